Background: an optimization exercise with open tools, aiming at small area, a short achievable clock period and few clock cycles. Do not read the settings as production practice. At most, simulation tests tie the RTL to the original design; equivalence was not proved. Runs are listed by start time; runs that overlapped did not see each other's results, and the first one shown may already differ from the original design. Not every run is shown, and edits may drop behaviour that the tests do not exercise. Function not checked in runs 2 to 8, 12, 20, 21, 24, 28, 35, 36 and 38: the RTL went through the layout flow alone. Power is estimated from default activity; no workload was simulated.

--- flow/design.v ---
`timescale 1ns/1ps
module ALU (
    input  [7:0] A,
    input  [7:0] B,
    input  [3:0] instruction,
    output reg [7:0] F
);
    always @(*) begin
        case (instruction)
            4'b0000: F = A + B;                                    
            4'b0001: F = A - B;                                    
            4'b0010: F = A >> B;                                   
            4'b0011: F = A << B;                                   
            4'b0100: F = (A >> B) | (A << (8 - B));               
            4'b0101: F = (A << B) | (A >> (8 - B));               
            4'b0110: F = A & B;                                    
            4'b0111: F = A | B;                                    
            4'b1000: F = ~A;                                       
            4'b1001: F = A ^ B;                                    
            default: F = 8'h00;                                    
        endcase
    end
endmodule
`timescale 1ns/1ps
module top (
    input clk,
    input rst_n,
    input start,
    input valid,
    input [7:0] data_A,
    input [7:0] data_B,
    input [3:0] instruction,
    input [7:0] count,
    output reg [7:0] third_largest,
    output reg finish
);
    wire rst = ~rst_n;  
    wire [7:0] alu_result;
    ALU alu_inst (
        .A(data_A),
        .B(data_B),
        .instruction(instruction),
        .F(alu_result)
    );
    localparam IDLE = 2'b00;
    localparam COLLECT = 2'b01;
    localparam PROCESS = 2'b10;
    localparam DONE = 2'b11;
    reg [1:0] state, next_state;
    reg [7:0] largest, second_largest, third_largest_reg;
    reg [7:0] data_counter;
    reg [7:0] total_count;
    always @(posedge clk or posedge rst) begin
        if (rst)
            state <= IDLE;
        else
            state <= next_state;
    end
    always @(*) begin
        case (state)
            IDLE: begin
                if (start)
                    next_state = COLLECT;
                else
                    next_state = IDLE;
            end
            COLLECT: begin
                if (data_counter >= total_count)
                    next_state = PROCESS;
                else
                    next_state = COLLECT;
            end
            PROCESS: begin
                next_state = DONE;
            end
            DONE: begin
                if (!start)
                    next_state = IDLE;
                else
                    next_state = DONE;
            end
            default: next_state = IDLE;
        endcase
    end
    always @(posedge clk or posedge rst) begin
        if (rst) begin
            largest <= 0;
            second_largest <= 0;
            third_largest_reg <= 0;
            data_counter <= 0;
            total_count <= 0;
            finish <= 0;
            third_largest <= 0;
        end
        else begin
            case (state)
                IDLE: begin
                    finish <= 0;
                    if (start) begin
                        largest <= 0;
                        second_largest <= 0;
                        third_largest_reg <= 0;
                        data_counter <= 0;
                        total_count <= count;
                    end
                end
                COLLECT: begin
                    if (valid && data_counter < total_count) begin
                        data_counter <= data_counter + 1;
                        if (alu_result > largest) begin
                            third_largest_reg <= second_largest;
                            second_largest <= largest;
                            largest <= alu_result;
                        end
                        else if (alu_result > second_largest && alu_result != largest) begin
                            third_largest_reg <= second_largest;
                            second_largest <= alu_result;
                        end
                        else if (alu_result > third_largest_reg && 
                                alu_result != largest && 
                                alu_result != second_largest) begin
                            third_largest_reg <= alu_result;
                        end
                    end
                end
                PROCESS: begin
                    third_largest <= third_largest_reg;
                end
                DONE: begin
                    finish <= 1;
                end
            endcase
        end
    end
endmodule
--- flow/run.sh ---
#!/bin/bash
# synth_recipe.tcl (not shown) runs the flow's synth.tcl, then flattens the netlist and writes it again
# the make line also repeats each setting of config.mk as NAME=value (left out here)
make -C /OpenROAD-flow-scripts/flow DESIGN_CONFIG=/design/flow/config.mk WORK_HOME=/design/flow/orfs CLKGATE_MAP_FILE= SYNTH_SCRIPT=/design/flow/synth_recipe.tcl finish
--- flow/config.mk ---
export PLATFORM = sky130hd
export DESIGN_NAME = top
export DESIGN_NICKNAME = top
export VERILOG_FILES = /design/flow/design.v
export SDC_FILE = /design/flow/constraint.sdc
export NUM_CORES = 4
export LEC_CHECK = 0
export CAP_MARGIN = 20
export CORE_MARGIN = 2
export CORE_UTILIZATION = 40
export SLEW_MARGIN = 20
--- flow/constraint.sdc ---
create_clock -name core_clock -period 6.0 [get_ports {clk}]
set_input_delay 1.2000 -clock core_clock [delete_from_list [all_inputs] [get_ports {clk}]]
set_output_delay 1.2000 -clock core_clock [all_outputs]
set_load 0.01 [all_outputs]
==> metrics.md, run 1 <==
| Metric | Value |
|---|---|
| Post-Syn Area | `5400 um2` |
| YS warnings | `2` |
| Largest net degree at the start of global routing | `31` |
| # clock sinks | `51` |
| Worst-Skew Late Latency | `0.30 ns` |
| Area leader, netlist | `dfrtp_1` |
| Required @ worst endpoint | `6.17 ns` |
| DR pass1 iterations | `5` |
| Routed WL | `16600 um` |
| Instance area at placement | `6540 um2` |
| Hold-fix buffers, CTS | `0` |
| Vias in the first global route | `5350` |
| Starting Density | `0.409` |
| Pwr dens | `306 nW/um2` |
| Register area | `1280 um2` |
| Fin. Hold Viols | `0` |
| Port Buffers | `40` |
| Hold/Removal Path Class | `flop to flop` |
| EDFF count, synth | `0` |
| Status | `finished clean` |
| Startpoint types | `primary input` |
| Die area | `14400 um2` |
| Gpl congestion | `0.930` |
| Yosys reg bits | `51` |
| TritonCTS clock tree | `done` |
| Layout overhead on the synthesized area | `27.9%` |
| Residual DRC count | `0` |
| Htree depth | `2` |
| Layout cell share with drive strength beyond 1 | `0.226` |
| Total core area | `13200 um2` |
| Final worst path period need | `5.72 ns` |
| TritonCTS buffer count | `5` |
| VDD IR max | `0.000121 V` |
| Root Driver | `clkbuf_16` |
| Worst-path fanout max | `8` |
| Slew headroom | `0.495` |
| Pleak | `3.15 nW` |
| Final period util | `0.953` |
| Initial DRC Count | `448` |
| Post-DP HPWL | `13200 um` |
| Slew Viols, Final | `0` |
| DR vias | `5375` |
| Post-route cell area | `6900 um2` |
| Initial antenna violation count | `0` |
| Reg clk slew, reported paths | `0.06 ns` |
| Fillers | `1239` |
| Die Ht | `120 um` |
| Post-Syn Nets | `749` |
| Die width | `120 um` |
| Synth cell types | `75` |
| Area of the multi-input gates | `3900 um2` |
| Max-Cap Viols | `0` |
| Hold WS | `0.504 ns` |
| Seq/Total Area, Yosys | `0.237` |
| Syn Inst Count | `657` |
| Reg2reg path depth | `9` |
| Synth area leaders | `dfrtp_1 24%, ha_1 14%, nand2_1 5.0%` |
| Worst Hold Path Cells | `1` |
| Final setup vio count | `0` |
| WL per Instance | `17.6 um` |
| Commonest non-fill, non-tap cell in the layout | `buf_4` |
| Antenna-violating nets left | `0` |
| Global-route wire length before repair | `26800 um` |
| Clk_skew | `0.00563 ns` |
| Clock Path Buffers | `2` |
| Worst Tran Pin Value | `0.755 ns` |
| Layout net count | `855` |
| FMAX | `175 MHz` |
| Share of flip-flops with an asynchronous set or reset | `1.00` |
| Yosys top cell area share | `0.237` |
| Overall Global Routing Usage | `0.233` |
| WS Path Type | `primary input to flop` |
| Critical path endpoint category | `flop` |
| Most frequent cells in the layout | `94 x buf_4, 72 x nand2_1, 57 x ha_1, 54 x inv_1, 51 x dfrtp_1` |
| Ys flop type | `dfrtp_1` |
| Place WS | `-0.404 ns` |
| Post-Syn Area per Cell | `8.21 um2` |
| Antenna cells | `0` |
| Setup slack after layout | `0.281 ns` |
| WP data arrival | `5.89 ns` |
| FP Rows | `42` |
| Max FFs per register | `16` |
| GR Overflow Total | `0` |
| Boundary Pins | `41` |
| Vias/cell | `5.72` |
layout make-up:
type	instances	area share
Sequential cell	51	0.185
Clock inverter	2	0.00508
Clock buffer	6	0.0201
Timing Repair Buffer	134	0.161
Tap cell	176	0.0319
Multi-Input combinational cell	513	0.565
Inverter	58	0.0316
path summary, 6_finish.rpt:
kind                                   from                    to  slack [ns]
hold / removal             third_largest[6]      third_largest[6]        0.50
setup / recovery             instruction[0]  third_largest_reg[3]        0.28
setup reg to reg                   state[1]  third_largest_reg[2]        2.51
hold reg to reg            third_largest[6]      third_largest[6]        0.50
min in group asynchronous             rst_n     second_largest[4]        0.86
max in group asynchronous             rst_n        total_count[6]        4.38
logic make-up after synthesis:
| logic type | count (synthesis) | share of synthesized area |
|---|---|---|
| compound gates | 177 | 0.234 |
| xor+xnor | 18 | 0.0306 |
| fa+ha+maj | 60 | 0.141 |
| buf+inv | 93 | 0.0712 |
| flops | 51 | 0.237 |
| mux | 39 | 0.0904 |
| simple gates | 219 | 0.197 |
per-stage QoR:
stage / setup TNS [ns] / utilization / cells / total power, mW
2_1_floorplan: 0 / - / 657 / 1.28
3_3_place_gp: -3.92 / 0.496 / 929 / 1.66
3_5_place_dp: -7.39 / 0.496 / 929 / 1.71
4_1_cts: 0 / 0.512 / 937 / 2.07
5_1_grt: -0.00727 / 0.523 / 940 / 2.28
6_report: 0 / 0.523 / 940 / 2.11
routing by layer:
layer / track usage / part of all wire / up-vias
met2: 0.417 / 0.50 / 189
met4: 0.103 / 0.041 / 0
met1: 0.284 / 0.41 / 2537
met3: 0.0185 / 0.045 / 49
met5: 0 / 0 / -
li1: - / - / 2600
cell usage after synthesis (7+ instances only):
library cell,number
a21oi_1,40
dfrtp_1,51
o31ai_1,8
nand2_1,72
nor2b_1,7
o221ai_1,9
ha_1,59
nor2_1,51
a21o_1,10
xnor2_1,14
a211oi_1,10
buf_2,10
clkbuf_1,20
nor3_1,21
o21ai_0,32
mux2i_1,9
inv_1,58
nand3_1,18
mux2_2,24
nand4_1,8
a31oi_1,7
critical path: stages:
cell and delay, ns:
clkdlybuf4s50_1 0.48, and2_4 0.16, nor2_1 0.05, a21o_1 0.17
buf_4 0.13, buf_4 0.12, fa_1 0.42, xnor2_1 0.14
nand2_1 0.08, a21oi_1 0.06, or4_1 0.51, a21oi_2 0.18
inv_1 0.08, buf_4 0.15, ha_1 0.27, nand2_1 0.06
nor2_2 0.14, a221o_1 0.18, a21oi_1 0.04, or2_2 0.30
mux2_4 0.32, a41oi_4 0.30, nor2_1 0.09, a311o_1 0.28
where the power goes:
group	switching (mW)	internal, mW
combinational	0.667	0.573
clock	0.126	0.207
sequential	0.0879	0.453
what timing repair did:
action / 4_1_cts / 5_1_grt
resized for setup: 8 / 33
pin swaps: 9 / 20
endpoints found under the hold margin: 0 / 0
buffers inserted: 0 / 3
endpoints found under the setup margin: 17 / 24
Testbench counts, summed over its fixed seeds: cycles 3,813.
==> run 2, diff against run 1 <==
==> flow/design.v (replaced) <==
`timescale 1ns/1ps
module ALU (
    input  [7:0] A,
    input  [7:0] B,
    input  [3:0] instruction,
    output [7:0] F
);
    wire [2:0] k    = B[2:0];
    wire       left = instruction[0];           
    wire       rot  = instruction[2];           
    wire [2:0] kn  = 3'd0 - k;
    wire [2:0] amt = left ? kn : k;
    wire [7:0] s1  = amt[0] ? {A[0],    A[7:1]}  : A;
    wire [7:0] s2  = amt[1] ? {s1[1:0], s1[7:2]} : s1;
    wire [7:0] s4  = amt[2] ? {s2[3:0], s2[7:4]} : s2;
    wire [7:0] mr = 8'hff >> k;                 
    wire [7:0] ml = 8'hff << k;                 
    wire [7:0] mask = rot ? 8'hff : (left ? ml : mr);
    wire big  = |B[7:3];
    wire zero = rot ? (|B[7:4] | (B[3] & |k)) : big;
    wire [7:0] sh = (s4 & mask) & {8{~zero}};
    wire       sub = instruction[0];
    wire [7:0] sum = A + (B ^ {8{sub}}) + {7'd0, sub};
    reg [7:0] f;
    always @(*) begin
        case (instruction)
            4'b0000, 4'b0001:                   f = sum;
            4'b0010, 4'b0011, 4'b0100, 4'b0101: f = sh;
            4'b0110:                            f = A & B;
            4'b0111:                            f = A | B;
            4'b1000:                            f = ~A;
            4'b1001:                            f = A ^ B;
            default:                            f = 8'h00;
        endcase
    end
    assign F = f;
endmodule
`timescale 1ns/1ps
module top (
    input clk,
    input rst_n,
    input start,
    input valid,
    input [7:0] data_A,
    input [7:0] data_B,
    input [3:0] instruction,
    input [7:0] count,
    output reg [7:0] third_largest,
    output reg finish
);
    reg [7:0] a_q, b_q;
    reg [3:0] op_q;
    reg [7:0] r;           
    reg [7:0] remaining;   
    reg [7:0] largest, second_largest;
    reg       last1, last2;
    wire [7:0] alu_result;
    ALU alu_inst (
        .A(a_q),
        .B(b_q),
        .instruction(op_q),
        .F(alu_result)
    );
    always @(posedge clk) begin
        a_q  <= data_A;
        b_q  <= data_B;
        op_q <= valid ? instruction : 4'b1111;
        r    <= alu_result;
        if (start)
            remaining <= count;
        else if (valid)
            remaining <= remaining - 8'd1;
    end
    always @(posedge clk or negedge rst_n) begin
        if (!rst_n) begin
            last1  <= 1'b0;
            last2  <= 1'b0;
            finish <= 1'b0;
        end else begin
            last1  <= (valid && remaining == 8'd1) || (start && count == 8'd0);
            last2  <= last1;
            finish <= last2;
        end
    end
    wire gt1 = r > largest;
    wire lt1 = r < largest;
    wire gt2 = r > second_largest;
    wire lt2 = r < second_largest;
    wire gt3 = r > third_largest;
    always @(posedge clk) begin
        if (start) begin
            largest        <= 8'd0;
            second_largest <= 8'd0;
            third_largest  <= 8'd0;
        end else begin
            if (gt1)
                largest <= r;
            if (gt1)
                second_largest <= largest;
            else if (gt2 && lt1)
                second_largest <= r;
            if (gt1 || (gt2 && lt1))
                third_largest <= second_largest;
            else if (gt3 && lt2)
                third_largest <= r;
        end
    end
endmodule
==> run 2 against run 1 <==
First-iteration DRC count shrank 69%. Utilization down 4.8 points. Wire length is 44% lower. Sequential share of layout area up 9.4 points. Final cell count fell by 33%. Combinational power is 47% lower. Critical path type is now flop to flop. Global-route usage decreased by 5.8 points. Largest power group unchanged. Via count down 38%. Sequential cell count grew 12. Setup slack improved by 2.6 ns.
==> metrics.md, run 2 <==
| Metric | Value |
|---|---|
| Largest net degree at the start of global routing | `41 (+32%)` |
| Initial antenna violation count | `0 (unchanged)` |
| Hold/Removal Path Class | `flop to flop` |
| Yosys top cell area share | `0.248 (+0.0118)` |
| Worst R2R Setup Slack | `2.90 ns (+0.39 ns)` |
| Seq/Total Area, Yosys | `0.324 (+0.0870)` |
| Total core area | `10200 um2 (-22%)` |
| Total Power | `1.59 mW (-25%)` |
| Critical path endpoint category | `flop` |
| Reg2reg path depth | `7 (-2)` |
| Routed WL | `9270 um (-44%)` |
| Final setup vio count | `0 (unchanged)` |
| Commonest cells post-synth | `52 x dfxtp_1, 52 x ha_1, 45 x inv_1` |
| Syn Inst Count | `451 (-31%)` |
| Max-Cap Viols | `0 (unchanged)` |
| Vias in the first global route | `3320 (-38%)` |
| Antenna cells | `0 (unchanged)` |
| YS warnings | `2 (unchanged)` |
| GR Overflow Total | `0 (unchanged)` |
| Layout net count | `571 (-33%)` |
| Die width | `106 um (-11%)` |
| Reg clk slew, reported paths | `0.08 ns (+0.02 ns)` |
| Final worst path period need | `3.10 ns (-2.62 ns)` |
| DR vias | `3359 (-38%)` |
| FP Rows | `37 (-12%)` |
| Synth area leaders | `dfxtp_1 25%, ha_1 16%, mux2i_1 9.3%` |
| Post-Syn Nets | `536 (-28%)` |
| Yosys reg bits | `63 (+24%)` |
| Pwr dens | `327 nW/um2 (+6.8%)` |
| EDFF count, synth | `8 (+8)` |
| Die area | `11300 um2 (-22%)` |
| Gpl congestion | `0.886 (-4.7%)` |
| Antenna-violating nets left | `0 (unchanged)` |
| Post-Syn Area | `4190 um2 (-22%)` |
| Most frequent cells in the layout | `52 x ha_1, 52 x dfxtp_1, 45 x inv_1, 40 x clkdlybuf4s50_1, 39 x mux2i_1` |
| Worst-Skew Late Latency | `0.35 ns (+0.05 ns)` |
| Htree depth | `3 (+1)` |
| Layout overhead on the synthesized area | `15.9%` |
| Boundary Pins | `41 (unchanged)` |
| # clock sinks | `63 (+24%)` |
| Area leader, netlist | `dfxtp_1` |
| WS Path Type | `flop to flop` |
| WP data arrival | `3.32 ns (-2.57 ns)` |
| Fillers | `964 (-22%)` |
| Slew headroom | `0.292 (-0.203)` |
| TritonCTS buffer count | `9 (+4)` |
| Status | `finished clean` |
| Post-CTS Setup Inserts | `0 (unchanged)` |
| WL per Instance | `14.8 um (-16%)` |
| Clock Path Buffers | `2 (unchanged)` |
| RSZ-0062 raised after global routing | `no` |
| Worst Tran Pin Value | `1.06 ns (+0.304 ns)` |
| Root Driver | `clkbuf_8` |
| Worst-path fanout max | `8 (unchanged)` |
| Ys flop type | `dfxtp_1` |
| Share of flip-flops with an asynchronous set or reset | `0.0476 (-0.952)` |
| Worst Hold Launch | `last1` |
| Slew Viols, Final | `0 (unchanged)` |
| Vias/cell | `5.36 (-6.3%)` |
| Port Buffers | `40 (unchanged)` |
| TritonCTS clock tree | `done` |
| Required @ worst endpoint | `6.23 ns (+0.06 ns)` |
| Pleak | `2.15 nW (-32%)` |
| Post-DP HPWL | `7000 um (-47%)` |
| CP endpoint | `r[7]` |
| Startpoint types | `flop` |
| DR pass1 iterations | `5 (unchanged)` |
| Instance area at placement | `4670 um2 (-29%)` |
| Initial DRC Count | `138 (-69%)` |
| Die Ht | `106 um (-11%)` |
| Post-route cell area | `4860 um2 (-30%)` |
| Global-route wire length before repair | `15900 um (-41%)` |
| Residual DRC count | `0 (unchanged)` |
| Origin of the worst setup path | `b_q[0]` |
| Clk_skew | `0.0139 ns (+0.00831 ns)` |
| Reg-to-reg endpoint | `r[7]` |
| Core Util, Final | `0.475 (-0.0482)` |
| Hold-fix buffers, CTS | `0 (unchanged)` |
| Starting Density | `0.410 (+0.000655)` |
| Synth cell types | `57 (-24%)` |
| Final period util | `0.516 (-0.437)` |
| FMAX | `323 MHz (+85%)` |
| Crit Reg-Reg Startpoint | `b_q[0]` |
| Post-Syn Area per Cell | `9.29 um2 (+13%)` |
| Fin. Hold Viols | `0 (unchanged)` |
| VDD IR max | `0.000147 V (+21%)` |
| Overall Global Routing Usage | `0.175 (-0.0576)` |
| Cts repair resizes | `0 (-8)` |
| Layout cell share with drive strength beyond 1 | `0.0509 (-0.176)` |
| Setup TNS | `0 ns (unchanged)` |
==> run 2: changes by cell type after synthesis, sizes merged, moves of 15 or more <==
cell / previous run / this run
nand2: 73 / 21
mux2i: 9 / 40
dfxtp: 0 / 52
mux2: 25 / 1
nor3: 21 / 6
dfrtp: 51 / 3
nor2: 52 / 29
==> run 2: cell families (layout without fill, tap and decap cells) <==
group | Yosys count | in the layout | synth area share
compound gates | 114 | 114 | 0.188
xor+xnor | 17 | 17 | 0.0355
fa+ha+maj | 53 | 53 | 0.160
buf+inv | 64 | 104 | 0.0687
flops | 63 | 63 | 0.324
mux | 41 | 41 | 0.101
simple gates | 99 | 99 | 0.123
==> run 2: worst max-delay path: stages (launching register included) <==
cell and delay, ns:
dfxtp_1 0.55, clkinv_1 0.33, ha_1 0.31, ha_1 0.28, mux2i_1 0.77, mux2i_1 0.28, nor3_1 0.07, or3_1 0.38
==> run 2: final cells by class <==
| type | instances | area, um2 | share of cell area |
|---|---|---|---|
| Sequential cell | 63 | 1360 | 0.279 |
| Timing Repair Buffer | 42 | 415 | 0.0855 |
| Clock inverter | 5 | 58.8 | 0.0121 |
| Inverter | 46 | 173 | 0.0355 |
| Clock buffer | 11 | 131 | 0.0270 |
| Multi-Input combinational cell | 324 | 2550 | 0.526 |
| Tap cell | 136 | 170 | 0.0350 |
==> run 2: worst min path at each step <==
stage               endpoint  slack [ns]  depth (start not counted)
finish                 last2        0.35                          0
global route          finish        0.37                          0
CTS                    last2        0.36                          0
detailed placement     last2        0.34                          0
global placement      finish        0.34                          0
floorplan             finish        0.33                          0
==> run 2: per-stage QoR <==
stage | hold WS, ns | std cells | setup WS, ns
5_1_grt | 0.367 | 627 | 2.78
3_3_place_gp | 0.337 | 611 | 3.05
6_report | 0.354 | 627 | 2.90
4_1_cts | 0.361 | 627 | 2.93
3_5_place_dp | 0.344 | 611 | 2.97
2_1_floorplan | 0.331 | 451 | 3.14
==> run 2: power by group <==
part	total (mW)	internal (mW)	switching, mW
registers	0.567	0.500	0.0670
logic	0.653	0.299	0.353
clock network	0.372	0.192	0.179
total	1.59	0.991	0.600
==> run 2: layer usage <==
layer,routed length (um),global-route usage,part of all wire,vias to the layer above
met2,4380,0.293,0.47,81
met5,0,0,0,-
met3,349,0.0294,0.038,20
met4,191,0.0686,0.021,0
met1,4350,0.225,0.47,1560
li1,-,-,-,1698
==> run 3, diff against run 2 <==
--- a/flow/design.v
+++ b/flow/design.v
@@ -49,4 +49,24 @@
     output reg finish
 );
+    function [1:0] cmp8;
+        input [7:0] a, b;
+        reg [7:0] g, l;
+        reg [3:0] g1, l1;
+        reg [1:0] g2, l2;
+        integer i;
+        begin
+            g = a & ~b;
+            l = ~a & b;
+            for (i = 0; i < 4; i = i + 1) begin
+                g1[i] = g[2*i+1] | (~l[2*i+1] & g[2*i]);
+                l1[i] = l[2*i+1] | (~g[2*i+1] & l[2*i]);
+            end
+            for (i = 0; i < 2; i = i + 1) begin
+                g2[i] = g1[2*i+1] | (~l1[2*i+1] & g1[2*i]);
+                l2[i] = l1[2*i+1] | (~g1[2*i+1] & l1[2*i]);
+            end
+            cmp8 = {g2[1] | (~l2[1] & g2[0]), l2[1] | (~g2[1] & l2[0])};
+        end
+    endfunction
     reg [7:0] a_q, b_q;
     reg [3:0] op_q;
@@ -62,4 +82,9 @@
         .F(alu_result)
     );
+    wire [7:0] low_zero = {~|remaining[6:0], ~|remaining[5:0], ~|remaining[4:0],
+                           ~|remaining[3:0], ~|remaining[2:0], ~|remaining[1:0],
+                           ~remaining[0], 1'b1};
+    wire [7:0] remaining_dec = remaining ^ low_zero;
+    wire       remaining_one = remaining == 8'd1;
     always @(posedge clk) begin
         a_q  <= data_A;
@@ -70,5 +95,5 @@
             remaining <= count;
         else if (valid)
-            remaining <= remaining - 8'd1;
+            remaining <= remaining_dec;
     end
     always @(posedge clk or negedge rst_n) begin
@@ -78,14 +103,15 @@
             finish <= 1'b0;
         end else begin
-            last1  <= (valid && remaining == 8'd1) || (start && count == 8'd0);
+            last1  <= (valid && remaining_one) || (start && count == 8'd0);
             last2  <= last1;
             finish <= last2;
         end
     end
-    wire gt1 = r > largest;
-    wire lt1 = r < largest;
-    wire gt2 = r > second_largest;
-    wire lt2 = r < second_largest;
-    wire gt3 = r > third_largest;
+    wire gt1, lt1, gt2, lt2, gt3, lt3;
+    assign {gt1, lt1} = cmp8(r, largest);
+    assign {gt2, lt2} = cmp8(r, second_largest);
+    assign {gt3, lt3} = cmp8(r, third_largest);
+    wire in2 = gt2 && lt1;     
+    wire in3 = gt3 && lt2;     
     always @(posedge clk) begin
         if (start) begin
@@ -98,9 +124,9 @@
             if (gt1)
                 second_largest <= largest;
-            else if (gt2 && lt1)
+            else if (in2)
                 second_largest <= r;
-            if (gt1 || (gt2 && lt1))
+            if (gt1 || in2)
                 third_largest <= second_largest;
-            else if (gt3 && lt2)
+            else if (in3)
                 third_largest <= r;
         end
==> run 3 against run 2 <==
Still clean on timing, DRC and antenna. First-iteration DRC count increased by 25%. Global-route usage increased by 0.81 points. Critical path depth unchanged. Largest cell class unchanged.
==> metrics.md, run 3 <==
| Metric | Value |
|---|---|
| Layout overhead on the synthesized area | `16.3%` |
| Hold WS | `0.355 ns (+0.000740 ns)` |
| Area of the multi-input gates | `2530 um2 (-0.88%)` |
| Required @ worst endpoint | `6.24 ns (about the same)` |
| Sw Ratio | `0.363 (-0.0140)` |
| Sequential Power Share | `0.410 (+0.054)` |
| GR Overflow Total | `0 (unchanged)` |
| TritonCTS clock tree | `done` |
| Most frequent cells in the layout | `52 x dfxtp_1, 43 x nand2_1, 41 x inv_1, 40 x clkdlybuf4s50_1, 39 x nor2_1` |
| Routed WL | `9770 um (+5.4%)` |
| Post-Syn Area per Cell | `8.77 um2 (-5.6%)` |
| Max-Cap Viols | `0 (unchanged)` |
| Combinational share of power | `0.335 (-0.075)` |
| Antenna-violating nets left | `0 (unchanged)` |
| Final period util | `0.535 (+0.0191)` |
| Overall Global Routing Usage | `0.183 (+0.00813)` |
| Port Buffers | `40 (unchanged)` |
| DR pass1 iterations | `5 (unchanged)` |
| Pwr dens | `272 nW/um2 (-17%)` |
| Die width | `106 um (-0.69%)` |
| DR vias | `3460 (+3.0%)` |
| YS warnings | `2 (unchanged)` |
| Residual DRC count | `0 (unchanged)` |
| Yosys reg bits | `63 (unchanged)` |
| Final setup vio count | `0 (unchanged)` |
| Fin. Hold Viols | `0 (unchanged)` |
| Fillers | `1009 (+4.7%)` |
| Clock Path Buffers | `2 (unchanged)` |
| Register area | `1360 um2 (unchanged)` |
| Worst Tran Pin Value | `1.02 ns (-0.0383 ns)` |
| Hold/Removal Path Class | `flop to flop` |
| Worst-Skew Late Latency | `0.35 ns (about the same)` |
| WP data arrival | `3.45 ns (+0.13 ns)` |
| Vias/cell | `5.36 (+0.13%)` |
| Clk_skew | `0.00962 ns (-0.00432 ns)` |
| Setup TNS | `0 ns (unchanged)` |
| Die Ht | `106 um (-0.69%)` |
| Root Driver | `clkbuf_8` |
| Setup slack after layout | `2.79 ns (-0.114 ns)` |
| Status | `finished clean` |
| Largest net degree at the start of global routing | `43 (+4.9%)` |
| FMAX | `311 MHz (-3.6%)` |
| Antenna cells | `0 (unchanged)` |
| Startpoint types | `flop` |
| EDFF count, synth | `8 (unchanged)` |
| Share of flip-flops with an asynchronous set or reset | `0.0476 (unchanged)` |
| Seq/Total Area, Yosys | `0.328 (+0.00470)` |
| Clock share of power | `0.256 (+0.022)` |
| Commonest cells post-synth | `52 x dfxtp_1, 43 x nand2_1, 41 x inv_1` |
| Synth area leaders | `dfxtp_1 25%, ha_1 9.4%, mux2i_1 7.5%` |
| Place WS | `2.69 ns (-0.276 ns)` |
| Boundary Pins | `41 (unchanged)` |
| TritonCTS buffer count | `9 (unchanged)` |
| Sw Pwr | `0.474 mW (-21%)` |
| Post-DP HPWL | `7210 um (+3.0%)` |
| Starting Density | `0.406 (-0.00403)` |
| Post-Syn Area | `4130 um2 (-1.4%)` |
| Cts repair resizes | `0 (unchanged)` |
| VDD IR max | `0.000127 V (-13%)` |
| Post-Syn Nets | `535 (-0.19%)` |
| Syn Inst Count | `471 (+4.4%)` |
| Global-route wire length before repair | `16400 um (+3.0%)` |
| Hold-fix buffers, CTS | `0 (unchanged)` |
| FP Rows | `37 (unchanged)` |
| Die area | `11200 um2 (-1.4%)` |
| # clock sinks | `63 (unchanged)` |
| WS Path Type | `flop to flop` |
| Critical path endpoint category | `flop` |
| Vias in the first global route | `3366 (+1.4%)` |
| Initial DRC Count | `172 (+25%)` |
| Slew Viols, Final | `0 (unchanged)` |
| Ys flop type | `dfxtp_1` |
| Pleak | `1.93 nW (-10%)` |
| Post-CTS Setup Inserts | `0 (unchanged)` |
| Htree depth | `3 (unchanged)` |
| Commonest non-fill, non-tap cell in the layout | `dfxtp_1` |
| WL per Instance | `15.2 um (+2.5%)` |
| Layout cell share with drive strength beyond 1 | `0.0747 (+0.0237)` |
| RSZ-0062 raised after global routing | `no` |
| Final worst path period need | `3.21 ns (+0.114 ns)` |
| Worst-path fanout max | `9 (+1)` |
| Yosys top cell area share | `0.252 (+0.00361)` |
| Most frequent cell after synthesis | `dfxtp_1` |
| Initial antenna violation count | `0 (unchanged)` |
| Slew headroom | `0.300 (+0.00758)` |
| Gpl congestion | `0.861 (-2.9%)` |
| Reg clk slew, reported paths | `0.08 ns (about the same)` |
| Layout net count | `568 (-0.53%)` |
| Area leader, netlist | `dfxtp_1` |
| Internal cell power | `0.832 mW (-16%)` |
| Total core area | `10200 um2 (-0.45%)` |
| Synth cell types | `68 (+19%)` |
[run 3: cell type report]
class / count / share of cell area
Sequential cell: 63 / 0.282
Clock buffer: 9 / 0.0258
Multi-Input combinational cell: 346 / 0.527
Clock inverter: 7 / 0.0102
Timing Repair Buffer: 42 / 0.0865
Inverter: 42 / 0.0328
Tap cell: 136 / 0.0354
[run 3: critical path, cell delays in order, from the launching register on]
cell      delay (ns)
dfxtp_1         0.60
clkinv_1        0.38
ha_1            0.33
inv_1           0.06
ha_1            0.22
mux2i_1         0.80
mux2_2          0.42
a221o_1         0.30
[run 3: cells by family after synthesis]
logic type                 count (synthesis)  share of synthesized area
xor gates and xnor gates                  17                     0.0360
AOI/OAI and AO/OA                        119                      0.211
buffers and inverters                     62                     0.0612
muxes                                     32                     0.0778
adders and majority gates                 41                      0.122
DFF                                       63                      0.328
and+or+nand+nor                          137                      0.164
[run 3: through the flow]
stage               cells   util  total power, mW  cell area, um2
floorplan             471      -            0.863            4130
global placement      629  0.454            0.970            4620
detailed placement    629  0.454            0.980            4620
CTS                   645  0.471             1.32            4790
global route          645  0.472             1.39            4800
finish                645  0.472             1.31            4800
[run 3: power by group through the flow]
stage	Sequential (mW)	Combinational [mW]	Clock, mW
2_1_floorplan	0.528	0.335	0
3_3_place_gp	0.542	0.429	0
3_5_place_dp	0.544	0.436	0
4_1_cts	0.534	0.438	0.346
5_1_grt	0.544	0.485	0.365
6_report	0.535	0.437	0.334
[run 3: worst paths after layout]
path                               end  depth (start not counted)   start  slack (ns)
worst max register to register    r[0]                          7  b_q[0]        2.79
max in group asynchronous       finish                          1   rst_n        4.84
worst max-delay path              r[0]                          7  b_q[0]        2.79
min in group asynchronous        last1                          1   rst_n        1.02
worst min register to register   last2                          0   last1        0.36
worst min-delay path             last2                          0   last1        0.36
[run 3: routing by layer]
metal	wire length, um	vias to the layer above	global-route usage
met1	4470	1636	0.225
li1	-	1751	-
met2	4710	61	0.316
met3	413	12	0.0495
met4	174	0	0.0498
met5	0	-	0
==> run 4, diff against run 3 <==
--- a/flow/config.mk
+++ b/flow/config.mk
@@ -6,6 +6,8 @@
 export NUM_CORES = 4
 export LEC_CHECK = 0
+export ABC_CLOCK_PERIOD_IN_PS = 2200
 export CAP_MARGIN = 20
 export CORE_MARGIN = 2
 export CORE_UTILIZATION = 40
+export SETUP_SLACK_MARGIN = 3.8
 export SLEW_MARGIN = 20
==> run 4 against run 3 <==
Clock skew shrank 0.0036 ns. Setup slack gained 0.94 ns. Wire length grew 16%. Sequential share of layout area shrank 3.1 points. Sequential power grew 1%. Non-clock buffer count grew 42. Largest power group is now combinational logic. Largest cell class unchanged. Power grew 18%. Fmax grew 41%.
==> metrics.md, run 4 <==
| Metric | Value |
|---|---|
| Required @ worst endpoint | `6.24 ns (about the same)` |
| Critical path endpoint category | `flop` |
| Ys flop type | `dfxtp_1` |
| Die Ht | `106 um (unchanged)` |
| Largest net degree at the start of global routing | `22 (-49%)` |
| Max-Cap Viols | `0 (unchanged)` |
| Startpoint types | `flop` |
| Die area | `11200 um2 (unchanged)` |
| Layout cell share with drive strength beyond 1 | `0.252 (+0.178)` |
| Root Driver | `clkbuf_8` |
| Worst-path cell chain | `or2b_1 > o2111ai_1 > and4_4 > a2111o_1 > o2bb2ai_4 > and4b_4 > a221o_1` |
| Hold Path Sink | `last2` |
| RSZ-0062 raised after global routing | `yes` |
| Boundary Pins | `41 (unchanged)` |
| Worst-path fanout max | `6 (-3)` |
| Worst-Skew Late Latency | `0.35 ns (about the same)` |
| DR vias | `3793 (+9.6%)` |
| Clock share of power | `0.255 (about the same)` |
| Final setup vio count | `0 (unchanged)` |
| Synth area leaders | `dfxtp_1 25%, ha_1 9.4%, mux2i_1 7.5%` |
| Layout overhead on the synthesized area | `34.4%` |
| Setup slack after layout | `3.72 ns (+0.936 ns)` |
| Core Util, Final | `0.545 (+0.0736)` |
| Slew Viols, Final | `0 (unchanged)` |
| Routed WL | `11300 um (+16%)` |
| Final period util | `0.380 (-0.156)` |
| Vias in the first global route | `3801 (+13%)` |
| TritonCTS clock tree | `done` |
| Htree depth | `3 (unchanged)` |
| Synth cell types | `68 (unchanged)` |
| Post-Syn Nets | `535 (unchanged)` |
| Commonest non-fill, non-tap cell in the layout | `nand2_1` |
| WS Path Type | `flop to flop` |
| Post-Syn Area per Cell | `8.77 um2 (unchanged)` |
| Crit Reg-Reg Startpoint | `r[4]` |
| Reg2reg path depth | `7 (unchanged)` |
| Layout net count | `614 (+8.1%)` |
| Yosys reg bits | `63 (unchanged)` |
| WP data arrival | `2.51 ns (-0.94 ns)` |
| Seq/Total Area, Yosys | `0.328 (unchanged)` |
| Overall Global Routing Usage | `0.208 (+0.0245)` |
| FP Rows | `37 (unchanged)` |
| Fin. Hold Viols | `0 (unchanged)` |
| Max incr delay on CP | `0.51 ns (-0.29 ns)` |
| Worst Hold Path Cells | `0 (unchanged)` |
| Crit-path slowest cell | `a2111o_1` |
| Clock Path Buffers | `2 (unchanged)` |
| Worst R2R Setup Slack | `3.72 ns (+0.94 ns)` |
| FMAX | `439 MHz (+41%)` |
| Status | `finished clean` |
| Syn Inst Count | `471 (unchanged)` |
| Instance area at placement | `4680 um2 (+1.2%)` |
| Yosys top cell area share | `0.252 (unchanged)` |
| Reg clk slew, reported paths | `0.08 ns (about the same)` |
| Residual DRC count | `0 (unchanged)` |
| Post-DP HPWL | `7200 um (-0.13%)` |
| Vias/cell | `5.49 (+2.3%)` |
| Antenna-violating nets left | `0 (unchanged)` |
| Commonest cells post-synth | `52 x dfxtp_1, 43 x nand2_1, 41 x inv_1` |
| WL per Instance | `16.4 um (+8.4%)` |
| Most frequent cells in the layout | `43 x nand2_1, 39 x inv_1, 39 x nor2_1, 33 x dfxtp_1, 32 x buf_4` |
| GR Overflow Total | `0 (unchanged)` |
| Global-route wire length before repair | `18400 um (+12%)` |
| Die width | `106 um (unchanged)` |
| Sequential Power Share | `0.353 (-0.057)` |
| Pwr dens | `277 nW/um2 (+1.8%)` |
| DR pass1 iterations | `4 (-1)` |
| Initial DRC Count | `241 (+40%)` |
| Total Power | `1.54 mW (+18%)` |
| # clock sinks | `63 (unchanged)` |
| TritonCTS buffer count | `9 (unchanged)` |
| Setup TNS | `0 ns (unchanged)` |
| Final worst path period need | `2.28 ns (-0.936 ns)` |
| Share of flip-flops with an asynchronous set or reset | `0.0476 (unchanged)` |
| Total core area | `10200 um2 (unchanged)` |
| Hold-fix buffers, CTS | `0 (unchanged)` |
| Pleak | `2.24 nW (+16%)` |
| Most frequent cell after synthesis | `dfxtp_1` |
| Starting Density | `0.406 (unchanged)` |
| Sw Pwr | `0.558 mW (+18%)` |
| Place WS | `3.14 ns (+0.442 ns)` |
| Combinational share of power | `0.392 (+0.057)` |
| Gpl congestion | `0.858 (-0.34%)` |
| Area leader, netlist | `dfxtp_1` |
| Internal cell power | `0.979 mW (+18%)` |
| Worst Tran Pin Value | `0.922 ns (-0.0999 ns)` |
| Slew headroom | `0.381 (+0.0813)` |
| Reg-to-reg endpoint | `third_largest[3]` |
| Post-route cell area | `5550 um2 (+16%)` |
| Port Buffers | `40 (unchanged)` |
| Initial antenna violation count | `0 (unchanged)` |
| Worst Hold Launch | `last1` |
| Antenna cells | `0 (unchanged)` |
| EDFF count, synth | `8 (unchanged)` |
| YS warnings | `2 (unchanged)` |
| Sw Ratio | `0.363 (about the same)` |
| Post-Syn Area | `4130 um2 (unchanged)` |
| VDD IR max | `0.000119 V (-6.6%)` |
| Clk_skew | `0.00599 ns (-0.00362 ns)` |
| Hold/Removal Path Class | `flop to flop` |
==> run 4: cell count changes in the layout (fill, tap and decap cells not counted), moves of 4 or more <==
cell and change:
a21oi_1 -7, dfxtp_4 +7, mux2i_1 -4, dfxtp_2 +12, clkdlybuf4s15_1 +6, buf_4 +30, buf_6 +8, dfxtp_1 -19
clkdlybuf4s50_1 -10, mux2i_4 +4, a21oi_2 +7
==> run 4: final cells by class <==
| cell class | instances | area, um2 |
|---|---|---|
| Tap cell | 136 | 170 |
| Timing Repair Buffer | 84 | 797 |
| Multi-Input combinational cell | 350 | 2820 |
| Clock buffer | 9 | 124 |
| Inverter | 42 | 168 |
| Fill cell | 916 | 4630 |
| Sequential cell | 63 | 1400 |
| Clock inverter | 7 | 81.3 |
==> run 4: timing repair <==
action / 4_1_cts / 5_1_grt
cloned: 5 / 0
resized for setup: 59 / 45
endpoints found under the setup margin: 51 / 31
pin swaps: 19 / 11
hold endpoints to repair: 0 / 0
setup buffers: 28 / 13
==> run 4: routing by layer <==
metal	vias up	GRT usage	wire length (um)
met3	26	0.0501	671
li1	1854	-	-
met4	0	0.0902	380
met2	139	0.354	5410
met5	-	0	0
met1	1774	0.248	4880
==> run 4: worst max-delay path by stage <==
stage	start	endpoint	slack, ns
CTS	r[5]	third_largest[3]	3.72
global placement	r[5]	third_largest[6]	3.20
global route	r[4]	second_largest[3]	3.65
detailed placement	r[5]	third_largest[3]	3.14
finish	r[4]	third_largest[3]	3.72
floorplan	op_q[0]	r[7]	3.71
==> run 4: logic make-up after synthesis <==
| logic type | share of synthesized area |
|---|---|
| fa+ha+maj | 0.122 |
| mux | 0.0778 |
| compound gates | 0.211 |
| flops | 0.328 |
| buf+inv | 0.0612 |
| xor+xnor | 0.0360 |
| simple gates | 0.164 |
==> run 4: stage by stage <==
step	cells	hold WS (ns)
floorplan	471	0.331
global placement	629	0.334
detailed placement	629	0.340
CTS	678	0.361
global route	691	0.378
finish	691	0.356
==> run 4: power groups by stage <==
stage / clock network, mW / logic (mW) / registers [mW]
global placement: 0 / 0.431 / 0.547
finish: 0.391 / 0.602 / 0.543
CTS: 0.403 / 0.545 / 0.539
global route: 0.426 / 0.648 / 0.551
floorplan: 0 / 0.346 / 0.529
detailed placement: 0 / 0.436 / 0.549
==> run 4: worst max-delay path, delay by kind of cell, from the launching register on <==
family,cells,cell delay (ns)
flops,1,0.38
compound gates,4,1.15
simple gates,3,0.64
==> run 5, diff against run 4 <==
==> flow/design.v (replaced) <==
module ALU (input [7:0] A, input [7:0] B, input [3:0] instruction, output [7:0] F);
    wire [3:0] op = instruction;
    wire [2:0] k  = B[2:0];
    wire is_as  = ~op[3] & ~op[2] & ~op[1];           
    wire sub    = ~op[3] & ~op[2] & ~op[1] & op[0];   
    wire is_shf = ~op[3] & ~op[2] & op[1];            
    wire is_rot = ~op[3] & op[2] & ~op[1];            
    wire left   = op[0];
    wire is_and = ~op[3] & op[2] & op[1] & ~op[0];
    wire is_or  = ~op[3] & op[2] & op[1] & op[0];
    wire is_not = op[3] & ~op[2] & ~op[1] & ~op[0];
    wire is_xor = op[3] & ~op[2] & ~op[1] & op[0];
    wire [7:0] bx = B ^ {8{sub}};
    wire [7:0] p  = A ^ bx;
    wire [7:0] g  = A & bx;
    genvar i;
    wire [7:0] G0 = {g[7:1], g[0] | (p[0] & sub)};
    wire [7:0] P0 = p;
    wire [7:0] G1 = G0 | (P0 & {G0[6:0], 1'b0});
    wire [7:0] P1 = P0 & {P0[6:0], 1'b1};
    wire [7:0] G2 = G1 | (P1 & {G1[5:0], 2'b0});
    wire [7:0] P2 = P1 & {P1[5:0], 2'b11};
    wire [7:0] G3 = G2 | (P2 & {G2[3:0], 4'b0});
    wire [8:0] c = {G3, sub};
    wire [7:0] sum = p ^ c[7:0];
    wire a0 = k[0];
    wire a1 = k[1] ^ (left & k[0]);
    wire a2 = k[2] ^ (left & (k[1] | k[0]));
    wire [7:0] s1 = a0 ? {A[0],    A[7:1]}  : A;
    wire [7:0] s2 = a1 ? {s1[1:0], s1[7:2]} : s1;
    wire [7:0] s4 = a2 ? {s2[3:0], s2[7:4]} : s2;
    wire shf_ok = is_shf & ~|B[7:3];
    wire rot_ok = is_rot & ~|B[7:4] & ~(B[3] & |k);
    wire [7:0] keep;
    generate for (i = 0; i < 8; i = i + 1) begin : kp
        assign keep[i] = rot_ok | (shf_ok & (left ? (k <= i) : (k <= 7 - i)));
    end endgenerate
    assign F = ({8{is_as}} & sum) | (keep & s4) |
               ({8{is_xor | is_or}} & p) | ({8{is_and | is_or}} & g) | ({8{is_not}} & ~A);
endmodule
`timescale 1ns/1ps
module top (
    input clk,
    input rst_n,
    input start,
    input valid,
    input [7:0] data_A,
    input [7:0] data_B,
    input [3:0] instruction,
    input [7:0] count,
    output reg [7:0] third_largest,
    output reg finish
);
    reg [7:0] a_q, b_q;
    reg [3:0] op_q;
    reg [7:0] r;           
    reg [7:0] remaining;   
    reg [7:0] largest, second_largest;
    reg       start_q;
    reg       last1, last2;
    wire [7:0] alu_result;
    ALU alu_inst (
        .A(a_q),
        .B(b_q),
        .instruction(op_q),
        .F(alu_result)
    );
    wire [7:0] low_zero = {~|remaining[6:0], ~|remaining[5:0], ~|remaining[4:0],
                           ~|remaining[3:0], ~|remaining[2:0], ~|remaining[1:0],
                           ~remaining[0], 1'b1};
    always @(posedge clk) begin
        a_q     <= data_A;
        b_q     <= data_B;
        r       <= alu_result;
        start_q <= start;
        if (start)
            remaining <= count;
        else if (valid)
            remaining <= remaining ^ low_zero;
    end
    always @(posedge clk or negedge rst_n) begin
        if (!rst_n)
            op_q <= 4'b1111;
        else
            op_q <= valid ? instruction : 4'b1111;
    end
    always @(posedge clk or negedge rst_n) begin
        if (!rst_n) begin
            last1  <= 1'b0;
            last2  <= 1'b0;
            finish <= 1'b0;
        end else begin
            last1  <= (valid && remaining == 8'd1) || (start && count == 8'd0);
            last2  <= last1;
            finish <= last2;
        end
    end
    function [1:0] cmp8;
        input [7:0] a, b;
        reg [7:0] g, l;
        reg [3:0] g1, l1;
        reg [1:0] g2, l2;
        integer i;
        begin
            g = a & ~b;
            l = ~a & b;
            for (i = 0; i < 4; i = i + 1) begin
                g1[i] = g[2*i+1] | (~l[2*i+1] & g[2*i]);
                l1[i] = l[2*i+1] | (~g[2*i+1] & l[2*i]);
            end
            for (i = 0; i < 2; i = i + 1) begin
                g2[i] = g1[2*i+1] | (~l1[2*i+1] & g1[2*i]);
                l2[i] = l1[2*i+1] | (~g1[2*i+1] & l1[2*i]);
            end
            cmp8 = {g2[1] | (~l2[1] & g2[0]), l2[1] | (~g2[1] & l2[0])};
        end
    endfunction
    wire gt1, lt1, gt2, lt2, gt3, lt3;
    assign {gt1, lt1} = cmp8(r, largest);
    assign {gt2, lt2} = cmp8(r, second_largest);
    assign {gt3, lt3} = cmp8(r, third_largest);
    wire eq1 = ~gt1 & ~lt1;
    wire eq2 = ~gt2 & ~lt2;
    wire upd1 = gt1;
    wire upd2 = gt2 & ~eq1;
    wire upd3 = gt3 & ~eq2 & ~eq1;
    wire [7:0] new2 = gt1 ? largest : r;
    wire [7:0] new3 = gt2 ? second_largest : r;
    always @(posedge clk) begin
        largest        <= ({8{upd1}} & r)    | ({8{~upd1}} & largest        & {8{~start_q}});
        second_largest <= ({8{upd2}} & new2) | ({8{~upd2}} & second_largest & {8{~start_q}});
        third_largest  <= ({8{upd3}} & new3) | ({8{~upd3}} & third_largest  & {8{~start_q}});
    end
endmodule
==> run 5 against run 4 <==
Still clean on timing, DRC and antenna. Power fell by 6.3%. Sequential power up 2%. Fmax is 12% lower. Clock power fell by 1%.
==> metrics.md, run 5 <==
| Metric | Value |
|---|---|
| Status | `finished clean` |
| Commonest non-fill, non-tap cell in the layout | `mux2i_1` |
| Pwr dens | `291 nW/um2 (+5.1%)` |
| Global-route wire length before repair | `15700 um (-15%)` |
| Post-Syn Nets | `480 (-10%)` |
| Critical path endpoint category | `flop` |
| Setup TNS | `0 ns (unchanged)` |
| Initial DRC Count | `137 (-43%)` |
| Slew Viols, Final | `0 (unchanged)` |
| Share of flip-flops with an asynchronous set or reset | `0.109 (+0.0618)` |
| Startpoint types | `flop` |
| # clock sinks | `64 (+1.6%)` |
| FMAX | `386 MHz (-12%)` |
| RSZ-0062 raised after global routing | `yes` |
| Hold/Removal Path Class | `flop to flop` |
| Crit Reg-Reg Startpoint | `op_q[0]` |
| Layout cell share with drive strength beyond 1 | `0.175 (-0.0771)` |
| Overall Global Routing Usage | `0.193 (-0.0151)` |
| Max-Cap Viols | `0 (unchanged)` |
| Fin. Hold Viols | `0 (unchanged)` |
| Hold Path Sink | `finish` |
| Reg-to-reg endpoint | `r[7]` |
| Initial antenna violation count | `0 (unchanged)` |
| Most frequent cells in the layout | `51 x mux2i_1, 37 x dfxtp_1, 30 x nand2b_1, 30 x clkdlybuf4s50_1, 29 x nand2_1` |
| Worst-path fanout max | `2 (-4)` |
| Reg clk slew, reported paths | `0.08 ns (about the same)` |
| YS warnings | `1 (-1)` |
| Root Driver | `clkbuf_8` |
| Worst R2R Setup Slack | `3.41 ns (-0.31 ns)` |
| WP data arrival | `2.82 ns (+0.31 ns)` |
| Largest net degree at the start of global routing | `25 (+14%)` |
| WL per Instance | `15.7 um (-4.3%)` |
| Residual DRC count | `0 (unchanged)` |
| Required @ worst endpoint | `6.23 ns (about the same)` |
| Worst Tran Pin Value | `0.885 ns (-0.0368 ns)` |
| Syn Inst Count | `435 (-7.6%)` |
| Gpl congestion | `0.885 (+3.1%)` |
| Post-Syn Area per Cell | `9.07 um2 (+3.4%)` |
| FP Rows | `36 (-2.7%)` |
| Routed WL | `9810 um (-14%)` |
| Synth area leaders | `dfxtp_1 25%, mux2i_1 13%, edfxtp_1 6.1%` |
| Ys flop type | `dfxtp_1` |
| Synth Area in Adders | `0.0695 (-0.0523)` |
| Pleak | `1.99 nW (-11%)` |
| WS Path Type | `flop to flop` |
| Most frequent cell after synthesis | `mux2i_1` |
| Clock Path Buffers | `2 (unchanged)` |
| TritonCTS buffer count | `9 (unchanged)` |
| GR Overflow Total | `0 (unchanged)` |
| Die area | `10700 um2 (-4.3%)` |
| Final worst path period need | `2.59 ns (+0.311 ns)` |
| Area leader, netlist | `dfxtp_1` |
| VDD IR max | `0.000136 V (+14%)` |
| Starting Density | `0.407 (+0.00171)` |
| Worst Hold Launch | `last2` |
| Reg2reg path depth | `9 (+2)` |
| Fillers | `900 (-1.7%)` |
| Multiplexer share of the synthesized area | `0.132 (+0.0544)` |
| Layout overhead on the synthesized area | `25.5%` |
| Worst-Skew Late Latency | `0.36 ns (about the same)` |
| Xor-xnor portion of the synthesized cell area | `0.0488 (+0.0128)` |
| Slew headroom | `0.406 (+0.0247)` |
| Boundary Pins | `41 (unchanged)` |
| Final period util | `0.431 (+0.0519)` |
| Seq/Total Area, Yosys | `0.355 (+0.0269)` |
| Vias/cell | `5.40 (-1.6%)` |
| EDFF count, synth | `8 (unchanged)` |
| Post-Syn Area | `3950 um2 (-4.5%)` |
| Vias in the first global route | `3279 (-14%)` |
| TritonCTS clock tree | `done` |
| Post-route cell area | `4950 um2 (-11%)` |
| Post-synthesis simple-gate area fraction | `0.182 (+0.0185)` |
| Yosys top cell area share | `0.249 (-0.00332)` |
| Layout net count | `532 (-13%)` |
| Clk_skew | `0.0122 ns (+0.00622 ns)` |
| Total core area | `9680 um2 (-4.9%)` |
| Worst Hold Path Cells | `0 (unchanged)` |
| Instance area at placement | `4440 um2 (-5.1%)` |
| Synth cell types | `61 (-10%)` |
| Hold WS | `0.352 ns (-0.00316 ns)` |
| Main combinational cell family by area after synthesis | `simple AND/OR/NAND/NOR gates` |
| Final setup vio count | `0 (unchanged)` |
| Post-DP HPWL | `6760 um (-6.0%)` |
| Yosys reg bits | `64 (+1.6%)` |
| DR pass1 iterations | `5 (+1)` |
| Die Ht | `103 um (-2.2%)` |
| DR vias | `3371 (-11%)` |
| Htree depth | `3 (unchanged)` |
| Antenna-violating nets left | `0 (unchanged)` |
| Antenna cells | `0 (unchanged)` |
| Synth Area in Compound Gates | `0.164 (-0.0471)` |
| Die width | `103 um (-2.2%)` |
| Port Buffers | `40 (unchanged)` |
| Commonest cells post-synth | `51 x mux2i_1, 49 x dfxtp_1, 30 x nand2_1, 30 x nand2b_1, 27 x o21ai_0` |
run 5: power breakdown:
group / switching [mW] / leakage [nW] / total [mW] / internal, mW
Clock: 0.174 / 0.103 / 0.386 / 0.212
Sequential: 0.0634 / 0.576 / 0.553 / 0.489
Combinational: 0.248 / 1.31 / 0.501 / 0.253
Total: 0.486 / 1.99 / 1.44 / 0.955
run 5: what timing repair did:
| item | in CTS | in global routing |
|---|---|---|
| gates cloned | 1 | 0 |
| hold buffers | 0 | 0 |
| pin swaps | 14 | 10 |
| setup endpoints to repair | 49 | 32 |
| resized for setup | 41 | 28 |
| setup buffers | 17 | 4 |
run 5: metal layers:
layer,global-route usage,wire length (um)
met1,0.226,4230
met2,0.330,4780
met3,0.0397,426
met4,0.104,369
met5,0,0
run 5: how the worst max path moves through the flow:
stage             from   end  slack [ns]
2_1_floorplan  op_q[0]  r[7]        3.42
3_3_place_gp    b_q[0]  r[7]        3.05
3_5_place_dp    b_q[0]  r[7]        2.88
4_1_cts        op_q[2]  r[6]        3.44
5_1_grt        op_q[2]  r[6]        3.32
6_report       op_q[0]  r[7]        3.41
run 5: through the flow:
stage,worst slack [ns],utilization,cells,total power [mW]
5_1_grt,3.32,0.511,624,1.52
2_1_floorplan,3.42,-,435,0.874
3_3_place_gp,3.05,0.458,587,0.987
4_1_cts,3.44,0.500,620,1.41
6_report,3.41,0.511,624,1.44
3_5_place_dp,2.88,0.458,587,0.991
run 5: worst max-delay path: stages (launching register included):
cell      delay, ns
dfstp_2        0.54
nor4b_4        0.23
buf_4          0.20
xor2_4         0.20
ha_4           0.23
a21o_1         0.20
a21oi_4        0.14
a21oi_2        0.08
o2111a_1       0.25
or4_1          0.40
run 5: logic make-up after synthesis:
family          after synthesis
buf+inv                      47
simple gates                128
fa+ha+maj                    23
compound gates               99
xor+xnor                     22
flops                        64
mux                          52
run 5: area by class of cell:
cell class,count,area [um2],share of cell area
repair buffers,61,576,0.116
flip-flops and latches,64,1420,0.287
inverters,26,97.6,0.0197
multi-input cells,325,2490,0.504
clock buffers,12,155,0.0313
well taps,133,166,0.0336
clock inverters,3,41.3,0.00834
==> run 6, diff against run 5 <==
--- a/flow/design.v
+++ b/flow/design.v
@@ -1,41 +1,36 @@
-module ALU (input [7:0] A, input [7:0] B, input [3:0] instruction, output [7:0] F);
+`timescale 1ns/1ps
+module ALU (
+    input  [7:0] A,
+    input  [7:0] B,
+    input  [3:0] instruction,
+    output [7:0] F
+);
     wire [3:0] op = instruction;
-    wire [2:0] k  = B[2:0];
-    wire is_as  = ~op[3] & ~op[2] & ~op[1];           
-    wire sub    = ~op[3] & ~op[2] & ~op[1] & op[0];   
-    wire is_shf = ~op[3] & ~op[2] & op[1];            
-    wire is_rot = ~op[3] & op[2] & ~op[1];            
-    wire left   = op[0];
-    wire is_and = ~op[3] & op[2] & op[1] & ~op[0];
-    wire is_or  = ~op[3] & op[2] & op[1] & op[0];
-    wire is_not = op[3] & ~op[2] & ~op[1] & ~op[0];
-    wire is_xor = op[3] & ~op[2] & ~op[1] & op[0];
-    wire [7:0] bx = B ^ {8{sub}};
-    wire [7:0] p  = A ^ bx;
-    wire [7:0] g  = A & bx;
-    genvar i;
-    wire [7:0] G0 = {g[7:1], g[0] | (p[0] & sub)};
-    wire [7:0] P0 = p;
-    wire [7:0] G1 = G0 | (P0 & {G0[6:0], 1'b0});
-    wire [7:0] P1 = P0 & {P0[6:0], 1'b1};
-    wire [7:0] G2 = G1 | (P1 & {G1[5:0], 2'b0});
-    wire [7:0] P2 = P1 & {P1[5:0], 2'b11};
-    wire [7:0] G3 = G2 | (P2 & {G2[3:0], 4'b0});
-    wire [8:0] c = {G3, sub};
-    wire [7:0] sum = p ^ c[7:0];
-    wire a0 = k[0];
-    wire a1 = k[1] ^ (left & k[0]);
-    wire a2 = k[2] ^ (left & (k[1] | k[0]));
-    wire [7:0] s1 = a0 ? {A[0],    A[7:1]}  : A;
-    wire [7:0] s2 = a1 ? {s1[1:0], s1[7:2]} : s1;
-    wire [7:0] s4 = a2 ? {s2[3:0], s2[7:4]} : s2;
-    wire shf_ok = is_shf & ~|B[7:3];
-    wire rot_ok = is_rot & ~|B[7:4] & ~(B[3] & |k);
-    wire [7:0] keep;
-    generate for (i = 0; i < 8; i = i + 1) begin : kp
-        assign keep[i] = rot_ok | (shf_ok & (left ? (k <= i) : (k <= 7 - i)));
-    end endgenerate
-    assign F = ({8{is_as}} & sum) | (keep & s4) |
-               ({8{is_xor | is_or}} & p) | ({8{is_and | is_or}} & g) | ({8{is_not}} & ~A);
+    wire [2:0] k    = B[2:0];
+    wire       left = op[0];                    
+    wire       rot  = op[2];                    
+    wire [2:0] amt = k ^ {3{left}};
+    wire [7:0] s0  = left   ? {A[0],    A[7:1]}  : A;
+    wire [7:0] s1  = amt[0] ? {s0[0],   s0[7:1]} : s0;
+    wire [7:0] s2  = amt[1] ? {s1[1:0], s1[7:2]} : s1;
+    wire [7:0] s4  = amt[2] ? {s2[3:0], s2[7:4]} : s2;
+    wire [7:0] mr = 8'hff >> k;                 
+    wire [7:0] ml = 8'hff << k;                 
+    wire [7:0] mask = rot ? 8'hff : (left ? ml : mr);
+    wire zero = rot ? (|B[7:4] | (B[3] & |k)) : |B[7:3];
+    wire sub = op == 4'b0001;
+    wire [7:0] sum = A + (B ^ {8{sub}}) + {7'd0, sub};
+    wire is_add = op[3:1] == 3'b000;
+    wire is_sh  = (op[3:2] == 2'b00 && op[1]) || op[3:1] == 3'b010;
+    wire is_and = op == 4'b0110;
+    wire is_or  = op == 4'b0111;
+    wire is_not = op == 4'b1000;
+    wire is_xor = op == 4'b1001;
+    assign F = ({8{is_add}} & sum) |
+               ({8{is_sh & ~zero}} & s4 & mask) |
+               ({8{is_and}} & (A & B)) |
+               ({8{is_or}}  & (A | B)) |
+               ({8{is_not}} & ~A) |
+               ({8{is_xor}} & (A ^ B));
 endmodule
 `timescale 1ns/1ps
==> run 6 against run 5 <==
Largest power group is now combinational logic. Die area grew 11%. Sequential power grew 6.5%. Final cell count grew 11%. Still clean. Sequential share of layout area shrank 2.6 points. Critical path type unchanged. Cell area grew 10%. Sequential cell count is the same.
==> metrics.md, run 6 <==
| Metric | Value |
|---|---|
| Antenna-violating nets left | `0 (unchanged)` |
| Total core area | `10800 um2 (+11%)` |
| Commonest non-fill, non-tap cell in the layout | `mux2i_1` |
| Routed WL | `10900 um (+11%)` |
| Post-Syn Area | `4420 um2 (+12%)` |
| Max incr delay on CP | `0.62 ns (+0.08 ns)` |
| Fillers | `995 (+11%)` |
| Seq/Total Area, Yosys | `0.317 (-0.0379)` |
| Post-Syn Nets | `561 (+17%)` |
| VDD IR max | `0.000163 V (+20%)` |
| Vias in the first global route | `3604 (+9.9%)` |
| Synth area leaders | `dfxtp_1 22%, mux2i_1 10%, ha_1 7.4%` |
| Required @ worst endpoint | `6.22 ns (about the same)` |
| Die width | `109 um (+5.6%)` |
| YS warnings | `1 (unchanged)` |
| # clock sinks | `64 (unchanged)` |
| Post-route cell area | `5450 um2 (+10%)` |
| Layout cell share with drive strength beyond 1 | `0.190 (+0.0151)` |
| Port Buffers | `40 (unchanged)` |
| Setup TNS | `0 ns (unchanged)` |
| Worst-path cell chain | `or4b_4 > xnor2_4 > fa_2 > a21o_1 > a21o_1 > xor2_1 > a221oi_2 > o31ai_1` |
| FMAX | `364 MHz (-5.8%)` |
| Residual DRC count | `0 (unchanged)` |
| Slew headroom | `0.418 (+0.0127)` |
| Synth cell types | `61 (unchanged)` |
| Critical path endpoint category | `flop` |
| Most frequent cells in the layout | `43 x mux2i_1, 38 x dfxtp_1, 36 x inv_1, 31 x nor2_1, 30 x clkdlybuf4s50_1` |
| Reg clk slew, reported paths | `0.08 ns (about the same)` |
| Yosys top cell area share | `0.222 (-0.0266)` |
| Layout net count | `606 (+14%)` |
| Die Ht | `109 um (+5.6%)` |
| Boundary Pins | `41 (unchanged)` |
| Area of the multi-input gates | `2900 um2 (+16%)` |
| Instance area at placement | `4920 um2 (+11%)` |
| GR Overflow Total | `0 (unchanged)` |
| Max-Cap Viols | `0 (unchanged)` |
| DR vias | `3758 (+11%)` |
| Fin. Hold Viols | `0 (unchanged)` |
| EDFF count, synth | `8 (unchanged)` |
| TritonCTS buffer count | `9 (unchanged)` |
| Initial antenna violation count | `0 (unchanged)` |
| WL per Instance | `15.8 um (+0.31%)` |
| Gpl congestion | `0.873 (-1.4%)` |
| Layout overhead on the synthesized area | `23.4%` |
| Crit-path slowest cell | `dfstp_4` |
| Largest net degree at the start of global routing | `25 (unchanged)` |
| Post-Syn Area per Cell | `8.80 um2 (-3.0%)` |
| Commonest cells post-synth | `49 x dfxtp_1, 44 x mux2i_1, 36 x inv_1` |
| Vias/cell | `5.43 (+0.53%)` |
| Bufs and invs on worst path | `0 (-1)` |
| Starting Density | `0.409 (+0.00186)` |
| TritonCTS clock tree | `done` |
| Final period util | `0.458 (+0.0266)` |
| Clock Path Buffers | `2 (unchanged)` |
| Most frequent cell after synthesis | `dfxtp_1` |
| Overall Global Routing Usage | `0.189 (-0.00375)` |
| Share of flip-flops with an asynchronous set or reset | `0.109 (unchanged)` |
| Htree depth | `3 (unchanged)` |
| Syn Inst Count | `502 (+15%)` |
| Family with the most delay on the worst path | `compound AO/OA/AOI/OAI gates` |
| DR pass1 iterations | `4 (-1)` |
| Startpoint types | `flop` |
| Area leader, netlist | `dfxtp_1` |
| FP Rows | `38 (+5.6%)` |
| Worst-path fanout max | `4 (+2)` |
| Final setup vio count | `0 (unchanged)` |
| Final worst path period need | `2.75 ns (+0.160 ns)` |
| Clk_skew | `0.0100 ns (-0.00219 ns)` |
| Hold/Removal Path Class | `flop to flop` |
| Initial DRC Count | `152 (+11%)` |
| Yosys reg bits | `64 (unchanged)` |
| Antenna cells | `0 (unchanged)` |
| Register area | `1420 um2 (+0.18%)` |
| Worst Tran Pin Value | `0.866 ns (-0.0190 ns)` |
| Post-DP HPWL | `7510 um (+11%)` |
| Worst-Skew Late Latency | `0.35 ns (about the same)` |
| Pleak | `2.30 nW (+16%)` |
| Die area | `11900 um2 (+11%)` |
| WS Path Type | `flop to flop` |
| Root Driver | `clkbuf_8` |
| Global-route wire length before repair | `17500 um (+11%)` |
| RSZ-0062 raised after global routing | `yes` |
| Pwr dens | `307 nW/um2 (+5.5%)` |
| Ys flop type | `dfxtp_1` |
| WP data arrival | `2.97 ns (+0.15 ns)` |
| Slew Viols, Final | `0 (unchanged)` |
| CP most frequent cell | `a21o_1` |
| Status | `finished clean` |
run 6: cell count changes after synthesis, sizes merged, moves of 5 or more:
cell / previous run / this run
ha: 12 / 26
o221ai: 6 / 0
nor2: 15 / 31
buf: 6 / 11
o22ai: 3 / 8
nor2b: 10 / 17
mux2i: 51 / 44
xnor2: 4 / 16
nand2b: 30 / 24
xor2: 18 / 10
mux2: 1 / 10
nand3: 6 / 15
inv: 26 / 36
run 6: final cells by class:
class | instances | share of cell area
clock inverter | 7 | 0.0216
timing repair buffer | 64 | 0.105
inverter | 37 | 0.0255
clock buffer | 9 | 0.0227
sequential | 64 | 0.261
multi-input combinational | 371 | 0.532
tap | 140 | 0.0321
run 6: cell families after synthesis:
family	share of synthesized area
and+or+nand+nor	0.159
AOI/OAI and AO/OA	0.169
buffers and inverters	0.0652
DFF	0.317
muxes	0.126
adders and majority gates	0.112
xor gates and xnor gates	0.0516
run 6: what timing repair did:
item	4_1_cts	5_1_grt
gates resized for setup	42	27
pin swaps	10	6
hold buffers	0	0
buffers inserted	15	7
endpoints found under the setup margin	49	37
run 6: final timing paths:
kind,to,depth (start not counted),slack (ns),startpoint
hold reg to reg,last2,0,0.36,last1
max in group asynchronous,op_q[3],1,4.62,rst_n
setup reg to reg,r[4],8,3.25,op_q[0]
min in group asynchronous,last1,1,1.09,rst_n
setup / recovery,r[4],8,3.25,op_q[0]
hold / removal,last2,0,0.36,last1
run 6: metrics by stage:
stage	instances	setup WS (ns)	utilization	hold slack, ns	total power [mW]
finish	692	3.25	0.505	0.361	1.67
global route	692	3.19	0.505	0.377	1.77
CTS	685	3.30	0.497	0.363	1.64
detailed placement	654	2.75	0.456	0.342	1.14
global placement	654	2.81	0.456	0.341	1.14
floorplan	502	3.28	-	0.331	1.01
run 6: report_power, final:
part | leakage [nW] | internal [mW] | total, mW | switching, mW
registers | 0.578 | 0.509 | 0.589 | 0.0805
logic | 1.61 | 0.320 | 0.622 | 0.302
clock network | 0.114 | 0.276 | 0.460 | 0.184
total | 2.30 | 1.10 | 1.67 | 0.566
run 6: per-layer routing:
layer  global-route usage  share of wire  vias up
li1                     -              -     1851
met1                0.232           0.45     1801
met2                0.322           0.48       85
met3               0.0400          0.040       21
met4               0.0733          0.025        0
met5                    0              0        -
run 6: worst register-to-register path, cell delays in order (launching register included):
cell	delay, ns
dfstp_4	0.62
or4b_4	0.53
xnor2_4	0.18
fa_2	0.39
a21o_1	0.18
a21o_1	0.17
xor2_1	0.16
a221oi_2	0.27
o31ai_1	0.12
==> run 7, diff against run 6 <==
--- a/flow/design.v
+++ b/flow/design.v
@@ -2,35 +2,45 @@
 module ALU (
     input  [7:0] A,
-    input  [7:0] B,
+    input  [7:0] Bx,
     input  [3:0] instruction,
+    input        item,
     output [7:0] F
 );
     wire [3:0] op = instruction;
-    wire [2:0] k    = B[2:0];
-    wire       left = op[0];                    
-    wire       rot  = op[2];                    
-    wire [2:0] amt = k ^ {3{left}};
-    wire [7:0] s0  = left   ? {A[0],    A[7:1]}  : A;
-    wire [7:0] s1  = amt[0] ? {s0[0],   s0[7:1]} : s0;
-    wire [7:0] s2  = amt[1] ? {s1[1:0], s1[7:2]} : s1;
-    wire [7:0] s4  = amt[2] ? {s2[3:0], s2[7:4]} : s2;
-    wire [7:0] mr = 8'hff >> k;                 
-    wire [7:0] ml = 8'hff << k;                 
-    wire [7:0] mask = rot ? 8'hff : (left ? ml : mr);
-    wire zero = rot ? (|B[7:4] | (B[3] & |k)) : |B[7:3];
-    wire sub = op == 4'b0001;
-    wire [7:0] sum = A + (B ^ {8{sub}}) + {7'd0, sub};
-    wire is_add = op[3:1] == 3'b000;
-    wire is_sh  = (op[3:2] == 2'b00 && op[1]) || op[3:1] == 3'b010;
-    wire is_and = op == 4'b0110;
-    wire is_or  = op == 4'b0111;
-    wire is_not = op == 4'b1000;
-    wire is_xor = op == 4'b1001;
-    assign F = ({8{is_add}} & sum) |
-               ({8{is_sh & ~zero}} & s4 & mask) |
-               ({8{is_and}} & (A & B)) |
-               ({8{is_or}}  & (A | B)) |
-               ({8{is_not}} & ~A) |
-               ({8{is_xor}} & (A ^ B));
+    wire [2:0] k  = Bx[2:0];                    
+    wire sub    = ~op[3] & ~op[2] & ~op[1] & op[0];           
+    wire is_as  = item & ~op[3] & ~op[2] & ~op[1];            
+    wire is_shf = item & ~op[3] & ~op[2] & op[1];             
+    wire is_rot = item & ~op[3] & op[2] & ~op[1];             
+    wire left   = op[0];
+    wire is_and = item & ~op[3] & op[2] & op[1] & ~op[0];    
+    wire is_or  = item & ~op[3] & op[2] & op[1] & op[0];     
+    wire is_not = item & op[3] & ~op[2] & ~op[1] & ~op[0];   
+    wire is_xor = item & op[3] & ~op[2] & ~op[1] & op[0];    
+    wire [7:0] p  = A ^ Bx;
+    wire [7:0] g  = A & Bx;
+    wire [7:0] G0 = {g[7:1], g[0] | (p[0] & sub)};
+    wire [7:0] P0 = p;
+    wire [7:0] G1 = G0 | (P0 & {G0[6:0], 1'b0});
+    wire [7:0] P1 = P0 & {P0[6:0], 1'b1};
+    wire [7:0] G2 = G1 | (P1 & {G1[5:0], 2'b0});
+    wire [7:0] P2 = P1 & {P1[5:0], 2'b11};
+    wire [7:0] G3 = G2 | (P2 & {G2[3:0], 4'b0});
+    wire [7:0] sum = p ^ {G3[6:0], sub};
+    wire a0 = k[0];
+    wire a1 = k[1] ^ (left & k[0]);
+    wire a2 = k[2] ^ (left & (k[1] | k[0]));
+    wire [7:0] s1 = a0 ? {A[0],    A[7:1]}  : A;
+    wire [7:0] s2 = a1 ? {s1[1:0], s1[7:2]} : s1;
+    wire [7:0] s4 = a2 ? {s2[3:0], s2[7:4]} : s2;
+    wire shf_ok = is_shf & ~|Bx[7:3];
+    wire rot_ok = is_rot & ~|Bx[7:4] & ~(Bx[3] & |k);
+    wire [7:0] keep;
+    genvar i;
+    generate for (i = 0; i < 8; i = i + 1) begin : kp
+        assign keep[i] = rot_ok | (shf_ok & (left ? (k <= i) : (k <= 7 - i)));
+    end endgenerate
+    assign F = ({8{is_as}} & sum) | (keep & s4) |
+               ({8{is_xor | is_or}} & p) | ({8{is_and | is_or}} & g) | ({8{is_not}} & ~A);
 endmodule
 `timescale 1ns/1ps
@@ -49,4 +59,5 @@
     reg [7:0] a_q, b_q;
     reg [3:0] op_q;
+    reg       item_q;      
     reg [7:0] r;           
     reg [7:0] remaining;   
@@ -57,6 +68,7 @@
     ALU alu_inst (
         .A(a_q),
-        .B(b_q),
+        .Bx(b_q),
         .instruction(op_q),
+        .item(item_q),
         .F(alu_result)
     );
@@ -66,5 +78,6 @@
     always @(posedge clk) begin
         a_q     <= data_A;
-        b_q     <= data_B;
+        b_q     <= data_B ^ {8{instruction == 4'b0001}};    
+        op_q    <= instruction;
         r       <= alu_result;
         start_q <= start;
@@ -76,7 +89,7 @@
     always @(posedge clk or negedge rst_n) begin
         if (!rst_n)
-            op_q <= 4'b1111;
+            item_q <= 1'b0;
         else
-            op_q <= valid ? instruction : 4'b1111;
+            item_q <= valid;
     end
     always @(posedge clk or negedge rst_n) begin
==> run 7 against run 6 <==
Still clean. Setup slack improved by 0.48 ns. Clock power decreased by 23%. Sequential share of layout area increased by 3.3 points. Power decreased by 13%. Sequential power decreased by 3%. Die area decreased by 12%. Critical path type unchanged. Critical endpoint is now r[6].
==> metrics.md, run 7 <==
| Metric | Value |
|---|---|
| Status | `finished clean` |
| # clock sinks | `65 (+1.6%)` |
| FMAX | `440 MHz (+21%)` |
| Required @ worst endpoint | `6.28 ns (+0.06 ns)` |
| Total Power | `1.46 mW (-13%)` |
| Commonest non-fill, non-tap cell in the layout | `nand2_1` |
| Crit Reg-Reg Startpoint | `op_q[1]` |
| Slew headroom | `0.524 (+0.105)` |
| Synth area leaders | `dfxtp_1 27%, mux2i_1 9.8%, edfxtp_1 6.2%` |
| RSZ-0062 raised after global routing | `yes` |
| Internal cell power | `0.959 mW (-13%)` |
| WP data arrival | `2.55 ns (-0.42 ns)` |
| Clk_skew | `0.00362 ns (-0.00640 ns)` |
| Area of the multi-input gates | `2450 um2 (-15%)` |
| Fin. Hold Viols | `0 (unchanged)` |
| Residual DRC count | `0 (unchanged)` |
| TritonCTS clock tree | `done` |
| VDD IR max | `0.000114 V (-30%)` |
| Sw Ratio | `0.342 (+0.00296)` |
| Die area | `10500 um2 (-12%)` |
| Hold-fix buffers, CTS | `0 (unchanged)` |
| Worst Hold Path Cells | `0 (unchanged)` |
| Clock share of power | `0.242 (-0.033)` |
| Die width | `103 um (-6.0%)` |
| WS Path Type | `flop to flop` |
| Vias/cell | `5.29 (-2.6%)` |
| Final period util | `0.378 (-0.0796)` |
| Syn Inst Count | `439 (-13%)` |
| Combinational share of power | `0.365 (-0.007)` |
| Setup TNS | `0 ns (unchanged)` |
| EDFF count, synth | `8 (unchanged)` |
| Hold Path Sink | `finish` |
| Fillers | `884 (-11%)` |
| Worst Hold Launch | `last2` |
| Yosys top cell area share | `0.273 (+0.0513)` |
| Layout cell share with drive strength beyond 1 | `0.176 (-0.0141)` |
| Startpoint types | `flop` |
| Port Buffers | `40 (unchanged)` |
| Initial DRC Count | `88 (-42%)` |
| Layout overhead on the synthesized area | `25.3%` |
| Reg2reg path depth | `11 (+3)` |
| Worst-Skew Late Latency | `0.34 ns (about the same)` |
| Antenna-violating nets left | `0 (unchanged)` |
| Starting Density | `0.416 (+0.00687)` |
| Register area | `1430 um2 (+0.61%)` |
| Origin of the worst setup path | `op_q[1]` |
| Vias in the first global route | `3114 (-14%)` |
| Routed WL | `9530 um (-13%)` |
| DR pass1 iterations | `4 (unchanged)` |
| Final setup vio count | `0 (unchanged)` |
| Core Util, Final | `0.522 (+0.0167)` |
| TritonCTS buffer count | `9 (unchanged)` |
| Overall Global Routing Usage | `0.190 (+0.000668)` |
| FP Rows | `35 (-7.9%)` |
| Boundary Pins | `41 (unchanged)` |
| Post-Syn Area | `3880 um2 (-12%)` |
| Layout net count | `535 (-12%)` |
| Sw Pwr | `0.498 mW (-12%)` |
| Post-route cell area | `4860 um2 (-11%)` |
| Global-route wire length before repair | `15400 um (-12%)` |
| Die Ht | `103 um (-6.0%)` |
| Synth cell types | `62 (+1.6%)` |
| DR vias | `3295 (-12%)` |
| Reg-to-reg endpoint | `r[6]` |
| Hold/Removal Path Class | `flop to flop` |
| Max-Cap Viols | `0 (unchanged)` |
| Pleak | `1.98 nW (-14%)` |
| Most frequent cell after synthesis | `nand2_1` |
| Antenna cells | `0 (unchanged)` |
| Reg clk slew, reported paths | `0.07 ns (about the same)` |
| Share of flip-flops with an asynchronous set or reset | `0.0615 (-0.0478)` |
| # placed instances | `588 (-10%)` |
| Worst Tran Pin Value | `0.714 ns (-0.152 ns)` |
| Most frequent cells in the layout | `54 x nand2_1, 38 x mux2i_1, 38 x dfxtp_1, 30 x clkdlybuf4s50_1` |
| Total core area | `9330 um2 (-14%)` |
| Sequential Power Share | `0.394 (+0.041)` |
| Post-Syn Nets | `485 (-14%)` |
| Final worst path period need | `2.27 ns (-0.478 ns)` |
| Finished Layout Cells | `623 (-10%)` |
| Slew Viols, Final | `0 (unchanged)` |
| Gpl congestion | `0.858 (-1.6%)` |
| Pwr dens | `299 nW/um2 (-2.4%)` |
| Clock Path Buffers | `2 (unchanged)` |
| WL per Instance | `15.3 um (-2.9%)` |
| Yosys reg bits | `65 (+1.6%)` |
| Critical path endpoint category | `flop` |
| Worst R2R Setup Slack | `3.73 ns (+0.48 ns)` |
| Ys flop type | `dfxtp_1` |
| YS warnings | `1 (unchanged)` |
| Seq/Total Area, Yosys | `0.361 (+0.0438)` |
| Post-DP HPWL | `6860 um (-8.7%)` |
| Htree depth | `3 (unchanged)` |
| Instance area at placement | `4380 um2 (-11%)` |
| Initial antenna violation count | `0 (unchanged)` |
| Commonest cells post-synth | `54 x nand2_1, 53 x dfxtp_1, 38 x mux2i_1` |
| Post-Syn Area per Cell | `8.84 um2 (+0.49%)` |
| GR Overflow Total | `0 (unchanged)` |
| Largest net degree at the start of global routing | `23 (-8.0%)` |
| Root Driver | `clkbuf_8` |
| Worst-path fanout max | `6 (+2)` |
| Area leader, netlist | `dfxtp_1` |
[run 7: metrics by stage]
| stage | hold WS (ns) | worst slack [ns] |
|---|---|---|
| finish | 0.359 | 3.73 |
| global route | 0.362 | 3.63 |
| CTS | 0.359 | 3.56 |
| detailed placement | 0.337 | 3.06 |
| global placement | 0.345 | 3.18 |
| floorplan | 0.331 | 3.73 |
[run 7: final cells by class]
cell class,count,share of cell area
tap,129,0.0332
multi-input combinational,331,0.504
inverter,22,0.0175
clock buffer,14,0.0358
timing repair buffer,60,0.113
clock inverter,2,0.00206
sequential,65,0.294
[run 7: cells by family (layout without fill, tap and decap cells)]
logic type	after synthesis	count (layout)	share of synthesized area
and+or+nand+nor	137	137	0.174
AOI/OAI and AO/OA	107	107	0.176
DFF	65	65	0.361
buffers and inverters	43	98	0.0448
muxes	42	42	0.118
adders and majority gates	25	25	0.0783
xor gates and xnor gates	20	20	0.0471
[run 7: worst max-delay path by stage]
| stage | end |
|---|---|
| CTS | r[7] |
| global placement | b_q[2] |
| detailed placement | b_q[3] |
| global route | r[6] |
| floorplan | r[6] |
| finish | r[6] |
[run 7: timing repair]
| item | CTS | global route |
|---|---|---|
| resized for setup | 44 | 28 |
| pin swaps | 11 | 16 |
| setup endpoints to repair | 57 | 34 |
| buffers inserted | 7 | 12 |
[run 7: power by group through the flow]
stage	logic, mW	registers [mW]	clock network (mW)
floorplan	0.341	0.557	0
finish	0.531	0.574	0.352
detailed placement	0.447	0.580	0
global placement	0.438	0.577	0
global route	0.579	0.582	0.390
CTS	0.484	0.571	0.364
[run 7: routing by layer]
metal | routed length [um] | up-vias | share of wire | global-route usage
met5 | 0 | - | 0 | 0
met4 | 226 | 0 | 0.024 | 0.0738
met3 | 304 | 20 | 0.032 | 0.0475
met2 | 4680 | 64 | 0.49 | 0.311
met1 | 4320 | 1539 | 0.45 | 0.241
li1 | - | 1672 | - | -
[run 7: worst max-delay path, cell delays in order (launching register included)]
cell and delay, ns:
dfxtp_2 0.36, nor2_4 0.09, nand3b_1 0.10, fa_2 0.38, fa_2 0.35, nor2b_1 0.13, o21ai_1 0.07, nand2b_1 0.11
a21o_1 0.14, a21oi_1 0.06, or3_1 0.34, nand4_1 0.08
==> run 8, diff against run 7 <==
==> flow/flow/run.sh (new file) <==
#!/bin/bash
# Standard layout, with plain buffers (buf_2) on the ports instead of the
# delay buffers buffer_ports picks by default.
set -o pipefail
ls -la > ls.log 2>&1
cat standard.sh > standard_copy.log
export BUFFER_PORTS_ARGS="-buffer_cell sky130_fd_sc_hd__buf_2"
bash standard.sh > standard.log 2>&1
==> flow/standard.sh (new file) <==
#!/bin/bash
# synth_recipe.tcl (not shown) runs the flow's synth.tcl, then flattens the netlist and writes it again
# the make line also repeats each setting of config.mk as NAME=value (left out here)
make -C /OpenROAD-flow-scripts/flow DESIGN_CONFIG=/design/flow/config.mk WORK_HOME=/design/flow/orfs CLKGATE_MAP_FILE= SYNTH_SCRIPT=/design/flow/synth_recipe.tcl "${@:-finish}"
removed: flow/run.sh
==> run 8 against run 7 <==
Still clean on timing, DRC and antenna. Setup slack got worse by 0.036 ns. Utilization shrank 1.7 points. Area after synthesis unchanged. Non-clock buffer count fell by 1. Clock skew increased by 0.0085 ns. Critical path depth unchanged. Wire length about the same. Critical path type unchanged. Largest power group unchanged.
==> metrics.md, run 8 <==
| Metric | Value |
|---|---|
| Worst-path fanout max | `2 (-4)` |
| Global-route wire length before repair | `15900 um (+3.5%)` |
| Die width | `103 um (unchanged)` |
| Synth cell types | `62 (unchanged)` |
| Hold-fix buffers, CTS | `0 (unchanged)` |
| Initial antenna violation count | `0 (unchanged)` |
| Residual DRC count | `0 (unchanged)` |
| Antenna cells | `0 (unchanged)` |
| Post-Syn Nets | `485 (unchanged)` |
| Clock Path Buffers | `2 (unchanged)` |
| Post-Syn Area | `3880 um2 (unchanged)` |
| Final period util | `0.384 (+0.00592)` |
| Layout net count | `534 (-0.19%)` |
| VDD IR max | `0.000113 V (-0.52%)` |
| Clock share of power | `0.277 (+0.035)` |
| Post-DP HPWL | `6840 um (-0.21%)` |
| Gpl congestion | `0.880 (+2.5%)` |
| Htree depth | `3 (unchanged)` |
| FP Rows | `35 (unchanged)` |
| Slew Viols, Final | `0 (unchanged)` |
| Worst-path cell chain | `nor2_4 > nand3b_1 > fa_2 > fa_2 > nor2b_2 > o21ai_1 > nand2b_1 > a21o_1 > a21oi_1 > or3_1 > nand4_1` |
| Bufs and invs on worst path | `0 (unchanged)` |
| Post-route cell area | `4700 um2 (-3.3%)` |
| Most frequent cell after synthesis | `nand2_1` |
| Reg clk slew, reported paths | `0.07 ns (about the same)` |
| # clock sinks | `65 (unchanged)` |
| Setup TNS | `0 ns (unchanged)` |
| Hold/Removal Path Class | `flop to flop` |
| Largest net degree at the start of global routing | `23 (unchanged)` |
| YS warnings | `1 (unchanged)` |
| Vias in the first global route | `3323 (+6.7%)` |
| Yosys top cell area share | `0.273 (unchanged)` |
| Pleak | `1.99 nW (+0.86%)` |
| Area leader, netlist | `dfxtp_1` |
| Overall Global Routing Usage | `0.193 (+0.00332)` |
| Port Buffers | `40 (unchanged)` |
| Max-Cap Viols | `0 (unchanged)` |
| Antenna-violating nets left | `0 (unchanged)` |
| Share of flip-flops with an asynchronous set or reset | `0.0615 (unchanged)` |
| Crit-path slowest cell | `fa_2` |
| Worst Tran Pin Value | `0.731 ns (+0.0174 ns)` |
| Required @ worst endpoint | `6.28 ns (about the same)` |
| GR Overflow Total | `0 (unchanged)` |
| TritonCTS clock tree | `done` |
| # placed instances | `588 (unchanged)` |
| Crit Reg-Reg Startpoint | `op_q[1]` |
| EDFF count, synth | `8 (unchanged)` |
| Sequential Power Share | `0.379 (-0.015)` |
| Origin of the worst setup path | `op_q[1]` |
| Layout overhead on the synthesized area | `21.2%` |
| Syn Inst Count | `439 (unchanged)` |
| Sw Pwr | `0.503 mW (+0.90%)` |
| CP endpoint | `r[6]` |
| Max incr delay on CP | `0.38 ns (about the same)` |
| Routed WL | `9540 um (about the same)` |
| WP data arrival | `2.59 ns (+0.04 ns)` |
| Pwr dens | `321 nW/um2 (+7.2%)` |
| RSZ-0062 raised after global routing | `yes` |
| FMAX | `434 MHz (-1.5%)` |
| Commonest cells post-synth | `54 x nand2_1, 53 x dfxtp_1, 38 x mux2i_1` |
| Finished Layout Cells | `621 (-0.32%)` |
| Root Driver | `clkbuf_8` |
| Post-Syn Area per Cell | `8.84 um2 (unchanged)` |
| Vias/cell | `5.44 (+2.9%)` |
| Die area | `10500 um2 (unchanged)` |
| Total core area | `9330 um2 (unchanged)` |
| Clk_skew | `0.0121 ns (+0.00846 ns)` |
| Worst R2R Setup Slack | `3.69 ns (-0.04 ns)` |
| Initial DRC Count | `115 (+31%)` |
| DR vias | `3379 (+2.5%)` |
| DR pass1 iterations | `4 (unchanged)` |
| Instance area at placement | `4180 um2 (-4.6%)` |
| Die Ht | `103 um (unchanged)` |
| Most frequent cells in the layout | `54 x nand2_1, 40 x buf_2, 39 x dfxtp_1, 38 x mux2i_1, 31 x a21oi_1` |
| Ys flop type | `dfxtp_1` |
| Boundary Pins | `41 (unchanged)` |
| Fin. Hold Viols | `0 (unchanged)` |
| Seq/Total Area, Yosys | `0.361 (unchanged)` |
| TritonCTS buffer count | `9 (unchanged)` |
| Fillers | `888 (+0.45%)` |
| Total Power | `1.51 mW (+3.7%)` |
| Starting Density | `0.416 (unchanged)` |
| Family with the most delay on the worst path | `simple AND/OR/NAND/NOR gates` |
| Critical path endpoint category | `flop` |
| Sw Ratio | `0.333 (-0.00914)` |
| Layout cell share with drive strength beyond 1 | `0.238 (+0.0617)` |
| WL per Instance | `15.4 um (+0.40%)` |
| Startpoint types | `flop` |
| Internal cell power | `1.01 mW (+5.1%)` |
| Status | `finished clean` |
| Commonest non-fill, non-tap cell in the layout | `nand2_1` |
| Synth area leaders | `dfxtp_1 27%, mux2i_1 9.8%, edfxtp_1 6.2%` |
| Yosys reg bits | `65 (unchanged)` |
| CP most frequent cell | `fa_2` |
| CP Depth | `11 (unchanged)` |
| Worst-Skew Late Latency | `0.34 ns (about the same)` |
| Reg2reg path depth | `11 (unchanged)` |
| WS Path Type | `flop to flop` |
| Final setup vio count | `0 (unchanged)` |
| Combinational share of power | `0.344 (-0.021)` |
| Slew headroom | `0.512 (-0.0116)` |
| Final worst path period need | `2.31 ns (+0.0355 ns)` |
| Reg-to-reg endpoint | `r[6]` |
==> run 8: cell counts after synthesis <==
Identical to the previous run, type by type.
==> run 8: area by class of cell <==
cell class | instances | area [um2] | share of cell area
clock buffer | 14 | 194 | 0.0412
clock inverter | 1 | 30.0 | 0.00638
inverter | 22 | 85.1 | 0.0181
multi-input combinational | 331 | 2440 | 0.518
sequential | 65 | 1430 | 0.305
tap | 129 | 161 | 0.0343
timing repair buffer | 59 | 363 | 0.0771
==> run 8: how the worst min path moves through the flow <==
| stage | from | end | cells after the start |
|---|---|---|---|
| 6_report | last2 | finish | 0 |
| 5_1_grt | last1 | last2 | 0 |
| 4_1_cts | last2 | finish | 0 |
| 3_5_place_dp | last1 | last2 | 0 |
| 3_3_place_gp | last2 | finish | 0 |
| 2_1_floorplan | last2 | finish | 0 |
==> run 8: cell families (layout without fill, tap and decap cells) <==
logic type,count (synthesis),in the layout,synth area share
AOI/OAI and AO/OA,107,107,0.176
and+or+nand+nor,137,137,0.174
xor gates and xnor gates,20,20,0.0471
DFF,65,65,0.361
adders and majority gates,25,25,0.0783
buffers and inverters,43,96,0.0448
muxes,42,42,0.118
==> run 8: power groups by stage <==
stage | sequential [mW] | clock (mW) | combinational [mW]
finish | 0.572 | 0.419 | 0.520
detailed placement | 0.580 | 0 | 0.421
global placement | 0.577 | 0 | 0.419
global route | 0.583 | 0.449 | 0.572
CTS | 0.570 | 0.427 | 0.458
floorplan | 0.557 | 0 | 0.341
==> run 8: per-stage QoR <==
step	worst slack (ns)	utilization	hold WS (ns)
global placement	3.27	0.449	0.336
global route	3.61	0.504	0.371
detailed placement	3.22	0.449	0.336
floorplan	3.73	-	0.331
finish	3.69	0.504	0.353
CTS	3.65	0.487	0.360
==> run 8: timing repair <==
| action | 4_1_cts | 5_1_grt |
|---|---|---|
| setup buffers | 10 | 8 |
| cloned | 0 | 0 |
| setup endpoints to repair | 30 | 25 |
| gates resized for setup | 17 | 29 |
| pin swaps | 4 | 15 |
==> run 8: metal layers <==
metal  track usage  up-vias  wire length (um)
met3        0.0319       17               405
met1         0.245     1605              4390
met2         0.325       81              4560
met4        0.0800        0               175
met5             0        -                 0
li1              -     1676                 -
==> run 9, diff against run 8 <==
--- a/flow/design.v
+++ b/flow/design.v
@@ -9,5 +9,4 @@
     wire [3:0] op = instruction;
     wire [2:0] k  = Bx[2:0];                    
-    wire sub    = ~op[3] & ~op[2] & ~op[1] & op[0];           
     wire is_as  = item & ~op[3] & ~op[2] & ~op[1];            
     wire is_shf = item & ~op[3] & ~op[2] & op[1];             
@@ -18,14 +17,7 @@
     wire is_not = item & op[3] & ~op[2] & ~op[1] & ~op[0];   
     wire is_xor = item & op[3] & ~op[2] & ~op[1] & op[0];    
-    wire [7:0] p  = A ^ Bx;
-    wire [7:0] g  = A & Bx;
-    wire [7:0] G0 = {g[7:1], g[0] | (p[0] & sub)};
-    wire [7:0] P0 = p;
-    wire [7:0] G1 = G0 | (P0 & {G0[6:0], 1'b0});
-    wire [7:0] P1 = P0 & {P0[6:0], 1'b1};
-    wire [7:0] G2 = G1 | (P1 & {G1[5:0], 2'b0});
-    wire [7:0] P2 = P1 & {P1[5:0], 2'b11};
-    wire [7:0] G3 = G2 | (P2 & {G2[3:0], 4'b0});
-    wire [7:0] sum = p ^ {G3[6:0], sub};
+    wire [7:0] sum = A + Bx;
+    wire [7:0] p   = A ^ Bx;
+    wire [7:0] g   = A & Bx;
     wire a0 = k[0];
     wire a1 = k[1] ^ (left & k[0]);
@@ -73,4 +65,6 @@
         .F(alu_result)
     );
+    wire [7:0] b_neg = {|data_B[6:0], |data_B[5:0], |data_B[4:0], |data_B[3:0],
+                        |data_B[2:0], |data_B[1:0], data_B[0], 1'b0};
     wire [7:0] low_zero = {~|remaining[6:0], ~|remaining[5:0], ~|remaining[4:0],
                            ~|remaining[3:0], ~|remaining[2:0], ~|remaining[1:0],
@@ -78,5 +72,5 @@
     always @(posedge clk) begin
         a_q     <= data_A;
-        b_q     <= data_B ^ {8{instruction == 4'b0001}};    
+        b_q     <= data_B ^ ({8{instruction == 4'b0001}} & b_neg);    
         op_q    <= instruction;
         r       <= alu_result;
==> flow/run.sh (new file) <==
#!/bin/bash
# synth_recipe.tcl (not shown) runs the flow's synth.tcl, then flattens the netlist and writes it again
# the make line also repeats each setting of config.mk as NAME=value (left out here)
make -C /OpenROAD-flow-scripts/flow DESIGN_CONFIG=/design/flow/config.mk WORK_HOME=/design/flow/orfs CLKGATE_MAP_FILE= SYNTH_SCRIPT=/design/flow/synth_recipe.tcl finish
removed: flow/flow/run.sh
removed: flow/standard.sh
==> run 9 against run 8 <==
Cell area rose by 5.5%. Critical endpoint is now second_largest[3]. Global-route usage fell by 1.2 points. First-iteration DRC count increased by 7.0%. Critical path depth down 3. Power down 5.0%. Combinational power fell by 6.2%. Largest power group unchanged. Clock skew decreased by 0.0048 ns. Still clean. Hold slack better by 0.0054 ns. Wire length is 3.6% lower.
==> metrics.md, run 9 <==
| Metric | Value |
|---|---|
| Commonest non-fill, non-tap cell in the layout | `mux2i_1` |
| Pwr dens | `289 nW/um2 (-9.9%)` |
| FP Rows | `36 (+2.9%)` |
| Commonest cells post-synth | `53 x dfxtp_1, 47 x mux2i_1, 44 x o21ai_0` |
| Worst-path fanout max | `8 (+6)` |
| DR pass1 iterations | `4 (unchanged)` |
| Residual DRC count | `0 (unchanged)` |
| Overall Global Routing Usage | `0.181 (-0.0123)` |
| VDD IR max | `0.000140 V (+24%)` |
| Origin of the worst setup path | `second_largest[4]` |
| Required @ worst endpoint | `6.22 ns (-0.06 ns)` |
| WS Path Type | `flop to flop` |
| Fillers | `940 (+5.9%)` |
| Port Buffers | `40 (unchanged)` |
| Worst Hold Launch | `last1` |
| WL per Instance | `14.9 um (-3.3%)` |
| Gpl congestion | `0.913 (+3.8%)` |
| Reg clk slew, reported paths | `0.07 ns (about the same)` |
| Setup TNS | `0 ns (unchanged)` |
| Final worst path period need | `2.27 ns (-0.0366 ns)` |
| DR vias | `3313 (-2.0%)` |
| Worst Hold Path Cells | `0 (unchanged)` |
| Synth area leaders | `dfxtp_1 27%, mux2i_1 12%, edfxtp_1 6.1%` |
| Post-Syn Area | `3940 um2 (+1.4%)` |
| Initial DRC Count | `123 (+7.0%)` |
| Most frequent cell after synthesis | `dfxtp_1` |
| Critical path endpoint category | `flop` |
| Hold/Removal Path Class | `flop to flop` |
| Clock Path Buffers | `2 (unchanged)` |
| Layout cell share with drive strength beyond 1 | `0.183 (-0.0547)` |
| # placed instances | `587 (-0.17%)` |
| Htree depth | `3 (unchanged)` |
| Crit Reg-Reg Startpoint | `second_largest[4]` |
| Area leader, netlist | `dfxtp_1` |
| Ys flop type | `dfxtp_1` |
| Final period util | `0.378 (-0.00611)` |
| Worst-Skew Late Latency | `0.34 ns (about the same)` |
| Worst R2R Setup Slack | `3.73 ns (+0.04 ns)` |
| Vias/cell | `5.35 (-1.6%)` |
| Routed WL | `9190 um (-3.6%)` |
| TritonCTS clock tree | `done` |
| Layout net count | `526 (-1.5%)` |
| GR Overflow Total | `0 (unchanged)` |
| Die width | `103 um (+0.66%)` |
| Max-Cap Viols | `0 (unchanged)` |
| RSZ-0062 raised after global routing | `yes` |
| Most frequent cells in the layout | `46 x mux2i_1, 41 x o21ai_0, 39 x dfxtp_1, 31 x nand2_1, 29 x nand2b_1` |
| Startpoint types | `flop` |
| Post-DP HPWL | `6690 um (-2.2%)` |
| Die Ht | `103 um (+0.66%)` |
| Initial antenna violation count | `0 (unchanged)` |
| Share of flip-flops with an asynchronous set or reset | `0.0615 (unchanged)` |
| Fin. Hold Viols | `0 (unchanged)` |
| Worst Tran Pin Value | `0.981 ns (+0.250 ns)` |
| Die area | `10600 um2 (+1.3%)` |
| Antenna cells | `0 (unchanged)` |
| Vias in the first global route | `3077 (-7.4%)` |
| Post-Syn Nets | `478 (-1.4%)` |
| Seq/Total Area, Yosys | `0.356 (-0.00494)` |
| Reg2reg path depth | `8 (-3)` |
| Starting Density | `0.408 (-0.00787)` |
| Hold-fix buffers, CTS | `0 (unchanged)` |
| Finished Layout Cells | `619 (-0.32%)` |
| Root Driver | `clkbuf_8` |
| Hold Path Sink | `last2` |
| Syn Inst Count | `433 (-1.4%)` |
| WP data arrival | `2.49 ns (-0.10 ns)` |
| Antenna-violating nets left | `0 (unchanged)` |
| Slew headroom | `0.341 (-0.171)` |
| Total Power | `1.44 mW (-5.0%)` |
| Largest net degree at the start of global routing | `25 (+8.7%)` |
| Global-route wire length before repair | `14700 um (-7.5%)` |
| YS warnings | `1 (unchanged)` |
| Pleak | `1.91 nW (-4.2%)` |
| Final setup vio count | `0 (unchanged)` |
| # clock sinks | `65 (unchanged)` |
| Slew Viols, Final | `0 (unchanged)` |
| Yosys reg bits | `65 (unchanged)` |
| Synth cell types | `54 (-13%)` |
| Post-Syn Area per Cell | `9.09 um2 (+2.8%)` |
| Status | `finished clean` |
| FMAX | `441 MHz (+1.6%)` |
| Layout overhead on the synthesized area | `26.2%` |
| Clk_skew | `0.00729 ns (-0.00478 ns)` |
| Yosys top cell area share | `0.270 (-0.00374)` |
| EDFF count, synth | `8 (unchanged)` |
| Boundary Pins | `41 (unchanged)` |
| TritonCTS buffer count | `9 (unchanged)` |
| Reg-to-reg endpoint | `second_largest[3]` |
| Total core area | `9640 um2 (+3.3%)` |
[run 9: cell types whose count changed in the layout (fill, tap and decap cells not counted), sizes merged, moves of 6 or more]
| cell | previous run | this run |
|---|---|---|
| buf | 59 | 17 |
| o21ai | 34 | 44 |
| mux2i | 38 | 47 |
| xor2 | 14 | 4 |
| clkdlybuf4s50 | 0 | 26 |
| nand2 | 54 | 31 |
| nand3b | 1 | 9 |
| nand2b | 17 | 30 |
| xnor2 | 6 | 18 |
| a21oi | 31 | 14 |
| maj3 | 11 | 18 |
| clkdlybuf4s15 | 0 | 6 |
[run 9: how the worst max path moves through the flow]
stage | end | slack, ns | cells after the start
floorplan | second_largest[4] | 3.81 | 8
global placement | b_q[5] | 3.24 | 4
detailed placement | b_q[2] | 3.16 | 4
CTS | r[7] | 3.58 | 5
global route | third_largest[4] | 3.66 | 8
finish | second_largest[3] | 3.73 | 8
[run 9: cell type report]
cell class | instances | area [um2] | area share
multi-input combinational | 327 | 2520 | 0.508
sequential | 65 | 1430 | 0.288
timing repair buffer | 57 | 549 | 0.111
tap | 133 | 166 | 0.0335
clock buffer | 10 | 138 | 0.0277
clock inverter | 6 | 81.3 | 0.0164
inverter | 21 | 78.8 | 0.0159
[run 9: critical path, cell delays in order, from the launching register on]
cell and delay [ns]:
dfxtp_4 0.38, and2b_1 0.18, maj3_2 0.29, maj3_2 0.31, maj3_2 0.35, a31o_4 0.25
nor2b_4 0.14, buf_12 0.15, mux2i_1 0.11
[run 9: per-stage QoR]
stage                     area [um2]  setup slack (ns)  hold WS (ns)  utilization
after global routing            4960              3.66         0.367        0.515
after floorplan                 3960              3.81         0.331            -
after detailed placement        4440              3.16         0.337        0.461
after global placement          4440              3.24         0.335        0.461
final                           4960              3.73         0.358        0.515
after CTS                       4850              3.58         0.359        0.503
[run 9: kinds of logic after synthesis]
family          count (synthesis)  synth area share
flops                          65             0.356
mux                            48             0.122
xor+xnor                       22            0.0490
simple gates                  125             0.177
fa+ha+maj                      31            0.0916
buf+inv                        41            0.0432
compound gates                101             0.161
[run 9: per-layer routing]
layer,GRT usage,share of wire,wire [um]
met1,0.222,0.44,4070
met2,0.298,0.50,4600
met3,0.0430,0.037,338
met4,0.0870,0.020,180
met5,0,0,0
[run 9: power breakdown]
group | total (mW) | switching, mW | internal [mW]
Combinational | 0.488 | 0.233 | 0.255
Sequential | 0.533 | 0.0500 | 0.483
Clock | 0.415 | 0.172 | 0.242
Total | 1.44 | 0.455 | 0.980
[run 9: what timing repair did]
item / in CTS / in global routing
cloned: 0 / 0
setup endpoints to repair: 53 / 37
gates resized for setup: 51 / 28
pin swaps: 11 / 8
setup buffers: 9 / 7
Testbench counts for the RTL of run 9, summed over its fixed seeds: cycles 3,621.
==> run 10, diff against run 9 <==
==> flow/flow/run.sh (new file) <==
#!/bin/bash
# Standard layout, with plain buffers (buf_2) on the ports instead of the
# delay buffers buffer_ports picks by default.
set -o pipefail
export BUFFER_PORTS_ARGS="-buffer_cell sky130_fd_sc_hd__buf_2"
bash standard.sh > standard.log 2>&1
==> flow/standard.sh (new file) <==
#!/bin/bash
# synth_recipe.tcl (not shown) runs the flow's synth.tcl, then flattens the netlist and writes it again
# the make line also repeats each setting of config.mk as NAME=value (left out here)
make -C /OpenROAD-flow-scripts/flow DESIGN_CONFIG=/design/flow/config.mk WORK_HOME=/design/flow/orfs CLKGATE_MAP_FILE= SYNTH_SCRIPT=/design/flow/synth_recipe.tcl "${@:-finish}"
--- a/flow/config.mk
+++ b/flow/config.mk
@@ -6,8 +6,8 @@
 export NUM_CORES = 4
 export LEC_CHECK = 0
-export ABC_CLOCK_PERIOD_IN_PS = 2200
+export ABC_CLOCK_PERIOD_IN_PS = 2000
 export CAP_MARGIN = 20
 export CORE_MARGIN = 2
 export CORE_UTILIZATION = 40
-export SETUP_SLACK_MARGIN = 3.8
+export SETUP_SLACK_MARGIN = 4.1
 export SLEW_MARGIN = 20
removed: flow/run.sh
==> run 10 against run 9 <==
Power down 0.47%. Fmax up 2.2%. Via count up 1.7%. Non-clock buffer count up 14. Clock skew up 0.00065 ns. Clock-buffer cell count up 2. Clock power down 5.3%. Die area unchanged. Largest cell class unchanged. Area after synthesis unchanged. Hold slack better by 0.021 ns. Setup slack better by 0.049 ns. Critical endpoint is now second_largest[6].
==> metrics.md, run 10 <==
| Metric | Value |
|---|---|
| Final period util | `0.370 (-0.00811)` |
| Worst-Skew Late Latency | `0.35 ns (about the same)` |
| # placed instances | `587 (unchanged)` |
| Worst R2R Setup Slack | `3.78 ns (+0.05 ns)` |
| M1 wire length | `4220 um (+3.5%)` |
| Startpoint types | `flop` |
| Status | `finished clean` |
| Family with the most delay on the worst path | `adder cells` |
| Die width | `103 um (unchanged)` |
| Metal2 WL | `4970 um (+8.0%)` |
| FP Rows | `36 (unchanged)` |
| Fin. Hold Viols | `0 (unchanged)` |
| Vias in the first global route | `3319 (+7.9%)` |
| Overall Global Routing Usage | `0.189 (+0.00895)` |
| Max-Cap Viols | `0 (unchanged)` |
| Layout cell share with drive strength beyond 1 | `0.316 (+0.133)` |
| Commonest non-fill, non-tap cell in the layout | `mux2i_1` |
| Largest net degree at the start of global routing | `25 (unchanged)` |
| Worst-path fanout max | `8 (unchanged)` |
| Port Buffers | `40 (unchanged)` |
| Worst Tran Pin Value | `0.638 ns (-0.343 ns)` |
| Commonest cells post-synth | `53 x dfxtp_1, 47 x mux2i_1, 44 x o21ai_0` |
| Crit Reg-Reg Startpoint | `second_largest[4]` |
| Layout net count | `540 (+2.7%)` |
| Hold Path Sink | `finish` |
| VDD IR max | `0.000110 V (-21%)` |
| Antenna cells | `0 (unchanged)` |
| Post-Syn Area | `3940 um2 (unchanged)` |
| Die Ht | `103 um (unchanged)` |
| WS Path Type | `flop to flop` |
| EDFF count, synth | `8 (unchanged)` |
| Met3 routed WL | `342 um (+1.2%)` |
| Post-DP HPWL | `6890 um (+2.9%)` |
| Post-Syn Nets | `478 (unchanged)` |
| Reg clk slew, reported paths | `0.08 ns (about the same)` |
| Syn Inst Count | `433 (unchanged)` |
| Seq/Total Area, Yosys | `0.356 (unchanged)` |
| Yosys top cell area share | `0.270 (unchanged)` |
| Synth area leaders | `dfxtp_1 27%, mux2i_1 12%, edfxtp_1 6.1%` |
| Final setup vio count | `0 (unchanged)` |
| Initial DRC Count | `93 (-24%)` |
| Gpl congestion | `0.872 (-4.5%)` |
| Yosys reg bits | `65 (unchanged)` |
| Routed WL | `9730 um (+5.8%)` |
| Pleak | `2.00 nW (+4.7%)` |
| Final worst path period need | `2.22 ns (-0.0487 ns)` |
| Clk_skew | `0.00795 ns (+0.000653 ns)` |
| Reg-to-reg endpoint | `second_largest[6]` |
| DR pass1 iterations | `4 (unchanged)` |
| Area leader, netlist | `dfxtp_1` |
| CP most frequent cell | `maj3_2` |
| GR Overflow Total | `0 (unchanged)` |
| Clock Path Buffers | `2 (unchanged)` |
| Most frequent cell after synthesis | `dfxtp_1` |
| Starting Density | `0.408 (unchanged)` |
| Critical path endpoint category | `flop` |
| Post-Syn Area per Cell | `9.09 um2 (unchanged)` |
| Worst Hold Path Cells | `0 (unchanged)` |
| DR vias | `3369 (+1.7%)` |
| Hold/Removal Path Class | `flop to flop` |
| Htree depth | `3 (unchanged)` |
| Slew headroom | `0.574 (+0.233)` |
| Fillers | `920 (-2.1%)` |
| Antenna-violating nets left | `0 (unchanged)` |
| Finished Layout Cells | `633 (+2.3%)` |
| Root Driver | `clkbuf_8` |
| Layout overhead on the synthesized area | `28.8%` |
| Max incr delay on CP | `0.35 ns (-0.03 ns)` |
| Setup TNS | `0 ns (unchanged)` |
| Slew Viols, Final | `0 (unchanged)` |
| Vias/cell | `5.32 (-0.56%)` |
| Global-route wire length before repair | `15500 um (+5.4%)` |
| TritonCTS clock tree | `done` |
| Residual DRC count | `0 (unchanged)` |
| Required @ worst endpoint | `6.24 ns (+0.02 ns)` |
| Worst Hold Launch | `last2` |
| Die area | `10600 um2 (unchanged)` |
| Ys flop type | `dfxtp_1` |
| WL per Instance | `15.4 um (+3.5%)` |
| Boundary Pins | `41 (unchanged)` |
| Total core area | `9640 um2 (unchanged)` |
| FMAX | `450 MHz (+2.2%)` |
| YS warnings | `1 (unchanged)` |
| # clock sinks | `65 (unchanged)` |
| Crit-path slowest cell | `dfxtp_2` |
| RSZ-0062 raised after global routing | `yes` |
| Max layer used | `met4` |
| WP data arrival | `2.46 ns (-0.03 ns)` |
| TritonCTS buffer count | `9 (unchanged)` |
| Share of flip-flops with an asynchronous set or reset | `0.0615 (unchanged)` |
| Synth cell types | `54 (unchanged)` |
| Bufs and invs on worst path | `1 (unchanged)` |
| Reg2reg path depth | `8 (unchanged)` |
| Worst-path cell chain | `and2b_1 > maj3_2 > maj3_2 > maj3_2 > a31o_4 > nor2b_4 > buf_12 > mux2i_1` |
| Initial antenna violation count | `0 (unchanged)` |
| Pwr dens | `282 nW/um2 (-2.5%)` |
| Most frequent cells in the layout | `44 x mux2i_1, 36 x o21ai_0, 32 x buf_2, 30 x nand2_1, 30 x dfxtp_1` |
[run 10: per-stage QoR]
step           hold WS [ns]  setup WS (ns)   util  total power, mW  cell area (um2)
2_1_floorplan         0.331           3.82      -            0.841             4010
3_3_place_gp          0.335           3.45  0.444            0.908             4280
3_5_place_dp          0.368           3.43  0.444            0.916             4280
4_1_cts               0.382           3.74  0.508             1.41             4900
5_1_grt               0.383           3.72  0.526             1.51             5070
6_report              0.379           3.78  0.526             1.43             5070
[run 10: logic make-up (layout without fill, tap and decap cells)]
family | count (synthesis) | count (layout) | share of synthesized area
buffers and inverters | 41 | 108 | 0.0432
AO/OA/AOI/OAI | 101 | 101 | 0.161
AND/OR/NAND/NOR | 125 | 125 | 0.177
adder cells (fa/ha/maj) | 31 | 31 | 0.0916
flip-flops | 65 | 65 | 0.356
XOR/XNOR | 22 | 22 | 0.0490
multiplexers | 48 | 48 | 0.122
[run 10: worst max-delay path by stage]
stage / cells after the start / endpoint / startpoint
floorplan: 3 / b_q[7] / data_B[1]
global placement: 5 / r[7] / b_q[0]
detailed placement: 7 / second_largest[6] / r[0]
CTS: 7 / second_largest[4] / largest[0]
global route: 8 / second_largest[4] / second_largest[4]
finish: 8 / second_largest[6] / second_largest[4]
[run 10: repair_timing]
action | 4_1_cts | 5_1_grt
cloned | 1 | 0
hold buffers | 0 | 0
setup endpoints to repair | 44 | 44
gates resized for setup | 56 | 30
buffers inserted | 24 | 5
pin swaps | 22 | 15
[run 10: per-layer routing]
metal | vias to the layer above | global-route usage
met4 | 0 | 0.0921
met3 | 16 | 0.0309
li1 | 1685 | -
met5 | - | 0
met2 | 71 | 0.330
met1 | 1597 | 0.227
[run 10: layout make-up]
type / count / area, um2 / area share
Multi-Input combinational cell: 327 / 2620 / 0.518
Tap cell: 133 / 166 / 0.0328
Timing Repair Buffer: 71 / 546 / 0.108
Clock inverter: 4 / 51.3 / 0.0101
Clock buffer: 12 / 155 / 0.0306
Sequential cell: 65 / 1450 / 0.286
Inverter: 21 / 78.8 / 0.0156
[run 10: power by group]
| group | total, mW | internal [mW] | switching, mW |
|---|---|---|---|
| logic | 0.502 | 0.270 | 0.232 |
| registers | 0.534 | 0.483 | 0.0511 |
| clock network | 0.393 | 0.215 | 0.178 |
==> run 11, diff against run 10 <==
--- a/flow/config.mk
+++ b/flow/config.mk
@@ -10,4 +10,4 @@
 export CORE_MARGIN = 2
 export CORE_UTILIZATION = 40
-export SETUP_SLACK_MARGIN = 4.1
+export SETUP_SLACK_MARGIN = 4.4
 export SLEW_MARGIN = 20
==> run 11 against run 10 <==
Utilization up 5.2 points. Critical path depth unchanged. Final cell count up 2.8%. Combinational power up 21%. Clock skew up 0.0032 ns. Via count up 3.8%. Fmax down 1.5%. Synthesized cell count unchanged. Wire length up 9.2%. Clock power down 16%.
==> metrics.md, run 11 <==
| Metric | Value |
|---|---|
| Status | `finished clean` |
| Commonest cells post-synth | `53 x dfxtp_1, 47 x mux2i_1, 44 x o21ai_0` |
| Pwr dens | `264 nW/um2 (-6.2%)` |
| Slew Viols, Final | `0 (unchanged)` |
| Hold/Removal Path Class | `flop to flop` |
| Htree depth | `3 (unchanged)` |
| Antenna cells | `0 (unchanged)` |
| Antenna-violating nets left | `0 (unchanged)` |
| Initial antenna violation count | `0 (unchanged)` |
| Most frequent cell after synthesis | `dfxtp_1` |
| Worst Tran Pin Value | `0.731 ns (+0.0931 ns)` |
| Initial DRC Count | `113 (+22%)` |
| DR pass1 iterations | `4 (unchanged)` |
| Share of flip-flops with an asynchronous set or reset | `0.0615 (unchanged)` |
| Post-DP HPWL | `6710 um (-2.6%)` |
| Syn Inst Count | `433 (unchanged)` |
| Hold WS | `0.351 ns (-0.0284 ns)` |
| Layout net count | `558 (+3.3%)` |
| Final period util | `0.376 (+0.00560)` |
| Final worst path period need | `2.25 ns (+0.0336 ns)` |
| Die area | `10600 um2 (unchanged)` |
| Global-route wire length before repair | `16200 um (+4.7%)` |
| TritonCTS buffer count | `9 (unchanged)` |
| Port Buffers | `40 (unchanged)` |
| Startpoint types | `flop` |
| TritonCTS clock tree | `done` |
| Synth area leaders | `dfxtp_1 27%, mux2i_1 12%, edfxtp_1 6.1%` |
| Max-Cap Viols | `0 (unchanged)` |
| Largest net degree at the start of global routing | `25 (unchanged)` |
| Total core area | `9640 um2 (unchanged)` |
| GR Overflow Total | `0 (unchanged)` |
| DR vias | `3497 (+3.8%)` |
| Synth Area in Adders | `0.0916 (unchanged)` |
| WS Path Type | `flop to flop` |
| Multiplexer share of the synthesized area | `0.122 (unchanged)` |
| Fillers | `829 (-9.9%)` |
| Synth Area in Compound Gates | `0.161 (unchanged)` |
| Commonest non-fill, non-tap cell in the layout | `mux2i_1` |
| Hold-fix buffers, CTS | `0 (unchanged)` |
| Routed WL | `10600 um (+9.2%)` |
| Main combinational cell family by area after synthesis | `simple AND/OR/NAND/NOR gates` |
| Layout overhead on the synthesized area | `41.7%` |
| Vias in the first global route | `3367 (+1.4%)` |
| Yosys top cell area share | `0.270 (unchanged)` |
| Post-Syn Area | `3940 um2 (unchanged)` |
| Clk_skew | `0.0112 ns (+0.00322 ns)` |
| WL per Instance | `16.3 um (+6.1%)` |
| Boundary Pins | `41 (unchanged)` |
| # clock sinks | `65 (unchanged)` |
| Setup TNS | `0 ns (unchanged)` |
| EDFF count, synth | `8 (unchanged)` |
| Required @ worst endpoint | `6.22 ns (-0.02 ns)` |
| Gpl congestion | `0.995 (+14%)` |
| RSZ-0062 raised after global routing | `yes` |
| VDD IR max | `0.000129 V (+17%)` |
| Ys flop type | `dfxtp_1` |
| FMAX | `444 MHz (-1.5%)` |
| Yosys reg bits | `65 (unchanged)` |
| Reg clk slew, reported paths | `0.07 ns (about the same)` |
| Vias/cell | `5.37 (+0.93%)` |
| Most frequent cells in the layout | `35 x mux2i_1, 32 x dfxtp_1, 29 x buf_4, 28 x buf_6` |
| Synth cell types | `54 (unchanged)` |
| Final setup vio count | `0 (unchanged)` |
| Seq/Total Area, Yosys | `0.356 (unchanged)` |
| Root Driver | `clkbuf_8` |
| Post-synthesis simple-gate area fraction | `0.177 (unchanged)` |
| Finished Layout Cells | `651 (+2.8%)` |
| Residual DRC count | `0 (unchanged)` |
| WP data arrival | `2.48 ns (+0.02 ns)` |
| Die width | `103 um (unchanged)` |
| FP Rows | `36 (unchanged)` |
| Fin. Hold Viols | `0 (unchanged)` |
| Clock Path Buffers | `2 (unchanged)` |
| Pleak | `2.17 nW (+8.6%)` |
| Area leader, netlist | `dfxtp_1` |
| # placed instances | `587 (unchanged)` |
| Die Ht | `103 um (unchanged)` |
| Starting Density | `0.408 (unchanged)` |
| YS warnings | `1 (unchanged)` |
| Critical path endpoint category | `flop` |
| Post-Syn Area per Cell | `9.09 um2 (unchanged)` |
| Layout cell share with drive strength beyond 1 | `0.419 (+0.103)` |
| Xor-xnor portion of the synthesized cell area | `0.0490 (unchanged)` |
| Slew headroom | `0.512 (-0.0622)` |
| Overall Global Routing Usage | `0.199 (+0.00951)` |
| Post-Syn Nets | `478 (unchanged)` |
| Total Power | `1.47 mW (+3.1%)` |
| Worst-Skew Late Latency | `0.35 ns (about the same)` |
| Worst-path fanout max | `7 (-1)` |
-- run 11: per-layer routing --
| layer | wire length, um | global-route usage | vias up | share of wire |
|---|---|---|---|---|
| li1 | - | - | 1722 | - |
| met2 | 5420 | 0.340 | 79 | 0.51 |
| met4 | 322 | 0.0951 | 0 | 0.030 |
| met3 | 321 | 0.0397 | 23 | 0.030 |
| met5 | 0 | 0 | - | 0 |
| met1 | 4560 | 0.241 | 1673 | 0.43 |
-- run 11: final cells by class --
type	count	area [um2]	area share
Clock inverter	4	20.0	0.00359
Inverter	21	78.8	0.0141
Timing Repair Buffer	89	783	0.141
Sequential cell	65	1450	0.260
Tap cell	133	166	0.0299
Multi-Input combinational cell	327	2930	0.526
Clock buffer	12	145	0.0260
-- run 11: worst max-delay path, stage by stage (launching register included) --
cell and delay (ns):
dfxtp_4 0.35, nand2b_1 0.14, maj3_2 0.30, maj3_2 0.31, maj3_2 0.31, a31o_4 0.30
nor2b_4 0.15, buf_12 0.15, mux2i_2 0.14
-- run 11: cells by family after synthesis --
kind of cell | count (synthesis)
flip-flops | 65
XOR/XNOR | 22
buffers and inverters | 41
AND/OR/NAND/NOR | 125
multiplexers | 48
AO/OA/AOI/OAI | 101
adder cells (fa/ha/maj) | 31
-- run 11: timing repair --
item / 4_1_cts / 5_1_grt
pin swaps: 31 / 25
gates resized for setup: 90 / 58
endpoints found under the setup margin: 58 / 50
cloned: 1 / 1
buffers inserted: 34 / 12
-- run 11: report_power, final --
part / internal (mW) / total (mW) / switching (mW) / leakage (nW)
sequential: 0.482 / 0.535 / 0.0525 / 0.582
combinational: 0.325 / 0.607 / 0.282 / 1.51
clock: 0.158 / 0.332 / 0.173 / 0.0815
-- run 11: worst paths after layout --
kind / from / endpoint / slack [ns] / depth (start not counted)
min in group asynchronous: rst_n / last1 / 0.64 / 1
min: last2 / finish / 0.35 / 0
min reg2reg: last2 / finish / 0.35 / 0
max reg2reg: r[4] / second_largest[6] / 3.75 / 8
max: r[4] / second_largest[6] / 3.75 / 8
max in group asynchronous: rst_n / item_q / 5.22 / 1
-- run 11: through the flow --
stage,worst slack (ns),instance area (um2),util
2_1_floorplan,3.82,4110,-
3_3_place_gp,3.62,4350,0.451
3_5_place_dp,3.53,4350,0.451
4_1_cts,3.75,5150,0.535
5_1_grt,3.68,5570,0.578
6_report,3.75,5570,0.578
==> run 12, diff against run 11 <==
--- a/flow/design.v
+++ b/flow/design.v
@@ -2,5 +2,5 @@
 module ALU (
     input  [7:0] A,
-    input  [7:0] Bx,
+    input  [7:0] B,
     input  [3:0] instruction,
     input        item,
@@ -8,5 +8,6 @@
 );
     wire [3:0] op = instruction;
-    wire [2:0] k  = Bx[2:0];                    
+    wire [2:0] k  = B[2:0];
+    wire sub    = ~op[3] & ~op[2] & ~op[1] & op[0];           
     wire is_as  = item & ~op[3] & ~op[2] & ~op[1];            
     wire is_shf = item & ~op[3] & ~op[2] & op[1];             
@@ -17,7 +18,5 @@
     wire is_not = item & op[3] & ~op[2] & ~op[1] & ~op[0];   
     wire is_xor = item & op[3] & ~op[2] & ~op[1] & op[0];    
-    wire [7:0] sum = A + Bx;
-    wire [7:0] p   = A ^ Bx;
-    wire [7:0] g   = A & Bx;
+    wire [7:0] sum = A + (B ^ {8{sub}}) + {7'd0, sub};
     wire a0 = k[0];
     wire a1 = k[1] ^ (left & k[0]);
@@ -26,6 +25,6 @@
     wire [7:0] s2 = a1 ? {s1[1:0], s1[7:2]} : s1;
     wire [7:0] s4 = a2 ? {s2[3:0], s2[7:4]} : s2;
-    wire shf_ok = is_shf & ~|Bx[7:3];
-    wire rot_ok = is_rot & ~|Bx[7:4] & ~(Bx[3] & |k);
+    wire shf_ok = is_shf & ~|B[7:3];
+    wire rot_ok = is_rot & ~|B[7:4] & ~(B[3] & |k);
     wire [7:0] keep;
     genvar i;
@@ -34,5 +33,6 @@
     end endgenerate
     assign F = ({8{is_as}} & sum) | (keep & s4) |
-               ({8{is_xor | is_or}} & p) | ({8{is_and | is_or}} & g) | ({8{is_not}} & ~A);
+               ({8{is_and}} & (A & B)) | ({8{is_or}} & (A | B)) |
+               ({8{is_not}} & ~A) | ({8{is_xor}} & (A ^ B));
 endmodule
 `timescale 1ns/1ps
@@ -49,29 +49,21 @@
     output reg finish
 );
-    reg [7:0] a_q, b_q;
-    reg [3:0] op_q;
-    reg       item_q;      
     reg [7:0] r;           
     reg [7:0] remaining;   
     reg [7:0] largest, second_largest;
-    reg       start_q;
-    reg       last1, last2;
+    reg       start_q;     
+    reg       last;        
     wire [7:0] alu_result;
     ALU alu_inst (
-        .A(a_q),
-        .Bx(b_q),
-        .instruction(op_q),
-        .item(item_q),
+        .A(data_A),
+        .B(data_B),
+        .instruction(instruction),
+        .item(valid),
         .F(alu_result)
     );
-    wire [7:0] b_neg = {|data_B[6:0], |data_B[5:0], |data_B[4:0], |data_B[3:0],
-                        |data_B[2:0], |data_B[1:0], data_B[0], 1'b0};
     wire [7:0] low_zero = {~|remaining[6:0], ~|remaining[5:0], ~|remaining[4:0],
                            ~|remaining[3:0], ~|remaining[2:0], ~|remaining[1:0],
                            ~remaining[0], 1'b1};
     always @(posedge clk) begin
-        a_q     <= data_A;
-        b_q     <= data_B ^ ({8{instruction == 4'b0001}} & b_neg);    
-        op_q    <= instruction;
         r       <= alu_result;
         start_q <= start;
@@ -82,18 +74,10 @@
     end
     always @(posedge clk or negedge rst_n) begin
-        if (!rst_n)
-            item_q <= 1'b0;
-        else
-            item_q <= valid;
-    end
-    always @(posedge clk or negedge rst_n) begin
         if (!rst_n) begin
-            last1  <= 1'b0;
-            last2  <= 1'b0;
+            last   <= 1'b0;
             finish <= 1'b0;
         end else begin
-            last1  <= (valid && remaining == 8'd1) || (start && count == 8'd0);
-            last2  <= last1;
-            finish <= last2;
+            last   <= (valid && remaining == 8'd1) || (start && count == 8'd0);
+            finish <= last;
         end
     end
--- a/flow/config.mk
+++ b/flow/config.mk
@@ -6,8 +6,8 @@
 export NUM_CORES = 4
 export LEC_CHECK = 0
-export ABC_CLOCK_PERIOD_IN_PS = 2000
+export ABC_CLOCK_PERIOD_IN_PS = 2200
 export CAP_MARGIN = 20
 export CORE_MARGIN = 2
 export CORE_UTILIZATION = 40
-export SETUP_SLACK_MARGIN = 4.4
+export SETUP_SLACK_MARGIN = 3.8
 export SLEW_MARGIN = 20
==> run 12 against run 11 <==
Still clean on timing, DRC and antenna. Clock power fell by 25%. Register-to-register slack improved by 0.05 ns. Final cell count is 6.3% lower. Wire length decreased by 11%. Global-route usage shrank 1.6 points. Sequential share of layout area shrank 5.4 points. Sequential cell count is 22 lower. Critical path depth rose by 4. Critical path type is now primary input to flop. Critical endpoint is now r[6]. Largest power group unchanged.
==> metrics.md, run 12 <==
| Metric | Value |
|---|---|
| Instance area at placement | `4170 um2 (-4.2%)` |
| Most frequent cell after synthesis | `mux2i_1` |
| Slew headroom | `0.388 (-0.124)` |
| # placed instances | `588 (+0.17%)` |
| WL per Instance | `15.4 um (-5.4%)` |
| Most frequent cells in the layout | `48 x mux2i_1, 38 x nand2_1, 34 x buf_2, 32 x dfxtp_1, 30 x inv_1` |
| Global-route wire length before repair | `15200 um (-6.4%)` |
| Initial antenna violation count | `0 (unchanged)` |
| FMAX | `345 MHz (-22%)` |
| Final period util | `0.484 (+0.108)` |
| Port Buffers | `40 (unchanged)` |
| Post-Syn Area | `3810 um2 (-3.1%)` |
| Required @ worst endpoint | `6.16 ns (-0.06 ns)` |
| Post-Syn Area per Cell | `8.75 um2 (-3.7%)` |
| Share of flip-flops with an asynchronous set or reset | `0.0465 (-0.0150)` |
| Starting Density | `0.413 (+0.00463)` |
| Clock Path Buffers | `2 (unchanged)` |
| Startpoint types | `primary input` |
| # clock sinks | `43 (-34%)` |
| Vias in the first global route | `3159 (-6.2%)` |
| Setup TNS | `0 ns (unchanged)` |
| EDFF count, synth | `8 (unchanged)` |
| Critical path endpoint category | `flop` |
| Reg clk slew, reported paths | `0.08 ns (about the same)` |
| Worst-path cell chain | `buf_8 > nor4b_4 > buf_6 > xnor2_4 > fa_2 > a21oi_2 > nor2_1 > nor2_2 > o21bai_1 > a21oi_1 > xor2_1 > o221ai_1` |
| Commonest cells post-synth | `50 x mux2i_1, 39 x nand2_1, 33 x dfxtp_1` |
| Fin. Hold Viols | `0 (unchanged)` |
| Setup slack after layout | `3.10 ns (-0.648 ns)` |
| Final worst path period need | `2.90 ns (+0.648 ns)` |
| Initial DRC Count | `95 (-16%)` |
| Area leader, netlist | `dfxtp_1` |
| Commonest non-fill, non-tap cell in the layout | `mux2i_1` |
| GR Overflow Total | `0 (unchanged)` |
| Place WS | `2.23 ns (-1.30 ns)` |
| Hold/Removal Path Class | `flop to flop` |
| Synth area leaders | `dfxtp_1 17%, mux2i_1 13%, ha_1 8.5%` |
| Worst-Skew Late Latency | `0.29 ns (-0.06 ns)` |
| Die width | `102 um (-1.5%)` |
| TritonCTS buffer count | `5 (-4)` |
| Fillers | `848 (+2.3%)` |
| Clk_skew | `0.00670 ns (-0.00446 ns)` |
| RSZ-0062 raised after global routing | `yes` |
| Slew Viols, Final | `0 (unchanged)` |
| Yosys reg bits | `43 (-34%)` |
| Worst Tran Pin Value | `0.911 ns (+0.180 ns)` |
| Finished Layout Cells | `610 (-6.3%)` |
| TritonCTS clock tree | `done` |
| Status | `finished clean` |
| Pwr dens | `238 nW/um2 (-9.8%)` |
| WS Path Type | `primary input to flop` |
| Htree depth | `2 (-1)` |
| Worst-path fanout max | `8 (+1)` |
| Ys flop type | `dfxtp_1` |
| Total core area | `9240 um2 (-4.1%)` |
| Worst Hold Launch | `last` |
| YS warnings | `1 (unchanged)` |
| Max-Cap Viols | `0 (unchanged)` |
| Layout cell share with drive strength beyond 1 | `0.235 (-0.184)` |
| Gpl congestion | `0.876 (-12%)` |
| Seq/Total Area, Yosys | `0.249 (-0.107)` |
| Antenna-violating nets left | `0 (unchanged)` |
| Origin of the worst setup path | `instruction[3]` |
| Residual DRC count | `0 (unchanged)` |
| Die Ht | `102 um (-1.5%)` |
| DR pass1 iterations | `4 (unchanged)` |
| Syn Inst Count | `436 (+0.69%)` |
| Crit Reg-Reg Startpoint | `r[5]` |
| Post-Syn Nets | `495 (+3.6%)` |
| Root Driver | `clkbuf_8` |
| FP Rows | `35 (-2.8%)` |
| Hold-fix buffers, CTS | `0 (unchanged)` |
| Overall Global Routing Usage | `0.183 (-0.0158)` |
| VDD IR max | `0.000140 V (+8.2%)` |
| WP data arrival | `3.06 ns (+0.58 ns)` |
| Boundary Pins | `41 (unchanged)` |
| Post-route cell area | `4630 um2 (-17%)` |
| DR vias | `3347 (-4.3%)` |
| Vias/cell | `5.49 (+2.1%)` |
| Synth cell types | `66 (+22%)` |
| Largest net degree at the start of global routing | `25 (unchanged)` |
| Final setup vio count | `0 (unchanged)` |
| Die area | `10300 um2 (-2.9%)` |
| Layout overhead on the synthesized area | `21.3%` |
| Antenna cells | `0 (unchanged)` |
| Pleak | `1.92 nW (-12%)` |
| Max incr delay on CP | `0.38 ns (+0.03 ns)` |
| Yosys top cell area share | `0.173 (-0.0965)` |
| Routed WL | `9410 um (-11%)` |
| Crit-path slowest cell | `fa_2` |
| Post-DP HPWL | `6880 um (+2.5%)` |
| Layout net count | `539 (-3.4%)` |
[run 12: worst max-delay path, delay by kind of cell]
family	cells	cell delay (ns)
AOI/OAI and AO/OA	4	0.49
and+or+nand+nor	3	0.43
adders and majority gates	1	0.38
buffers and inverters	2	0.29
xor gates and xnor gates	2	0.24
[run 12: area by class of cell]
type                            instances  area, um2  area share
Clock buffer                            7       97.6      0.0211
Clock inverter                          1       30.0     0.00649
Inverter                               35        140      0.0303
Multi-Input combinational cell        341       2850       0.615
Sequential cell                        43        952       0.206
Tap cell                              129        161      0.0349
Timing Repair Buffer                   54        400      0.0865
[run 12: timing repair]
action | in CTS | in global routing
resized for setup | 28 | 14
pin swaps | 23 | 16
gates cloned | 0 | 1
buffers inserted | 10 | 3
endpoints found under the setup margin | 20 | 27
[run 12: power by group]
part	total (mW)	internal, mW	switching (mW)
combinational	0.488	0.231	0.257
sequential	0.367	0.327	0.0398
clock	0.248	0.150	0.0988
total	1.10	0.708	0.396
[run 12: kinds of logic (layout without fill, tap and decap cells)]
| group | after synthesis | after routing | synth area share |
|---|---|---|---|
| XOR/XNOR | 28 | 28 | 0.0692 |
| flip-flops | 43 | 43 | 0.249 |
| AO/OA/AOI/OAI | 99 | 100 | 0.193 |
| buffers and inverters | 53 | 97 | 0.0603 |
| adder cells (fa/ha/maj) | 34 | 34 | 0.110 |
| AND/OR/NAND/NOR | 128 | 128 | 0.183 |
| multiplexers | 51 | 51 | 0.135 |
[run 12: per-layer routing]
metal	GRT usage	routed length, um	up-vias
li1	-	-	1646
met1	0.232	4300	1625
met2	0.319	4560	59
met3	0.0228	297	17
met4	0.0644	249	0
met5	0	0	-
[run 12: through the flow]
step           utilization  power [mW]  hold WS [ns]
6_report             0.501        1.10         0.354
5_1_grt              0.501        1.16         0.361
4_1_cts              0.488        1.06         0.357
2_1_floorplan            -       0.704         0.331
3_5_place_dp         0.451       0.790         0.337
3_3_place_gp         0.451       0.785         0.335
[run 12: final timing paths]
path,end,slack [ns],depth (start not counted)
setup / recovery,r[6],3.10,12
hold / removal,finish,0.35,0
min in group asynchronous,finish,0.67,1
setup reg to reg,second_largest[4],3.80,8
max in group asynchronous,last,5.23,1
hold reg to reg,finish,0.35,0
==> run 13, diff against run 12 <==
==> flow/design.v: back to that of run 9 <==
--- a/flow/config.mk
+++ b/flow/config.mk
@@ -6,8 +6,8 @@
 export NUM_CORES = 4
 export LEC_CHECK = 0
-export ABC_CLOCK_PERIOD_IN_PS = 2200
+export ABC_CLOCK_PERIOD_IN_PS = 1400
 export CAP_MARGIN = 20
 export CORE_MARGIN = 2
 export CORE_UTILIZATION = 40
-export SETUP_SLACK_MARGIN = 3.8
+export SETUP_SLACK_MARGIN = 4.0
 export SLEW_MARGIN = 20
==> run 13 against run 12 <==
Clock power increased by 67%. Sequential power up 44%. Utilization is 0.74 points higher. Largest power group is now sequential cells.
==> metrics.md, run 13 <==
| Metric | Value |
|---|---|
| Initial antenna violation count | `0 (unchanged)` |
| Commonest non-fill, non-tap cell in the layout | `mux2i_1` |
| Critical path endpoint category | `flop` |
| Layout overhead on the synthesized area | `24.5%` |
| Slew headroom | `0.560 (+0.172)` |
| Largest net degree at the start of global routing | `25 (unchanged)` |
| Ys flop type | `dfxtp_1` |
| Htree depth | `3 (+1)` |
| Root Driver | `clkbuf_8` |
| RSZ-0062 raised after global routing | `yes` |
| Required @ worst endpoint | `6.24 ns (+0.08 ns)` |
| DR vias | `3290 (-1.7%)` |
| Global-route wire length before repair | `15100 um (-0.68%)` |
| Syn Inst Count | `433 (-0.69%)` |
| FP Rows | `36 (+2.9%)` |
| Reg-to-reg endpoint | `second_largest[0]` |
| Post-route cell area | `4900 um2 (+5.9%)` |
| Met1 Usage GRT | `0.238 (+0.00626)` |
| Post-DP HPWL | `6680 um (-2.8%)` |
| Synth cell types | `54 (-18%)` |
| Vias/cell | `5.24 (-4.5%)` |
| Worst-Skew Late Latency | `0.35 ns (+0.06 ns)` |
| Worst-path fanout max | `8 (unchanged)` |
| Crit Reg-Reg Startpoint | `second_largest[4]` |
| Vias in the first global route | `3123 (-1.1%)` |
| Area leader, netlist | `dfxtp_1` |
| Place WS | `3.36 ns (+1.14 ns)` |
| Clk_skew | `0.00993 ns (+0.00323 ns)` |
| WP data arrival | `2.48 ns (-0.58 ns)` |
| FMAX | `446 MHz (+30%)` |
| GR Overflow Total | `0 (unchanged)` |
| Fin. Hold Viols | `0 (unchanged)` |
| Yosys reg bits | `65 (+51%)` |
| Synth area leaders | `dfxtp_1 27%, mux2i_1 12%, edfxtp_1 6.1%` |
| Layout cell share with drive strength beyond 1 | `0.265 (+0.0297)` |
| Initial DRC Count | `109 (+15%)` |
| WL per Instance | `14.7 um (-5.0%)` |
| Die area | `10600 um2 (+3.0%)` |
| Finished Layout Cells | `628 (+3.0%)` |
| Antenna-violating nets left | `0 (unchanged)` |
| WS Path Type | `flop to flop` |
| Die width | `103 um (+1.5%)` |
| Status | `finished clean` |
| Reg2reg path depth | `8 (unchanged)` |
| Commonest cells post-synth | `53 x dfxtp_1, 47 x mux2i_1, 44 x o21ai_0` |
| Final setup vio count | `0 (unchanged)` |
| # placed instances | `587 (-0.17%)` |
| TritonCTS clock tree | `done` |
| Yosys top cell area share | `0.270 (+0.0965)` |
| CP endpoint | `second_largest[0]` |
| Met3 global-route usage | `0.0309 (+0.00814)` |
| Seq/Total Area, Yosys | `0.356 (+0.107)` |
| Gpl congestion | `0.849 (-3.0%)` |
| Clock Path Buffers | `2 (unchanged)` |
| Max-Cap Viols | `0 (unchanged)` |
| Port Buffers | `40 (unchanged)` |
| Slew Viols, Final | `0 (unchanged)` |
| Reg clk slew, reported paths | `0.08 ns (about the same)` |
| Setup TNS | `0 ns (unchanged)` |
| # clock sinks | `65 (+51%)` |
| VDD IR max | `0.000123 V (-12%)` |
| Hold/Removal Path Class | `flop to flop` |
| TritonCTS buffer count | `9 (+4)` |
| Die Ht | `103 um (+1.5%)` |
| Layout net count | `535 (-0.74%)` |
| Most frequent cells in the layout | `47 x mux2i_1, 38 x o21ai_0, 34 x dfxtp_1, 32 x buf_2, 31 x nand2_1` |
| Setup slack after layout | `3.76 ns (+0.663 ns)` |
| Final period util | `0.373 (-0.110)` |
| Overall Global Routing Usage | `0.181 (-0.00232)` |
| YS warnings | `1 (unchanged)` |
| Pwr dens | `289 nW/um2 (+21%)` |
| Origin of the worst setup path | `second_largest[4]` |
| Instance area at placement | `4260 um2 (+2.4%)` |
| Worst Hold Launch | `last1` |
| Pleak | `1.96 nW (+2.4%)` |
| Worst R2R Setup Slack | `3.76 ns (-0.04 ns)` |
| Boundary Pins | `41 (unchanged)` |
| Worst Tran Pin Value | `0.659 ns (-0.252 ns)` |
| Final worst path period need | `2.24 ns (-0.663 ns)` |
| Total core area | `9640 um2 (+4.3%)` |
| Post-Syn Area per Cell | `9.09 um2 (+3.9%)` |
| Most used routing layer | `met2` |
| Antenna cells | `0 (unchanged)` |
| Residual DRC count | `0 (unchanged)` |
| Post-Syn Nets | `478 (-3.4%)` |
| Share of flip-flops with an asynchronous set or reset | `0.0615 (+0.0150)` |
| EDFF count, synth | `8 (unchanged)` |
| Startpoint types | `flop` |
| Post-Syn Area | `3940 um2 (+3.1%)` |
| Hold-fix buffers, CTS | `0 (unchanged)` |
| Most frequent cell after synthesis | `dfxtp_1` |
| Starting Density | `0.408 (-0.00463)` |
| Routed WL | `9200 um (-2.2%)` |
| DR pass1 iterations | `4 (unchanged)` |
| Grt met2 use | `0.302 (-0.0171)` |
-- run 13: cell count changes in the layout (fill, tap and decap cells not counted), moves of 6 or more --
cell / previous run / this run
o21ai_0: 24 / 38
buf_6: 4 / 16
ha_1: 23 / 11
dfxtp_2: 1 / 11
inv_1: 30 / 20
dfxtp_4: 0 / 8
buf_4: 10 / 17
maj3_2: 2 / 9
nand2_1: 38 / 31
a21o_1: 2 / 8
a22oi_1: 0 / 6
o221ai_1: 9 / 3
o22ai_1: 7 / 1
-- run 13: worst min-delay path by stage --
stage / to / slack [ns] / cells past startpoint
after floorplan: finish / 0.33 / 0
after global placement: last2 / 0.33 / 0
after detailed placement: last2 / 0.34 / 0
after CTS: last2 / 0.36 / 0
after global routing: last2 / 0.36 / 0
final: last2 / 0.36 / 0
-- run 13: cell families (layout without fill, tap and decap cells) --
logic type,Yosys count,count (layout),synth area share
simple gates,125,125,0.177
buf+inv,41,103,0.0432
fa+ha+maj,31,31,0.0916
flops,65,65,0.356
xor+xnor,22,22,0.0490
compound gates,101,101,0.161
mux,48,48,0.122
-- run 13: layout make-up --
type / instances / area (um2)
well taps: 133 / 166
multi-input cells: 327 / 2500
inverters: 21 / 78.8
clock buffers: 9 / 124
fillers: 927 / 4740
clock inverters: 7 / 93.8
flip-flops and latches: 65 / 1450
repair buffers: 66 / 488
-- run 13: critical path, stage by stage, from the launching register on --
cell	delay (ns)
dfxtp_2	0.35
and2b_1	0.18
maj3_2	0.30
maj3_2	0.29
maj3_2	0.33
a31o_4	0.28
nor2b_4	0.15
buf_6	0.14
mux2i_1	0.11
-- run 13: metal layers --
layer  share of wire  vias to the layer above
met4           0.018                        0
met3           0.034                       13
met2            0.50                       72
li1                -                     1669
met5               0                        -
met1            0.45                     1536
-- run 13: timing repair --
item                                    in CTS  in global routing
pin swaps                                    9                 17
resized for setup                           43                 22
setup buffers                               16                  8
endpoints found under the setup margin      42                 43
gates cloned                                 0                  1
-- run 13: where the power goes --
group | internal (mW) | switching, mW
logic | 0.246 | 0.223
registers | 0.483 | 0.0476
clock network | 0.234 | 0.181
-- run 13: metrics by stage --
step | utilization | total power [mW] | hold WS [ns]
after global routing | 0.508 | 1.50 | 0.365
after CTS | 0.495 | 1.40 | 0.360
final | 0.508 | 1.42 | 0.358
after detailed placement | 0.442 | 0.912 | 0.342
after floorplan | - | 0.839 | 0.331
after global placement | 0.442 | 0.905 | 0.335
Testbench counts for the RTL of run 13, summed over its fixed seeds: cycles 3,621.
==> run 14, diff against run 13 <==
--- a/flow/config.mk
+++ b/flow/config.mk
@@ -6,8 +6,8 @@
 export NUM_CORES = 4
 export LEC_CHECK = 0
-export ABC_CLOCK_PERIOD_IN_PS = 1400
+export ABC_CLOCK_PERIOD_IN_PS = 1000
 export CAP_MARGIN = 20
 export CORE_MARGIN = 2
 export CORE_UTILIZATION = 40
-export SETUP_SLACK_MARGIN = 4.0
+export SETUP_SLACK_MARGIN = 3.8
 export SLEW_MARGIN = 20
==> run 14 against run 13 <==
Global-route usage increased by 0.57 points. First-iteration DRC count decreased by 22%. Sequential share of layout area increased by 0.59 points. Fmax increased by 0.31%. Via count increased by 3.0%. Cell area decreased by 3.2%. Clock skew decreased by 0.0032 ns. Final cell count decreased by 0.96%. Synthesized cell count unchanged. Sequential cell count unchanged. Critical path type unchanged. Hold slack got worse by 0.0041 ns.
==> metrics.md, run 14 <==
| Metric | Value |
|---|---|
| Post-Syn Nets | `478 (unchanged)` |
| Vias/cell | `5.45 (+4.0%)` |
| Post-route cell area | `4740 um2 (-3.2%)` |
| Critical path endpoint category | `flop` |
| Global-route wire length before repair | `15400 um (+2.0%)` |
| Instance area at placement | `4240 um2 (-0.50%)` |
| WL per Instance | `15.4 um (+5.0%)` |
| FP Rows | `36 (unchanged)` |
| Clk_skew | `0.00672 ns (-0.00321 ns)` |
| Area leader, netlist | `dfxtp_1` |
| DR vias | `3390 (+3.0%)` |
| Share of flip-flops with an asynchronous set or reset | `0.0615 (unchanged)` |
| Overall Global Routing Usage | `0.187 (+0.00571)` |
| Core Util, Final | `0.492 (-0.0164)` |
| Worst Hold Path Cells | `0 (unchanged)` |
| Startpoint types | `flop` |
| Max layer used | `met4` |
| Yosys reg bits | `65 (unchanged)` |
| Routed WL | `9570 um (+4.0%)` |
| Fin. Hold Viols | `0 (unchanged)` |
| Vias in the first global route | `3236 (+3.6%)` |
| Root Driver | `clkbuf_8` |
| Most frequent cell after synthesis | `dfxtp_1` |
| Multiplexer share of the synthesized area | `0.122 (unchanged)` |
| YS warnings | `1 (unchanged)` |
| Port Buffers | `40 (unchanged)` |
| WS Path Type | `flop to flop` |
| Initial DRC Count | `85 (-22%)` |
| Crit Reg-Reg Startpoint | `second_largest[4]` |
| Met3 routed WL | `401 um (+27%)` |
| Max-Cap Viols | `0 (unchanged)` |
| # clock sinks | `65 (unchanged)` |
| Reg2reg path depth | `9 (+1)` |
| Total core area | `9640 um2 (unchanged)` |
| Layout cell share with drive strength beyond 1 | `0.239 (-0.0254)` |
| Final worst path period need | `2.23 ns (-0.00687 ns)` |
| Reg-to-reg endpoint | `second_largest[4]` |
| Post-DP HPWL | `6820 um (+2.1%)` |
| DR pass1 iterations | `5 (+1)` |
| Ys flop type | `dfxtp_1` |
| Slew Viols, Final | `0 (unchanged)` |
| Largest net degree at the start of global routing | `25 (unchanged)` |
| Worst Hold Launch | `last1` |
| Layout net count | `529 (-1.1%)` |
| Post-synthesis simple-gate area fraction | `0.177 (unchanged)` |
| Syn Inst Count | `433 (unchanged)` |
| Synth area leaders | `dfxtp_1 27%, mux2i_1 12%, edfxtp_1 6.1%` |
| Starting Density | `0.408 (unchanged)` |
| Pwr dens | `296 nW/um2 (+2.5%)` |
| Setup TNS | `0 ns (unchanged)` |
| GR Overflow Total | `0 (unchanged)` |
| Boundary Pins | `41 (unchanged)` |
| Hold Path Sink | `last2` |
| Die Ht | `103 um (unchanged)` |
| RSZ-0062 raised after global routing | `yes` |
| Hold/Removal Path Class | `flop to flop` |
| Slew headroom | `0.329 (-0.232)` |
| Worst-path fanout max | `7 (-1)` |
| EDFF count, synth | `8 (unchanged)` |
| Reg clk slew, reported paths | `0.07 ns (about the same)` |
| Status | `finished clean` |
| Metal2 WL | `4920 um (+7.4%)` |
| Post-Syn Area per Cell | `9.09 um2 (unchanged)` |
| Gpl congestion | `0.899 (+5.9%)` |
| VDD IR max | `0.000158 V (+28%)` |
| Post-Syn Area | `3940 um2 (unchanged)` |
| Commonest cells post-synth | `53 x dfxtp_1, 47 x mux2i_1, 44 x o21ai_0` |
| M1 wire length | `4110 um (-0.87%)` |
| Xor-xnor portion of the synthesized cell area | `0.0490 (unchanged)` |
| Initial antenna violation count | `0 (unchanged)` |
| Seq/Total Area, Yosys | `0.356 (unchanged)` |
| Required @ worst endpoint | `6.22 ns (-0.02 ns)` |
| Hold-fix buffers, CTS | `0 (unchanged)` |
| FMAX | `448 MHz (+0.31%)` |
| Layout overhead on the synthesized area | `20.5%` |
| Most frequent cells in the layout | `47 x mux2i_1, 43 x dfxtp_1, 40 x o21ai_0, 40 x buf_2, 31 x nand2_1` |
| Synth Area in Adders | `0.0916 (unchanged)` |
| Die area | `10600 um2 (unchanged)` |
| Antenna cells | `0 (unchanged)` |
| Die width | `103 um (unchanged)` |
| Main combinational cell family by area after synthesis | `simple AND/OR/NAND/NOR gates` |
| Residual DRC count | `0 (unchanged)` |
| TritonCTS buffer count | `9 (unchanged)` |
| Htree depth | `3 (unchanged)` |
| Antenna-violating nets left | `0 (unchanged)` |
| Pleak | `1.91 nW (-2.3%)` |
| WP data arrival | `2.45 ns (-0.03 ns)` |
| Synth Area in Compound Gates | `0.161 (unchanged)` |
| TritonCTS clock tree | `done` |
| Hold WS | `0.354 ns (-0.00410 ns)` |
| Worst-Skew Late Latency | `0.34 ns (about the same)` |
| Worst Tran Pin Value | `1.00 ns (+0.341 ns)` |
| Yosys top cell area share | `0.270 (unchanged)` |
| Worst R2R Setup Slack | `3.77 ns (about the same)` |
| Commonest non-fill, non-tap cell in the layout | `mux2i_1` |
| Synth cell types | `54 (unchanged)` |
| Final period util | `0.372 (-0.00115)` |
| Clock Path Buffers | `2 (unchanged)` |
| Final setup vio count | `0 (unchanged)` |
-- run 14: final cells by class --
| type | count | area [um2] |
|---|---|---|
| clock buffers | 10 | 128 |
| clock inverters | 6 | 82.6 |
| fillers | 939 | 4900 |
| inverters | 21 | 78.8 |
| multi-input cells | 327 | 2480 |
| flip-flops and latches | 65 | 1430 |
| well taps | 133 | 166 |
| repair buffers | 60 | 374 |
-- run 14: power by group --
group	internal [mW]	switching (mW)	total (mW)
Combinational	0.240	0.227	0.468
Clock	0.232	0.173	0.405
Sequential	0.482	0.0491	0.531
Total	0.954	0.450	1.40
-- run 14: metal layers --
layer | vias to the layer above | track usage
met2 | 101 | 0.324
met3 | 13 | 0.0370
li1 | 1661 | -
met1 | 1615 | 0.229
met5 | - | 0
met4 | 0 | 0.0688
-- run 14: kinds of logic (layout without fill, tap and decap cells) --
| family | after synthesis | after routing |
|---|---|---|
| buffers and inverters | 41 | 97 |
| adder cells (fa/ha/maj) | 31 | 31 |
| AO/OA/AOI/OAI | 101 | 101 |
| flip-flops | 65 | 65 |
| AND/OR/NAND/NOR | 125 | 125 |
| XOR/XNOR | 22 | 22 |
| multiplexers | 48 | 48 |
-- run 14: worst max path at each step --
stage               slack, ns              start                end
floorplan                3.81               r[0]  second_largest[4]
CTS                      3.77               r[4]  second_largest[4]
global placement         3.30             b_q[0]               r[7]
detailed placement       3.18             b_q[0]               r[7]
finish                   3.77  second_largest[4]  second_largest[4]
global route             3.72               r[4]  second_largest[5]
-- run 14: critical path, cell delays in order (launching register included) --
cell and delay [ns]:
dfxtp_2 0.34, buf_4 0.11, nand2b_4 0.05, maj3_2 0.31
maj3_2 0.31, maj3_2 0.30, a31o_4 0.28, nor2b_4 0.15
buf_12 0.15, mux2i_1 0.11
-- run 14: timing repair --
item	in CTS	in global routing
buffers inserted	15	4
pin swaps	10	4
resized for setup	21	18
endpoints found under the setup margin	28	21
-- run 14: metrics by stage --
stage / instances / setup slack, ns / power, mW
after floorplan: 433 / 3.81 / 0.836
after global placement: 587 / 3.30 / 0.906
after detailed placement: 587 / 3.18 / 0.916
after CTS: 618 / 3.77 / 1.39
after global routing: 622 / 3.72 / 1.49
final: 622 / 3.77 / 1.40
==> run 15, diff against run 14 <==
--- a/flow/config.mk
+++ b/flow/config.mk
@@ -6,8 +6,8 @@
 export NUM_CORES = 4
 export LEC_CHECK = 0
-export ABC_CLOCK_PERIOD_IN_PS = 1000
+export ABC_CLOCK_PERIOD_IN_PS = 800
 export CAP_MARGIN = 20
 export CORE_MARGIN = 2
 export CORE_UTILIZATION = 40
-export SETUP_SLACK_MARGIN = 3.8
+export SETUP_SLACK_MARGIN = 4.0
 export SLEW_MARGIN = 20
==> run 15 against run 14 <==
Sequential cell count unchanged. Wire length decreased by 3.8%. Largest power group unchanged. Area after synthesis unchanged. Synthesized cell count unchanged. Via count decreased by 2.9%. Sequential share of layout area decreased by 0.59 points. Power increased by 0.78%. Combinational power about the same. Fmax decreased by 0.31%. Still clean on timing, DRC and antenna.
==> metrics.md, run 15 <==
| Metric | Value |
|---|---|
| Layout cell share with drive strength beyond 1 | `0.265 (+0.0254)` |
| Worst Hold Launch | `last1` |
| Sw Pwr | `0.452 mW (+0.62%)` |
| Starting Density | `0.408 (unchanged)` |
| Syn Inst Count | `433 (unchanged)` |
| Routed WL | `9200 um (-3.8%)` |
| Fin. Hold Viols | `0 (unchanged)` |
| Fillers | `927 (-1.3%)` |
| Global-route wire length before repair | `15100 um (-1.9%)` |
| Vias/cell | `5.24 (-3.9%)` |
| Hold/Removal Path Class | `flop to flop` |
| Slew headroom | `0.560 (+0.232)` |
| Layout net count | `535 (+1.1%)` |
| Yosys reg bits | `65 (unchanged)` |
| Sw Ratio | `0.320 (-0.000528)` |
| Layout overhead on the synthesized area | `24.5%` |
| Combinational share of power | `0.332 (about the same)` |
| Pleak | `1.96 nW (+2.4%)` |
| Synth cell types | `54 (unchanged)` |
| Antenna cells | `0 (unchanged)` |
| Area leader, netlist | `dfxtp_1` |
| Initial antenna violation count | `0 (unchanged)` |
| Overall Global Routing Usage | `0.181 (-0.00571)` |
| Clock Path Buffers | `2 (unchanged)` |
| Area of the multi-input gates | `2500 um2 (+0.71%)` |
| Hold-fix buffers, CTS | `0 (unchanged)` |
| CP Depth | `8 (-1)` |
| DR vias | `3290 (-2.9%)` |
| Reg2reg path depth | `8 (-1)` |
| WL per Instance | `14.7 um (-4.8%)` |
| Antenna-violating nets left | `0 (unchanged)` |
| Post-Syn Nets | `478 (unchanged)` |
| FMAX | `446 MHz (-0.31%)` |
| Core Util, Final | `0.508 (+0.0164)` |
| Yosys top cell area share | `0.270 (unchanged)` |
| Instance area at placement | `4260 um2 (+0.50%)` |
| DR pass1 iterations | `4 (-1)` |
| Worst-path fanout max | `8 (+1)` |
| Post-route cell area | `4900 um2 (+3.3%)` |
| Worst Hold Path Cells | `0 (unchanged)` |
| WS Path Type | `flop to flop` |
| Synth area leaders | `dfxtp_1 27%, mux2i_1 12%, edfxtp_1 6.1%` |
| Slew Viols, Final | `0 (unchanged)` |
| Register area | `1450 um2 (+1.3%)` |
| EDFF count, synth | `8 (unchanged)` |
| CP most frequent cell | `maj3_2` |
| Setup TNS | `0 ns (unchanged)` |
| Die Ht | `103 um (unchanged)` |
| Internal cell power | `0.963 mW (+0.86%)` |
| Most frequent cells in the layout | `47 x mux2i_1, 38 x o21ai_0, 34 x dfxtp_1, 32 x buf_2, 31 x nand2_1` |
| Post-Syn Area | `3940 um2 (unchanged)` |
| Required @ worst endpoint | `6.24 ns (+0.02 ns)` |
| Htree depth | `3 (unchanged)` |
| Clk_skew | `0.00993 ns (+0.00321 ns)` |
| Worst-Skew Late Latency | `0.35 ns (about the same)` |
| Max incr delay on CP | `0.35 ns (about the same)` |
| Share of flip-flops with an asynchronous set or reset | `0.0615 (unchanged)` |
| Origin of the worst setup path | `second_largest[4]` |
| YS warnings | `1 (unchanged)` |
| Boundary Pins | `41 (unchanged)` |
| Vias in the first global route | `3123 (-3.5%)` |
| Crit Reg-Reg Startpoint | `second_largest[4]` |
| Reg clk slew, reported paths | `0.08 ns (about the same)` |
| Die area | `10600 um2 (unchanged)` |
| FP Rows | `36 (unchanged)` |
| Worst-path cell chain | `and2b_1 > maj3_2 > maj3_2 > maj3_2 > a31o_4 > nor2b_4 > buf_6 > mux2i_1` |
| Crit-path slowest cell | `dfxtp_2` |
| Bufs and invs on worst path | `1 (-1)` |
| Post-DP HPWL | `6680 um (-2.1%)` |
| Total core area | `9640 um2 (unchanged)` |
| Reg-to-reg endpoint | `second_largest[0]` |
| Die width | `103 um (unchanged)` |
| TritonCTS clock tree | `done` |
| Max-Cap Viols | `0 (unchanged)` |
| RSZ-0062 raised after global routing | `yes` |
| Family with the most delay on the worst path | `adder cells` |
| VDD IR max | `0.000123 V (-22%)` |
| Ys flop type | `dfxtp_1` |
| Final worst path period need | `2.24 ns (+0.00687 ns)` |
| WP data arrival | `2.48 ns (+0.03 ns)` |
| Port Buffers | `40 (unchanged)` |
| Worst Tran Pin Value | `0.659 ns (-0.341 ns)` |
| Critical path endpoint category | `flop` |
| Hold Path Sink | `last2` |
| Most frequent cell after synthesis | `dfxtp_1` |
| Largest net degree at the start of global routing | `25 (unchanged)` |
| Status | `finished clean` |
| Worst R2R Setup Slack | `3.76 ns (about the same)` |
| Commonest non-fill, non-tap cell in the layout | `mux2i_1` |
| Post-Syn Area per Cell | `9.09 um2 (unchanged)` |
| Commonest cells post-synth | `53 x dfxtp_1, 47 x mux2i_1, 44 x o21ai_0` |
| GR Overflow Total | `0 (unchanged)` |
| Initial DRC Count | `109 (+28%)` |
| TritonCTS buffer count | `9 (unchanged)` |
| Final period util | `0.373 (+0.00115)` |
| # clock sinks | `65 (unchanged)` |
| Seq/Total Area, Yosys | `0.356 (unchanged)` |
| Gpl congestion | `0.849 (-5.6%)` |
| Final setup vio count | `0 (unchanged)` |
| Startpoint types | `flop` |
| Sequential Power Share | `0.375 (-0.003)` |
| Pwr dens | `289 nW/um2 (-2.5%)` |
| Clock share of power | `0.293 (+0.004)` |
| Residual DRC count | `0 (unchanged)` |
| Root Driver | `clkbuf_8` |
==> run 15: cell counts after synthesis <==
No cell type changed its count.
==> run 15: what timing repair did <==
item / in CTS / in global routing
setup buffers: 16 / 8
hold endpoints to repair: 0 / 0
pin swaps: 9 / 17
setup endpoints to repair: 42 / 43
gates resized for setup: 43 / 22
gates cloned: 0 / 1
==> run 15: kinds of logic after synthesis <==
group / after synthesis / share of synthesized area
adders and majority gates: 31 / 0.0916
buffers and inverters: 41 / 0.0432
and+or+nand+nor: 125 / 0.177
muxes: 48 / 0.122
xor gates and xnor gates: 22 / 0.0490
DFF: 65 / 0.356
AOI/OAI and AO/OA: 101 / 0.161
==> run 15: layer usage <==
layer	vias to the layer above	track usage	share of wire
met3	13	0.0309	0.034
li1	1669	-	-
met2	72	0.302	0.50
met1	1536	0.238	0.45
met5	-	0	0
met4	0	0.0597	0.018
==> run 15: final cells by class <==
type	instances	area share
Tap cell	133	0.0340
Clock buffer	9	0.0253
Inverter	21	0.0161
Clock inverter	7	0.0192
Sequential cell	65	0.295
Multi-Input combinational cell	327	0.511
Timing Repair Buffer	66	0.0996
==> run 15: power groups by stage <==
stage	Clock (mW)	Sequential [mW]	Combinational, mW
detailed placement	0	0.541	0.371
global placement	0	0.539	0.366
CTS	0.425	0.530	0.447
global route	0.444	0.538	0.514
floorplan	0	0.521	0.318
finish	0.415	0.530	0.470
==> run 15: stage by stage <==
step | setup slack, ns | hold WS (ns) | power, mW | cells
6_report | 3.76 | 0.358 | 1.42 | 628
2_1_floorplan | 3.82 | 0.331 | 0.839 | 433
3_5_place_dp | 3.36 | 0.342 | 0.912 | 587
5_1_grt | 3.70 | 0.365 | 1.50 | 628
4_1_cts | 3.75 | 0.360 | 1.40 | 619
3_3_place_gp | 3.50 | 0.335 | 0.905 | 587
==> run 15: worst max-delay path by stage <==
stage / to
3_3_place_gp: r[7]
5_1_grt: second_largest[0]
4_1_cts: second_largest[2]
3_5_place_dp: r[7]
2_1_floorplan: b_q[7]
6_report: second_largest[0]
==> run 16, diff against run 15 <==
--- a/flow/config.mk
+++ b/flow/config.mk
@@ -6,8 +6,8 @@
 export NUM_CORES = 4
 export LEC_CHECK = 0
-export ABC_CLOCK_PERIOD_IN_PS = 800
+export ABC_CLOCK_PERIOD_IN_PS = 2200
 export CAP_MARGIN = 20
 export CORE_MARGIN = 2
 export CORE_UTILIZATION = 40
-export SETUP_SLACK_MARGIN = 4.0
+export SETUP_SLACK_MARGIN = 3.8
 export SLEW_MARGIN = 20
==> run 16 against run 15 <==
Register-to-register slack hardly changed. Sequential cell count stayed put. Die area stayed put. Wire length is 4.0% higher. Largest power group unchanged. Cell area is 3.2% lower. Sequential power hardly changed. Synthesized cell count stayed put. Still clean. Clock skew is 0.0032 ns lower. Combinational power hardly changed. Global-route usage is 0.57 points higher. Fmax is 0.31% higher. Utilization is 1.6 points lower.
==> metrics.md, run 16 <==
| Metric | Value |
|---|---|
| Status | `finished clean` |
| Global-route wire length before repair | `15400 um (+2.0%)` |
| VDD IR max | `0.000158 V (+28%)` |
| YS warnings | `1 (unchanged)` |
| FMAX | `448 MHz (+0.31%)` |
| Clk_skew | `0.00672 ns (-0.00321 ns)` |
| Final worst path period need | `2.23 ns (-0.00687 ns)` |
| Antenna-violating nets left | `0 (unchanged)` |
| Most frequent cells in the layout | `47 x mux2i_1, 43 x dfxtp_1, 40 x o21ai_0, 40 x buf_2, 31 x nand2_1` |
| Layout cell share with drive strength beyond 1 | `0.239 (-0.0254)` |
| # clock sinks | `65 (unchanged)` |
| EDFF count, synth | `8 (unchanged)` |
| DR vias | `3390 (+3.0%)` |
| Worst-Skew Late Latency | `0.34 ns (about the same)` |
| Layout net count | `529 (-1.1%)` |
| RSZ-0062 raised after global routing | `yes` |
| Post-Syn Area per Cell | `9.09 um2 (unchanged)` |
| Worst-path fanout max | `7 (-1)` |
| Post-Syn Area | `3940 um2 (unchanged)` |
| WL per Instance | `15.4 um (+5.0%)` |
| Gpl congestion | `0.899 (+5.9%)` |
| Met1 Usage GRT | `0.229 (-0.00907)` |
| Startpoint types | `flop` |
| Port Buffers | `40 (unchanged)` |
| Post-DP HPWL | `6820 um (+2.1%)` |
| Initial DRC Count | `85 (-22%)` |
| Hold/Removal Path Class | `flop to flop` |
| Ys flop type | `dfxtp_1` |
| FP Rows | `36 (unchanged)` |
| Most frequent cell after synthesis | `dfxtp_1` |
| Die Ht | `103 um (unchanged)` |
| CP most frequent cell | `maj3_2` |
| Commonest cells post-synth | `53 x dfxtp_1, 47 x mux2i_1, 44 x o21ai_0` |
| Most used routing layer | `met2` |
| Required @ worst endpoint | `6.22 ns (-0.02 ns)` |
| Reg-to-reg endpoint | `second_largest[4]` |
| Hold Path Sink | `last2` |
| Vias in the first global route | `3236 (+3.6%)` |
| Antenna cells | `0 (unchanged)` |
| Overall Global Routing Usage | `0.187 (+0.00571)` |
| Final setup vio count | `0 (unchanged)` |
| Commonest non-fill, non-tap cell in the layout | `mux2i_1` |
| Initial antenna violation count | `0 (unchanged)` |
| GR Overflow Total | `0 (unchanged)` |
| Pwr dens | `296 nW/um2 (+2.5%)` |
| Htree depth | `3 (unchanged)` |
| Routed WL | `9570 um (+4.0%)` |
| Largest net degree at the start of global routing | `25 (unchanged)` |
| Grt met2 use | `0.324 (+0.0220)` |
| Clock Path Buffers | `2 (unchanged)` |
| Worst Hold Path Cells | `0 (unchanged)` |
| Place WS | `3.18 ns (-0.185 ns)` |
| Setup slack after layout | `3.77 ns (+0.00687 ns)` |
| Combinational share of power | `0.333 (about the same)` |
| Reg2reg path depth | `9 (+1)` |
| Fillers | `939 (+1.3%)` |
| Max incr delay on CP | `0.34 ns (about the same)` |
| Crit Reg-Reg Startpoint | `second_largest[4]` |
| Total Power | `1.40 mW (-0.78%)` |
| Setup TNS | `0 ns (unchanged)` |
| Sequential Power Share | `0.378 (+0.003)` |
| Worst Hold Launch | `last1` |
| Final period util | `0.372 (-0.00115)` |
| Synth cell types | `54 (unchanged)` |
| DR pass1 iterations | `5 (+1)` |
| Seq/Total Area, Yosys | `0.356 (unchanged)` |
| Pleak | `1.91 nW (-2.3%)` |
| Share of flip-flops with an asynchronous set or reset | `0.0615 (unchanged)` |
| Die width | `103 um (unchanged)` |
| Vias/cell | `5.45 (+4.0%)` |
| Root Driver | `clkbuf_8` |
| Yosys top cell area share | `0.270 (unchanged)` |
| Crit-path slowest cell | `dfxtp_2` |
| Hold WS | `0.354 ns (-0.00410 ns)` |
| Sw Pwr | `0.450 mW (-0.61%)` |
| Met3 global-route usage | `0.0370 (+0.00605)` |
| WS Path Type | `flop to flop` |
| Layout overhead on the synthesized area | `20.5%` |
| Starting Density | `0.408 (unchanged)` |
| Yosys reg bits | `65 (unchanged)` |
| Origin of the worst setup path | `second_largest[4]` |
| Reg clk slew, reported paths | `0.07 ns (about the same)` |
| Clock share of power | `0.289 (-0.004)` |
| Residual DRC count | `0 (unchanged)` |
| Worst Tran Pin Value | `1.00 ns (+0.341 ns)` |
| Syn Inst Count | `433 (unchanged)` |
| Total core area | `9640 um2 (unchanged)` |
| Worst R2R Setup Slack | `3.77 ns (about the same)` |
| TritonCTS buffer count | `9 (unchanged)` |
| Core Util, Final | `0.492 (-0.0164)` |
| Sw Ratio | `0.320 (+0.000528)` |
| Die area | `10600 um2 (unchanged)` |
| Synth area leaders | `dfxtp_1 27%, mux2i_1 12%, edfxtp_1 6.1%` |
| Slew Viols, Final | `0 (unchanged)` |
| Boundary Pins | `41 (unchanged)` |
| Slew headroom | `0.329 (-0.232)` |
| Critical path endpoint category | `flop` |
| TritonCTS clock tree | `done` |
| Internal cell power | `0.954 mW (-0.85%)` |
| Post-Syn Nets | `478 (unchanged)` |
| Max-Cap Viols | `0 (unchanged)` |
| Worst-path cell chain | `buf_4 > nand2b_4 > maj3_2 > maj3_2 > maj3_2 > a31o_4 > nor2b_4 > buf_12 > mux2i_1` |
| Area leader, netlist | `dfxtp_1` |
| WP data arrival | `2.45 ns (-0.03 ns)` |
| Fin. Hold Viols | `0 (unchanged)` |
-- run 16: area by class of cell --
cell class / count / area (um2) / area share
multi-input combinational: 327 / 2480 / 0.524
sequential: 65 / 1430 / 0.301
timing repair buffer: 60 / 374 / 0.0789
tap: 133 / 166 / 0.0351
clock buffer: 10 / 128 / 0.0269
clock inverter: 6 / 82.6 / 0.0174
inverter: 21 / 78.8 / 0.0166
-- run 16: worst max path at each step --
stage	to	cells after the start
after floorplan	second_largest[4]	8
after global placement	r[7]	7
after detailed placement	r[7]	7
after CTS	second_largest[4]	8
after global routing	second_largest[5]	8
final	second_largest[4]	9
-- run 16: metrics by stage --
stage	area (um2)	cells
5_1_grt	4740	622
3_5_place_dp	4240	587
4_1_cts	4650	618
2_1_floorplan	3960	433
3_3_place_gp	4240	587
6_report	4740	622
-- run 16: cells by family after synthesis --
family                   count (synthesis)  synth area share
XOR/XNOR                                22            0.0490
buffers and inverters                   41            0.0432
adder cells (fa/ha/maj)                 31            0.0916
multiplexers                            48             0.122
AO/OA/AOI/OAI                          101             0.161
flip-flops                              65             0.356
AND/OR/NAND/NOR                        125             0.177
-- run 16: critical path: cells and delay by family, from the launching register on --
| kind | cells | cell delay [ns] |
|---|---|---|
| AO/OA/AOI/OAI | 1 | 0.28 |
| multiplexers | 1 | 0.11 |
| buffers and inverters | 2 | 0.26 |
| flip-flops | 1 | 0.34 |
| adder cells (fa/ha/maj) | 3 | 0.92 |
| AND/OR/NAND/NOR | 2 | 0.20 |
-- run 16: what timing repair did --
action                     in CTS  in global routing
hold buffers                    0                  0
setup endpoints to repair      28                 21
pin swaps                      10                  4
gates resized for setup        21                 18
buffers inserted               15                  4
-- run 16: power groups by stage --
stage	clock network, mW	logic (mW)	registers (mW)
CTS	0.416	0.440	0.529
global placement	0	0.366	0.540
floorplan	0	0.315	0.521
detailed placement	0	0.374	0.542
global route	0.443	0.507	0.537
finish	0.405	0.468	0.531
-- run 16: metal layers --
| metal | part of all wire | wire (um) |
|---|---|---|
| met1 | 0.43 | 4110 |
| met2 | 0.51 | 4920 |
| met3 | 0.042 | 401 |
| met4 | 0.015 | 144 |
| met5 | 0 | 0 |
==> run 17, diff against run 16 <==
--- a/flow/design.v
+++ b/flow/design.v
@@ -55,5 +55,4 @@
     reg [7:0] remaining;   
     reg [7:0] largest, second_largest;
-    reg       start_q;
     reg       last1, last2;
     wire [7:0] alu_result;
@@ -75,5 +74,4 @@
         op_q    <= instruction;
         r       <= alu_result;
-        start_q <= start;
         if (start)
             remaining <= count;
@@ -124,13 +122,13 @@
     wire eq1 = ~gt1 & ~lt1;
     wire eq2 = ~gt2 & ~lt2;
-    wire upd1 = gt1;
-    wire upd2 = gt2 & ~eq1;
-    wire upd3 = gt3 & ~eq2 & ~eq1;
+    wire upd1 = gt1 | start;
+    wire upd2 = (gt2 & ~eq1) | start;
+    wire upd3 = (gt3 & ~eq2 & ~eq1) | start;
     wire [7:0] new2 = gt1 ? largest : r;
     wire [7:0] new3 = gt2 ? second_largest : r;
     always @(posedge clk) begin
-        largest        <= ({8{upd1}} & r)    | ({8{~upd1}} & largest        & {8{~start_q}});
-        second_largest <= ({8{upd2}} & new2) | ({8{~upd2}} & second_largest & {8{~start_q}});
-        third_largest  <= ({8{upd3}} & new3) | ({8{~upd3}} & third_largest  & {8{~start_q}});
+        if (upd1) largest        <= r;
+        if (upd2) second_largest <= new2;
+        if (upd3) third_largest  <= new3;
     end
 endmodule
==> run 17 against run 16 <==
Still clean on timing, DRC and antenna. Utilization down 0.99 points. Clock power down 23%. Register-to-register slack worse by 0.05 ns. Synthesized cell count down 12%. Largest cell class unchanged. Hold slack worse by 0.0038 ns. Critical endpoint is now third_largest[0]. Power down 17%.
==> metrics.md, run 17 <==
| Metric | Value |
|---|---|
| Status | `finished clean` |
| Worst-Skew Late Latency | `0.35 ns (about the same)` |
| Clk_skew | `0.0122 ns (+0.00546 ns)` |
| Starting Density | `0.410 (+0.00189)` |
| # clock sinks | `64 (-1.5%)` |
| Pleak | `1.75 nW (-8.3%)` |
| Htree depth | `3 (unchanged)` |
| Commonest non-fill, non-tap cell in the layout | `buf_2` |
| Final setup vio count | `0 (unchanged)` |
| Slew Viols, Final | `0 (unchanged)` |
| Antenna cells | `0 (unchanged)` |
| TritonCTS clock tree | `done` |
| Antenna-violating nets left | `0 (unchanged)` |
| Synth area leaders | `edfxtp_1 26%, dfxtp_1 15%, mux2i_1 5.9%` |
| Die width | `101 um (-2.2%)` |
| Hold/Removal Path Class | `flop to flop` |
| DR pass1 iterations | `4 (-1)` |
| Layout overhead on the synthesized area | `17.5%` |
| Area leader, netlist | `edfxtp_1` |
| Initial DRC Count | `131 (+54%)` |
| Yosys reg bits | `64 (-1.5%)` |
| Share of flip-flops with an asynchronous set or reset | `0.0625 (+0.000962)` |
| GR Overflow Total | `0 (unchanged)` |
| Overall Global Routing Usage | `0.173 (-0.0133)` |
| Post-Syn Area per Cell | `9.90 um2 (+9.0%)` |
| Routed WL | `8380 um (-12%)` |
| Reg clk slew, reported paths | `0.07 ns (about the same)` |
| TritonCTS buffer count | `9 (unchanged)` |
| Startpoint types | `flop` |
| Yosys top cell area share | `0.256 (-0.0136)` |
| Pwr dens | `263 nW/um2 (-11%)` |
| Root Driver | `clkbuf_8` |
| FP Rows | `35 (-2.8%)` |
| RSZ-0062 raised after global routing | `yes` |
| Vias in the first global route | `2910 (-10%)` |
| Worst Tran Pin Value | `0.676 ns (-0.324 ns)` |
| Commonest cells post-synth | `32 x edfxtp_1, 32 x o21ai_0, 28 x dfxtp_1` |
| Most frequent cells in the layout | `40 x buf_2, 32 x o21ai_0, 32 x edfxtp_1, 24 x inv_1, 24 x nand2_1` |
| Layout net count | `470 (-11%)` |
| Slew headroom | `0.545 (+0.217)` |
| EDFF count, synth | `32 (+24)` |
| Layout cell share with drive strength beyond 1 | `0.242 (+0.00260)` |
| FMAX | `438 MHz (-2.1%)` |
| WP data arrival | `2.38 ns (-0.07 ns)` |
| YS warnings | `1 (unchanged)` |
| Final worst path period need | `2.28 ns (+0.0478 ns)` |
| Critical path endpoint category | `flop` |
| Global-route wire length before repair | `13500 um (-12%)` |
| VDD IR max | `0.000111 V (-30%)` |
| Boundary Pins | `41 (unchanged)` |
| Fin. Hold Viols | `0 (unchanged)` |
| Gpl congestion | `0.864 (-3.9%)` |
| Total Power | `1.16 mW (-17%)` |
| Max-Cap Viols | `0 (unchanged)` |
| Die area | `10200 um2 (-4.4%)` |
| Ys flop type | `edfxtp_1` |
| Required @ worst endpoint | `6.10 ns (-0.12 ns)` |
| Largest net degree at the start of global routing | `20 (-20%)` |
| Synth cell types | `62 (+15%)` |
| WS Path Type | `flop to flop` |
| Seq/Total Area, Yosys | `0.432 (+0.0759)` |
| Vias/cell | `5.48 (+0.49%)` |
| Post-Syn Area | `3750 um2 (-4.6%)` |
| Setup TNS | `0 ns (unchanged)` |
| Final period util | `0.380 (+0.00797)` |
| Initial antenna violation count | `0 (unchanged)` |
| WL per Instance | `15.5 um (+0.63%)` |
| Post-Syn Nets | `424 (-11%)` |
| DR vias | `2963 (-13%)` |
| Clock Path Buffers | `2 (unchanged)` |
| Port Buffers | `40 (unchanged)` |
| Die Ht | `101 um (-2.2%)` |
| Worst-path fanout max | `5 (-2)` |
| Residual DRC count | `0 (unchanged)` |
| Syn Inst Count | `379 (-12%)` |
| Total core area | `9150 um2 (-5.0%)` |
| Post-DP HPWL | `6230 um (-8.7%)` |
-- run 17: cell count changes after synthesis, sizes merged, moves of 5 or more --
cell	before	now
nand3b	9	1
a21o	8	3
edfxtp	8	32
mux2	1	7
nand2	31	24
dfxtp	53	28
o21ai	44	34
and3	2	7
mux2i	47	22
nand2b	30	7
-- run 17: path summary, 6_finish.rpt --
kind	from	end	slack [ns]	cells past startpoint
max	second_largest[0]	third_largest[0]	3.72	6
min in group asynchronous	rst_n	last1	0.63	1
min reg2reg	last2	finish	0.35	0
max in group asynchronous	rst_n	item_q	5.24	1
max reg2reg	second_largest[0]	third_largest[0]	3.72	6
min	last2	finish	0.35	0
-- run 17: logic make-up after synthesis --
group / count (synthesis) / share of synthesized area
buf+inv: 39 / 0.0410
compound gates: 97 / 0.164
fa+ha+maj: 27 / 0.0837
flops: 64 / 0.432
xor+xnor: 22 / 0.0553
mux: 29 / 0.0817
simple gates: 101 / 0.142
-- run 17: layer usage --
layer,vias to the layer above,wire [um],global-route usage
li1,1484,-,-
met1,1383,3660,0.211
met2,80,4140,0.299
met3,16,416,0.0416
met4,0,168,0.0601
met5,-,0,0
-- run 17: timing repair --
item / in CTS / in global routing
pin swaps: 8 / 5
endpoints found under the setup margin: 37 / 45
endpoints found under the hold margin: 0 / 0
hold buffers: 0 / 0
gates resized for setup: 13 / 12
setup buffers: 6 / 2
-- run 17: area by class of cell --
| type | count | area, um2 |
|---|---|---|
| clock inverter | 2 | 10.0 |
| clock buffer | 14 | 143 |
| tap | 111 | 139 |
| sequential | 64 | 1640 |
| fill | 870 | 4740 |
| multi-input combinational | 276 | 2110 |
| timing repair buffer | 49 | 280 |
| inverter | 25 | 93.8 |
-- run 17: report_power, final --
group / switching, mW / total, mW / internal [mW]
Combinational: 0.144 / 0.284 / 0.140
Clock: 0.161 / 0.311 / 0.149
Sequential: 0.0453 / 0.565 / 0.519
-- run 17: worst max-delay path: stages (launching register included) --
cell      delay (ns)
edfxtp_1        0.35
and2b_1         0.20
maj3_2          0.31
maj3_2          0.31
maj3_2          0.32
a21o_4          0.24
mux2_4          0.29
-- run 17: metrics by stage --
stage	cell area [um2]	setup WS (ns)	util	std cells	hold slack (ns)
floorplan	3800	3.76	-	379	0.331
global placement	4090	3.57	0.446	517	0.337
detailed placement	4090	3.49	0.446	517	0.340
CTS	4340	3.72	0.474	539	0.355
global route	4410	3.67	0.482	541	0.368
finish	4410	3.72	0.482	541	0.350
Testbench counts for the RTL of run 17, summed over its fixed seeds: cycles 3,621.
==> run 18, diff against run 17 <==
==> flow/flow/run.sh (replaced) <==
#!/bin/bash
# Standard layout, with plain buffers (buf_2) on the ports instead of the
# delay buffers buffer_ports picks by default.
set -o pipefail
export BUFFER_PORTS_ARGS="-buffer_cell sky130_fd_sc_hd__buf_1"
bash standard.sh > standard.log 2>&1
==> run 18 against run 17 <==
Synthesized cell count unchanged. Hold slack better by 0.0091 ns. Cell area down 0.51%. Critical path type unchanged.
==> metrics.md, run 18 <==
| Metric | Value |
|---|---|
| DR vias | `2960 (-0.10%)` |
| Boundary Pins | `41 (unchanged)` |
| Seq/Total Area, Yosys | `0.432 (unchanged)` |
| Synth cell types | `62 (unchanged)` |
| Clock share of power | `0.285 (+0.017)` |
| Die area | `10200 um2 (unchanged)` |
| # clock sinks | `64 (unchanged)` |
| Port Buffers | `40 (unchanged)` |
| Antenna cells | `0 (unchanged)` |
| Post-DP HPWL | `6160 um (-1.2%)` |
| Commonest cells post-synth | `32 x edfxtp_1, 32 x o21ai_0, 28 x dfxtp_1` |
| Initial antenna violation count | `0 (unchanged)` |
| Root Driver | `clkbuf_8` |
| Commonest non-fill, non-tap cell in the layout | `buf_1` |
| Global-route wire length before repair | `13200 um (-2.6%)` |
| Vias/cell | `5.47 (-0.10%)` |
| Post-Syn Nets | `424 (unchanged)` |
| Layout cell share with drive strength beyond 1 | `0.153 (-0.0884)` |
| Reg2reg path depth | `6 (unchanged)` |
| WS Path Type | `flop to flop` |
| Yosys top cell area share | `0.256 (unchanged)` |
| Yosys reg bits | `64 (unchanged)` |
| TritonCTS clock tree | `done` |
| Clock Path Buffers | `2 (unchanged)` |
| Htree depth | `3 (unchanged)` |
| Die Ht | `101 um (unchanged)` |
| Most frequent cells in the layout | `40 x buf_1, 32 x o21ai_0, 32 x edfxtp_1, 24 x inv_1, 24 x nand2_1` |
| RSZ-0062 raised after global routing | `yes` |
| Place WS | `3.55 ns (+0.0618 ns)` |
| Sequential Power Share | `0.481 (-0.006)` |
| Pleak | `1.65 nW (-6.2%)` |
| Slew headroom | `0.486 (-0.0593)` |
| Max layer used | `met4` |
| Hold-fix buffers, CTS | `0 (unchanged)` |
| Vias in the first global route | `2886 (-0.82%)` |
| Final setup vio count | `0 (unchanged)` |
| Instance area at placement | `4030 um2 (-1.4%)` |
| Clk_skew | `0.0108 ns (-0.00141 ns)` |
| Post-Syn Area per Cell | `9.90 um2 (unchanged)` |
| Routed WL | `8070 um (-3.7%)` |
| Post-Syn Area | `3750 um2 (unchanged)` |
| Max incr delay on CP | `0.38 ns (+0.03 ns)` |
| Worst Tran Pin Value | `0.771 ns (+0.0952 ns)` |
| Critical path endpoint category | `flop` |
| Combinational share of power | `0.234 (-0.011)` |
| Syn Inst Count | `379 (unchanged)` |
| Crit-path slowest cell | `dfxtp_4` |
| Final period util | `0.376 (-0.00376)` |
| Gpl congestion | `0.839 (-2.9%)` |
| Initial DRC Count | `137 (+4.6%)` |
| Synth area leaders | `edfxtp_1 26%, dfxtp_1 15%, mux2i_1 5.9%` |
| Finished Layout Cells | `541 (unchanged)` |
| Sw Ratio | `0.297 (-0.00573)` |
| Antenna-violating nets left | `0 (unchanged)` |
| FP Rows | `35 (unchanged)` |
| Layout net count | `470 (unchanged)` |
| Fillers | `873 (+0.34%)` |
| Met3 routed WL | `258 um (-38%)` |
| Internal cell power | `0.825 mW (+2.0%)` |
| Reg clk slew, reported paths | `0.07 ns (about the same)` |
| Fin. Hold Viols | `0 (unchanged)` |
| WP data arrival | `2.35 ns (-0.03 ns)` |
| Setup TNS | `0 ns (unchanged)` |
| Sw Pwr | `0.348 mW (-0.73%)` |
| Pwr dens | `267 nW/um2 (+1.7%)` |
| Die width | `101 um (unchanged)` |
| FMAX | `443 MHz (+1.0%)` |
| Layout overhead on the synthesized area | `16.9%` |
| Worst-Skew Late Latency | `0.34 ns (about the same)` |
| Largest net degree at the start of global routing | `20 (unchanged)` |
| Startpoint types | `flop` |
| Post-route cell area | `4390 um2 (-0.51%)` |
| Residual DRC count | `0 (unchanged)` |
| Final worst path period need | `2.26 ns (-0.0225 ns)` |
| Ys flop type | `edfxtp_1` |
| Area leader, netlist | `edfxtp_1` |
| Setup slack after layout | `3.74 ns (+0.0225 ns)` |
| M1 wire length | `3570 um (-2.3%)` |
| # placed instances | `516 (-0.19%)` |
| Total core area | `9150 um2 (unchanged)` |
| YS warnings | `1 (unchanged)` |
| CP most frequent cell | `maj3_2` |
| DR pass1 iterations | `4 (unchanged)` |
| EDFF count, synth | `32 (unchanged)` |
| Share of flip-flops with an asynchronous set or reset | `0.0625 (unchanged)` |
| Worst-path fanout max | `7 (+2)` |
| TritonCTS buffer count | `9 (unchanged)` |
| WL per Instance | `14.9 um (-3.7%)` |
| Metal2 WL | `4130 um (about the same)` |
| Worst Hold Path Cells | `0 (unchanged)` |
| GR Overflow Total | `0 (unchanged)` |
| Slew Viols, Final | `0 (unchanged)` |
| VDD IR max | `0.000137 V (+24%)` |
| Max-Cap Viols | `0 (unchanged)` |
| Hold/Removal Path Class | `flop to flop` |
| Overall Global Routing Usage | `0.166 (-0.00711)` |
| Required @ worst endpoint | `6.09 ns (about the same)` |
| Worst-path cell chain | `and2b_1 > maj3_2 > maj3_2 > maj3_2 > a21o_4 > mux2_4` |
| Starting Density | `0.410 (unchanged)` |
| Status | `finished clean` |
-- run 18: cell types whose count changed in the layout (fill, tap and decap cells not counted), moves of 2 or more --
| cell | previous run | this run |
|---|---|---|
| buf_6 | 0 | 2 |
| buf_2 | 40 | 0 |
| clkbuf_8 | 9 | 11 |
| clkbuf_1 | 5 | 2 |
| buf_4 | 8 | 6 |
| buf_1 | 0 | 40 |
-- run 18: power by group through the flow --
stage	Combinational (mW)	Clock (mW)	Sequential, mW
after CTS	0.268	0.342	0.564
after floorplan	0.194	0	0.562
after global placement	0.243	0	0.570
final	0.274	0.334	0.565
after global routing	0.305	0.360	0.572
after detailed placement	0.246	0	0.573
-- run 18: logic make-up (layout without fill, tap and decap cells) --
kind of cell | count (synthesis) | count (layout) | share of synthesized area
simple gates | 101 | 101 | 0.142
buf+inv | 39 | 90 | 0.0410
mux | 29 | 29 | 0.0817
xor+xnor | 22 | 22 | 0.0553
compound gates | 97 | 97 | 0.164
fa+ha+maj | 27 | 27 | 0.0837
flops | 64 | 64 | 0.432
-- run 18: repair_timing --
item | 4_1_cts | 5_1_grt
resized for setup | 19 | 7
pin swaps | 8 | 4
buffers inserted | 6 | 3
setup endpoints to repair | 38 | 40
-- run 18: worst paths after layout --
kind | startpoint | to | slack [ns]
max | r[0] | third_largest[0] | 3.74
min | last1 | last2 | 0.36
max reg2reg | r[0] | third_largest[0] | 3.74
min reg2reg | last1 | last2 | 0.36
max in group asynchronous | rst_n | item_q | 5.15
min in group asynchronous | rst_n | last2 | 0.67
-- run 18: critical path, delay by kind of cell (launching register included) --
family / cells / cell delay [ns]
fa+ha+maj: 3 / 0.92
compound gates: 1 / 0.24
flops: 1 / 0.38
simple gates: 1 / 0.18
mux: 1 / 0.29
-- run 18: cell type report --
cell class / count / area [um2] / share of cell area
clock buffer: 13 / 159 / 0.0362
clock inverter: 3 / 17.5 / 0.00399
inverter: 25 / 93.8 / 0.0214
multi-input combinational: 276 / 2100 / 0.480
sequential: 64 / 1640 / 0.373
tap: 111 / 139 / 0.0317
timing repair buffer: 49 / 238 / 0.0542
-- run 18: layer usage --
layer	vias to the layer above	track usage
met2	55	0.296
met3	9	0.0416
met4	0	0.0506
met5	-	0
met1	1411	0.196
li1	1485	-
-- run 18: metrics by stage --
step,util,total power [mW],hold WS [ns]
after floorplan,-,0.756,0.331
after global placement,0.440,0.814,0.339
after detailed placement,0.440,0.819,0.340
after CTS,0.473,1.17,0.362
after global routing,0.479,1.24,0.383
final,0.479,1.17,0.360
==> run 19, diff against run 18 <==
==> flow/flow/run.sh (replaced) <==
#!/bin/bash
# Standard layout, except:
#  - plain buffers (buf_1) on the ports instead of the delay buffers
#    buffer_ports picks by default;
#  - synthesis maps the logic with a delay-driven ABC script
#    (flow/abc_delay.script) instead of ORFS's abc_speed script. Everything
#    else in synthesis is the standard flow's own (flow/synth.tcl is synth_recipe.tcl with
#    an abc wrapper that swaps in the script), so the registers are the same.
set -o pipefail
FLOW_DIR=$(cd "$(dirname "$0")" && pwd)
export BUFFER_PORTS_ARGS="-buffer_cell sky130_fd_sc_hd__buf_1"
export MY_ABC_SCRIPT=$FLOW_DIR/abc_delay.script
bash standard.sh SYNTH_SCRIPT=$FLOW_DIR/synth.tcl finish > standard.log 2>&1
==> flow/flow/abc_delay.script (new file) <==
strash
dch
map -D 1000
buffer -p
upsize -D 1000
dnsize -D 1000
stime -p
==> flow/flow/synth.tcl (new file) <==
proc synth {args} { yosys synth -nofsm -noshare {*}$args }

proc abc {args} {
  set i [lsearch -exact $args -script]
  if {$i >= 0 && [info exists ::env(MY_ABC_SCRIPT)]} { lset args [expr {$i + 1}] $::env(MY_ABC_SCRIPT) }
  yosys abc {*}$args
}
source $::env(SCRIPTS_DIR)/synth.tcl
# left out here: clear keep_hierarchy, flatten, clean up, hide names made inside functions, write 1_2_yosys.v
--- a/flow/config.mk
+++ b/flow/config.mk
@@ -6,8 +6,7 @@
 export NUM_CORES = 4
 export LEC_CHECK = 0
-export ABC_CLOCK_PERIOD_IN_PS = 2200
 export CAP_MARGIN = 20
 export CORE_MARGIN = 2
 export CORE_UTILIZATION = 40
-export SETUP_SLACK_MARGIN = 3.8
+export SETUP_SLACK_MARGIN = 4.0
 export SLEW_MARGIN = 20
==> run 19 against run 18 <==
Still clean. Final cell count increased by 13%. Combinational power increased by 7%. Cell area decreased by 1.5%. Utilization increased by 1.6 points. Sequential cell count unchanged. Sequential share of layout area increased by 0.41 points. Clock power increased by 17%. Setup slack improved by 0.18 ns. Clock skew about the same. Highest routed layer unchanged.
==> metrics.md, run 19 <==
| Metric | Value |
|---|---|
| Pwr dens | `290 nW/um2 (+8.3%)` |
| Root Driver | `clkbuf_8` |
| YS warnings | `1 (unchanged)` |
| WS Path Type | `flop to output pin` |
| Initial antenna violation count | `0 (unchanged)` |
| TritonCTS clock tree | `done` |
| Reg-to-reg endpoint | `r[7]` |
| Crit-path slowest cell | `edfxtp_1` |
| Post-route cell area | `4320 um2 (-1.5%)` |
| Crit Reg-Reg Startpoint | `b_q[2]` |
| Slew Viols, Final | `0 (unchanged)` |
| Fillers | `845 (-3.2%)` |
| Share of flip-flops with an asynchronous set or reset | `0.0625 (unchanged)` |
| Yosys reg bits | `64 (unchanged)` |
| Die area | `9780 um2 (-3.8%)` |
| Worst-path cell chain | `clkbuf_2` |
| Initial DRC Count | `126 (-8.0%)` |
| Seq/Total Area, Yosys | `0.450 (+0.0180)` |
| Worst R2R Setup Slack | `3.99 ns (+0.25 ns)` |
| Starting Density | `0.413 (+0.00308)` |
| Antenna-violating nets left | `0 (unchanged)` |
| Status | `finished clean` |
| Worst-Skew Late Latency | `0.34 ns (about the same)` |
| Hold-fix buffers, CTS | `0 (unchanged)` |
| Layout net count | `543 (+16%)` |
| Total core area | `8720 um2 (-4.7%)` |
| Synth area leaders | `edfxtp_1 27%, dfxtp_1 16%, nand2_1 10%` |
| Vias/cell | `5.23 (-4.4%)` |
| Commonest non-fill, non-tap cell in the layout | `nand2_1` |
| Worst-path fanout max | `3 (-4)` |
| WL per Instance | `13.4 um (-10%)` |
| Reg clk slew, reported paths | `0.07 ns (about the same)` |
| # clock sinks | `64 (unchanged)` |
| Antenna cells | `0 (unchanged)` |
| Post-DP HPWL | `6260 um (+1.7%)` |
| Instance area at placement | `3870 um2 (-3.9%)` |
| Hold/Removal Path Class | `flop to flop` |
| Die width | `98.9 um (-1.9%)` |
| WP data arrival | `0.88 ns (-1.47 ns)` |
| Most frequent cell after synthesis | `nand2_1` |
| TritonCTS buffer count | `9 (unchanged)` |
| Final worst path period need | `2.08 ns (-0.179 ns)` |
| Clk_skew | `0.0107 ns (-0.000116 ns)` |
| Fin. Hold Viols | `0 (unchanged)` |
| Sequential Power Share | `0.454 (-0.027)` |
| GR Overflow Total | `0 (unchanged)` |
| Largest net degree at the start of global routing | `20 (unchanged)` |
| Combinational share of power | `0.233 (about the same)` |
| Clock share of power | `0.313 (+0.028)` |
| Most frequent cells in the layout | `98 x nand2_1, 40 x inv_1, 33 x o21ai_0, 32 x buf_1, 32 x edfxtp_1` |
| Post-Syn Nets | `481 (+13%)` |
| Family with the most delay on the worst path | `flip-flops` |
| EDFF count, synth | `32 (unchanged)` |
| Yosys top cell area share | `0.267 (+0.0107)` |
| RSZ-0062 raised after global routing | `yes` |
| Final setup vio count | `0 (unchanged)` |
| Htree depth | `3 (unchanged)` |
| Origin of the worst setup path | `third_largest[1]` |
| Bufs and invs on worst path | `1 (+1)` |
| Vias in the first global route | `3147 (+9.0%)` |
| Gpl congestion | `0.873 (+4.1%)` |
| Die Ht | `98.9 um (-1.9%)` |
| Clock Path Buffers | `2 (unchanged)` |
| Worst Tran Pin Value | `0.536 ns (-0.234 ns)` |
| Max incr delay on CP | `0.40 ns (+0.02 ns)` |
| Synth cell types | `47 (-24%)` |
| VDD IR max | `0.000126 V (-7.9%)` |
| Sw Pwr | `0.379 mW (+8.9%)` |
| Boundary Pins | `41 (unchanged)` |
| CP Depth | `1 (-5)` |
| Startpoint types | `flop` |
| DR pass1 iterations | `4 (unchanged)` |
| FMAX | `481 MHz (+8.6%)` |
| Setup TNS | `0 ns (unchanged)` |
| Area leader, netlist | `edfxtp_1` |
| Pleak | `1.81 nW (+9.8%)` |
| Required @ worst endpoint | `4.80 ns (-1.29 ns)` |
| Ys flop type | `edfxtp_1` |
| Slew headroom | `0.641 (+0.155)` |
| Reg2reg path depth | `9 (+3)` |
| Global-route wire length before repair | `13900 um (+5.2%)` |
| Final period util | `0.346 (-0.0299)` |
| Layout overhead on the synthesized area | `19.9%` |
| Post-Syn Area | `3600 um2 (-4.0%)` |
| Post-Syn Area per Cell | `8.26 um2 (-17%)` |
| Residual DRC count | `0 (unchanged)` |
| Sw Ratio | `0.303 (+0.00644)` |
| Critical path endpoint category | `output pin` |
| DR vias | `3195 (+7.9%)` |
| Syn Inst Count | `436 (+15%)` |
| CP endpoint | `third_largest[1]` |
| Port Buffers | `40 (unchanged)` |
| Layout cell share with drive strength beyond 1 | `0.157 (+0.00357)` |
| Overall Global Routing Usage | `0.175 (+0.00938)` |
| Routed WL | `8180 um (+1.4%)` |
| Max-Cap Viols | `0 (unchanged)` |
| Commonest cells post-synth | `100 x nand2_1, 42 x inv_1, 36 x o21ai_0` |
| Internal cell power | `0.872 mW (+5.6%)` |
| FP Rows | `34 (-2.9%)` |
[run 19: cell count changes after synthesis, moves of 7 or more]
cell	delta
nand2_1	+76
o21ai_1	+19
inv_1	+18
mux2i_1	-18
clkbuf_1	-11
maj3_1	-11
nand3_1	+11
nor2_1	+10
xnor2_1	-9
a21oi_1	+8
nor2b_1	-8
and3_1	-7
nand2b_1	-7
o31ai_1	-7
[run 19: layout make-up]
class | instances | area [um2] | area share
multi-input combinational | 318 | 1840 | 0.427
sequential | 64 | 1630 | 0.377
timing repair buffer | 57 | 315 | 0.0730
inverter | 48 | 183 | 0.0423
clock buffer | 11 | 163 | 0.0376
tap | 108 | 135 | 0.0313
clock inverter | 5 | 52.6 | 0.0122
[run 19: per-stage QoR]
stage | util | setup slack, ns | hold WS, ns | power (mW) | instances
floorplan | - | 3.96 | 0.331 | 0.760 | 436
global placement | 0.444 | 3.56 | 0.346 | 0.812 | 578
detailed placement | 0.444 | 3.47 | 0.345 | 0.825 | 578
CTS | 0.480 | 3.90 | 0.362 | 1.24 | 602
global route | 0.495 | 3.87 | 0.378 | 1.32 | 611
finish | 0.495 | 3.92 | 0.357 | 1.25 | 611
[run 19: power groups by stage]
stage | logic (mW) | clock network (mW) | registers [mW]
after detailed placement | 0.245 | 0 | 0.580
after global placement | 0.236 | 0 | 0.576
after global routing | 0.330 | 0.418 | 0.575
after floorplan | 0.187 | 0 | 0.573
after CTS | 0.274 | 0.399 | 0.567
final | 0.292 | 0.392 | 0.567
[run 19: cells by family (layout without fill, tap and decap cells)]
| group | after synthesis | after routing | synth area share |
|---|---|---|---|
| simple gates | 169 | 169 | 0.199 |
| compound gates | 121 | 121 | 0.201 |
| flops | 64 | 64 | 0.450 |
| buf+inv | 54 | 121 | 0.0635 |
| fa+ha+maj | 13 | 13 | 0.0472 |
| xor+xnor | 11 | 11 | 0.0288 |
| mux | 4 | 4 | 0.0111 |
[run 19: timing repair]
action	in CTS	in global routing
endpoints found under the setup margin	42	37
pin swaps	1	6
gates resized for setup	9	27
buffers inserted	8	9
[run 19: how the worst min path moves through the flow]
stage | from | end | slack, ns | cells past startpoint
after detailed placement | last1 | last2 | 0.35 | 0
after global placement | last2 | finish | 0.35 | 0
after CTS | last2 | finish | 0.36 | 0
final | last2 | finish | 0.36 | 0
after floorplan | last2 | finish | 0.33 | 0
after global routing | last2 | finish | 0.38 | 0
[run 19: routing by layer]
metal / wire length [um] / up-vias / part of all wire / GRT usage
li1: - / 1650 / - / -
met1: 3480 / 1478 / 0.43 / 0.202
met2: 4260 / 56 / 0.52 / 0.318
met3: 278 / 11 / 0.034 / 0.0369
met4: 157 / 0 / 0.019 / 0.0664
met5: 0 / - / 0 / 0
==> run 20, diff against run 19 <==
--- a/flow/design.v
+++ b/flow/design.v
@@ -122,13 +122,13 @@
     wire eq1 = ~gt1 & ~lt1;
     wire eq2 = ~gt2 & ~lt2;
-    wire upd1 = gt1 | start;
-    wire upd2 = (gt2 & ~eq1) | start;
-    wire upd3 = (gt3 & ~eq2 & ~eq1) | start;
+    wire upd1 = gt1;
+    wire upd2 = gt2 & ~eq1;
+    wire upd3 = gt3 & ~eq2 & ~eq1;
     wire [7:0] new2 = gt1 ? largest : r;
     wire [7:0] new3 = gt2 ? second_largest : r;
     always @(posedge clk) begin
-        if (upd1) largest        <= r;
-        if (upd2) second_largest <= new2;
-        if (upd3) third_largest  <= new3;
+        largest        <= upd1 ? r    : (largest        & {8{~start}});
+        second_largest <= upd2 ? new2 : (second_largest & {8{~start}});
+        third_largest  <= upd3 ? new3 : (third_largest  & {8{~start}});
     end
 endmodule
--- a/flow/config.mk
+++ b/flow/config.mk
@@ -9,4 +9,4 @@
 export CORE_MARGIN = 2
 export CORE_UTILIZATION = 40
-export SETUP_SLACK_MARGIN = 4.0
+export SETUP_SLACK_MARGIN = 3.8
 export SLEW_MARGIN = 20
==> run 20 against run 19 <==
Sequential cell count did not move. First-iteration DRC count rose by 79%. Global-route usage rose by 0.31 points. Utilization fell by 1.3 points. Via count rose by 8.8%. Non-clock buffer count fell by 10. Largest cell class unchanged. Largest power group unchanged.
==> metrics.md, run 20 <==
| Metric | Value |
|---|---|
| Status | `finished clean` |
| Area leader, netlist | `dfxtp_1` |
| Final worst path period need | `2.14 ns (+0.0562 ns)` |
| TritonCTS clock tree | `done` |
| Hold/Removal Path Class | `flop to flop` |
| Post-Syn Area | `3630 um2 (+0.66%)` |
| WP data arrival | `0.94 ns (+0.06 ns)` |
| Post-Syn Area per Cell | `7.31 um2 (-12%)` |
| Yosys reg bits | `64 (unchanged)` |
| Die Ht | `99.2 um (+0.31%)` |
| Seq/Total Area, Yosys | `0.381 (-0.0692)` |
| Pleak | `1.69 nW (-6.5%)` |
| # placed instances | `632 (+9.3%)` |
| Core Util, Final | `0.483 (-0.0127)` |
| Clock Path Buffers | `2 (unchanged)` |
| Reg-to-reg endpoint | `r[6]` |
| WS Path Type | `flop to output pin` |
| # clock sinks | `64 (unchanged)` |
| DR pass1 iterations | `4 (unchanged)` |
| Worst Tran Pin Value | `0.610 ns (+0.0738 ns)` |
| Overall Global Routing Usage | `0.179 (+0.00314)` |
| Commonest non-fill, non-tap cell in the layout | `nand2_1` |
| GR Overflow Total | `0 (unchanged)` |
| Most frequent cells in the layout | `102 x nand2_1, 66 x o21ai_0, 51 x dfxtp_1, 45 x inv_1, 39 x buf_1` |
| Htree depth | `3 (unchanged)` |
| TritonCTS buffer count | `9 (unchanged)` |
| Residual DRC count | `0 (unchanged)` |
| Boundary Pins | `41 (unchanged)` |
| VDD IR max | `0.000152 V (+20%)` |
| Global-route wire length before repair | `14200 um (+2.3%)` |
| Reg clk slew, reported paths | `0.07 ns (about the same)` |
| Routed WL | `8750 um (+7.0%)` |
| Fin. Hold Viols | `0 (unchanged)` |
| Post-DP HPWL | `6500 um (+3.8%)` |
| Commonest cells post-synth | `103 x nand2_1, 67 x o21ai_0, 52 x dfxtp_1` |
| Antenna cells | `0 (unchanged)` |
| Most frequent cell after synthesis | `nand2_1` |
| Largest net degree at the start of global routing | `25 (+25%)` |
| Worst-path cell chain | `buf_1` |
| YS warnings | `1 (unchanged)` |
| Layout overhead on the synthesized area | `16.6%` |
| Port Buffers | `40 (unchanged)` |
| FP Rows | `34 (unchanged)` |
| Hold-fix buffers, CTS | `0 (unchanged)` |
| Required @ worst endpoint | `4.80 ns (about the same)` |
| Synth cell types | `44 (-6.4%)` |
| Worst R2R Setup Slack | `3.94 ns (-0.05 ns)` |
| Layout cell share with drive strength beyond 1 | `0.0839 (-0.0731)` |
| Die width | `99.2 um (+0.31%)` |
| Worst-path fanout max | `4 (+1)` |
| Max-Cap Viols | `0 (unchanged)` |
| Gpl congestion | `0.873 (about the same)` |
| FMAX | `468 MHz (-2.6%)` |
| Sw Ratio | `0.366 (+0.0624)` |
| Pwr dens | `339 nW/um2 (+17%)` |
| Starting Density | `0.414 (+0.000707)` |
| Startpoint types | `flop` |
| Clk_skew | `0.00698 ns (-0.00367 ns)` |
| Syn Inst Count | `496 (+14%)` |
| Initial antenna violation count | `0 (unchanged)` |
| RSZ-0062 raised after global routing | `no` |
| CP Depth | `1 (unchanged)` |
| Sw Pwr | `0.524 mW (+38%)` |
| Ys flop type | `dfxtp_1` |
| Antenna-violating nets left | `0 (unchanged)` |
| Slew headroom | `0.590 (-0.0510)` |
| Internal cell power | `0.910 mW (+4.4%)` |
| Worst Hold Path Cells | `0 (unchanged)` |
| Total core area | `8760 um2 (+0.49%)` |
| Vias/cell | `5.30 (+1.3%)` |
| Share of flip-flops with an asynchronous set or reset | `0.0625 (unchanged)` |
| Finished Layout Cells | `656 (+7.4%)` |
| Bufs and invs on worst path | `1 (unchanged)` |
| Max incr delay on CP | `0.41 ns (about the same)` |
| Clock share of power | `0.267 (-0.046)` |
| Vias in the first global route | `3052 (-3.0%)` |
| Initial DRC Count | `226 (+79%)` |
| Sequential Power Share | `0.390 (-0.064)` |
| Critical path endpoint category | `output pin` |
| Synth area leaders | `dfxtp_1 29%, nand2_1 11%, o21ai_0 9.2%` |
| Die area | `9850 um2 (+0.63%)` |
| Final period util | `0.356 (+0.00936)` |
| Crit-path slowest cell | `dfxtp_1` |
| Combinational share of power | `0.343 (+0.110)` |
| Post-Syn Nets | `541 (+12%)` |
| Final setup vio count | `0 (unchanged)` |
| Root Driver | `clkbuf_8` |
| Crit Reg-Reg Startpoint | `a_q[0]` |
| Hold Path Sink | `finish` |
| WL per Instance | `13.3 um (-0.37%)` |
| Layout net count | `588 (+8.3%)` |
| Setup TNS | `0 ns (unchanged)` |
| Worst-Skew Late Latency | `0.34 ns (about the same)` |
| EDFF count, synth | `8 (-75%)` |
| DR vias | `3475 (+8.8%)` |
| Yosys top cell area share | `0.287 (+0.0203)` |
| Slew Viols, Final | `0 (unchanged)` |
| Reg2reg path depth | `11 (+2)` |
| Family with the most delay on the worst path | `flip-flops` |
| Worst Hold Launch | `last2` |
-- run 20: power by group through the flow --
| stage | Sequential (mW) | Combinational [mW] | Clock, mW |
|---|---|---|---|
| final | 0.559 | 0.493 | 0.383 |
| after global placement | 0.567 | 0.397 | 0 |
| after global routing | 0.569 | 0.551 | 0.409 |
| after floorplan | 0.563 | 0.318 | 0 |
| after CTS | 0.560 | 0.424 | 0.390 |
| after detailed placement | 0.569 | 0.400 | 0 |
-- run 20: timing repair --
| action | CTS | global route |
|---|---|---|
| cloned | 0 | 1 |
| pin swaps | 0 | 3 |
| setup buffers | 0 | 7 |
| endpoints found under the setup margin | 42 | 26 |
| gates resized for setup | 8 | 10 |
-- run 20: worst max path at each step --
stage	to	slack, ns	start
3_3_place_gp	remaining[6]	2.66	start
6_report	third_largest[3]	3.86	third_largest[3]
3_5_place_dp	remaining[6]	2.64	start
4_1_cts	r[0]	3.83	b_q[0]
5_1_grt	remaining[6]	3.81	start
2_1_floorplan	b_q[7]	3.83	data_B[1]
-- run 20: final cells by class --
type                       count  area, um2
clock inverter                 3       40.0
timing repair buffer          47        234
sequential                    64       1390
multi-input combinational    370       2080
inverter                      51        196
tap                          108        135
fill                         909       4530
clock buffer                  13        160
-- run 20: per-stage QoR --
stage / worst slack (ns) / hold WS, ns / cell area, um2 / power (mW)
after global routing: 3.81 / 0.377 / 4230 / 1.53
after detailed placement: 2.64 / 0.341 / 3850 / 0.969
final: 3.86 / 0.372 / 4230 / 1.43
after floorplan: 3.83 / 0.331 / 3630 / 0.881
after global placement: 2.66 / 0.344 / 3850 / 0.964
after CTS: 3.83 / 0.370 / 4100 / 1.37
-- run 20: per-layer routing --
metal / part of all wire / wire, um / track usage / vias to the layer above
li1: - / - / - / 1805
met1: 0.50 / 4330 / 0.247 / 1559
met2: 0.43 / 3760 / 0.282 / 100
met3: 0.061 / 534 / 0.0309 / 11
met4: 0.014 / 123 / 0.0632 / 0
met5: 0 / 0 / 0 / -
-- run 20: logic make-up after synthesis --
group | Yosys count | synth area share
flops | 64 | 0.381
buf+inv | 63 | 0.0704
mux | 4 | 0.0110
compound gates | 148 | 0.239
xor+xnor | 11 | 0.0266
simple gates | 193 | 0.225
fa+ha+maj | 13 | 0.0469
==> run 21, diff against run 20 <==
--- a/flow/design.v
+++ b/flow/design.v
@@ -122,13 +122,13 @@
     wire eq1 = ~gt1 & ~lt1;
     wire eq2 = ~gt2 & ~lt2;
-    wire upd1 = gt1;
-    wire upd2 = gt2 & ~eq1;
+    wire upd1 = gt1 | start;
+    wire upd2 = (gt2 & ~eq1) | start;
     wire upd3 = gt3 & ~eq2 & ~eq1;
     wire [7:0] new2 = gt1 ? largest : r;
     wire [7:0] new3 = gt2 ? second_largest : r;
     always @(posedge clk) begin
-        largest        <= upd1 ? r    : (largest        & {8{~start}});
-        second_largest <= upd2 ? new2 : (second_largest & {8{~start}});
-        third_largest  <= upd3 ? new3 : (third_largest  & {8{~start}});
+        if (upd1) largest <= r;
+        if (upd2) second_largest <= new2;
+        third_largest <= upd3 ? new3 : (third_largest & {8{~start}});
     end
 endmodule
==> run 21 against run 20 <==
Critical path type unchanged. Sequential share of layout area increased by 4.5 points. Global-route usage decreased by 1.0 points. Fmax increased by 2.3%. Clock-buffer cell count decreased by 2. Final cell count decreased by 6.3%. Area after synthesis decreased by 1.1%. Sequential power increased by 5.7%.
==> metrics.md, run 21 <==
| Metric | Value |
|---|---|
| Crit-path slowest cell | `dfxtp_1` |
| Worst-Skew Late Latency | `0.34 ns (about the same)` |
| Most frequent cells in the layout | `88 x nand2_1, 50 x o21ai_0, 43 x inv_1, 39 x buf_1, 35 x dfxtp_1` |
| Setup TNS | `0 ns (unchanged)` |
| Vias/cell | `5.22 (-1.5%)` |
| Synth area leaders | `dfxtp_1 20%, edfxtp_1 20%, nand2_1 9.3%` |
| Bufs and invs on worst path | `1 (unchanged)` |
| Fin. Hold Viols | `0 (unchanged)` |
| Routed WL | `7900 um (-9.7%)` |
| Yosys top cell area share | `0.201 (-0.0860)` |
| Synth cell types | `43 (-2.3%)` |
| FP Rows | `34 (unchanged)` |
| Core Util, Final | `0.476 (-0.00683)` |
| Layout net count | `547 (-7.0%)` |
| Finished Layout Cells | `615 (-6.3%)` |
| Vias in the first global route | `2982 (-2.3%)` |
| Final period util | `0.348 (-0.00798)` |
| Status | `finished clean` |
| Die Ht | `98.7 um (-0.55%)` |
| Initial DRC Count | `119 (-47%)` |
| Post-Syn Area per Cell | `7.95 um2 (+8.7%)` |
| Antenna cells | `0 (unchanged)` |
| Worst Hold Launch | `last1` |
| Residual DRC count | `0 (unchanged)` |
| RSZ-0062 raised after global routing | `no` |
| Worst Tran Pin Value | `0.763 ns (+0.153 ns)` |
| Family with the most delay on the worst path | `flip-flops` |
| Slew headroom | `0.492 (-0.0986)` |
| Max-Cap Viols | `0 (unchanged)` |
| Origin of the worst setup path | `third_largest[6]` |
| Overall Global Routing Usage | `0.168 (-0.0104)` |
| Fillers | `845 (-7.0%)` |
| Max incr delay on CP | `0.38 ns (-0.03 ns)` |
| Clk_skew | `0.00841 ns (+0.00143 ns)` |
| Commonest non-fill, non-tap cell in the layout | `nand2_1` |
| Critical path endpoint category | `output pin` |
| WL per Instance | `12.8 um (-3.6%)` |
| Ys flop type | `dfxtp_1` |
| DR pass1 iterations | `4 (unchanged)` |
| Required @ worst endpoint | `4.80 ns (about the same)` |
| Share of flip-flops with an asynchronous set or reset | `0.0625 (unchanged)` |
| Layout overhead on the synthesized area | `15.7%` |
| Setup slack after layout | `3.91 ns (+0.0479 ns)` |
| WS Path Type | `flop to output pin` |
| GR Overflow Total | `0 (unchanged)` |
| Slew Viols, Final | `0 (unchanged)` |
| Total core area | `8720 um2 (-0.49%)` |
| Largest net degree at the start of global routing | `20 (-20%)` |
| Htree depth | `3 (unchanged)` |
| Startpoint types | `flop` |
| Final setup vio count | `0 (unchanged)` |
| VDD IR max | `0.000131 V (-14%)` |
| Clock Path Buffers | `2 (unchanged)` |
| Root Driver | `clkbuf_8` |
| Place WS | `3.19 ns (+0.558 ns)` |
| YS warnings | `1 (unchanged)` |
| Gpl congestion | `0.904 (+3.7%)` |
| Area leader, netlist | `dfxtp_1` |
| Crit Reg-Reg Startpoint | `b_q[0]` |
| Post-DP HPWL | `6070 um (-6.6%)` |
| Pleak | `1.73 nW (+2.5%)` |
| Die area | `9740 um2 (-1.1%)` |
| Antenna-violating nets left | `0 (unchanged)` |
| TritonCTS buffer count | `9 (unchanged)` |
| # clock sinks | `64 (unchanged)` |
| Global-route wire length before repair | `13100 um (-7.5%)` |
| Layout cell share with drive strength beyond 1 | `0.103 (+0.0186)` |
| Die width | `98.7 um (-0.55%)` |
| Most frequent cell after synthesis | `nand2_1` |
| Worst-path cell chain | `buf_1` |
| # placed instances | `591 (-6.5%)` |
| Total Power | `1.34 mW (-6.5%)` |
| WP data arrival | `0.89 ns (-0.05 ns)` |
| Hold/Removal Path Class | `flop to flop` |
| Commonest cells post-synth | `89 x nand2_1, 52 x o21ai_0, 43 x inv_1` |
| Reg clk slew, reported paths | `0.07 ns (about the same)` |
| Post-Syn Nets | `496 (-8.3%)` |
| FMAX | `479 MHz (+2.3%)` |
| Seq/Total Area, Yosys | `0.430 (+0.0490)` |
| Yosys reg bits | `64 (unchanged)` |
| EDFF count, synth | `24 (+16)` |
| Boundary Pins | `41 (unchanged)` |
| Syn Inst Count | `451 (-9.1%)` |
| Port Buffers | `40 (unchanged)` |
| DR vias | `3209 (-7.7%)` |
| TritonCTS clock tree | `done` |
| Worst-path fanout max | `4 (unchanged)` |
| Final worst path period need | `2.09 ns (-0.0479 ns)` |
| Initial antenna violation count | `0 (unchanged)` |
| Pwr dens | `323 nW/um2 (-4.7%)` |
| Post-Syn Area | `3590 um2 (-1.1%)` |
| Starting Density | `0.411 (-0.00272)` |
[run 21: timing repair]
action	CTS	global route
setup buffers	0	8
endpoints found under the setup margin	24	25
pin swaps	0	2
resized for setup	5	6
hold buffers	0	0
[run 21: final timing paths]
path	to	depth (start not counted)	slack, ns
worst max-delay path	third_largest[6]	1	3.91
worst min-delay path	last2	0	0.37
worst max register to register	r[6]	11	3.94
worst min register to register	last2	0	0.37
max in group asynchronous	item_q	1	5.13
min in group asynchronous	finish	1	0.68
[run 21: cells by family (layout without fill, tap and decap cells)]
group                      count (synthesis)  in the layout  share of synthesized area
DFF                                       64             64                      0.430
xor gates and xnor gates                  11             11                     0.0269
buffers and inverters                     57            113                     0.0635
muxes                                      4              4                     0.0112
AOI/OAI and AO/OA                        130            130                      0.217
and+or+nand+nor                          172            172                      0.204
adders and majority gates                 13             13                     0.0475
[run 21: area by class of cell]
| cell class | instances | area [um2] | area share |
|---|---|---|---|
| Tap cell | 108 | 135 | 0.0326 |
| Multi-Input combinational cell | 330 | 1870 | 0.450 |
| Inverter | 49 | 184 | 0.0443 |
| Timing Repair Buffer | 48 | 211 | 0.0509 |
| Clock buffer | 11 | 153 | 0.0368 |
| Sequential cell | 64 | 1550 | 0.372 |
| Clock inverter | 5 | 52.6 | 0.0127 |
[run 21: worst reg2reg max path, cell delays in order (launching register included)]
cell	delay, ns
dfxtp_4	0.41
ha_1	0.24
fa_1	0.41
nand2_1	0.09
nand2_1	0.06
a21oi_1	0.17
or2_2	0.15
nand2_1	0.05
nand2_1	0.05
nand2_1	0.06
o21ai_0	0.14
o2111ai_1	0.11
[run 21: through the flow]
| step | hold slack [ns] | cell area (um2) |
|---|---|---|
| after CTS | 0.371 | 4050 |
| after floorplan | 0.331 | 3590 |
| final | 0.368 | 4150 |
| after global placement | 0.336 | 3830 |
| after global routing | 0.376 | 4150 |
| after detailed placement | 0.344 | 3830 |
[run 21: where the power goes]
group	internal (mW)	total [mW]	switching (mW)
Sequential	0.532	0.591	0.0593
Combinational	0.144	0.366	0.221
Clock	0.216	0.384	0.168
[run 21: routing by layer]
| layer | vias to the layer above | GRT usage | routed length [um] |
|---|---|---|---|
| met4 | 0 | 0.0959 | 213 |
| met1 | 1457 | 0.205 | 3610 |
| met3 | 16 | 0.0319 | 292 |
| met5 | - | 0 | 0 |
| met2 | 67 | 0.279 | 3790 |
| li1 | 1669 | - | - |
==> run 22, diff against run 21 <==
--- a/flow/design.v
+++ b/flow/design.v
@@ -124,11 +124,11 @@
     wire upd1 = gt1 | start;
     wire upd2 = (gt2 & ~eq1) | start;
-    wire upd3 = gt3 & ~eq2 & ~eq1;
+    wire upd3 = (gt3 & ~eq2 & ~eq1) | start;
     wire [7:0] new2 = gt1 ? largest : r;
     wire [7:0] new3 = gt2 ? second_largest : r;
     always @(posedge clk) begin
-        if (upd1) largest <= r;
+        if (upd1) largest        <= r;
         if (upd2) second_largest <= new2;
-        third_largest <= upd3 ? new3 : (third_largest & {8{~start}});
+        if (upd3) third_largest  <= new3;
     end
 endmodule
--- a/flow/config.mk
+++ b/flow/config.mk
@@ -9,4 +9,4 @@
 export CORE_MARGIN = 2
 export CORE_UTILIZATION = 40
-export SETUP_SLACK_MARGIN = 3.8
+export SETUP_SLACK_MARGIN = 3.6
 export SLEW_MARGIN = 20
==> run 22 against run 21 <==
Still clean on timing, DRC and antenna. Register-to-register slack got worse by 0.15 ns. Clock power is 9.9% lower. Clock skew rose by 0.0026 ns. Synthesized cell count decreased by 3.3%. Critical path type is now primary input to flop. Critical endpoint is now b_q[7].
==> metrics.md, run 22 <==
| Metric | Value |
|---|---|
| Ys flop type | `edfxtp_1` |
| Largest net degree at the start of global routing | `20 (unchanged)` |
| Post-synthesis simple-gate area fraction | `0.199 (-0.00551)` |
| Internal cell power | `0.803 mW (-9.9%)` |
| Core Util, Final | `0.464 (-0.0122)` |
| YS warnings | `1 (unchanged)` |
| Die Ht | `98.9 um (+0.24%)` |
| Multiplexer share of the synthesized area | `0.0111 (-0.0000543)` |
| Crit Reg-Reg Startpoint | `r[7]` |
| DR pass1 iterations | `4 (unchanged)` |
| Combinational share of power | `0.211 (-0.062)` |
| Clock share of power | `0.298 (+0.011)` |
| Pwr dens | `287 nW/um2 (-11%)` |
| Xor-xnor portion of the synthesized cell area | `0.0288 (+0.00195)` |
| Sequential Power Share | `0.491 (+0.050)` |
| WP data arrival | `2.49 ns (+1.60 ns)` |
| Starting Density | `0.413 (+0.00201)` |
| Routed WL | `7780 um (-1.5%)` |
| Clock Path Buffers | `2 (unchanged)` |
| Post-Syn Nets | `481 (-3.0%)` |
| Worst Hold Launch | `last2` |
| TritonCTS clock tree | `done` |
| Antenna-violating nets left | `0 (unchanged)` |
| GR Overflow Total | `0 (unchanged)` |
| Post-CTS Setup Inserts | `0 (unchanged)` |
| Final setup vio count | `0 (unchanged)` |
| Main combinational cell family by area after synthesis | `compound AO/OA/AOI/OAI gates` |
| Vias in the first global route | `2961 (-0.70%)` |
| Final worst path period need | `2.23 ns (+0.141 ns)` |
| Post-Syn Area per Cell | `8.26 um2 (+3.9%)` |
| WS Path Type | `primary input to flop` |
| # clock sinks | `64 (unchanged)` |
| Max-Cap Viols | `0 (unchanged)` |
| Setup TNS | `0 ns (unchanged)` |
| Worst-path fanout max | `5 (+1)` |
| Layout overhead on the synthesized area | `12.2%` |
| Critical path endpoint category | `flop` |
| Fillers | `875 (+3.6%)` |
| Most frequent cell after synthesis | `nand2_1` |
| Layout net count | `526 (-3.8%)` |
| Synth Area in Compound Gates | `0.201 (-0.0163)` |
| Worst Tran Pin Value | `0.693 ns (-0.0699 ns)` |
| Port Buffers | `40 (unchanged)` |
| Synth area leaders | `edfxtp_1 27%, dfxtp_1 16%, nand2_1 10%` |
| Sw Ratio | `0.309 (-0.0259)` |
| DR vias | `3117 (-2.9%)` |
| Synth Area in Adders | `0.0472 (-0.000231)` |
| FP Rows | `34 (unchanged)` |
| Antenna cells | `0 (unchanged)` |
| Syn Inst Count | `436 (-3.3%)` |
| Initial DRC Count | `124 (+4.2%)` |
| Origin of the worst setup path | `instruction[1]` |
| Yosys top cell area share | `0.267 (+0.0657)` |
| Clk_skew | `0.0111 ns (+0.00264 ns)` |
| Slew headroom | `0.534 (+0.0424)` |
| Pleak | `1.66 nW (-4.4%)` |
| Hold/Removal Path Class | `flop to flop` |
| EDFF count, synth | `32 (+33%)` |
| Post-DP HPWL | `6130 um (+1.0%)` |
| Worst R2R Setup Slack | `3.79 ns (-0.15 ns)` |
| Slew Viols, Final | `0 (unchanged)` |
| Gpl congestion | `0.893 (-1.2%)` |
| Die area | `9780 um2 (+0.48%)` |
| Htree depth | `3 (unchanged)` |
| Global-route wire length before repair | `13100 um (-0.21%)` |
| Area leader, netlist | `edfxtp_1` |
| WL per Instance | `13.1 um (+2.0%)` |
| Place WS | `3.41 ns (+0.215 ns)` |
| RSZ-0062 raised after global routing | `no` |
| Status | `finished clean` |
| FMAX | `449 MHz (-6.3%)` |
| Setup slack after layout | `3.77 ns (-0.141 ns)` |
| Sw Pwr | `0.359 mW (-20%)` |
| VDD IR max | `0.000238 V (+82%)` |
| Post-Syn Area | `3600 um2 (+0.49%)` |
| Required @ worst endpoint | `6.26 ns (+1.46 ns)` |
| Synth cell types | `47 (+9.3%)` |
| Commonest non-fill, non-tap cell in the layout | `nand2_1` |
| Reg clk slew, reported paths | `0.06 ns (about the same)` |
| Layout cell share with drive strength beyond 1 | `0.0761 (-0.0264)` |
| Yosys reg bits | `64 (unchanged)` |
| TritonCTS buffer count | `9 (unchanged)` |
| Root Driver | `clkbuf_8` |
| Commonest cells post-synth | `100 x nand2_1, 42 x inv_1, 36 x o21ai_0` |
| Worst-Skew Late Latency | `0.33 ns (about the same)` |
| Residual DRC count | `0 (unchanged)` |
| Boundary Pins | `41 (unchanged)` |
| Startpoint types | `primary input` |
| Fin. Hold Viols | `0 (unchanged)` |
| Share of flip-flops with an asynchronous set or reset | `0.0625 (unchanged)` |
| Initial antenna violation count | `0 (unchanged)` |
| Final period util | `0.371 (+0.0235)` |
| Die width | `98.9 um (+0.24%)` |
| Total core area | `8720 um2 (unchanged)` |
| Overall Global Routing Usage | `0.167 (-0.00119)` |
| Most frequent cells in the layout | `100 x nand2_1, 42 x inv_1, 39 x buf_1, 36 x o21ai_0, 32 x edfxtp_1` |
| Seq/Total Area, Yosys | `0.450 (+0.0201)` |
| Vias/cell | `5.25 (+0.57%)` |
==> run 22: changes by cell type in the layout (fill, tap and decap cells not counted), sizes merged, moves of 5 or more <==
cell	change
a21oi	-7
edfxtp	+8
nor3	-5
nand3	-7
o21ai	-6
buf	-9
dfxtp	-8
nand2	+11
nor2	-5
==> run 22: worst paths after layout <==
path                                         end  depth (start not counted)
worst min-delay path                      finish                          0
worst max register to register  third_largest[2]                         10
worst max-delay path                      b_q[7]                          5
min in group asynchronous                 item_q                          1
max in group asynchronous                  last2                          1
worst min register to register            finish                          0
==> run 22: per-layer routing <==
layer / GRT usage / routed length [um]
met1: 0.190 / 3280
met2: 0.292 / 3860
met5: 0 / 0
met3: 0.0461 / 384
met4: 0.0738 / 261
==> run 22: layout make-up <==
type,count,area (um2),share of cell area
Tap cell,108,135,0.0334
Inverter,48,180,0.0446
Multi-Input combinational cell,318,1770,0.437
Timing Repair Buffer,40,151,0.0374
Sequential cell,64,1620,0.401
Clock buffer,9,124,0.0306
Clock inverter,7,62.6,0.0155
==> run 22: worst max-delay path: stages <==
cell and delay [ns]:
buf_1 0.08, nor4_1 0.63, o21ai_0 0.27, o21ai_0 0.16, xor2_1 0.15
==> run 22: cells by family (layout without fill, tap and decap cells) <==
family	count (synthesis)	count (layout)
flops	64	64
simple gates	169	169
compound gates	121	121
mux	4	4
xor+xnor	11	11
fa+ha+maj	13	13
buf+inv	54	104
==> run 22: what timing repair did <==
action | in CTS | in global routing
endpoints found under the setup margin | 0 | 25
hold buffers | 0 | 0
gates resized for setup | 0 | 4
==> run 22: metrics by stage <==
| step | hold slack (ns) | instance area, um2 | power [mW] | std cells |
|---|---|---|---|---|
| 3_3_place_gp | 0.336 | 3840 | 0.811 | 578 |
| 3_5_place_dp | 0.336 | 3840 | 0.823 | 578 |
| 4_1_cts | 0.359 | 4030 | 1.17 | 594 |
| 2_1_floorplan | 0.331 | 3600 | 0.759 | 436 |
| 6_report | 0.356 | 4040 | 1.16 | 594 |
| 5_1_grt | 0.361 | 4040 | 1.24 | 594 |
==> run 22: power groups by stage <==
| stage | combinational (mW) | clock [mW] | sequential (mW) |
|---|---|---|---|
| after floorplan | 0.186 | 0 | 0.573 |
| after global placement | 0.233 | 0 | 0.578 |
| after detailed placement | 0.242 | 0 | 0.581 |
| after CTS | 0.243 | 0.358 | 0.571 |
| after global routing | 0.281 | 0.377 | 0.579 |
| final | 0.245 | 0.346 | 0.571 |
Testbench counts for the RTL of run 22, summed over its fixed seeds: cycles 3,621.
==> run 23, diff against run 22 <==
==> flow/flow/abc_delay.script (replaced) <==
strash
dch
map -D 800
buffer -p
upsize -D 800
dnsize -D 800
stime -p
--- a/flow/config.mk
+++ b/flow/config.mk
@@ -9,4 +9,4 @@
 export CORE_MARGIN = 2
 export CORE_UTILIZATION = 40
-export SETUP_SLACK_MARGIN = 3.6
+export SETUP_SLACK_MARGIN = 3.8
 export SLEW_MARGIN = 20
==> run 23 against run 22 <==
Non-clock buffer count grew 3. Still clean. Clock power up 4%. Setup slack improved by 0.11 ns. Combinational power is 6% higher. Power increased by 2.4%. Sequential power is essentially flat. Via count increased by 2.4%.
==> metrics.md, run 23 <==
| Metric | Value |
|---|---|
| Place WS | `3.45 ns (+0.0446 ns)` |
| Internal cell power | `0.816 mW (+1.6%)` |
| Reg-to-reg endpoint | `r[4]` |
| Overall Global Routing Usage | `0.166 (-0.00139)` |
| Hold Path Sink | `last2` |
| Max-Cap Viols | `0 (unchanged)` |
| Core Util, Final | `0.470 (+0.00603)` |
| Area of the multi-input gates | `1820 um2 (+3.2%)` |
| Global-route wire length before repair | `12900 um (-1.2%)` |
| Family with the most delay on the worst path | `flip-flops` |
| Hold WS | `0.353 ns (-0.00253 ns)` |
| Vias/cell | `5.27 (+0.38%)` |
| Htree depth | `3 (unchanged)` |
| Die width | `99.3 um (+0.38%)` |
| Worst-Skew Late Latency | `0.35 ns (+0.02 ns)` |
| Max incr delay on CP | `0.43 ns (-0.20 ns)` |
| Routed WL | `7760 um (-0.36%)` |
| Critical path endpoint category | `output pin` |
| Port Buffers | `40 (unchanged)` |
| Initial antenna violation count | `0 (unchanged)` |
| Hold-fix buffers, CTS | `0 (unchanged)` |
| Clock share of power | `0.301 (+0.003)` |
| Syn Inst Count | `445 (+2.1%)` |
| Total core area | `8760 um2 (+0.49%)` |
| Initial DRC Count | `99 (-20%)` |
| Reg2reg path depth | `7 (-3)` |
| Antenna-violating nets left | `0 (unchanged)` |
| Post-Syn Area per Cell | `8.16 um2 (-1.2%)` |
| Layout net count | `538 (+2.3%)` |
| Sw Ratio | `0.315 (+0.00575)` |
| Vias in the first global route | `2932 (-0.98%)` |
| Crit-path slowest cell | `edfxtp_1` |
| Post-Syn Area | `3630 um2 (+0.80%)` |
| EDFF count, synth | `32 (unchanged)` |
| Die area | `9860 um2 (+0.76%)` |
| Total Power | `1.19 mW (+2.4%)` |
| Commonest non-fill, non-tap cell in the layout | `nand2_1` |
| Worst R2R Setup Slack | `3.99 ns (+0.20 ns)` |
| Layout cell share with drive strength beyond 1 | `0.0823 (+0.00620)` |
| Worst-path fanout max | `4 (-1)` |
| Worst Tran Pin Value | `0.868 ns (+0.175 ns)` |
| DR pass1 iterations | `5 (+1)` |
| Boundary Pins | `41 (unchanged)` |
| Pwr dens | `289 nW/um2 (+0.61%)` |
| FP Rows | `34 (unchanged)` |
| GR Overflow Total | `0 (unchanged)` |
| FMAX | `471 MHz (+5.0%)` |
| # clock sinks | `64 (unchanged)` |
| Required @ worst endpoint | `4.80 ns (-1.46 ns)` |
| Setup slack after layout | `3.88 ns (+0.106 ns)` |
| Metal2 WL | `3900 um (+0.91%)` |
| Antenna cells | `0 (unchanged)` |
| DR vias | `3192 (+2.4%)` |
| Root Driver | `clkbuf_8` |
| Met3 routed WL | `296 um (-23%)` |
| Starting Density | `0.414 (+0.00128)` |
| Fillers | `880 (+0.57%)` |
| Pleak | `1.70 nW (+2.8%)` |
| WS Path Type | `flop to output pin` |
| Synth area leaders | `edfxtp_1 26%, dfxtp_1 15%, nand2_1 11%` |
| M1 wire length | `3410 um (+4.0%)` |
| Post-Syn Nets | `490 (+1.9%)` |
| Slew headroom | `0.416 (-0.118)` |
| YS warnings | `1 (unchanged)` |
| Commonest cells post-synth | `107 x nand2_1, 49 x o21ai_0, 41 x inv_1` |
| WL per Instance | `12.8 um (-2.3%)` |
| Share of flip-flops with an asynchronous set or reset | `0.0625 (unchanged)` |
| Worst-path cell chain | `buf_1` |
| Seq/Total Area, Yosys | `0.446 (-0.00357)` |
| Sw Pwr | `0.374 mW (+4.3%)` |
| Final setup vio count | `0 (unchanged)` |
| Worst Hold Path Cells | `0 (unchanged)` |
| Startpoint types | `flop` |
| Bufs and invs on worst path | `1 (unchanged)` |
| Final worst path period need | `2.12 ns (-0.106 ns)` |
| Most frequent cells in the layout | `106 x nand2_1, 48 x o21ai_0, 41 x inv_1, 39 x buf_1, 32 x edfxtp_1` |
| Area leader, netlist | `edfxtp_1` |
| Post-DP HPWL | `6150 um (+0.20%)` |
| Sequential Power Share | `0.480 (-0.011)` |
| RSZ-0062 raised after global routing | `no` |
| Clk_skew | `0.0100 ns (-0.00102 ns)` |
| Clock Path Buffers | `2 (unchanged)` |
| Max layer used | `met4` |
| Hold/Removal Path Class | `flop to flop` |
| Yosys reg bits | `64 (unchanged)` |
| Origin of the worst setup path | `third_largest[3]` |
| Most frequent cell after synthesis | `nand2_1` |
| TritonCTS buffer count | `9 (unchanged)` |
| Setup TNS | `0 ns (unchanged)` |
| Status | `finished clean` |
| Layout overhead on the synthesized area | `13.3%` |
| Crit Reg-Reg Startpoint | `b_q[0]` |
| Synth cell types | `47 (unchanged)` |
| TritonCTS clock tree | `done` |
| Die Ht | `99.3 um (+0.38%)` |
| Reg clk slew, reported paths | `0.07 ns (about the same)` |
| Residual DRC count | `0 (unchanged)` |
| Ys flop type | `edfxtp_1` |
| VDD IR max | `0.000114 V (-52%)` |
| Yosys top cell area share | `0.265 (-0.00211)` |
| Register area | `1620 um2 (unchanged)` |
| Gpl congestion | `0.822 (-8.0%)` |
| Largest net degree at the start of global routing | `20 (unchanged)` |
| Final period util | `0.354 (-0.0177)` |
| Fin. Hold Viols | `0 (unchanged)` |
| Slew Viols, Final | `0 (unchanged)` |
| WP data arrival | `0.92 ns (-1.57 ns)` |
| Combinational share of power | `0.219 (+0.008)` |
| Worst Hold Launch | `last1` |
[run 23: changes by cell type in the layout (fill, tap and decap cells not counted), sizes merged, moves of 2 or more]
cell,delta
o21ai,-3
o2111ai,-2
nand2,+7
a31oi,+2
buf,+3
o211ai,+2
nand4,+3
inv,-2
nand3,+5
nand3b,+2
a211oi,+2
a22oi,-5
a21oi,-5
a221oi,+2
[run 23: layout make-up]
| type | instances | area share |
|---|---|---|
| inverter | 46 | 0.0419 |
| sequential | 64 | 0.394 |
| multi-input combinational | 329 | 0.443 |
| clock inverter | 6 | 0.0146 |
| tap | 108 | 0.0328 |
| clock buffer | 10 | 0.0310 |
| timing repair buffer | 43 | 0.0422 |
[run 23: per-stage QoR]
step / std cells / instance area [um2]
4_1_cts: 603 / 4090
6_report: 606 / 4120
3_3_place_gp: 587 / 3890
3_5_place_dp: 587 / 3890
2_1_floorplan: 445 / 3640
5_1_grt: 606 / 4120
[run 23: worst max path at each step]
| stage | endpoint | cells past startpoint | slack, ns |
|---|---|---|---|
| global route | b_q[7] | 5 | 3.80 |
| detailed placement | largest[7] | 3 | 3.45 |
| CTS | largest[1] | 3 | 3.79 |
| finish | third_largest[3] | 1 | 3.88 |
| floorplan | b_q[7] | 5 | 3.83 |
| global placement | largest[6] | 3 | 3.49 |
[run 23: what timing repair did]
action	in CTS	in global routing
gates resized for setup	2	3
pin swaps	1	1
setup buffers	0	3
endpoints found under the setup margin	12	33
[run 23: cells by family after synthesis]
logic type	Yosys count	share of synthesized area
AOI/OAI and AO/OA	115	0.189
xor gates and xnor gates	13	0.0334
adders and majority gates	13	0.0468
buffers and inverters	52	0.0575
DFF	64	0.446
muxes	4	0.0110
and+or+nand+nor	184	0.215
[run 23: power by group through the flow]
stage / Sequential [mW] / Combinational (mW) / Clock (mW)
6_report: 0.571 / 0.260 / 0.359
5_1_grt: 0.578 / 0.297 / 0.391
4_1_cts: 0.571 / 0.254 / 0.369
3_5_place_dp: 0.580 / 0.252 / 0
3_3_place_gp: 0.578 / 0.245 / 0
2_1_floorplan: 0.576 / 0.192 / 0
[run 23: layer usage]
layer / up-vias / track usage
met4: 0 / 0.0632
li1: 1660 / -
met1: 1450 / 0.195
met2: 70 / 0.293
met3: 12 / 0.0379
met5: - / 0
==> run 24, diff against run 23 <==
--- a/flow/design.v
+++ b/flow/design.v
@@ -17,5 +17,7 @@
     wire is_not = item & op[3] & ~op[2] & ~op[1] & ~op[0];   
     wire is_xor = item & op[3] & ~op[2] & ~op[1] & op[0];    
-    wire [7:0] sum = A + Bx;
+    wire       sub = ~op[3] & ~op[2] & ~op[1] & op[0];    
+    wire [8:0] sum9 = {A, 1'b1} + {Bx, sub};      
+    wire [7:0] sum  = sum9[8:1];
     wire [7:0] p   = A ^ Bx;
     wire [7:0] g   = A & Bx;
@@ -64,6 +66,4 @@
         .F(alu_result)
     );
-    wire [7:0] b_neg = {|data_B[6:0], |data_B[5:0], |data_B[4:0], |data_B[3:0],
-                        |data_B[2:0], |data_B[1:0], data_B[0], 1'b0};
     wire [7:0] low_zero = {~|remaining[6:0], ~|remaining[5:0], ~|remaining[4:0],
                            ~|remaining[3:0], ~|remaining[2:0], ~|remaining[1:0],
@@ -71,5 +71,5 @@
     always @(posedge clk) begin
         a_q     <= data_A;
-        b_q     <= data_B ^ ({8{instruction == 4'b0001}} & b_neg);    
+        b_q     <= data_B ^ {8{instruction == 4'b0001}};    
         op_q    <= instruction;
         r       <= alu_result;
==> flow/flow/abc_delay.script (replaced) <==
strash
dch
map -D 1000
buffer -p
upsize -D 1000
dnsize -D 1000
stime -p
==> run 24 against run 23 <==
Critical path depth unchanged. Wire length up 7.4%. Final cell count down 0.17%. Largest cell class unchanged. Still clean on timing, DRC and antenna. Register-to-register slack worse by 0.05 ns. Hold slack better by 0.0081 ns.
==> metrics.md, run 24 <==
| Metric | Value |
|---|---|
| Xor-xnor portion of the synthesized cell area | `0.0311 (-0.00230)` |
| WS Path Type | `flop to output pin` |
| Pleak | `1.73 nW (+1.4%)` |
| Most frequent cell after synthesis | `nand2_1` |
| Antenna-violating nets left | `0 (unchanged)` |
| Status | `finished clean` |
| Synth Area in Compound Gates | `0.204 (+0.0143)` |
| Starting Density | `0.416 (+0.00112)` |
| FP Rows | `34 (unchanged)` |
| Commonest cells post-synth | `102 x nand2_1, 47 x o21ai_0, 42 x inv_1` |
| Gpl congestion | `0.949 (+15%)` |
| EDFF count, synth | `32 (unchanged)` |
| Layout net count | `537 (-0.19%)` |
| Global-route wire length before repair | `13700 um (+6.1%)` |
| DR vias | `3140 (-1.6%)` |
| Synth cell types | `53 (+13%)` |
| Hold/Removal Path Class | `flop to flop` |
| RSZ-0062 raised after global routing | `yes` |
| Reg clk slew, reported paths | `0.07 ns (about the same)` |
| Layout overhead on the synthesized area | `15.9%` |
| Final worst path period need | `2.11 ns (-0.0116 ns)` |
| Crit-path slowest cell | `edfxtp_1` |
| Slew Viols, Final | `0 (unchanged)` |
| Largest net degree at the start of global routing | `20 (unchanged)` |
| Post-Syn Area | `3660 um2 (+0.76%)` |
| Final setup vio count | `0 (unchanged)` |
| Commonest non-fill, non-tap cell in the layout | `nand2_1` |
| Family with the most delay on the worst path | `flip-flops` |
| Routed WL | `8330 um (+7.4%)` |
| Most frequent cells in the layout | `101 x nand2_1, 46 x o21ai_0, 39 x inv_1, 39 x buf_1, 32 x edfxtp_1` |
| Seq/Total Area, Yosys | `0.443 (-0.00336)` |
| Multiplexer share of the synthesized area | `0.00274 (-0.00829)` |
| WP data arrival | `0.91 ns (about the same)` |
| TritonCTS buffer count | `9 (unchanged)` |
| Boundary Pins | `41 (unchanged)` |
| Htree depth | `3 (unchanged)` |
| Slew headroom | `0.682 (+0.266)` |
| Worst Hold Launch | `last2` |
| Synth Area in Adders | `0.0465 (-0.000352)` |
| Critical path endpoint category | `output pin` |
| Share of flip-flops with an asynchronous set or reset | `0.0625 (unchanged)` |
| Initial DRC Count | `97 (-2.0%)` |
| Root Driver | `clkbuf_8` |
| TritonCTS clock tree | `done` |
| VDD IR max | `0.000125 V (+9.6%)` |
| Die width | `99.7 um (+0.36%)` |
| Pwr dens | `295 nW/um2 (+2.1%)` |
| Instance area at placement | `3900 um2 (+0.39%)` |
| Worst-path fanout max | `4 (unchanged)` |
| Fillers | `870 (-1.1%)` |
| Setup TNS | `0 ns (unchanged)` |
| Core Util, Final | `0.482 (+0.0119)` |
| Port Buffers | `40 (unchanged)` |
| Syn Inst Count | `442 (-0.67%)` |
| Layout cell share with drive strength beyond 1 | `0.123 (+0.0404)` |
| DR pass1 iterations | `4 (-1)` |
| Fin. Hold Viols | `0 (unchanged)` |
| YS warnings | `1 (unchanged)` |
| Worst-Skew Late Latency | `0.34 ns (about the same)` |
| Main combinational cell family by area after synthesis | `simple AND/OR/NAND/NOR gates` |
| Final period util | `0.352 (-0.00193)` |
| Bufs and invs on worst path | `1 (unchanged)` |
| # clock sinks | `64 (unchanged)` |
| Initial antenna violation count | `0 (unchanged)` |
| Crit Reg-Reg Startpoint | `op_q[2]` |
| GR Overflow Total | `0 (unchanged)` |
| Worst-path cell chain | `buf_1` |
| Hold-fix buffers, CTS | `0 (unchanged)` |
| Post-route cell area | `4240 um2 (+3.0%)` |
| Post-DP HPWL | `6460 um (+5.2%)` |
| Clock Path Buffers | `2 (unchanged)` |
| Vias in the first global route | `2972 (+1.4%)` |
| Required @ worst endpoint | `4.80 ns (about the same)` |
| Yosys top cell area share | `0.263 (-0.00199)` |
| Clk_skew | `0.00455 ns (-0.00550 ns)` |
| Area leader, netlist | `edfxtp_1` |
| Die area | `9930 um2 (+0.73%)` |
| Antenna cells | `0 (unchanged)` |
| Synth area leaders | `edfxtp_1 26%, dfxtp_1 15%, nand2_1 10%` |
| Overall Global Routing Usage | `0.176 (+0.0106)` |
| Residual DRC count | `0 (unchanged)` |
| Vias/cell | `5.19 (-1.5%)` |
| WL per Instance | `13.8 um (+7.6%)` |
| Post-Syn Area per Cell | `8.28 um2 (+1.4%)` |
| Max-Cap Viols | `0 (unchanged)` |
| Total core area | `8810 um2 (+0.49%)` |
| Yosys reg bits | `64 (unchanged)` |
| FMAX | `474 MHz (+0.55%)` |
| Startpoint types | `flop` |
| Post-Syn Nets | `487 (-0.61%)` |
| Ys flop type | `edfxtp_1` |
| Origin of the worst setup path | `third_largest[5]` |
| Post-synthesis simple-gate area fraction | `0.213 (-0.00230)` |
| Die Ht | `99.7 um (+0.36%)` |
| Worst Tran Pin Value | `0.475 ns (-0.392 ns)` |
| Max incr delay on CP | `0.42 ns (about the same)` |
## run 24: cell count changes after synthesis, moves of 3 or more
cell      before  now
nand2_1      107  102
nor4_1         6    1
xor2_1         6    2
and2_1         0    3
xnor2_1        6   11
a21oi_1       22   32
mux2i_1        4    1
o211ai_1       4    1
a221oi_1       5    2
a31oi_1        5    2
## run 24: final timing paths
path / depth (start not counted) / end / slack [ns]
worst max-delay path: 1 / third_largest[5] / 3.89
worst min-delay path: 0 / finish / 0.36
worst max register to register: 11 / r[7] / 3.94
worst min register to register: 0 / finish / 0.36
max in group asynchronous: 1 / last1 / 5.16
min in group asynchronous: 1 / item_q / 0.67
## run 24: kinds of logic after synthesis
family / after synthesis
AO/OA/AOI/OAI: 122
XOR/XNOR: 13
adder cells (fa/ha/maj): 13
buffers and inverters: 54
flip-flops: 64
multiplexers: 1
AND/OR/NAND/NOR: 175
## run 24: final cells by class
cell class	instances	area [um2]	share of cell area
timing repair buffer	46	196	0.0463
sequential	64	1630	0.384
inverter	47	181	0.0428
multi-input combinational	324	1880	0.443
tap	108	135	0.0319
clock inverter	7	96.3	0.0227
clock buffer	9	124	0.0292
## run 24: what timing repair did
action                                  in CTS  in global routing
buffers inserted                             1                  5
pin swaps                                    1                  9
endpoints found under the setup margin      13                 29
cloned                                       0                  0
resized for setup                            5                 20
## run 24: per-layer routing
| metal | up-vias | global-route usage | part of all wire |
|---|---|---|---|
| met5 | - | 0 | 0 |
| met4 | 0 | 0.0506 | 0.012 |
| met3 | 11 | 0.0422 | 0.035 |
| met2 | 65 | 0.319 | 0.52 |
| met1 | 1420 | 0.207 | 0.44 |
| li1 | 1644 | - | - |
## run 24: through the flow
| step | hold WS [ns] | power [mW] | worst slack (ns) | cells |
|---|---|---|---|---|
| 5_1_grt | 0.369 | 1.33 | 3.74 | 605 |
| 6_report | 0.361 | 1.25 | 3.89 | 605 |
| 4_1_cts | 0.364 | 1.24 | 3.82 | 600 |
| 2_1_floorplan | 0.331 | 0.763 | 3.76 | 442 |
| 3_5_place_dp | 0.337 | 0.830 | 3.44 | 583 |
| 3_3_place_gp | 0.350 | 0.823 | 3.47 | 583 |
## run 24: where the power goes
group | internal [mW] | switching (mW) | leakage, nW | total [mW]
Sequential | 0.526 | 0.0438 | 0.623 | 0.570
Combinational | 0.101 | 0.173 | 0.991 | 0.275
Clock | 0.234 | 0.172 | 0.113 | 0.407
Total | 0.862 | 0.390 | 1.73 | 1.25
==> run 25, diff against run 24 <==
--- a/flow/design.v
+++ b/flow/design.v
@@ -17,7 +17,5 @@
     wire is_not = item & op[3] & ~op[2] & ~op[1] & ~op[0];   
     wire is_xor = item & op[3] & ~op[2] & ~op[1] & op[0];    
-    wire       sub = ~op[3] & ~op[2] & ~op[1] & op[0];    
-    wire [8:0] sum9 = {A, 1'b1} + {Bx, sub};      
-    wire [7:0] sum  = sum9[8:1];
+    wire [7:0] sum = A + Bx;
     wire [7:0] p   = A ^ Bx;
     wire [7:0] g   = A & Bx;
@@ -66,4 +64,6 @@
         .F(alu_result)
     );
+    wire [7:0] b_neg = {|data_B[6:0], |data_B[5:0], |data_B[4:0], |data_B[3:0],
+                        |data_B[2:0], |data_B[1:0], data_B[0], 1'b0};
     wire [7:0] low_zero = {~|remaining[6:0], ~|remaining[5:0], ~|remaining[4:0],
                            ~|remaining[3:0], ~|remaining[2:0], ~|remaining[1:0],
@@ -71,5 +71,5 @@
     always @(posedge clk) begin
         a_q     <= data_A;
-        b_q     <= data_B ^ {8{instruction == 4'b0001}};    
+        b_q     <= data_B ^ ({8{instruction == 4'b0001}} & b_neg);    
         op_q    <= instruction;
         r       <= alu_result;
==> run 25 against run 24 <==
Power shrank 6.3%. Sequential power is essentially flat. Die area shrank 1.5%. Critical path depth is the same. Global-route usage shrank 0.13 points. Synthesized cell count shrank 1.4%. Combinational power shrank 7.3%. Clock skew grew 0.0057 ns. Non-clock buffer count shrank 2. Cell area shrank 3.3%. Critical endpoint unchanged. Highest routed layer unchanged.
==> metrics.md, run 25 <==
| Metric | Value |
|---|---|
| Crit Reg-Reg Startpoint | `r[7]` |
| WP data arrival | `0.91 ns (about the same)` |
| Syn Inst Count | `436 (-1.4%)` |
| Share of flip-flops with an asynchronous set or reset | `0.0625 (unchanged)` |
| Met1 Usage GRT | `0.210 (+0.00312)` |
| Starting Density | `0.413 (-0.00240)` |
| Routed WL | `7960 um (-4.5%)` |
| Worst-path cell chain | `buf_1` |
| WS Path Type | `flop to output pin` |
| Final period util | `0.352 (+0.000605)` |
| Hold/Removal Path Class | `flop to flop` |
| Worst Tran Pin Value | `0.558 ns (+0.0822 ns)` |
| VDD IR max | `0.000128 V (+2.3%)` |
| Area leader, netlist | `edfxtp_1` |
| Die Ht | `98.9 um (-0.74%)` |
| Post-DP HPWL | `6080 um (-5.9%)` |
| Slew Viols, Final | `0 (unchanged)` |
| Max-Cap Viols | `0 (unchanged)` |
| Hold-fix buffers, CTS | `0 (unchanged)` |
| Post-Syn Area | `3600 um2 (-1.5%)` |
| Fillers | `871 (+0.11%)` |
| Clock Path Buffers | `2 (unchanged)` |
| Antenna cells | `0 (unchanged)` |
| Crit-path slowest cell | `edfxtp_1` |
| Bufs and invs on worst path | `1 (unchanged)` |
| Htree depth | `3 (unchanged)` |
| Residual DRC count | `0 (unchanged)` |
| Root Driver | `clkbuf_8` |
| Core Util, Final | `0.470 (-0.0112)` |
| Boundary Pins | `41 (unchanged)` |
| Met3 global-route usage | `0.0383 (-0.00387)` |
| Critical path endpoint category | `output pin` |
| Port Buffers | `40 (unchanged)` |
| Worst Hold Launch | `last2` |
| Slew headroom | `0.627 (-0.0552)` |
| # clock sinks | `64 (unchanged)` |
| Worst-path fanout max | `4 (unchanged)` |
| GR Overflow Total | `0 (unchanged)` |
| Hold Path Sink | `finish` |
| Worst R2R Setup Slack | `4.03 ns (+0.09 ns)` |
| Pleak | `1.68 nW (-2.5%)` |
| Vias/cell | `5.29 (+1.9%)` |
| Layout overhead on the synthesized area | `13.9%` |
| FMAX | `473 MHz (-0.17%)` |
| Largest net degree at the start of global routing | `20 (unchanged)` |
| Startpoint types | `flop` |
| Synth area leaders | `edfxtp_1 27%, dfxtp_1 16%, nand2_1 10%` |
| TritonCTS buffer count | `9 (unchanged)` |
| Most used routing layer | `met2` |
| Synth cell types | `47 (-11%)` |
| Most frequent cell after synthesis | `nand2_1` |
| Clk_skew | `0.0103 ns (+0.00572 ns)` |
| Layout cell share with drive strength beyond 1 | `0.0939 (-0.0289)` |
| Family with the most delay on the worst path | `flip-flops` |
| DR pass1 iterations | `4 (unchanged)` |
| Fin. Hold Viols | `0 (unchanged)` |
| Reg-to-reg endpoint | `third_largest[0]` |
| Worst Hold Path Cells | `0 (unchanged)` |
| Layout net count | `530 (-1.3%)` |
| Vias in the first global route | `3110 (+4.6%)` |
| Initial antenna violation count | `0 (unchanged)` |
| Most frequent cells in the layout | `99 x nand2_1, 42 x inv_1, 39 x buf_1, 35 x o21ai_0, 32 x edfxtp_1` |
| Max incr delay on CP | `0.43 ns (about the same)` |
| Antenna-violating nets left | `0 (unchanged)` |
| Reg2reg path depth | `10 (-1)` |
| Overall Global Routing Usage | `0.175 (-0.00126)` |
| Yosys reg bits | `64 (unchanged)` |
| Commonest non-fill, non-tap cell in the layout | `nand2_1` |
| Seq/Total Area, Yosys | `0.450 (+0.00692)` |
| Reg clk slew, reported paths | `0.07 ns (about the same)` |
| Final worst path period need | `2.11 ns (+0.00363 ns)` |
| Commonest cells post-synth | `100 x nand2_1, 42 x inv_1, 36 x o21ai_0` |
| Required @ worst endpoint | `4.80 ns (about the same)` |
| FP Rows | `34 (unchanged)` |
| Final setup vio count | `0 (unchanged)` |
| Global-route wire length before repair | `13700 um (about the same)` |
| Total core area | `8720 um2 (-0.97%)` |
| Status | `finished clean` |
| WL per Instance | `13.3 um (-3.4%)` |
| TritonCTS clock tree | `done` |
| Post-Syn Area per Cell | `8.26 um2 (-0.18%)` |
| Gpl congestion | `0.904 (-4.8%)` |
| Post-Syn Nets | `481 (-1.2%)` |
| Die area | `9780 um2 (-1.5%)` |
| RSZ-0062 raised after global routing | `yes` |
| Ys flop type | `edfxtp_1` |
| Yosys top cell area share | `0.267 (+0.00410)` |
| EDFF count, synth | `32 (unchanged)` |
| Grt met2 use | `0.300 (-0.0187)` |
| Setup TNS | `0 ns (unchanged)` |
| Die width | `98.9 um (-0.74%)` |
| DR vias | `3162 (+0.70%)` |
| Initial DRC Count | `134 (+38%)` |
| Worst-Skew Late Latency | `0.34 ns (about the same)` |
| Pwr dens | `286 nW/um2 (-3.1%)` |
| YS warnings | `1 (unchanged)` |
-- run 25: how the worst max path moves through the flow --
stage | from | end | slack [ns] | depth (start not counted)
2_1_floorplan | data_B[1] | b_q[7] | 3.83 | 5
3_5_place_dp | data_B[1] | b_q[7] | 3.46 | 6
4_1_cts | data_B[1] | b_q[7] | 3.83 | 6
5_1_grt | b_q[2] | r[7] | 3.76 | 9
3_3_place_gp | data_B[1] | b_q[7] | 3.53 | 6
6_report | third_largest[5] | third_largest[5] | 3.89 | 1
-- run 25: layout make-up --
type | count | area, um2 | share of cell area
Clock buffer | 13 | 169 | 0.0412
Clock inverter | 3 | 16.3 | 0.00396
Inverter | 48 | 180 | 0.0439
Multi-Input combinational cell | 318 | 1800 | 0.438
Sequential cell | 64 | 1620 | 0.396
Tap cell | 108 | 135 | 0.0329
Timing Repair Buffer | 44 | 181 | 0.0442
-- run 25: logic make-up (layout without fill, tap and decap cells) --
logic type / count (synthesis) / count (layout) / synth area share
AOI/OAI and AO/OA: 121 / 121 / 0.201
buffers and inverters: 54 / 108 / 0.0635
DFF: 64 / 64 / 0.450
muxes: 4 / 4 / 0.0111
adders and majority gates: 13 / 13 / 0.0472
xor gates and xnor gates: 11 / 11 / 0.0288
and+or+nand+nor: 169 / 169 / 0.199
-- run 25: repair_timing --
item / CTS / global route
gates cloned: 0 / 0
pin swaps: 1 / 0
endpoints found under the setup margin: 24 / 28
resized for setup: 4 / 5
buffers inserted: 1 / 3
-- run 25: power by group --
part	internal [mW]	leakage [nW]	switching, mW
combinational	0.0954	0.968	0.160
sequential	0.527	0.622	0.0428
clock	0.182	0.0931	0.166
total	0.804	1.68	0.368
-- run 25: per-stage QoR --
stage	area [um2]	hold WS [ns]	power (mW)	std cells	setup slack (ns)
floorplan	3610	0.331	0.760	436	3.83
global placement	3850	0.349	0.811	578	3.53
detailed placement	3850	0.343	0.821	578	3.46
CTS	4060	0.358	1.18	595	3.83
global route	4100	0.362	1.25	598	3.76
finish	4100	0.356	1.17	598	3.89
-- run 25: routing by layer --
metal	routed length, um	vias to the layer above
met5	0	-
met4	211	0
met3	268	15
met2	3950	74
met1	3520	1453
li1	-	1620
Testbench counts for the RTL of run 25, summed over its fixed seeds: cycles 3,621.
==> run 26, diff against run 25 <==
--- a/flow/config.mk
+++ b/flow/config.mk
@@ -9,4 +9,6 @@
 export CORE_MARGIN = 2
 export CORE_UTILIZATION = 40
+export CTS_CLUSTER_DIAMETER = 100
+export CTS_CLUSTER_SIZE = 30
 export SETUP_SLACK_MARGIN = 3.8
 export SLEW_MARGIN = 20
==> run 26 against run 25 <==
Clock-buffer cell count did not move. Largest power group unchanged. Synthesized cell count did not move. Fmax did not move. Clock power barely moved. First-iteration DRC count did not move. Critical path type unchanged. Global-route usage did not move. Non-clock buffer count did not move. Register-to-register slack barely moved. Cell area did not move. Critical path depth did not move. Via count did not move.
==> metrics.md, run 26 <==
| Metric | Value |
|---|---|
| Status | `finished clean` |
| Total core area | `8720 um2 (unchanged)` |
| Initial DRC Count | `134 (unchanged)` |
| Pleak | `1.68 nW (unchanged)` |
| Layout cell share with drive strength beyond 1 | `0.0939 (unchanged)` |
| Grt met2 use | `0.300 (unchanged)` |
| Reg clk slew, reported paths | `0.07 ns (about the same)` |
| Bufs and invs on worst path | `1 (unchanged)` |
| Gpl congestion | `0.904 (unchanged)` |
| Port Buffers | `40 (unchanged)` |
| Vias in the first global route | `3110 (unchanged)` |
| Post-Syn Area | `3600 um2 (unchanged)` |
| Setup slack after layout | `3.89 ns (unchanged)` |
| Overall Global Routing Usage | `0.175 (unchanged)` |
| Residual DRC count | `0 (unchanged)` |
| FP Rows | `34 (unchanged)` |
| WP data arrival | `0.91 ns (about the same)` |
| TritonCTS clock tree | `done` |
| Initial antenna violation count | `0 (unchanged)` |
| Post-DP HPWL | `6080 um (unchanged)` |
| # clock sinks | `64 (unchanged)` |
| Sw Pwr | `0.368 mW (unchanged)` |
| Most frequent cells in the layout | `99 x nand2_1, 42 x inv_1, 39 x buf_1, 35 x o21ai_0, 32 x edfxtp_1` |
| Most frequent cell after synthesis | `nand2_1` |
| Place WS | `3.46 ns (unchanged)` |
| Finished Layout Cells | `598 (unchanged)` |
| Max incr delay on CP | `0.43 ns (about the same)` |
| Die area | `9780 um2 (unchanged)` |
| Routed WL | `7960 um (unchanged)` |
| TritonCTS buffer count | `9 (unchanged)` |
| Crit-path slowest cell | `edfxtp_1` |
| Most used routing layer | `met2` |
| Worst Tran Pin Value | `0.558 ns (unchanged)` |
| Slew Viols, Final | `0 (unchanged)` |
| RSZ-0062 raised after global routing | `yes` |
| GR Overflow Total | `0 (unchanged)` |
| Ys flop type | `edfxtp_1` |
| Core Util, Final | `0.470 (unchanged)` |
| Final period util | `0.352 (unchanged)` |
| Hold/Removal Path Class | `flop to flop` |
| WL per Instance | `13.3 um (unchanged)` |
| Sw Ratio | `0.314 (unchanged)` |
| Area of the multi-input gates | `1800 um2 (unchanged)` |
| Synth area leaders | `edfxtp_1 27%, dfxtp_1 16%, nand2_1 10%` |
| EDFF count, synth | `32 (unchanged)` |
| Final setup vio count | `0 (unchanged)` |
| Register area | `1620 um2 (unchanged)` |
| Root Driver | `clkbuf_8` |
| Starting Density | `0.413 (unchanged)` |
| Family with the most delay on the worst path | `flip-flops` |
| Fin. Hold Viols | `0 (unchanged)` |
| Setup TNS | `0 ns (unchanged)` |
| Crit Reg-Reg Startpoint | `r[7]` |
| Met3 global-route usage | `0.0383 (unchanged)` |
| Critical path endpoint category | `output pin` |
| Global-route wire length before repair | `13700 um (unchanged)` |
| Met1 Usage GRT | `0.210 (unchanged)` |
| Yosys reg bits | `64 (unchanged)` |
| Combinational share of power | `0.218 (about the same)` |
| YS warnings | `1 (unchanged)` |
| # placed instances | `578 (unchanged)` |
| Layout overhead on the synthesized area | `13.9% (unchanged)` |
| Slew headroom | `0.627 (unchanged)` |
| Yosys top cell area share | `0.267 (unchanged)` |
| Final worst path period need | `2.11 ns (unchanged)` |
| Post-Syn Nets | `481 (unchanged)` |
| Area leader, netlist | `edfxtp_1` |
| Max-Cap Viols | `0 (unchanged)` |
| Worst Hold Launch | `last2` |
| Largest net degree at the start of global routing | `20 (unchanged)` |
| FMAX | `473 MHz (unchanged)` |
| Clk_skew | `0.0103 ns (unchanged)` |
| Hold WS | `0.356 ns (unchanged)` |
| VDD IR max | `0.000128 V (unchanged)` |
| Die width | `98.9 um (unchanged)` |
| Boundary Pins | `41 (unchanged)` |
| WS Path Type | `flop to output pin` |
| Instance area at placement | `3850 um2 (unchanged)` |
| Worst-path fanout max | `4 (unchanged)` |
| Htree depth | `3 (unchanged)` |
| Antenna cells | `0 (unchanged)` |
| Post-Syn Area per Cell | `8.26 um2 (unchanged)` |
| Pwr dens | `286 nW/um2 (unchanged)` |
| Seq/Total Area, Yosys | `0.450 (unchanged)` |
| Die Ht | `98.9 um (unchanged)` |
| Origin of the worst setup path | `third_largest[5]` |
| Fillers | `871 (unchanged)` |
| Required @ worst endpoint | `4.80 ns (about the same)` |
| Total Power | `1.17 mW (unchanged)` |
| Hold-fix buffers, CTS | `0 (unchanged)` |
| Vias/cell | `5.29 (unchanged)` |
| Sequential Power Share | `0.486 (about the same)` |
| Clock Path Buffers | `2 (unchanged)` |
| Worst-path cell chain | `buf_1` |
| Commonest non-fill, non-tap cell in the layout | `nand2_1` |
| Syn Inst Count | `436 (unchanged)` |
| Post-route cell area | `4100 um2 (unchanged)` |
| Commonest cells post-synth | `100 x nand2_1, 42 x inv_1, 36 x o21ai_0` |
| DR vias | `3162 (unchanged)` |
| Synth cell types | `47 (unchanged)` |
| Internal cell power | `0.804 mW (unchanged)` |
| Share of flip-flops with an asynchronous set or reset | `0.0625 (unchanged)` |
| Worst-Skew Late Latency | `0.34 ns (about the same)` |
| Startpoint types | `flop` |
| Layout net count | `530 (unchanged)` |
| Clock share of power | `0.297 (about the same)` |
| DR pass1 iterations | `4 (unchanged)` |
| Antenna-violating nets left | `0 (unchanged)` |
==> run 26: cell counts in the layout (fill, tap and decap cells not counted) <==
Identical to the previous run, type by type.
==> run 26: timing repair <==
item / CTS / global route
endpoints found under the hold margin: 0 / 0
setup endpoints to repair: 24 / 28
setup buffers: 1 / 3
resized for setup: 4 / 5
pin swaps: 1 / 0
==> run 26: area by class of cell <==
cell class	count	area share
inverter	48	0.0439
sequential	64	0.396
multi-input combinational	318	0.438
clock inverter	3	0.00396
timing repair buffer	44	0.0442
tap	108	0.0329
clock buffer	13	0.0412
==> run 26: per-layer routing <==
metal,routed length [um],vias to the layer above,part of all wire
met3,268,15,0.034
met2,3950,74,0.50
li1,-,1620,-
met5,0,-,0
met4,211,0,0.027
met1,3520,1453,0.44
==> run 26: cells by family after synthesis <==
family                   count (synthesis)  share of synthesized area
flip-flops                              64                      0.450
AO/OA/AOI/OAI                          121                      0.201
XOR/XNOR                                11                     0.0288
adder cells (fa/ha/maj)                 13                     0.0472
multiplexers                             4                     0.0111
AND/OR/NAND/NOR                        169                      0.199
buffers and inverters                   54                     0.0635
==> run 26: path summary, 6_finish.rpt <==
path	end	slack [ns]	cells after the start
worst max-delay path	third_largest[5]	3.89	1
worst min-delay path	finish	0.36	0
worst max register to register	third_largest[0]	4.03	10
worst min register to register	finish	0.36	0
max in group asynchronous	last1	5.16	1
min in group asynchronous	finish	0.67	1
==> run 26: power by group through the flow <==
stage | registers, mW | clock network, mW | logic (mW)
2_1_floorplan | 0.573 | 0 | 0.187
3_3_place_gp | 0.577 | 0 | 0.235
3_5_place_dp | 0.579 | 0 | 0.242
4_1_cts | 0.570 | 0.358 | 0.249
5_1_grt | 0.579 | 0.375 | 0.294
6_report | 0.570 | 0.348 | 0.255
==> run 26: worst reg2reg max path, stage by stage (launching register included) <==
cell and delay [ns]:
dfxtp_1 0.43, inv_2 0.10, nor2_1 0.13, o21a_1 0.17, nand3_1 0.07, and2_1 0.16
o21ai_4 0.07, inv_2 0.05, nand4_1 0.09, nand3_1 0.08, nand2_1 0.28
==> run 27, diff against run 26 <==
--- a/flow/config.mk
+++ b/flow/config.mk
@@ -8,7 +8,5 @@
 export CAP_MARGIN = 20
 export CORE_MARGIN = 2
-export CORE_UTILIZATION = 40
-export CTS_CLUSTER_DIAMETER = 100
-export CTS_CLUSTER_SIZE = 30
+export CORE_UTILIZATION = 60
 export SETUP_SLACK_MARGIN = 3.8
 export SLEW_MARGIN = 20
==> run 27 against run 26 <==
Still clean on timing, DRC and antenna. Area after synthesis unchanged. Setup slack worse by 0.014 ns. Clock skew down 0.0012 ns. First-iteration DRC count up 100%. Die area down 32%. Utilization up 22 points. Hold slack better by 0.0033 ns. Sequential share of layout area up 0.53 points. Synthesized cell count unchanged. Critical path type unchanged.
==> metrics.md, run 27 <==
| Metric | Value |
|---|---|
| Status | `finished clean` |
| WS Path Type | `flop to output pin` |
| Seq/Total Area, Yosys | `0.450 (unchanged)` |
| Vias/cell | `5.70 (+7.8%)` |
| Final period util | `0.355 (+0.00229)` |
| Port Buffers | `40 (unchanged)` |
| Vias in the first global route | `2804 (-9.8%)` |
| Antenna cells | `0 (unchanged)` |
| Largest net degree at the start of global routing | `20 (unchanged)` |
| Syn Inst Count | `436 (unchanged)` |
| Most frequent cell after synthesis | `nand2_1` |
| Layout cell share with drive strength beyond 1 | `0.0903 (-0.00353)` |
| TritonCTS clock tree | `done` |
| GR Overflow Total | `0 (unchanged)` |
| Worst Tran Pin Value | `0.494 ns (-0.0632 ns)` |
| Boundary Pins | `41 (unchanged)` |
| Gpl congestion | `0.999 (+11%)` |
| Hold-fix buffers, CTS | `0 (unchanged)` |
| Post-Syn Area | `3600 um2 (unchanged)` |
| Total Power | `1.21 mW (+3.2%)` |
| Layout net count | `527 (-0.57%)` |
| Residual DRC count | `0 (unchanged)` |
| Overall Global Routing Usage | `0.254 (+0.0793)` |
| Yosys top cell area share | `0.267 (unchanged)` |
| Most frequent cells in the layout | `98 x nand2_1, 42 x inv_1, 39 x buf_1, 35 x o21ai_0, 32 x edfxtp_1` |
| Ys flop type | `edfxtp_1` |
| Commonest non-fill, non-tap cell in the layout | `nand2_1` |
| EDFF count, synth | `32 (unchanged)` |
| Register area | `1620 um2 (about the same)` |
| TritonCTS buffer count | `9 (unchanged)` |
| Total core area | `5850 um2 (-33%)` |
| Routed WL | `7890 um (-0.84%)` |
| Clk_skew | `0.00902 ns (-0.00125 ns)` |
| Die width | `81.5 um (-18%)` |
| YS warnings | `1 (unchanged)` |
| Family with the most delay on the worst path | `flip-flops` |
| Slew headroom | `0.669 (+0.0423)` |
| WP data arrival | `0.93 ns (+0.02 ns)` |
| Slew Viols, Final | `0 (unchanged)` |
| FMAX | `470 MHz (-0.65%)` |
| Setup TNS | `0 ns (unchanged)` |
| WL per Instance | `14.0 um (+5.5%)` |
| Startpoint types | `flop` |
| Critical path endpoint category | `output pin` |
| Worst-path cell chain | `buf_1` |
| FP Rows | `28 (-18%)` |
| Reg clk slew, reported paths | `0.07 ns (about the same)` |
| Global-route wire length before repair | `12800 um (-6.8%)` |
| Die area | `6640 um2 (-32%)` |
| Worst-path fanout max | `4 (unchanged)` |
| Fillers | `480 (-45%)` |
| Starting Density | `0.616 (+0.203)` |
| Max-Cap Viols | `0 (unchanged)` |
| Post-Syn Nets | `481 (unchanged)` |
| RSZ-0062 raised after global routing | `yes` |
| Post-DP HPWL | `5960 um (-2.0%)` |
| Initial antenna violation count | `0 (unchanged)` |
| Die Ht | `81.5 um (-18%)` |
| Antenna-violating nets left | `0 (unchanged)` |
| Final setup vio count | `0 (unchanged)` |
| Clock Path Buffers | `2 (unchanged)` |
| Required @ worst endpoint | `4.80 ns (about the same)` |
| Synth area leaders | `edfxtp_1 27%, dfxtp_1 16%, nand2_1 10%` |
| # clock sinks | `64 (unchanged)` |
| Yosys reg bits | `64 (unchanged)` |
| Share of flip-flops with an asynchronous set or reset | `0.0625 (unchanged)` |
| VDD IR max | `0.000200 V (+56%)` |
| Area leader, netlist | `edfxtp_1` |
| Initial DRC Count | `268 (+100%)` |
| Max incr delay on CP | `0.43 ns (about the same)` |
| Root Driver | `clkbuf_8` |
| Htree depth | `3 (unchanged)` |
| DR pass1 iterations | `5 (+1)` |
| Fin. Hold Viols | `0 (unchanged)` |
| Pleak | `1.68 nW (about the same)` |
| Final worst path period need | `2.13 ns (+0.0137 ns)` |
| Hold/Removal Path Class | `flop to flop` |
| Pwr dens | `299 nW/um2 (+4.5%)` |
| Synth cell types | `47 (unchanged)` |
| Post-Syn Area per Cell | `8.26 um2 (unchanged)` |
| Area of the multi-input gates | `1790 um2 (-0.70%)` |
| Commonest cells post-synth | `100 x nand2_1, 42 x inv_1, 36 x o21ai_0` |
| Crit-path slowest cell | `edfxtp_1` |
| DR vias | `3202 (+1.3%)` |
| Worst-Skew Late Latency | `0.34 ns (about the same)` |
| Layout overhead on the synthesized area | `12.4%` |
| Bufs and invs on worst path | `1 (unchanged)` |
## run 27: metal layers
metal / vias to the layer above / share of wire / track usage
met1: 1450 / 0.49 / 0.378
li1: 1622 / - / -
met2: 123 / 0.42 / 0.368
met3: 7 / 0.081 / 0.0670
met4: 0 / 0.010 / 0.0678
met5: - / 0 / 0
## run 27: cell type report
type / count / area share
clock buffers: 13 / 0.0417
flip-flops and latches: 64 / 0.401
well taps: 75 / 0.0232
inverters: 48 / 0.0445
clock inverters: 3 / 0.00988
repair buffers: 41 / 0.0392
multi-input cells: 318 / 0.441
## run 27: kinds of logic (layout without fill, tap and decap cells)
| group | Yosys count | after routing | share of synthesized area |
|---|---|---|---|
| and+or+nand+nor | 169 | 169 | 0.199 |
| AOI/OAI and AO/OA | 121 | 121 | 0.201 |
| DFF | 64 | 64 | 0.450 |
| buffers and inverters | 54 | 105 | 0.0635 |
| adders and majority gates | 13 | 13 | 0.0472 |
| xor gates and xnor gates | 11 | 11 | 0.0288 |
| muxes | 4 | 4 | 0.0111 |
## run 27: timing repair
item / in CTS / in global routing
pin swaps: 1 / 0
buffers inserted: 1 / 0
endpoints found under the setup margin: 24 / 34
gates resized for setup: 2 / 6
## run 27: worst paths after layout
kind / cells after the start / endpoint / from / slack [ns]
min in group asynchronous: 1 / last1 / rst_n / 0.68
hold reg to reg: 0 / finish / last2 / 0.36
max in group asynchronous: 1 / item_q / rst_n / 5.14
hold / removal: 0 / finish / last2 / 0.36
setup reg to reg: 9 / r[7] / a_q[2] / 3.92
setup / recovery: 1 / third_largest[5] / third_largest[5] / 3.87
## run 27: report_power, final
part / leakage [nW] / internal, mW / switching, mW
registers: 0.622 / 0.527 / 0.0455
clock network: 0.109 / 0.225 / 0.161
logic: 0.950 / 0.0918 / 0.161
total: 1.68 / 0.844 / 0.367
## run 27: through the flow
step | std cells | util | setup slack [ns] | hold WS (ns) | cell area, um2
after floorplan | 436 | - | 3.83 | 0.331 | 3610
after global placement | 545 | 0.650 | 3.56 | 0.345 | 3800
after detailed placement | 545 | 0.650 | 3.51 | 0.344 | 3800
after CTS | 562 | 0.689 | 3.86 | 0.360 | 4030
after global routing | 562 | 0.692 | 3.73 | 0.365 | 4050
final | 562 | 0.692 | 3.87 | 0.359 | 4050
==> run 28, diff against run 27 <==
--- a/flow/design.v
+++ b/flow/design.v
@@ -2,5 +2,5 @@
 module ALU (
     input  [7:0] A,
-    input  [7:0] Bx,
+    input  [7:0] B,
     input  [3:0] instruction,
     input        item,
@@ -8,5 +8,6 @@
 );
     wire [3:0] op = instruction;
-    wire [2:0] k  = Bx[2:0];                    
+    wire [2:0] k  = B[2:0];
+    wire sub    = ~op[3] & ~op[2] & ~op[1] & op[0];           
     wire is_as  = item & ~op[3] & ~op[2] & ~op[1];            
     wire is_shf = item & ~op[3] & ~op[2] & op[1];             
@@ -17,7 +18,6 @@
     wire is_not = item & op[3] & ~op[2] & ~op[1] & ~op[0];   
     wire is_xor = item & op[3] & ~op[2] & ~op[1] & op[0];    
-    wire [7:0] sum = A + Bx;
-    wire [7:0] p   = A ^ Bx;
-    wire [7:0] g   = A & Bx;
+    wire [8:0] sum9 = {A, 1'b1} + {B ^ {8{sub}}, sub};    
+    wire [7:0] sum  = sum9[8:1];
     wire a0 = k[0];
     wire a1 = k[1] ^ (left & k[0]);
@@ -26,6 +26,6 @@
     wire [7:0] s2 = a1 ? {s1[1:0], s1[7:2]} : s1;
     wire [7:0] s4 = a2 ? {s2[3:0], s2[7:4]} : s2;
-    wire shf_ok = is_shf & ~|Bx[7:3];
-    wire rot_ok = is_rot & ~|Bx[7:4] & ~(Bx[3] & |k);
+    wire shf_ok = is_shf & ~|B[7:3];
+    wire rot_ok = is_rot & ~|B[7:4] & ~(B[3] & |k);
     wire [7:0] keep;
     genvar i;
@@ -34,5 +34,6 @@
     end endgenerate
     assign F = ({8{is_as}} & sum) | (keep & s4) |
-               ({8{is_xor | is_or}} & p) | ({8{is_and | is_or}} & g) | ({8{is_not}} & ~A);
+               ({8{is_and}} & (A & B)) | ({8{is_or}} & (A | B)) |
+               ({8{is_not}} & ~A) | ({8{is_xor}} & (A ^ B));
 endmodule
 `timescale 1ns/1ps
@@ -49,29 +50,23 @@
     output reg finish
 );
-    reg [7:0] a_q, b_q;
-    reg [3:0] op_q;
-    reg       item_q;      
     reg [7:0] r;           
     reg [7:0] remaining;   
     reg [7:0] largest, second_largest;
-    reg       last1, last2;
+    reg       start_q;     
+    reg       last;        
     wire [7:0] alu_result;
     ALU alu_inst (
-        .A(a_q),
-        .Bx(b_q),
-        .instruction(op_q),
-        .item(item_q),
+        .A(data_A),
+        .B(data_B),
+        .instruction(instruction),
+        .item(valid),
         .F(alu_result)
     );
-    wire [7:0] b_neg = {|data_B[6:0], |data_B[5:0], |data_B[4:0], |data_B[3:0],
-                        |data_B[2:0], |data_B[1:0], data_B[0], 1'b0};
     wire [7:0] low_zero = {~|remaining[6:0], ~|remaining[5:0], ~|remaining[4:0],
                            ~|remaining[3:0], ~|remaining[2:0], ~|remaining[1:0],
                            ~remaining[0], 1'b1};
     always @(posedge clk) begin
-        a_q     <= data_A;
-        b_q     <= data_B ^ ({8{instruction == 4'b0001}} & b_neg);    
-        op_q    <= instruction;
         r       <= alu_result;
+        start_q <= start;
         if (start)
             remaining <= count;
@@ -80,18 +75,10 @@
     end
     always @(posedge clk or negedge rst_n) begin
-        if (!rst_n)
-            item_q <= 1'b0;
-        else
-            item_q <= valid;
-    end
-    always @(posedge clk or negedge rst_n) begin
         if (!rst_n) begin
-            last1  <= 1'b0;
-            last2  <= 1'b0;
+            last   <= 1'b0;
             finish <= 1'b0;
         end else begin
-            last1  <= (valid && remaining == 8'd1) || (start && count == 8'd0);
-            last2  <= last1;
-            finish <= last2;
+            last   <= (valid && remaining == 8'd1) || (start && count == 8'd0);
+            finish <= last;
         end
     end
@@ -122,7 +109,7 @@
     wire eq1 = ~gt1 & ~lt1;
     wire eq2 = ~gt2 & ~lt2;
-    wire upd1 = gt1 | start;
-    wire upd2 = (gt2 & ~eq1) | start;
-    wire upd3 = (gt3 & ~eq2 & ~eq1) | start;
+    wire upd1 = gt1 | start_q;
+    wire upd2 = (gt2 & ~eq1) | start_q;
+    wire upd3 = (gt3 & ~eq2 & ~eq1) | start_q;
     wire [7:0] new2 = gt1 ? largest : r;
     wire [7:0] new3 = gt2 ? second_largest : r;
--- a/flow/config.mk
+++ b/flow/config.mk
@@ -8,5 +8,5 @@
 export CAP_MARGIN = 20
 export CORE_MARGIN = 2
-export CORE_UTILIZATION = 60
+export CORE_UTILIZATION = 40
 export SETUP_SLACK_MARGIN = 3.8
 export SLEW_MARGIN = 20
==> run 28 against run 27 <==
Still clean. Critical path depth increased by 12. Setup slack got worse by 0.66 ns. Clock power is 44% lower. Sequential cell count decreased by 21. Sequential power down 29%. Final cell count grew 11%. Critical path type is now primary input to flop. Critical endpoint is now r[4]. Largest power group unchanged.
==> metrics.md, run 28 <==
| Metric | Value |
|---|---|
| Worst-path fanout max | `5 (+1)` |
| EDFF count, synth | `32 (unchanged)` |
| Grt met2 use | `0.331 (-0.0372)` |
| Fin. Hold Viols | `0 (unchanged)` |
| Slew Viols, Final | `0 (unchanged)` |
| Htree depth | `2 (-1)` |
| # clock sinks | `43 (-33%)` |
| Xor-xnor portion of the synthesized cell area | `0.0323 (+0.00348)` |
| Total core area | `8640 um2 (+48%)` |
| Ys flop type | `edfxtp_1` |
| Residual DRC count | `0 (unchanged)` |
| Antenna-violating nets left | `0 (unchanged)` |
| Most used routing layer | `met2` |
| CP most frequent cell | `nor2_1` |
| Slew headroom | `0.643 (-0.0258)` |
| Critical path endpoint category | `flop` |
| Post-Syn Nets | `506 (+5.2%)` |
| Global-route wire length before repair | `14400 um (+13%)` |
| Required @ worst endpoint | `6.23 ns (+1.43 ns)` |
| Vias in the first global route | `3111 (+11%)` |
| Synth Area in Adders | `0.0994 (+0.0522)` |
| Initial antenna violation count | `0 (unchanged)` |
| Yosys top cell area share | `0.273 (+0.00596)` |
| Synth area leaders | `edfxtp_1 27%, ha_1 9.9%, nand2_1 9.4%` |
| Clk_skew | `0.00734 ns (-0.00168 ns)` |
| Initial DRC Count | `143 (-47%)` |
| Layout net count | `577 (+9.5%)` |
| VDD IR max | `0.000110 V (-45%)` |
| TritonCTS clock tree | `done` |
| Vias/cell | `5.32 (-6.6%)` |
| Boundary Pins | `41 (unchanged)` |
| Hold-fix buffers, CTS | `0 (unchanged)` |
| Register area | `1190 um2 (-27%)` |
| Synth Area in Compound Gates | `0.206 (+0.00555)` |
| Setup TNS | `0 ns (unchanged)` |
| Die width | `97.9 um (+20%)` |
| Commonest cells post-synth | `88 x nand2_1, 46 x o21ai_0, 45 x inv_1` |
| FMAX | `359 MHz (-24%)` |
| # placed instances | `587 (+7.7%)` |
| Main combinational cell family by area after synthesis | `simple AND/OR/NAND/NOR gates` |
| Met1 Usage GRT | `0.224 (-0.153)` |
| Routed WL | `8800 um (+12%)` |
| Met3 global-route usage | `0.0215 (-0.0456)` |
| Final worst path period need | `2.78 ns (+0.656 ns)` |
| Final period util | `0.464 (+0.109)` |
| Reg clk slew, reported paths | `0.08 ns (about the same)` |
| DR vias | `3330 (+4.0%)` |
| Seq/Total Area, Yosys | `0.338 (-0.112)` |
| Max incr delay on CP | `0.31 ns (-0.12 ns)` |
| WL per Instance | `14.1 um (+0.15%)` |
| Most frequent cells in the layout | `80 x nand2_1, 43 x inv_1, 43 x o21ai_0, 38 x nor2_1, 33 x buf_1` |
| Share of flip-flops with an asynchronous set or reset | `0.0465 (-0.0160)` |
| Startpoint types | `primary input` |
| Gpl congestion | `0.935 (-6.4%)` |
| Commonest non-fill, non-tap cell in the layout | `nand2_1` |
| Port Buffers | `40 (unchanged)` |
| Clock Path Buffers | `2 (unchanged)` |
| Layout overhead on the synthesized area | `24.8%` |
| Post-synthesis simple-gate area fraction | `0.233 (+0.0339)` |
| Max-Cap Viols | `0 (unchanged)` |
| Status | `finished clean` |
| Syn Inst Count | `446 (+2.3%)` |
| Worst Tran Pin Value | `0.533 ns (+0.0386 ns)` |
| Yosys reg bits | `43 (-33%)` |
| Multiplexer share of the synthesized area | `0.0227 (+0.0116)` |
| Pwr dens | `215 nW/um2 (-28%)` |
| Synth cell types | `53 (+13%)` |
| Post-DP HPWL | `6690 um (+12%)` |
| Antenna cells | `0 (unchanged)` |
| Overall Global Routing Usage | `0.183 (-0.0716)` |
| Post-Syn Area per Cell | `7.90 um2 (-4.4%)` |
| Pleak | `1.83 nW (+9.0%)` |
| Total Power | `0.946 mW (-22%)` |
| YS warnings | `1 (unchanged)` |
| Crit-path slowest cell | `ha_1` |
| FP Rows | `34 (+21%)` |
| WS Path Type | `primary input to flop` |
| Post-Syn Area | `3520 um2 (-2.2%)` |
| Area of the multi-input gates | `2280 um2 (+28%)` |
| DR pass1 iterations | `4 (-1)` |
| Largest net degree at the start of global routing | `20 (unchanged)` |
| Hold/Removal Path Class | `flop to flop` |
| Finished Layout Cells | `626 (+11%)` |
| Root Driver | `clkbuf_8` |
| Final setup vio count | `0 (unchanged)` |
| RSZ-0062 raised after global routing | `yes` |
| Most frequent cell after synthesis | `nand2_1` |
| Fillers | `835 (+74%)` |
| Worst-Skew Late Latency | `0.29 ns (-0.05 ns)` |
| Area leader, netlist | `edfxtp_1` |
| Worst-path cell chain | `buf_1 > inv_2 > nand3_4 > xor2_2 > buf_4 > ha_1 > a211oi_2 > nor2_2 > a21oi_2 > nor2_1 > nor2_1 > nand2_1 > nand3_1` |
| Die Ht | `97.9 um (+20%)` |
| Starting Density | `0.408 (-0.208)` |
| TritonCTS buffer count | `5 (-4)` |
| GR Overflow Total | `0 (unchanged)` |
| WP data arrival | `3.01 ns (+2.08 ns)` |
| Layout cell share with drive strength beyond 1 | `0.208 (+0.118)` |
| Die area | `9580 um2 (+44%)` |
[run 28: changes by cell type after synthesis, moves of 4 or more]
| cell | previous run | this run |
|---|---|---|
| dfxtp_1 | 28 | 9 |
| o21ai_1 | 21 | 4 |
| ha_1 | 12 | 28 |
| nand2_1 | 100 | 88 |
| nor2_1 | 28 | 40 |
| o21ai_0 | 36 | 46 |
| a22oi_1 | 6 | 1 |
| o22ai_1 | 7 | 2 |
| mux2i_1 | 4 | 8 |
| o31ai_1 | 0 | 4 |
| xor2_1 | 5 | 9 |
[run 28: routing by layer]
metal / vias up / routed length (um)
met5: - / 0
met4: 0 / 202
met3: 14 / 390
met2: 87 / 4440
met1: 1531 / 3770
li1: 1698 / -
[run 28: worst paths after layout]
kind | startpoint | endpoint | slack [ns] | depth (start not counted)
setup / recovery | instruction[3] | r[4] | 3.22 | 13
hold / removal | last | finish | 0.35 | 0
min in group asynchronous | rst_n | finish | 0.68 | 1
max in group asynchronous | rst_n | last | 5.20 | 1
setup reg to reg | r[2] | largest[7] | 4.01 | 6
hold reg to reg | last | finish | 0.35 | 0
[run 28: where the power goes]
part	leakage [nW]	internal, mW	switching, mW
registers	0.436	0.380	0.0290
clock network	0.0556	0.122	0.0948
logic	1.34	0.132	0.187
[run 28: through the flow]
stage / setup slack [ns] / utilization / instance area, um2 / hold slack (ns)
3_3_place_gp: 2.63 / 0.441 / 3800 / 0.336
2_1_floorplan: 3.21 / - / 3590 / 0.331
3_5_place_dp: 2.58 / 0.441 / 3800 / 0.335
4_1_cts: 3.21 / 0.489 / 4220 / 0.353
5_1_grt: 3.10 / 0.509 / 4400 / 0.359
6_report: 3.22 / 0.509 / 4400 / 0.351
[run 28: worst max-delay path, delay by kind of cell]
family	cells	cell delay (ns)
AO/OA/AOI/OAI	2	0.44
XOR/XNOR	1	0.19
adder cells (fa/ha/maj)	1	0.31
AND/OR/NAND/NOR	6	0.49
buffers and inverters	3	0.39
[run 28: cell families after synthesis]
| logic type | Yosys count |
|---|---|
| AND/OR/NAND/NOR | 180 |
| multiplexers | 8 |
| flip-flops | 43 |
| adder cells (fa/ha/maj) | 28 |
| buffers and inverters | 57 |
| XOR/XNOR | 13 |
| AO/OA/AOI/OAI | 117 |
[run 28: repair_timing]
action | in CTS | in global routing
pin swaps | 24 | 21
gates cloned | 1 | 0
endpoints found under the setup margin | 32 | 32
gates resized for setup | 41 | 25
setup buffers | 20 | 10
[run 28: final cells by class]
class / instances / share of cell area
multi-input cells: 347 / 0.519
flip-flops and latches: 43 / 0.271
repair buffers: 70 / 0.106
inverters: 50 / 0.0484
well taps: 108 / 0.0307
clock buffers: 5 / 0.0156
clock inverters: 3 / 0.00882
==> run 29, diff against run 28 <==
==> flow/design.v: back to that of run 17 <==
--- a/flow/config.mk
+++ b/flow/config.mk
@@ -11,2 +11,3 @@
 export SETUP_SLACK_MARGIN = 3.8
 export SLEW_MARGIN = 20
+export TNS_END_PERCENT = 10
==> run 29 against run 28 <==
Clock skew increased by 0.0029 ns. Setup slack improved by 0.60 ns. Via count decreased by 4.6%. Sequential power increased by 39%. Area after synthesis increased by 2.2%. Critical path type unchanged. Synthesized cell count decreased by 2.2%. Global-route usage decreased by 0.78 points. Power increased by 24%. Largest cell class unchanged. Non-clock buffer count decreased by 28. Die area increased by 2.1%. Cell area decreased by 7.5%.
==> metrics.md, run 29 <==
| Metric | Value |
|---|---|
| Status | `finished clean` |
| Pleak | `1.67 nW (-8.8%)` |
| Initial DRC Count | `148 (+3.5%)` |
| Ys flop type | `edfxtp_1` |
| Port Buffers | `40 (unchanged)` |
| Yosys top cell area share | `0.267 (-0.00596)` |
| Initial antenna violation count | `0 (unchanged)` |
| Pwr dens | `287 nW/um2 (+34%)` |
| Share of flip-flops with an asynchronous set or reset | `0.0625 (+0.0160)` |
| Gpl congestion | `0.904 (-3.3%)` |
| Slew Viols, Final | `0 (unchanged)` |
| Multiplexer share of the synthesized area | `0.0111 (-0.0116)` |
| Reg clk slew, reported paths | `0.07 ns (about the same)` |
| Root Driver | `clkbuf_8` |
| VDD IR max | `0.000128 V (+16%)` |
| Most frequent cell after synthesis | `nand2_1` |
| Setup TNS | `0 ns (unchanged)` |
| Hold WS | `0.356 ns (+0.00480 ns)` |
| Antenna-violating nets left | `0 (unchanged)` |
| Global-route wire length before repair | `13700 um (-5.1%)` |
| Post-synthesis simple-gate area fraction | `0.199 (-0.0339)` |
| Area leader, netlist | `edfxtp_1` |
| Clk_skew | `0.0103 ns (+0.00295 ns)` |
| Sw Pwr | `0.367 mW (+18%)` |
| GR Overflow Total | `0 (unchanged)` |
| # clock sinks | `64 (+49%)` |
| Sw Ratio | `0.314 (-0.0149)` |
| Commonest cells post-synth | `100 x nand2_1, 42 x inv_1, 36 x o21ai_0` |
| Overall Global Routing Usage | `0.175 (-0.00785)` |
| Post-Syn Area per Cell | `8.26 um2 (+4.6%)` |
| TritonCTS clock tree | `done` |
| Most frequent cells in the layout | `100 x nand2_1, 42 x inv_1, 39 x buf_1, 35 x o21ai_0, 32 x edfxtp_1` |
| Starting Density | `0.413 (+0.00506)` |
| Place WS | `3.46 ns (+0.887 ns)` |
| WP data arrival | `2.41 ns (-0.60 ns)` |
| Synth area leaders | `edfxtp_1 27%, dfxtp_1 16%, nand2_1 10%` |
| Main combinational cell family by area after synthesis | `compound AO/OA/AOI/OAI gates` |
| Total core area | `8720 um2 (+0.99%)` |
| Die area | `9780 um2 (+2.1%)` |
| Xor-xnor portion of the synthesized cell area | `0.0288 (-0.00348)` |
| Synth Area in Compound Gates | `0.201 (-0.00555)` |
| Post-Syn Nets | `481 (-4.9%)` |
| Hold/Removal Path Class | `flop to flop` |
| Startpoint types | `primary input` |
| Post-DP HPWL | `6080 um (-9.1%)` |
| Largest net degree at the start of global routing | `20 (unchanged)` |
| Final period util | `0.364 (-0.0997)` |
| Layout cell share with drive strength beyond 1 | `0.0840 (-0.124)` |
| DR pass1 iterations | `5 (+1)` |
| Required @ worst endpoint | `6.23 ns (about the same)` |
| Final setup vio count | `0 (unchanged)` |
| Vias in the first global route | `3109 (-0.064%)` |
| Yosys reg bits | `64 (+49%)` |
| Antenna cells | `0 (unchanged)` |
| FP Rows | `34 (unchanged)` |
| Worst Hold Path Cells | `0 (unchanged)` |
| YS warnings | `1 (unchanged)` |
| TritonCTS buffer count | `9 (+4)` |
| Vias/cell | `5.33 (+0.21%)` |
| Die width | `98.9 um (+1.1%)` |
| Post-Syn Area | `3600 um2 (+2.2%)` |
| FMAX | `458 MHz (+27%)` |
| Hold-fix buffers, CTS | `0 (unchanged)` |
| Layout overhead on the synthesized area | `13.0%` |
| Routed WL | `7970 um (-9.5%)` |
| Fin. Hold Viols | `0 (unchanged)` |
| WL per Instance | `13.4 um (-4.9%)` |
| Residual DRC count | `0 (unchanged)` |
| Htree depth | `3 (+1)` |
| Worst Tran Pin Value | `0.563 ns (+0.0304 ns)` |
| Setup slack after layout | `3.81 ns (+0.598 ns)` |
| Synth cell types | `47 (-11%)` |
| Reg2reg path depth | `9 (+3)` |
| Syn Inst Count | `436 (-2.2%)` |
| Synth Area in Adders | `0.0472 (-0.0522)` |
| Clock Path Buffers | `2 (unchanged)` |
| WS Path Type | `primary input to flop` |
| Boundary Pins | `41 (unchanged)` |
| Internal cell power | `0.803 mW (+26%)` |
| Worst-path fanout max | `4 (-1)` |
| Slew headroom | `0.623 (-0.0204)` |
| Max-Cap Viols | `0 (unchanged)` |
| RSZ-0062 raised after global routing | `yes` |
| Seq/Total Area, Yosys | `0.450 (+0.112)` |
| Clock share of power | `0.298 (+0.069)` |
| Sequential Power Share | `0.487 (+0.054)` |
| Commonest non-fill, non-tap cell in the layout | `nand2_1` |
| Die Ht | `98.9 um (+1.1%)` |
| Total Power | `1.17 mW (+24%)` |
| Worst-Skew Late Latency | `0.34 ns (+0.05 ns)` |
| Final worst path period need | `2.19 ns (-0.598 ns)` |
| Critical path endpoint category | `flop` |
| Layout net count | `528 (-8.5%)` |
| EDFF count, synth | `32 (unchanged)` |
| Combinational share of power | `0.215 (-0.123)` |
| DR vias | `3177 (-4.6%)` |
==> run 29: kinds of logic after synthesis <==
| logic type | Yosys count |
|---|---|
| AND/OR/NAND/NOR | 169 |
| AO/OA/AOI/OAI | 121 |
| flip-flops | 64 |
| multiplexers | 4 |
| XOR/XNOR | 11 |
| adder cells (fa/ha/maj) | 13 |
| buffers and inverters | 54 |
==> run 29: through the flow <==
stage / area (um2) / util / std cells
3_3_place_gp: 3850 / 0.441 / 578
5_1_grt: 4070 / 0.467 / 596
2_1_floorplan: 3610 / - / 436
6_report: 4070 / 0.467 / 596
4_1_cts: 4050 / 0.464 / 594
3_5_place_dp: 3850 / 0.441 / 578
==> run 29: cell type report <==
type / instances / area (um2)
timing repair buffer: 42 / 166
fill: 872 / 4650
multi-input combinational: 318 / 1780
inverter: 48 / 180
clock inverter: 3 / 16.3
clock buffer: 13 / 169
sequential: 64 / 1620
tap: 108 / 135
==> run 29: per-layer routing <==
metal / GRT usage / wire length, um / up-vias
met5: 0 / 0 / -
met4: 0.0769 / 215 / 0
met3: 0.0383 / 326 / 17
met2: 0.299 / 3920 / 84
met1: 0.210 / 3510 / 1459
li1: - / - / 1617
==> run 29: repair_timing <==
action,in CTS,in global routing
hold endpoints to repair,0,0
pin swaps,0,1
buffers inserted,0,2
setup endpoints to repair,24,28
gates resized for setup,3,2
==> run 29: power by group through the flow <==
stage,clock network (mW),registers [mW],logic (mW)
2_1_floorplan,0,0.573,0.187
3_3_place_gp,0,0.577,0.235
3_5_place_dp,0,0.579,0.242
4_1_cts,0.358,0.570,0.246
5_1_grt,0.375,0.579,0.290
6_report,0.349,0.570,0.251
==> run 29: final timing paths <==
kind	slack [ns]	startpoint	end
max	3.81	data_B[1]	b_q[7]
min	0.36	last2	finish
max reg2reg	3.91	r[1]	second_largest[4]
min reg2reg	0.36	last2	finish
max in group asynchronous	5.15	rst_n	last1
min in group asynchronous	0.67	rst_n	finish
==> run 29: critical path, cell delays in order <==
cell	delay, ns
buf_1	0.11
nor4_1	0.47
nand2_1	0.15
o21ai_1	0.20
o21ai_0	0.13
xor2_1	0.15
Testbench counts for the RTL of run 29, summed over its fixed seeds: cycles 3,621.
==> run 30, diff against run 29 <==
==> flow/flow/abc_delay.script (replaced) <==
strash
dc2
dch
map -D 1200
buffer -p
upsize -D 1200
dnsize -D 1200
--- a/flow/config.mk
+++ b/flow/config.mk
@@ -11,3 +11,2 @@
 export SETUP_SLACK_MARGIN = 3.8
 export SLEW_MARGIN = 20
-export TNS_END_PERCENT = 10
==> run 30 against run 29 <==
Still clean. Wire length grew 1.7%. Global-route usage shrank 1.2 points. First-iteration DRC count shrank 20%. Setup slack gained 0.013 ns. Hold slack lost 0.0029 ns. Fmax grew 0.60%. Cell area grew 8.8%. Critical endpoint is now b_q[6]. Largest cell class unchanged.
==> metrics.md, run 30 <==
| Metric | Value |
|---|---|
| Status | `finished clean` |
| Slew headroom | `0.612 (-0.0113)` |
| Max incr delay on CP | `0.19 ns (-0.28 ns)` |
| Finished Layout Cells | `598 (+0.34%)` |
| Yosys top cell area share | `0.269 (+0.00234)` |
| Root Driver | `clkbuf_8` |
| YS warnings | `1 (unchanged)` |
| Clk_skew | `0.0148 ns (+0.00454 ns)` |
| Hold/Removal Path Class | `flop to flop` |
| VDD IR max | `0.000135 V (+5.3%)` |
| Internal cell power | `0.891 mW (+11%)` |
| Residual DRC count | `0 (unchanged)` |
| Most frequent cells in the layout | `81 x nand2_1, 51 x o21ai_0, 44 x inv_1, 37 x buf_1, 32 x edfxtp_1` |
| Layout overhead on the synthesized area | `23.9%` |
| Total core area | `8680 um2 (-0.49%)` |
| Vias/cell | `5.18 (-2.8%)` |
| Hold WS | `0.353 ns (-0.00289 ns)` |
| Final worst path period need | `2.17 ns (-0.0131 ns)` |
| Place WS | `3.35 ns (-0.118 ns)` |
| Required @ worst endpoint | `6.22 ns (about the same)` |
| Core Util, Final | `0.510 (+0.0434)` |
| TritonCTS buffer count | `9 (unchanged)` |
| Synth area leaders | `edfxtp_1 27%, dfxtp_1 16%, nand2_1 8.6%` |
| Fin. Hold Viols | `0 (unchanged)` |
| Initial DRC Count | `118 (-20%)` |
| WS Path Type | `primary input to flop` |
| # placed instances | `561 (-2.9%)` |
| Largest net degree at the start of global routing | `23 (+15%)` |
| Yosys reg bits | `64 (unchanged)` |
| Starting Density | `0.412 (-0.00158)` |
| # clock sinks | `64 (unchanged)` |
| Layout net count | `530 (+0.38%)` |
| Startpoint types | `primary input` |
| Post-Syn Nets | `463 (-3.7%)` |
| Critical path endpoint category | `flop` |
| Most frequent cell after synthesis | `nand2_1` |
| Initial antenna violation count | `0 (unchanged)` |
| Boundary Pins | `41 (unchanged)` |
| Layout cell share with drive strength beyond 1 | `0.169 (+0.0854)` |
| Syn Inst Count | `418 (-4.1%)` |
| Die area | `9700 um2 (-0.84%)` |
| Crit-path slowest cell | `a21oi_4` |
| Post-Syn Area per Cell | `8.55 um2 (+3.4%)` |
| WP data arrival | `2.40 ns (about the same)` |
| Worst-Skew Late Latency | `0.34 ns (about the same)` |
| Slew Viols, Final | `0 (unchanged)` |
| Post-Syn Area | `3570 um2 (-0.87%)` |
| Antenna cells | `0 (unchanged)` |
| Port Buffers | `40 (unchanged)` |
| Share of flip-flops with an asynchronous set or reset | `0.0625 (unchanged)` |
| DR vias | `3099 (-2.5%)` |
| Post-route cell area | `4430 um2 (+8.8%)` |
| Register area | `1640 um2 (+1.2%)` |
| Antenna-violating nets left | `0 (unchanged)` |
| Die Ht | `98.5 um (-0.42%)` |
| FMAX | `460 MHz (+0.60%)` |
| Htree depth | `3 (unchanged)` |
| Worst-path cell chain | `buf_1 > nor4_4 > buf_4 > buf_4 > buf_4 > a21oi_4 > o21ai_2 > buf_4 > xor2_1` |
| Die width | `98.5 um (-0.42%)` |
| Instance area at placement | `3830 um2 (-0.29%)` |
| WL per Instance | `13.6 um (+1.4%)` |
| TritonCTS clock tree | `done` |
| Area leader, netlist | `edfxtp_1` |
| Pleak | `1.77 nW (+5.9%)` |
| Sw Pwr | `0.401 mW (+9.2%)` |
| Max-Cap Viols | `0 (unchanged)` |
| Clock Path Buffers | `2 (unchanged)` |
| Vias in the first global route | `2818 (-9.4%)` |
| CP most frequent cell | `buf_4` |
| Pwr dens | `292 nW/um2 (+1.6%)` |
| Reg clk slew, reported paths | `0.08 ns (about the same)` |
| Routed WL | `8110 um (+1.7%)` |
| DR pass1 iterations | `4 (-1)` |
| Final setup vio count | `0 (unchanged)` |
| Combinational share of power | `0.236 (+0.021)` |
| Ys flop type | `edfxtp_1` |
| Sequential Power Share | `0.441 (-0.046)` |
| FP Rows | `34 (unchanged)` |
| Post-DP HPWL | `5980 um (-1.6%)` |
| EDFF count, synth | `32 (unchanged)` |
| Commonest cells post-synth | `82 x nand2_1, 56 x o21ai_0, 47 x inv_1` |
| Hold-fix buffers, CTS | `0 (unchanged)` |
| Global-route wire length before repair | `12700 um (-7.1%)` |
| Overall Global Routing Usage | `0.163 (-0.0115)` |
| RSZ-0062 raised after global routing | `no` |
| Setup slack after layout | `3.83 ns (+0.0131 ns)` |
| Sw Ratio | `0.310 (-0.00353)` |
| Final period util | `0.362 (-0.00218)` |
| Clock share of power | `0.323 (+0.025)` |
| Commonest non-fill, non-tap cell in the layout | `nand2_1` |
| Synth cell types | `46 (-2.1%)` |
| Area of the multi-input gates | `1890 um2 (+6.1%)` |
| Total Power | `1.29 mW (+10%)` |
| GR Overflow Total | `0 (unchanged)` |
| Worst-path fanout max | `4 (unchanged)` |
| Worst Tran Pin Value | `0.580 ns (+0.0171 ns)` |
| Seq/Total Area, Yosys | `0.454 (+0.00394)` |
| Setup TNS | `0 ns (unchanged)` |
| Fillers | `851 (-2.4%)` |
| Gpl congestion | `0.813 (-10%)` |
[run 30: changes by cell type after synthesis, sizes merged, moves of 3 or more]
| cell | previous run | this run |
|---|---|---|
| a221oi | 3 | 0 |
| mux2i | 4 | 8 |
| nand2 | 101 | 84 |
| nor2 | 29 | 22 |
| nor3 | 4 | 7 |
| o211ai | 2 | 5 |
| or2 | 6 | 1 |
[run 30: per-layer routing]
layer | global-route usage | routed length [um] | up-vias
li1 | - | - | 1597
met1 | 0.209 | 3620 | 1420
met2 | 0.275 | 4010 | 70
met3 | 0.0319 | 342 | 12
met4 | 0.0590 | 137 | 0
met5 | 0 | 0 | -
[run 30: path summary, 6_finish.rpt]
check                          startpoint                to  slack (ns)  cells past startpoint
setup reg to reg               largest[3]  third_largest[3]        3.91                     10
setup / recovery           instruction[3]            b_q[6]        3.83                      9
hold reg to reg                     last2            finish        0.35                      0
min in group asynchronous           rst_n            item_q        0.67                      1
hold / removal                      last2            finish        0.35                      0
max in group asynchronous           rst_n            finish        5.14                      1
[run 30: layout make-up]
cell class,instances,share of cell area
Clock buffer,9,0.0280
Clock inverter,7,0.0237
Inverter,49,0.0441
Multi-Input combinational cell,300,0.427
Sequential cell,64,0.371
Tap cell,108,0.0305
Timing Repair Buffer,61,0.0760
[run 30: cells by family after synthesis]
kind of cell               Yosys count  synth area share
muxes                                8            0.0224
and+or+nand+nor                    143             0.179
xor gates and xnor gates            11            0.0270
adders and majority gates           13            0.0476
AOI/OAI and AO/OA                  125             0.211
buffers and inverters               54            0.0588
DFF                                 64             0.454
[run 30: power groups by stage]
| stage | sequential, mW | clock, mW | combinational [mW] |
|---|---|---|---|
| final | 0.570 | 0.417 | 0.305 |
| after global routing | 0.578 | 0.446 | 0.341 |
| after CTS | 0.570 | 0.427 | 0.255 |
| after detailed placement | 0.580 | 0 | 0.239 |
| after global placement | 0.577 | 0 | 0.235 |
| after floorplan | 0.574 | 0 | 0.182 |
[run 30: worst max-delay path, delay by kind of cell]
family	cells	cell delay (ns)
buffers and inverters	5	0.71
xor gates and xnor gates	1	0.13
and+or+nand+nor	1	0.06
AOI/OAI and AO/OA	2	0.29
[run 30: timing repair]
action | 4_1_cts | 5_1_grt
endpoints found under the setup margin | 20 | 28
setup buffers | 8 | 13
cloned | 0 | 0
resized for setup | 11 | 38
pin swaps | 4 | 10
==> run 31, diff against run 30 <==
==> flow/flow/abc_delay.script (replaced) <==
strash
dch
map -D 1500
buffer -p
upsize -D 1500
dnsize -D 1500
==> run 31 against run 30 <==
Still clean on timing, DRC and antenna. Final cell count grew 2.2%. Clock skew shrank 0.0057 ns. Critical path depth shrank 8. Clock-buffer cell count is the same. Power shrank 11%. Sequential share of layout area grew 2.3 points. Fmax grew 2.8%.
==> metrics.md, run 31 <==
| Metric | Value |
|---|---|
| Fin. Hold Viols | `0 (unchanged)` |
| Slew headroom | `0.594 (-0.0180)` |
| Vias/cell | `5.19 (about the same)` |
| Reg clk slew, reported paths | `0.08 ns (about the same)` |
| TritonCTS clock tree | `done` |
| Starting Density | `0.412 (about the same)` |
| Post-DP HPWL | `6110 um (+2.2%)` |
| Most frequent cells in the layout | `84 x nand2_1, 62 x inv_1, 56 x o21ai_0, 44 x nor2_1, 39 x buf_1` |
| Layout cell share with drive strength beyond 1 | `0.0795 (-0.0899)` |
| TritonCTS buffer count | `9 (unchanged)` |
| Synth area leaders | `edfxtp_1 27%, dfxtp_1 16%, nand2_1 9.1%` |
| Worst R2R Setup Slack | `3.89 ns (-0.02 ns)` |
| Root Driver | `clkbuf_8` |
| Vias in the first global route | `2885 (+2.4%)` |
| RSZ-0062 raised after global routing | `yes` |
| Final setup vio count | `0 (unchanged)` |
| Setup TNS | `0 ns (unchanged)` |
| Boundary Pins | `41 (unchanged)` |
| Die area | `9750 um2 (+0.54%)` |
| Post-Syn Nets | `494 (+6.7%)` |
| EDFF count, synth | `32 (unchanged)` |
| Hold/Removal Path Class | `flop to flop` |
| Total Power | `1.15 mW (-11%)` |
| Worst Hold Launch | `last1` |
| Combinational share of power | `0.218 (-0.018)` |
| Yosys reg bits | `64 (unchanged)` |
| Worst-path cell chain | `buf_1` |
| Sw Pwr | `0.381 mW (-5.1%)` |
| Total core area | `8720 um2 (+0.49%)` |
| Crit-path slowest cell | `edfxtp_1` |
| Post-Syn Area per Cell | `8.00 um2 (-6.4%)` |
| GR Overflow Total | `0 (unchanged)` |
| Reg2reg path depth | `8 (-2)` |
| Syn Inst Count | `449 (+7.4%)` |
| Clock share of power | `0.285 (-0.038)` |
| Die Ht | `98.8 um (+0.27%)` |
| Pwr dens | `278 nW/um2 (-4.8%)` |
| Share of flip-flops with an asynchronous set or reset | `0.0625 (unchanged)` |
| Bufs and invs on worst path | `1 (-4)` |
| Worst Hold Path Cells | `0 (unchanged)` |
| Max layer used | `met4` |
| Antenna-violating nets left | `0 (unchanged)` |
| Layout overhead on the synthesized area | `14.9%` |
| Pleak | `1.70 nW (-3.9%)` |
| Seq/Total Area, Yosys | `0.451 (-0.00253)` |
| Gpl congestion | `0.901 (+11%)` |
| WL per Instance | `13.2 um (-2.8%)` |
| Global-route wire length before repair | `13100 um (+2.7%)` |
| Commonest cells post-synth | `87 x nand2_1, 62 x inv_1, 58 x o21ai_0` |
| Metal2 WL | `3910 um (-2.4%)` |
| Final worst path period need | `2.11 ns (-0.0596 ns)` |
| Critical path endpoint category | `output pin` |
| Antenna cells | `0 (unchanged)` |
| Initial antenna violation count | `0 (unchanged)` |
| WP data arrival | `0.91 ns (-1.49 ns)` |
| Clk_skew | `0.00913 ns (-0.00569 ns)` |
| Met3 routed WL | `375 um (+9.6%)` |
| # clock sinks | `64 (unchanged)` |
| Most frequent cell after synthesis | `nand2_1` |
| Routed WL | `8060 um (-0.64%)` |
| DR pass1 iterations | `4 (unchanged)` |
| Family with the most delay on the worst path | `flip-flops` |
| Max incr delay on CP | `0.42 ns (+0.23 ns)` |
| Commonest non-fill, non-tap cell in the layout | `nand2_1` |
| Worst Tran Pin Value | `0.607 ns (+0.0269 ns)` |
| FMAX | `473 MHz (+2.8%)` |
| Slew Viols, Final | `0 (unchanged)` |
| Sw Ratio | `0.332 (+0.0213)` |
| Ys flop type | `edfxtp_1` |
| WS Path Type | `flop to output pin` |
| M1 wire length | `3590 um (-0.91%)` |
| Area leader, netlist | `edfxtp_1` |
| Clock Path Buffers | `2 (unchanged)` |
| VDD IR max | `0.000118 V (-13%)` |
| Required @ worst endpoint | `4.80 ns (-1.42 ns)` |
| Sequential Power Share | `0.497 (+0.056)` |
| # placed instances | `591 (+5.3%)` |
| Crit Reg-Reg Startpoint | `b_q[0]` |
| Synth cell types | `37 (-20%)` |
| Largest net degree at the start of global routing | `20 (-13%)` |
| Die width | `98.8 um (+0.27%)` |
| Finished Layout Cells | `611 (+2.2%)` |
| Overall Global Routing Usage | `0.168 (+0.00464)` |
| Post-Syn Area | `3590 um2 (+0.56%)` |
| Hold Path Sink | `last2` |
| Internal cell power | `0.767 mW (-14%)` |
| Status | `finished clean` |
| Port Buffers | `40 (unchanged)` |
| Worst-path fanout max | `4 (unchanged)` |
| Final period util | `0.352 (-0.00993)` |
| DR vias | `3169 (+2.3%)` |
| YS warnings | `1 (unchanged)` |
| Initial DRC Count | `184 (+56%)` |
| Yosys top cell area share | `0.268 (-0.00150)` |
| Reg-to-reg endpoint | `r[3]` |
| Htree depth | `3 (unchanged)` |
| Startpoint types | `flop` |
| Residual DRC count | `0 (unchanged)` |
| Layout net count | `543 (+2.5%)` |
| Max-Cap Viols | `0 (unchanged)` |
| FP Rows | `34 (unchanged)` |
| Hold-fix buffers, CTS | `0 (unchanged)` |
| Worst-Skew Late Latency | `0.35 ns (about the same)` |
[run 31: how the worst max path moves through the flow]
stage	from	slack (ns)	cells past startpoint	end
2_1_floorplan	data_B[1]	3.83	5	b_q[7]
3_3_place_gp	r[7]	3.35	11	third_largest[7]
3_5_place_dp	r[7]	3.26	11	third_largest[7]
4_1_cts	op_q[3]	3.80	9	r[4]
5_1_grt	b_q[0]	3.73	11	r[4]
6_report	third_largest[5]	3.89	1	third_largest[5]
[run 31: metal layers]
metal,track usage,vias up
li1,-,1640
met1,0.210,1433
met2,0.281,78
met3,0.0404,18
met4,0.0632,0
met5,0,-
[run 31: what timing repair did]
item,4_1_cts,5_1_grt
cloned,0,1
setup endpoints to repair,35,25
gates resized for setup,8,12
pin swaps,1,0
buffers inserted,1,2
[run 31: cell families after synthesis]
kind of cell | after synthesis | share of synthesized area
mux | 4 | 0.0111
buf+inv | 68 | 0.0731
flops | 64 | 0.451
simple gates | 167 | 0.193
xor+xnor | 12 | 0.0293
compound gates | 121 | 0.195
fa+ha+maj | 13 | 0.0474
[run 31: area by class of cell]
type	instances	area, um2
Sequential cell	64	1630
Clock inverter	7	47.5
Timing Repair Buffer	43	174
Fill cell	863	4590
Tap cell	108	135
Clock buffer	9	124
Multi-Input combinational cell	318	1790
Inverter	62	233
[run 31: metrics by stage]
step                worst slack, ns  hold WS (ns)  area, um2  utilization
floorplan                      3.83         0.331       3600            -
global placement               3.35         0.334       3850        0.442
detailed placement             3.26         0.341       3850        0.442
CTS                            3.80         0.354       4060        0.466
global route                   3.73         0.358       4130        0.473
finish                         3.89         0.353       4130        0.473
[run 31: power groups by stage]
stage / clock [mW] / sequential (mW) / combinational, mW
6_report: 0.327 / 0.570 / 0.250
2_1_floorplan: 0 / 0.573 / 0.172
4_1_cts: 0.335 / 0.570 / 0.242
3_3_place_gp: 0 / 0.578 / 0.230
3_5_place_dp: 0 / 0.580 / 0.232
5_1_grt: 0.356 / 0.578 / 0.288
==> run 32, diff against run 31 <==
==> flow/flow/abc_delay.script (replaced) <==
strash
dch
map -D 1000
buffer -p
upsize -D 1000
dnsize -D 1000
stime -p
--- a/flow/config.mk
+++ b/flow/config.mk
@@ -9,4 +9,5 @@
 export CORE_MARGIN = 2
 export CORE_UTILIZATION = 40
+export PLACE_DENSITY = 0.8
 export SETUP_SLACK_MARGIN = 3.8
 export SLEW_MARGIN = 20
==> run 32 against run 31 <==
Clock skew up 0.0019 ns. Sequential share of layout area decreased by 0.16 points. Largest cell class unchanged. Non-clock buffer count increased by 3. Critical endpoint is now third_largest[3]. Still clean on timing, DRC and antenna. Sequential power hardly changed. Area after synthesis grew 0.31%. Setup slack worse by 0.0055 ns.
==> metrics.md, run 32 <==
| Metric | Value |
|---|---|
| Layout cell share with drive strength beyond 1 | `0.0996 (+0.0201)` |
| Seq/Total Area, Yosys | `0.450 (-0.00141)` |
| Root Driver | `clkbuf_8` |
| Total core area | `8720 um2 (unchanged)` |
| Worst Hold Path Cells | `0 (unchanged)` |
| Synth area leaders | `edfxtp_1 27%, dfxtp_1 16%, nand2_1 10%` |
| Yosys top cell area share | `0.267 (-0.000836)` |
| Post-route cell area | `4130 um2 (about the same)` |
| Max incr delay on CP | `0.43 ns (about the same)` |
| Initial DRC Count | `157 (-15%)` |
| Largest net degree at the start of global routing | `20 (unchanged)` |
| # clock sinks | `64 (unchanged)` |
| Final period util | `0.353 (+0.000922)` |
| Ys flop type | `edfxtp_1` |
| FP Rows | `34 (unchanged)` |
| WL per Instance | `13.3 um (+0.52%)` |
| RSZ-0062 raised after global routing | `no` |
| Port Buffers | `40 (unchanged)` |
| Reg2reg path depth | `9 (+1)` |
| Total Power | `1.18 mW (+3.0%)` |
| Antenna-violating nets left | `0 (unchanged)` |
| GR Overflow Total | `0 (unchanged)` |
| Final worst path period need | `2.12 ns (+0.00553 ns)` |
| VDD IR max | `0.000165 V (+41%)` |
| Layout net count | `532 (-2.0%)` |
| Most frequent cell after synthesis | `nand2_1` |
| Required @ worst endpoint | `4.80 ns (about the same)` |
| Fin. Hold Viols | `0 (unchanged)` |
| Commonest non-fill, non-tap cell in the layout | `nand2_1` |
| Commonest cells post-synth | `100 x nand2_1, 42 x inv_1, 36 x o21ai_0` |
| EDFF count, synth | `32 (unchanged)` |
| Global-route wire length before repair | `13200 um (+0.69%)` |
| Reg-to-reg endpoint | `r[7]` |
| Starting Density | `0.413 (+0.00129)` |
| Slew headroom | `0.681 (+0.0868)` |
| Post-Syn Area | `3600 um2 (+0.31%)` |
| Htree depth | `3 (unchanged)` |
| YS warnings | `1 (unchanged)` |
| Die Ht | `98.9 um (+0.15%)` |
| Overall Global Routing Usage | `0.169 (+0.000798)` |
| Synth cell types | `47 (+27%)` |
| Most frequent cells in the layout | `99 x nand2_1, 41 x inv_1, 39 x buf_1, 35 x o21ai_0, 32 x edfxtp_1` |
| Crit-path slowest cell | `edfxtp_1` |
| Worst-path cell chain | `buf_1` |
| Area leader, netlist | `edfxtp_1` |
| Hold Path Sink | `finish` |
| FMAX | `472 MHz (-0.26%)` |
| Startpoint types | `flop` |
| Family with the most delay on the worst path | `flip-flops` |
| Crit Reg-Reg Startpoint | `b_q[2]` |
| DR vias | `3198 (+0.92%)` |
| Share of flip-flops with an asynchronous set or reset | `0.0625 (unchanged)` |
| Residual DRC count | `0 (unchanged)` |
| Hold/Removal Path Class | `flop to flop` |
| Critical path endpoint category | `output pin` |
| Worst R2R Setup Slack | `3.91 ns (+0.02 ns)` |
| WS Path Type | `flop to output pin` |
| Max-Cap Viols | `0 (unchanged)` |
| DR pass1 iterations | `4 (unchanged)` |
| Bufs and invs on worst path | `1 (unchanged)` |
| Final setup vio count | `0 (unchanged)` |
| Setup TNS | `0 ns (unchanged)` |
| Pleak | `1.70 nW (about the same)` |
| Vias/cell | `5.33 (+2.8%)` |
| Post-Syn Area per Cell | `8.26 um2 (+3.3%)` |
| Status | `finished clean` |
| Hold-fix buffers, CTS | `0 (unchanged)` |
| Worst Hold Launch | `last2` |
| TritonCTS buffer count | `9 (unchanged)` |
| Pwr dens | `286 nW/um2 (+2.9%)` |
| Clock Path Buffers | `2 (unchanged)` |
| Gpl congestion | `0.956 (+6.1%)` |
| Post-DP HPWL | `6130 um (+0.36%)` |
| Die area | `9780 um2 (+0.30%)` |
| Layout overhead on the synthesized area | `14.7%` |
| Worst-Skew Late Latency | `0.34 ns (about the same)` |
| Instance area at placement | `3850 um2 (-0.19%)` |
| Routed WL | `7950 um (-1.3%)` |
| Initial antenna violation count | `0 (unchanged)` |
| Reg clk slew, reported paths | `0.07 ns (about the same)` |
| TritonCTS clock tree | `done` |
| Worst Tran Pin Value | `0.477 ns (-0.130 ns)` |
| Vias in the first global route | `3043 (+5.5%)` |
| Slew Viols, Final | `0 (unchanged)` |
| Boundary Pins | `41 (unchanged)` |
| Post-Syn Nets | `481 (-2.6%)` |
| Yosys reg bits | `64 (unchanged)` |
| Antenna cells | `0 (unchanged)` |
| Syn Inst Count | `436 (-2.9%)` |
| Worst-path fanout max | `4 (unchanged)` |
| Die width | `98.9 um (+0.15%)` |
| WP data arrival | `0.92 ns (about the same)` |
| Clk_skew | `0.0111 ns (+0.00194 ns)` |
-- run 32: changes by cell type after synthesis, sizes merged, moves of 2 or more --
cell | before | now
nor2 | 46 | 29
inv | 62 | 48
nand2 | 87 | 101
nand3 | 12 | 18
a31oi | 8 | 4
buf | 2 | 4
clkbuf | 4 | 2
o2111ai | 4 | 2
o22ai | 5 | 7
-- run 32: cells by family after synthesis --
kind of cell               share of synthesized area
DFF                                            0.450
buffers and inverters                         0.0635
AOI/OAI and AO/OA                              0.201
adders and majority gates                     0.0472
xor gates and xnor gates                      0.0288
muxes                                         0.0111
and+or+nand+nor                                0.199
-- run 32: how the worst max path moves through the flow --
stage                           from          endpoint  slack (ns)  cells after the start
global placement               start  third_largest[0]        3.58                      3
floorplan                  data_B[1]            b_q[7]        3.83                      5
global route                  b_q[2]              r[7]        3.78                      9
finish              third_largest[3]  third_largest[3]        3.88                      1
detailed placement             start  third_largest[1]        3.52                      3
CTS                             r[7]  third_largest[1]        3.81                     10
-- run 32: cell type report --
| type | instances | area (um2) |
|---|---|---|
| sequential | 64 | 1620 |
| timing repair buffer | 46 | 209 |
| multi-input combinational | 318 | 1790 |
| fill | 804 | 4590 |
| clock inverter | 4 | 25.0 |
| tap | 108 | 135 |
| inverter | 48 | 180 |
| clock buffer | 12 | 166 |
-- run 32: stage by stage --
step / utilization / setup WS [ns] / hold slack, ns / cells
after CTS: 0.465 / 3.81 / 0.369 / 594
final: 0.474 / 3.88 / 0.366 / 600
after floorplan: - / 3.83 / 0.331 / 436
after detailed placement: 0.441 / 3.52 / 0.342 / 578
after global placement: 0.441 / 3.58 / 0.337 / 578
after global routing: 0.474 / 3.78 / 0.377 / 600
-- run 32: where the power goes --
group | switching (mW) | leakage, nW | internal, mW
Clock | 0.163 | 0.0984 | 0.186
Sequential | 0.0432 | 0.622 | 0.527
Combinational | 0.163 | 0.982 | 0.0993
Total | 0.370 | 1.70 | 0.812
-- run 32: what timing repair did --
action,4_1_cts,5_1_grt
pin swaps,0,1
gates resized for setup,3,6
buffers inserted,0,6
endpoints found under the setup margin,24,28
-- run 32: per-layer routing --
layer	up-vias	track usage	part of all wire
li1	1626	-	-
met1	1458	0.189	0.41
met2	98	0.297	0.51
met3	16	0.0553	0.046
met4	0	0.0653	0.025
met5	-	0	0
==> run 33, diff against run 32 <==
--- a/flow/config.mk
+++ b/flow/config.mk
@@ -9,5 +9,4 @@
 export CORE_MARGIN = 2
 export CORE_UTILIZATION = 40
-export PLACE_DENSITY = 0.8
-export SETUP_SLACK_MARGIN = 3.8
+export SETUP_SLACK_MARGIN = 3.7
 export SLEW_MARGIN = 20
==> run 33 against run 32 <==
Highest routed layer unchanged. Critical path type unchanged. Setup slack worse by 0.0070 ns. Wire length down 0.11%. Final cell count is 0.67% lower. First-iteration DRC count down 31%. Still clean on timing, DRC and antenna. Via count shrank 1.9%.
==> metrics.md, run 33 <==
| Metric | Value |
|---|---|
| Yosys top cell area share | `0.267 (unchanged)` |
| # clock sinks | `64 (unchanged)` |
| Vias in the first global route | `2962 (-2.7%)` |
| Bufs and invs on worst path | `1 (unchanged)` |
| Worst R2R Setup Slack | `3.88 ns (-0.03 ns)` |
| Routed WL | `7940 um (-0.11%)` |
| Hold-fix buffers, CTS | `0 (unchanged)` |
| Crit-path slowest cell | `edfxtp_1` |
| Crit Reg-Reg Startpoint | `r[1]` |
| Slew headroom | `0.671 (-0.00995)` |
| Die area | `9780 um2 (unchanged)` |
| Max incr delay on CP | `0.44 ns (about the same)` |
| Instance area at placement | `3840 um2 (-0.16%)` |
| WL per Instance | `13.3 um (+0.56%)` |
| Final worst path period need | `2.13 ns (+0.00700 ns)` |
| Overall Global Routing Usage | `0.167 (-0.00169)` |
| Layout overhead on the synthesized area | `13.1%` |
| Largest net degree at the start of global routing | `20 (unchanged)` |
| FMAX | `470 MHz (-0.33%)` |
| GR Overflow Total | `0 (unchanged)` |
| Area leader, netlist | `edfxtp_1` |
| Clk_skew | `0.0114 ns (+0.000287 ns)` |
| VDD IR max | `0.000239 V (+45%)` |
| Die Ht | `98.9 um (unchanged)` |
| Fin. Hold Viols | `0 (unchanged)` |
| Starting Density | `0.413 (unchanged)` |
| Initial antenna violation count | `0 (unchanged)` |
| Hold/Removal Path Class | `flop to flop` |
| Max-Cap Viols | `0 (unchanged)` |
| Residual DRC count | `0 (unchanged)` |
| Required @ worst endpoint | `4.80 ns (about the same)` |
| Critical path endpoint category | `output pin` |
| Status | `finished clean` |
| Post-DP HPWL | `6130 um (about the same)` |
| Hold Path Sink | `finish` |
| Reg clk slew, reported paths | `0.07 ns (about the same)` |
| Gpl congestion | `0.893 (-6.6%)` |
| WP data arrival | `0.93 ns (about the same)` |
| Share of flip-flops with an asynchronous set or reset | `0.0625 (unchanged)` |
| Commonest non-fill, non-tap cell in the layout | `nand2_1` |
| Layout net count | `528 (-0.75%)` |
| Reg-to-reg endpoint | `second_largest[0]` |
| Initial DRC Count | `109 (-31%)` |
| Layout cell share with drive strength beyond 1 | `0.0861 (-0.0135)` |
| Post-route cell area | `4080 um2 (-1.4%)` |
| Global-route wire length before repair | `13100 um (-0.58%)` |
| DR pass1 iterations | `4 (unchanged)` |
| Most frequent cells in the layout | `100 x nand2_1, 42 x inv_1, 39 x buf_1, 36 x o21ai_0, 32 x edfxtp_1` |
| Port Buffers | `40 (unchanged)` |
| Final setup vio count | `0 (unchanged)` |
| Reg2reg path depth | `9 (unchanged)` |
| Die width | `98.9 um (unchanged)` |
| Worst Hold Launch | `last2` |
| TritonCTS buffer count | `9 (unchanged)` |
| Synth cell types | `47 (unchanged)` |
| Antenna cells | `0 (unchanged)` |
| Clock Path Buffers | `2 (unchanged)` |
| Post-Syn Nets | `481 (unchanged)` |
| Worst-Skew Late Latency | `0.34 ns (about the same)` |
| WS Path Type | `flop to output pin` |
| Commonest cells post-synth | `100 x nand2_1, 42 x inv_1, 36 x o21ai_0` |
| Seq/Total Area, Yosys | `0.450 (unchanged)` |
| Antenna-violating nets left | `0 (unchanged)` |
| Pleak | `1.67 nW (-2.0%)` |
| Ys flop type | `edfxtp_1` |
| Worst-path fanout max | `4 (unchanged)` |
| Syn Inst Count | `436 (unchanged)` |
| Yosys reg bits | `64 (unchanged)` |
| Post-Syn Area per Cell | `8.26 um2 (unchanged)` |
| DR vias | `3137 (-1.9%)` |
| YS warnings | `1 (unchanged)` |
| Slew Viols, Final | `0 (unchanged)` |
| Synth area leaders | `edfxtp_1 27%, dfxtp_1 16%, nand2_1 10%` |
| FP Rows | `34 (unchanged)` |
| Htree depth | `3 (unchanged)` |
| Setup TNS | `0 ns (unchanged)` |
| Worst Tran Pin Value | `0.492 ns (+0.0149 ns)` |
| Setup slack after layout | `3.87 ns (-0.00700 ns)` |
| Worst Hold Path Cells | `0 (unchanged)` |
| Pwr dens | `287 nW/um2 (+0.35%)` |
| Place WS | `3.41 ns (-0.109 ns)` |
| RSZ-0062 raised after global routing | `no` |
| Vias/cell | `5.26 (-1.2%)` |
| TritonCTS clock tree | `done` |
| Post-Syn Area | `3600 um2 (unchanged)` |
| Total core area | `8720 um2 (unchanged)` |
| Startpoint types | `flop` |
| Most frequent cell after synthesis | `nand2_1` |
| Boundary Pins | `41 (unchanged)` |
| EDFF count, synth | `32 (unchanged)` |
| Final period util | `0.354 (+0.00117)` |
| Worst-path cell chain | `buf_1` |
| Root Driver | `clkbuf_8` |
| Family with the most delay on the worst path | `flip-flops` |
-- run 33: metal layers --
metal  routed length [um]  track usage  vias up
met5                    0            0        -
met4                  211       0.0738        0
met3                  359       0.0461       20
met2                 4050        0.292       80
met1                 3320        0.190     1418
li1                     -            -     1619
-- run 33: cell type report --
cell class	instances	area, um2
Multi-Input combinational cell	318	1780
Tap cell	108	135
Fill cell	872	4650
Inverter	48	180
Timing Repair Buffer	42	166
Clock inverter	7	62.6
Clock buffer	9	124
Sequential cell	64	1620
-- run 33: worst max path at each step --
stage / startpoint / depth (start not counted) / endpoint / slack (ns)
after CTS: r[2] / 10 / third_largest[1] / 3.77
final: third_largest[3] / 1 / third_largest[3] / 3.87
after floorplan: data_B[1] / 5 / b_q[7] / 3.75
after global routing: r[1] / 9 / second_largest[7] / 3.72
after detailed placement: instruction[1] / 5 / b_q[7] / 3.41
after global placement: start / 5 / last1 / 3.39
-- run 33: what timing repair did --
item / CTS / global route
pin swaps: 0 / 1
setup endpoints to repair: 18 / 25
buffers inserted: 0 / 2
resized for setup: 2 / 5
-- run 33: cell families (layout without fill, tap and decap cells) --
kind of cell / Yosys count / count (layout) / synth area share
XOR/XNOR: 11 / 11 / 0.0288
AO/OA/AOI/OAI: 121 / 121 / 0.201
AND/OR/NAND/NOR: 169 / 169 / 0.199
flip-flops: 64 / 64 / 0.450
adder cells (fa/ha/maj): 13 / 13 / 0.0472
multiplexers: 4 / 4 / 0.0111
buffers and inverters: 54 / 106 / 0.0635
-- run 33: power breakdown --
| group | internal [mW] | switching [mW] |
|---|---|---|
| clock | 0.187 | 0.159 |
| combinational | 0.0931 | 0.159 |
| sequential | 0.527 | 0.0440 |
-- run 33: metrics by stage --
step / hold slack (ns) / total power, mW / utilization / instances
detailed placement: 0.336 / 0.823 / 0.440 / 578
floorplan: 0.331 / 0.759 / - / 436
global placement: 0.336 / 0.811 / 0.440 / 578
finish: 0.355 / 1.17 / 0.467 / 596
CTS: 0.359 / 1.18 / 0.463 / 594
global route: 0.361 / 1.24 / 0.467 / 596
==> run 34, diff against run 33 <==
--- a/flow/config.mk
+++ b/flow/config.mk
@@ -9,4 +9,4 @@
 export CORE_MARGIN = 2
 export CORE_UTILIZATION = 40
-export SETUP_SLACK_MARGIN = 3.7
+export SETUP_SLACK_MARGIN = 3.9
 export SLEW_MARGIN = 20
==> run 34 against run 33 <==
Critical endpoint unchanged. Highest routed layer unchanged. Area after synthesis unchanged. First-iteration DRC count increased by 20%. Hold slack got worse by 0.0027 ns.
==> metrics.md, run 34 <==
| Metric | Value |
|---|---|
| Status | `finished clean` |
| DR vias | `3148 (+0.35%)` |
| Antenna-violating nets left | `0 (unchanged)` |
| Crit-path slowest cell | `edfxtp_1` |
| Total Power | `1.29 mW (+10%)` |
| Finished Layout Cells | `604 (+1.3%)` |
| Reg clk slew, reported paths | `0.07 ns (about the same)` |
| Htree depth | `3 (unchanged)` |
| Startpoint types | `flop` |
| Clk_skew | `0.00912 ns (-0.00224 ns)` |
| # placed instances | `578 (unchanged)` |
| VDD IR max | `0.000162 V (-33%)` |
| Routed WL | `7830 um (-1.4%)` |
| Die Ht | `98.9 um (unchanged)` |
| Worst-Skew Late Latency | `0.34 ns (about the same)` |
| # clock sinks | `64 (unchanged)` |
| Post-DP HPWL | `5990 um (-2.3%)` |
| WS Path Type | `flop to output pin` |
| FP Rows | `34 (unchanged)` |
| Worst-path fanout max | `4 (unchanged)` |
| Residual DRC count | `0 (unchanged)` |
| Initial DRC Count | `131 (+20%)` |
| Most frequent cell after synthesis | `nand2_1` |
| Post-Syn Area | `3600 um2 (unchanged)` |
| Syn Inst Count | `436 (unchanged)` |
| Critical path endpoint category | `output pin` |
| Vias in the first global route | `3018 (+1.9%)` |
| Layout overhead on the synthesized area | `17.9%` |
| Final setup vio count | `0 (unchanged)` |
| Yosys top cell area share | `0.267 (unchanged)` |
| CP Depth | `1 (unchanged)` |
| EDFF count, synth | `32 (unchanged)` |
| Post-Syn Area per Cell | `8.26 um2 (unchanged)` |
| WP data arrival | `0.91 ns (-0.02 ns)` |
| Worst R2R Setup Slack | `4.07 ns (+0.19 ns)` |
| Gpl congestion | `0.901 (+0.82%)` |
| Hold-fix buffers, CTS | `0 (unchanged)` |
| Overall Global Routing Usage | `0.169 (+0.00239)` |
| Post-Syn Nets | `481 (unchanged)` |
| TritonCTS clock tree | `done` |
| Setup TNS | `0 ns (unchanged)` |
| RSZ-0062 raised after global routing | `yes` |
| Vias/cell | `5.21 (-0.98%)` |
| Total core area | `8720 um2 (unchanged)` |
| Slew headroom | `0.648 (-0.0226)` |
| Pwr dens | `303 nW/um2 (+5.6%)` |
| YS warnings | `1 (unchanged)` |
| Yosys reg bits | `64 (unchanged)` |
| Bufs and invs on worst path | `1 (unchanged)` |
| Most frequent cells in the layout | `97 x nand2_1, 42 x inv_1, 37 x buf_1, 35 x o21ai_0, 32 x edfxtp_1` |
| Layout cell share with drive strength beyond 1 | `0.121 (+0.0349)` |
| Die area | `9780 um2 (unchanged)` |
| Commonest non-fill, non-tap cell in the layout | `nand2_1` |
| Largest net degree at the start of global routing | `20 (unchanged)` |
| Clock Path Buffers | `2 (unchanged)` |
| Max incr delay on CP | `0.43 ns (about the same)` |
| WL per Instance | `13.0 um (-2.7%)` |
| Initial antenna violation count | `0 (unchanged)` |
| Worst-path cell chain | `clkbuf_2` |
| TritonCTS buffer count | `9 (unchanged)` |
| Seq/Total Area, Yosys | `0.450 (unchanged)` |
| Slew Viols, Final | `0 (unchanged)` |
| Ys flop type | `edfxtp_1` |
| Family with the most delay on the worst path | `flip-flops` |
| Worst Tran Pin Value | `0.526 ns (+0.0338 ns)` |
| Global-route wire length before repair | `13200 um (+1.2%)` |
| Required @ worst endpoint | `4.80 ns (about the same)` |
| Starting Density | `0.413 (unchanged)` |
| Share of flip-flops with an asynchronous set or reset | `0.0625 (unchanged)` |
| Pleak | `1.75 nW (+5.0%)` |
| Hold/Removal Path Class | `flop to flop` |
| Synth area leaders | `edfxtp_1 27%, dfxtp_1 16%, nand2_1 10%` |
| Synth cell types | `47 (unchanged)` |
| FMAX | `475 MHz (+0.88%)` |
| Area leader, netlist | `edfxtp_1` |
| Final period util | `0.351 (-0.00309)` |
| Antenna cells | `0 (unchanged)` |
| Root Driver | `clkbuf_8` |
| GR Overflow Total | `0 (unchanged)` |
| Final worst path period need | `2.11 ns (-0.0185 ns)` |
| Port Buffers | `40 (unchanged)` |
| Max-Cap Viols | `0 (unchanged)` |
| Die width | `98.9 um (unchanged)` |
| Layout net count | `536 (+1.5%)` |
| Worst Hold Path Cells | `0 (unchanged)` |
| DR pass1 iterations | `4 (unchanged)` |
| Fin. Hold Viols | `0 (unchanged)` |
| Reg2reg path depth | `8 (-1)` |
| Boundary Pins | `41 (unchanged)` |
| Commonest cells post-synth | `100 x nand2_1, 42 x inv_1, 36 x o21ai_0` |
[run 34: kinds of logic (layout without fill, tap and decap cells)]
logic type,Yosys count,count (layout),share of synthesized area
compound gates,121,121,0.201
xor+xnor,11,11,0.0288
fa+ha+maj,13,13,0.0472
buf+inv,54,114,0.0635
flops,64,64,0.450
mux,4,4,0.0111
simple gates,169,169,0.199
[run 34: final timing paths]
| check | start | endpoint |
|---|---|---|
| setup / recovery | third_largest[3] | third_largest[3] |
| hold / removal | last2 | finish |
| setup reg to reg | b_q[0] | r[6] |
| hold reg to reg | last2 | finish |
| max in group asynchronous | rst_n | finish |
| min in group asynchronous | rst_n | last1 |
[run 34: metal layers]
layer / GRT usage / vias to the layer above / part of all wire / routed length, um
li1: - / 1635 / - / -
met1: 0.208 / 1433 / 0.45 / 3520
met2: 0.293 / 66 / 0.49 / 3850
met3: 0.0270 / 14 / 0.037 / 287
met4: 0.0759 / 0 / 0.023 / 180
met5: 0 / - / 0 / 0
[run 34: through the flow]
step | util | hold slack [ns] | setup WS [ns] | instance area (um2)
final | 0.487 | 0.353 | 3.89 | 4250
after global routing | 0.487 | 0.359 | 3.85 | 4250
after CTS | 0.477 | 0.356 | 3.87 | 4160
after detailed placement | 0.443 | 0.346 | 3.48 | 3860
after global placement | 0.443 | 0.340 | 3.54 | 3860
after floorplan | - | 0.331 | 3.90 | 3630
[run 34: area by class of cell]
cell class              instances  area, um2
fillers                       827       4470
multi-input cells             318       1820
flip-flops and latches         64       1620
repair buffers                 50        241
inverters                      48        180
well taps                     108        135
clock buffers                   9        124
clock inverters                 7        119
[run 34: timing repair]
item / in CTS / in global routing
endpoints found under the setup margin: 38 / 24
buffers inserted: 5 / 5
pin swaps: 1 / 1
resized for setup: 4 / 10
[run 34: power breakdown]
group	internal [mW]	switching, mW	leakage (nW)
clock	0.276	0.172	0.116
sequential	0.527	0.0405	0.622
combinational	0.107	0.165	1.01
==> run 35, diff against run 34 <==
--- a/flow/design.v
+++ b/flow/design.v
@@ -9,15 +9,14 @@
     wire [3:0] op = instruction;
     wire [2:0] k  = Bx[2:0];                    
-    wire is_as  = item & ~op[3] & ~op[2] & ~op[1];            
-    wire is_shf = item & ~op[3] & ~op[2] & op[1];             
-    wire is_rot = item & ~op[3] & op[2] & ~op[1];             
-    wire left   = op[0];
-    wire is_and = item & ~op[3] & op[2] & op[1] & ~op[0];    
-    wire is_or  = item & ~op[3] & op[2] & op[1] & op[0];     
-    wire is_not = item & op[3] & ~op[2] & ~op[1] & ~op[0];   
-    wire is_xor = item & op[3] & ~op[2] & ~op[1] & op[0];    
-    wire [7:0] sum = A + Bx;
-    wire [7:0] p   = A ^ Bx;
-    wire [7:0] g   = A & Bx;
+    wire sub      = ~op[3] & ~op[2] & ~op[1] & op[0];                     
+    wire is_as    = item & ~op[3] & ~op[2] & ~op[1];                      
+    wire is_shf   = item & ~op[3] & ~op[2] & op[1];                       
+    wire is_rot   = item & ~op[3] & op[2] & ~op[1];                       
+    wire is_logic = item & ((~op[3] & op[2] & op[1]) |                    
+                            (op[3] & ~op[2] & ~op[1]));                   
+    wire left     = op[0];
+    wire [8:0] sum9 = {A, 1'b1} + {Bx, sub};    
+    wire [7:0] sum  = sum9[8:1];
+    wire [7:0] p    = A ^ Bx;
     wire a0 = k[0];
     wire a1 = k[1] ^ (left & k[0]);
@@ -33,6 +32,5 @@
         assign keep[i] = rot_ok | (shf_ok & (left ? (k <= i) : (k <= 7 - i)));
     end endgenerate
-    assign F = ({8{is_as}} & sum) | (keep & s4) |
-               ({8{is_xor | is_or}} & p) | ({8{is_and | is_or}} & g) | ({8{is_not}} & ~A);
+    assign F = ({8{is_as}} & sum) | ({8{is_logic}} & p) | (keep & s4);
 endmodule
 `timescale 1ns/1ps
@@ -64,6 +62,8 @@
         .F(alu_result)
     );
-    wire [7:0] b_neg = {|data_B[6:0], |data_B[5:0], |data_B[4:0], |data_B[3:0],
-                        |data_B[2:0], |data_B[1:0], data_B[0], 1'b0};
+    wire [7:0] b_in = (instruction == 4'b0001) ? ~data_B :
+                      (instruction == 4'b0110) ? data_A & ~data_B :
+                      (instruction == 4'b0111) ? ~data_A & data_B :
+                      (instruction == 4'b1000) ? 8'hff : data_B;
     wire [7:0] low_zero = {~|remaining[6:0], ~|remaining[5:0], ~|remaining[4:0],
                            ~|remaining[3:0], ~|remaining[2:0], ~|remaining[1:0],
@@ -71,5 +71,5 @@
     always @(posedge clk) begin
         a_q     <= data_A;
-        b_q     <= data_B ^ ({8{instruction == 4'b0001}} & b_neg);    
+        b_q     <= b_in;
         op_q    <= instruction;
         r       <= alu_result;
--- a/flow/config.mk
+++ b/flow/config.mk
@@ -9,4 +9,4 @@
 export CORE_MARGIN = 2
 export CORE_UTILIZATION = 40
-export SETUP_SLACK_MARGIN = 3.9
+export SETUP_SLACK_MARGIN = 3.8
 export SLEW_MARGIN = 20
==> run 35 against run 34 <==
Sequential power is 11% higher. Wire length is 2.9% higher. Synthesized cell count is 3.2% higher. Non-clock buffer count is 3 lower. Fmax is 0.88% lower. Largest power group unchanged.
==> metrics.md, run 35 <==
| Metric | Value |
|---|---|
| Layout overhead on the synthesized area | `15.0%` |
| Final setup vio count | `0 (unchanged)` |
| Slew Viols, Final | `0 (unchanged)` |
| Reg clk slew, reported paths | `0.07 ns (about the same)` |
| Starting Density | `0.408 (-0.00551)` |
| Max incr delay on CP | `0.44 ns (about the same)` |
| FP Rows | `35 (+2.9%)` |
| Hold-fix buffers, CTS | `0 (unchanged)` |
| Status | `finished clean` |
| TritonCTS buffer count | `9 (unchanged)` |
| DR vias | `3191 (+1.4%)` |
| Post-Syn Nets | `494 (+2.7%)` |
| Yosys top cell area share | `0.259 (-0.00791)` |
| Fin. Hold Viols | `0 (unchanged)` |
| DR pass1 iterations | `6 (+2)` |
| Die area | `10100 um2 (+2.9%)` |
| Bufs and invs on worst path | `1 (unchanged)` |
| Final period util | `0.354 (+0.00313)` |
| Seq/Total Area, Yosys | `0.437 (-0.0133)` |
| EDFF count, synth | `32 (unchanged)` |
| Yosys reg bits | `64 (unchanged)` |
| Vias in the first global route | `2745 (-9.0%)` |
| Worst-path fanout max | `4 (unchanged)` |
| Routed WL | `8060 um (+2.9%)` |
| Ys flop type | `edfxtp_1` |
| Crit-path slowest cell | `edfxtp_1` |
| Most frequent cell after synthesis | `nand2_1` |
| RSZ-0062 raised after global routing | `yes` |
| Family with the most delay on the worst path | `flip-flops` |
| VDD IR max | `0.000130 V (-20%)` |
| WL per Instance | `13.1 um (+0.69%)` |
| Initial antenna violation count | `0 (unchanged)` |
| Final worst path period need | `2.13 ns (+0.0188 ns)` |
| Global-route wire length before repair | `12500 um (-5.6%)` |
| Port Buffers | `40 (unchanged)` |
| Worst-Skew Late Latency | `0.32 ns (-0.02 ns)` |
| Post-Syn Area per Cell | `8.25 um2 (-0.15%)` |
| Pleak | `1.78 nW (+1.7%)` |
| YS warnings | `1 (unchanged)` |
| WP data arrival | `0.93 ns (+0.02 ns)` |
| Layout net count | `545 (+1.7%)` |
| Syn Inst Count | `450 (+3.2%)` |
| Max-Cap Viols | `0 (unchanged)` |
| Synth area leaders | `edfxtp_1 26%, dfxtp_1 15%, nand2_1 9.1%` |
| Post-DP HPWL | `6280 um (+4.7%)` |
| Overall Global Routing Usage | `0.160 (-0.00961)` |
| Boundary Pins | `41 (unchanged)` |
| Die width | `100 um (+1.5%)` |
| Total core area | `9110 um2 (+4.4%)` |
| Synth cell types | `53 (+13%)` |
| Pwr dens | `327 nW/um2 (+7.9%)` |
| Worst Tran Pin Value | `0.483 ns (-0.0431 ns)` |
| Root Driver | `clkbuf_8` |
| Setup slack after layout | `3.87 ns (-0.0188 ns)` |
| Antenna-violating nets left | `0 (unchanged)` |
| Worst-path cell chain | `buf_1` |
| Share of flip-flops with an asynchronous set or reset | `0.0625 (unchanged)` |
| Htree depth | `3 (unchanged)` |
| Vias/cell | `5.17 (-0.77%)` |
| # clock sinks | `64 (unchanged)` |
| Die Ht | `100 um (+1.5%)` |
| Gpl congestion | `0.893 (-0.90%)` |
| WS Path Type | `flop to output pin` |
| Commonest non-fill, non-tap cell in the layout | `nand2_1` |
| TritonCTS clock tree | `done` |
| Startpoint types | `flop` |
| Clk_skew | `0.00551 ns (-0.00360 ns)` |
| Place WS | `3.34 ns (-0.142 ns)` |
| Commonest cells post-synth | `90 x nand2_1, 51 x inv_1, 48 x o21ai_0` |
| GR Overflow Total | `0 (unchanged)` |
| Antenna cells | `0 (unchanged)` |
| Most frequent cells in the layout | `88 x nand2_1, 50 x inv_1, 48 x o21ai_0, 46 x a21oi_1, 37 x nor2_1` |
| Initial DRC Count | `141 (+7.6%)` |
| Slew headroom | `0.675 (+0.0270)` |
| Required @ worst endpoint | `4.80 ns (about the same)` |
| Layout cell share with drive strength beyond 1 | `0.107 (-0.0142)` |
| Residual DRC count | `0 (unchanged)` |
| Post-Syn Area | `3710 um2 (+3.1%)` |
| Setup TNS | `0 ns (unchanged)` |
| Clock Path Buffers | `2 (unchanged)` |
| Area leader, netlist | `edfxtp_1` |
| Hold/Removal Path Class | `flop to flop` |
| Hold WS | `0.360 ns (+0.00695 ns)` |
| Critical path endpoint category | `output pin` |
| FMAX | `470 MHz (-0.88%)` |
| Largest net degree at the start of global routing | `25 (+25%)` |
[run 35: logic make-up (layout without fill, tap and decap cells)]
group | Yosys count | in the layout | share of synthesized area
and+or+nand+nor | 165 | 165 | 0.199
AOI/OAI and AO/OA | 134 | 134 | 0.214
DFF | 64 | 64 | 0.437
buffers and inverters | 60 | 116 | 0.0677
adders and majority gates | 12 | 12 | 0.0425
muxes | 8 | 8 | 0.0216
xor gates and xnor gates | 7 | 7 | 0.0185
[run 35: path summary, 6_finish.rpt]
kind	cells past startpoint	from	end	slack, ns
min	0	last2	finish	0.36
max reg2reg	10	op_q[3]	r[7]	3.93
min reg2reg	0	last2	finish	0.36
max in group asynchronous	1	rst_n	item_q	5.12
max	1	third_largest[5]	third_largest[5]	3.87
min in group asynchronous	1	rst_n	last1	0.69
[run 35: cell type report]
cell class              instances  area (um2)
repair buffers                 47         208
clock buffers                   9         124
fillers                       901        4840
multi-input cells             326        1890
flip-flops and latches         64        1630
clock inverters                 7        86.3
inverters                      53         199
well taps                     111         139
[run 35: timing repair]
item                                    4_1_cts  5_1_grt
resized for setup                             5       13
endpoints found under the setup margin       23       32
setup buffers                                 1        6
pin swaps                                     2        3
endpoints found under the hold margin         0        0
[run 35: metrics by stage]
step / std cells / power [mW] / util / cell area (um2)
floorplan: 450 / 0.899 / - / 3710
global placement: 594 / 0.979 / 0.434 / 3950
detailed placement: 594 / 0.988 / 0.434 / 3950
CTS: 611 / 1.39 / 0.459 / 4180
global route: 617 / 1.50 / 0.469 / 4270
finish: 617 / 1.40 / 0.469 / 4270
[run 35: power breakdown]
part | internal, mW | total (mW) | switching [mW]
clock | 0.230 | 0.387 | 0.157
sequential | 0.562 | 0.627 | 0.0646
combinational | 0.144 | 0.384 | 0.240
[run 35: routing by layer]
| metal | track usage | share of wire | up-vias |
|---|---|---|---|
| met1 | 0.197 | 0.45 | 1440 |
| met4 | 0.0717 | 0.020 | 0 |
| met3 | 0.0369 | 0.038 | 10 |
| met5 | 0 | 0 | - |
| met2 | 0.267 | 0.50 | 76 |
| li1 | - | - | 1665 |
==> run 36, diff against run 35 <==
--- a/flow/design.v
+++ b/flow/design.v
@@ -9,28 +9,27 @@
     wire [3:0] op = instruction;
     wire [2:0] k  = Bx[2:0];                    
-    wire sub      = ~op[3] & ~op[2] & ~op[1] & op[0];                     
-    wire is_as    = item & ~op[3] & ~op[2] & ~op[1];                      
-    wire is_shf   = item & ~op[3] & ~op[2] & op[1];                       
-    wire is_rot   = item & ~op[3] & op[2] & ~op[1];                       
-    wire is_logic = item & ((~op[3] & op[2] & op[1]) |                    
-                            (op[3] & ~op[2] & ~op[1]));                   
-    wire left     = op[0];
-    wire [8:0] sum9 = {A, 1'b1} + {Bx, sub};    
-    wire [7:0] sum  = sum9[8:1];
-    wire [7:0] p    = A ^ Bx;
-    wire a0 = k[0];
-    wire a1 = k[1] ^ (left & k[0]);
-    wire a2 = k[2] ^ (left & (k[1] | k[0]));
-    wire [7:0] s1 = a0 ? {A[0],    A[7:1]}  : A;
-    wire [7:0] s2 = a1 ? {s1[1:0], s1[7:2]} : s1;
-    wire [7:0] s4 = a2 ? {s2[3:0], s2[7:4]} : s2;
+    wire is_as  = item & ~op[3] & ~op[2] & ~op[1];            
+    wire is_shf = item & ~op[3] & ~op[2] & op[1];             
+    wire is_rot = item & ~op[3] & op[2] & ~op[1];             
+    wire left   = op[0];
+    wire is_and = item & ~op[3] & op[2] & op[1] & ~op[0];    
+    wire is_or  = item & ~op[3] & op[2] & op[1] & op[0];     
+    wire is_not = item & op[3] & ~op[2] & ~op[1] & ~op[0];   
+    wire is_xor = item & op[3] & ~op[2] & ~op[1] & op[0];    
+    wire [7:0] sum = A + Bx;
+    wire [7:0] p   = A ^ Bx;
+    wire [7:0] g   = A & Bx;
+    wire [7:0] Ar = {A[0], A[1], A[2], A[3], A[4], A[5], A[6], A[7]};
+    wire [7:0] s0 = left ? Ar : A;
+    wire [7:0] s1 = k[0] ? {s0[0],   s0[7:1]} : s0;
+    wire [7:0] s2 = k[1] ? {s1[1:0], s1[7:2]} : s1;
+    wire [7:0] s4 = k[2] ? {s2[3:0], s2[7:4]} : s2;
     wire shf_ok = is_shf & ~|Bx[7:3];
     wire rot_ok = is_rot & ~|Bx[7:4] & ~(Bx[3] & |k);
-    wire [7:0] keep;
-    genvar i;
-    generate for (i = 0; i < 8; i = i + 1) begin : kp
-        assign keep[i] = rot_ok | (shf_ok & (left ? (k <= i) : (k <= 7 - i)));
-    end endgenerate
-    assign F = ({8{is_as}} & sum) | ({8{is_logic}} & p) | (keep & s4);
+    wire [7:0] keep = {8{rot_ok}} | ({8{shf_ok}} & (8'hff >> k));
+    wire [7:0] o  = s4 & keep;
+    wire [7:0] sh = left ? {o[0], o[1], o[2], o[3], o[4], o[5], o[6], o[7]} : o;
+    assign F = ({8{is_as}} & sum) | sh |
+               ({8{is_xor | is_or}} & p) | ({8{is_and | is_or}} & g) | ({8{is_not}} & ~A);
 endmodule
 `timescale 1ns/1ps
@@ -62,8 +61,6 @@
         .F(alu_result)
     );
-    wire [7:0] b_in = (instruction == 4'b0001) ? ~data_B :
-                      (instruction == 4'b0110) ? data_A & ~data_B :
-                      (instruction == 4'b0111) ? ~data_A & data_B :
-                      (instruction == 4'b1000) ? 8'hff : data_B;
+    wire [7:0] b_neg = {|data_B[6:0], |data_B[5:0], |data_B[4:0], |data_B[3:0],
+                        |data_B[2:0], |data_B[1:0], data_B[0], 1'b0};
     wire [7:0] low_zero = {~|remaining[6:0], ~|remaining[5:0], ~|remaining[4:0],
                            ~|remaining[3:0], ~|remaining[2:0], ~|remaining[1:0],
@@ -71,5 +68,5 @@
     always @(posedge clk) begin
         a_q     <= data_A;
-        b_q     <= b_in;
+        b_q     <= data_B ^ ({8{instruction == 4'b0001}} & b_neg);    
         op_q    <= instruction;
         r       <= alu_result;
==> run 36 against run 35 <==
Still clean. Via count rose by 2.0%. Fmax up 0.87%. Clock-buffer cell count is 1 higher. Utilization rose by 0.80 points. Largest cell class unchanged. Highest routed layer unchanged.
==> metrics.md, run 36 <==
| Metric | Value |
|---|---|
| Status | `finished clean` |
| Die width | `99.4 um (-1.0%)` |
| Yosys reg bits | `64 (unchanged)` |
| Required @ worst endpoint | `4.80 ns (about the same)` |
| Initial DRC Count | `189 (+34%)` |
| Starting Density | `0.415 (+0.00736)` |
| Max incr delay on CP | `0.42 ns (-0.02 ns)` |
| Port Buffers | `40 (unchanged)` |
| Synth cell types | `48 (-9.4%)` |
| Vias/cell | `5.33 (+3.0%)` |
| Sw Pwr | `0.369 mW (-20%)` |
| WS Path Type | `flop to output pin` |
| Commonest non-fill, non-tap cell in the layout | `nand2_1` |
| Syn Inst Count | `453 (+0.67%)` |
| Worst-Skew Late Latency | `0.34 ns (+0.02 ns)` |
| Fillers | `838 (-7.0%)` |
| Post-Syn Nets | `498 (+0.81%)` |
| Post-Syn Area | `3640 um2 (-2.1%)` |
| Layout cell share with drive strength beyond 1 | `0.101 (-0.00533)` |
| Die area | `9870 um2 (-2.0%)` |
| Pleak | `1.65 nW (-7.3%)` |
| Slew Viols, Final | `0 (unchanged)` |
| Ys flop type | `edfxtp_1` |
| Boundary Pins | `41 (unchanged)` |
| YS warnings | `1 (unchanged)` |
| Hold/Removal Path Class | `flop to flop` |
| Total core area | `8760 um2 (-3.8%)` |
| Multiplexer share of the synthesized area | `0.00275 (-0.0188)` |
| Routed WL | `8110 um (+0.66%)` |
| FMAX | `475 MHz (+0.87%)` |
| Clock Path Buffers | `2 (unchanged)` |
| Synth Area in Compound Gates | `0.187 (-0.0268)` |
| Worst Hold Launch | `last1` |
| Seq/Total Area, Yosys | `0.446 (+0.00916)` |
| Hold WS | `0.353 ns (-0.00642 ns)` |
| Residual DRC count | `0 (unchanged)` |
| Worst Tran Pin Value | `0.654 ns (+0.171 ns)` |
| Htree depth | `3 (unchanged)` |
| Clk_skew | `0.00809 ns (+0.00258 ns)` |
| WP data arrival | `0.91 ns (-0.02 ns)` |
| Largest net degree at the start of global routing | `26 (+4.0%)` |
| Post-Syn Area per Cell | `8.03 um2 (-2.7%)` |
| Sw Ratio | `0.312 (-0.0177)` |
| VDD IR max | `0.000121 V (-7.1%)` |
| Final worst path period need | `2.11 ns (-0.0184 ns)` |
| Crit Reg-Reg Startpoint | `op_q[1]` |
| Critical path endpoint category | `output pin` |
| Hold-fix buffers, CTS | `0 (unchanged)` |
| Max-Cap Viols | `0 (unchanged)` |
| Clock share of power | `0.302 (+0.025)` |
| Post-synthesis simple-gate area fraction | `0.234 (+0.0345)` |
| Layout overhead on the synthesized area | `14.9% (about the same)` |
| Layout net count | `543 (-0.37%)` |
| # clock sinks | `64 (unchanged)` |
| RSZ-0062 raised after global routing | `yes` |
| Combinational share of power | `0.212 (-0.063)` |
| EDFF count, synth | `32 (unchanged)` |
| Area leader, netlist | `edfxtp_1` |
| Final period util | `0.351 (-0.00307)` |
| Post-DP HPWL | `6260 um (-0.34%)` |
| Most frequent cells in the layout | `119 x nand2_1, 44 x o21ai_0, 41 x inv_1, 39 x buf_1, 32 x edfxtp_1` |
| Startpoint types | `flop` |
| Die Ht | `99.4 um (-1.0%)` |
| Antenna cells | `0 (unchanged)` |
| Global-route wire length before repair | `13400 um (+7.1%)` |
| Setup TNS | `0 ns (unchanged)` |
| Family with the most delay on the worst path | `flip-flops` |
| Commonest cells post-synth | `122 x nand2_1, 45 x o21ai_0, 43 x inv_1` |
| Fin. Hold Viols | `0 (unchanged)` |
| FP Rows | `34 (-2.9%)` |
| Main combinational cell family by area after synthesis | `simple AND/OR/NAND/NOR gates` |
| Final setup vio count | `0 (unchanged)` |
| Worst-path cell chain | `buf_1` |
| Xor-xnor portion of the synthesized cell area | `0.0241 (+0.00555)` |
| Slew headroom | `0.560 (-0.115)` |
| Synth Area in Adders | `0.0468 (+0.00433)` |
| Bufs and invs on worst path | `1 (unchanged)` |
| WL per Instance | `13.3 um (+1.6%)` |
| Sequential Power Share | `0.486 (+0.038)` |
| GR Overflow Total | `0 (unchanged)` |
| Origin of the worst setup path | `third_largest[3]` |
| Crit-path slowest cell | `edfxtp_1` |
| Most frequent cell after synthesis | `nand2_1` |
| Initial antenna violation count | `0 (unchanged)` |
| DR vias | `3254 (+2.0%)` |
| TritonCTS clock tree | `done` |
| Worst-path fanout max | `3 (-1)` |
| Synth area leaders | `edfxtp_1 26%, dfxtp_1 15%, nand2_1 13%` |
| Root Driver | `clkbuf_8` |
| Share of flip-flops with an asynchronous set or reset | `0.0625 (unchanged)` |
| Antenna-violating nets left | `0 (unchanged)` |
| Yosys top cell area share | `0.264 (+0.00543)` |
| DR pass1 iterations | `5 (-1)` |
| TritonCTS buffer count | `9 (unchanged)` |
| Pwr dens | `283 nW/um2 (-14%)` |
| Internal cell power | `0.813 mW (-13%)` |
| Reg clk slew, reported paths | `0.07 ns (about the same)` |
| Overall Global Routing Usage | `0.171 (+0.0115)` |
| Vias in the first global route | `2980 (+8.6%)` |
| Gpl congestion | `0.871 (-2.4%)` |
==> run 36: cell types whose count changed in the layout (fill, tap and decap cells not counted), sizes merged, moves of 5 or more <==
cell    previous run  this run
a21oi             48        20
a221oi             0         5
a31oi              4         9
inv               53        43
mux2i              8         1
nand2             92       123
nand3             11        17
nor2              38        22
==> run 36: cells by family (layout without fill, tap and decap cells) <==
logic type | Yosys count | count (layout)
AND/OR/NAND/NOR | 197 | 197
AO/OA/AOI/OAI | 114 | 114
flip-flops | 64 | 64
buffers and inverters | 54 | 104
adder cells (fa/ha/maj) | 13 | 13
XOR/XNOR | 10 | 10
multiplexers | 1 | 1
==> run 36: area by class of cell <==
| class | instances | area (um2) | share of cell area |
|---|---|---|---|
| tap | 108 | 135 | 0.0323 |
| clock buffer | 10 | 128 | 0.0305 |
| inverter | 45 | 173 | 0.0413 |
| sequential | 64 | 1630 | 0.390 |
| clock inverter | 6 | 60.1 | 0.0144 |
| timing repair buffer | 43 | 174 | 0.0416 |
| multi-input combinational | 335 | 1880 | 0.450 |
==> run 36: routing by layer <==
metal	global-route usage	share of wire	routed length [um]	vias to the layer above
met1	0.215	0.45	3660	1482
met4	0.0801	0.024	192	0
li1	-	-	-	1670
met2	0.288	0.49	3950	85
met3	0.0274	0.038	308	17
met5	0	0	0	-
==> run 36: metrics by stage <==
stage          total power [mW]  instance area, um2  cells  worst slack, ns  utilization
5_1_grt                    1.25                4180    611             3.74        0.477
2_1_floorplan             0.746                3640    453             3.83            -
4_1_cts                    1.17                4100    608             3.81        0.467
6_report                   1.18                4180    611             3.89        0.477
3_3_place_gp              0.805                3880    592             3.53        0.443
3_5_place_dp              0.813                3880    592             3.48        0.443
==> run 36: repair_timing <==
item	4_1_cts	5_1_grt
setup endpoints to repair	32	32
resized for setup	8	16
cloned	0	0
buffers inserted	0	3
pin swaps	0	3
==> run 36: power groups by stage <==
stage          logic, mW  registers, mW  clock network, mW
4_1_cts            0.236          0.573              0.366
3_5_place_dp       0.231          0.582                  0
2_1_floorplan      0.173          0.573                  0
3_3_place_gp       0.225          0.580                  0
5_1_grt            0.289          0.582              0.382
6_report           0.251          0.574              0.357
==> run 36: path summary, 6_finish.rpt <==
| kind | to | slack (ns) | cells past startpoint |
|---|---|---|---|
| max in group asynchronous | item_q | 5.13 | 1 |
| setup / recovery | third_largest[3] | 3.89 | 1 |
| hold reg to reg | last2 | 0.35 | 0 |
| min in group asynchronous | last2 | 0.68 | 1 |
| hold / removal | last2 | 0.35 | 0 |
| setup reg to reg | r[5] | 3.94 | 6 |
==> run 37, diff against run 36 <==
--- a/flow/design.v
+++ b/flow/design.v
@@ -20,15 +20,18 @@
     wire [7:0] p   = A ^ Bx;
     wire [7:0] g   = A & Bx;
-    wire [7:0] Ar = {A[0], A[1], A[2], A[3], A[4], A[5], A[6], A[7]};
-    wire [7:0] s0 = left ? Ar : A;
-    wire [7:0] s1 = k[0] ? {s0[0],   s0[7:1]} : s0;
-    wire [7:0] s2 = k[1] ? {s1[1:0], s1[7:2]} : s1;
-    wire [7:0] s4 = k[2] ? {s2[3:0], s2[7:4]} : s2;
+    wire a0 = k[0];
+    wire a1 = k[1] ^ (left & k[0]);
+    wire a2 = k[2] ^ (left & (k[1] | k[0]));
+    wire [7:0] s1 = a0 ? {A[0],    A[7:1]}  : A;
+    wire [7:0] s2 = a1 ? {s1[1:0], s1[7:2]} : s1;
+    wire [7:0] s4 = a2 ? {s2[3:0], s2[7:4]} : s2;
     wire shf_ok = is_shf & ~|Bx[7:3];
     wire rot_ok = is_rot & ~|Bx[7:4] & ~(Bx[3] & |k);
-    wire [7:0] keep = {8{rot_ok}} | ({8{shf_ok}} & (8'hff >> k));
-    wire [7:0] o  = s4 & keep;
-    wire [7:0] sh = left ? {o[0], o[1], o[2], o[3], o[4], o[5], o[6], o[7]} : o;
-    assign F = ({8{is_as}} & sum) | sh |
+    wire [7:0] keep;
+    genvar i;
+    generate for (i = 0; i < 8; i = i + 1) begin : kp
+        assign keep[i] = rot_ok | (shf_ok & (left ? (k <= i) : (k <= 7 - i)));
+    end endgenerate
+    assign F = ({8{is_as}} & sum) | (keep & s4) |
                ({8{is_xor | is_or}} & p) | ({8{is_and | is_or}} & g) | ({8{is_not}} & ~A);
 endmodule
--- a/flow/config.mk
+++ b/flow/config.mk
@@ -9,4 +9,5 @@
 export CORE_MARGIN = 2
 export CORE_UTILIZATION = 40
+export CTS_BUF_LIST = sky130_fd_sc_hd__clkbuf_8 sky130_fd_sc_hd__clkbuf_4
 export SETUP_SLACK_MARGIN = 3.8
 export SLEW_MARGIN = 20
==> run 37 against run 36 <==
Clock-buffer cell count grew 3. Global-route usage grew 0.37 points. Sequential cell count is the same. Fmax shrank 0.26%. Synthesized cell count shrank 3.8%. Setup slack lost 0.0055 ns. Final cell count shrank 2.1%. Critical path depth is the same. Clock skew grew 0.0040 ns. Sequential share of layout area grew 0.53 points. Critical path type unchanged. Critical endpoint is now third_largest[5]. Largest cell class unchanged.
==> metrics.md, run 37 <==
| Metric | Value |
|---|---|
| Antenna cells | `0 (unchanged)` |
| Layout net count | `530 (-2.4%)` |
| Status | `finished clean` |
| Pwr dens | `287 nW/um2 (+1.3%)` |
| Vias in the first global route | `3110 (+4.4%)` |
| GR Overflow Total | `0 (unchanged)` |
| Reg clk slew, reported paths | `0.07 ns (about the same)` |
| Layout overhead on the synthesized area | `14.0%` |
| Routed WL | `7960 um (-1.9%)` |
| Total core area | `8720 um2 (-0.49%)` |
| TritonCTS clock tree | `done` |
| Die Ht | `98.9 um (-0.44%)` |
| Synth cell types | `47 (-2.1%)` |
| DR vias | `3154 (-3.1%)` |
| FMAX | `473 MHz (-0.26%)` |
| Htree depth | `3 (unchanged)` |
| Family with the most delay on the worst path | `flip-flops` |
| Die width | `98.9 um (-0.44%)` |
| Antenna-violating nets left | `0 (unchanged)` |
| YS warnings | `1 (unchanged)` |
| Instance area at placement | `3850 um2 (-0.87%)` |
| Vias/cell | `5.27 (-0.97%)` |
| VDD IR max | `0.000128 V (+6.2%)` |
| Required @ worst endpoint | `4.80 ns (about the same)` |
| Post-Syn Area per Cell | `8.26 um2 (+2.9%)` |
| Worst-Skew Late Latency | `0.34 ns (about the same)` |
| Starting Density | `0.413 (-0.00185)` |
| Clock Path Buffers | `2 (unchanged)` |
| Post-Syn Nets | `481 (-3.4%)` |
| Max-Cap Viols | `0 (unchanged)` |
| Critical path endpoint category | `output pin` |
| Syn Inst Count | `436 (-3.8%)` |
| Largest net degree at the start of global routing | `20 (-23%)` |
| Final setup vio count | `0 (unchanged)` |
| Worst-path cell chain | `buf_1` |
| Commonest non-fill, non-tap cell in the layout | `nand2_1` |
| Seq/Total Area, Yosys | `0.450 (+0.00418)` |
| Gpl congestion | `0.904 (+3.8%)` |
| Area leader, netlist | `edfxtp_1` |
| Most frequent cell after synthesis | `nand2_1` |
| Overall Global Routing Usage | `0.175 (+0.00369)` |
| Layout cell share with drive strength beyond 1 | `0.0959 (-0.00547)` |
| Slew headroom | `0.627 (+0.0670)` |
| DR pass1 iterations | `4 (-1)` |
| Post-route cell area | `4110 um2 (-1.7%)` |
| Startpoint types | `flop` |
| Initial DRC Count | `134 (-29%)` |
| FP Rows | `34 (unchanged)` |
| Post-Syn Area | `3600 um2 (-0.93%)` |
| Commonest cells post-synth | `100 x nand2_1, 42 x inv_1, 36 x o21ai_0` |
| Max incr delay on CP | `0.43 ns (about the same)` |
| Pleak | `1.69 nW (+2.2%)` |
| Port Buffers | `40 (unchanged)` |
| Post-DP HPWL | `6080 um (-2.8%)` |
| Root Driver | `clkbuf_8` |
| Final period util | `0.352 (+0.000920)` |
| TritonCTS buffer count | `9 (unchanged)` |
| RSZ-0062 raised after global routing | `yes` |
| Yosys top cell area share | `0.267 (+0.00248)` |
| Setup TNS | `0 ns (unchanged)` |
| Global-route wire length before repair | `13700 um (+2.5%)` |
| Ys flop type | `edfxtp_1` |
| Worst-path fanout max | `4 (+1)` |
| Bufs and invs on worst path | `1 (unchanged)` |
| WS Path Type | `flop to output pin` |
| Fin. Hold Viols | `0 (unchanged)` |
| Share of flip-flops with an asynchronous set or reset | `0.0625 (unchanged)` |
| Hold/Removal Path Class | `flop to flop` |
| Most frequent cells in the layout | `99 x nand2_1, 42 x inv_1, 39 x buf_1, 35 x o21ai_0, 32 x edfxtp_1` |
| Final worst path period need | `2.11 ns (+0.00552 ns)` |
| Slew Viols, Final | `0 (unchanged)` |
| EDFF count, synth | `32 (unchanged)` |
| WP data arrival | `0.91 ns (about the same)` |
| Synth area leaders | `edfxtp_1 27%, dfxtp_1 16%, nand2_1 10%` |
| Initial antenna violation count | `0 (unchanged)` |
| Die area | `9780 um2 (-0.88%)` |
| Worst Tran Pin Value | `0.557 ns (-0.0966 ns)` |
| WL per Instance | `13.3 um (+0.27%)` |
| # clock sinks | `64 (unchanged)` |
| Crit-path slowest cell | `edfxtp_1` |
| Boundary Pins | `41 (unchanged)` |
| Clk_skew | `0.0121 ns (+0.00398 ns)` |
| Yosys reg bits | `64 (unchanged)` |
| Residual DRC count | `0 (unchanged)` |
==> run 37: logic make-up after synthesis <==
family | Yosys count | synth area share
adders and majority gates | 13 | 0.0472
and+or+nand+nor | 169 | 0.199
buffers and inverters | 54 | 0.0635
DFF | 64 | 0.450
xor gates and xnor gates | 11 | 0.0288
muxes | 4 | 0.0111
AOI/OAI and AO/OA | 121 | 0.201
==> run 37: repair_timing <==
action,in CTS,in global routing
gates resized for setup,4,5
hold buffers,0,0
setup buffers,1,3
pin swaps,1,0
endpoints found under the setup margin,24,28
==> run 37: cell type report <==
type / count / area, um2
fillers: 869 / 4610
multi-input cells: 318 / 1800
flip-flops and latches: 64 / 1620
repair buffers: 44 / 181
inverters: 48 / 180
clock buffers: 13 / 173
well taps: 108 / 135
clock inverters: 3 / 16.3
==> run 37: metrics by stage <==
stage | hold slack [ns] | utilization | power, mW | worst slack (ns) | cells
5_1_grt | 0.362 | 0.471 | 1.25 | 3.76 | 598
2_1_floorplan | 0.331 | - | 0.760 | 3.83 | 436
6_report | 0.356 | 0.471 | 1.18 | 3.89 | 598
3_5_place_dp | 0.343 | 0.441 | 0.821 | 3.46 | 578
4_1_cts | 0.358 | 0.466 | 1.18 | 3.83 | 595
3_3_place_gp | 0.349 | 0.441 | 0.811 | 3.53 | 578
==> run 37: worst paths after layout <==
check                            startpoint               end  slack [ns]  cells after the start
setup / recovery           third_largest[5]  third_largest[5]        3.89                      1
max in group asynchronous             rst_n             last1        5.16                      1
hold / removal                        last2            finish        0.36                      0
setup reg to reg                       r[7]  third_largest[0]        4.03                     10
hold reg to reg                       last2            finish        0.36                      0
min in group asynchronous             rst_n            finish        0.67                      1
==> run 37: power by group <==
| part | total (mW) | internal (mW) | switching [mW] |
|---|---|---|---|
| registers | 0.570 | 0.527 | 0.0428 |
| logic | 0.255 | 0.0954 | 0.160 |
| clock network | 0.352 | 0.187 | 0.166 |
==> run 37: metal layers <==
metal	wire length [um]	track usage
met4	181	0.0769
met3	289	0.0383
met1	3540	0.210
met5	0	0
met2	3950	0.300
Testbench counts for the RTL of run 37, summed over its fixed seeds: cycles 3,621.
==> run 38, diff against run 37 <==
--- a/flow/design.v
+++ b/flow/design.v
@@ -124,11 +124,11 @@
     wire upd1 = gt1 | start;
     wire upd2 = (gt2 & ~eq1) | start;
-    wire upd3 = (gt3 & ~eq2 & ~eq1) | start;
+    wire upd3 = gt3 & ~eq2 & ~eq1;
     wire [7:0] new2 = gt1 ? largest : r;
     wire [7:0] new3 = gt2 ? second_largest : r;
     always @(posedge clk) begin
-        if (upd1) largest        <= r;
+        if (upd1) largest <= r;
         if (upd2) second_largest <= new2;
-        if (upd3) third_largest  <= new3;
+        third_largest <= upd3 ? new3 : (third_largest & {8{~start}});
     end
 endmodule
--- a/flow/config.mk
+++ b/flow/config.mk
@@ -9,5 +9,4 @@
 export CORE_MARGIN = 2
 export CORE_UTILIZATION = 40
-export CTS_BUF_LIST = sky130_fd_sc_hd__clkbuf_8 sky130_fd_sc_hd__clkbuf_4
-export SETUP_SLACK_MARGIN = 3.8
+export SETUP_SLACK_MARGIN = 3.7
 export SLEW_MARGIN = 20
==> run 38 against run 37 <==
Die area decreased by 0.47%. Clock power increased by 2%. Critical path depth rose by 5. Clock-buffer cell count is 4 lower. Area after synthesis fell by 0.49%. Critical endpoint is now b_q[7]. Global-route usage down 0.98 points. Non-clock buffer count grew 1. Still clean on timing, DRC and antenna. Combinational power increased by 39%. Clock skew fell by 0.0087 ns. First-iteration DRC count down 9.7%. Critical path type is now primary input to flop.
==> metrics.md, run 38 <==
| Metric | Value |
|---|---|
| Status | `finished clean` |
| Root Driver | `clkbuf_8` |
| Critical path endpoint category | `flop` |
| Vias/cell | `5.19 (-1.5%)` |
| Layout cell share with drive strength beyond 1 | `0.0992 (+0.00329)` |
| Routed WL | `7750 um (-2.6%)` |
| Crit-path slowest cell | `nor4_2` |
| Synth Area in Compound Gates | `0.217 (+0.0163)` |
| VDD IR max | `0.000141 V (+10%)` |
| Crit Reg-Reg Startpoint | `b_q[0]` |
| CP Depth | `6 (+5)` |
| Syn Inst Count | `451 (+3.4%)` |
| DR vias | `3178 (+0.76%)` |
| RSZ-0062 raised after global routing | `yes` |
| Port Buffers | `40 (unchanged)` |
| Yosys reg bits | `64 (unchanged)` |
| Die Ht | `98.7 um (-0.24%)` |
| Most frequent cells in the layout | `88 x nand2_1, 51 x o21ai_0, 43 x inv_1, 39 x buf_1, 35 x dfxtp_1` |
| Sequential Power Share | `0.453 (-0.031)` |
| Synth Area in Adders | `0.0475 (+0.000231)` |
| Global-route wire length before repair | `13000 um (-5.2%)` |
| Multiplexer share of the synthesized area | `0.0112 (+0.0000543)` |
| Clk_skew | `0.00334 ns (-0.00873 ns)` |
| Reg2reg path depth | `11 (+1)` |
| Hold/Removal Path Class | `flop to flop` |
| Pwr dens | `319 nW/um2 (+11%)` |
| WL per Instance | `12.7 um (-4.8%)` |
| TritonCTS clock tree | `done` |
| # clock sinks | `64 (unchanged)` |
| Max-Cap Viols | `0 (unchanged)` |
| Layout overhead on the synthesized area | `14.1%` |
| Area leader, netlist | `dfxtp_1` |
| Met3 global-route usage | `0.0383 (unchanged)` |
| Pleak | `1.71 nW (+1.4%)` |
| Slew Viols, Final | `0 (unchanged)` |
| Antenna cells | `0 (unchanged)` |
| FMAX | `464 MHz (-2.0%)` |
| Xor-xnor portion of the synthesized cell area | `0.0269 (-0.00195)` |
| Worst Hold Launch | `last1` |
| Seq/Total Area, Yosys | `0.430 (-0.0201)` |
| Die width | `98.7 um (-0.24%)` |
| Die area | `9740 um2 (-0.47%)` |
| Htree depth | `3 (unchanged)` |
| TritonCTS buffer count | `9 (unchanged)` |
| Final setup vio count | `0 (unchanged)` |
| Final period util | `0.359 (+0.00720)` |
| Gpl congestion | `0.907 (+0.34%)` |
| Vias in the first global route | `2951 (-5.1%)` |
| YS warnings | `1 (unchanged)` |
| Most frequent cell after synthesis | `nand2_1` |
| Post-route cell area | `4090 um2 (-0.34%)` |
| Commonest non-fill, non-tap cell in the layout | `nand2_1` |
| Post-Syn Area per Cell | `7.95 um2 (-3.8%)` |
| Overall Global Routing Usage | `0.165 (-0.00984)` |
| EDFF count, synth | `24 (-25%)` |
| Boundary Pins | `41 (unchanged)` |
| Ys flop type | `dfxtp_1` |
| Share of flip-flops with an asynchronous set or reset | `0.0625 (unchanged)` |
| Main combinational cell family by area after synthesis | `compound AO/OA/AOI/OAI gates` |
| Worst-path fanout max | `4 (unchanged)` |
| Reg clk slew, reported paths | `0.07 ns (about the same)` |
| Post-Syn Area | `3590 um2 (-0.49%)` |
| Family with the most delay on the worst path | `simple AND/OR/NAND/NOR gates` |
| Starting Density | `0.411 (-0.00201)` |
| WP data arrival | `2.38 ns (+1.47 ns)` |
| Initial DRC Count | `121 (-9.7%)` |
| Worst Hold Path Cells | `0 (unchanged)` |
| Internal cell power | `0.861 mW (+6.5%)` |
| Met1 Usage GRT | `0.204 (-0.00636)` |
| Reg-to-reg endpoint | `r[6]` |
| Clock share of power | `0.275 (-0.024)` |
| Initial antenna violation count | `0 (unchanged)` |
| Final worst path period need | `2.16 ns (+0.0432 ns)` |
| Instance area at placement | `3830 um2 (-0.49%)` |
| Clock Path Buffers | `2 (unchanged)` |
| Antenna-violating nets left | `0 (unchanged)` |
| Worst Tran Pin Value | `0.680 ns (+0.123 ns)` |
| Post-DP HPWL | `6060 um (-0.27%)` |
| Worst-path cell chain | `buf_1 > nor4_2 > nand2_1 > o21ai_0 > o21ai_0 > xor2_1` |
| Bufs and invs on worst path | `1 (unchanged)` |
| Synth area leaders | `dfxtp_1 20%, edfxtp_1 20%, nand2_1 9.3%` |
| Required @ worst endpoint | `6.22 ns (+1.42 ns)` |
| Layout net count | `544 (+2.6%)` |
| WS Path Type | `primary input to flop` |
| Yosys top cell area share | `0.201 (-0.0657)` |
| Total core area | `8720 um2 (unchanged)` |
| Setup TNS | `0 ns (unchanged)` |
| Worst R2R Setup Slack | `3.90 ns (-0.13 ns)` |
| GR Overflow Total | `0 (unchanged)` |
| CP most frequent cell | `o21ai_0` |
| Combinational share of power | `0.271 (+0.054)` |
| Startpoint types | `primary input` |
| Post-Syn Nets | `496 (+3.1%)` |
| Grt met2 use | `0.278 (-0.0220)` |
| Sw Pwr | `0.443 mW (+20%)` |
| Hold Path Sink | `last2` |
| Worst-Skew Late Latency | `0.34 ns (about the same)` |
| Largest net degree at the start of global routing | `20 (unchanged)` |
| Residual DRC count | `0 (unchanged)` |
| Max incr delay on CP | `0.36 ns (-0.07 ns)` |
| Fin. Hold Viols | `0 (unchanged)` |
| Most used routing layer | `met2` |
| Sw Ratio | `0.340 (+0.0268)` |
| Synth cell types | `43 (-8.5%)` |
| Commonest cells post-synth | `89 x nand2_1, 52 x o21ai_0, 43 x inv_1` |
| Slew headroom | `0.545 (-0.0818)` |
| DR pass1 iterations | `4 (unchanged)` |
| Hold WS | `0.358 ns (+0.00225 ns)` |
| FP Rows | `34 (unchanged)` |
| Post-synthesis simple-gate area fraction | `0.204 (+0.00551)` |
| Fillers | `872 (+0.35%)` |
| Total Power | `1.30 mW (+11%)` |
==> run 38: kinds of logic (layout without fill, tap and decap cells) <==
family	after synthesis	count (layout)
AND/OR/NAND/NOR	172	172
AO/OA/AOI/OAI	130	130
flip-flops	64	64
buffers and inverters	57	110
adder cells (fa/ha/maj)	13	13
XOR/XNOR	11	11
multiplexers	4	4
==> run 38: repair_timing <==
action	4_1_cts	5_1_grt
pin swaps	0	2
hold buffers	0	0
resized for setup	4	5
setup buffers	0	5
setup endpoints to repair	24	36
endpoints found under the hold margin	0	0
==> run 38: power groups by stage <==
stage          Sequential (mW)  Combinational [mW]  Clock [mW]
3_3_place_gp             0.597               0.331           0
2_1_floorplan            0.598               0.265           0
5_1_grt                  0.601               0.406       0.394
6_report                 0.591               0.354       0.359
3_5_place_dp             0.601               0.339           0
4_1_cts                  0.592               0.342       0.373
==> run 38: layout make-up <==
| type | count | area (um2) | area share |
|---|---|---|---|
| Tap cell | 108 | 135 | 0.0330 |
| Clock inverter | 7 | 71.3 | 0.0174 |
| Multi-Input combinational cell | 330 | 1850 | 0.451 |
| Sequential cell | 64 | 1540 | 0.377 |
| Timing Repair Buffer | 45 | 189 | 0.0462 |
| Inverter | 49 | 184 | 0.0449 |
| Clock buffer | 9 | 124 | 0.0303 |
==> run 38: metrics by stage <==
step	std cells	util	worst slack, ns
after floorplan	451	-	3.73
after global placement	591	0.439	3.17
after detailed placement	591	0.439	3.17
after CTS	607	0.462	3.70
after global routing	612	0.469	3.61
final	612	0.469	3.84
==> run 38: worst max-delay path by stage <==
stage,startpoint,to
6_report,data_B[1],b_q[7]
4_1_cts,instruction[1],b_q[7]
5_1_grt,data_B[1],b_q[7]
3_5_place_dp,start,second_largest[3]
2_1_floorplan,second_largest[7],second_largest[0]
3_3_place_gp,start,second_largest[2]
==> run 38: metal layers <==
layer | share of wire | vias to the layer above
met5 | 0 | -
met4 | 0.019 | 0
met3 | 0.038 | 10
met2 | 0.49 | 72
met1 | 0.45 | 1434
li1 | - | 1662
==> run 38: worst reg2reg max path, delay by kind of cell, from the launching register on <==
family	cells	cell delay, ns
adder cells (fa/ha/maj)	2	0.68
AO/OA/AOI/OAI	3	0.43
AND/OR/NAND/NOR	6	0.45
flip-flops	1	0.41

-- port drivers added, routing unchanged --
In the flow no input, the clock included, has a driving cell. The finished layouts below were timed again as built, in two steps.
Step 1, drivers: a clkbuf_16 drives clk and a buf_2 each remaining input, both assumed.
Step 2 moves the port delays by t, midway between the first and last clock arrival at a register: inputs arrive t later, outputs are due t later. That takes back most of the time a late clock gives input paths.
a / b / c = ideal ports / drivers / drivers and shift; a / b = the first two.
run	t (ns)	setup slack, ns	worst setup path at the end
run 1	0.325	0.281 / 0.282 / -0.043	input to register
run 2	0.374	2.902 / 2.902 / 2.902	register to register
run 3	0.379	2.787 / 2.787 / 2.787	register to register
run 4	0.377	3.723 / 3.723 / 3.586	input to register
run 5	0.384	3.412 / 3.412 / 3.412	register to register
run 6	0.380	3.252 / 3.252 / 3.252	register to register
run 7	0.369	3.730 / 3.730 / 3.583	input to register
run 8	0.369	3.694 / 3.694 / 3.694	register to register
run 9	0.370	3.731 / 3.731 / 3.481	input to register
run 10	0.378	3.780 / 3.780 / 3.613	input to register
run 11	0.374	3.746 / 3.746 / 3.636	input to register
run 12	0.325	3.097 / 3.091 / 2.766	input to register
run 13	0.378	3.760 / 3.760 / 3.644	input to register
run 14	0.366	3.767 / 3.767 / 3.622	input to register
run 15	0.378	3.760 / 3.760 / 3.644	input to register
run 16	0.366	3.767 / 3.767 / 3.622	input to register
run 17	0.374	3.719 / 3.719 / 3.616	input to register
run 18	0.364	3.742 / 3.742 / 3.546	input to register
run 19	0.369	3.921 / 3.890 / 3.689	input to register
run 20	0.369	3.865 / 3.833 / 3.555	input to register
run 21	0.368	3.913 / 3.880 / 3.582	input to register
run 22	0.359	3.772 / 3.781 / 3.422	input to register
run 23	0.372	3.879 / 3.848 / 3.625	input to register
run 24	0.367	3.890 / 3.860 / 3.724	input to register
run 25	0.367	3.886 / 3.855 / 3.596	input to register
run 26	0.367	3.886 / 3.855 / 3.596	input to register
run 27	0.365	3.873 / 3.843 / 3.596	input to register
run 28	0.316	3.216 / 3.208 / 2.893	input to register
run 29	0.366	3.814 / 3.826 / 3.459	input to register
run 30	0.370	3.827 / 3.838 / 3.468	input to register
run 31	0.374	3.887 / 3.855 / 3.583	input to register
run 32	0.366	3.881 / 3.851 / 3.582	input to register
run 33	0.360	3.874 / 3.844 / 3.525	input to register
run 34	0.363	3.893 / 3.862 / 3.664	input to register
run 35	0.353	3.874 / 3.843 / 3.540	input to register
run 36	0.370	3.893 / 3.861 / 3.633	input to register
run 37	0.368	3.887 / 3.855 / 3.595	input to register
run 38	0.364	3.844 / 3.855 / 3.491	input to register
With both steps, setup timing fails in run 1, where it was met with ideal ports. The setup slack of run 30, which loses most, moves by +0.011 ns with the drivers and by -0.359 ns with both steps.
